Background: an optimization exercise with open tools, aiming at small area, a short achievable clock period and few clock cycles per item. Do not read the settings as production practice. Where RTL was checked, it was by simulation tests only, not by an equivalence proof against the original. Runs are listed by start time; runs that overlapped did not see each other's results, and the first one shown may already differ from the original design. Not every run is shown, and edits may drop behaviour that the tests do not exercise. No functional check of the RTL was part of runs 6, 7, 9, 13 to 15, 17, 21, 25 and 26. Power figures rest on the tool's default switching activity, not on a simulated workload.

<file path="flow/design.v">
`timescale 1ns/1ps
module fc_layer #(
    parameter INPUT_SIZE  = 16,
    parameter OUTPUT_SIZE = 8,
    parameter DATA_WIDTH  = 8
)(
    input  logic                          clk,
    input  logic                          reset,
    input  logic                          start,
    output logic                          done,
    input  logic signed [INPUT_SIZE*DATA_WIDTH-1:0]  input_data_flat,
    input  logic signed [OUTPUT_SIZE*INPUT_SIZE*DATA_WIDTH-1:0] weights_flat,
    input  logic signed [OUTPUT_SIZE*DATA_WIDTH-1:0]            bias_flat,
    output logic signed [OUTPUT_SIZE*DATA_WIDTH-1:0] output_data_flat
);
    logic signed [DATA_WIDTH-1:0] input_data     [INPUT_SIZE];
    logic signed [DATA_WIDTH-1:0] weights        [OUTPUT_SIZE][INPUT_SIZE];
    logic signed [DATA_WIDTH-1:0] bias           [OUTPUT_SIZE];
    logic signed [DATA_WIDTH-1:0] output_data    [OUTPUT_SIZE];
    logic [$clog2(INPUT_SIZE)-1:0] counter;
    logic computing;
    logic signed [2*DATA_WIDTH-1:0] acc [OUTPUT_SIZE];
    typedef enum logic [1:0] {
        IDLE      = 2'b00,
        COMPUTE   = 2'b01,
        COMPLETE  = 2'b10,
        WAIT_DONE = 2'b11
    } state_t;
    state_t state, next_state;
    always_ff @(posedge clk or posedge reset) begin
        if (reset)
            state <= IDLE;
        else
            state <= next_state;
    end
    always_comb begin
        case (state)
            IDLE:       next_state = start ? COMPUTE : IDLE;
            COMPUTE:    next_state = (counter == INPUT_SIZE-1) ? COMPLETE : COMPUTE;
            COMPLETE:   next_state = WAIT_DONE;
            WAIT_DONE:  next_state = start ? WAIT_DONE : IDLE;
            default:    next_state = IDLE;
        endcase
    end
    always_comb begin
        for (int i = 0; i < INPUT_SIZE; i++) begin
            input_data[i] = input_data_flat[(i+1)*DATA_WIDTH-1 -: DATA_WIDTH];
        end
        for (int i = 0; i < OUTPUT_SIZE; i++) begin
            bias[i] = bias_flat[(i+1)*DATA_WIDTH-1 -: DATA_WIDTH];
            for (int j = 0; j < INPUT_SIZE; j++) begin
                weights[i][j] = weights_flat[(i*INPUT_SIZE + j + 1)*DATA_WIDTH-1 -: DATA_WIDTH];
            end
        end
    end
    always_ff @(posedge clk or posedge reset) begin
        if (reset) begin
            counter    <= 0;
            done       <= 0;
            computing  <= 0;
            for (int i = 0; i < OUTPUT_SIZE; i++) begin
                acc[i] <= 0;
                output_data[i] <= 0;
            end
        end else begin
            case (state)
                IDLE: begin
                    counter   <= 0;
                    done      <= 0;
                    computing <= 0;
                    for (int i = 0; i < OUTPUT_SIZE; i++) begin
                        acc[i] <= bias[i];
                    end
                end
                COMPUTE: begin
                    for (int i = 0; i < OUTPUT_SIZE; i++) begin
                        acc[i] <= acc[i] + weights[i][counter] * input_data[counter];
                    end
                    counter <= counter + 1;
                end
                COMPLETE: begin
                    for (int i = 0; i < OUTPUT_SIZE; i++) begin
                        if (acc[i] > $signed(2**(DATA_WIDTH-1)-1))
                            output_data[i] <= $signed(2**(DATA_WIDTH-1)-1);
                        else if (acc[i] < $signed(-1 * 2**(DATA_WIDTH-1)))
                            output_data[i] <= $signed(-1 * 2**(DATA_WIDTH-1));
                        else
                            output_data[i] <= acc[i][DATA_WIDTH-1:0];
                    end
                    done <= 1;
                end
                WAIT_DONE: begin
                    done <= 0;
                end
            endcase
        end
    end
    always_comb begin
        for (int i = 0; i < OUTPUT_SIZE; i++) begin
            output_data_flat[(i+1)*DATA_WIDTH-1 -: DATA_WIDTH] = output_data[i];
        end
    end
endmodule
</file>
<file path="flow/run.sh">
#!/bin/bash
# synth_recipe.tcl (not shown) runs the flow's synth.tcl, then flattens the netlist and writes it again
# the make line also repeats each setting of config.mk as NAME=value (left out here)
make -C /OpenROAD-flow-scripts/flow DESIGN_CONFIG=/design/flow/config.mk WORK_HOME=/design/flow/orfs CLKGATE_MAP_FILE= SYNTH_SCRIPT=/design/flow/synth_recipe.tcl finish
</file>
<file path="flow/config.mk">
export PLATFORM = sky130hd
export DESIGN_NAME = fc_layer
export DESIGN_NICKNAME = fc_layer
export VERILOG_FILES = /design/flow/design.v
export SDC_FILE = /design/flow/constraint.sdc
export NUM_CORES = 4
export LEC_CHECK = 0
export CAP_MARGIN = 20
export CORE_AREA = 5 5 475 475
export DIE_AREA = 0 0 480 480
export SLEW_MARGIN = 20
</file>
<file path="flow/constraint.sdc">
create_clock -name core_clock -period 10.0 [get_ports {clk}]
set_input_delay 2.0000 -clock core_clock [delete_from_list [all_inputs] [get_ports {clk}]]
set_output_delay 2.0000 -clock core_clock [all_outputs]
set_load 0.01 [all_outputs]
</file>
==> impl_metrics.env, run 1 <==
export IMPL_drive_gt1_frac=0.0715
export IMPL_crit_chain="clkdlybuf4s50_1, a222oi_1, buf_4, nor2_1, nor4_1, a2bb2oi_2, nor2_1, fa_1, inv_1, fa_1, inv_1, fa_1, fa_1, ha_1, ha_1, or3_1, a21oi_1, o31ai_1, a2111oi_0, nor3_1"
export IMPL_syn_instance_count=4835
export IMPL_grtUsageTotal=0.267
export IMPL_clk_latency_ns=0.57
export IMPL_setup_tns_ns=0
export IMPL_critPathLaunchType="input pin"
export IMPL_synthAdderAreaFrac=0.360
export IMPL_antenna_left=0
export IMPL_crit_type="in -> reg"
export IMPL_htreeDepth=4
export IMPL_rsz0062_at_grt="false"
export IMPL_cts_tree="yes"
export IMPL_max_freq_ghz=0.113
export IMPL_routabilityCongestion=0.982
export IMPL_hold_buffers=0
export IMPL_cts_buffers=17
export IMPL_synth_simple_gate_area_frac=0.133
export IMPL_area_growth_pct=42.1
export IMPL_hold_viol=0
export IMPL_drt_iter0_drc=4196
export IMPL_yosys_warnings=6
export IMPL_start_util=0.193
export IMPL_synth_xor_area_frac=0.0276
export IMPL_ys_seq_area_frac=0.118
export IMPL_dp_slack_ns=0.531
export IMPL_worstPathArrival_ns=9.26
export IMPL_io_pins=1284
export IMPL_clockBufferDepth=2
export IMPL_avgSynthCellArea_um2=8.76
export IMPL_cp_common_cell="fa_1"
export IMPL_grt_busiest_layer="met2"
export IMPL_gr_total_overflow=0
export IMPL_post_cts_setup_buffer_count=0
export IMPL_first_pass_iters=9
export IMPL_cp_max_fo=11
export IMPL_cts_resized=0
export IMPL_place_detailed_instances=8936
export IMPL_clkSinkCount=199
export IMPL_ys_types=81
export IMPL_fin_worst_skew_ns=0.0283
export IMPL_met2_usage=0.420
export IMPL_status="no timing/DRC/antenna violations"
export IMPL_end_kind="flop"
export IMPL_clockRootBuffer="clkbuf_16"
export IMPL_slew_viol_final=0
export IMPL_min_period_ns=8.85
export IMPL_vias=45200
export IMPL_async_flop_share=1.00
export IMPL_grt_antenna_before_repair=144
export IMPL_slew_headroom=0.206
export IMPL_setup_viol=0
export IMPL_drc=0
export IMPL_vias_per_cell=4.97
export IMPL_die_h_um=480
export IMPL_synth_enable_flop_cells=0
export IMPL_wirelength_um=320000
export IMPL_max_slew_worst_pin_slew_ns=1.19
export IMPL_gr_usage_met1=0.320
export IMPL_cp_data_required_time_ns=10.42
export IMPL_coreArea_mm2=0.220
export IMPL_synth_top_family_by_area="adder cells"
export IMPL_layout_commonest_cell="clkdlybuf4s50_1"
export IMPL_hold_path_class="reg -> reg"
export IMPL_drv_cap=0
export IMPL_cpPeakStageDelay_ns=0.92
export IMPL_hpwl_um=270000
export IMPL_post_route_period_util=0.885
export IMPL_ys_flop_type="dfrtp_1"
export IMPL_synthMuxAreaShare=0.0485
export IMPL_worst_slack_ns=1.15
export IMPL_layout_nets=8090
export IMPL_grt_pass1_wl_um=419000
export IMPL_grt_pass1_vias=46100
export IMPL_layout_common_cells="clkdlybuf4s50_1, inv_1, fa_1"
export IMPL_num_rows=172
export IMPL_synth_compound_area_frac=0.212
export IMPL_die_w_um=480
export IMPL_slowest_stage="nor4_1"
export IMPL_clk_pin_slew_ns=0.08
export IMPL_portBuffers=1283
export IMPL_synth_seq_cells=199
export IMPL_wl_per_cell_um=35.3
export IMPL_syn_cell_area_mm2=0.0423
export IMPL_holdWs_ns=0.520
export IMPL_die_area_mm2=0.230
export IMPL_final_fill_count=23500
export IMPL_finalNonFillerCells=9078
export IMPL_grt_util_met3=0.0724
export IMPL_grt_max_degree=117
-- cells by family after synthesis --
family / Yosys count
buffers and inverters: 1033
multiplexers: 181
XOR/XNOR: 121
AO/OA/AOI/OAI: 1225
adder cells (fa/ha/maj): 873
flip-flops: 199
AND/OR/NAND/NOR: 1203
-- synthesized netlist by cell type, drive strengths merged (17+ instances only) --
master,count,share of area
a21o,30,0.0053
xnor2,97,0.020
a22oi,157,0.028
dfrtp,199,0.12
nor2b,21,0.0031
o21ai,227,0.027
a31oi,56,0.0098
or2,51,0.0075
nand4,17,0.0025
a211oi,42,0.0074
mux2,42,0.011
and2,93,0.014
buf,217,0.030
a22o,46,0.0095
nor4,36,0.0055
or3,22,0.0033
nand2b,52,0.0077
and3,33,0.0049
inv,717,0.064
a31o,24,0.0050
nand2,346,0.031
a221oi,86,0.018
o21a,38,0.0067
o2bb2ai,28,0.0058
nor2,374,0.034
ha,297,0.088
o22ai,76,0.011
a21oi,135,0.016
nand3,82,0.0097
mux2i,124,0.029
nor3,52,0.0063
clkbuf,99,0.0088
o211ai,25,0.0044
a222oi,90,0.021
fa,576,0.27
-- flip-flops by register name, indices dropped and copies added, names as in the netlist --
register     flops
output_data     64
acc            128
done             1
state            2
counter          4
-- metrics by stage --
stage          area, um^2  utilization
2_1_floorplan       42300            -
3_3_place_gp        59200        0.269
3_5_place_dp        59300        0.270
4_1_cts             59900        0.273
5_1_grt             60000        0.273
6_report            60200        0.274
-- final timing paths --
kind / startpoint / to / slack [ns] / depth (start not counted)
worst max-delay path: weights_flat[527] / acc[4][13]$_DFFE_PP0P_ / 1.15 / 20
max in group asynchronous: reset / output_data[4][2]$_DFFE_PP0N_ / 6.80 / 3
worst min-delay path: output_data[2][7]$_DFFE_PP0N_ / output_data[2][7]$_DFFE_PP0N_ / 0.52 / 1
worst min register to register: output_data[2][7]$_DFFE_PP0N_ / output_data[2][7]$_DFFE_PP0N_ / 0.52 / 1
min in group asynchronous: reset / output_data[5][1]$_DFFE_PP0N_ / 1.87 / 2
worst max register to register: counter[1]$_DFFE_PP0P_ / acc[4][13]$_DFFE_PP0P_ / 1.33 / 23
-- metal layers --
metal	vias up	wire length, um
met5	-	217
met3	510	27800
li1	19200	-
met2	2405	145000
met4	30	23600
met1	23000	123000
-- layout make-up --
type,instances,area (um^2),share of cell area
diodes,110,275,0.00458
clock buffers,18,439,0.00730
clock inverters,13,173,0.00287
inverters,717,2710,0.0450
multi-input cells,3603,33500,0.556
flip-flops and latches,199,4990,0.0829
well taps,2958,3700,0.0615
repair buffers,1460,14400,0.239
-- worst max-delay path, delay by kind of cell --
| kind | cells | cell delay [ns] |
|---|---|---|
| simple gates | 5 | 1.80 |
| buf+inv | 4 | 0.81 |
| compound gates | 5 | 1.92 |
| fa+ha+maj | 6 | 2.71 |
Testbench counts, summed over its fixed seeds: cycles 7,296, inferences 384.
Power of run 1 is not shown: default switching activity piles up to over one toggle a cycle in this logic, so the estimate is an artifact.
==> run 2: changes to the inputs <==
==> flow/design.v (replaced) <==
`timescale 1ns/1ps
module fc_layer #(
    parameter INPUT_SIZE  = 16,
    parameter OUTPUT_SIZE = 8,
    parameter DATA_WIDTH  = 8
)(
    input  logic                          clk,
    input  logic                          reset,
    input  logic                          start,
    output logic                          done,
    input  logic signed [INPUT_SIZE*DATA_WIDTH-1:0]  input_data_flat,
    input  logic signed [OUTPUT_SIZE*INPUT_SIZE*DATA_WIDTH-1:0] weights_flat,
    input  logic signed [OUTPUT_SIZE*DATA_WIDTH-1:0]            bias_flat,
    output logic signed [OUTPUT_SIZE*DATA_WIDTH-1:0] output_data_flat
);
    logic [1:0] k;
    logic       valid;    
    logic       first, last, en;
    assign first = (k == 2'd3);
    assign last  = (k == 2'd0);
    assign en    = !first || start;
    always_ff @(posedge clk or posedge reset) begin
        if (reset) begin
            k     <= 2'd3;
            done  <= 1'b0;
            valid <= 1'b0;
        end else begin
            if (en) k <= k - 2'd1;
            done <= last;
            if (last) valid <= 1'b1;
        end
    end
    logic [15:0] neg, one, two;
    always_comb begin
        for (int j = 0; j < 16; j++) begin
            logic b2, b1, b0;
            case (k)
                2'd3: begin b2 = input_data_flat[8*j+7]; b1 = input_data_flat[8*j+6]; b0 = input_data_flat[8*j+5]; end
                2'd2: begin b2 = input_data_flat[8*j+5]; b1 = input_data_flat[8*j+4]; b0 = input_data_flat[8*j+3]; end
                2'd1: begin b2 = input_data_flat[8*j+3]; b1 = input_data_flat[8*j+2]; b0 = input_data_flat[8*j+1]; end
                default: begin b2 = input_data_flat[8*j+1]; b1 = input_data_flat[8*j+0]; b0 = 1'b0; end
            endcase
            one[j] = b1 ^ b0;
            two[j] = (b2 & !b1 & !b0) | (!b2 & b1 & b0);
            neg[j] = b2 & !(b1 & b0);
        end
    end
    logic [4:0] e;
    fc_popcount u_pc (.n(neg), .e(e));
    localparam logic [15:0] K0 = 16'h02C0;
    logic [15:0] s_q [OUTPUT_SIZE];
    logic [15:0] c_q [OUTPUT_SIZE];
    for (genvar i = 0; i < OUTPUT_SIZE; i++) begin : g_out
        logic [143:0] pp;
        logic [15:0]  as_, ac_, bb, so, co;
        always_comb begin
            for (int j = 0; j < 16; j++) begin
                logic [8:0] w, wn;
                w  = {weights_flat[8*(16*i+j)+7], weights_flat[8*(16*i+j) +: 8]};
                wn = w ^ {9{neg[j]}};
                pp[9*j] = (one[j] & wn[0]) | (two[j] & neg[j]);
                for (int t = 1; t < 9; t++)
                    pp[9*j+t] = (one[j] & wn[t]) | (two[j] & wn[t-1]);
            end
            as_ = first ? K0 : {s_q[i][13:0], 2'b00};
            ac_ = first ? 16'h0000 : {c_q[i][13:0], 2'b00};
            bb  = last ? {{8{bias_flat[8*i+7]}}, bias_flat[8*i +: 8]} : 16'h0000;
        end
        fc_csa u_csa (.pp(pp), .as_(as_), .ac_(ac_), .bb(bb), .e(e), .so(so), .co(co));
        always_ff @(posedge clk) begin
            if (en) begin
                s_q[i] <= so;
                c_q[i] <= co;
            end
        end
        logic [15:0] acc;
        assign acc = s_q[i] + c_q[i];
        always_comb begin
            if (!valid)
                output_data_flat[8*i +: 8] = 8'h00;
            else if (!acc[15] && acc[14:7] != 8'h00)
                output_data_flat[8*i +: 8] = 8'h7f;
            else if (acc[15] && acc[14:7] != 8'hff)
                output_data_flat[8*i +: 8] = 8'h80;
            else
                output_data_flat[8*i +: 8] = acc[7:0];
        end
    end
endmodule
module fc_popcount (
  input  logic [15:0] n,
  output logic [4:0]  e
);
  wire ps1 = n[0] ^ n[1] ^ n[2];
  wire pc2 = (n[0] & n[1]) | (n[0] & n[2]) | (n[1] & n[2]);
  wire ps3 = n[3] ^ n[4] ^ n[5];
  wire pc4 = (n[3] & n[4]) | (n[3] & n[5]) | (n[4] & n[5]);
  wire ps5 = n[6] ^ n[7] ^ n[8];
  wire pc6 = (n[6] & n[7]) | (n[6] & n[8]) | (n[7] & n[8]);
  wire ps7 = n[9] ^ n[10] ^ n[11];
  wire pc8 = (n[9] & n[10]) | (n[9] & n[11]) | (n[10] & n[11]);
  wire ps9 = n[12] ^ n[13] ^ n[14];
  wire pc10 = (n[12] & n[13]) | (n[12] & n[14]) | (n[13] & n[14]);
  wire ps11 = n[15] ^ ps1 ^ ps3;
  wire pc12 = (n[15] & ps1) | (n[15] & ps3) | (ps1 & ps3);
  wire ps13 = ps5 ^ ps7 ^ ps9;
  wire pc14 = (ps5 & ps7) | (ps5 & ps9) | (ps7 & ps9);
  wire ps15 = ps11 ^ ps13;
  wire pc16 = ps11 & ps13;
  wire ps17 = pc2 ^ pc4 ^ pc6;
  wire pc18 = (pc2 & pc4) | (pc2 & pc6) | (pc4 & pc6);
  wire ps19 = pc8 ^ pc10 ^ pc12;
  wire pc20 = (pc8 & pc10) | (pc8 & pc12) | (pc10 & pc12);
  wire ps21 = pc14 ^ ps17 ^ pc16;
  wire pc22 = (pc14 & ps17) | (pc14 & pc16) | (ps17 & pc16);
  wire ps23 = ps19 ^ ps21;
  wire pc24 = ps19 & ps21;
  wire ps25 = pc18 ^ pc20 ^ pc22;
  wire pc26 = (pc18 & pc20) | (pc18 & pc22) | (pc20 & pc22);
  wire ps27 = pc24 ^ ps25;
  wire pc28 = pc24 & ps25;
  wire ps29 = pc26 ^ pc28;
  wire pc30 = pc26 & pc28;
  assign e[0] = ps15;
  assign e[1] = ps23;
  assign e[2] = ps27;
  assign e[3] = ps29;
  assign e[4] = pc30;
endmodule
module fc_csa (
  input  logic [143:0] pp,
  input  logic [15:0]  as_,
  input  logic [15:0]  ac_,
  input  logic [15:0]  bb,
  input  logic [4:0]   e,
  output logic [15:0]  so,
  output logic [15:0]  co
);
  wire ts1 = bb[0] ^ pp[0] ^ pp[9];
  wire tc2 = (bb[0] & pp[0]) | (bb[0] & pp[9]) | (pp[0] & pp[9]);
  wire ts3 = pp[18] ^ pp[27] ^ pp[36];
  wire tc4 = (pp[18] & pp[27]) | (pp[18] & pp[36]) | (pp[27] & pp[36]);
  wire ts5 = pp[45] ^ pp[54] ^ pp[63];
  wire tc6 = (pp[45] & pp[54]) | (pp[45] & pp[63]) | (pp[54] & pp[63]);
  wire ts7 = pp[72] ^ pp[81] ^ pp[90];
  wire tc8 = (pp[72] & pp[81]) | (pp[72] & pp[90]) | (pp[81] & pp[90]);
  wire ts9 = pp[99] ^ pp[108] ^ pp[117];
  wire tc10 = (pp[99] & pp[108]) | (pp[99] & pp[117]) | (pp[108] & pp[117]);
  wire ts11 = pp[126] ^ pp[135] ^ ts1;
  wire tc12 = (pp[126] & pp[135]) | (pp[126] & ts1) | (pp[135] & ts1);
  wire ts13 = ts3 ^ ts5 ^ ts7;
  wire tc14 = (ts3 & ts5) | (ts3 & ts7) | (ts5 & ts7);
  wire ts15 = ts9 ^ ts11 ^ ts13;
  wire tc16 = (ts9 & ts11) | (ts9 & ts13) | (ts11 & ts13);
  wire ts17 = bb[1] ^ pp[1] ^ pp[10];
  wire tc18 = (bb[1] & pp[1]) | (bb[1] & pp[10]) | (pp[1] & pp[10]);
  wire ts19 = pp[19] ^ pp[28] ^ pp[37];
  wire tc20 = (pp[19] & pp[28]) | (pp[19] & pp[37]) | (pp[28] & pp[37]);
  wire ts21 = pp[46] ^ pp[55] ^ pp[64];
  wire tc22 = (pp[46] & pp[55]) | (pp[46] & pp[64]) | (pp[55] & pp[64]);
  wire ts23 = pp[73] ^ pp[82] ^ pp[91];
  wire tc24 = (pp[73] & pp[82]) | (pp[73] & pp[91]) | (pp[82] & pp[91]);
  wire ts25 = pp[100] ^ pp[109] ^ pp[118];
  wire tc26 = (pp[100] & pp[109]) | (pp[100] & pp[118]) | (pp[109] & pp[118]);
  wire ts27 = pp[127] ^ pp[136] ^ tc2;
  wire tc28 = (pp[127] & pp[136]) | (pp[127] & tc2) | (pp[136] & tc2);
  wire ts29 = tc4 ^ tc6 ^ tc8;
  wire tc30 = (tc4 & tc6) | (tc4 & tc8) | (tc6 & tc8);
  wire ts31 = tc10 ^ ts17 ^ ts19;
  wire tc32 = (tc10 & ts17) | (tc10 & ts19) | (ts17 & ts19);
  wire ts33 = ts21 ^ ts23 ^ ts25;
  wire tc34 = (ts21 & ts23) | (ts21 & ts25) | (ts23 & ts25);
  wire ts35 = tc12 ^ tc14 ^ ts27;
  wire tc36 = (tc12 & tc14) | (tc12 & ts27) | (tc14 & ts27);
  wire ts37 = ts29 ^ ts31 ^ ts33;
  wire tc38 = (ts29 & ts31) | (ts29 & ts33) | (ts31 & ts33);
  wire ts39 = tc16 ^ ts35 ^ ts37;
  wire tc40 = (tc16 & ts35) | (tc16 & ts37) | (ts35 & ts37);
  wire ts41 = as_[2] ^ ac_[2] ^ bb[2];
  wire tc42 = (as_[2] & ac_[2]) | (as_[2] & bb[2]) | (ac_[2] & bb[2]);
  wire ts43 = pp[2] ^ pp[11] ^ pp[20];
  wire tc44 = (pp[2] & pp[11]) | (pp[2] & pp[20]) | (pp[11] & pp[20]);
  wire ts45 = pp[29] ^ pp[38] ^ pp[47];
  wire tc46 = (pp[29] & pp[38]) | (pp[29] & pp[47]) | (pp[38] & pp[47]);
  wire ts47 = pp[56] ^ pp[65] ^ pp[74];
  wire tc48 = (pp[56] & pp[65]) | (pp[56] & pp[74]) | (pp[65] & pp[74]);
  wire ts49 = pp[83] ^ pp[92] ^ pp[101];
  wire tc50 = (pp[83] & pp[92]) | (pp[83] & pp[101]) | (pp[92] & pp[101]);
  wire ts51 = pp[110] ^ pp[119] ^ pp[128];
  wire tc52 = (pp[110] & pp[119]) | (pp[110] & pp[128]) | (pp[119] & pp[128]);
  wire ts53 = pp[137] ^ ts41 ^ tc18;
  wire tc54 = (pp[137] & ts41) | (pp[137] & tc18) | (ts41 & tc18);
  wire ts55 = tc20 ^ tc22 ^ tc24;
  wire tc56 = (tc20 & tc22) | (tc20 & tc24) | (tc22 & tc24);
  wire ts57 = tc26 ^ ts43 ^ ts45;
  wire tc58 = (tc26 & ts43) | (tc26 & ts45) | (ts43 & ts45);
  wire ts59 = ts47 ^ ts49 ^ ts51;
  wire tc60 = (ts47 & ts49) | (ts47 & ts51) | (ts49 & ts51);
  wire ts61 = tc28 ^ tc30 ^ tc32;
  wire tc62 = (tc28 & tc30) | (tc28 & tc32) | (tc30 & tc32);
  wire ts63 = tc34 ^ ts53 ^ ts55;
  wire tc64 = (tc34 & ts53) | (tc34 & ts55) | (ts53 & ts55);
  wire ts65 = ts57 ^ ts59 ^ tc36;
  wire tc66 = (ts57 & ts59) | (ts57 & tc36) | (ts59 & tc36);
  wire ts67 = tc38 ^ ts61 ^ ts63;
  wire tc68 = (tc38 & ts61) | (tc38 & ts63) | (ts61 & ts63);
  wire ts69 = ts65 ^ tc40 ^ ts67;
  wire tc70 = (ts65 & tc40) | (ts65 & ts67) | (tc40 & ts67);
  wire ts71 = as_[3] ^ ac_[3] ^ bb[3];
  wire tc72 = (as_[3] & ac_[3]) | (as_[3] & bb[3]) | (ac_[3] & bb[3]);
  wire ts73 = tc42 ^ pp[3] ^ pp[12];
  wire tc74 = (tc42 & pp[3]) | (tc42 & pp[12]) | (pp[3] & pp[12]);
  wire ts75 = pp[21] ^ pp[30] ^ pp[39];
  wire tc76 = (pp[21] & pp[30]) | (pp[21] & pp[39]) | (pp[30] & pp[39]);
  wire ts77 = pp[48] ^ pp[57] ^ pp[66];
  wire tc78 = (pp[48] & pp[57]) | (pp[48] & pp[66]) | (pp[57] & pp[66]);
  wire ts79 = pp[75] ^ pp[84] ^ pp[93];
  wire tc80 = (pp[75] & pp[84]) | (pp[75] & pp[93]) | (pp[84] & pp[93]);
  wire ts81 = pp[102] ^ pp[111] ^ pp[120];
  wire tc82 = (pp[102] & pp[111]) | (pp[102] & pp[120]) | (pp[111] & pp[120]);
  wire ts83 = pp[129] ^ pp[138] ^ ts71;
  wire tc84 = (pp[129] & pp[138]) | (pp[129] & ts71) | (pp[138] & ts71);
  wire ts85 = tc44 ^ tc46 ^ tc48;
  wire tc86 = (tc44 & tc46) | (tc44 & tc48) | (tc46 & tc48);
  wire ts87 = tc50 ^ tc52 ^ ts73;
  wire tc88 = (tc50 & tc52) | (tc50 & ts73) | (tc52 & ts73);
  wire ts89 = ts75 ^ ts77 ^ ts79;
  wire tc90 = (ts75 & ts77) | (ts75 & ts79) | (ts77 & ts79);
  wire ts91 = ts81 ^ ts83 ^ tc54;
  wire tc92 = (ts81 & ts83) | (ts81 & tc54) | (ts83 & tc54);
  wire ts93 = tc56 ^ tc58 ^ tc60;
  wire tc94 = (tc56 & tc58) | (tc56 & tc60) | (tc58 & tc60);
  wire ts95 = ts85 ^ ts87 ^ ts89;
  wire tc96 = (ts85 & ts87) | (ts85 & ts89) | (ts87 & ts89);
  wire ts97 = tc62 ^ tc64 ^ ts91;
  wire tc98 = (tc62 & tc64) | (tc62 & ts91) | (tc64 & ts91);
  wire ts99 = ts93 ^ ts95 ^ tc66;
  wire tc100 = (ts93 & ts95) | (ts93 & tc66) | (ts95 & tc66);
  wire ts101 = tc68 ^ ts97 ^ ts99;
  wire tc102 = (tc68 & ts97) | (tc68 & ts99) | (ts97 & ts99);
  wire ts103 = tc70 ^ e[3];
  wire tc104 = tc70 & e[3];
  wire ts105 = as_[4] ^ ac_[4] ^ bb[4];
  wire tc106 = (as_[4] & ac_[4]) | (as_[4] & bb[4]) | (ac_[4] & bb[4]);
  wire ts107 = tc72 ^ pp[4] ^ pp[13];
  wire tc108 = (tc72 & pp[4]) | (tc72 & pp[13]) | (pp[4] & pp[13]);
  wire ts109 = pp[22] ^ pp[31] ^ pp[40];
  wire tc110 = (pp[22] & pp[31]) | (pp[22] & pp[40]) | (pp[31] & pp[40]);
  wire ts111 = pp[49] ^ pp[58] ^ pp[67];
  wire tc112 = (pp[49] & pp[58]) | (pp[49] & pp[67]) | (pp[58] & pp[67]);
  wire ts113 = pp[76] ^ pp[85] ^ pp[94];
  wire tc114 = (pp[76] & pp[85]) | (pp[76] & pp[94]) | (pp[85] & pp[94]);
  wire ts115 = pp[103] ^ pp[112] ^ pp[121];
  wire tc116 = (pp[103] & pp[112]) | (pp[103] & pp[121]) | (pp[112] & pp[121]);
  wire ts117 = pp[130] ^ pp[139] ^ ts105;
  wire tc118 = (pp[130] & pp[139]) | (pp[130] & ts105) | (pp[139] & ts105);
  wire ts119 = tc74 ^ tc76 ^ tc78;
  wire tc120 = (tc74 & tc76) | (tc74 & tc78) | (tc76 & tc78);
  wire ts121 = tc80 ^ tc82 ^ tc84;
  wire tc122 = (tc80 & tc82) | (tc80 & tc84) | (tc82 & tc84);
  wire ts123 = ts107 ^ ts109 ^ ts111;
  wire tc124 = (ts107 & ts109) | (ts107 & ts111) | (ts109 & ts111);
  wire ts125 = ts113 ^ ts115 ^ ts117;
  wire tc126 = (ts113 & ts115) | (ts113 & ts117) | (ts115 & ts117);
  wire ts127 = tc86 ^ tc88 ^ tc90;
  wire tc128 = (tc86 & tc88) | (tc86 & tc90) | (tc88 & tc90);
  wire ts129 = ts119 ^ ts121 ^ ts123;
  wire tc130 = (ts119 & ts121) | (ts119 & ts123) | (ts121 & ts123);
  wire ts131 = ts125 ^ tc92 ^ tc94;
  wire tc132 = (ts125 & tc92) | (ts125 & tc94) | (tc92 & tc94);
  wire ts133 = tc96 ^ ts127 ^ ts129;
  wire tc134 = (tc96 & ts127) | (tc96 & ts129) | (ts127 & ts129);
  wire ts135 = tc98 ^ ts131 ^ ts133;
  wire tc136 = (tc98 & ts131) | (tc98 & ts133) | (ts131 & ts133);
  wire ts137 = tc100 ^ ts135 ^ e[4];
  wire tc138 = (tc100 & ts135) | (tc100 & e[4]) | (ts135 & e[4]);
  wire ts139 = tc102 ^ tc104;
  wire tc140 = tc102 & tc104;
  wire ts141 = as_[5] ^ ac_[5] ^ bb[5];
  wire tc142 = (as_[5] & ac_[5]) | (as_[5] & bb[5]) | (ac_[5] & bb[5]);
  wire ts143 = tc106 ^ pp[5] ^ pp[14];
  wire tc144 = (tc106 & pp[5]) | (tc106 & pp[14]) | (pp[5] & pp[14]);
  wire ts145 = pp[23] ^ pp[32] ^ pp[41];
  wire tc146 = (pp[23] & pp[32]) | (pp[23] & pp[41]) | (pp[32] & pp[41]);
  wire ts147 = pp[50] ^ pp[59] ^ pp[68];
  wire tc148 = (pp[50] & pp[59]) | (pp[50] & pp[68]) | (pp[59] & pp[68]);
  wire ts149 = pp[77] ^ pp[86] ^ pp[95];
  wire tc150 = (pp[77] & pp[86]) | (pp[77] & pp[95]) | (pp[86] & pp[95]);
  wire ts151 = pp[104] ^ pp[113] ^ pp[122];
  wire tc152 = (pp[104] & pp[113]) | (pp[104] & pp[122]) | (pp[113] & pp[122]);
  wire ts153 = pp[131] ^ pp[140] ^ ts141;
  wire tc154 = (pp[131] & pp[140]) | (pp[131] & ts141) | (pp[140] & ts141);
  wire ts155 = tc108 ^ tc110 ^ tc112;
  wire tc156 = (tc108 & tc110) | (tc108 & tc112) | (tc110 & tc112);
  wire ts157 = tc114 ^ tc116 ^ tc118;
  wire tc158 = (tc114 & tc116) | (tc114 & tc118) | (tc116 & tc118);
  wire ts159 = ts143 ^ ts145 ^ ts147;
  wire tc160 = (ts143 & ts145) | (ts143 & ts147) | (ts145 & ts147);
  wire ts161 = ts149 ^ ts151 ^ ts153;
  wire tc162 = (ts149 & ts151) | (ts149 & ts153) | (ts151 & ts153);
  wire ts163 = tc120 ^ tc122 ^ tc124;
  wire tc164 = (tc120 & tc122) | (tc120 & tc124) | (tc122 & tc124);
  wire ts165 = tc126 ^ ts155 ^ ts157;
  wire tc166 = (tc126 & ts155) | (tc126 & ts157) | (ts155 & ts157);
  wire ts167 = ts159 ^ ts161 ^ tc128;
  wire tc168 = (ts159 & ts161) | (ts159 & tc128) | (ts161 & tc128);
  wire ts169 = tc130 ^ ts163 ^ ts165;
  wire tc170 = (tc130 & ts163) | (tc130 & ts165) | (ts163 & ts165);
  wire ts171 = tc132 ^ ts167 ^ tc134;
  wire tc172 = (tc132 & ts167) | (tc132 & tc134) | (ts167 & tc134);
  wire ts173 = ts169 ^ tc136 ^ ts171;
  wire tc174 = (ts169 & tc136) | (ts169 & ts171) | (tc136 & ts171);
  wire ts175 = ts173 ^ tc138;
  wire tc176 = ts173 & tc138;
  wire ts177 = as_[6] ^ ac_[6] ^ bb[6];
  wire tc178 = (as_[6] & ac_[6]) | (as_[6] & bb[6]) | (ac_[6] & bb[6]);
  wire ts179 = tc142 ^ pp[6] ^ pp[15];
  wire tc180 = (tc142 & pp[6]) | (tc142 & pp[15]) | (pp[6] & pp[15]);
  wire ts181 = pp[24] ^ pp[33] ^ pp[42];
  wire tc182 = (pp[24] & pp[33]) | (pp[24] & pp[42]) | (pp[33] & pp[42]);
  wire ts183 = pp[51] ^ pp[60] ^ pp[69];
  wire tc184 = (pp[51] & pp[60]) | (pp[51] & pp[69]) | (pp[60] & pp[69]);
  wire ts185 = pp[78] ^ pp[87] ^ pp[96];
  wire tc186 = (pp[78] & pp[87]) | (pp[78] & pp[96]) | (pp[87] & pp[96]);
  wire ts187 = pp[105] ^ pp[114] ^ pp[123];
  wire tc188 = (pp[105] & pp[114]) | (pp[105] & pp[123]) | (pp[114] & pp[123]);
  wire ts189 = pp[132] ^ pp[141] ^ ts177;
  wire tc190 = (pp[132] & pp[141]) | (pp[132] & ts177) | (pp[141] & ts177);
  wire ts191 = tc144 ^ tc146 ^ tc148;
  wire tc192 = (tc144 & tc146) | (tc144 & tc148) | (tc146 & tc148);
  wire ts193 = tc150 ^ tc152 ^ tc154;
  wire tc194 = (tc150 & tc152) | (tc150 & tc154) | (tc152 & tc154);
  wire ts195 = ts179 ^ ts181 ^ ts183;
  wire tc196 = (ts179 & ts181) | (ts179 & ts183) | (ts181 & ts183);
  wire ts197 = ts185 ^ ts187 ^ ts189;
  wire tc198 = (ts185 & ts187) | (ts185 & ts189) | (ts187 & ts189);
  wire ts199 = tc156 ^ tc158 ^ tc160;
  wire tc200 = (tc156 & tc158) | (tc156 & tc160) | (tc158 & tc160);
  wire ts201 = tc162 ^ ts191 ^ ts193;
  wire tc202 = (tc162 & ts191) | (tc162 & ts193) | (ts191 & ts193);
  wire ts203 = ts195 ^ ts197 ^ tc164;
  wire tc204 = (ts195 & ts197) | (ts195 & tc164) | (ts197 & tc164);
  wire ts205 = tc166 ^ ts199 ^ ts201;
  wire tc206 = (tc166 & ts199) | (tc166 & ts201) | (ts199 & ts201);
  wire ts207 = tc168 ^ tc170 ^ ts203;
  wire tc208 = (tc168 & tc170) | (tc168 & ts203) | (tc170 & ts203);
  wire ts209 = ts205 ^ tc172 ^ ts207;
  wire tc210 = (ts205 & tc172) | (ts205 & ts207) | (tc172 & ts207);
  wire ts211 = ts209 ^ tc174;
  wire tc212 = ts209 & tc174;
  wire ts213 = as_[7] ^ ac_[7] ^ bb[7];
  wire tc214 = (as_[7] & ac_[7]) | (as_[7] & bb[7]) | (ac_[7] & bb[7]);
  wire ts215 = tc178 ^ pp[7] ^ pp[16];
  wire tc216 = (tc178 & pp[7]) | (tc178 & pp[16]) | (pp[7] & pp[16]);
  wire ts217 = pp[25] ^ pp[34] ^ pp[43];
  wire tc218 = (pp[25] & pp[34]) | (pp[25] & pp[43]) | (pp[34] & pp[43]);
  wire ts219 = pp[52] ^ pp[61] ^ pp[70];
  wire tc220 = (pp[52] & pp[61]) | (pp[52] & pp[70]) | (pp[61] & pp[70]);
  wire ts221 = pp[79] ^ pp[88] ^ pp[97];
  wire tc222 = (pp[79] & pp[88]) | (pp[79] & pp[97]) | (pp[88] & pp[97]);
  wire ts223 = pp[106] ^ pp[115] ^ pp[124];
  wire tc224 = (pp[106] & pp[115]) | (pp[106] & pp[124]) | (pp[115] & pp[124]);
  wire ts225 = pp[133] ^ pp[142] ^ ts213;
  wire tc226 = (pp[133] & pp[142]) | (pp[133] & ts213) | (pp[142] & ts213);
  wire ts227 = tc180 ^ tc182 ^ tc184;
  wire tc228 = (tc180 & tc182) | (tc180 & tc184) | (tc182 & tc184);
  wire ts229 = tc186 ^ tc188 ^ tc190;
  wire tc230 = (tc186 & tc188) | (tc186 & tc190) | (tc188 & tc190);
  wire ts231 = ts215 ^ ts217 ^ ts219;
  wire tc232 = (ts215 & ts217) | (ts215 & ts219) | (ts217 & ts219);
  wire ts233 = ts221 ^ ts223 ^ ts225;
  wire tc234 = (ts221 & ts223) | (ts221 & ts225) | (ts223 & ts225);
  wire ts235 = tc192 ^ tc194 ^ tc196;
  wire tc236 = (tc192 & tc194) | (tc192 & tc196) | (tc194 & tc196);
  wire ts237 = tc198 ^ ts227 ^ ts229;
  wire tc238 = (tc198 & ts227) | (tc198 & ts229) | (ts227 & ts229);
  wire ts239 = ts231 ^ ts233 ^ tc200;
  wire tc240 = (ts231 & ts233) | (ts231 & tc200) | (ts233 & tc200);
  wire ts241 = tc202 ^ ts235 ^ ts237;
  wire tc242 = (tc202 & ts235) | (tc202 & ts237) | (ts235 & ts237);
  wire ts243 = tc204 ^ tc206 ^ ts239;
  wire tc244 = (tc204 & tc206) | (tc204 & ts239) | (tc206 & ts239);
  wire ts245 = ts241 ^ tc208 ^ ts243;
  wire tc246 = (ts241 & tc208) | (ts241 & ts243) | (tc208 & ts243);
  wire ts247 = tc210 ^ ts245;
  wire tc248 = tc210 & ts245;
  wire ts249 = as_[8] ^ ac_[8] ^ bb[8];
  wire tc250 = (as_[8] & ac_[8]) | (as_[8] & bb[8]) | (ac_[8] & bb[8]);
  wire ts251 = tc214 ^ ~pp[8] ^ ~pp[17];
  wire tc252 = (tc214 & ~pp[8]) | (tc214 & ~pp[17]) | (~pp[8] & ~pp[17]);
  wire ts253 = ~pp[26] ^ ~pp[35] ^ ~pp[44];
  wire tc254 = (~pp[26] & ~pp[35]) | (~pp[26] & ~pp[44]) | (~pp[35] & ~pp[44]);
  wire ts255 = ~pp[53] ^ ~pp[62] ^ ~pp[71];
  wire tc256 = (~pp[53] & ~pp[62]) | (~pp[53] & ~pp[71]) | (~pp[62] & ~pp[71]);
  wire ts257 = ~pp[80] ^ ~pp[89] ^ ~pp[98];
  wire tc258 = (~pp[80] & ~pp[89]) | (~pp[80] & ~pp[98]) | (~pp[89] & ~pp[98]);
  wire ts259 = ~pp[107] ^ ~pp[116] ^ ~pp[125];
  wire tc260 = (~pp[107] & ~pp[116]) | (~pp[107] & ~pp[125]) | (~pp[116] & ~pp[125]);
  wire ts261 = ~pp[134] ^ ~pp[143] ^ ts249;
  wire tc262 = (~pp[134] & ~pp[143]) | (~pp[134] & ts249) | (~pp[143] & ts249);
  wire ts263 = tc216 ^ tc218 ^ tc220;
  wire tc264 = (tc216 & tc218) | (tc216 & tc220) | (tc218 & tc220);
  wire ts265 = tc222 ^ tc224 ^ tc226;
  wire tc266 = (tc222 & tc224) | (tc222 & tc226) | (tc224 & tc226);
  wire ts267 = ts251 ^ ts253 ^ ts255;
  wire tc268 = (ts251 & ts253) | (ts251 & ts255) | (ts253 & ts255);
  wire ts269 = ts257 ^ ts259 ^ ts261;
  wire tc270 = (ts257 & ts259) | (ts257 & ts261) | (ts259 & ts261);
  wire ts271 = tc228 ^ tc230 ^ tc232;
  wire tc272 = (tc228 & tc230) | (tc228 & tc232) | (tc230 & tc232);
  wire ts273 = tc234 ^ ts263 ^ ts265;
  wire tc274 = (tc234 & ts263) | (tc234 & ts265) | (ts263 & ts265);
  wire ts275 = ts267 ^ ts269 ^ tc236;
  wire tc276 = (ts267 & ts269) | (ts267 & tc236) | (ts269 & tc236);
  wire ts277 = tc238 ^ ts271 ^ ts273;
  wire tc278 = (tc238 & ts271) | (tc238 & ts273) | (ts271 & ts273);
  wire ts279 = tc240 ^ tc242 ^ ts275;
  wire tc280 = (tc240 & tc242) | (tc240 & ts275) | (tc242 & ts275);
  wire ts281 = ts277 ^ tc244 ^ ts279;
  wire tc282 = (ts277 & tc244) | (ts277 & ts279) | (tc244 & ts279);
  wire ts283 = tc246 ^ ts281;
  wire tc284 = tc246 & ts281;
  wire ts285 = as_[9] ^ ac_[9] ^ bb[9];
  wire tc286 = (as_[9] & ac_[9]) | (as_[9] & bb[9]) | (ac_[9] & bb[9]);
  wire ts287 = tc250 ^ ts285 ^ tc252;
  wire tc288 = (tc250 & ts285) | (tc250 & tc252) | (ts285 & tc252);
  wire ts289 = tc254 ^ tc256 ^ tc258;
  wire tc290 = (tc254 & tc256) | (tc254 & tc258) | (tc256 & tc258);
  wire ts291 = tc260 ^ tc262 ^ tc264;
  wire tc292 = (tc260 & tc262) | (tc260 & tc264) | (tc262 & tc264);
  wire ts293 = tc266 ^ tc268 ^ tc270;
  wire tc294 = (tc266 & tc268) | (tc266 & tc270) | (tc268 & tc270);
  wire ts295 = ts287 ^ ts289 ^ tc272;
  wire tc296 = (ts287 & ts289) | (ts287 & tc272) | (ts289 & tc272);
  wire ts297 = tc274 ^ ts291 ^ ts293;
  wire tc298 = (tc274 & ts291) | (tc274 & ts293) | (ts291 & ts293);
  wire ts299 = tc276 ^ tc278 ^ ts295;
  wire tc300 = (tc276 & tc278) | (tc276 & ts295) | (tc278 & ts295);
  wire ts301 = ts297 ^ tc280 ^ ts299;
  wire tc302 = (ts297 & tc280) | (ts297 & ts299) | (tc280 & ts299);
  wire ts303 = tc282 ^ ts301;
  wire tc304 = tc282 & ts301;
  wire ts305 = as_[10] ^ ac_[10] ^ bb[10];
  wire tc306 = (as_[10] & ac_[10]) | (as_[10] & bb[10]) | (ac_[10] & bb[10]);
  wire ts307 = tc286 ^ ts305 ^ tc288;
  wire tc308 = (tc286 & ts305) | (tc286 & tc288) | (ts305 & tc288);
  wire ts309 = tc290 ^ tc292 ^ tc294;
  wire tc310 = (tc290 & tc292) | (tc290 & tc294) | (tc292 & tc294);
  wire ts311 = ts307 ^ tc296 ^ tc298;
  wire tc312 = (ts307 & tc296) | (ts307 & tc298) | (tc296 & tc298);
  wire ts313 = ts309 ^ tc300 ^ ts311;
  wire tc314 = (ts309 & tc300) | (ts309 & ts311) | (tc300 & ts311);
  wire ts315 = tc302 ^ ts313;
  wire tc316 = tc302 & ts313;
  wire ts317 = as_[11] ^ ac_[11] ^ bb[11];
  wire tc318 = (as_[11] & ac_[11]) | (as_[11] & bb[11]) | (ac_[11] & bb[11]);
  wire ts319 = tc306 ^ ts317 ^ tc308;
  wire tc320 = (tc306 & ts317) | (tc306 & tc308) | (ts317 & tc308);
  wire ts321 = tc310 ^ ts319 ^ tc312;
  wire tc322 = (tc310 & ts319) | (tc310 & tc312) | (ts319 & tc312);
  wire ts323 = tc314 ^ ts321;
  wire tc324 = tc314 & ts321;
  wire ts325 = as_[12] ^ ac_[12] ^ bb[12];
  wire tc326 = (as_[12] & ac_[12]) | (as_[12] & bb[12]) | (ac_[12] & bb[12]);
  wire ts327 = tc318 ^ ts325 ^ tc320;
  wire tc328 = (tc318 & ts325) | (tc318 & tc320) | (ts325 & tc320);
  wire ts329 = ts327 ^ tc322;
  wire tc330 = ts327 & tc322;
  wire ts331 = as_[13] ^ ac_[13] ^ bb[13];
  wire tc332 = (as_[13] & ac_[13]) | (as_[13] & bb[13]) | (ac_[13] & bb[13]);
  wire ts333 = tc326 ^ ts331 ^ tc328;
  wire tc334 = (tc326 & ts331) | (tc326 & tc328) | (ts331 & tc328);
  wire ts335 = as_[14] ^ ac_[14] ^ bb[14];
  wire tc336 = (as_[14] & ac_[14]) | (as_[14] & bb[14]) | (ac_[14] & bb[14]);
  wire ts337 = tc332 ^ ts335;
  wire tc338 = tc332 & ts335;
  wire ts339 = as_[15] ^ ac_[15] ^ bb[15];
  wire ts340 = tc336 ^ ts339;
  assign so[0] = e[0];
  assign co[0] = ts15;
  assign so[1] = e[1];
  assign co[1] = ts39;
  assign so[2] = e[2];
  assign co[2] = ts69;
  assign so[3] = ts101;
  assign co[3] = ts103;
  assign so[4] = ts137;
  assign co[4] = ts139;
  assign so[5] = tc140;
  assign co[5] = ts175;
  assign so[6] = tc176;
  assign co[6] = ts211;
  assign so[7] = tc212;
  assign co[7] = ts247;
  assign so[8] = tc248;
  assign co[8] = ts283;
  assign so[9] = tc284;
  assign co[9] = ts303;
  assign so[10] = tc304;
  assign co[10] = ts315;
  assign so[11] = tc316;
  assign co[11] = ts323;
  assign so[12] = tc324;
  assign co[12] = ts329;
  assign so[13] = tc330;
  assign co[13] = ts333;
  assign so[14] = tc334;
  assign co[14] = ts337;
  assign so[15] = tc338;
  assign co[15] = ts340;
endmodule
--- a/flow/config.mk
+++ b/flow/config.mk
@@ -6,6 +6,6 @@
 export NUM_CORES = 4
 export LEC_CHECK = 0
 export CAP_MARGIN = 20
-export CORE_AREA = 5 5 475 475
-export DIE_AREA = 0 0 480 480
+export CORE_AREA = 5 5 315 315
+export DIE_AREA = 0 0 320 320
 export SLEW_MARGIN = 20
==> run 2 against run 1 <==
  * The flow now stops in I/O pin placement (3_2_place_iop)
  * Synthesized area up 59%
  * Synthesized cell count grew 47%
==> impl_metrics.env, run 2 <==
export IMPL_status="did not finish"
export IMPL_haltStage="I/O pin placement (3_2_place_iop)"
export IMPL_tool_error="[ERROR PPL-0024] Number of IO pins (1284) exceeds maximum number of available positions (1154). Increase the die perimeter from 1280.00um to 1746.24um."
export IMPL_die_w_um=320
export IMPL_syn_instance_count=7131
export IMPL_synth_top_family_by_area="adder cells"
export IMPL_yosys_area_top_type="fa_1"
export IMPL_start_util=0.710
export IMPL_synth_top_cell_area_share=0.380
export IMPL_async_flop_share=0.0167
export IMPL_synth_compound_area_frac=0.152
export IMPL_ys_seq_area_frac=0.106
export IMPL_syn_cell_area_mm2=0.0675
export IMPL_yosys_warnings=3
export IMPL_num_rows=113
export IMPL_synthAdderAreaFrac=0.423
export IMPL_synth_seq_cells=239
export IMPL_yosysMostFrequentCell="fa_1"
export IMPL_synth_xor_area_frac=0.150
export IMPL_ys_types=98
export IMPL_synth_simple_gate_area_frac=0.0729
export IMPL_ys_top_cells_by_area="fa_1, edfxtp_1, xor2_1, xnor2_1, inv_1"
export IMPL_netlist_top_cells_count="fa_1, inv_1, xor2_1"
export IMPL_avgSynthCellArea_um2=9.47
export IMPL_ys_flop_type="edfxtp_1"
export IMPL_synthMuxAreaShare=0.00145
export IMPL_synth_enable_flop_cells=235
export IMPL_die_h_um=320
## run 2: cells by family after synthesis
family / count (synthesis)
mux: 9
flops: 239
simple gates: 1045
compound gates: 1542
fa+ha+maj: 1515
xor+xnor: 1154
buf+inv: 1627
Testbench counts for the RTL of run 2, summed over its fixed seeds: cycles 1,920, inferences 384.
==> run 3: changes to the inputs <==
==> flow/design.v (replaced) <==
`timescale 1ns/1ps
module fc_layer #(
    parameter INPUT_SIZE  = 16,
    parameter OUTPUT_SIZE = 8,
    parameter DATA_WIDTH  = 8
)(
    input  logic                          clk,
    input  logic                          reset,
    input  logic                          start,
    output logic                          done,
    input  logic signed [INPUT_SIZE*DATA_WIDTH-1:0]  input_data_flat,
    input  logic signed [OUTPUT_SIZE*INPUT_SIZE*DATA_WIDTH-1:0] weights_flat,
    input  logic signed [OUTPUT_SIZE*DATA_WIDTH-1:0]            bias_flat,
    output logic signed [OUTPUT_SIZE*DATA_WIDTH-1:0] output_data_flat
);
    logic [1:0] k;
    logic       valid;    
    logic       first, last, en;
    assign first = (k == 2'd3);
    assign last  = (k == 2'd0);
    assign en    = !first || start;
    always_ff @(posedge clk or posedge reset) begin
        if (reset) begin
            k     <= 2'd3;
            done  <= 1'b0;
            valid <= 1'b0;
        end else begin
            if (en) k <= k - 2'd1;
            done <= last;
            if (last) valid <= 1'b1;
        end
    end
    logic [15:0] neg, one, two;
    always_comb begin
        for (int j = 0; j < 16; j++) begin
            logic b2, b1, b0;
            case (k)
                2'd3: begin b2 = input_data_flat[8*j+7]; b1 = input_data_flat[8*j+6]; b0 = input_data_flat[8*j+5]; end
                2'd2: begin b2 = input_data_flat[8*j+5]; b1 = input_data_flat[8*j+4]; b0 = input_data_flat[8*j+3]; end
                2'd1: begin b2 = input_data_flat[8*j+3]; b1 = input_data_flat[8*j+2]; b0 = input_data_flat[8*j+1]; end
                default: begin b2 = input_data_flat[8*j+1]; b1 = input_data_flat[8*j+0]; b0 = 1'b0; end
            endcase
            one[j] = b1 ^ b0;
            two[j] = (b2 & !b1 & !b0) | (!b2 & b1 & b0);
            neg[j] = b2 & !(b1 & b0);
        end
    end
    logic [4:0] e;
    fc_popcount u_pc (.n(neg), .e(e));
    localparam logic [15:0] K0 = 16'h02C0;
    logic [15:0] s_q [OUTPUT_SIZE];
    logic [15:0] c_q [OUTPUT_SIZE];
    for (genvar i = 0; i < OUTPUT_SIZE; i++) begin : g_out
        logic [143:0] pp;
        logic [15:0]  as_, ac_, bb, so, co;
        always_comb begin
            for (int j = 0; j < 16; j++) begin
                logic [8:0] w, wn;
                w  = {weights_flat[8*(16*i+j)+7], weights_flat[8*(16*i+j) +: 8]};
                wn = w ^ {9{neg[j]}};
                pp[9*j] = (one[j] & wn[0]) | (two[j] & neg[j]);
                for (int t = 1; t < 9; t++)
                    pp[9*j+t] = (one[j] & wn[t]) | (two[j] & wn[t-1]);
            end
            as_ = first ? K0 : {s_q[i][13:0], 2'b00};
            ac_ = first ? 16'h0000 : {c_q[i][13:0], 2'b00};
            bb  = last ? {{8{bias_flat[8*i+7]}}, bias_flat[8*i +: 8]} : 16'h0000;
        end
        fc_csa u_csa (.pp(pp), .as_(as_), .ac_(ac_), .bb(bb), .e(e), .so(so), .co(co));
        always_ff @(posedge clk) begin
            if (en) begin
                s_q[i] <= so;
                c_q[i] <= co;
            end
        end
        logic [15:0] acc;
        assign acc = s_q[i] + c_q[i];
        always_comb begin
            if (!valid)
                output_data_flat[8*i +: 8] = 8'h00;
            else if (!acc[15] && acc[14:7] != 8'h00)
                output_data_flat[8*i +: 8] = 8'h7f;
            else if (acc[15] && acc[14:7] != 8'hff)
                output_data_flat[8*i +: 8] = 8'h80;
            else
                output_data_flat[8*i +: 8] = acc[7:0];
        end
    end
endmodule
module fc_popcount (
  input  logic [15:0] n,
  output logic [4:0]  e
);
  wire ps1, pc2;
  fc_fa u_ps1 (.a(n[0]), .b(n[1]), .c(n[2]), .s(ps1), .co(pc2));
  wire ps3, pc4;
  fc_fa u_ps3 (.a(n[3]), .b(n[4]), .c(n[5]), .s(ps3), .co(pc4));
  wire ps5, pc6;
  fc_fa u_ps5 (.a(n[6]), .b(n[7]), .c(n[8]), .s(ps5), .co(pc6));
  wire ps7, pc8;
  fc_fa u_ps7 (.a(n[9]), .b(n[10]), .c(n[11]), .s(ps7), .co(pc8));
  wire ps9, pc10;
  fc_fa u_ps9 (.a(n[12]), .b(n[13]), .c(n[14]), .s(ps9), .co(pc10));
  wire ps11, pc12;
  fc_fa u_ps11 (.a(n[15]), .b(ps1), .c(ps3), .s(ps11), .co(pc12));
  wire ps13, pc14;
  fc_fa u_ps13 (.a(ps5), .b(ps7), .c(ps9), .s(ps13), .co(pc14));
  wire ps15, pc16;
  fc_ha u_ps15 (.a(ps11), .b(ps13), .s(ps15), .co(pc16));
  wire ps17, pc18;
  fc_fa u_ps17 (.a(pc2), .b(pc4), .c(pc6), .s(ps17), .co(pc18));
  wire ps19, pc20;
  fc_fa u_ps19 (.a(pc8), .b(pc10), .c(pc12), .s(ps19), .co(pc20));
  wire ps21, pc22;
  fc_fa u_ps21 (.a(pc14), .b(ps17), .c(pc16), .s(ps21), .co(pc22));
  wire ps23, pc24;
  fc_ha u_ps23 (.a(ps19), .b(ps21), .s(ps23), .co(pc24));
  wire ps25, pc26;
  fc_fa u_ps25 (.a(pc18), .b(pc20), .c(pc22), .s(ps25), .co(pc26));
  wire ps27, pc28;
  fc_ha u_ps27 (.a(pc24), .b(ps25), .s(ps27), .co(pc28));
  wire ps29, pc30;
  fc_ha u_ps29 (.a(pc26), .b(pc28), .s(ps29), .co(pc30));
  assign e[0] = ps15;
  assign e[1] = ps23;
  assign e[2] = ps27;
  assign e[3] = ps29;
  assign e[4] = pc30;
endmodule
module fc_csa (
  input  logic [143:0] pp,
  input  logic [15:0]  as_,
  input  logic [15:0]  ac_,
  input  logic [15:0]  bb,
  input  logic [4:0]   e,
  output logic [15:0]  so,
  output logic [15:0]  co
);
  wire ts1, tc2;
  fc_fa u_ts1 (.a(bb[0]), .b(pp[0]), .c(pp[9]), .s(ts1), .co(tc2));
  wire ts3, tc4;
  fc_fa u_ts3 (.a(pp[18]), .b(pp[27]), .c(pp[36]), .s(ts3), .co(tc4));
  wire ts5, tc6;
  fc_fa u_ts5 (.a(pp[45]), .b(pp[54]), .c(pp[63]), .s(ts5), .co(tc6));
  wire ts7, tc8;
  fc_fa u_ts7 (.a(pp[72]), .b(pp[81]), .c(pp[90]), .s(ts7), .co(tc8));
  wire ts9, tc10;
  fc_fa u_ts9 (.a(pp[99]), .b(pp[108]), .c(pp[117]), .s(ts9), .co(tc10));
  wire ts11, tc12;
  fc_fa u_ts11 (.a(pp[126]), .b(pp[135]), .c(ts1), .s(ts11), .co(tc12));
  wire ts13, tc14;
  fc_fa u_ts13 (.a(ts3), .b(ts5), .c(ts7), .s(ts13), .co(tc14));
  wire ts15, tc16;
  fc_fa u_ts15 (.a(ts9), .b(ts11), .c(ts13), .s(ts15), .co(tc16));
  wire ts17, tc18;
  fc_fa u_ts17 (.a(bb[1]), .b(pp[1]), .c(pp[10]), .s(ts17), .co(tc18));
  wire ts19, tc20;
  fc_fa u_ts19 (.a(pp[19]), .b(pp[28]), .c(pp[37]), .s(ts19), .co(tc20));
  wire ts21, tc22;
  fc_fa u_ts21 (.a(pp[46]), .b(pp[55]), .c(pp[64]), .s(ts21), .co(tc22));
  wire ts23, tc24;
  fc_fa u_ts23 (.a(pp[73]), .b(pp[82]), .c(pp[91]), .s(ts23), .co(tc24));
  wire ts25, tc26;
  fc_fa u_ts25 (.a(pp[100]), .b(pp[109]), .c(pp[118]), .s(ts25), .co(tc26));
  wire ts27, tc28;
  fc_fa u_ts27 (.a(pp[127]), .b(pp[136]), .c(tc2), .s(ts27), .co(tc28));
  wire ts29, tc30;
  fc_fa u_ts29 (.a(tc4), .b(tc6), .c(tc8), .s(ts29), .co(tc30));
  wire ts31, tc32;
  fc_fa u_ts31 (.a(tc10), .b(ts17), .c(ts19), .s(ts31), .co(tc32));
  wire ts33, tc34;
  fc_fa u_ts33 (.a(ts21), .b(ts23), .c(ts25), .s(ts33), .co(tc34));
  wire ts35, tc36;
  fc_fa u_ts35 (.a(tc12), .b(tc14), .c(ts27), .s(ts35), .co(tc36));
  wire ts37, tc38;
  fc_fa u_ts37 (.a(ts29), .b(ts31), .c(ts33), .s(ts37), .co(tc38));
  wire ts39, tc40;
  fc_fa u_ts39 (.a(tc16), .b(ts35), .c(ts37), .s(ts39), .co(tc40));
  wire ts41, tc42;
  fc_fa u_ts41 (.a(as_[2]), .b(ac_[2]), .c(bb[2]), .s(ts41), .co(tc42));
  wire ts43, tc44;
  fc_fa u_ts43 (.a(pp[2]), .b(pp[11]), .c(pp[20]), .s(ts43), .co(tc44));
  wire ts45, tc46;
  fc_fa u_ts45 (.a(pp[29]), .b(pp[38]), .c(pp[47]), .s(ts45), .co(tc46));
  wire ts47, tc48;
  fc_fa u_ts47 (.a(pp[56]), .b(pp[65]), .c(pp[74]), .s(ts47), .co(tc48));
  wire ts49, tc50;
  fc_fa u_ts49 (.a(pp[83]), .b(pp[92]), .c(pp[101]), .s(ts49), .co(tc50));
  wire ts51, tc52;
  fc_fa u_ts51 (.a(pp[110]), .b(pp[119]), .c(pp[128]), .s(ts51), .co(tc52));
  wire ts53, tc54;
  fc_fa u_ts53 (.a(pp[137]), .b(ts41), .c(tc18), .s(ts53), .co(tc54));
  wire ts55, tc56;
  fc_fa u_ts55 (.a(tc20), .b(tc22), .c(tc24), .s(ts55), .co(tc56));
  wire ts57, tc58;
  fc_fa u_ts57 (.a(tc26), .b(ts43), .c(ts45), .s(ts57), .co(tc58));
  wire ts59, tc60;
  fc_fa u_ts59 (.a(ts47), .b(ts49), .c(ts51), .s(ts59), .co(tc60));
  wire ts61, tc62;
  fc_fa u_ts61 (.a(tc28), .b(tc30), .c(tc32), .s(ts61), .co(tc62));
  wire ts63, tc64;
  fc_fa u_ts63 (.a(tc34), .b(ts53), .c(ts55), .s(ts63), .co(tc64));
  wire ts65, tc66;
  fc_fa u_ts65 (.a(ts57), .b(ts59), .c(tc36), .s(ts65), .co(tc66));
  wire ts67, tc68;
  fc_fa u_ts67 (.a(tc38), .b(ts61), .c(ts63), .s(ts67), .co(tc68));
  wire ts69, tc70;
  fc_fa u_ts69 (.a(ts65), .b(tc40), .c(ts67), .s(ts69), .co(tc70));
  wire ts71, tc72;
  fc_fa u_ts71 (.a(as_[3]), .b(ac_[3]), .c(bb[3]), .s(ts71), .co(tc72));
  wire ts73, tc74;
  fc_fa u_ts73 (.a(tc42), .b(pp[3]), .c(pp[12]), .s(ts73), .co(tc74));
  wire ts75, tc76;
  fc_fa u_ts75 (.a(pp[21]), .b(pp[30]), .c(pp[39]), .s(ts75), .co(tc76));
  wire ts77, tc78;
  fc_fa u_ts77 (.a(pp[48]), .b(pp[57]), .c(pp[66]), .s(ts77), .co(tc78));
  wire ts79, tc80;
  fc_fa u_ts79 (.a(pp[75]), .b(pp[84]), .c(pp[93]), .s(ts79), .co(tc80));
  wire ts81, tc82;
  fc_fa u_ts81 (.a(pp[102]), .b(pp[111]), .c(pp[120]), .s(ts81), .co(tc82));
  wire ts83, tc84;
  fc_fa u_ts83 (.a(pp[129]), .b(pp[138]), .c(ts71), .s(ts83), .co(tc84));
  wire ts85, tc86;
  fc_fa u_ts85 (.a(tc44), .b(tc46), .c(tc48), .s(ts85), .co(tc86));
  wire ts87, tc88;
  fc_fa u_ts87 (.a(tc50), .b(tc52), .c(ts73), .s(ts87), .co(tc88));
  wire ts89, tc90;
  fc_fa u_ts89 (.a(ts75), .b(ts77), .c(ts79), .s(ts89), .co(tc90));
  wire ts91, tc92;
  fc_fa u_ts91 (.a(ts81), .b(ts83), .c(tc54), .s(ts91), .co(tc92));
  wire ts93, tc94;
  fc_fa u_ts93 (.a(tc56), .b(tc58), .c(tc60), .s(ts93), .co(tc94));
  wire ts95, tc96;
  fc_fa u_ts95 (.a(ts85), .b(ts87), .c(ts89), .s(ts95), .co(tc96));
  wire ts97, tc98;
  fc_fa u_ts97 (.a(tc62), .b(tc64), .c(ts91), .s(ts97), .co(tc98));
  wire ts99, tc100;
  fc_fa u_ts99 (.a(ts93), .b(ts95), .c(tc66), .s(ts99), .co(tc100));
  wire ts101, tc102;
  fc_fa u_ts101 (.a(tc68), .b(ts97), .c(ts99), .s(ts101), .co(tc102));
  wire ts103, tc104;
  fc_ha u_ts103 (.a(tc70), .b(e[3]), .s(ts103), .co(tc104));
  wire ts105, tc106;
  fc_fa u_ts105 (.a(as_[4]), .b(ac_[4]), .c(bb[4]), .s(ts105), .co(tc106));
  wire ts107, tc108;
  fc_fa u_ts107 (.a(tc72), .b(pp[4]), .c(pp[13]), .s(ts107), .co(tc108));
  wire ts109, tc110;
  fc_fa u_ts109 (.a(pp[22]), .b(pp[31]), .c(pp[40]), .s(ts109), .co(tc110));
  wire ts111, tc112;
  fc_fa u_ts111 (.a(pp[49]), .b(pp[58]), .c(pp[67]), .s(ts111), .co(tc112));
  wire ts113, tc114;
  fc_fa u_ts113 (.a(pp[76]), .b(pp[85]), .c(pp[94]), .s(ts113), .co(tc114));
  wire ts115, tc116;
  fc_fa u_ts115 (.a(pp[103]), .b(pp[112]), .c(pp[121]), .s(ts115), .co(tc116));
  wire ts117, tc118;
  fc_fa u_ts117 (.a(pp[130]), .b(pp[139]), .c(ts105), .s(ts117), .co(tc118));
  wire ts119, tc120;
  fc_fa u_ts119 (.a(tc74), .b(tc76), .c(tc78), .s(ts119), .co(tc120));
  wire ts121, tc122;
  fc_fa u_ts121 (.a(tc80), .b(tc82), .c(tc84), .s(ts121), .co(tc122));
  wire ts123, tc124;
  fc_fa u_ts123 (.a(ts107), .b(ts109), .c(ts111), .s(ts123), .co(tc124));
  wire ts125, tc126;
  fc_fa u_ts125 (.a(ts113), .b(ts115), .c(ts117), .s(ts125), .co(tc126));
  wire ts127, tc128;
  fc_fa u_ts127 (.a(tc86), .b(tc88), .c(tc90), .s(ts127), .co(tc128));
  wire ts129, tc130;
  fc_fa u_ts129 (.a(ts119), .b(ts121), .c(ts123), .s(ts129), .co(tc130));
  wire ts131, tc132;
  fc_fa u_ts131 (.a(ts125), .b(tc92), .c(tc94), .s(ts131), .co(tc132));
  wire ts133, tc134;
  fc_fa u_ts133 (.a(tc96), .b(ts127), .c(ts129), .s(ts133), .co(tc134));
  wire ts135, tc136;
  fc_fa u_ts135 (.a(tc98), .b(ts131), .c(ts133), .s(ts135), .co(tc136));
  wire ts137, tc138;
  fc_fa u_ts137 (.a(tc100), .b(ts135), .c(e[4]), .s(ts137), .co(tc138));
  wire ts139, tc140;
  fc_ha u_ts139 (.a(tc102), .b(tc104), .s(ts139), .co(tc140));
  wire ts141, tc142;
  fc_fa u_ts141 (.a(as_[5]), .b(ac_[5]), .c(bb[5]), .s(ts141), .co(tc142));
  wire ts143, tc144;
  fc_fa u_ts143 (.a(tc106), .b(pp[5]), .c(pp[14]), .s(ts143), .co(tc144));
  wire ts145, tc146;
  fc_fa u_ts145 (.a(pp[23]), .b(pp[32]), .c(pp[41]), .s(ts145), .co(tc146));
  wire ts147, tc148;
  fc_fa u_ts147 (.a(pp[50]), .b(pp[59]), .c(pp[68]), .s(ts147), .co(tc148));
  wire ts149, tc150;
  fc_fa u_ts149 (.a(pp[77]), .b(pp[86]), .c(pp[95]), .s(ts149), .co(tc150));
  wire ts151, tc152;
  fc_fa u_ts151 (.a(pp[104]), .b(pp[113]), .c(pp[122]), .s(ts151), .co(tc152));
  wire ts153, tc154;
  fc_fa u_ts153 (.a(pp[131]), .b(pp[140]), .c(ts141), .s(ts153), .co(tc154));
  wire ts155, tc156;
  fc_fa u_ts155 (.a(tc108), .b(tc110), .c(tc112), .s(ts155), .co(tc156));
  wire ts157, tc158;
  fc_fa u_ts157 (.a(tc114), .b(tc116), .c(tc118), .s(ts157), .co(tc158));
  wire ts159, tc160;
  fc_fa u_ts159 (.a(ts143), .b(ts145), .c(ts147), .s(ts159), .co(tc160));
  wire ts161, tc162;
  fc_fa u_ts161 (.a(ts149), .b(ts151), .c(ts153), .s(ts161), .co(tc162));
  wire ts163, tc164;
  fc_fa u_ts163 (.a(tc120), .b(tc122), .c(tc124), .s(ts163), .co(tc164));
  wire ts165, tc166;
  fc_fa u_ts165 (.a(tc126), .b(ts155), .c(ts157), .s(ts165), .co(tc166));
  wire ts167, tc168;
  fc_fa u_ts167 (.a(ts159), .b(ts161), .c(tc128), .s(ts167), .co(tc168));
  wire ts169, tc170;
  fc_fa u_ts169 (.a(tc130), .b(ts163), .c(ts165), .s(ts169), .co(tc170));
  wire ts171, tc172;
  fc_fa u_ts171 (.a(tc132), .b(ts167), .c(tc134), .s(ts171), .co(tc172));
  wire ts173, tc174;
  fc_fa u_ts173 (.a(ts169), .b(tc136), .c(ts171), .s(ts173), .co(tc174));
  wire ts175, tc176;
  fc_ha u_ts175 (.a(ts173), .b(tc138), .s(ts175), .co(tc176));
  wire ts177, tc178;
  fc_fa u_ts177 (.a(as_[6]), .b(ac_[6]), .c(bb[6]), .s(ts177), .co(tc178));
  wire ts179, tc180;
  fc_fa u_ts179 (.a(tc142), .b(pp[6]), .c(pp[15]), .s(ts179), .co(tc180));
  wire ts181, tc182;
  fc_fa u_ts181 (.a(pp[24]), .b(pp[33]), .c(pp[42]), .s(ts181), .co(tc182));
  wire ts183, tc184;
  fc_fa u_ts183 (.a(pp[51]), .b(pp[60]), .c(pp[69]), .s(ts183), .co(tc184));
  wire ts185, tc186;
  fc_fa u_ts185 (.a(pp[78]), .b(pp[87]), .c(pp[96]), .s(ts185), .co(tc186));
  wire ts187, tc188;
  fc_fa u_ts187 (.a(pp[105]), .b(pp[114]), .c(pp[123]), .s(ts187), .co(tc188));
  wire ts189, tc190;
  fc_fa u_ts189 (.a(pp[132]), .b(pp[141]), .c(ts177), .s(ts189), .co(tc190));
  wire ts191, tc192;
  fc_fa u_ts191 (.a(tc144), .b(tc146), .c(tc148), .s(ts191), .co(tc192));
  wire ts193, tc194;
  fc_fa u_ts193 (.a(tc150), .b(tc152), .c(tc154), .s(ts193), .co(tc194));
  wire ts195, tc196;
  fc_fa u_ts195 (.a(ts179), .b(ts181), .c(ts183), .s(ts195), .co(tc196));
  wire ts197, tc198;
  fc_fa u_ts197 (.a(ts185), .b(ts187), .c(ts189), .s(ts197), .co(tc198));
  wire ts199, tc200;
  fc_fa u_ts199 (.a(tc156), .b(tc158), .c(tc160), .s(ts199), .co(tc200));
  wire ts201, tc202;
  fc_fa u_ts201 (.a(tc162), .b(ts191), .c(ts193), .s(ts201), .co(tc202));
  wire ts203, tc204;
  fc_fa u_ts203 (.a(ts195), .b(ts197), .c(tc164), .s(ts203), .co(tc204));
  wire ts205, tc206;
  fc_fa u_ts205 (.a(tc166), .b(ts199), .c(ts201), .s(ts205), .co(tc206));
  wire ts207, tc208;
  fc_fa u_ts207 (.a(tc168), .b(tc170), .c(ts203), .s(ts207), .co(tc208));
  wire ts209, tc210;
  fc_fa u_ts209 (.a(ts205), .b(tc172), .c(ts207), .s(ts209), .co(tc210));
  wire ts211, tc212;
  fc_ha u_ts211 (.a(ts209), .b(tc174), .s(ts211), .co(tc212));
  wire ts213, tc214;
  fc_fa u_ts213 (.a(as_[7]), .b(ac_[7]), .c(bb[7]), .s(ts213), .co(tc214));
  wire ts215, tc216;
  fc_fa u_ts215 (.a(tc178), .b(pp[7]), .c(pp[16]), .s(ts215), .co(tc216));
  wire ts217, tc218;
  fc_fa u_ts217 (.a(pp[25]), .b(pp[34]), .c(pp[43]), .s(ts217), .co(tc218));
  wire ts219, tc220;
  fc_fa u_ts219 (.a(pp[52]), .b(pp[61]), .c(pp[70]), .s(ts219), .co(tc220));
  wire ts221, tc222;
  fc_fa u_ts221 (.a(pp[79]), .b(pp[88]), .c(pp[97]), .s(ts221), .co(tc222));
  wire ts223, tc224;
  fc_fa u_ts223 (.a(pp[106]), .b(pp[115]), .c(pp[124]), .s(ts223), .co(tc224));
  wire ts225, tc226;
  fc_fa u_ts225 (.a(pp[133]), .b(pp[142]), .c(ts213), .s(ts225), .co(tc226));
  wire ts227, tc228;
  fc_fa u_ts227 (.a(tc180), .b(tc182), .c(tc184), .s(ts227), .co(tc228));
  wire ts229, tc230;
  fc_fa u_ts229 (.a(tc186), .b(tc188), .c(tc190), .s(ts229), .co(tc230));
  wire ts231, tc232;
  fc_fa u_ts231 (.a(ts215), .b(ts217), .c(ts219), .s(ts231), .co(tc232));
  wire ts233, tc234;
  fc_fa u_ts233 (.a(ts221), .b(ts223), .c(ts225), .s(ts233), .co(tc234));
  wire ts235, tc236;
  fc_fa u_ts235 (.a(tc192), .b(tc194), .c(tc196), .s(ts235), .co(tc236));
  wire ts237, tc238;
  fc_fa u_ts237 (.a(tc198), .b(ts227), .c(ts229), .s(ts237), .co(tc238));
  wire ts239, tc240;
  fc_fa u_ts239 (.a(ts231), .b(ts233), .c(tc200), .s(ts239), .co(tc240));
  wire ts241, tc242;
  fc_fa u_ts241 (.a(tc202), .b(ts235), .c(ts237), .s(ts241), .co(tc242));
  wire ts243, tc244;
  fc_fa u_ts243 (.a(tc204), .b(tc206), .c(ts239), .s(ts243), .co(tc244));
  wire ts245, tc246;
  fc_fa u_ts245 (.a(ts241), .b(tc208), .c(ts243), .s(ts245), .co(tc246));
  wire ts247, tc248;
  fc_ha u_ts247 (.a(tc210), .b(ts245), .s(ts247), .co(tc248));
  wire ts249, tc250;
  fc_fa u_ts249 (.a(as_[8]), .b(ac_[8]), .c(bb[8]), .s(ts249), .co(tc250));
  wire ts251, tc252;
  fc_fa u_ts251 (.a(tc214), .b(~pp[8]), .c(~pp[17]), .s(ts251), .co(tc252));
  wire ts253, tc254;
  fc_fa u_ts253 (.a(~pp[26]), .b(~pp[35]), .c(~pp[44]), .s(ts253), .co(tc254));
  wire ts255, tc256;
  fc_fa u_ts255 (.a(~pp[53]), .b(~pp[62]), .c(~pp[71]), .s(ts255), .co(tc256));
  wire ts257, tc258;
  fc_fa u_ts257 (.a(~pp[80]), .b(~pp[89]), .c(~pp[98]), .s(ts257), .co(tc258));
  wire ts259, tc260;
  fc_fa u_ts259 (.a(~pp[107]), .b(~pp[116]), .c(~pp[125]), .s(ts259), .co(tc260));
  wire ts261, tc262;
  fc_fa u_ts261 (.a(~pp[134]), .b(~pp[143]), .c(ts249), .s(ts261), .co(tc262));
  wire ts263, tc264;
  fc_fa u_ts263 (.a(tc216), .b(tc218), .c(tc220), .s(ts263), .co(tc264));
  wire ts265, tc266;
  fc_fa u_ts265 (.a(tc222), .b(tc224), .c(tc226), .s(ts265), .co(tc266));
  wire ts267, tc268;
  fc_fa u_ts267 (.a(ts251), .b(ts253), .c(ts255), .s(ts267), .co(tc268));
  wire ts269, tc270;
  fc_fa u_ts269 (.a(ts257), .b(ts259), .c(ts261), .s(ts269), .co(tc270));
  wire ts271, tc272;
  fc_fa u_ts271 (.a(tc228), .b(tc230), .c(tc232), .s(ts271), .co(tc272));
  wire ts273, tc274;
  fc_fa u_ts273 (.a(tc234), .b(ts263), .c(ts265), .s(ts273), .co(tc274));
  wire ts275, tc276;
  fc_fa u_ts275 (.a(ts267), .b(ts269), .c(tc236), .s(ts275), .co(tc276));
  wire ts277, tc278;
  fc_fa u_ts277 (.a(tc238), .b(ts271), .c(ts273), .s(ts277), .co(tc278));
  wire ts279, tc280;
  fc_fa u_ts279 (.a(tc240), .b(tc242), .c(ts275), .s(ts279), .co(tc280));
  wire ts281, tc282;
  fc_fa u_ts281 (.a(ts277), .b(tc244), .c(ts279), .s(ts281), .co(tc282));
  wire ts283, tc284;
  fc_ha u_ts283 (.a(tc246), .b(ts281), .s(ts283), .co(tc284));
  wire ts285, tc286;
  fc_fa u_ts285 (.a(as_[9]), .b(ac_[9]), .c(bb[9]), .s(ts285), .co(tc286));
  wire ts287, tc288;
  fc_fa u_ts287 (.a(tc250), .b(ts285), .c(tc252), .s(ts287), .co(tc288));
  wire ts289, tc290;
  fc_fa u_ts289 (.a(tc254), .b(tc256), .c(tc258), .s(ts289), .co(tc290));
  wire ts291, tc292;
  fc_fa u_ts291 (.a(tc260), .b(tc262), .c(tc264), .s(ts291), .co(tc292));
  wire ts293, tc294;
  fc_fa u_ts293 (.a(tc266), .b(tc268), .c(tc270), .s(ts293), .co(tc294));
  wire ts295, tc296;
  fc_fa u_ts295 (.a(ts287), .b(ts289), .c(tc272), .s(ts295), .co(tc296));
  wire ts297, tc298;
  fc_fa u_ts297 (.a(tc274), .b(ts291), .c(ts293), .s(ts297), .co(tc298));
  wire ts299, tc300;
  fc_fa u_ts299 (.a(tc276), .b(tc278), .c(ts295), .s(ts299), .co(tc300));
  wire ts301, tc302;
  fc_fa u_ts301 (.a(ts297), .b(tc280), .c(ts299), .s(ts301), .co(tc302));
  wire ts303, tc304;
  fc_ha u_ts303 (.a(tc282), .b(ts301), .s(ts303), .co(tc304));
  wire ts305, tc306;
  fc_fa u_ts305 (.a(as_[10]), .b(ac_[10]), .c(bb[10]), .s(ts305), .co(tc306));
  wire ts307, tc308;
  fc_fa u_ts307 (.a(tc286), .b(ts305), .c(tc288), .s(ts307), .co(tc308));
  wire ts309, tc310;
  fc_fa u_ts309 (.a(tc290), .b(tc292), .c(tc294), .s(ts309), .co(tc310));
  wire ts311, tc312;
  fc_fa u_ts311 (.a(ts307), .b(tc296), .c(tc298), .s(ts311), .co(tc312));
  wire ts313, tc314;
  fc_fa u_ts313 (.a(ts309), .b(tc300), .c(ts311), .s(ts313), .co(tc314));
  wire ts315, tc316;
  fc_ha u_ts315 (.a(tc302), .b(ts313), .s(ts315), .co(tc316));
  wire ts317, tc318;
  fc_fa u_ts317 (.a(as_[11]), .b(ac_[11]), .c(bb[11]), .s(ts317), .co(tc318));
  wire ts319, tc320;
  fc_fa u_ts319 (.a(tc306), .b(ts317), .c(tc308), .s(ts319), .co(tc320));
  wire ts321, tc322;
  fc_fa u_ts321 (.a(tc310), .b(ts319), .c(tc312), .s(ts321), .co(tc322));
  wire ts323, tc324;
  fc_ha u_ts323 (.a(tc314), .b(ts321), .s(ts323), .co(tc324));
  wire ts325, tc326;
  fc_fa u_ts325 (.a(as_[12]), .b(ac_[12]), .c(bb[12]), .s(ts325), .co(tc326));
  wire ts327, tc328;
  fc_fa u_ts327 (.a(tc318), .b(ts325), .c(tc320), .s(ts327), .co(tc328));
  wire ts329, tc330;
  fc_ha u_ts329 (.a(ts327), .b(tc322), .s(ts329), .co(tc330));
  wire ts331, tc332;
  fc_fa u_ts331 (.a(as_[13]), .b(ac_[13]), .c(bb[13]), .s(ts331), .co(tc332));
  wire ts333, tc334;
  fc_fa u_ts333 (.a(tc326), .b(ts331), .c(tc328), .s(ts333), .co(tc334));
  wire ts335, tc336;
  fc_fa u_ts335 (.a(as_[14]), .b(ac_[14]), .c(bb[14]), .s(ts335), .co(tc336));
  wire ts337, tc338;
  fc_ha u_ts337 (.a(tc332), .b(ts335), .s(ts337), .co(tc338));
  wire ts339, tc340;
  fc_fa u_ts339 (.a(as_[15]), .b(ac_[15]), .c(bb[15]), .s(ts339), .co(tc340));
  wire ts341, tc342;
  fc_ha u_ts341 (.a(tc336), .b(ts339), .s(ts341), .co(tc342));
  assign so[0] = e[0];
  assign co[0] = ts15;
  assign so[1] = e[1];
  assign co[1] = ts39;
  assign so[2] = e[2];
  assign co[2] = ts69;
  assign so[3] = ts101;
  assign co[3] = ts103;
  assign so[4] = ts137;
  assign co[4] = ts139;
  assign so[5] = tc140;
  assign co[5] = ts175;
  assign so[6] = tc176;
  assign co[6] = ts211;
  assign so[7] = tc212;
  assign co[7] = ts247;
  assign so[8] = tc248;
  assign co[8] = ts283;
  assign so[9] = tc284;
  assign co[9] = ts303;
  assign so[10] = tc304;
  assign co[10] = ts315;
  assign so[11] = tc316;
  assign co[11] = ts323;
  assign so[12] = tc324;
  assign co[12] = ts329;
  assign so[13] = tc330;
  assign co[13] = ts333;
  assign so[14] = tc334;
  assign co[14] = ts337;
  assign so[15] = tc338;
  assign co[15] = ts341;
endmodule
module fc_fa (
  input  logic a, b, c,
  output logic s, co
);
  assign s  = a ^ b ^ c;
  assign co = (a & b) | (a & c) | (b & c);
endmodule
module fc_ha (
  input  logic a, b,
  output logic s, co
);
  assign s  = a ^ b;
  assign co = a & b;
endmodule
--- a/flow/config.mk
+++ b/flow/config.mk
@@ -6,6 +6,8 @@
 export NUM_CORES = 4
 export LEC_CHECK = 0
 export CAP_MARGIN = 20
-export CORE_AREA = 5 5 315 315
-export DIE_AREA = 0 0 320 320
+export CORE_AREA = 5 5 435 435
+export DIE_AREA = 0 0 440 440
 export SLEW_MARGIN = 20
+export SYNTH_HIERARCHICAL = 1
+export SYNTH_MINIMUM_KEEP_SIZE = 0
==> run 3 against run 2 <==
  * The run now finishes clean
  * Synthesized cell count shrank 13%
  * Synthesized area fell by 3.5%
==> impl_metrics.env, run 3 <==
export IMPL_status="no timing/DRC/antenna violations"
export IMPL_multi_input_area_mm2=0.0534
export IMPL_placed_area_mm2=0.0794
export IMPL_start_util=0.355
export IMPL_clk_latency_ns=0.59
export IMPL_yosys_warnings=9
export IMPL_worstPathArrival_ns=8.61
export IMPL_r2r_cells=18
export IMPL_setup_tns_ns=0
export IMPL_grt_util_met3=0.122
export IMPL_rrSetupSlack_ns=2.04
export IMPL_die_w_um=440
export IMPL_layout_commonest_cell="fa_1"
export IMPL_io_pins=1284
export IMPL_post_cts_setup_buffer_count=0
export IMPL_cp_data_required_time_ns=10.32
export IMPL_drc=0
export IMPL_rsz0062_at_grt="false"
export IMPL_grtUsageTotal=0.394
export IMPL_crit_type="in -> reg"
export IMPL_syn_instance_count=6172
export IMPL_gr_total_overflow=0
export IMPL_cts_tree="yes"
export IMPL_min_period_ns=8.29
export IMPL_hpwl_um=319000
export IMPL_avgSynthCellArea_um2=10.6
export IMPL_hold_viol=0
export IMPL_met2_usage=0.595
export IMPL_grt_pass1_vias=62300
export IMPL_htreeDepth=2
export IMPL_hold_buffers=0
export IMPL_setup_viol=0
export IMPL_clk_pin_slew_ns=0.06
export IMPL_gr_usage_met1=0.494
export IMPL_final_fill_count=17700
export IMPL_syn_cell_area_mm2=0.0652
export IMPL_slew_headroom=0.171
export IMPL_hold_path_depth=2
export IMPL_grt_max_degree=160
export IMPL_cts_resized=0
export IMPL_layout_nets=9705
export IMPL_seqCellArea_mm2=0.00779
export IMPL_hold_path_class="reg -> reg"
export IMPL_clockBufferDepth=3
export IMPL_die_h_um=440
export IMPL_coreArea_mm2=0.183
export IMPL_fin_worst_skew_ns=0.0269
export IMPL_slew_viol_final=0
export IMPL_first_pass_iters=6
export IMPL_drive_gt1_frac=0.0480
export IMPL_portBuffers=1283
export IMPL_vias_per_cell=6.26
export IMPL_hp_start="k[1]$_DFFE_PP1P_"
export IMPL_top_regs="c_q (128), s_q (128), k (2)"
export IMPL_max_slew_worst_pin_slew_ns=1.24
export IMPL_num_rows=157
export IMPL_end_kind="flop"
export IMPL_critPathLaunchType="input pin"
export IMPL_die_area_mm2=0.194
export IMPL_wirelength_um=393000
export IMPL_clkSinkCount=260
export IMPL_worstHoldEndpoint="k[1]$_DFFE_PP1P_"
export IMPL_max_freq_ghz=0.121
export IMPL_antenna_left=0
export IMPL_rr_startpoint="k[0]$_DFFE_PP1P_"
export IMPL_wl_per_cell_um=41.2
export IMPL_clockRootBuffer="clkbuf_16"
export IMPL_post_route_period_util=0.829
export IMPL_routabilityCongestion=1.02
export IMPL_grt_busiest_layer="met2"
export IMPL_drv_cap=0
export IMPL_vias=59700
export IMPL_cts_buffers=36
export IMPL_final_cell_area_mm2=0.0808
export IMPL_grt_pass1_wl_um=520000
export IMPL_area_growth_pct=24.0
export IMPL_grt_antenna_before_repair=105
export IMPL_drt_iter0_drc=7730
export IMPL_cp_max_fo=22
export IMPL_r2r_end="c_q[7][5]$_DFFE_PP_"
export IMPL_layout_common_cells="fa_1, clkdlybuf4s50_1, xnor2_1"
run 3: routing by layer:
layer | vias up | routed length (um)
met5 | - | 286
met4 | 28 | 28100
met3 | 1100 | 44200
met2 | 4761 | 173000
met1 | 30800 | 147000
li1 | 23000 | -
run 3: through the flow:
stage	setup slack (ns)	util	cells	hold WS [ns]
after floorplan	1.14	-	6172	0.499
after global placement	1.12	0.432	9378	0.526
after detailed placement	1.28	0.433	9379	0.538
after CTS	1.88	0.439	9444	0.545
after global routing	1.69	0.440	9492	0.577
final	1.71	0.441	9538	0.547
run 3: final cells by class:
class | count | share of cell area
Sequential cell | 260 | 0.0964
Clock inverter | 22 | 0.00245
Clock buffer | 43 | 0.0120
Antenna cell | 92 | 0.00285
Tap cell | 2464 | 0.0381
Inverter | 206 | 0.0101
Timing Repair Buffer | 1418 | 0.177
Multi-Input combinational cell | 5033 | 0.661
run 3: worst max path at each step:
stage | start | to | slack [ns] | depth (start not counted)
floorplan | start | c_q[0][0]$_DFFE_PP_ | 1.14 | 1
global placement | input_data_flat[71] | c_q[3][5]$_DFFE_PP_ | 1.12 | 15
detailed placement | input_data_flat[60] | c_q[2][5]$_DFFE_PP_ | 1.28 | 16
CTS | input_data_flat[60] | c_q[2][5]$_DFFE_PP_ | 1.88 | 16
global route | input_data_flat[60] | c_q[2][5]$_DFFE_PP_ | 1.69 | 16
finish | input_data_flat[60] | c_q[2][4]$_DFFE_PP_ | 1.71 | 16
run 3: worst max-delay path: stages:
cell and delay (ns):
clkdlybuf4s50_1 0.44, a222oi_1 0.48, nand2_1 0.20, o21a_1 0.19
ha_1 0.21, nor2_4 0.32, buf_4 0.47, xnor2_1 0.37
o21ai_0 0.76, fa_1 0.66, fa_1 0.47, fa_1 0.44
fa_1 0.41, fa_1 0.46, fa_1 0.38, ha_1 0.30
Testbench counts for the RTL of run 3, summed over its fixed seeds: cycles 1,920, inferences 384.
Power of run 3 is left out for the same reason.
==> run 4: changes to the inputs <==
==> flow/design.v (replaced) <==
`timescale 1ns/1ps
module fc_layer #(
    parameter INPUT_SIZE  = 16,
    parameter OUTPUT_SIZE = 8,
    parameter DATA_WIDTH  = 8
)(
    input  logic                          clk,
    input  logic                          reset,
    input  logic                          start,
    output logic                          done,
    input  logic signed [INPUT_SIZE*DATA_WIDTH-1:0]  input_data_flat,
    input  logic signed [OUTPUT_SIZE*INPUT_SIZE*DATA_WIDTH-1:0] weights_flat,
    input  logic signed [OUTPUT_SIZE*DATA_WIDTH-1:0]            bias_flat,
    output logic signed [OUTPUT_SIZE*DATA_WIDTH-1:0] output_data_flat
);
    logic [1:0] k;
    logic       valid;    
    logic       first, last, en;
    assign first = (k == 2'd0);
    assign last  = (k == 2'd3);
    assign en    = !first || start;
    always_ff @(posedge clk or posedge reset) begin
        if (reset) begin
            k     <= 2'd0;
            done  <= 1'b0;
            valid <= 1'b0;
        end else begin
            if (en) k <= k + 2'd1;
            done <= last;
            if (last) valid <= 1'b1;
        end
    end
    logic [15:0] neg, one, two;
    always_comb begin
        for (int j = 0; j < 16; j++) begin
            logic b2, b1, b0;
            case (k)
                2'd0: begin b2 = input_data_flat[8*j+1]; b1 = input_data_flat[8*j+0]; b0 = 1'b0; end
                2'd1: begin b2 = input_data_flat[8*j+3]; b1 = input_data_flat[8*j+2]; b0 = input_data_flat[8*j+1]; end
                2'd2: begin b2 = input_data_flat[8*j+5]; b1 = input_data_flat[8*j+4]; b0 = input_data_flat[8*j+3]; end
                default: begin b2 = input_data_flat[8*j+7]; b1 = input_data_flat[8*j+6]; b0 = input_data_flat[8*j+5]; end
            endcase
            one[j] = b1 ^ b0;
            two[j] = (b2 & !b1 & !b0) | (!b2 & b1 & b0);
            neg[j] = b2 & !(b1 & b0);
        end
    end
    logic [4:0] e;
    fc_popcount u_pc (.n(neg), .e(e));
    localparam logic [15:0] K0 = 16'hB000;
    logic [13:0] s_q  [OUTPUT_SIZE];
    logic [13:0] c_q  [OUTPUT_SIZE];
    logic [7:0]  lo_q [OUTPUT_SIZE];
    for (genvar i = 0; i < OUTPUT_SIZE; i++) begin : g_out
        logic [143:0] pp;
        logic [15:0]  as_, ac_;
        logic [15:2]  so, co;
        logic [1:0]   r;
        always_comb begin
            for (int j = 0; j < 16; j++) begin
                logic [8:0] w, wn;
                w  = {weights_flat[8*(16*i+j)+7], weights_flat[8*(16*i+j) +: 8]};
                wn = w ^ {9{neg[j]}};
                pp[9*j] = (one[j] & wn[0]) | (two[j] & neg[j]);
                for (int t = 1; t < 9; t++)
                    pp[9*j+t] = (one[j] & wn[t]) | (two[j] & wn[t-1]);
            end
            as_ = first ? {{8{bias_flat[8*i+7]}}, bias_flat[8*i +: 8]} : {2'b00, s_q[i]};
            ac_ = first ? K0 : {2'b00, c_q[i]};
        end
        fc_csa u_csa (.pp(pp), .as_(as_), .ac_(ac_), .e(e), .r(r), .so(so), .co(co));
        always_ff @(posedge clk) begin
            if (en) begin
                s_q[i][7:0] <= so[9:2];
                c_q[i][7:0] <= co[9:2];
                lo_q[i]     <= {r, lo_q[i][7:2]};
            end
            s_q[i][13:8] <= so[15:10];
            c_q[i][13:8] <= co[15:10];
        end
        logic [7:0]  hi;
        logic [15:0] acc;
        assign hi  = s_q[i][7:0] + c_q[i][7:0];
        assign acc = {hi, lo_q[i]};
        always_comb begin
            if (!valid)
                output_data_flat[8*i +: 8] = 8'h00;
            else if (!acc[15] && acc[14:7] != 8'h00)
                output_data_flat[8*i +: 8] = 8'h7f;
            else if (acc[15] && acc[14:7] != 8'hff)
                output_data_flat[8*i +: 8] = 8'h80;
            else
                output_data_flat[8*i +: 8] = acc[7:0];
        end
    end
endmodule
module fc_popcount (
  input  logic [15:0] n,
  output logic [4:0]  e
);
  wire ps1, pc2;
  fc_fa u_ps1 (.a(n[0]), .b(n[1]), .c(n[2]), .s(ps1), .co(pc2));
  wire ps3, pc4;
  fc_fa u_ps3 (.a(n[3]), .b(n[4]), .c(n[5]), .s(ps3), .co(pc4));
  wire ps5, pc6;
  fc_fa u_ps5 (.a(n[6]), .b(n[7]), .c(n[8]), .s(ps5), .co(pc6));
  wire ps7, pc8;
  fc_fa u_ps7 (.a(n[9]), .b(n[10]), .c(n[11]), .s(ps7), .co(pc8));
  wire ps9, pc10;
  fc_fa u_ps9 (.a(n[12]), .b(n[13]), .c(n[14]), .s(ps9), .co(pc10));
  wire ps11, pc12;
  fc_fa u_ps11 (.a(n[15]), .b(ps1), .c(ps3), .s(ps11), .co(pc12));
  wire ps13, pc14;
  fc_fa u_ps13 (.a(ps5), .b(ps7), .c(ps9), .s(ps13), .co(pc14));
  wire ps15, pc16;
  fc_ha u_ps15 (.a(ps11), .b(ps13), .s(ps15), .co(pc16));
  wire ps17, pc18;
  fc_fa u_ps17 (.a(pc2), .b(pc4), .c(pc6), .s(ps17), .co(pc18));
  wire ps19, pc20;
  fc_fa u_ps19 (.a(pc8), .b(pc10), .c(pc12), .s(ps19), .co(pc20));
  wire ps21, pc22;
  fc_fa u_ps21 (.a(pc14), .b(ps17), .c(pc16), .s(ps21), .co(pc22));
  wire ps23, pc24;
  fc_ha u_ps23 (.a(ps19), .b(ps21), .s(ps23), .co(pc24));
  wire ps25, pc26;
  fc_fa u_ps25 (.a(pc18), .b(pc20), .c(pc22), .s(ps25), .co(pc26));
  wire ps27, pc28;
  fc_ha u_ps27 (.a(pc24), .b(ps25), .s(ps27), .co(pc28));
  wire ps29, pc30;
  fc_ha u_ps29 (.a(pc26), .b(pc28), .s(ps29), .co(pc30));
  assign e[0] = ps15;
  assign e[1] = ps23;
  assign e[2] = ps27;
  assign e[3] = ps29;
  assign e[4] = pc30;
endmodule
module fc_csa (
  input  logic [143:0] pp,
  input  logic [15:0]  as_,
  input  logic [15:0]  ac_,
  input  logic [4:0]   e,
  output logic [1:0]   r,
  output logic [15:2]  so,
  output logic [15:2]  co
);
  wire ts1, tc2;
  fc_fa u_ts1 (.a(as_[0]), .b(ac_[0]), .c(pp[0]), .s(ts1), .co(tc2));
  wire ts3, tc4;
  fc_fa u_ts3 (.a(pp[9]), .b(pp[18]), .c(pp[27]), .s(ts3), .co(tc4));
  wire ts5, tc6;
  fc_fa u_ts5 (.a(pp[36]), .b(pp[45]), .c(pp[54]), .s(ts5), .co(tc6));
  wire ts7, tc8;
  fc_fa u_ts7 (.a(pp[63]), .b(pp[72]), .c(pp[81]), .s(ts7), .co(tc8));
  wire ts9, tc10;
  fc_fa u_ts9 (.a(pp[90]), .b(pp[99]), .c(pp[108]), .s(ts9), .co(tc10));
  wire ts11, tc12;
  fc_fa u_ts11 (.a(pp[117]), .b(pp[126]), .c(pp[135]), .s(ts11), .co(tc12));
  wire ts13, tc14;
  fc_fa u_ts13 (.a(ts1), .b(ts3), .c(ts5), .s(ts13), .co(tc14));
  wire ts15, tc16;
  fc_fa u_ts15 (.a(ts7), .b(ts9), .c(ts11), .s(ts15), .co(tc16));
  wire ts17, tc18;
  fc_fa u_ts17 (.a(ts13), .b(ts15), .c(e[0]), .s(ts17), .co(tc18));
  wire ts19, tc20;
  fc_fa u_ts19 (.a(as_[1]), .b(ac_[1]), .c(pp[1]), .s(ts19), .co(tc20));
  wire ts21, tc22;
  fc_fa u_ts21 (.a(pp[10]), .b(pp[19]), .c(pp[28]), .s(ts21), .co(tc22));
  wire ts23, tc24;
  fc_fa u_ts23 (.a(pp[37]), .b(pp[46]), .c(pp[55]), .s(ts23), .co(tc24));
  wire ts25, tc26;
  fc_fa u_ts25 (.a(pp[64]), .b(pp[73]), .c(pp[82]), .s(ts25), .co(tc26));
  wire ts27, tc28;
  fc_fa u_ts27 (.a(pp[91]), .b(pp[100]), .c(pp[109]), .s(ts27), .co(tc28));
  wire ts29, tc30;
  fc_fa u_ts29 (.a(pp[118]), .b(pp[127]), .c(pp[136]), .s(ts29), .co(tc30));
  wire ts31, tc32;
  fc_fa u_ts31 (.a(tc2), .b(tc4), .c(tc6), .s(ts31), .co(tc32));
  wire ts33, tc34;
  fc_fa u_ts33 (.a(tc8), .b(tc10), .c(tc12), .s(ts33), .co(tc34));
  wire ts35, tc36;
  fc_fa u_ts35 (.a(ts19), .b(ts21), .c(ts23), .s(ts35), .co(tc36));
  wire ts37, tc38;
  fc_fa u_ts37 (.a(ts25), .b(ts27), .c(ts29), .s(ts37), .co(tc38));
  wire ts39, tc40;
  fc_fa u_ts39 (.a(tc14), .b(tc16), .c(ts31), .s(ts39), .co(tc40));
  wire ts41, tc42;
  fc_fa u_ts41 (.a(ts33), .b(ts35), .c(ts37), .s(ts41), .co(tc42));
  wire ts43, tc44;
  fc_fa u_ts43 (.a(ts39), .b(ts41), .c(tc18), .s(ts43), .co(tc44));
  wire ts45, tc46;
  fc_ha u_ts45 (.a(e[1]), .b(ts43), .s(ts45), .co(tc46));
  wire ts47, tc48;
  fc_fa u_ts47 (.a(as_[2]), .b(ac_[2]), .c(pp[2]), .s(ts47), .co(tc48));
  wire ts49, tc50;
  fc_fa u_ts49 (.a(pp[11]), .b(pp[20]), .c(pp[29]), .s(ts49), .co(tc50));
  wire ts51, tc52;
  fc_fa u_ts51 (.a(pp[38]), .b(pp[47]), .c(pp[56]), .s(ts51), .co(tc52));
  wire ts53, tc54;
  fc_fa u_ts53 (.a(pp[65]), .b(pp[74]), .c(pp[83]), .s(ts53), .co(tc54));
  wire ts55, tc56;
  fc_fa u_ts55 (.a(pp[92]), .b(pp[101]), .c(pp[110]), .s(ts55), .co(tc56));
  wire ts57, tc58;
  fc_fa u_ts57 (.a(pp[119]), .b(pp[128]), .c(pp[137]), .s(ts57), .co(tc58));
  wire ts59, tc60;
  fc_fa u_ts59 (.a(tc20), .b(tc22), .c(tc24), .s(ts59), .co(tc60));
  wire ts61, tc62;
  fc_fa u_ts61 (.a(tc26), .b(tc28), .c(tc30), .s(ts61), .co(tc62));
  wire ts63, tc64;
  fc_fa u_ts63 (.a(ts47), .b(ts49), .c(ts51), .s(ts63), .co(tc64));
  wire ts65, tc66;
  fc_fa u_ts65 (.a(ts53), .b(ts55), .c(ts57), .s(ts65), .co(tc66));
  wire ts67, tc68;
  fc_fa u_ts67 (.a(tc32), .b(tc34), .c(tc36), .s(ts67), .co(tc68));
  wire ts69, tc70;
  fc_fa u_ts69 (.a(tc38), .b(ts59), .c(ts61), .s(ts69), .co(tc70));
  wire ts71, tc72;
  fc_fa u_ts71 (.a(ts63), .b(ts65), .c(tc40), .s(ts71), .co(tc72));
  wire ts73, tc74;
  fc_fa u_ts73 (.a(tc42), .b(ts67), .c(ts69), .s(ts73), .co(tc74));
  wire ts75, tc76;
  fc_fa u_ts75 (.a(ts71), .b(ts73), .c(tc44), .s(ts75), .co(tc76));
  wire ts77, tc78;
  fc_ha u_ts77 (.a(e[2]), .b(tc46), .s(ts77), .co(tc78));
  wire ts79, tc80;
  fc_fa u_ts79 (.a(as_[3]), .b(ac_[3]), .c(pp[3]), .s(ts79), .co(tc80));
  wire ts81, tc82;
  fc_fa u_ts81 (.a(pp[12]), .b(pp[21]), .c(pp[30]), .s(ts81), .co(tc82));
  wire ts83, tc84;
  fc_fa u_ts83 (.a(pp[39]), .b(pp[48]), .c(pp[57]), .s(ts83), .co(tc84));
  wire ts85, tc86;
  fc_fa u_ts85 (.a(pp[66]), .b(pp[75]), .c(pp[84]), .s(ts85), .co(tc86));
  wire ts87, tc88;
  fc_fa u_ts87 (.a(pp[93]), .b(pp[102]), .c(pp[111]), .s(ts87), .co(tc88));
  wire ts89, tc90;
  fc_fa u_ts89 (.a(pp[120]), .b(pp[129]), .c(pp[138]), .s(ts89), .co(tc90));
  wire ts91, tc92;
  fc_fa u_ts91 (.a(tc48), .b(tc50), .c(tc52), .s(ts91), .co(tc92));
  wire ts93, tc94;
  fc_fa u_ts93 (.a(tc54), .b(tc56), .c(tc58), .s(ts93), .co(tc94));
  wire ts95, tc96;
  fc_fa u_ts95 (.a(ts79), .b(ts81), .c(ts83), .s(ts95), .co(tc96));
  wire ts97, tc98;
  fc_fa u_ts97 (.a(ts85), .b(ts87), .c(ts89), .s(ts97), .co(tc98));
  wire ts99, tc100;
  fc_fa u_ts99 (.a(tc60), .b(tc62), .c(tc64), .s(ts99), .co(tc100));
  wire ts101, tc102;
  fc_fa u_ts101 (.a(tc66), .b(ts91), .c(ts93), .s(ts101), .co(tc102));
  wire ts103, tc104;
  fc_fa u_ts103 (.a(ts95), .b(ts97), .c(tc68), .s(ts103), .co(tc104));
  wire ts105, tc106;
  fc_fa u_ts105 (.a(tc70), .b(ts99), .c(ts101), .s(ts105), .co(tc106));
  wire ts107, tc108;
  fc_fa u_ts107 (.a(tc72), .b(tc74), .c(ts103), .s(ts107), .co(tc108));
  wire ts109, tc110;
  fc_fa u_ts109 (.a(ts105), .b(ts107), .c(tc76), .s(ts109), .co(tc110));
  wire ts111, tc112;
  fc_ha u_ts111 (.a(e[3]), .b(tc78), .s(ts111), .co(tc112));
  wire ts113, tc114;
  fc_fa u_ts113 (.a(as_[4]), .b(ac_[4]), .c(pp[4]), .s(ts113), .co(tc114));
  wire ts115, tc116;
  fc_fa u_ts115 (.a(pp[13]), .b(pp[22]), .c(pp[31]), .s(ts115), .co(tc116));
  wire ts117, tc118;
  fc_fa u_ts117 (.a(pp[40]), .b(pp[49]), .c(pp[58]), .s(ts117), .co(tc118));
  wire ts119, tc120;
  fc_fa u_ts119 (.a(pp[67]), .b(pp[76]), .c(pp[85]), .s(ts119), .co(tc120));
  wire ts121, tc122;
  fc_fa u_ts121 (.a(pp[94]), .b(pp[103]), .c(pp[112]), .s(ts121), .co(tc122));
  wire ts123, tc124;
  fc_fa u_ts123 (.a(pp[121]), .b(pp[130]), .c(pp[139]), .s(ts123), .co(tc124));
  wire ts125, tc126;
  fc_fa u_ts125 (.a(tc80), .b(tc82), .c(tc84), .s(ts125), .co(tc126));
  wire ts127, tc128;
  fc_fa u_ts127 (.a(tc86), .b(tc88), .c(tc90), .s(ts127), .co(tc128));
  wire ts129, tc130;
  fc_fa u_ts129 (.a(ts113), .b(ts115), .c(ts117), .s(ts129), .co(tc130));
  wire ts131, tc132;
  fc_fa u_ts131 (.a(ts119), .b(ts121), .c(ts123), .s(ts131), .co(tc132));
  wire ts133, tc134;
  fc_fa u_ts133 (.a(tc92), .b(tc94), .c(tc96), .s(ts133), .co(tc134));
  wire ts135, tc136;
  fc_fa u_ts135 (.a(tc98), .b(ts125), .c(ts127), .s(ts135), .co(tc136));
  wire ts137, tc138;
  fc_fa u_ts137 (.a(ts129), .b(ts131), .c(tc100), .s(ts137), .co(tc138));
  wire ts139, tc140;
  fc_fa u_ts139 (.a(tc102), .b(ts133), .c(ts135), .s(ts139), .co(tc140));
  wire ts141, tc142;
  fc_fa u_ts141 (.a(tc104), .b(tc106), .c(ts137), .s(ts141), .co(tc142));
  wire ts143, tc144;
  fc_fa u_ts143 (.a(ts139), .b(tc108), .c(ts141), .s(ts143), .co(tc144));
  wire ts145, tc146;
  fc_fa u_ts145 (.a(e[4]), .b(ts143), .c(tc110), .s(ts145), .co(tc146));
  wire ts147, tc148;
  fc_fa u_ts147 (.a(as_[5]), .b(ac_[5]), .c(pp[5]), .s(ts147), .co(tc148));
  wire ts149, tc150;
  fc_fa u_ts149 (.a(pp[14]), .b(pp[23]), .c(pp[32]), .s(ts149), .co(tc150));
  wire ts151, tc152;
  fc_fa u_ts151 (.a(pp[41]), .b(pp[50]), .c(pp[59]), .s(ts151), .co(tc152));
  wire ts153, tc154;
  fc_fa u_ts153 (.a(pp[68]), .b(pp[77]), .c(pp[86]), .s(ts153), .co(tc154));
  wire ts155, tc156;
  fc_fa u_ts155 (.a(pp[95]), .b(pp[104]), .c(pp[113]), .s(ts155), .co(tc156));
  wire ts157, tc158;
  fc_fa u_ts157 (.a(pp[122]), .b(pp[131]), .c(pp[140]), .s(ts157), .co(tc158));
  wire ts159, tc160;
  fc_fa u_ts159 (.a(tc114), .b(tc116), .c(tc118), .s(ts159), .co(tc160));
  wire ts161, tc162;
  fc_fa u_ts161 (.a(tc120), .b(tc122), .c(tc124), .s(ts161), .co(tc162));
  wire ts163, tc164;
  fc_fa u_ts163 (.a(ts147), .b(ts149), .c(ts151), .s(ts163), .co(tc164));
  wire ts165, tc166;
  fc_fa u_ts165 (.a(ts153), .b(ts155), .c(ts157), .s(ts165), .co(tc166));
  wire ts167, tc168;
  fc_fa u_ts167 (.a(tc126), .b(tc128), .c(tc130), .s(ts167), .co(tc168));
  wire ts169, tc170;
  fc_fa u_ts169 (.a(tc132), .b(ts159), .c(ts161), .s(ts169), .co(tc170));
  wire ts171, tc172;
  fc_fa u_ts171 (.a(ts163), .b(ts165), .c(tc134), .s(ts171), .co(tc172));
  wire ts173, tc174;
  fc_fa u_ts173 (.a(tc136), .b(ts167), .c(ts169), .s(ts173), .co(tc174));
  wire ts175, tc176;
  fc_fa u_ts175 (.a(tc138), .b(tc140), .c(ts171), .s(ts175), .co(tc176));
  wire ts177, tc178;
  fc_fa u_ts177 (.a(ts173), .b(tc142), .c(ts175), .s(ts177), .co(tc178));
  wire ts179, tc180;
  fc_ha u_ts179 (.a(tc144), .b(ts177), .s(ts179), .co(tc180));
  wire ts181, tc182;
  fc_fa u_ts181 (.a(as_[6]), .b(ac_[6]), .c(pp[6]), .s(ts181), .co(tc182));
  wire ts183, tc184;
  fc_fa u_ts183 (.a(pp[15]), .b(pp[24]), .c(pp[33]), .s(ts183), .co(tc184));
  wire ts185, tc186;
  fc_fa u_ts185 (.a(pp[42]), .b(pp[51]), .c(pp[60]), .s(ts185), .co(tc186));
  wire ts187, tc188;
  fc_fa u_ts187 (.a(pp[69]), .b(pp[78]), .c(pp[87]), .s(ts187), .co(tc188));
  wire ts189, tc190;
  fc_fa u_ts189 (.a(pp[96]), .b(pp[105]), .c(pp[114]), .s(ts189), .co(tc190));
  wire ts191, tc192;
  fc_fa u_ts191 (.a(pp[123]), .b(pp[132]), .c(pp[141]), .s(ts191), .co(tc192));
  wire ts193, tc194;
  fc_fa u_ts193 (.a(tc148), .b(tc150), .c(tc152), .s(ts193), .co(tc194));
  wire ts195, tc196;
  fc_fa u_ts195 (.a(tc154), .b(tc156), .c(tc158), .s(ts195), .co(tc196));
  wire ts197, tc198;
  fc_fa u_ts197 (.a(ts181), .b(ts183), .c(ts185), .s(ts197), .co(tc198));
  wire ts199, tc200;
  fc_fa u_ts199 (.a(ts187), .b(ts189), .c(ts191), .s(ts199), .co(tc200));
  wire ts201, tc202;
  fc_fa u_ts201 (.a(tc160), .b(tc162), .c(tc164), .s(ts201), .co(tc202));
  wire ts203, tc204;
  fc_fa u_ts203 (.a(tc166), .b(ts193), .c(ts195), .s(ts203), .co(tc204));
  wire ts205, tc206;
  fc_fa u_ts205 (.a(ts197), .b(ts199), .c(tc168), .s(ts205), .co(tc206));
  wire ts207, tc208;
  fc_fa u_ts207 (.a(tc170), .b(ts201), .c(ts203), .s(ts207), .co(tc208));
  wire ts209, tc210;
  fc_fa u_ts209 (.a(tc172), .b(tc174), .c(ts205), .s(ts209), .co(tc210));
  wire ts211, tc212;
  fc_fa u_ts211 (.a(ts207), .b(tc176), .c(ts209), .s(ts211), .co(tc212));
  wire ts213, tc214;
  fc_ha u_ts213 (.a(tc178), .b(ts211), .s(ts213), .co(tc214));
  wire ts215, tc216;
  fc_fa u_ts215 (.a(as_[7]), .b(ac_[7]), .c(pp[7]), .s(ts215), .co(tc216));
  wire ts217, tc218;
  fc_fa u_ts217 (.a(pp[16]), .b(pp[25]), .c(pp[34]), .s(ts217), .co(tc218));
  wire ts219, tc220;
  fc_fa u_ts219 (.a(pp[43]), .b(pp[52]), .c(pp[61]), .s(ts219), .co(tc220));
  wire ts221, tc222;
  fc_fa u_ts221 (.a(pp[70]), .b(pp[79]), .c(pp[88]), .s(ts221), .co(tc222));
  wire ts223, tc224;
  fc_fa u_ts223 (.a(pp[97]), .b(pp[106]), .c(pp[115]), .s(ts223), .co(tc224));
  wire ts225, tc226;
  fc_fa u_ts225 (.a(pp[124]), .b(pp[133]), .c(pp[142]), .s(ts225), .co(tc226));
  wire ts227, tc228;
  fc_fa u_ts227 (.a(tc182), .b(tc184), .c(tc186), .s(ts227), .co(tc228));
  wire ts229, tc230;
  fc_fa u_ts229 (.a(tc188), .b(tc190), .c(tc192), .s(ts229), .co(tc230));
  wire ts231, tc232;
  fc_fa u_ts231 (.a(ts215), .b(ts217), .c(ts219), .s(ts231), .co(tc232));
  wire ts233, tc234;
  fc_fa u_ts233 (.a(ts221), .b(ts223), .c(ts225), .s(ts233), .co(tc234));
  wire ts235, tc236;
  fc_fa u_ts235 (.a(tc194), .b(tc196), .c(tc198), .s(ts235), .co(tc236));
  wire ts237, tc238;
  fc_fa u_ts237 (.a(tc200), .b(ts227), .c(ts229), .s(ts237), .co(tc238));
  wire ts239, tc240;
  fc_fa u_ts239 (.a(ts231), .b(ts233), .c(tc202), .s(ts239), .co(tc240));
  wire ts241, tc242;
  fc_fa u_ts241 (.a(tc204), .b(ts235), .c(ts237), .s(ts241), .co(tc242));
  wire ts243, tc244;
  fc_fa u_ts243 (.a(tc206), .b(tc208), .c(ts239), .s(ts243), .co(tc244));
  wire ts245, tc246;
  fc_fa u_ts245 (.a(ts241), .b(tc210), .c(ts243), .s(ts245), .co(tc246));
  wire ts247, tc248;
  fc_ha u_ts247 (.a(tc212), .b(ts245), .s(ts247), .co(tc248));
  wire ts249, tc250;
  fc_fa u_ts249 (.a(as_[8]), .b(ac_[8]), .c(~pp[8]), .s(ts249), .co(tc250));
  wire ts251, tc252;
  fc_fa u_ts251 (.a(~pp[17]), .b(~pp[26]), .c(~pp[35]), .s(ts251), .co(tc252));
  wire ts253, tc254;
  fc_fa u_ts253 (.a(~pp[44]), .b(~pp[53]), .c(~pp[62]), .s(ts253), .co(tc254));
  wire ts255, tc256;
  fc_fa u_ts255 (.a(~pp[71]), .b(~pp[80]), .c(~pp[89]), .s(ts255), .co(tc256));
  wire ts257, tc258;
  fc_fa u_ts257 (.a(~pp[98]), .b(~pp[107]), .c(~pp[116]), .s(ts257), .co(tc258));
  wire ts259, tc260;
  fc_fa u_ts259 (.a(~pp[125]), .b(~pp[134]), .c(~pp[143]), .s(ts259), .co(tc260));
  wire ts261, tc262;
  fc_fa u_ts261 (.a(tc216), .b(tc218), .c(tc220), .s(ts261), .co(tc262));
  wire ts263, tc264;
  fc_fa u_ts263 (.a(tc222), .b(tc224), .c(tc226), .s(ts263), .co(tc264));
  wire ts265, tc266;
  fc_fa u_ts265 (.a(ts249), .b(ts251), .c(ts253), .s(ts265), .co(tc266));
  wire ts267, tc268;
  fc_fa u_ts267 (.a(ts255), .b(ts257), .c(ts259), .s(ts267), .co(tc268));
  wire ts269, tc270;
  fc_fa u_ts269 (.a(tc228), .b(tc230), .c(tc232), .s(ts269), .co(tc270));
  wire ts271, tc272;
  fc_fa u_ts271 (.a(tc234), .b(ts261), .c(ts263), .s(ts271), .co(tc272));
  wire ts273, tc274;
  fc_fa u_ts273 (.a(ts265), .b(ts267), .c(tc236), .s(ts273), .co(tc274));
  wire ts275, tc276;
  fc_fa u_ts275 (.a(tc238), .b(ts269), .c(ts271), .s(ts275), .co(tc276));
  wire ts277, tc278;
  fc_fa u_ts277 (.a(tc240), .b(tc242), .c(ts273), .s(ts277), .co(tc278));
  wire ts279, tc280;
  fc_fa u_ts279 (.a(ts275), .b(tc244), .c(ts277), .s(ts279), .co(tc280));
  wire ts281, tc282;
  fc_ha u_ts281 (.a(tc246), .b(ts279), .s(ts281), .co(tc282));
  wire ts283, tc284;
  fc_fa u_ts283 (.a(as_[9]), .b(ac_[9]), .c(tc250), .s(ts283), .co(tc284));
  wire ts285, tc286;
  fc_fa u_ts285 (.a(tc252), .b(tc254), .c(tc256), .s(ts285), .co(tc286));
  wire ts287, tc288;
  fc_fa u_ts287 (.a(tc258), .b(tc260), .c(tc262), .s(ts287), .co(tc288));
  wire ts289, tc290;
  fc_fa u_ts289 (.a(tc264), .b(tc266), .c(tc268), .s(ts289), .co(tc290));
  wire ts291, tc292;
  fc_fa u_ts291 (.a(ts283), .b(ts285), .c(tc270), .s(ts291), .co(tc292));
  wire ts293, tc294;
  fc_fa u_ts293 (.a(tc272), .b(ts287), .c(ts289), .s(ts293), .co(tc294));
  wire ts295, tc296;
  fc_fa u_ts295 (.a(tc274), .b(tc276), .c(ts291), .s(ts295), .co(tc296));
  wire ts297, tc298;
  fc_fa u_ts297 (.a(ts293), .b(tc278), .c(ts295), .s(ts297), .co(tc298));
  wire ts299, tc300;
  fc_ha u_ts299 (.a(tc280), .b(ts297), .s(ts299), .co(tc300));
  wire ts301, tc302;
  fc_fa u_ts301 (.a(as_[10]), .b(ac_[10]), .c(tc284), .s(ts301), .co(tc302));
  wire ts303, tc304;
  fc_fa u_ts303 (.a(tc286), .b(tc288), .c(tc290), .s(ts303), .co(tc304));
  wire ts305, tc306;
  fc_fa u_ts305 (.a(ts301), .b(tc292), .c(tc294), .s(ts305), .co(tc306));
  wire ts307, tc308;
  fc_fa u_ts307 (.a(ts303), .b(tc296), .c(ts305), .s(ts307), .co(tc308));
  wire ts309, tc310;
  fc_ha u_ts309 (.a(tc298), .b(ts307), .s(ts309), .co(tc310));
  wire ts311, tc312;
  fc_fa u_ts311 (.a(as_[11]), .b(ac_[11]), .c(tc302), .s(ts311), .co(tc312));
  wire ts313, tc314;
  fc_fa u_ts313 (.a(tc304), .b(ts311), .c(tc306), .s(ts313), .co(tc314));
  wire ts315, tc316;
  fc_ha u_ts315 (.a(tc308), .b(ts313), .s(ts315), .co(tc316));
  wire ts317, tc318;
  fc_fa u_ts317 (.a(as_[12]), .b(ac_[12]), .c(tc312), .s(ts317), .co(tc318));
  wire ts319, tc320;
  fc_ha u_ts319 (.a(ts317), .b(tc314), .s(ts319), .co(tc320));
  wire ts321, tc322;
  fc_fa u_ts321 (.a(as_[13]), .b(ac_[13]), .c(tc318), .s(ts321), .co(tc322));
  wire ts323, tc324;
  fc_ha u_ts323 (.a(as_[14]), .b(ac_[14]), .s(ts323), .co(tc324));
  wire ts325, tc326;
  fc_ha u_ts325 (.a(as_[15]), .b(ac_[15]), .s(ts325), .co(tc326));
  assign r[0] = ts17;
  assign r[1] = ts45;
  assign so[2] = ts75;
  assign co[2] = ts77;
  assign so[3] = ts109;
  assign co[3] = ts111;
  assign so[4] = tc112;
  assign co[4] = ts145;
  assign so[5] = tc146;
  assign co[5] = ts179;
  assign so[6] = tc180;
  assign co[6] = ts213;
  assign so[7] = tc214;
  assign co[7] = ts247;
  assign so[8] = tc248;
  assign co[8] = ts281;
  assign so[9] = tc282;
  assign co[9] = ts299;
  assign so[10] = tc300;
  assign co[10] = ts309;
  assign so[11] = tc310;
  assign co[11] = ts315;
  assign so[12] = tc316;
  assign co[12] = ts319;
  assign so[13] = tc320;
  assign co[13] = ts321;
  assign so[14] = tc322;
  assign co[14] = ts323;
  assign so[15] = tc324;
  assign co[15] = ts325;
endmodule
module fc_fa (
  input  logic a, b, c,
  output logic s, co
);
  assign s  = a ^ b ^ c;
  assign co = (a & b) | (a & c) | (b & c);
endmodule
module fc_ha (
  input  logic a, b,
  output logic s, co
);
  assign s  = a ^ b;
  assign co = a & b;
endmodule
==> run 4 against run 3 <==
  * Utilization down 2.0 points
  * Critical path type unchanged
  * Synthesized area down 4.5%
  * Still clean
  * Final cell count down 5.3%
  * Non-clock buffer count up 8
==> impl_metrics.env, run 4 <==
export IMPL_status="no timing/DRC/antenna violations"
export IMPL_cpPeakStageDelay_ns=0.77
export IMPL_crit_chain="clkdlybuf4s50_1, a222oi_1, or2_1, a21o_2, inv_6, buf_12, xnor2_1, o22ai_1, fa_1, fa_1, fa_1, fa_1, fa_1, fa_1, ha_1"
export IMPL_start_util=0.339
export IMPL_multi_input_area_mm2=0.0492
export IMPL_setup_tns_ns=0
export IMPL_die_h_um=440
export IMPL_drive_gt1_frac=0.0701
export IMPL_clk_pin_slew_ns=0.06
export IMPL_r2r_cells=17
export IMPL_drv_cap=0
export IMPL_hold_buffers=0
export IMPL_cp_data_required_time_ns=10.42
export IMPL_first_pass_iters=6
export IMPL_layout_commonest_cell="clkdlybuf4s50_1"
export IMPL_clockRootBuffer="clkbuf_16"
export IMPL_critPathLaunchType="input pin"
export IMPL_end_kind="flop"
export IMPL_yosys_warnings=10
export IMPL_hpwl_um=302000
export IMPL_hold_path_depth=0
export IMPL_avgSynthCellArea_um2=11.1
export IMPL_worst_path_buf_inv=3
export IMPL_slew_headroom=0.185
export IMPL_yosysMostFrequentCell="fa_1"
export IMPL_setup_viol=0
export IMPL_wirelength_um=370000
export IMPL_ys_seq_area_frac=0.125
export IMPL_fin_worst_skew_ns=0.0291
export IMPL_cts_resized=0
export IMPL_vias=54200
export IMPL_synth_seq_cells=292
export IMPL_die_w_um=440
export IMPL_slew_viol_final=0
export IMPL_crit_type="in -> reg"
export IMPL_hold_viol=0
export IMPL_worstPathArrival_ns=8.85
export IMPL_min_period_ns=8.43
export IMPL_post_route_period_util=0.843
export IMPL_layout_common_cells="clkdlybuf4s50_1, fa_1, o22ai_1"
export IMPL_hold_path_class="reg -> reg"
export IMPL_clkSinkCount=292
export IMPL_cp_max_fo=26
export IMPL_portBuffers=1283
export IMPL_post_cts_setup_buffer_count=0
export IMPL_grt_pass1_vias=57000
export IMPL_coreArea_mm2=0.183
export IMPL_die_area_mm2=0.194
export IMPL_seqCellArea_mm2=0.00779
export IMPL_netlist_top_cells_count="fa_1, o22ai_1, xnor2_1"
export IMPL_path_depth=15
export IMPL_rsz0062_at_grt="false"
export IMPL_clk_latency_ns=0.69
export IMPL_io_pins=1284
export IMPL_cts_buffers=48
export IMPL_final_fill_count=17700
export IMPL_ys_flop_type="edfxtp_1"
export IMPL_holdWs_ns=0.437
export IMPL_gr_total_overflow=0
export IMPL_antenna_left=0
export IMPL_top_regs="c_q (112), s_q (112), lo_q (64)"
export IMPL_synth_enable_flop_cells=192
export IMPL_cts_tree="yes"
export IMPL_async_flop_share=0.0137
export IMPL_syn_instance_count=5618
export IMPL_ys_types=66
export IMPL_drt_iter0_drc=6547
export IMPL_grtUsageTotal=0.371
export IMPL_grt_antenna_before_repair=111
export IMPL_max_freq_ghz=0.119
export IMPL_routabilityCongestion=1.01
export IMPL_htreeDepth=2
export IMPL_synth_top_cell_area_share=0.392
export IMPL_area_growth_pct=23.9
export IMPL_max_slew_worst_pin_slew_ns=1.22
export IMPL_vias_per_cell=6.00
export IMPL_cp_common_cell="fa_1"
export IMPL_ys_top_cells_by_area="fa_1, xnor2_1, o22ai_1, edfxtp_1, ha_1"
export IMPL_path_delay_family="adder cells"
export IMPL_slowest_stage="a21o_2"
export IMPL_yosys_area_top_type="fa_1"
export IMPL_syn_cell_area_mm2=0.0623
export IMPL_num_rows=157
export IMPL_layout_nets=9074
export IMPL_wl_per_cell_um=40.9
export IMPL_grt_max_degree=105
export IMPL_clockBufferDepth=3
export IMPL_grt_pass1_wl_um=488000
export IMPL_drc=0
run 4: changes by cell type in the layout (fill, tap and decap cells not counted), moves of 38 or more:
| cell | change |
|---|---|
| ha_1 | -59 |
| edfxtp_1 | -64 |
| nor2b_1 | -104 |
| o21ai_0 | -123 |
| fa_1 | -72 |
| mux2_2 | +73 |
| o22ai_1 | +119 |
| nor3_1 | -38 |
| a21oi_1 | +86 |
| and2_1 | -61 |
| xnor2_2 | +59 |
| xnor2_1 | -101 |
| nor2_1 | -203 |
| dfxtp_1 | +96 |
run 4: worst paths after layout:
path,startpoint,to,slack (ns)
min reg2reg,lo_q[4][6]$_DFFE_PP_,lo_q[4][4]$_DFFE_PP_,0.44
min in group asynchronous,reset,done$_DFF_PP0_,1.57
max in group asynchronous,reset,valid$_DFFE_PP0P_,8.22
min,lo_q[4][6]$_DFFE_PP_,lo_q[4][4]$_DFFE_PP_,0.44
max reg2reg,k[0]$_DFFE_PP0P_,c_q[0][5]$_DFFE_PP_,1.82
max,input_data_flat[29],c_q[0][5]$_DFFE_PP_,1.57
run 4: final cells by class:
type | count | area share
clock buffer | 61 | 0.0171
inverter | 233 | 0.0124
tap | 2464 | 0.0400
multi-input combinational | 4451 | 0.637
antenna | 77 | 0.00250
clock inverter | 29 | 0.00302
sequential | 292 | 0.101
timing repair buffer | 1426 | 0.187
run 4: per-module statistics from Yosys, one instance, submodules excluded:
module,copies in the design,cells inside,flip-flops and latches
fc_layer,1,3926,292
fc_popcount,1,5,0
fc_fa,1211,1,0
fc_csa,8,46,0
fc_ha,108,1,0
run 4: kinds of logic (layout without fill, tap and decap cells):
kind of cell	count (synthesis)	count (layout)	share of synthesized area
compound gates	1500	1500	0.152
fa+ha+maj	1403	1403	0.429
xor+xnor	1075	1075	0.159
buf+inv	882	1749	0.0896
simple gates	388	388	0.0318
flops	292	292	0.125
mux	77	77	0.0138
other cells	1	85	0.0000602
run 4: worst register-to-register path: cells and delay by family (launching register included):
| kind | cells | cell delay (ns) |
|---|---|---|
| adder cells (fa/ha/maj) | 9 | 4.14 |
| buffers and inverters | 3 | 1.54 |
| AO/OA/AOI/OAI | 3 | 1.13 |
| XOR/XNOR | 1 | 0.57 |
| flip-flops | 1 | 0.43 |
| AND/OR/NAND/NOR | 1 | 0.12 |
run 4: layer usage:
layer	global-route usage	up-vias	share of wire
met5	0.00857	-	0.00075
met4	0.247	24	0.081
met3	0.110	960	0.11
met2	0.557	4081	0.44
met1	0.462	28000	0.37
li1	-	21200	-
run 4: stage by stage:
stage / util / instances / setup WS, ns / area (um^2)
5_1_grt: 0.420 / 9013 / 1.42 / 77100
3_5_place_dp: 0.411 / 8866 / 0.909 / 75400
2_1_floorplan: - / 5625 / 2.56 / 62300
6_report: 0.421 / 9033 / 1.57 / 77200
3_3_place_gp: 0.411 / 8866 / 0.848 / 75400
4_1_cts: 0.419 / 8956 / 1.67 / 76900
Testbench counts for the RTL of run 4, summed over its fixed seeds: cycles 1,920, inferences 384.
Power of run 4 is left out for the same reason.
==> run 5: changes to the inputs <==
--- a/flow/config.mk
+++ b/flow/config.mk
@@ -8,6 +8,7 @@
 export CAP_MARGIN = 20
 export CORE_AREA = 5 5 435 435
 export DIE_AREA = 0 0 440 440
+export SETUP_SLACK_MARGIN = 3
 export SLEW_MARGIN = 20
 export SYNTH_HIERARCHICAL = 1
 export SYNTH_MINIMUM_KEEP_SIZE = 0
==> run 5 against run 4 <==
  * Still clean
  * Non-clock buffer count rose by 248
  * Register-to-register slack improved by 1.1 ns
  * Clock skew rose by 0.027 ns
  * Global-route usage rose by 3.5 points
  * Synthesized cell count did not move
  * Maximum frequency rose by 16%
  * Sequential share of layout area fell by 1.4 points
  * Clock-buffer cell count rose by 2
  * Worst setup slack improved by 1.2 ns
  * Highest routed layer unchanged
==> impl_metrics.env, run 5 <==
export IMPL_synth_seq_cells=292
export IMPL_yosysMostFrequentCell="fa_1"
export IMPL_clk_pin_slew_ns=0.06
export IMPL_io_pins=1284
export IMPL_first_pass_iters=7
export IMPL_drv_cap=0
export IMPL_wirelength_um=415000
export IMPL_critPathLaunchType="input pin"
export IMPL_layout_commonest_cell="clkdlybuf4s50_1"
export IMPL_layout_common_cells="clkdlybuf4s50_1, o22ai_1, fa_1"
export IMPL_area_growth_pct=44.1
export IMPL_multi_input_area_mm2=0.0563
export IMPL_synth_compound_area_frac=0.152
export IMPL_synth_simple_gate_area_frac=0.0318
export IMPL_netlist_top_cells_count="fa_1, o22ai_1, xnor2_1"
export IMPL_worstPathArrival_ns=7.71
export IMPL_end_kind="flop"
export IMPL_routabilityCongestion=1.04
export IMPL_start_util=0.339
export IMPL_cp_max_fo=72
export IMPL_clk_latency_ns=0.71
export IMPL_cts_buffers=47
export IMPL_crit_chain="clkdlybuf4s50_1, a222oi_1, buf_4, buf_4, nand3_1, o31ai_1, o21ai_4, buf_12, o22ai_1, fa_2, fa_2, fa_1, fa_1, fa_2, fa_1, fa_1"
export IMPL_worst_slack_ns=2.72
export IMPL_status="no timing/DRC/antenna violations"
export IMPL_drive_gt1_frac=0.281
export IMPL_cts_tree="yes"
export IMPL_cp_common_cell="fa_1"
export IMPL_crit_type="in -> reg"
export IMPL_hold_viol=0
export IMPL_grt_pass1_wl_um=527000
export IMPL_grt_max_degree=122
export IMPL_synth_top_family_by_area="adder cells"
export IMPL_syn_instance_count=5618
export IMPL_clkSinkCount=292
export IMPL_wl_per_cell_um=44.5
export IMPL_coreArea_mm2=0.183
export IMPL_grt_pass1_vias=59100
export IMPL_ys_types=66
export IMPL_vias=57400
export IMPL_die_area_mm2=0.194
export IMPL_max_freq_ghz=0.137
export IMPL_slowest_stage="fa_2"
export IMPL_grt_antenna_before_repair=94
export IMPL_setup_tns_ns=0
export IMPL_gr_total_overflow=0
export IMPL_slew_viol_final=0
export IMPL_avgSynthCellArea_um2=11.1
export IMPL_htreeDepth=2
export IMPL_async_flop_share=0.0137
export IMPL_grtUsageTotal=0.406
export IMPL_seqCellArea_mm2=0.00779
export IMPL_setup_viol=0
export IMPL_fin_worst_skew_ns=0.0562
export IMPL_die_w_um=440
export IMPL_rsz0062_at_grt="true"
export IMPL_layout_nets=9358
export IMPL_max_slew_worst_pin_slew_ns=1.13
export IMPL_top_regs="c_q (112), s_q (112), lo_q (64)"
export IMPL_clockBufferDepth=3
export IMPL_synthMuxAreaShare=0.0138
export IMPL_clockRootBuffer="clkbuf_16"
export IMPL_synth_enable_flop_cells=192
export IMPL_ys_seq_area_frac=0.125
export IMPL_final_fill_count=16500
export IMPL_post_route_period_util=0.728
export IMPL_num_rows=157
export IMPL_synth_xor_area_frac=0.159
export IMPL_drt_iter0_drc=6825
export IMPL_hold_path_class="reg -> reg"
export IMPL_dp_slack_ns=0.953
export IMPL_drc=0
export IMPL_yosys_warnings=10
export IMPL_slew_headroom=0.245
export IMPL_vias_per_cell=6.16
export IMPL_antenna_left=0
export IMPL_portBuffers=1283
export IMPL_min_period_ns=7.28
export IMPL_cpPeakStageDelay_ns=0.55
export IMPL_synth_top_cell_area_share=0.392
export IMPL_syn_cell_area_mm2=0.0623
export IMPL_ys_top_cells_by_area="fa_1, xnor2_1, o22ai_1, edfxtp_1, ha_1"
export IMPL_synthAdderAreaFrac=0.429
export IMPL_cp_data_required_time_ns=10.43
export IMPL_die_h_um=440
export IMPL_hpwl_um=300000
export IMPL_ys_flop_type="edfxtp_1"
export IMPL_yosys_area_top_type="fa_1"
run 5: cell counts after synthesis:
No cell type changed its count.
run 5: cell families (layout without fill, tap and decap cells):
kind of cell | count (synthesis) | count (layout)
AND/OR/NAND/NOR | 388 | 388
adder cells (fa/ha/maj) | 1403 | 1403
XOR/XNOR | 1075 | 1075
multiplexers | 77 | 77
other | 1 | 87
buffers and inverters | 882 | 2031
AO/OA/AOI/OAI | 1500 | 1500
flip-flops | 292 | 292
run 5: cell type report:
cell class                      count  area share
Clock buffer                       63      0.0151
Inverter                          233      0.0155
Clock inverter                     24     0.00262
Antenna cell                       79     0.00220
Timing Repair inverter             37     0.00862
Timing Repair Buffer             1674       0.207
Tap cell                         2464      0.0344
Multi-Input combinational cell   4451       0.628
Sequential cell                   292      0.0868
run 5: critical path: cells and delay by family:
family	cells	cell delay, ns
adders and majority gates	7	3.22
buffers and inverters	4	0.98
AOI/OAI and AO/OA	4	1.12
and+or+nand+nor	1	0.09
run 5: path summary, 6_finish.rpt:
| kind | slack (ns) | start | to | depth (start not counted) |
|---|---|---|---|---|
| worst max-delay path | 2.72 | input_data_flat[77] | c_q[4][2]$_DFFE_PP_ | 16 |
| worst min-delay path | 0.45 | lo_q[3][3]$_DFFE_PP_ | lo_q[3][1]$_DFFE_PP_ | 0 |
| worst max register to register | 2.96 | k[1]$_DFFE_PP0P_ | c_q[4][2]$_DFFE_PP_ | 16 |
| worst min register to register | 0.45 | lo_q[3][3]$_DFFE_PP_ | lo_q[3][1]$_DFFE_PP_ | 0 |
| max in group asynchronous | 8.22 | reset | valid$_DFFE_PP0P_ | 2 |
| min in group asynchronous | 1.52 | reset | done$_DFF_PP0_ | 2 |
run 5: routing by layer:
layer	wire, um	track usage
met1	148000	0.488
met2	178000	0.602
met3	50900	0.150
met4	37800	0.284
met5	167	0.00428
run 5: through the flow:
| stage | hold slack [ns] | std cells | util | area, um^2 |
|---|---|---|---|---|
| finish | 0.447 | 9317 | 0.489 | 89700 |
| global route | 0.455 | 9296 | 0.489 | 89700 |
| CTS | 0.448 | 9149 | 0.463 | 84900 |
| detailed placement | 0.434 | 8850 | 0.417 | 76500 |
| global placement | 0.419 | 8848 | 0.416 | 76400 |
| floorplan | 0.417 | 5625 | - | 63400 |
run 5: what timing repair did:
| item | 4_1_cts | 5_1_grt |
|---|---|---|
| endpoints found under the hold margin | 0 | 0 |
| setup endpoints to repair | 203 | 118 |
| cloned | 55 | 20 |
| pin swaps | 152 | 189 |
| resized for setup | 721 | 582 |
| hold buffers | 0 | 0 |
| buffers inserted | 157 | 69 |
run 5: Yosys stat by module, one instance, submodules excluded:
module,cell area [um^2],flip-flops and latches,times used,cells inside
fc_popcount,37.5,0,1,5
fc_ha,12.5,0,108,1
fc_csa,285,0,8,46
fc_fa,20.0,0,1211,1
fc_layer,34300,292,1,3926
Power of run 5 is left out for the same reason.
==> run 6: changes to the inputs <==
--- a/flow/design.v
+++ b/flow/design.v
@@ -30,7 +30,7 @@
             if (last) valid <= 1'b1;
         end
     end
-    logic [15:0] neg, one, two;
+    logic [15:0] sgn, neg, one, two;
     always_comb begin
         for (int j = 0; j < 16; j++) begin
             logic b2, b1, b0;
@@ -40,6 +40,7 @@
                 2'd2: begin b2 = input_data_flat[8*j+5]; b1 = input_data_flat[8*j+4]; b0 = input_data_flat[8*j+3]; end
                 default: begin b2 = input_data_flat[8*j+7]; b1 = input_data_flat[8*j+6]; b0 = input_data_flat[8*j+5]; end
             endcase
+            sgn[j] = b2;
             one[j] = b1 ^ b0;
             two[j] = (b2 & !b1 & !b0) | (!b2 & b1 & b0);
             neg[j] = b2 & !(b1 & b0);
@@ -60,8 +61,8 @@
             for (int j = 0; j < 16; j++) begin
                 logic [8:0] w, wn;
                 w  = {weights_flat[8*(16*i+j)+7], weights_flat[8*(16*i+j) +: 8]};
-                wn = w ^ {9{neg[j]}};
-                pp[9*j] = (one[j] & wn[0]) | (two[j] & neg[j]);
+                wn = w ^ {9{sgn[j]}};
+                pp[9*j] = (one[j] & wn[0]) | (two[j] & sgn[j]);
                 for (int t = 1; t < 9; t++)
                     pp[9*j+t] = (one[j] & wn[t]) | (two[j] & wn[t-1]);
             end
==> flow/flow/run.sh (new file) <==
#!/bin/bash
# The standard layout, except that the ports are buffered with sky130_fd_sc_hd__buf_1
# rather than the delay buffer buffer_ports picks by itself.
set -euo pipefail
bash standard.sh "BUFFER_PORTS_ARGS=-buffer_cell sky130_fd_sc_hd__buf_1" finish > run_make.log 2>&1
==> flow/standard.sh (new file) <==
#!/bin/bash
# synth_recipe.tcl (not shown) runs the flow's synth.tcl, then flattens the netlist and writes it again
# the make line also repeats each setting of config.mk as NAME=value (left out here)
make -C /OpenROAD-flow-scripts/flow DESIGN_CONFIG=/design/flow/config.mk WORK_HOME=/design/flow/orfs CLKGATE_MAP_FILE= SYNTH_SCRIPT=/design/flow/synth_recipe.tcl "${@:-finish}"
--- a/flow/config.mk
+++ b/flow/config.mk
@@ -8,7 +8,6 @@
 export CAP_MARGIN = 20
 export CORE_AREA = 5 5 435 435
 export DIE_AREA = 0 0 440 440
-export SETUP_SLACK_MARGIN = 3
 export SLEW_MARGIN = 20
 export SYNTH_HIERARCHICAL = 1
 export SYNTH_MINIMUM_KEEP_SIZE = 0
removed: flow/run.sh
==> run 6 against run 5 <==
  * Still clean on timing, DRC and antenna
  * Sequential share of layout area is 2.7 points higher
  * Via count is 5.2% lower
  * Global-route usage is 5.8 points lower
  * Routed wire length is 16% lower
  * Non-clock buffer count is 286 lower
  * Sequential cell count stayed put
  * Worst hold slack hardly changed
  * First-iteration DRC count is 1.1% higher
  * Die area stayed put
  * Synthesized area is 1.2% lower
  * Largest cell class unchanged
==> impl_metrics.env, run 6 <==
export IMPL_vias_per_cell=6.04
export IMPL_synthMuxAreaShare=0.0154
export IMPL_rr_startpoint="k[0]$_DFFE_PP0P_"
export IMPL_fin_worst_skew_ns=0.0258
export IMPL_yosys_area_top_type="fa_1"
export IMPL_gr_total_overflow=0
export IMPL_clockBufferDepth=3
export IMPL_rsz0062_at_grt="false"
export IMPL_top_regs="c_q (112), s_q (112), lo_q (64)"
export IMPL_ys_seq_area_frac=0.127
export IMPL_layout_nets=9067
export IMPL_synth_compound_area_frac=0.152
export IMPL_cts_buffers=47
export IMPL_hold_path_class="reg -> reg"
export IMPL_wirelength_um=349000
export IMPL_coreArea_mm2=0.183
export IMPL_clkSinkCount=292
export IMPL_syn_instance_count=5629
export IMPL_hp_start="lo_q[4][3]$_DFFE_PP_"
export IMPL_drc=0
export IMPL_vias=54400
export IMPL_drive_gt1_frac=0.0591
export IMPL_clk_pin_slew_ns=0.06
export IMPL_setup_viol=0
export IMPL_async_flop_share=0.0137
export IMPL_yosys_warnings=10
export IMPL_netlist_top_cells_count="fa_1, xnor2_1, o22ai_1"
export IMPL_area_growth_pct=11.4
export IMPL_drv_cap=0
export IMPL_first_pass_iters=8
export IMPL_hpwl_um=284000
export IMPL_post_route_period_util=0.776
export IMPL_cts_resized=0
export IMPL_worstPathArrival_ns=8.16
export IMPL_slew_viol_final=0
export IMPL_io_pins=1284
export IMPL_cp_data_required_time_ns=10.40
export IMPL_num_rows=157
export IMPL_cts_tree="yes"
export IMPL_syn_cell_area_mm2=0.0615
export IMPL_drt_iter0_drc=6897
export IMPL_clockRootBuffer="clkbuf_16"
export IMPL_antenna_left=0
export IMPL_wl_per_cell_um=38.8
export IMPL_start_util=0.335
export IMPL_grt_pass1_wl_um=461000
export IMPL_layout_commonest_cell="buf_1"
export IMPL_hold_viol=0
export IMPL_routabilityCongestion=1.06
export IMPL_hold_buffers=0
export IMPL_setup_tns_ns=0
export IMPL_cp_max_fo=49
export IMPL_end_kind="flop"
export IMPL_ys_top_cells_by_area="fa_1, xnor2_1, edfxtp_1, o22ai_1, ha_1"
export IMPL_portBuffers=1283
export IMPL_synth_xor_area_frac=0.152
export IMPL_synth_seq_cells=292
export IMPL_seqCellArea_mm2=0.00779
export IMPL_final_fill_count=18600
export IMPL_critPathLaunchType="flop"
export IMPL_slew_headroom=0.193
export IMPL_die_h_um=440
export IMPL_ys_types=76
export IMPL_ys_flop_type="edfxtp_1"
export IMPL_avgSynthCellArea_um2=10.9
export IMPL_grtUsageTotal=0.349
export IMPL_synth_top_family_by_area="adder cells"
export IMPL_crit_start="k[0]$_DFFE_PP0P_"
export IMPL_crit_type="reg -> reg"
export IMPL_synth_simple_gate_area_frac=0.0382
export IMPL_layout_common_cells="buf_1, fa_1, xnor2_1"
export IMPL_grt_pass1_vias=56400
export IMPL_synth_enable_flop_cells=192
export IMPL_grt_max_degree=122
export IMPL_htreeDepth=2
export IMPL_max_slew_worst_pin_slew_ns=1.20
export IMPL_yosysMostFrequentCell="fa_1"
export IMPL_post_cts_setup_buffer_count=0
export IMPL_clk_latency_ns=0.68
export IMPL_synthAdderAreaFrac=0.434
export IMPL_die_w_um=440
export IMPL_multi_input_area_mm2=0.0491
export IMPL_max_freq_ghz=0.129
export IMPL_synth_top_cell_area_share=0.397
export IMPL_min_period_ns=7.76
export IMPL_grt_antenna_before_repair=84
export IMPL_die_area_mm2=0.194
export IMPL_status="no timing/DRC/antenna violations"
## run 6: cell types whose count changed after synthesis, moves of 13 or more
cell | before | now
buf_12 | 31 | 0
inv_1 | 202 | 215
nor2_1 | 53 | 74
o21ai_0 | 86 | 222
o21ai_1 | 25 | 6
o22ai_1 | 1016 | 897
o31ai_1 | 20 | 6
xnor2_1 | 978 | 1038
xnor2_2 | 62 | 0
## run 6: metrics by stage
step                      utilization  cell area (um^2)  hold slack, ns  std cells  setup WS (ns)
final                           0.373             68500           0.447       9014           2.24
after global placement          0.363             66600           0.432       8858           1.80
after floorplan                     -             61600           0.426       5636           2.73
after CTS                       0.372             68300           0.444       8947           2.45
after detailed placement        0.363             66700           0.435       8859           1.83
after global routing            0.373             68400           0.462       8976           2.12
## run 6: critical path, cell delays in order (launching register included)
cell and delay (ns):
dfrtp_1 0.40, ha_2 0.21, clkinv_2 0.60, buf_4 0.55, mux2_8 0.61, xnor2_1 1.03, o22ai_1 0.64, fa_1 0.65
fa_1 0.47, fa_1 0.51, fa_1 0.41, fa_1 0.53, fa_1 0.42, ha_1 0.28
## run 6: cell families (layout without fill, tap and decap cells)
group,after synthesis,count (layout)
XOR/XNOR,1071,1071
adder cells (fa/ha/maj),1403,1403
other,1,74
flip-flops,292,292
buffers and inverters,859,1707
AND/OR/NAND/NOR,440,440
AO/OA/AOI/OAI,1481,1481
multiplexers,82,82
## run 6: cell type report
| type | instances | area share |
|---|---|---|
| multi-input cells | 4485 | 0.717 |
| clock inverters | 21 | 0.00332 |
| flip-flops and latches | 292 | 0.114 |
| diodes | 66 | 0.00241 |
| clock buffers | 67 | 0.0205 |
| inverters | 231 | 0.0133 |
| well taps | 2464 | 0.0450 |
| repair buffers | 1388 | 0.0847 |
## run 6: path summary, 6_finish.rpt
path | endpoint | slack, ns | cells past startpoint
worst max register to register | c_q[6][4]$_DFFE_PP_ | 2.24 | 13
worst max-delay path | c_q[6][4]$_DFFE_PP_ | 2.24 | 13
max in group asynchronous | valid$_DFFE_PP0P_ | 8.59 | 2
worst min register to register | lo_q[4][1]$_DFFE_PP_ | 0.45 | 0
min in group asynchronous | done$_DFF_PP0_ | 1.19 | 2
worst min-delay path | lo_q[4][1]$_DFFE_PP_ | 0.45 | 0
## run 6: routing by layer
metal | vias to the layer above | share of wire | track usage
met1 | 28100 | 0.37 | 0.438
met3 | 991 | 0.11 | 0.0922
met4 | 16 | 0.078 | 0.227
met5 | - | 0.00032 | 0
met2 | 4298 | 0.44 | 0.531
li1 | 21000 | - | -
## run 6: modules after synthesis, one instance, submodules excluded
module | cell area (um^2) | flops+latches
fc_popcount | 37.5 | 0
fc_layer | 33600 | 292
fc_csa | 285 | 0
fc_fa | 20.0 | 0
fc_ha | 12.5 | 0
Power of run 6 is left out for the same reason.
==> run 7: changes to the inputs <==
--- a/flow/design.v
+++ b/flow/design.v
@@ -30,16 +30,25 @@
             if (last) valid <= 1'b1;
         end
     end
+    logic [2:0]  d_q [16];
     logic [15:0] sgn, neg, one, two;
-    always_comb begin
+    always_ff @(posedge clk) begin
         for (int j = 0; j < 16; j++) begin
-            logic b2, b1, b0;
             case (k)
-                2'd0: begin b2 = input_data_flat[8*j+1]; b1 = input_data_flat[8*j+0]; b0 = 1'b0; end
-                2'd1: begin b2 = input_data_flat[8*j+3]; b1 = input_data_flat[8*j+2]; b0 = input_data_flat[8*j+1]; end
-                2'd2: begin b2 = input_data_flat[8*j+5]; b1 = input_data_flat[8*j+4]; b0 = input_data_flat[8*j+3]; end
-                default: begin b2 = input_data_flat[8*j+7]; b1 = input_data_flat[8*j+6]; b0 = input_data_flat[8*j+5]; end
+                2'd0:    d_q[j] <= input_data_flat[8*j+1 +: 3];
+                2'd1:    d_q[j] <= input_data_flat[8*j+3 +: 3];
+                default: d_q[j] <= input_data_flat[8*j+5 +: 3];
             endcase
+        end
+    end
+    always_comb begin
+        for (int j = 0; j < 16; j++) begin
+            logic b2, b1, b0;
+            if (first) begin
+                b2 = input_data_flat[8*j+1]; b1 = input_data_flat[8*j+0]; b0 = 1'b0;
+            end else begin
+                {b2, b1, b0} = d_q[j];
+            end
             sgn[j] = b2;
             one[j] = b1 ^ b0;
             two[j] = (b2 & !b1 & !b0) | (!b2 & b1 & b0);
==> run 7 against run 6 <==
  * Still clean
  * Clock-buffer cell count is 1 higher
  * Register-to-register slack got worse by 0.33 ns
  * Synthesized area increased by 5.0%
  * Via count fell by 0.65%
  * Synthesized cell count increased by 1.4%
  * Critical endpoint is now c_q[2][8]$_DFF_P_
  * Highest routed layer unchanged
==> impl_metrics.env, run 7 <==
export IMPL_cts_buffers=50
export IMPL_wl_per_cell_um=40.6
export IMPL_ys_types=53
export IMPL_min_period_ns=8.10
export IMPL_antenna_left=0
export IMPL_ys_top_cells_by_area="fa_1, xnor2_1, a22o_1, edfxtp_1, dfxtp_1"
export IMPL_wirelength_um=367000
export IMPL_crit_start="k[0]$_DFFE_PP0P_"
export IMPL_clkSinkCount=340
export IMPL_clk_latency_ns=0.68
export IMPL_ys_seq_area_frac=0.135
export IMPL_die_area_mm2=0.194
export IMPL_area_growth_pct=10.6
export IMPL_slew_headroom=0.199
export IMPL_post_route_util=0.389
export IMPL_num_rows=157
export IMPL_portBuffers=1283
export IMPL_cts_resized=0
export IMPL_clockRootBuffer="clkbuf_16"
export IMPL_avgSynthCellArea_um2=11.3
export IMPL_clockBufferDepth=3
export IMPL_first_pass_iters=8
export IMPL_setup_viol=0
export IMPL_grt_pass1_wl_um=481000
export IMPL_vias_per_cell=5.97
export IMPL_syn_instance_count=5705
export IMPL_top_regs="c_q (112), s_q (112), lo_q (64)"
export IMPL_post_route_period_util=0.810
export IMPL_cp_max_fo=45
export IMPL_yosysMostFrequentCell="fa_1"
export IMPL_die_w_um=440
export IMPL_synth_top_cell_area_share=0.378
export IMPL_setup_tns_ns=0
export IMPL_hold_buffers=0
export IMPL_layout_nets=9120
export IMPL_post_cts_setup_buffer_count=0
export IMPL_clk_pin_slew_ns=0.06
export IMPL_coreArea_mm2=0.183
export IMPL_critPathLaunchType="flop"
export IMPL_layout_common_cells="buf_1, fa_1, xnor2_1"
export IMPL_max_slew_worst_pin_slew_ns=1.20
export IMPL_drt_iter0_drc=6151
export IMPL_grt_max_degree=104
export IMPL_finalNonFillerCells=9050
export IMPL_synth_enable_flop_cells=192
export IMPL_drive_gt1_frac=0.0538
export IMPL_rr_startpoint="k[0]$_DFFE_PP0P_"
export IMPL_hold_path_class="reg -> reg"
export IMPL_slew_viol_final=0
export IMPL_status="no timing/DRC/antenna violations"
export IMPL_ys_flop_type="edfxtp_1"
export IMPL_worstPathArrival_ns=8.61
export IMPL_hpwl_um=293000
export IMPL_crit_type="reg -> reg"
export IMPL_netlist_top_cells_count="fa_1, xnor2_1, a22o_1"
export IMPL_place_detailed_instances=8910
export IMPL_max_freq_ghz=0.124
export IMPL_syn_cell_area_mm2=0.0646
export IMPL_vias=54100
export IMPL_hp_start="lo_q[2][3]$_DFFE_PP_"
export IMPL_drv_cap=0
export IMPL_fin_worst_skew_ns=0.0511
export IMPL_grt_pass1_vias=57300
export IMPL_yosys_warnings=11
export IMPL_drc=0
export IMPL_htreeDepth=2
export IMPL_cp_data_required_time_ns=10.52
export IMPL_grt_antenna_before_repair=52
export IMPL_cts_tree="yes"
export IMPL_die_h_um=440
export IMPL_rsz0062_at_grt="false"
export IMPL_synth_seq_cells=340
export IMPL_layout_commonest_cell="buf_1"
export IMPL_async_flop_share=0.0118
export IMPL_io_pins=1284
export IMPL_yosys_area_top_type="fa_1"
export IMPL_end_kind="flop"
export IMPL_gr_total_overflow=0
export IMPL_hold_viol=0
export IMPL_grtUsageTotal=0.368
export IMPL_start_util=0.352
export IMPL_routabilityCongestion=1.04
[run 7: changes by cell type after synthesis, moves of 67 or more]
cell,previous run,this run
a21oi_1,144,20
a22o_1,1,896
buf_2,128,61
buf_4,266,340
nand2_1,130,368
nor2b_1,112,240
o21ai_0,222,88
o22ai_1,897,5
[run 7: critical path, cell delays in order, from the launching register on]
cell     delay (ns)
dfrtp_1        0.40
inv_1          0.14
ha_4           0.74
buf_4          0.42
mux2i_4        0.31
or3_2          0.79
nand2_4        0.87
nor2_4         0.98
nor2b_1        0.10
inv_1          0.10
fa_1           0.45
fa_1           0.46
fa_1           0.49
fa_1           0.39
fa_1           0.52
fa_1           0.42
ha_1           0.29
[run 7: path summary, 6_finish.rpt]
kind,end,slack (ns),cells after the start
max reg2reg,c_q[2][8]$_DFF_P_,1.90,16
max,c_q[2][8]$_DFF_P_,1.90,16
max in group asynchronous,valid$_DFFE_PP0P_,8.62,2
min reg2reg,lo_q[2][1]$_DFFE_PP_,0.45,0
min in group asynchronous,k[0]$_DFFE_PP0P_,1.21,2
min,lo_q[2][1]$_DFFE_PP_,0.45,0
[run 7: per-module statistics from Yosys, one instance, submodules excluded]
module	area, um^2	flip-flops and latches	copies in the design
fc_layer	36700	340	1
fc_fa	20.0	0	1211
fc_ha	12.5	0	108
fc_popcount	37.5	0	1
fc_csa	285	0	8
[run 7: cell type report]
type                            instances  area [um^2]
Fill cell                           18300       112000
Multi-Input combinational cell       4546        51400
Sequential cell                       340         8750
Timing Repair Buffer                 1365         5650
Tap cell                             2464         3080
Clock buffer                           68         1500
Inverter                              196          736
Clock inverter                         26          259
Antenna cell                           45          113
[run 7: metrics by stage]
stage,cell area (um^2),hold WS (ns),setup slack [ns]
after detailed placement,69600,0.436,1.53
after CTS,71300,0.451,1.95
final,71500,0.450,1.90
after floorplan,64600,0.427,2.73
after global placement,69600,0.432,1.58
after global routing,71400,0.462,1.86
[run 7: logic make-up after synthesis]
family / after synthesis / share of synthesized area
xor+xnor: 1076 / 0.146
simple gates: 801 / 0.0608
buf+inv: 826 / 0.0789
mux: 88 / 0.0159
other cells: 1 / 0.0000580
flops: 340 / 0.135
compound gates: 1171 / 0.150
fa+ha+maj: 1402 / 0.413
[run 7: per-layer routing]
layer	GRT usage	up-vias	part of all wire
li1	-	20800	-
met1	0.452	28000	0.37
met2	0.543	4219	0.43
met3	0.113	1047	0.11
met4	0.273	18	0.091
met5	0.00176	-	0.00041
Power of run 7 is left out for the same reason.
==> run 8: changes to the inputs <==
--- a/flow/design.v
+++ b/flow/design.v
@@ -30,26 +30,16 @@
             if (last) valid <= 1'b1;
         end
     end
-    logic [2:0]  d_q [16];
-    logic [15:0] sgn, neg, one, two;
-    always_ff @(posedge clk) begin
-        for (int j = 0; j < 16; j++) begin
-            case (k)
-                2'd0:    d_q[j] <= input_data_flat[8*j+1 +: 3];
-                2'd1:    d_q[j] <= input_data_flat[8*j+3 +: 3];
-                default: d_q[j] <= input_data_flat[8*j+5 +: 3];
-            endcase
-        end
-    end
+    logic [15:0] neg, one, two;
     always_comb begin
         for (int j = 0; j < 16; j++) begin
             logic b2, b1, b0;
-            if (first) begin
-                b2 = input_data_flat[8*j+1]; b1 = input_data_flat[8*j+0]; b0 = 1'b0;
-            end else begin
-                {b2, b1, b0} = d_q[j];
-            end
-            sgn[j] = b2;
+            case (k)
+                2'd0: begin b2 = input_data_flat[8*j+1]; b1 = input_data_flat[8*j+0]; b0 = 1'b0; end
+                2'd1: begin b2 = input_data_flat[8*j+3]; b1 = input_data_flat[8*j+2]; b0 = input_data_flat[8*j+1]; end
+                2'd2: begin b2 = input_data_flat[8*j+5]; b1 = input_data_flat[8*j+4]; b0 = input_data_flat[8*j+3]; end
+                default: begin b2 = input_data_flat[8*j+7]; b1 = input_data_flat[8*j+6]; b0 = input_data_flat[8*j+5]; end
+            endcase
             one[j] = b1 ^ b0;
             two[j] = (b2 & !b1 & !b0) | (!b2 & b1 & b0);
             neg[j] = b2 & !(b1 & b0);
@@ -70,8 +60,8 @@
             for (int j = 0; j < 16; j++) begin
                 logic [8:0] w, wn;
                 w  = {weights_flat[8*(16*i+j)+7], weights_flat[8*(16*i+j) +: 8]};
-                wn = w ^ {9{sgn[j]}};
-                pp[9*j] = (one[j] & wn[0]) | (two[j] & sgn[j]);
+                wn = w ^ {9{neg[j]}};
+                pp[9*j] = (one[j] & wn[0]) | (two[j] & neg[j]);
                 for (int t = 1; t < 9; t++)
                     pp[9*j+t] = (one[j] & wn[t]) | (two[j] & wn[t-1]);
             end
==> run 8 against run 7 <==
  * Still clean
  * Die area unchanged
  * Maximum frequency down 1.6%
  * Global-route usage down 0.40 points
  * Worst hold slack worse by 0.015 ns
  * Synthesized cell count down 1.5%
  * Utilization down 1.3 points
  * First-iteration DRC count up 18%
==> impl_metrics.env, run 8 <==
export IMPL_avgSynthCellArea_um2=11.1
export IMPL_synth_top_cell_area_share=0.392
export IMPL_grt_antenna_before_repair=97
export IMPL_cts_tree="yes"
export IMPL_synth_seq_cells=292
export IMPL_holdWs_ns=0.435
export IMPL_io_pins=1284
export IMPL_layout_commonest_cell="buf_1"
export IMPL_clockRootBuffer="clkbuf_16"
export IMPL_critPathLaunchType="input pin"
export IMPL_die_h_um=440
export IMPL_dp_slack_ns=1.12
export IMPL_slew_headroom=0.183
export IMPL_worstPathArrival_ns=8.63
export IMPL_max_freq_ghz=0.122
export IMPL_ys_types=66
export IMPL_top_regs="c_q (112), s_q (112), lo_q (64)"
export IMPL_die_area_mm2=0.194
export IMPL_cp_max_fo=30
export IMPL_ys_top_cells_by_area="fa_1, xnor2_1, o22ai_1, edfxtp_1, ha_1"
export IMPL_ys_flop_type="edfxtp_1"
export IMPL_crit_chain="buf_1, a22oi_1, nand2_1, mux2_2, ha_1, or3_2, inv_4, buf_12, buf_4, xnor2_1, o22ai_1, fa_1, fa_1, fa_1, fa_1, fa_1, fa_1, fa_1"
export IMPL_layout_nets=9065
export IMPL_layout_common_cells="buf_1, fa_1, o22ai_1"
export IMPL_post_route_period_util=0.823
export IMPL_rrSetupSlack_ns=1.87
export IMPL_clk_latency_ns=0.69
export IMPL_status="no timing/DRC/antenna violations"
export IMPL_netlist_top_cells_count="fa_1, o22ai_1, xnor2_1"
export IMPL_wl_per_cell_um=40.3
export IMPL_drv_cap=0
export IMPL_cts_resized=0
export IMPL_rsz0062_at_grt="false"
export IMPL_wirelength_um=364000
export IMPL_finalNonFillerCells=9034
export IMPL_num_rows=157
export IMPL_synth_enable_flop_cells=192
export IMPL_end_kind="flop"
export IMPL_hpwl_um=296000
export IMPL_drt_iter0_drc=7255
export IMPL_place_detailed_instances=8858
export IMPL_syn_cell_area_mm2=0.0623
export IMPL_hold_viol=0
export IMPL_ys_seq_area_frac=0.125
export IMPL_htreeDepth=2
export IMPL_yosys_area_top_type="fa_1"
export IMPL_gr_total_overflow=0
export IMPL_portBuffers=1283
export IMPL_drive_gt1_frac=0.0687
export IMPL_post_cts_setup_buffer_count=0
export IMPL_cpPeakStageDelay_ns=0.89
export IMPL_cp_data_required_time_ns=10.40
export IMPL_antenna_left=0
export IMPL_coreArea_mm2=0.183
export IMPL_slew_viol_final=0
export IMPL_vias=54700
export IMPL_worst_slack_ns=1.77
export IMPL_yosys_warnings=10
export IMPL_min_period_ns=8.23
export IMPL_drc=0
export IMPL_clk_pin_slew_ns=0.06
export IMPL_clockBufferDepth=3
export IMPL_grt_max_degree=98
export IMPL_grt_pass1_vias=57000
export IMPL_die_w_um=440
export IMPL_grt_pass1_wl_um=479000
export IMPL_area_growth_pct=10.9
export IMPL_vias_per_cell=6.06
export IMPL_cts_buffers=47
export IMPL_syn_instance_count=5618
export IMPL_first_pass_iters=8
export IMPL_hold_buffers=0
export IMPL_setup_tns_ns=0
export IMPL_slowest_stage="or3_2"
export IMPL_routabilityCongestion=1.09
export IMPL_hold_path_class="reg -> reg"
export IMPL_setup_viol=0
export IMPL_crit_type="in -> reg"
export IMPL_yosysMostFrequentCell="fa_1"
export IMPL_async_flop_share=0.0137
export IMPL_clkSinkCount=292
export IMPL_start_util=0.339
export IMPL_grtUsageTotal=0.364
export IMPL_cp_common_cell="fa_1"
export IMPL_fin_worst_skew_ns=0.0661
export IMPL_max_slew_worst_pin_slew_ns=1.22
-- run 8: layout make-up --
class	instances	area (um^2)
antenna	88	220
sequential	292	7790
multi-input combinational	4451	49200
clock inverter	22	209
timing repair buffer	1418	6220
clock buffer	66	1400
tap	2464	3080
inverter	233	957
fill	18600	114000
-- run 8: final timing paths --
kind / startpoint / end / cells after the start
setup / recovery: input_data_flat[4] / c_q[2][2]$_DFFE_PP_ / 18
hold / removal: lo_q[3][4]$_DFFE_PP_ / lo_q[3][2]$_DFFE_PP_ / 0
setup reg to reg: k[0]$_DFFE_PP0P_ / c_q[6][2]$_DFFE_PP_ / 19
hold reg to reg: lo_q[3][4]$_DFFE_PP_ / lo_q[3][2]$_DFFE_PP_ / 0
max in group asynchronous: reset / valid$_DFFE_PP0P_ / 2
min in group asynchronous: reset / done$_DFF_PP0_ / 2
-- run 8: metal layers --
| layer | up-vias | GRT usage | share of wire |
|---|---|---|---|
| li1 | 21100 | - | - |
| met1 | 28100 | 0.442 | 0.36 |
| met2 | 4479 | 0.533 | 0.43 |
| met3 | 1005 | 0.138 | 0.12 |
| met4 | 22 | 0.251 | 0.085 |
| met5 | - | 0 | 0.00040 |
-- run 8: kinds of logic after synthesis --
kind of cell,Yosys count,share of synthesized area
xor+xnor,1075,0.159
compound gates,1500,0.152
simple gates,388,0.0318
buf+inv,882,0.0896
other cells,1,0.0000602
mux,77,0.0138
flops,292,0.125
fa+ha+maj,1403,0.429
-- run 8: critical path: cells and delay by family --
family | cells | cell delay [ns]
adder cells (fa/ha/maj) | 8 | 3.49
XOR/XNOR | 1 | 0.16
AND/OR/NAND/NOR | 2 | 1.00
buffers and inverters | 4 | 1.15
AO/OA/AOI/OAI | 2 | 0.39
multiplexers | 1 | 0.27
-- run 8: per-module statistics from Yosys (local to each module, per instance) --
module	flip-flops and latches	area, um^2	cells inside
fc_fa	0	20.0	1
fc_csa	0	285	46
fc_ha	0	12.5	1
fc_layer	292	34300	3926
fc_popcount	0	37.5	5
-- run 8: per-stage QoR --
step | area (um^2) | util
5_1_grt | 69000 | 0.376
4_1_cts | 68800 | 0.375
6_report | 69000 | 0.376
2_1_floorplan | 62300 | -
3_5_place_dp | 67200 | 0.366
3_3_place_gp | 67200 | 0.366
Testbench counts for the RTL of run 8, summed over its fixed seeds: cycles 1,920, inferences 384.
Power of run 8 is left out for the same reason.
==> run 9: changes to the inputs <==
--- a/flow/design.v
+++ b/flow/design.v
@@ -30,7 +30,7 @@
             if (last) valid <= 1'b1;
         end
     end
-    logic [15:0] neg, one, two;
+    logic [15:0] sgn, neg, one, two;
     always_comb begin
         for (int j = 0; j < 16; j++) begin
             logic b2, b1, b0;
@@ -40,6 +40,7 @@
                 2'd2: begin b2 = input_data_flat[8*j+5]; b1 = input_data_flat[8*j+4]; b0 = input_data_flat[8*j+3]; end
                 default: begin b2 = input_data_flat[8*j+7]; b1 = input_data_flat[8*j+6]; b0 = input_data_flat[8*j+5]; end
             endcase
+            sgn[j] = b2;
             one[j] = b1 ^ b0;
             two[j] = (b2 & !b1 & !b0) | (!b2 & b1 & b0);
             neg[j] = b2 & !(b1 & b0);
@@ -60,8 +61,8 @@
             for (int j = 0; j < 16; j++) begin
                 logic [8:0] w, wn;
                 w  = {weights_flat[8*(16*i+j)+7], weights_flat[8*(16*i+j) +: 8]};
-                wn = w ^ {9{neg[j]}};
-                pp[9*j] = (one[j] & wn[0]) | (two[j] & neg[j]);
+                wn = w ^ {9{sgn[j]}};
+                pp[9*j] = (one[j] & wn[0]) | (two[j] & sgn[j]);
                 for (int t = 1; t < 9; t++)
                     pp[9*j+t] = (one[j] & wn[t]) | (two[j] & wn[t-1]);
             end
--- a/flow/config.mk
+++ b/flow/config.mk
@@ -8,6 +8,7 @@
 export CAP_MARGIN = 20
 export CORE_AREA = 5 5 435 435
 export DIE_AREA = 0 0 440 440
+export SETUP_SLACK_MARGIN = 3
 export SLEW_MARGIN = 20
 export SYNTH_HIERARCHICAL = 1
 export SYNTH_MINIMUM_KEEP_SIZE = 0
==> run 9 against run 8 <==
  * The layout now fails its checks (antenna violations)
  * Utilization up 1.1 points
  * Critical path type unchanged
  * Global-route usage down 0.68 points
  * Clock skew down 0.033 ns
==> impl_metrics.env, run 9 <==
export IMPL_status="failed layout checks"
export IMPL_so_faults="antenna violations"
export IMPL_antenna_left=2
export IMPL_portBuffers=1283
export IMPL_start_util=0.335
export IMPL_slew_headroom=0.238
export IMPL_cp_common_cell="fa_1"
export IMPL_coreArea_mm2=0.183
export IMPL_yosys_warnings=10
export IMPL_fin_worst_skew_ns=0.0328
export IMPL_rsz0062_at_grt="true"
export IMPL_grtUsageTotal=0.357
export IMPL_synth_top_family_by_area="adder cells"
export IMPL_grt_pass1_vias=56400
export IMPL_clkSinkCount=292
export IMPL_clockBufferDepth=3
export IMPL_die_area_mm2=0.194
export IMPL_layout_nets=9167
export IMPL_synth_simple_gate_area_frac=0.0382
export IMPL_cts_tree="yes"
export IMPL_synthMuxAreaShare=0.0154
export IMPL_area_growth_pct=15.4
export IMPL_worst_slack_ns=2.92
export IMPL_min_period_ns=7.08
export IMPL_synthAdderAreaFrac=0.434
export IMPL_syn_cell_area_mm2=0.0615
export IMPL_slew_viol_final=0
export IMPL_vias=55100
export IMPL_yosys_area_top_type="fa_1"
export IMPL_yosysMostFrequentCell="fa_1"
export IMPL_async_flop_share=0.0137
export IMPL_dp_slack_ns=1.83
export IMPL_max_freq_ghz=0.141
export IMPL_ys_flop_type="edfxtp_1"
export IMPL_first_pass_iters=8
export IMPL_layout_commonest_cell="buf_1"
export IMPL_hpwl_um=286000
export IMPL_holdWs_ns=0.453
export IMPL_netlist_top_cells_count="fa_1, xnor2_1, o22ai_1"
export IMPL_slowest_stage="xnor2_1"
export IMPL_synth_xor_area_frac=0.152
export IMPL_clk_latency_ns=0.67
export IMPL_critPathLaunchType="input pin"
export IMPL_drt_iter0_drc=6545
export IMPL_synth_seq_cells=292
export IMPL_setup_viol=0
export IMPL_layout_common_cells="buf_1, fa_1, xnor2_1"
export IMPL_ys_seq_area_frac=0.127
export IMPL_hold_viol=0
export IMPL_grt_pass1_wl_um=468000
export IMPL_cpPeakStageDelay_ns=0.74
export IMPL_cts_buffers=46
export IMPL_synth_enable_flop_cells=192
export IMPL_avgSynthCellArea_um2=10.9
export IMPL_die_h_um=440
export IMPL_num_rows=157
export IMPL_post_route_util=0.387
export IMPL_routabilityCongestion=1.04
export IMPL_synth_top_cell_area_share=0.397
export IMPL_ys_top_cells_by_area="fa_1, xnor2_1, edfxtp_1, o22ai_1, ha_1"
export IMPL_drive_gt1_frac=0.0901
export IMPL_cp_max_fo=5
export IMPL_post_route_period_util=0.708
export IMPL_max_slew_worst_pin_slew_ns=1.13
export IMPL_cp_data_required_time_ns=10.40
export IMPL_crit_type="in -> reg"
export IMPL_wl_per_cell_um=41.1
export IMPL_grt_antenna_before_repair=81
export IMPL_gr_total_overflow=0
export IMPL_final_fill_count=18400
export IMPL_grt_max_degree=136
export IMPL_hold_path_class="reg -> reg"
export IMPL_top_regs="c_q (112), s_q (112), lo_q (64)"
export IMPL_worstPathArrival_ns=7.48
export IMPL_drc=0
export IMPL_synth_compound_area_frac=0.152
export IMPL_clockRootBuffer="clkbuf_16"
export IMPL_clk_pin_slew_ns=0.05
export IMPL_wirelength_um=375000
export IMPL_drv_cap=0
export IMPL_syn_instance_count=5629
export IMPL_end_kind="flop"
export IMPL_htreeDepth=2
export IMPL_die_w_um=440
export IMPL_io_pins=1284
export IMPL_setup_tns_ns=0
export IMPL_vias_per_cell=6.05
export IMPL_ys_types=76
export IMPL_crit_chain="buf_1, a22oi_2, nand2_2, mux2_8, buf_12, xnor2_1, o22ai_1, fa_1, fa_1, fa_1, fa_1, fa_1, fa_1, ha_1"
## run 9: stage by stage
stage	std cells	instance area [um^2]
floorplan	5636	61600
global placement	8864	66700
detailed placement	8866	66700
CTS	8979	69000
global route	9080	70900
finish	9117	71000
## run 9: path summary, 6_finish.rpt
check | slack (ns) | depth (start not counted) | end | from
hold / removal | 0.45 | 0 | lo_q[3][3]$_DFFE_PP_ | lo_q[3][5]$_DFFE_PP_
setup reg to reg | 3.09 | 16 | c_q[3][2]$_DFFE_PP_ | k[0]$_DFFE_PP0P_
max in group asynchronous | 8.54 | 2 | valid$_DFFE_PP0P_ | reset
min in group asynchronous | 1.23 | 2 | done$_DFF_PP0_ | reset
setup / recovery | 2.92 | 14 | c_q[6][3]$_DFFE_PP_ | input_data_flat[45]
hold reg to reg | 0.45 | 0 | lo_q[3][3]$_DFFE_PP_ | lo_q[3][5]$_DFFE_PP_
## run 9: critical path: cells and delay by family
| kind | cells | cell delay, ns |
|---|---|---|
| compound gates | 2 | 0.45 |
| fa+ha+maj | 7 | 3.18 |
| buf+inv | 2 | 0.30 |
| mux | 1 | 0.47 |
| xor+xnor | 1 | 0.74 |
| simple gates | 1 | 0.31 |
## run 9: modules after synthesis, one instance, submodules excluded
module	area, um^2	copies in the design	cells inside
fc_ha	12.5	108	1
fc_fa	20.0	1211	1
fc_csa	285	8	46
fc_popcount	37.5	1	5
fc_layer	33600	1	3937
## run 9: final cells by class
class / count / area, um^2 / share of cell area
timing repair buffer: 1467 / 6920 / 0.0975
clock buffer: 59 / 1240 / 0.0175
multi-input combinational: 4500 / 50400 / 0.710
sequential: 292 / 7790 / 0.110
inverter: 231 / 1120 / 0.0158
clock inverter: 27 / 230 / 0.00324
antenna: 70 / 175 / 0.00247
tap: 2464 / 3080 / 0.0434
timing repair inverter: 7 / 61.3 / 0.000863
## run 9: cell families after synthesis
logic type	Yosys count
compound gates	1481
xor+xnor	1071
fa+ha+maj	1403
buf+inv	859
flops	292
mux	82
other cells	1
simple gates	440
## run 9: metal layers
| metal | wire length (um) | vias up | global-route usage |
|---|---|---|---|
| li1 | - | 21300 | - |
| met1 | 133000 | 28100 | 0.428 |
| met2 | 162000 | 4455 | 0.536 |
| met3 | 45800 | 1219 | 0.115 |
| met4 | 34400 | 24 | 0.263 |
| met5 | 212 | - | 0 |
## run 9: repair_timing
item	CTS	global route
hold endpoints to repair	0	0
hold buffers	0	0
endpoints found under the setup margin	125	103
gates cloned	8	16
setup buffers	19	52
gates resized for setup	87	198
pin swaps	7	10
Power of run 9 is left out for the same reason.
==> run 10: changes to the inputs <==
--- a/flow/design.v
+++ b/flow/design.v
@@ -13,37 +13,42 @@
     input  logic signed [OUTPUT_SIZE*DATA_WIDTH-1:0]            bias_flat,
     output logic signed [OUTPUT_SIZE*DATA_WIDTH-1:0] output_data_flat
 );
-    logic [1:0] k;
+    logic [3:0] st;
     logic       valid;    
     logic       first, last, en;
-    assign first = (k == 2'd0);
-    assign last  = (k == 2'd3);
+    assign first = st[0];
+    assign last  = st[3];
     assign en    = !first || start;
     always_ff @(posedge clk or posedge reset) begin
         if (reset) begin
-            k     <= 2'd0;
+            st    <= 4'b0001;
             done  <= 1'b0;
             valid <= 1'b0;
         end else begin
-            if (en) k <= k + 2'd1;
+            if (en) st <= {st[2:0], st[3]};
             done <= last;
             if (last) valid <= 1'b1;
         end
     end
     logic [15:0] sgn, neg, one, two;
+    logic [15:0] sgnn, onen, twon, nz;
     always_comb begin
         for (int j = 0; j < 16; j++) begin
             logic b2, b1, b0;
-            case (k)
-                2'd0: begin b2 = input_data_flat[8*j+1]; b1 = input_data_flat[8*j+0]; b0 = 1'b0; end
-                2'd1: begin b2 = input_data_flat[8*j+3]; b1 = input_data_flat[8*j+2]; b0 = input_data_flat[8*j+1]; end
-                2'd2: begin b2 = input_data_flat[8*j+5]; b1 = input_data_flat[8*j+4]; b0 = input_data_flat[8*j+3]; end
-                default: begin b2 = input_data_flat[8*j+7]; b1 = input_data_flat[8*j+6]; b0 = input_data_flat[8*j+5]; end
-            endcase
+            b2 = (st[0] & input_data_flat[8*j+1]) | (st[1] & input_data_flat[8*j+3]) |
+                 (st[2] & input_data_flat[8*j+5]) | (st[3] & input_data_flat[8*j+7]);
+            b1 = (st[0] & input_data_flat[8*j+0]) | (st[1] & input_data_flat[8*j+2]) |
+                 (st[2] & input_data_flat[8*j+4]) | (st[3] & input_data_flat[8*j+6]);
+            b0 = (st[1] & input_data_flat[8*j+1]) | (st[2] & input_data_flat[8*j+3]) |
+                 (st[3] & input_data_flat[8*j+5]);
             sgn[j] = b2;
             one[j] = b1 ^ b0;
             two[j] = (b2 & !b1 & !b0) | (!b2 & b1 & b0);
             neg[j] = b2 & !(b1 & b0);
+            sgnn[j] = !sgn[j];
+            onen[j] = !one[j];
+            twon[j] = !two[j];
+            nz[j]   = one[j] | two[j];
         end
     end
     logic [4:0] e;
@@ -58,17 +63,18 @@
         logic [15:2]  so, co;
         logic [1:0]   r;
         always_comb begin
-            for (int j = 0; j < 16; j++) begin
-                logic [8:0] w, wn;
-                w  = {weights_flat[8*(16*i+j)+7], weights_flat[8*(16*i+j) +: 8]};
-                wn = w ^ {9{sgn[j]}};
-                pp[9*j] = (one[j] & wn[0]) | (two[j] & sgn[j]);
-                for (int t = 1; t < 9; t++)
-                    pp[9*j+t] = (one[j] & wn[t]) | (two[j] & wn[t-1]);
-            end
             as_ = first ? {{8{bias_flat[8*i+7]}}, bias_flat[8*i +: 8]} : {2'b00, s_q[i]};
             ac_ = first ? K0 : {2'b00, c_q[i]};
         end
+        for (genvar j = 0; j < 16; j++) begin : g_row
+            logic [7:0] wnn;
+            assign wnn = ~(weights_flat[8*(16*i+j) +: 8] ^ {8{sgn[j]}});
+            fc_sel u_s0 (.a1(onen[j]), .a2(wnn[0]), .b1(twon[j]), .b2(sgnn[j]), .y(pp[9*j]));
+            for (genvar t = 1; t < 8; t++) begin : g_bit
+                fc_sel u_s (.a1(onen[j]), .a2(wnn[t]), .b1(twon[j]), .b2(wnn[t-1]), .y(pp[9*j+t]));
+            end
+            assign pp[9*j+8] = ~(nz[j] & ~wnn[7]);   
+        end
         fc_csa u_csa (.pp(pp), .as_(as_), .ac_(ac_), .e(e), .r(r), .so(so), .co(co));
         always_ff @(posedge clk) begin
             if (en) begin
@@ -95,6 +101,12 @@
         end
     end
 endmodule
+module fc_sel (
+    input  logic a1, a2, b1, b2,
+    output logic y
+);
+    assign y = !((a1 | a2) & (b1 | b2));
+endmodule
 module fc_popcount (
   input  logic [15:0] n,
   output logic [4:0]  e
@@ -393,17 +405,17 @@
   wire ts247, tc248;
   fc_ha u_ts247 (.a(tc212), .b(ts245), .s(ts247), .co(tc248));
   wire ts249, tc250;
-  fc_fa u_ts249 (.a(as_[8]), .b(ac_[8]), .c(~pp[8]), .s(ts249), .co(tc250));
+  fc_fa u_ts249 (.a(as_[8]), .b(ac_[8]), .c(pp[8]), .s(ts249), .co(tc250));
   wire ts251, tc252;
-  fc_fa u_ts251 (.a(~pp[17]), .b(~pp[26]), .c(~pp[35]), .s(ts251), .co(tc252));
+  fc_fa u_ts251 (.a(pp[17]), .b(pp[26]), .c(pp[35]), .s(ts251), .co(tc252));
   wire ts253, tc254;
-  fc_fa u_ts253 (.a(~pp[44]), .b(~pp[53]), .c(~pp[62]), .s(ts253), .co(tc254));
+  fc_fa u_ts253 (.a(pp[44]), .b(pp[53]), .c(pp[62]), .s(ts253), .co(tc254));
   wire ts255, tc256;
-  fc_fa u_ts255 (.a(~pp[71]), .b(~pp[80]), .c(~pp[89]), .s(ts255), .co(tc256));
+  fc_fa u_ts255 (.a(pp[71]), .b(pp[80]), .c(pp[89]), .s(ts255), .co(tc256));
   wire ts257, tc258;
-  fc_fa u_ts257 (.a(~pp[98]), .b(~pp[107]), .c(~pp[116]), .s(ts257), .co(tc258));
+  fc_fa u_ts257 (.a(pp[98]), .b(pp[107]), .c(pp[116]), .s(ts257), .co(tc258));
   wire ts259, tc260;
-  fc_fa u_ts259 (.a(~pp[125]), .b(~pp[134]), .c(~pp[143]), .s(ts259), .co(tc260));
+  fc_fa u_ts259 (.a(pp[125]), .b(pp[134]), .c(pp[143]), .s(ts259), .co(tc260));
   wire ts261, tc262;
   fc_fa u_ts261 (.a(tc216), .b(tc218), .c(tc220), .s(ts261), .co(tc262));
   wire ts263, tc264;
--- a/flow/config.mk
+++ b/flow/config.mk
@@ -8,7 +8,6 @@
 export CAP_MARGIN = 20
 export CORE_AREA = 5 5 435 435
 export DIE_AREA = 0 0 440 440
-export SETUP_SLACK_MARGIN = 3
 export SLEW_MARGIN = 20
 export SYNTH_HIERARCHICAL = 1
 export SYNTH_MINIMUM_KEEP_SIZE = 0
==> run 10 against run 9 <==
  * The run now finishes clean
  * Utilization decreased by 1.8 points
  * Synthesized cell count decreased by 8.4%
  * Via count decreased by 2.6%
  * Routed wire length increased by 2.0%
==> impl_metrics.env, run 10 <==
export IMPL_async_flop_share=0.0204
export IMPL_syn_instance_count=5155
export IMPL_ys_flop_type="edfxtp_1"
export IMPL_num_rows=157
export IMPL_critPathLaunchType="input pin"
export IMPL_p_sw_frac=0.407
export IMPL_multi_input_area_mm2=0.0485
export IMPL_rr_startpoint="st[2]$_DFFE_PP0P_"
export IMPL_ys_top_cells_by_area="fa_1, xnor2_1, o22ai_1, edfxtp_1, buf_4"
export IMPL_post_cts_setup_buffer_count=0
export IMPL_antenna_left=0
export IMPL_cts_resized=0
export IMPL_ys_types=61
export IMPL_clockRootBuffer="clkbuf_16"
export IMPL_clkSinkCount=294
export IMPL_grt_antenna_before_repair=64
export IMPL_yosysMostFrequentCell="fa_1"
export IMPL_worstPathArrival_ns=8.48
export IMPL_slew_viol_final=0
export IMPL_drv_cap=0
export IMPL_worst_path_buf_inv=3
export IMPL_hold_buffers=0
export IMPL_max_slew_worst_pin_slew_ns=1.21
export IMPL_grt_pass1_vias=56200
export IMPL_drc=0
export IMPL_crit_type="in -> reg"
export IMPL_end_kind="flop"
export IMPL_post_route_period_util=0.793
export IMPL_max_freq_ghz=0.126
export IMPL_synth_seq_cells=294
export IMPL_combPwrFrac=0.471
export IMPL_placed_area_mm2=0.0659
export IMPL_htreeDepth=2
export IMPL_slew_headroom=0.188
export IMPL_slowest_stage="a31oi_4"
export IMPL_first_pass_iters=6
export IMPL_netlist_top_cells_count="fa_1, xnor2_1, o22ai_1"
export IMPL_layout_common_cells="buf_1, fa_1, xnor2_1"
export IMPL_cp_common_cell="fa_1"
export IMPL_seq_power_share=0.278
export IMPL_portBuffers=1283
export IMPL_synth_enable_flop_cells=192
export IMPL_power_share_clock=0.251
export IMPL_holdWs_ns=0.453
export IMPL_final_fill_count=18600
export IMPL_syn_cell_area_mm2=0.0592
export IMPL_top_regs="c_q (112), s_q (112), lo_q (64)"
export IMPL_internal_power_mw=4.33
export IMPL_yosys_area_top_type="fa_1"
export IMPL_powerDensity_mw_per_mm2=108
export IMPL_min_period_ns=7.93
export IMPL_seqCellArea_mm2=0.00785
export IMPL_cts_tree="yes"
export IMPL_grt_pass1_wl_um=497000
export IMPL_layout_nets=8832
export IMPL_r2r_cells=15
export IMPL_clk_pin_slew_ns=0.06
export IMPL_clk_latency_ns=0.71
export IMPL_wl_per_cell_um=43.7
export IMPL_hp_start="lo_q[4][5]$_DFFE_PP_"
export IMPL_power_switching_mw=2.97
export IMPL_ir_worst_vdd_uv=215
export IMPL_yosys_warnings=10
export IMPL_cpPeakStageDelay_ns=0.64
export IMPL_clockBufferDepth=3
export IMPL_avgSynthCellArea_um2=11.5
export IMPL_die_area_mm2=0.194
export IMPL_cp_max_fo=33
export IMPL_routabilityCongestion=1.05
export IMPL_synth_top_cell_area_share=0.412
export IMPL_vias=53700
export IMPL_wirelength_um=383000
export IMPL_vias_per_cell=6.13
export IMPL_hold_path_depth=0
export IMPL_hold_path_class="reg -> reg"
export IMPL_path_delay_family="adder cells"
export IMPL_hpwl_um=311000
export IMPL_die_h_um=440
export IMPL_fin_worst_skew_ns=0.0619
export IMPL_rrSetupSlack_ns=2.45
export IMPL_cts_buffers=47
export IMPL_setup_tns_ns=0
export IMPL_ys_seq_area_frac=0.132
export IMPL_coreArea_mm2=0.183
export IMPL_cp_data_required_time_ns=10.55
export IMPL_grtUsageTotal=0.384
export IMPL_start_util=0.322
export IMPL_p_leak_nw=25.9
export IMPL_worstHoldEndpoint="lo_q[4][3]$_DFFE_PP_"
export IMPL_hold_viol=0
export IMPL_layout_commonest_cell="buf_1"
export IMPL_area_growth_pct=14.3
export IMPL_rsz0062_at_grt="false"
export IMPL_status="no timing/DRC/antenna violations"
export IMPL_worst_slack_ns=2.07
export IMPL_crit_chain="buf_1, a22oi_1, nand2_4, inv_2, nor3_1, a31oi_4, buf_12, nand2_2, nand2b_1, fa_1, fa_1, fa_1, fa_1, fa_1, fa_1, ha_1"
export IMPL_final_cell_area_mm2=0.0676
export IMPL_r2r_end="c_q[2][8]$_DFF_P_"
export IMPL_die_w_um=440
export IMPL_gr_total_overflow=0
export IMPL_drive_gt1_frac=0.0657
export IMPL_setup_viol=0
export IMPL_post_route_util=0.369
export IMPL_dp_slack_ns=1.56
export IMPL_io_pins=1284
export IMPL_grt_max_degree=66
export IMPL_drt_iter0_drc=6483
-- run 10: changes by cell type in the layout (fill, tap and decap cells not counted), moves of 30 or more --
cell	change
xnor2_1	+98
o21ai_0	-137
diode_2	-30
nand2_1	-35
nand2b_1	+130
a22oi_1	+57
inv_1	-146
a21oi_1	-120
xnor2_2	-81
o22ai_1	+132
-- run 10: area by class of cell --
cell class / count / area share
sequential: 294 / 0.116
clock inverter: 26 / 0.00355
clock buffer: 62 / 0.0209
timing repair buffer: 1411 / 0.0889
antenna: 40 / 0.00148
inverter: 100 / 0.00586
tap: 2464 / 0.0456
multi-input combinational: 4360 / 0.718
-- run 10: per-stage QoR --
stage / power [mW] / instances
floorplan: 5.10 / 5162
global placement: 5.39 / 8628
detailed placement: 5.45 / 8628
CTS: 7.32 / 8716
global route: 7.80 / 8742
finish: 7.29 / 8757
-- run 10: modules after synthesis, one instance, submodules excluded --
module       cells  flip-flops and latches  area, um^2
fc_csa          30                       0         225
fc_fa            1                       0        20.0
fc_ha            1                       0        12.5
fc_layer      2567                     294       25300
fc_popcount      5                       0        37.5
fc_sel           1                       0        6.26
-- run 10: power groups by stage --
stage | combinational [mW] | clock, mW | sequential [mW]
floorplan | 3.17 | 0 | 1.93
global placement | 3.36 | 0 | 2.03
detailed placement | 3.41 | 0 | 2.04
finish | 3.44 | 1.83 | 2.03
global route | 3.85 | 1.90 | 2.06
CTS | 3.44 | 1.86 | 2.02
-- run 10: worst register-to-register path, delay by kind of cell (launching register included) --
kind / cells / cell delay [ns]
adders and majority gates: 7 / 3.08
and+or+nand+nor: 4 / 1.96
DFF: 1 / 1.08
buffers and inverters: 2 / 0.85
AOI/OAI and AO/OA: 2 / 0.40
-- run 10: kinds of logic after synthesis --
group,share of synthesized area
multiplexers,0.0114
adder cells (fa/ha/maj),0.451
AND/OR/NAND/NOR,0.0432
flip-flops,0.132
other,0.0000634
XOR/XNOR,0.160
buffers and inverters,0.0546
AO/OA/AOI/OAI,0.148
-- run 10: metal layers --
layer,share of wire,global-route usage,vias up
met5,0.00030,0.00101,-
met4,0.091,0.276,14
met3,0.10,0.110,1084
met2,0.44,0.578,4328
met1,0.37,0.471,27900
li1,-,-,20300
-- run 10: worst max path at each step --
stage | slack (ns) | endpoint | cells past startpoint | startpoint
after floorplan | 0.96 | c_q[0][2]$_DFFE_PP_ | 14 | input_data_flat[61]
after global placement | 1.62 | c_q[7][8]$_DFF_P_ | 16 | input_data_flat[13]
after detailed placement | 1.56 | c_q[2][8]$_DFF_P_ | 16 | input_data_flat[13]
after CTS | 2.30 | c_q[2][8]$_DFF_P_ | 16 | input_data_flat[13]
after global routing | 2.03 | c_q[3][8]$_DFF_P_ | 16 | input_data_flat[13]
final | 2.07 | c_q[2][8]$_DFF_P_ | 16 | input_data_flat[81]
Testbench counts for the RTL of run 10, summed over its fixed seeds: cycles 1,920, inferences 384.
==> run 11: changes to the inputs <==
--- a/flow/config.mk
+++ b/flow/config.mk
@@ -8,6 +8,7 @@
 export CAP_MARGIN = 20
 export CORE_AREA = 5 5 435 435
 export DIE_AREA = 0 0 440 440
+export SETUP_SLACK_MARGIN = 4
 export SLEW_MARGIN = 20
 export SYNTH_HIERARCHICAL = 1
 export SYNTH_MINIMUM_KEEP_SIZE = 0
==> run 11 against run 10 <==
  * First-iteration DRC count up 17%
  * Cell area up 20%
  * Maximum frequency up 17%
  * Sequential cell count unchanged
  * Routed wire length up 16%
  * Die area unchanged
  * Synthesized cell count unchanged
  * Final cell count up 4.9%
  * Clock power down 4%
  * Synthesized area unchanged
  * Critical endpoint is now c_q[6][4]$_DFFE_PP_
  * Largest power group unchanged
==> impl_metrics.env, run 11 <==
export IMPL_die_w_um=440
export IMPL_grt_pass1_vias=60400
export IMPL_syn_instance_count=5155
export IMPL_cts_buffers=46
export IMPL_yosysMostFrequentCell="fa_1"
export IMPL_fin_worst_skew_ns=0.0776
export IMPL_async_flop_share=0.0204
export IMPL_cts_tree="yes"
export IMPL_die_area_mm2=0.194
export IMPL_grtUsageTotal=0.444
export IMPL_setup_tns_ns=0
export IMPL_coreArea_mm2=0.183
export IMPL_synth_enable_flop_cells=192
export IMPL_clk_pin_slew_ns=0.06
export IMPL_drt_iter0_drc=7587
export IMPL_wl_per_cell_um=48.5
export IMPL_grt_max_degree=111
export IMPL_clockBufferDepth=3
export IMPL_cp_data_required_time_ns=10.44
export IMPL_slew_headroom=0.264
export IMPL_rsz0062_at_grt="true"
export IMPL_htreeDepth=2
export IMPL_critPathLaunchType="input pin"
export IMPL_gr_usage_met1=0.519
export IMPL_status="no timing/DRC/antenna violations"
export IMPL_die_h_um=440
export IMPL_setup_viol=0
export IMPL_syn_cell_area_mm2=0.0592
export IMPL_routabilityCongestion=1.08
export IMPL_p_leak_nw=30.0
export IMPL_cp_max_fo=36
export IMPL_hpwl_um=312000
export IMPL_netlist_top_cells_count="fa_1, xnor2_1, o22ai_1"
export IMPL_grt_busiest_layer="met2"
export IMPL_ys_flop_type="edfxtp_1"
export IMPL_synth_top_cell_area_share=0.412
export IMPL_area_growth_pct=37.5
export IMPL_clockRootBuffer="clkbuf_16"
export IMPL_min_period_ns=6.80
export IMPL_ys_top_cells_by_area="fa_1, xnor2_1, o22ai_1, edfxtp_1, buf_4"
export IMPL_layout_nets=9220
export IMPL_grt_util_met3=0.164
export IMPL_avgSynthCellArea_um2=11.5
export IMPL_worstPathArrival_ns=7.24
export IMPL_vias=58200
export IMPL_top_regs="c_q (112), s_q (112), lo_q (64)"
export IMPL_ys_types=61
export IMPL_hold_buffers=0
export IMPL_max_slew_worst_pin_slew_ns=1.10
export IMPL_drv_cap=0
export IMPL_clk_latency_ns=0.70
export IMPL_end_kind="flop"
export IMPL_num_rows=157
export IMPL_finalNonFillerCells=9182
export IMPL_hold_viol=0
export IMPL_hold_path_class="reg -> reg"
export IMPL_yosys_warnings=10
export IMPL_drive_gt1_frac=0.297
export IMPL_grt_pass1_wl_um=566000
export IMPL_gr_total_overflow=0
export IMPL_first_pass_iters=8
export IMPL_vias_per_cell=6.34
export IMPL_max_freq_ghz=0.147
export IMPL_start_util=0.322
export IMPL_crit_type="in -> reg"
export IMPL_clkSinkCount=294
export IMPL_antenna_left=0
export IMPL_powerDensity_mw_per_mm2=97.3
export IMPL_met2_usage=0.645
export IMPL_slew_viol_final=0
export IMPL_io_pins=1284
export IMPL_yosys_area_top_type="fa_1"
export IMPL_portBuffers=1283
export IMPL_drc=0
export IMPL_layout_commonest_cell="buf_1"
export IMPL_ir_worst_vdd_uv=126
export IMPL_grt_antenna_before_repair=94
export IMPL_layout_common_cells="buf_1, o22ai_1, xnor2_1"
export IMPL_place_detailed_instances=8632
export IMPL_synth_seq_cells=294
export IMPL_holdWs_ns=0.450
export IMPL_post_route_period_util=0.680
export IMPL_wirelength_um=445000
export IMPL_ys_seq_area_frac=0.132
-- run 11: cell counts after synthesis --
No cell type changed its count.
-- run 11: layout make-up --
cell class	instances	area, um^2
Fill cell	17400	102000
Tap cell	2464	3080
Timing Repair inverter	5	37.5
Multi-Input combinational cell	4364	55400
Clock buffer	63	1370
Sequential cell	294	7850
Clock inverter	23	158
Antenna cell	78	195
Timing Repair Buffer	1791	12600
Inverter	100	644
-- run 11: power breakdown --
| group | internal [mW] | switching (mW) | total [mW] |
|---|---|---|---|
| Clock | 0.968 | 0.786 | 1.75 |
| Combinational | 1.88 | 2.25 | 4.13 |
| Sequential | 1.80 | 0.234 | 2.03 |
| Total | 4.65 | 3.27 | 7.92 |
-- run 11: logic make-up after synthesis --
kind of cell               after synthesis  synth area share
DFF                                    294             0.132
buffers and inverters                  508            0.0546
xor gates and xnor gates              1075             0.160
AOI/OAI and AO/OA                     1339             0.148
muxes                                   60            0.0114
and+or+nand+nor                        479            0.0432
adders and majority gates             1399             0.451
other                                    1         0.0000634
-- run 11: repair_timing --
action	4_1_cts	5_1_grt
buffers inserted	270	33
hold endpoints to repair	0	0
pin swaps	185	162
setup endpoints to repair	194	168
gates resized for setup	1225	311
gates cloned	77	6
-- run 11: final timing paths --
path | from | cells past startpoint | to | slack [ns]
worst max register to register | st[1]$_DFFE_PP0P_ | 14 | c_q[5][6]$_DFFE_PP_ | 3.34
worst min register to register | lo_q[0][3]$_DFFE_PP_ | 0 | lo_q[0][1]$_DFFE_PP_ | 0.45
max in group asynchronous | reset | 2 | st[0]$_DFFE_PP1P_ | 8.38
min in group asynchronous | reset | 2 | done$_DFF_PP0_ | 1.29
worst max-delay path | input_data_flat[37] | 13 | c_q[6][4]$_DFFE_PP_ | 3.20
worst min-delay path | lo_q[0][3]$_DFFE_PP_ | 0 | lo_q[0][1]$_DFFE_PP_ | 0.45
-- run 11: routing by layer --
metal  up-vias  share of wire  wire length (um)
li1      21300              -                 -
met1     30000           0.35            155000
met2      5261           0.42            187000
met3      1605           0.12             55000
met4        12           0.11             47200
met5         -        0.00022                99
-- run 11: per-stage QoR --
| stage | area, um^2 | util | setup WS [ns] | total power [mW] |
|---|---|---|---|---|
| 6_report | 81300 | 0.443 | 3.20 | 7.92 |
| 2_1_floorplan | 60200 | - | 2.72 | 5.16 |
| 4_1_cts | 79200 | 0.432 | 3.52 | 7.46 |
| 3_3_place_gp | 66600 | 0.363 | 1.46 | 5.43 |
| 5_1_grt | 81300 | 0.443 | 3.24 | 8.41 |
| 3_5_place_dp | 66600 | 0.363 | 1.46 | 5.53 |
-- run 11: critical path, stage by stage --
cell     delay [ns]
buf_1          0.11
a22oi_2        0.25
nand2_4        0.19
buf_12         0.22
xnor2_2        0.79
o22ai_2        0.32
fa_1           0.50
fa_1           0.48
fa_1           0.45
fa_1           0.47
fa_1           0.54
fa_1           0.42
ha_1           0.28
-- run 11: Yosys stat by module (local to each module, per instance) --
module,area [um^2],cells inside,flops+latches,times used
fc_csa,225,30,0,8
fc_fa,20.0,1,0,1211
fc_ha,12.5,1,0,108
fc_layer,25300,2567,294,1
fc_popcount,37.5,5,0,1
fc_sel,6.26,1,0,1024
==> run 12: changes to the inputs <==
--- a/flow/config.mk
+++ b/flow/config.mk
@@ -8,7 +8,7 @@
 export CAP_MARGIN = 20
 export CORE_AREA = 5 5 435 435
 export DIE_AREA = 0 0 440 440
-export SETUP_SLACK_MARGIN = 4
+export SETUP_SLACK_MARGIN = 3
 export SLEW_MARGIN = 20
 export SYNTH_HIERARCHICAL = 1
 export SYNTH_MINIMUM_KEEP_SIZE = 0
==> run 12 against run 11 <==
  * Still clean on timing, DRC and antenna
  * Cell area is 14% lower
  * Via count fell by 5.6%
  * Sequential cell count unchanged
  * Final cell count down 3.2%
  * Clock power rose by 2%
  * Clock skew shrank 0.027 ns
  * Worst hold slack worse by 0.0037 ns
  * Sequential share of layout area rose by 1.6 points
  * Global-route usage fell by 5.9 points
  * Clock-buffer cell count grew 3
  * Critical path depth increased by 2
  * Routed wire length decreased by 13%
  * Critical endpoint is now c_q[4][8]$_DFF_P_
  * Largest cell class unchanged
==> impl_metrics.env, run 12 <==
export IMPL_post_route_period_util=0.704
export IMPL_drive_gt1_frac=0.0978
export IMPL_netlist_top_cells_count="fa_1, xnor2_1, o22ai_1"
export IMPL_slew_headroom=0.162
export IMPL_grt_pass1_vias=57300
export IMPL_ir_worst_vdd_uv=155
export IMPL_first_pass_iters=8
export IMPL_placed_area_mm2=0.0663
export IMPL_clk_pin_slew_ns=0.06
export IMPL_rrSetupSlack_ns=3.14
export IMPL_layout_nets=8930
export IMPL_layout_common_cells="buf_1, fa_1, xnor2_1"
export IMPL_powerDensity_mw_per_mm2=104
export IMPL_avgSynthCellArea_um2=11.5
export IMPL_fin_worst_skew_ns=0.0509
export IMPL_hold_viol=0
export IMPL_rsz0062_at_grt="true"
export IMPL_slew_viol_final=0
export IMPL_async_flop_share=0.0204
export IMPL_io_pins=1284
export IMPL_clockRootBuffer="clkbuf_16"
export IMPL_htreeDepth=2
export IMPL_wirelength_um=388000
export IMPL_cts_tree="yes"
export IMPL_final_fill_count=18300
export IMPL_worst_slack_ns=2.96
export IMPL_final_cell_area_mm2=0.0698
export IMPL_hold_buffers=0
export IMPL_drv_cap=0
export IMPL_hold_path_class="reg -> reg"
export IMPL_start_util=0.322
export IMPL_min_period_ns=7.04
export IMPL_hpwl_um=301000
export IMPL_status="no timing/DRC/antenna violations"
export IMPL_grtUsageTotal=0.385
export IMPL_max_slew_worst_pin_slew_ns=1.25
export IMPL_grt_antenna_before_repair=100
export IMPL_setup_viol=0
export IMPL_yosysMostFrequentCell="fa_1"
export IMPL_finalNonFillerCells=8887
export IMPL_end_kind="flop"
export IMPL_cp_max_fo=57
export IMPL_coreArea_mm2=0.183
export IMPL_top_regs="c_q (112), s_q (112), lo_q (64)"
export IMPL_cp_data_required_time_ns=10.56
export IMPL_synth_enable_flop_cells=192
export IMPL_syn_cell_area_mm2=0.0592
export IMPL_portBuffers=1283
export IMPL_cts_buffers=47
export IMPL_ys_types=61
export IMPL_yosys_area_top_type="fa_1"
export IMPL_max_freq_ghz=0.142
export IMPL_gr_total_overflow=0
export IMPL_antenna_left=0
export IMPL_drc=0
export IMPL_routabilityCongestion=1.07
export IMPL_grt_pass1_wl_um=500000
export IMPL_drt_iter0_drc=6911
export IMPL_worstPathArrival_ns=7.59
export IMPL_vias_per_cell=6.18
export IMPL_clk_latency_ns=0.69
export IMPL_yosys_warnings=10
export IMPL_grt_max_degree=108
export IMPL_vias=54900
export IMPL_layout_commonest_cell="buf_1"
export IMPL_num_rows=157
export IMPL_die_w_um=440
export IMPL_ys_flop_type="edfxtp_1"
export IMPL_p_leak_nw=26.8
export IMPL_synth_seq_cells=294
export IMPL_area_growth_pct=17.9
export IMPL_dp_slack_ns=1.47
export IMPL_wl_per_cell_um=43.7
export IMPL_syn_instance_count=5155
export IMPL_ys_top_cells_by_area="fa_1, xnor2_1, o22ai_1, edfxtp_1, buf_4"
export IMPL_ys_seq_area_frac=0.132
export IMPL_place_detailed_instances=8624
export IMPL_die_h_um=440
export IMPL_die_area_mm2=0.194
export IMPL_synth_top_cell_area_share=0.412
export IMPL_clkSinkCount=294
export IMPL_critPathLaunchType="input pin"
export IMPL_clockBufferDepth=3
export IMPL_crit_type="in -> reg"
export IMPL_setup_tns_ns=0
[run 12: cell counts after synthesis]
No cell type changed its count.
[run 12: worst paths after layout]
check | from | endpoint | depth (start not counted)
worst max-delay path | input_data_flat[124] | c_q[4][8]$_DFF_P_ | 15
worst min-delay path | lo_q[5][6]$_DFFE_PP_ | lo_q[5][4]$_DFFE_PP_ | 0
worst max register to register | st[0]$_DFFE_PP1P_ | c_q[4][8]$_DFF_P_ | 15
worst min register to register | lo_q[5][6]$_DFFE_PP_ | lo_q[5][4]$_DFFE_PP_ | 0
max in group asynchronous | reset | st[0]$_DFFE_PP1P_ | 2
min in group asynchronous | reset | valid$_DFFE_PP0P_ | 2
[run 12: power by group]
part	internal, mW	total, mW	leakage (nW)	switching [mW]
sequential	1.80	2.02	3.01	0.222
clock	1.03	1.79	0.798	0.757
combinational	1.49	3.43	23.0	1.94
[run 12: critical path: stages]
cell and delay, ns:
buf_1 0.08, a22oi_2 0.40, nand2_2 0.23, ha_1 0.36
clkinvlp_4 0.23, buf_12 0.36, nand2_2 0.62, nand2b_1 0.29
fa_1 0.48, fa_1 0.41, fa_1 0.46, fa_1 0.40
fa_1 0.51, fa_1 0.42, ha_1 0.28
[run 12: stage by stage]
stage	hold slack, ns	total power, mW	util
finish	0.447	7.24	0.380
global route	0.456	7.79	0.380
CTS	0.450	7.25	0.376
detailed placement	0.433	5.41	0.361
global placement	0.433	5.33	0.361
floorplan	0.349	5.11	-
[run 12: kinds of logic after synthesis]
group                    after synthesis  synth area share
AO/OA/AOI/OAI                       1339             0.148
XOR/XNOR                            1075             0.160
adder cells (fa/ha/maj)             1399             0.451
buffers and inverters                508            0.0546
flip-flops                           294             0.132
multiplexers                          60            0.0114
other                                  1         0.0000634
AND/OR/NAND/NOR                      479            0.0432
[run 12: Yosys stat by module (local to each module, per instance)]
module,times used,flops+latches,area [um^2]
fc_fa,1211,0,20.0
fc_csa,8,0,225
fc_popcount,1,0,37.5
fc_ha,108,0,12.5
fc_layer,1,294,25300
fc_sel,1024,0,6.26
[run 12: per-layer routing]
layer | track usage | up-vias | wire, um
met5 | 0 | - | 228
met4 | 0.311 | 14 | 38800
met3 | 0.135 | 1371 | 47800
met2 | 0.547 | 5040 | 161000
met1 | 0.472 | 27900 | 140000
li1 | - | 20600 | -
[run 12: cell type report]
cell class	instances	area [um^2]	area share
timing repair buffer	1503	7160	0.103
timing repair inverter	4	27.5	0.000394
antenna	74	185	0.00265
multi-input combinational	4362	49300	0.707
tap	2464	3080	0.0442
clock buffer	66	1480	0.0212
clock inverter	20	119	0.00170
sequential	294	7850	0.112
inverter	100	543	0.00778
[run 12: repair_timing]
item,CTS,global route
pin swaps,12,5
cloned,9,4
endpoints found under the setup margin,159,95
setup buffers,51,39
gates resized for setup,86,65
==> run 13: changes to the inputs <==
--- a/flow/design.v
+++ b/flow/design.v
@@ -32,6 +32,7 @@
     end
     logic [15:0] sgn, neg, one, two;
     logic [15:0] sgnn, onen, twon, nz;
+    logic [15:0] db1, db0;
     always_comb begin
         for (int j = 0; j < 16; j++) begin
             logic b2, b1, b0;
@@ -42,15 +43,19 @@
             b0 = (st[1] & input_data_flat[8*j+1]) | (st[2] & input_data_flat[8*j+3]) |
                  (st[3] & input_data_flat[8*j+5]);
             sgn[j] = b2;
-            one[j] = b1 ^ b0;
+            db1[j] = b1;
+            db0[j] = b0;
             two[j] = (b2 & !b1 & !b0) | (!b2 & b1 & b0);
             neg[j] = b2 & !(b1 & b0);
             sgnn[j] = !sgn[j];
-            onen[j] = !one[j];
             twon[j] = !two[j];
-            nz[j]   = one[j] | two[j];
+            nz[j]   = !((b2 & b1 & b0) | (!b2 & !b1 & !b0));
         end
     end
+    for (genvar j = 0; j < 16; j++) begin : g_enc
+        fc_xnor u_onen (.a(db1[j]), .b(db0[j]), .y(onen[j]));
+    end
+    assign one = ~onen;
     logic [4:0] e;
     fc_popcount u_pc (.n(neg), .e(e));
     localparam logic [15:0] K0 = 16'hB000;
@@ -73,7 +78,7 @@
             for (genvar t = 1; t < 8; t++) begin : g_bit
                 fc_sel u_s (.a1(onen[j]), .a2(wnn[t]), .b1(twon[j]), .b2(wnn[t-1]), .y(pp[9*j+t]));
             end
-            assign pp[9*j+8] = ~(nz[j] & ~wnn[7]);   
+            fc_nb u_s8 (.a(wnn[7]), .b(nz[j]), .y(pp[9*j+8]));   
         end
         fc_csa u_csa (.pp(pp), .as_(as_), .ac_(ac_), .e(e), .r(r), .so(so), .co(co));
         always_ff @(posedge clk) begin
@@ -107,6 +112,18 @@
 );
     assign y = !((a1 | a2) & (b1 | b2));
 endmodule
+module fc_xnor (
+    input  logic a, b,
+    output logic y
+);
+    assign y = !(a ^ b);
+endmodule
+module fc_nb (
+    input  logic a, b,
+    output logic y
+);
+    assign y = !(!a & b);
+endmodule
 module fc_popcount (
   input  logic [15:0] n,
   output logic [4:0]  e
==> run 13 against run 12 <==
  * Critical path type unchanged
  * Still clean on timing, DRC and antenna
  * Critical endpoint is now c_q[6][2]$_DFFE_PP_
  * Utilization up 0.16 points
  * Synthesized cell count up 0.16%
  * Worst setup slack worse by 0.066 ns
  * Register-to-register slack worse by 0.02 ns
==> impl_metrics.env, run 13 <==
export IMPL_ys_top_cells_by_area="fa_1, xnor2_1, o22ai_1, edfxtp_1, ha_1"
export IMPL_synth_seq_cells=294
export IMPL_max_freq_ghz=0.141
export IMPL_portBuffers=1283
export IMPL_coreArea_mm2=0.183
export IMPL_grt_pass1_vias=56900
export IMPL_hold_buffers=0
export IMPL_htreeDepth=2
export IMPL_status="no timing/DRC/antenna violations"
export IMPL_total_power_mw=7.32
export IMPL_syn_instance_count=5163
export IMPL_hold_viol=0
export IMPL_hold_path_depth=0
export IMPL_grt_pass1_wl_um=492000
export IMPL_crit_type="in -> reg"
export IMPL_synth_top_cell_area_share=0.414
export IMPL_multi_input_area_mm2=0.0498
export IMPL_powerDensity_mw_per_mm2=104
export IMPL_grtUsageTotal=0.377
export IMPL_wirelength_um=384000
export IMPL_final_cell_area_mm2=0.0701
export IMPL_ir_worst_vdd_uv=138
export IMPL_layout_nets=8906
export IMPL_place_detailed_instances=8642
export IMPL_yosys_area_top_type="fa_1"
export IMPL_slew_headroom=0.142
export IMPL_first_pass_iters=9
export IMPL_fin_worst_skew_ns=0.0366
export IMPL_ys_seq_area_frac=0.133
export IMPL_dp_slack_ns=1.40
export IMPL_drv_cap=0
export IMPL_cp_data_required_time_ns=10.42
export IMPL_final_fill_count=18400
export IMPL_area_growth_pct=19.0
export IMPL_cp_max_fo=39
export IMPL_cts_buffers=48
export IMPL_clockBufferDepth=3
export IMPL_seqCellArea_mm2=0.00785
export IMPL_routabilityCongestion=1.04
export IMPL_max_slew_worst_pin_slew_ns=1.28
export IMPL_clk_latency_ns=0.68
export IMPL_finalNonFillerCells=8860
export IMPL_die_w_um=440
export IMPL_async_flop_share=0.0204
export IMPL_synth_enable_flop_cells=192
export IMPL_netlist_top_cells_count="fa_1, xnor2_1, o22ai_1"
export IMPL_r2r_cells=16
export IMPL_clkSinkCount=294
export IMPL_antenna_left=0
export IMPL_setup_tns_ns=0
export IMPL_min_period_ns=7.10
export IMPL_setup_viol=0
export IMPL_worst_slack_ns=2.90
export IMPL_yosys_warnings=10
export IMPL_start_util=0.321
export IMPL_die_h_um=440
export IMPL_ys_types=58
export IMPL_die_area_mm2=0.194
export IMPL_grt_antenna_before_repair=84
export IMPL_placed_area_mm2=0.0666
export IMPL_post_route_period_util=0.710
export IMPL_clockRootBuffer="clkbuf_16"
export IMPL_worstPathArrival_ns=7.52
export IMPL_gr_total_overflow=0
export IMPL_rsz0062_at_grt="true"
export IMPL_yosysMostFrequentCell="fa_1"
export IMPL_vias=54400
export IMPL_grt_max_degree=92
export IMPL_hold_path_class="reg -> reg"
export IMPL_critPathLaunchType="input pin"
export IMPL_p_leak_nw=26.8
export IMPL_vias_per_cell=6.14
export IMPL_io_pins=1284
export IMPL_syn_cell_area_mm2=0.0589
export IMPL_avgSynthCellArea_um2=11.4
export IMPL_holdWs_ns=0.459
export IMPL_wl_per_cell_um=43.3
export IMPL_post_route_util=0.382
export IMPL_hpwl_um=301000
export IMPL_layout_common_cells="buf_1, fa_1, xnor2_1"
export IMPL_layout_commonest_cell="buf_1"
export IMPL_ys_flop_type="edfxtp_1"
export IMPL_slew_viol_final=0
export IMPL_drt_iter0_drc=6970
export IMPL_cts_tree="yes"
export IMPL_drive_gt1_frac=0.0998
export IMPL_end_kind="flop"
export IMPL_top_regs="c_q (112), s_q (112), lo_q (64)"
export IMPL_drc=0
export IMPL_clk_pin_slew_ns=0.06
export IMPL_num_rows=157
## run 13: critical path: stages
cell	delay [ns]
buf_1	0.11
a22oi_1	0.34
nand2_4	0.34
buf_12	0.31
xnor2_1	0.61
o22ai_1	0.31
fa_1	0.59
fa_1	0.44
fa_1	0.44
fa_1	0.45
fa_1	0.43
fa_1	0.55
fa_1	0.41
## run 13: modules after synthesis (local to each module, per instance)
module       flip-flops and latches  area (um^2)  times used
fc_layer                        294        24100           1
fc_csa                            0          225           8
fc_popcount                       0         37.5           1
fc_fa                             0         20.0        1211
fc_ha                             0         12.5         108
fc_xnor                           0         8.76          16
fc_nb                             0         6.26         128
fc_sel                            0         6.26        1024
## run 13: cell families after synthesis
family | synth area share
buffers and inverters | 0.0496
adder cells (fa/ha/maj) | 0.449
XOR/XNOR | 0.163
flip-flops | 0.133
other | 0.0000637
multiplexers | 0.0111
AND/OR/NAND/NOR | 0.0450
AO/OA/AOI/OAI | 0.149
## run 13: path summary, 6_finish.rpt
kind | start | end | slack (ns)
hold reg to reg | lo_q[4][4]$_DFFE_PP_ | lo_q[4][2]$_DFFE_PP_ | 0.46
max in group asynchronous | reset | st[0]$_DFFE_PP1P_ | 8.48
setup reg to reg | st[1]$_DFFE_PP0P_ | c_q[5][2]$_DFFE_PP_ | 3.12
hold / removal | lo_q[4][4]$_DFFE_PP_ | lo_q[4][2]$_DFFE_PP_ | 0.46
min in group asynchronous | reset | done$_DFF_PP0_ | 1.23
setup / recovery | input_data_flat[45] | c_q[6][2]$_DFFE_PP_ | 2.90
## run 13: cell type report
cell class	count	share of cell area
Antenna cell	52	0.00186
Tap cell	2464	0.0440
Inverter	90	0.00632
Timing Repair Buffer	1486	0.101
Multi-Input combinational cell	4384	0.711
Clock buffer	67	0.0207
Sequential cell	294	0.112
Clock inverter	23	0.00264
## run 13: report_power, final
| part | internal, mW | total, mW | switching (mW) |
|---|---|---|---|
| registers | 1.80 | 2.05 | 0.250 |
| logic | 1.49 | 3.44 | 1.95 |
| clock network | 1.05 | 1.82 | 0.778 |
| total | 4.34 | 7.32 | 2.98 |
## run 13: layer usage
metal	GRT usage	share of wire	up-vias
met4	0.245	0.082	36
met2	0.588	0.45	4583
li1	-	-	20600
met3	0.124	0.12	1124
met1	0.446	0.35	28100
met5	0.00857	0.0011	-
## run 13: repair_timing
item | 4_1_cts | 5_1_grt
pin swaps | 3 | 15
gates cloned | 1 | 7
endpoints found under the setup margin | 138 | 70
buffers inserted | 16 | 52
gates resized for setup | 74 | 94
==> run 14: changes to the inputs <==
--- a/flow/design.v
+++ b/flow/design.v
@@ -33,15 +33,19 @@
     logic [15:0] sgn, neg, one, two;
     logic [15:0] sgnn, onen, twon, nz;
     logic [15:0] db1, db0;
+    logic [2:0]  dig_q [16];
+    always_ff @(posedge clk) begin
+        for (int j = 0; j < 16; j++)
+            dig_q[j] <= ({3{st[0]}} & input_data_flat[8*j+1 +: 3]) |
+                        ({3{st[1]}} & input_data_flat[8*j+3 +: 3]) |
+                        ({3{st[2]}} & input_data_flat[8*j+5 +: 3]);
+    end
     always_comb begin
         for (int j = 0; j < 16; j++) begin
             logic b2, b1, b0;
-            b2 = (st[0] & input_data_flat[8*j+1]) | (st[1] & input_data_flat[8*j+3]) |
-                 (st[2] & input_data_flat[8*j+5]) | (st[3] & input_data_flat[8*j+7]);
-            b1 = (st[0] & input_data_flat[8*j+0]) | (st[1] & input_data_flat[8*j+2]) |
-                 (st[2] & input_data_flat[8*j+4]) | (st[3] & input_data_flat[8*j+6]);
-            b0 = (st[1] & input_data_flat[8*j+1]) | (st[2] & input_data_flat[8*j+3]) |
-                 (st[3] & input_data_flat[8*j+5]);
+            b2 = first ? input_data_flat[8*j+1] : dig_q[j][2];
+            b1 = first ? input_data_flat[8*j+0] : dig_q[j][1];
+            b0 = !first & dig_q[j][0];
             sgn[j] = b2;
             db1[j] = b1;
             db0[j] = b0;
==> run 14 against run 13 <==
  * Via count fell by 0.75%
  * Synthesized cell count increased by 1.5%
  * Die area unchanged
  * Cell area down 0.40%
  * Global-route usage down 2.9 points
  * Clock-buffer cell count is 2 higher
==> impl_metrics.env, run 14 <==
export IMPL_portBuffers=1283
export IMPL_final_fill_count=18400
export IMPL_avgSynthCellArea_um2=11.5
export IMPL_antenna_left=0
export IMPL_io_pins=1284
export IMPL_clk_pin_slew_ns=0.06
export IMPL_ir_worst_vdd_uv=154
export IMPL_slew_headroom=0.155
export IMPL_top_regs="c_q (112), s_q (112), lo_q (64)"
export IMPL_vias_per_cell=6.09
export IMPL_synth_top_cell_area_share=0.404
export IMPL_setup_tns_ns=0
export IMPL_clkSinkCount=342
export IMPL_num_rows=157
export IMPL_min_period_ns=6.97
export IMPL_drt_iter0_drc=6757
export IMPL_cp_data_required_time_ns=10.42
export IMPL_area_growth_pct=15.5
export IMPL_first_pass_iters=6
export IMPL_routabilityCongestion=1.03
export IMPL_hold_viol=0
export IMPL_synth_enable_flop_cells=192
export IMPL_drive_gt1_frac=0.0681
export IMPL_start_util=0.329
export IMPL_cts_buffers=51
export IMPL_ys_seq_area_frac=0.146
export IMPL_coreArea_mm2=0.183
export IMPL_wirelength_um=350000
export IMPL_wl_per_cell_um=39.5
export IMPL_end_kind="flop"
export IMPL_grt_antenna_before_repair=89
export IMPL_placed_area_mm2=0.0676
export IMPL_grt_pass1_wl_um=461000
export IMPL_grtUsageTotal=0.348
export IMPL_die_h_um=440
export IMPL_clockBufferDepth=3
export IMPL_clockRootBuffer="clkbuf_16"
export IMPL_fin_worst_skew_ns=0.0367
export IMPL_die_w_um=440
export IMPL_critPathLaunchType="input pin"
export IMPL_ys_flop_type="edfxtp_1"
export IMPL_drv_cap=0
export IMPL_htreeDepth=2
export IMPL_layout_nets=8908
export IMPL_layout_commonest_cell="buf_1"
export IMPL_cts_tree="yes"
export IMPL_setup_viol=0
export IMPL_yosys_area_top_type="fa_1"
export IMPL_max_freq_ghz=0.143
export IMPL_worstPathArrival_ns=7.39
export IMPL_crit_type="in -> reg"
export IMPL_place_detailed_instances=8701
export IMPL_yosysMostFrequentCell="fa_1"
export IMPL_layout_common_cells="buf_1, fa_1, xor2_1"
export IMPL_hold_path_class="reg -> reg"
export IMPL_total_power_mw=7.46
export IMPL_powerDensity_mw_per_mm2=107
export IMPL_synth_seq_cells=342
export IMPL_final_cell_area_mm2=0.0698
export IMPL_yosys_warnings=11
export IMPL_syn_cell_area_mm2=0.0604
export IMPL_gr_total_overflow=0
export IMPL_finalNonFillerCells=8870
export IMPL_grt_max_degree=90
export IMPL_post_route_period_util=0.697
export IMPL_vias=54000
export IMPL_dp_slack_ns=2.00
export IMPL_cp_max_fo=25
export IMPL_async_flop_share=0.0175
export IMPL_netlist_top_cells_count="fa_1, xor2_1, o22ai_1"
export IMPL_grt_pass1_vias=56700
export IMPL_slew_viol_final=0
export IMPL_rsz0062_at_grt="true"
export IMPL_drc=0
export IMPL_p_leak_nw=28.2
export IMPL_die_area_mm2=0.194
export IMPL_status="no timing/DRC/antenna violations"
export IMPL_clk_latency_ns=0.68
export IMPL_r2r_cells=13
export IMPL_max_slew_worst_pin_slew_ns=1.26
export IMPL_worst_slack_ns=3.03
export IMPL_hpwl_um=278000
export IMPL_ys_types=57
export IMPL_hold_path_depth=0
export IMPL_ys_top_cells_by_area="fa_1, xor2_1, o22ai_1, edfxtp_1, dfxtp_1"
export IMPL_syn_instance_count=5242
[run 14: cell types whose count changed in the layout (fill, tap and decap cells not counted), moves of 39 or more]
cell,previous run,this run
xnor2_2,39,0
xnor2_1,1005,13
xor2_1,31,1059
dfxtp_1,96,144
o22ai_1,978,1024
a22oi_1,69,16
nand2_1,43,90
o22ai_2,46,0
[run 14: power breakdown]
part           switching (mW)  internal, mW
Sequential              0.216          1.99
Clock                   0.825          1.10
Combinational            1.91          1.42
Total                    2.95          4.51
[run 14: final timing paths]
path	from	endpoint	slack, ns
max in group asynchronous	reset	st[0]$_DFFE_PP1P_	8.47
min in group asynchronous	reset	st[2]$_DFFE_PP0P_	1.24
worst max-delay path	input_data_flat[49]	c_q[5][2]$_DFFE_PP_	3.03
worst min-delay path	st[3]$_DFFE_PP0P_	done$_DFF_PP0_	0.42
worst min register to register	st[3]$_DFFE_PP0P_	done$_DFF_PP0_	0.42
worst max register to register	st[0]$_DFFE_PP1P_	c_q[5][2]$_DFFE_PP_	3.06
[run 14: cell type report]
class	count	area, um^2	area share
multi-input combinational	4402	49500	0.709
sequential	342	8810	0.126
timing repair buffer	1410	6170	0.0885
tap	2464	3080	0.0442
clock buffer	69	1550	0.0223
inverter	99	372	0.00532
clock inverter	26	190	0.00272
antenna	58	145	0.00208
[run 14: repair_timing]
action                                  in CTS  in global routing
cloned                                       0                  2
buffers inserted                             8                  3
endpoints found under the setup margin      40                 22
hold buffers                                 0                  0
pin swaps                                    0                  4
resized for setup                            3                 24
[run 14: logic make-up (layout without fill, tap and decap cells)]
kind of cell	Yosys count	in the layout	synth area share
buffers and inverters	507	1604	0.0504
other	1	66	0.0000621
adders and majority gates	1383	1383	0.438
DFF	342	342	0.146
muxes	92	92	0.0175
AOI/OAI and AO/OA	1336	1336	0.147
xor gates and xnor gates	1091	1091	0.158
and+or+nand+nor	490	492	0.0437
[run 14: modules after synthesis, one instance, submodules excluded]
module	cells inside	times used	flops+latches	area (um^2)
fc_layer	2510	1	342	25600
fc_nb	1	128	0	6.26
fc_popcount	5	1	0	37.5
fc_xnor	1	16	0	8.76
fc_csa	30	8	0	225
fc_fa	1	1211	0	20.0
fc_ha	1	108	0	12.5
fc_sel	1	1024	0	6.26
[run 14: worst max-delay path, stage by stage]
cell	delay, ns
buf_1	0.12
mux2i_4	0.28
buf_4	0.44
buf_4	0.56
xor2_1	0.46
o22ai_1	0.18
fa_1	0.48
fa_1	0.41
fa_1	0.45
fa_1	0.57
fa_1	0.44
fa_1	0.52
fa_1	0.41
[run 14: metal layers]
metal	up-vias	share of wire	track usage
met5	-	0.00048	0
met3	1136	0.11	0.107
met1	27900	0.36	0.421
met2	4299	0.45	0.536
met4	20	0.082	0.232
li1	20600	-	-
[run 14: per-stage QoR]
stage / util / hold WS, ns
floorplan: - / 0.375
global placement: 0.368 / 0.404
detailed placement: 0.368 / 0.414
CTS: 0.378 / 0.429
global route: 0.380 / 0.456
finish: 0.380 / 0.421
==> run 15: changes to the inputs <==
==> flow/design.v (replaced) <==
`timescale 1ns/1ps
module fc_layer #(
    parameter INPUT_SIZE  = 16,
    parameter OUTPUT_SIZE = 8,
    parameter DATA_WIDTH  = 8
)(
    input  logic                          clk,
    input  logic                          reset,
    input  logic                          start,
    output logic                          done,
    input  logic signed [INPUT_SIZE*DATA_WIDTH-1:0]  input_data_flat,
    input  logic signed [OUTPUT_SIZE*INPUT_SIZE*DATA_WIDTH-1:0] weights_flat,
    input  logic signed [OUTPUT_SIZE*DATA_WIDTH-1:0]            bias_flat,
    output logic signed [OUTPUT_SIZE*DATA_WIDTH-1:0] output_data_flat
);
    logic [3:0] st;
    logic       valid;    
    logic       first, last, en;
    assign first = st[0];
    assign last  = st[3];
    assign en    = !first || start;
    always_ff @(posedge clk or posedge reset) begin
        if (reset) begin
            st    <= 4'b0001;
            done  <= 1'b0;
            valid <= 1'b0;
        end else begin
            if (en) st <= {st[2:0], st[3]};
            done <= last;
            if (last) valid <= 1'b1;
        end
    end
    logic [15:0] sgn, neg, one, two;
    logic [15:0] sgnn, onen, twon, nz;
    always_comb begin
        for (int j = 0; j < 16; j++) begin
            logic b2, b1, b0;
            b2 = (st[0] & input_data_flat[8*j+1]) | (st[1] & input_data_flat[8*j+3]) |
                 (st[2] & input_data_flat[8*j+5]) | (st[3] & input_data_flat[8*j+7]);
            b1 = (st[0] & input_data_flat[8*j+0]) | (st[1] & input_data_flat[8*j+2]) |
                 (st[2] & input_data_flat[8*j+4]) | (st[3] & input_data_flat[8*j+6]);
            b0 = (st[1] & input_data_flat[8*j+1]) | (st[2] & input_data_flat[8*j+3]) |
                 (st[3] & input_data_flat[8*j+5]);
            sgn[j] = b2;
            one[j] = b1 ^ b0;
            two[j] = (b2 & !b1 & !b0) | (!b2 & b1 & b0);
            neg[j] = b2 & !(b1 & b0);
            sgnn[j] = !sgn[j];
            onen[j] = !one[j];
            twon[j] = !two[j];
            nz[j]   = one[j] | two[j];
        end
    end
    logic [4:0] e;
    fc_popcount u_pc (.n(neg), .e(e));
    localparam logic [15:0] K0 = 16'hB000;
    logic [15:0] s_q  [OUTPUT_SIZE];
    logic [15:0] c_q  [OUTPUT_SIZE];
    logic [5:0]  lo_q [OUTPUT_SIZE];
    for (genvar i = 0; i < OUTPUT_SIZE; i++) begin : g_out
        logic [143:0] pp;
        logic [15:0]  as_, ac_;
        logic [15:0]  so, co;
        logic [1:0]   r;
        logic         cy;
        assign {cy, r} = s_q[i][1:0] + c_q[i][1:0];
        always_comb begin
            as_ = first ? {{8{bias_flat[8*i+7]}}, bias_flat[8*i +: 8]} : {2'b00, s_q[i][15:2]};
            ac_ = first ? K0 : {2'b00, c_q[i][15:2]};
        end
        for (genvar j = 0; j < 16; j++) begin : g_row
            logic [7:0] wnn;
            assign wnn = ~(weights_flat[8*(16*i+j) +: 8] ^ {8{sgn[j]}});
            fc_sel u_s0 (.a1(onen[j]), .a2(wnn[0]), .b1(twon[j]), .b2(sgnn[j]), .y(pp[9*j]));
            for (genvar t = 1; t < 8; t++) begin : g_bit
                fc_sel u_s (.a1(onen[j]), .a2(wnn[t]), .b1(twon[j]), .b2(wnn[t-1]), .y(pp[9*j+t]));
            end
            assign pp[9*j+8] = ~(nz[j] & ~wnn[7]);   
        end
        fc_csa u_csa (.pp(pp), .as_(as_), .ac_(ac_), .ci(!first & cy), .e(e), .so(so), .co(co));
        always_ff @(posedge clk) begin
            if (en) begin
                s_q[i][9:0] <= so[9:0];
                c_q[i][9:0] <= co[9:0];
                lo_q[i]     <= {r, lo_q[i][5:2]};
            end
            s_q[i][15:10] <= so[15:10];
            c_q[i][15:10] <= co[15:10];
        end
        logic [9:0]  hi;
        logic [15:0] acc;
        assign hi  = s_q[i][9:0] + c_q[i][9:0];
        assign acc = {hi, lo_q[i]};
        always_comb begin
            if (!valid)
                output_data_flat[8*i +: 8] = 8'h00;
            else if (!acc[15] && acc[14:7] != 8'h00)
                output_data_flat[8*i +: 8] = 8'h7f;
            else if (acc[15] && acc[14:7] != 8'hff)
                output_data_flat[8*i +: 8] = 8'h80;
            else
                output_data_flat[8*i +: 8] = acc[7:0];
        end
    end
endmodule
module fc_sel (
    input  logic a1, a2, b1, b2,
    output logic y
);
    assign y = !((a1 | a2) & (b1 | b2));
endmodule
module fc_popcount (
  input  logic [15:0] n,
  output logic [4:0]  e
);
  wire ps1, pc2;
  fc_fa u_ps1 (.a(n[0]), .b(n[1]), .c(n[2]), .s(ps1), .co(pc2));
  wire ps3, pc4;
  fc_fa u_ps3 (.a(n[3]), .b(n[4]), .c(n[5]), .s(ps3), .co(pc4));
  wire ps5, pc6;
  fc_fa u_ps5 (.a(n[6]), .b(n[7]), .c(n[8]), .s(ps5), .co(pc6));
  wire ps7, pc8;
  fc_fa u_ps7 (.a(n[9]), .b(n[10]), .c(n[11]), .s(ps7), .co(pc8));
  wire ps9, pc10;
  fc_fa u_ps9 (.a(n[12]), .b(n[13]), .c(n[14]), .s(ps9), .co(pc10));
  wire ps11, pc12;
  fc_fa u_ps11 (.a(n[15]), .b(ps1), .c(ps3), .s(ps11), .co(pc12));
  wire ps13, pc14;
  fc_fa u_ps13 (.a(ps5), .b(ps7), .c(ps9), .s(ps13), .co(pc14));
  wire ps15, pc16;
  fc_ha u_ps15 (.a(ps11), .b(ps13), .s(ps15), .co(pc16));
  wire ps17, pc18;
  fc_fa u_ps17 (.a(pc2), .b(pc4), .c(pc6), .s(ps17), .co(pc18));
  wire ps19, pc20;
  fc_fa u_ps19 (.a(pc8), .b(pc10), .c(pc12), .s(ps19), .co(pc20));
  wire ps21, pc22;
  fc_fa u_ps21 (.a(pc14), .b(ps17), .c(pc16), .s(ps21), .co(pc22));
  wire ps23, pc24;
  fc_ha u_ps23 (.a(ps19), .b(ps21), .s(ps23), .co(pc24));
  wire ps25, pc26;
  fc_fa u_ps25 (.a(pc18), .b(pc20), .c(pc22), .s(ps25), .co(pc26));
  wire ps27, pc28;
  fc_ha u_ps27 (.a(pc24), .b(ps25), .s(ps27), .co(pc28));
  wire ps29, pc30;
  fc_ha u_ps29 (.a(pc26), .b(pc28), .s(ps29), .co(pc30));
  assign e[0] = ps15;
  assign e[1] = ps23;
  assign e[2] = ps27;
  assign e[3] = ps29;
  assign e[4] = pc30;
endmodule
module fc_csa (
  input  logic [143:0] pp,
  input  logic [15:0]  as_,
  input  logic [15:0]  ac_,
  input  logic         ci,
  input  logic [4:0]   e,
  output logic [15:0]  so,
  output logic [15:0]  co
);
  wire ts1, tc2;
  fc_fa u_ts1 (.a(as_[0]), .b(ac_[0]), .c(ci), .s(ts1), .co(tc2));
  wire ts3, tc4;
  fc_fa u_ts3 (.a(ts1), .b(pp[0]), .c(pp[9]), .s(ts3), .co(tc4));
  wire ts5, tc6;
  fc_fa u_ts5 (.a(pp[18]), .b(pp[27]), .c(pp[36]), .s(ts5), .co(tc6));
  wire ts7, tc8;
  fc_fa u_ts7 (.a(pp[45]), .b(pp[54]), .c(pp[63]), .s(ts7), .co(tc8));
  wire ts9, tc10;
  fc_fa u_ts9 (.a(pp[72]), .b(pp[81]), .c(pp[90]), .s(ts9), .co(tc10));
  wire ts11, tc12;
  fc_fa u_ts11 (.a(pp[99]), .b(pp[108]), .c(pp[117]), .s(ts11), .co(tc12));
  wire ts13, tc14;
  fc_fa u_ts13 (.a(pp[126]), .b(pp[135]), .c(ts3), .s(ts13), .co(tc14));
  wire ts15, tc16;
  fc_fa u_ts15 (.a(ts5), .b(ts7), .c(ts9), .s(ts15), .co(tc16));
  wire ts17, tc18;
  fc_fa u_ts17 (.a(ts11), .b(ts13), .c(ts15), .s(ts17), .co(tc18));
  wire ts19, tc20;
  fc_fa u_ts19 (.a(as_[1]), .b(ac_[1]), .c(tc2), .s(ts19), .co(tc20));
  wire ts21, tc22;
  fc_fa u_ts21 (.a(ts19), .b(pp[1]), .c(pp[10]), .s(ts21), .co(tc22));
  wire ts23, tc24;
  fc_fa u_ts23 (.a(pp[19]), .b(pp[28]), .c(pp[37]), .s(ts23), .co(tc24));
  wire ts25, tc26;
  fc_fa u_ts25 (.a(pp[46]), .b(pp[55]), .c(pp[64]), .s(ts25), .co(tc26));
  wire ts27, tc28;
  fc_fa u_ts27 (.a(pp[73]), .b(pp[82]), .c(pp[91]), .s(ts27), .co(tc28));
  wire ts29, tc30;
  fc_fa u_ts29 (.a(pp[100]), .b(pp[109]), .c(pp[118]), .s(ts29), .co(tc30));
  wire ts31, tc32;
  fc_fa u_ts31 (.a(pp[127]), .b(pp[136]), .c(tc4), .s(ts31), .co(tc32));
  wire ts33, tc34;
  fc_fa u_ts33 (.a(tc6), .b(tc8), .c(tc10), .s(ts33), .co(tc34));
  wire ts35, tc36;
  fc_fa u_ts35 (.a(tc12), .b(ts21), .c(ts23), .s(ts35), .co(tc36));
  wire ts37, tc38;
  fc_fa u_ts37 (.a(ts25), .b(ts27), .c(ts29), .s(ts37), .co(tc38));
  wire ts39, tc40;
  fc_fa u_ts39 (.a(tc14), .b(tc16), .c(ts31), .s(ts39), .co(tc40));
  wire ts41, tc42;
  fc_fa u_ts41 (.a(ts33), .b(ts35), .c(ts37), .s(ts41), .co(tc42));
  wire ts43, tc44;
  fc_fa u_ts43 (.a(tc18), .b(ts39), .c(ts41), .s(ts43), .co(tc44));
  wire ts45, tc46;
  fc_fa u_ts45 (.a(as_[2]), .b(ac_[2]), .c(tc20), .s(ts45), .co(tc46));
  wire ts47, tc48;
  fc_fa u_ts47 (.a(pp[2]), .b(pp[11]), .c(pp[20]), .s(ts47), .co(tc48));
  wire ts49, tc50;
  fc_fa u_ts49 (.a(pp[29]), .b(pp[38]), .c(pp[47]), .s(ts49), .co(tc50));
  wire ts51, tc52;
  fc_fa u_ts51 (.a(pp[56]), .b(pp[65]), .c(pp[74]), .s(ts51), .co(tc52));
  wire ts53, tc54;
  fc_fa u_ts53 (.a(pp[83]), .b(pp[92]), .c(pp[101]), .s(ts53), .co(tc54));
  wire ts55, tc56;
  fc_fa u_ts55 (.a(pp[110]), .b(pp[119]), .c(pp[128]), .s(ts55), .co(tc56));
  wire ts57, tc58;
  fc_fa u_ts57 (.a(pp[137]), .b(ts45), .c(tc22), .s(ts57), .co(tc58));
  wire ts59, tc60;
  fc_fa u_ts59 (.a(tc24), .b(tc26), .c(tc28), .s(ts59), .co(tc60));
  wire ts61, tc62;
  fc_fa u_ts61 (.a(tc30), .b(ts47), .c(ts49), .s(ts61), .co(tc62));
  wire ts63, tc64;
  fc_fa u_ts63 (.a(ts51), .b(ts53), .c(ts55), .s(ts63), .co(tc64));
  wire ts65, tc66;
  fc_fa u_ts65 (.a(tc32), .b(tc34), .c(tc36), .s(ts65), .co(tc66));
  wire ts67, tc68;
  fc_fa u_ts67 (.a(tc38), .b(ts57), .c(ts59), .s(ts67), .co(tc68));
  wire ts69, tc70;
  fc_fa u_ts69 (.a(ts61), .b(ts63), .c(tc40), .s(ts69), .co(tc70));
  wire ts71, tc72;
  fc_fa u_ts71 (.a(tc42), .b(ts65), .c(ts67), .s(ts71), .co(tc72));
  wire ts73, tc74;
  fc_fa u_ts73 (.a(ts69), .b(tc44), .c(ts71), .s(ts73), .co(tc74));
  wire ts75, tc76;
  fc_fa u_ts75 (.a(as_[3]), .b(ac_[3]), .c(pp[3]), .s(ts75), .co(tc76));
  wire ts77, tc78;
  fc_fa u_ts77 (.a(pp[12]), .b(pp[21]), .c(pp[30]), .s(ts77), .co(tc78));
  wire ts79, tc80;
  fc_fa u_ts79 (.a(pp[39]), .b(pp[48]), .c(pp[57]), .s(ts79), .co(tc80));
  wire ts81, tc82;
  fc_fa u_ts81 (.a(pp[66]), .b(pp[75]), .c(pp[84]), .s(ts81), .co(tc82));
  wire ts83, tc84;
  fc_fa u_ts83 (.a(pp[93]), .b(pp[102]), .c(pp[111]), .s(ts83), .co(tc84));
  wire ts85, tc86;
  fc_fa u_ts85 (.a(pp[120]), .b(pp[129]), .c(pp[138]), .s(ts85), .co(tc86));
  wire ts87, tc88;
  fc_fa u_ts87 (.a(tc46), .b(tc48), .c(tc50), .s(ts87), .co(tc88));
  wire ts89, tc90;
  fc_fa u_ts89 (.a(tc52), .b(tc54), .c(tc56), .s(ts89), .co(tc90));
  wire ts91, tc92;
  fc_fa u_ts91 (.a(ts75), .b(ts77), .c(ts79), .s(ts91), .co(tc92));
  wire ts93, tc94;
  fc_fa u_ts93 (.a(ts81), .b(ts83), .c(ts85), .s(ts93), .co(tc94));
  wire ts95, tc96;
  fc_fa u_ts95 (.a(tc58), .b(tc60), .c(tc62), .s(ts95), .co(tc96));
  wire ts97, tc98;
  fc_fa u_ts97 (.a(tc64), .b(ts87), .c(ts89), .s(ts97), .co(tc98));
  wire ts99, tc100;
  fc_fa u_ts99 (.a(ts91), .b(ts93), .c(tc66), .s(ts99), .co(tc100));
  wire ts101, tc102;
  fc_fa u_ts101 (.a(tc68), .b(ts95), .c(ts97), .s(ts101), .co(tc102));
  wire ts103, tc104;
  fc_fa u_ts103 (.a(tc70), .b(tc72), .c(ts99), .s(ts103), .co(tc104));
  wire ts105, tc106;
  fc_fa u_ts105 (.a(ts101), .b(tc74), .c(ts103), .s(ts105), .co(tc106));
  wire ts107, tc108;
  fc_fa u_ts107 (.a(as_[4]), .b(ac_[4]), .c(pp[4]), .s(ts107), .co(tc108));
  wire ts109, tc110;
  fc_fa u_ts109 (.a(pp[13]), .b(pp[22]), .c(pp[31]), .s(ts109), .co(tc110));
  wire ts111, tc112;
  fc_fa u_ts111 (.a(pp[40]), .b(pp[49]), .c(pp[58]), .s(ts111), .co(tc112));
  wire ts113, tc114;
  fc_fa u_ts113 (.a(pp[67]), .b(pp[76]), .c(pp[85]), .s(ts113), .co(tc114));
  wire ts115, tc116;
  fc_fa u_ts115 (.a(pp[94]), .b(pp[103]), .c(pp[112]), .s(ts115), .co(tc116));
  wire ts117, tc118;
  fc_fa u_ts117 (.a(pp[121]), .b(pp[130]), .c(pp[139]), .s(ts117), .co(tc118));
  wire ts119, tc120;
  fc_fa u_ts119 (.a(tc76), .b(tc78), .c(tc80), .s(ts119), .co(tc120));
  wire ts121, tc122;
  fc_fa u_ts121 (.a(tc82), .b(tc84), .c(tc86), .s(ts121), .co(tc122));
  wire ts123, tc124;
  fc_fa u_ts123 (.a(ts107), .b(ts109), .c(ts111), .s(ts123), .co(tc124));
  wire ts125, tc126;
  fc_fa u_ts125 (.a(ts113), .b(ts115), .c(ts117), .s(ts125), .co(tc126));
  wire ts127, tc128;
  fc_fa u_ts127 (.a(tc88), .b(tc90), .c(tc92), .s(ts127), .co(tc128));
  wire ts129, tc130;
  fc_fa u_ts129 (.a(tc94), .b(ts119), .c(ts121), .s(ts129), .co(tc130));
  wire ts131, tc132;
  fc_fa u_ts131 (.a(ts123), .b(ts125), .c(tc96), .s(ts131), .co(tc132));
  wire ts133, tc134;
  fc_fa u_ts133 (.a(tc98), .b(ts127), .c(ts129), .s(ts133), .co(tc134));
  wire ts135, tc136;
  fc_fa u_ts135 (.a(tc100), .b(tc102), .c(ts131), .s(ts135), .co(tc136));
  wire ts137, tc138;
  fc_fa u_ts137 (.a(ts133), .b(tc104), .c(ts135), .s(ts137), .co(tc138));
  wire ts139, tc140;
  fc_ha u_ts139 (.a(e[4]), .b(tc106), .s(ts139), .co(tc140));
  wire ts141, tc142;
  fc_fa u_ts141 (.a(as_[5]), .b(ac_[5]), .c(pp[5]), .s(ts141), .co(tc142));
  wire ts143, tc144;
  fc_fa u_ts143 (.a(pp[14]), .b(pp[23]), .c(pp[32]), .s(ts143), .co(tc144));
  wire ts145, tc146;
  fc_fa u_ts145 (.a(pp[41]), .b(pp[50]), .c(pp[59]), .s(ts145), .co(tc146));
  wire ts147, tc148;
  fc_fa u_ts147 (.a(pp[68]), .b(pp[77]), .c(pp[86]), .s(ts147), .co(tc148));
  wire ts149, tc150;
  fc_fa u_ts149 (.a(pp[95]), .b(pp[104]), .c(pp[113]), .s(ts149), .co(tc150));
  wire ts151, tc152;
  fc_fa u_ts151 (.a(pp[122]), .b(pp[131]), .c(pp[140]), .s(ts151), .co(tc152));
  wire ts153, tc154;
  fc_fa u_ts153 (.a(tc108), .b(tc110), .c(tc112), .s(ts153), .co(tc154));
  wire ts155, tc156;
  fc_fa u_ts155 (.a(tc114), .b(tc116), .c(tc118), .s(ts155), .co(tc156));
  wire ts157, tc158;
  fc_fa u_ts157 (.a(ts141), .b(ts143), .c(ts145), .s(ts157), .co(tc158));
  wire ts159, tc160;
  fc_fa u_ts159 (.a(ts147), .b(ts149), .c(ts151), .s(ts159), .co(tc160));
  wire ts161, tc162;
  fc_fa u_ts161 (.a(tc120), .b(tc122), .c(tc124), .s(ts161), .co(tc162));
  wire ts163, tc164;
  fc_fa u_ts163 (.a(tc126), .b(ts153), .c(ts155), .s(ts163), .co(tc164));
  wire ts165, tc166;
  fc_fa u_ts165 (.a(ts157), .b(ts159), .c(tc128), .s(ts165), .co(tc166));
  wire ts167, tc168;
  fc_fa u_ts167 (.a(tc130), .b(ts161), .c(ts163), .s(ts167), .co(tc168));
  wire ts169, tc170;
  fc_fa u_ts169 (.a(tc132), .b(tc134), .c(ts165), .s(ts169), .co(tc170));
  wire ts171, tc172;
  fc_fa u_ts171 (.a(ts167), .b(tc136), .c(ts169), .s(ts171), .co(tc172));
  wire ts173, tc174;
  fc_ha u_ts173 (.a(tc138), .b(ts171), .s(ts173), .co(tc174));
  wire ts175, tc176;
  fc_fa u_ts175 (.a(as_[6]), .b(ac_[6]), .c(pp[6]), .s(ts175), .co(tc176));
  wire ts177, tc178;
  fc_fa u_ts177 (.a(pp[15]), .b(pp[24]), .c(pp[33]), .s(ts177), .co(tc178));
  wire ts179, tc180;
  fc_fa u_ts179 (.a(pp[42]), .b(pp[51]), .c(pp[60]), .s(ts179), .co(tc180));
  wire ts181, tc182;
  fc_fa u_ts181 (.a(pp[69]), .b(pp[78]), .c(pp[87]), .s(ts181), .co(tc182));
  wire ts183, tc184;
  fc_fa u_ts183 (.a(pp[96]), .b(pp[105]), .c(pp[114]), .s(ts183), .co(tc184));
  wire ts185, tc186;
  fc_fa u_ts185 (.a(pp[123]), .b(pp[132]), .c(pp[141]), .s(ts185), .co(tc186));
  wire ts187, tc188;
  fc_fa u_ts187 (.a(tc142), .b(tc144), .c(tc146), .s(ts187), .co(tc188));
  wire ts189, tc190;
  fc_fa u_ts189 (.a(tc148), .b(tc150), .c(tc152), .s(ts189), .co(tc190));
  wire ts191, tc192;
  fc_fa u_ts191 (.a(ts175), .b(ts177), .c(ts179), .s(ts191), .co(tc192));
  wire ts193, tc194;
  fc_fa u_ts193 (.a(ts181), .b(ts183), .c(ts185), .s(ts193), .co(tc194));
  wire ts195, tc196;
  fc_fa u_ts195 (.a(tc154), .b(tc156), .c(tc158), .s(ts195), .co(tc196));
  wire ts197, tc198;
  fc_fa u_ts197 (.a(tc160), .b(ts187), .c(ts189), .s(ts197), .co(tc198));
  wire ts199, tc200;
  fc_fa u_ts199 (.a(ts191), .b(ts193), .c(tc162), .s(ts199), .co(tc200));
  wire ts201, tc202;
  fc_fa u_ts201 (.a(tc164), .b(ts195), .c(ts197), .s(ts201), .co(tc202));
  wire ts203, tc204;
  fc_fa u_ts203 (.a(tc166), .b(tc168), .c(ts199), .s(ts203), .co(tc204));
  wire ts205, tc206;
  fc_fa u_ts205 (.a(ts201), .b(tc170), .c(ts203), .s(ts205), .co(tc206));
  wire ts207, tc208;
  fc_ha u_ts207 (.a(tc172), .b(ts205), .s(ts207), .co(tc208));
  wire ts209, tc210;
  fc_fa u_ts209 (.a(as_[7]), .b(ac_[7]), .c(pp[7]), .s(ts209), .co(tc210));
  wire ts211, tc212;
  fc_fa u_ts211 (.a(pp[16]), .b(pp[25]), .c(pp[34]), .s(ts211), .co(tc212));
  wire ts213, tc214;
  fc_fa u_ts213 (.a(pp[43]), .b(pp[52]), .c(pp[61]), .s(ts213), .co(tc214));
  wire ts215, tc216;
  fc_fa u_ts215 (.a(pp[70]), .b(pp[79]), .c(pp[88]), .s(ts215), .co(tc216));
  wire ts217, tc218;
  fc_fa u_ts217 (.a(pp[97]), .b(pp[106]), .c(pp[115]), .s(ts217), .co(tc218));
  wire ts219, tc220;
  fc_fa u_ts219 (.a(pp[124]), .b(pp[133]), .c(pp[142]), .s(ts219), .co(tc220));
  wire ts221, tc222;
  fc_fa u_ts221 (.a(tc176), .b(tc178), .c(tc180), .s(ts221), .co(tc222));
  wire ts223, tc224;
  fc_fa u_ts223 (.a(tc182), .b(tc184), .c(tc186), .s(ts223), .co(tc224));
  wire ts225, tc226;
  fc_fa u_ts225 (.a(ts209), .b(ts211), .c(ts213), .s(ts225), .co(tc226));
  wire ts227, tc228;
  fc_fa u_ts227 (.a(ts215), .b(ts217), .c(ts219), .s(ts227), .co(tc228));
  wire ts229, tc230;
  fc_fa u_ts229 (.a(tc188), .b(tc190), .c(tc192), .s(ts229), .co(tc230));
  wire ts231, tc232;
  fc_fa u_ts231 (.a(tc194), .b(ts221), .c(ts223), .s(ts231), .co(tc232));
  wire ts233, tc234;
  fc_fa u_ts233 (.a(ts225), .b(ts227), .c(tc196), .s(ts233), .co(tc234));
  wire ts235, tc236;
  fc_fa u_ts235 (.a(tc198), .b(ts229), .c(ts231), .s(ts235), .co(tc236));
  wire ts237, tc238;
  fc_fa u_ts237 (.a(tc200), .b(tc202), .c(ts233), .s(ts237), .co(tc238));
  wire ts239, tc240;
  fc_fa u_ts239 (.a(ts235), .b(tc204), .c(ts237), .s(ts239), .co(tc240));
  wire ts241, tc242;
  fc_ha u_ts241 (.a(tc206), .b(ts239), .s(ts241), .co(tc242));
  wire ts243, tc244;
  fc_fa u_ts243 (.a(as_[8]), .b(ac_[8]), .c(pp[8]), .s(ts243), .co(tc244));
  wire ts245, tc246;
  fc_fa u_ts245 (.a(pp[17]), .b(pp[26]), .c(pp[35]), .s(ts245), .co(tc246));
  wire ts247, tc248;
  fc_fa u_ts247 (.a(pp[44]), .b(pp[53]), .c(pp[62]), .s(ts247), .co(tc248));
  wire ts249, tc250;
  fc_fa u_ts249 (.a(pp[71]), .b(pp[80]), .c(pp[89]), .s(ts249), .co(tc250));
  wire ts251, tc252;
  fc_fa u_ts251 (.a(pp[98]), .b(pp[107]), .c(pp[116]), .s(ts251), .co(tc252));
  wire ts253, tc254;
  fc_fa u_ts253 (.a(pp[125]), .b(pp[134]), .c(pp[143]), .s(ts253), .co(tc254));
  wire ts255, tc256;
  fc_fa u_ts255 (.a(tc210), .b(tc212), .c(tc214), .s(ts255), .co(tc256));
  wire ts257, tc258;
  fc_fa u_ts257 (.a(tc216), .b(tc218), .c(tc220), .s(ts257), .co(tc258));
  wire ts259, tc260;
  fc_fa u_ts259 (.a(ts243), .b(ts245), .c(ts247), .s(ts259), .co(tc260));
  wire ts261, tc262;
  fc_fa u_ts261 (.a(ts249), .b(ts251), .c(ts253), .s(ts261), .co(tc262));
  wire ts263, tc264;
  fc_fa u_ts263 (.a(tc222), .b(tc224), .c(tc226), .s(ts263), .co(tc264));
  wire ts265, tc266;
  fc_fa u_ts265 (.a(tc228), .b(ts255), .c(ts257), .s(ts265), .co(tc266));
  wire ts267, tc268;
  fc_fa u_ts267 (.a(ts259), .b(ts261), .c(tc230), .s(ts267), .co(tc268));
  wire ts269, tc270;
  fc_fa u_ts269 (.a(tc232), .b(ts263), .c(ts265), .s(ts269), .co(tc270));
  wire ts271, tc272;
  fc_fa u_ts271 (.a(tc234), .b(tc236), .c(ts267), .s(ts271), .co(tc272));
  wire ts273, tc274;
  fc_fa u_ts273 (.a(ts269), .b(tc238), .c(ts271), .s(ts273), .co(tc274));
  wire ts275, tc276;
  fc_ha u_ts275 (.a(tc240), .b(ts273), .s(ts275), .co(tc276));
  wire ts277, tc278;
  fc_fa u_ts277 (.a(as_[9]), .b(ac_[9]), .c(tc244), .s(ts277), .co(tc278));
  wire ts279, tc280;
  fc_fa u_ts279 (.a(tc246), .b(tc248), .c(tc250), .s(ts279), .co(tc280));
  wire ts281, tc282;
  fc_fa u_ts281 (.a(tc252), .b(tc254), .c(tc256), .s(ts281), .co(tc282));
  wire ts283, tc284;
  fc_fa u_ts283 (.a(tc258), .b(tc260), .c(tc262), .s(ts283), .co(tc284));
  wire ts285, tc286;
  fc_fa u_ts285 (.a(ts277), .b(ts279), .c(tc264), .s(ts285), .co(tc286));
  wire ts287, tc288;
  fc_fa u_ts287 (.a(tc266), .b(ts281), .c(ts283), .s(ts287), .co(tc288));
  wire ts289, tc290;
  fc_fa u_ts289 (.a(tc268), .b(tc270), .c(ts285), .s(ts289), .co(tc290));
  wire ts291, tc292;
  fc_fa u_ts291 (.a(ts287), .b(tc272), .c(ts289), .s(ts291), .co(tc292));
  wire ts293, tc294;
  fc_ha u_ts293 (.a(tc274), .b(ts291), .s(ts293), .co(tc294));
  wire ts295, tc296;
  fc_fa u_ts295 (.a(as_[10]), .b(ac_[10]), .c(tc278), .s(ts295), .co(tc296));
  wire ts297, tc298;
  fc_fa u_ts297 (.a(tc280), .b(tc282), .c(tc284), .s(ts297), .co(tc298));
  wire ts299, tc300;
  fc_fa u_ts299 (.a(ts295), .b(tc286), .c(tc288), .s(ts299), .co(tc300));
  wire ts301, tc302;
  fc_fa u_ts301 (.a(ts297), .b(tc290), .c(ts299), .s(ts301), .co(tc302));
  wire ts303, tc304;
  fc_ha u_ts303 (.a(tc292), .b(ts301), .s(ts303), .co(tc304));
  wire ts305, tc306;
  fc_fa u_ts305 (.a(as_[11]), .b(ac_[11]), .c(tc296), .s(ts305), .co(tc306));
  wire ts307, tc308;
  fc_fa u_ts307 (.a(tc298), .b(ts305), .c(tc300), .s(ts307), .co(tc308));
  wire ts309, tc310;
  fc_ha u_ts309 (.a(tc302), .b(ts307), .s(ts309), .co(tc310));
  wire ts311, tc312;
  fc_fa u_ts311 (.a(as_[12]), .b(ac_[12]), .c(tc306), .s(ts311), .co(tc312));
  wire ts313, tc314;
  fc_ha u_ts313 (.a(ts311), .b(tc308), .s(ts313), .co(tc314));
  wire ts315, tc316;
  fc_fa u_ts315 (.a(as_[13]), .b(ac_[13]), .c(tc312), .s(ts315), .co(tc316));
  wire ts317, tc318;
  fc_ha u_ts317 (.a(as_[14]), .b(ac_[14]), .s(ts317), .co(tc318));
  wire ts319, tc320;
  fc_ha u_ts319 (.a(as_[15]), .b(ac_[15]), .s(ts319), .co(tc320));
  assign so[0] = e[0];
  assign co[0] = ts17;
  assign so[1] = e[1];
  assign co[1] = ts43;
  assign so[2] = e[2];
  assign co[2] = ts73;
  assign so[3] = e[3];
  assign co[3] = ts105;
  assign so[4] = ts137;
  assign co[4] = ts139;
  assign so[5] = tc140;
  assign co[5] = ts173;
  assign so[6] = tc174;
  assign co[6] = ts207;
  assign so[7] = tc208;
  assign co[7] = ts241;
  assign so[8] = tc242;
  assign co[8] = ts275;
  assign so[9] = tc276;
  assign co[9] = ts293;
  assign so[10] = tc294;
  assign co[10] = ts303;
  assign so[11] = tc304;
  assign co[11] = ts309;
  assign so[12] = tc310;
  assign co[12] = ts313;
  assign so[13] = tc314;
  assign co[13] = ts315;
  assign so[14] = tc316;
  assign co[14] = ts317;
  assign so[15] = tc318;
  assign co[15] = ts319;
endmodule
module fc_fa (
  input  logic a, b, c,
  output logic s, co
);
  assign s  = a ^ b ^ c;
  assign co = (a & b) | (a & c) | (b & c);
endmodule
module fc_ha (
  input  logic a, b,
  output logic s, co
);
  assign s  = a ^ b;
  assign co = a & b;
endmodule
==> run 15 against run 14 <==
  * Still clean
  * Critical path depth increased by 1
  * Worst setup slack got worse by 0.073 ns
  * Clock-buffer cell count increased by 5
  * Maximum frequency decreased by 1.0%
  * Sequential cell count decreased by 32
  * Register-to-register slack improved by 0.14 ns
  * Clock skew decreased by 0.0031 ns
  * Critical path type unchanged
  * Largest power group unchanged
==> impl_metrics.env, run 15 <==
export IMPL_min_period_ns=7.04
export IMPL_hold_path_class="reg -> reg"
export IMPL_cpPeakStageDelay_ns=0.71
export IMPL_hold_viol=0
export IMPL_worst_path_buf_inv=3
export IMPL_max_freq_ghz=0.142
export IMPL_status="no timing/DRC/antenna violations"
export IMPL_portBuffers=1283
export IMPL_vias=56500
export IMPL_routabilityCongestion=1.04
export IMPL_gr_total_overflow=0
export IMPL_max_slew_worst_pin_slew_ns=1.23
export IMPL_rrSetupSlack_ns=3.20
export IMPL_slowest_stage="xnor2_1"
export IMPL_powerDensity_mw_per_mm2=106
export IMPL_io_pins=1284
export IMPL_die_w_um=440
export IMPL_ys_top_cells_by_area="fa_1, xnor2_1, o22ai_1, edfxtp_1, ha_1"
export IMPL_avgSynthCellArea_um2=11.2
export IMPL_ys_types=69
export IMPL_start_util=0.328
export IMPL_syn_cell_area_mm2=0.0601
export IMPL_post_route_period_util=0.704
export IMPL_clockRootBuffer="clkbuf_16"
export IMPL_drv_cap=0
export IMPL_drc=0
export IMPL_grt_pass1_vias=58900
export IMPL_crit_type="in -> reg"
export IMPL_p_leak_nw=27.0
export IMPL_ys_flop_type="edfxtp_1"
export IMPL_htreeDepth=2
export IMPL_top_regs="c_q (128), s_q (128), lo_q (48)"
export IMPL_vias_per_cell=6.22
export IMPL_first_pass_iters=9
export IMPL_drt_iter0_drc=6950
export IMPL_hold_buffers=0
export IMPL_die_h_um=440
export IMPL_cts_buffers=48
export IMPL_num_rows=157
export IMPL_critPathLaunchType="input pin"
export IMPL_ir_worst_vdd_uv=127
export IMPL_slew_viol_final=0
export IMPL_grt_max_degree=105
export IMPL_crit_chain="buf_1, a22oi_1, nand2_4, buf_4, buf_4, xnor2_1, o22ai_1, fa_1, fa_1, fa_1, fa_1, fa_1, fa_1, ha_1"
export IMPL_cp_common_cell="fa_1"
export IMPL_clockBufferDepth=3
export IMPL_clkSinkCount=310
export IMPL_yosys_warnings=10
export IMPL_clk_latency_ns=0.67
export IMPL_netlist_top_cells_count="fa_1, xnor2_1, o22ai_1"
export IMPL_slew_headroom=0.175
export IMPL_post_route_util=0.386
export IMPL_worstPathArrival_ns=7.43
export IMPL_cp_max_fo=30
export IMPL_end_kind="flop"
export IMPL_coreArea_mm2=0.183
export IMPL_synth_seq_cells=310
export IMPL_holdWs_ns=0.432
export IMPL_grt_antenna_before_repair=116
export IMPL_yosys_area_top_type="fa_1"
export IMPL_ys_seq_area_frac=0.138
export IMPL_die_area_mm2=0.194
export IMPL_total_power_mw=7.50
export IMPL_grt_pass1_wl_um=503000
export IMPL_setup_viol=0
export IMPL_wl_per_cell_um=42.8
export IMPL_final_cell_area_mm2=0.0709
export IMPL_synth_top_cell_area_share=0.403
export IMPL_hpwl_um=307000
export IMPL_placed_area_mm2=0.0677
export IMPL_layout_common_cells="buf_1, fa_1, xnor2_1"
export IMPL_synth_enable_flop_cells=208
export IMPL_async_flop_share=0.0194
export IMPL_clk_pin_slew_ns=0.06
export IMPL_fin_worst_skew_ns=0.0336
export IMPL_layout_commonest_cell="buf_1"
export IMPL_drive_gt1_frac=0.0944
export IMPL_grtUsageTotal=0.387
export IMPL_cts_tree="yes"
export IMPL_cp_data_required_time_ns=10.39
export IMPL_syn_instance_count=5367
export IMPL_yosysMostFrequentCell="fa_1"
export IMPL_area_growth_pct=17.9
export IMPL_antenna_left=0
export IMPL_setup_tns_ns=0
export IMPL_rsz0062_at_grt="true"
export IMPL_path_delay_family="adder cells"
export IMPL_layout_nets=9094
export IMPL_wirelength_um=390000
==> run 15: metrics by stage <==
stage / std cells / setup WS (ns)
floorplan: 5374 / 2.83
global placement: 8820 / 1.42
detailed placement: 8826 / 1.44
CTS: 8956 / 3.01
global route: 9045 / 3.00
finish: 9092 / 2.96
==> run 15: cells by family after synthesis <==
group                      synth area share
and+or+nand+nor                      0.0507
DFF                                   0.138
buffers and inverters                0.0542
xor gates and xnor gates              0.158
adders and majority gates             0.441
other                             0.0000624
muxes                                0.0114
AOI/OAI and AO/OA                     0.147
==> run 15: routing by layer <==
layer / vias up / track usage / wire (um)
li1: 21200 / - / -
met5: - / 0 / 106
met1: 29000 / 0.455 / 138000
met2: 4922 / 0.577 / 170000
met4: 16 / 0.319 / 38100
met3: 1351 / 0.122 / 43700
==> run 15: modules after synthesis, one instance, submodules excluded <==
module,flops+latches,cells,cell area [um^2]
fc_ha,0,1,12.5
fc_csa,0,32,240
fc_popcount,0,5,37.5
fc_fa,0,1,20.0
fc_sel,0,1,6.26
fc_layer,310,2787,26500
==> run 15: worst paths after layout <==
path,end,cells after the start,from
max reg2reg,c_q[5][4]$_DFFE_PP_,12,st[0]$_DFFE_PP1P_
min in group asynchronous,st[2]$_DFFE_PP0P_,2,reset
min,lo_q[6][0]$_DFFE_PP_,0,lo_q[6][2]$_DFFE_PP_
max in group asynchronous,st[0]$_DFFE_PP1P_,2,reset
min reg2reg,lo_q[6][0]$_DFFE_PP_,0,lo_q[6][2]$_DFFE_PP_
max,c_q[3][9]$_DFFE_PP_,14,input_data_flat[49]
==> run 15: area by class of cell <==
class	count	area, um^2
flip-flops and latches	310	8330
fillers	18500	113000
repair buffers	1483	7040
clock buffers	74	1540
well taps	2464	3080
clock inverters	16	98.8
inverters	135	634
repair inverters	2	15.0
multi-input cells	4504	49900
diodes	104	260
==> run 15: power by group <==
group          total (mW)  internal [mW]  switching [mW]
clock                1.82           1.06           0.756
sequential           2.06           1.87           0.192
combinational        3.62           1.57            2.05
==> run 15: repair_timing <==
| item | in CTS | in global routing |
|---|---|---|
| endpoints found under the setup margin | 162 | 105 |
| setup buffers | 38 | 30 |
| pin swaps | 2 | 10 |
| resized for setup | 66 | 54 |
| cloned | 2 | 2 |
==> run 16: changes to the inputs <==
==> flow/design.v: back to that of run 10 <==
--- a/flow/config.mk
+++ b/flow/config.mk
@@ -8,7 +8,7 @@
 export CAP_MARGIN = 20
 export CORE_AREA = 5 5 435 435
 export DIE_AREA = 0 0 440 440
-export SETUP_SLACK_MARGIN = 3
+export SETUP_SLACK_MARGIN = 2.5
 export SLEW_MARGIN = 20
 export SYNTH_HIERARCHICAL = 1
 export SYNTH_MINIMUM_KEEP_SIZE = 0
==> run 16 against run 15 <==
  * Via count is 4.7% lower
  * Combinational power is 5% lower
  * Sequential cell count is 16 lower
  * Sequential share of layout area is 0.20 points lower
  * Worst hold slack worse by 0.0021 ns
  * Die area stayed put
  * Non-clock buffer count is 59 lower
  * Critical path depth stayed put
  * Final cell count is 3.3% lower
  * Global-route usage is 0.55 points lower
  * Utilization is 1.6 points lower
  * Sequential power hardly changed
  * Critical path type unchanged
==> impl_metrics.env, run 16 <==
export IMPL_grt_max_degree=66
export IMPL_internal_power_mw=4.39
export IMPL_routed_wl_met3_um=39600
export IMPL_yosys_warnings=10
export IMPL_avgSynthCellArea_um2=11.5
export IMPL_dp_slack_ns=1.43
export IMPL_p_leak_nw=26.0
export IMPL_synth_seq_cells=294
export IMPL_p_sw_frac=0.403
export IMPL_end_kind="flop"
export IMPL_post_route_period_util=0.755
export IMPL_grt_pass1_vias=56300
export IMPL_post_route_util=0.370
export IMPL_die_h_um=440
export IMPL_slowest_stage="clkinv_2"
export IMPL_die_area_mm2=0.194
export IMPL_layout_common_cells="buf_1, fa_1, xnor2_1"
export IMPL_synth_top_family_by_area="adder cells"
export IMPL_wl_per_cell_um=43.3
export IMPL_layout_commonest_cell="buf_1"
export IMPL_clk_pin_slew_ns=0.05
export IMPL_layout_nets=8846
export IMPL_max_freq_ghz=0.132
export IMPL_hold_viol=0
export IMPL_ys_seq_area_frac=0.132
export IMPL_synth_xor_area_frac=0.160
export IMPL_setup_viol=0
export IMPL_met1_length_um=142000
export IMPL_clk_latency_ns=0.68
export IMPL_vias_per_cell=6.13
export IMPL_final_cell_area_mm2=0.0679
export IMPL_fin_worst_skew_ns=0.0617
export IMPL_min_period_ns=7.55
export IMPL_clockRootBuffer="clkbuf_16"
export IMPL_worst_slack_ns=2.45
export IMPL_routabilityCongestion=1.06
export IMPL_ys_flop_type="edfxtp_1"
export IMPL_drv_cap=0
export IMPL_placed_area_mm2=0.0659
export IMPL_drt_iter0_drc=6757
export IMPL_yosysMostFrequentCell="fa_1"
export IMPL_syn_cell_area_mm2=0.0592
export IMPL_hold_path_class="reg -> reg"
export IMPL_cp_max_fo=40
export IMPL_area_growth_pct=14.8
export IMPL_hpwl_um=307000
export IMPL_seq_power_share=0.277
export IMPL_wirelength_um=381000
export IMPL_netlist_top_cells_count="fa_1, xnor2_1, o22ai_1"
export IMPL_num_rows=157
export IMPL_rsz0062_at_grt="false"
export IMPL_grt_antenna_before_repair=97
export IMPL_cp_data_required_time_ns=10.36
export IMPL_status="no timing/DRC/antenna violations"
export IMPL_top_regs="c_q (112), s_q (112), lo_q (64)"
export IMPL_yosys_area_top_type="fa_1"
export IMPL_powerDensity_mw_per_mm2=108
export IMPL_gr_total_overflow=0
export IMPL_synthAdderAreaFrac=0.451
export IMPL_cpPeakStageDelay_ns=0.57
export IMPL_htreeDepth=2
export IMPL_crit_type="in -> reg"
export IMPL_synth_enable_flop_cells=192
export IMPL_drc=0
export IMPL_cts_buffers=48
export IMPL_async_flop_share=0.0204
export IMPL_wl_met2_um=166000
export IMPL_die_w_um=440
export IMPL_finalNonFillerCells=8796
export IMPL_clkSinkCount=294
export IMPL_grtUsageTotal=0.381
export IMPL_holdWs_ns=0.430
export IMPL_slew_headroom=0.127
export IMPL_cp_common_cell="fa_1"
export IMPL_combPwrFrac=0.468
export IMPL_io_pins=1284
export IMPL_total_power_mw=7.35
export IMPL_dr_max_layer_used="met5"
export IMPL_drive_gt1_frac=0.0683
export IMPL_coreArea_mm2=0.183
export IMPL_slew_viol_final=0
export IMPL_antenna_left=0
export IMPL_vias=53900
export IMPL_ys_types=61
export IMPL_synth_top_cell_area_share=0.412
export IMPL_power_share_clock=0.255
export IMPL_grt_pass1_wl_um=494000
export IMPL_power_switching_mw=2.96
export IMPL_syn_instance_count=5155
export IMPL_crit_chain="buf_1, a22oi_1, nand2_1, ha_1, clkinv_2, buf_12, o22ai_1, fa_1, fa_1, fa_1, fa_1, fa_1, fa_1, fa_1"
export IMPL_ir_worst_vdd_uv=135
export IMPL_ys_top_cells_by_area="fa_1, xnor2_1, o22ai_1, edfxtp_1, buf_4"
export IMPL_synthMuxAreaShare=0.0114
export IMPL_first_pass_iters=8
export IMPL_worstPathArrival_ns=7.91
export IMPL_max_slew_worst_pin_slew_ns=1.30
export IMPL_synth_compound_area_frac=0.148
export IMPL_clockBufferDepth=3
export IMPL_place_detailed_instances=8635
export IMPL_start_util=0.322
export IMPL_cts_tree="yes"
export IMPL_critPathLaunchType="input pin"
export IMPL_synth_simple_gate_area_frac=0.0432
export IMPL_setup_tns_ns=0
export IMPL_portBuffers=1283
==> run 16: cell type report <==
type,count,area (um^2)
fill,18500,116000
multi-input combinational,4360,48600
sequential,294,7850
timing repair buffer,1424,6130
tap,2464,3080
clock buffer,55,1310
inverter,100,417
clock inverter,34,390
antenna,65,163
==> run 16: power groups by stage <==
stage	logic (mW)	registers, mW	clock network, mW
final	3.44	2.04	1.87
after global routing	3.87	2.06	1.95
after CTS	3.43	2.03	1.91
after detailed placement	3.40	2.05	0
after global placement	3.32	2.04	0
after floorplan	3.17	1.93	0
==> run 16: what timing repair did <==
item                       CTS  global route
gates resized for setup     11            18
hold buffers                 0             0
setup endpoints to repair   90            51
buffers inserted             7             0
pin swaps                    0             0
==> run 16: modules after synthesis, one instance, submodules excluded <==
module,cells inside,flops+latches
fc_layer,2567,294
fc_csa,30,0
fc_popcount,5,0
fc_fa,1,0
fc_ha,1,0
fc_sel,1,0
==> run 16: kinds of logic after synthesis <==
logic type	count (synthesis)
fa+ha+maj	1399
compound gates	1339
xor+xnor	1075
buf+inv	508
simple gates	479
flops	294
mux	60
other cells	1
==> run 16: worst paths after layout <==
check / startpoint / endpoint / slack, ns / cells past startpoint
setup / recovery: input_data_flat[48] / c_q[3][2]$_DFFE_PP_ / 2.45 / 14
hold / removal: lo_q[0][2]$_DFFE_PP_ / lo_q[0][0]$_DFFE_PP_ / 0.43 / 0
setup reg to reg: st[0]$_DFFE_PP1P_ / c_q[3][8]$_DFF_P_ / 2.86 / 15
hold reg to reg: lo_q[0][2]$_DFFE_PP_ / lo_q[0][0]$_DFFE_PP_ / 0.43 / 0
max in group asynchronous: reset / st[0]$_DFFE_PP1P_ / 8.30 / 2
min in group asynchronous: reset / st[1]$_DFFE_PP0P_ / 1.38 / 2
==> run 16: per-layer routing <==
metal  vias to the layer above  track usage
met5                         -      0.00101
met4                        16        0.276
met3                      1122        0.110
met2                      4338        0.570
met1                     28000        0.469
li1                      20400            -
==> run 16: worst max-delay path: cells and delay by family <==
family,cells,cell delay (ns)
compound gates,2,0.52
fa+ha+maj,8,3.77
buf+inv,3,1.10
simple gates,1,0.36
Testbench counts for the RTL of run 16, summed over its fixed seeds: cycles 1,920, inferences 384.
==> run 17: changes to the inputs <==
==> flow/design.v (replaced) <==
`timescale 1ns/1ps
module fc_layer #(
    parameter INPUT_SIZE  = 16,
    parameter OUTPUT_SIZE = 8,
    parameter DATA_WIDTH  = 8
)(
    input  logic                          clk,
    input  logic                          reset,
    input  logic                          start,
    output logic                          done,
    input  logic signed [INPUT_SIZE*DATA_WIDTH-1:0]  input_data_flat,
    input  logic signed [OUTPUT_SIZE*INPUT_SIZE*DATA_WIDTH-1:0] weights_flat,
    input  logic signed [OUTPUT_SIZE*DATA_WIDTH-1:0]            bias_flat,
    output logic signed [OUTPUT_SIZE*DATA_WIDTH-1:0] output_data_flat
);
    logic [3:0] st;
    logic       valid;    
    logic       first, last, en;
    assign first = st[0];
    assign last  = st[3];
    assign en    = !first || start;
    always_ff @(posedge clk or posedge reset) begin
        if (reset) begin
            st    <= 4'b0001;
            done  <= 1'b0;
            valid <= 1'b0;
        end else begin
            if (en) st <= {st[2:0], st[3]};
            done <= last;
            if (last) valid <= 1'b1;
        end
    end
    logic [15:0] sgn0, onen0, twon0, nz0, neg0;
    logic [15:0] sgn_n, onen_n, twon_n, nz_n, neg_n;
    logic [15:0] sgn_q, onen_q, twon_q, nz_q;
    logic [15:0] sgn, sgnn, onen, twon, nz;
    logic [4:0]  e, e0, e_n, e_q;
    always_comb begin
        for (int j = 0; j < 16; j++) begin
            logic b2, b1, b0;
            sgn0[j]  = input_data_flat[8*j+1];
            onen0[j] = !input_data_flat[8*j+0];
            twon0[j] = !(input_data_flat[8*j+1] & !input_data_flat[8*j+0]);
            nz0[j]   = input_data_flat[8*j+1] | input_data_flat[8*j+0];
            neg0[j]  = input_data_flat[8*j+1];
            b2 = (st[0] & input_data_flat[8*j+3]) | (st[1] & input_data_flat[8*j+5]) |
                 (st[2] & input_data_flat[8*j+7]);
            b1 = (st[0] & input_data_flat[8*j+2]) | (st[1] & input_data_flat[8*j+4]) |
                 (st[2] & input_data_flat[8*j+6]);
            b0 = (st[0] & input_data_flat[8*j+1]) | (st[1] & input_data_flat[8*j+3]) |
                 (st[2] & input_data_flat[8*j+5]);
            sgn_n[j]  = b2;
            onen_n[j] = !(b1 ^ b0);
            twon_n[j] = !((b2 & !b1 & !b0) | (!b2 & b1 & b0));
            nz_n[j]   = !((b2 & b1 & b0) | (!b2 & !b1 & !b0));
            neg_n[j]  = b2 & !(b1 & b0);
        end
    end
    fc_popcount u_pc0 (.n(neg0), .e(e0));
    fc_popcount u_pcn (.n(neg_n), .e(e_n));
    always_ff @(posedge clk) begin
        sgn_q  <= sgn_n;
        onen_q <= onen_n;
        twon_q <= twon_n;
        nz_q   <= nz_n;
        e_q    <= e_n;
    end
    fc_pick #(.W(69)) u_pick (.sel(first), .a({sgn0, onen0, twon0, nz0, e0}),
                              .b({sgn_q, onen_q, twon_q, nz_q, e_q}), .y({sgn, onen, twon, nz, e}));
    assign sgnn = ~sgn;
    localparam logic [15:0] K0 = 16'hB000;
    logic [15:0] s_q  [OUTPUT_SIZE];
    logic [15:0] c_q  [OUTPUT_SIZE];
    logic [5:0]  lo_q [OUTPUT_SIZE];
    for (genvar i = 0; i < OUTPUT_SIZE; i++) begin : g_out
        logic [143:0] pp;
        logic [15:0]  as_, ac_;
        logic [15:0]  so, co;
        logic [1:0]   r;
        logic         cy;
        assign {cy, r} = s_q[i][1:0] + c_q[i][1:0];
        always_comb begin
            as_ = first ? {{8{bias_flat[8*i+7]}}, bias_flat[8*i +: 8]} : {2'b00, s_q[i][15:2]};
            ac_ = first ? K0 : {2'b00, c_q[i][15:2]};
        end
        for (genvar j = 0; j < 16; j++) begin : g_row
            logic [7:0] wnn;
            assign wnn = ~(weights_flat[8*(16*i+j) +: 8] ^ {8{sgn[j]}});
            fc_sel u_s0 (.a1(onen[j]), .a2(wnn[0]), .b1(twon[j]), .b2(sgnn[j]), .y(pp[9*j]));
            for (genvar t = 1; t < 8; t++) begin : g_bit
                fc_sel u_s (.a1(onen[j]), .a2(wnn[t]), .b1(twon[j]), .b2(wnn[t-1]), .y(pp[9*j+t]));
            end
            assign pp[9*j+8] = ~(nz[j] & ~wnn[7]);   
        end
        fc_csa u_csa (.pp(pp), .as_(as_), .ac_(ac_), .ci(!first & cy), .e(e), .so(so), .co(co));
        always_ff @(posedge clk) begin
            if (en) begin
                s_q[i][9:0] <= so[9:0];
                c_q[i][9:0] <= co[9:0];
                lo_q[i]     <= {r, lo_q[i][5:2]};
            end
            s_q[i][15:10] <= so[15:10];
            c_q[i][15:10] <= co[15:10];
        end
        logic [9:0]  hi;
        logic [15:0] acc;
        assign hi  = s_q[i][9:0] + c_q[i][9:0];
        assign acc = {hi, lo_q[i]};
        always_comb begin
            if (!valid)
                output_data_flat[8*i +: 8] = 8'h00;
            else if (!acc[15] && acc[14:7] != 8'h00)
                output_data_flat[8*i +: 8] = 8'h7f;
            else if (acc[15] && acc[14:7] != 8'hff)
                output_data_flat[8*i +: 8] = 8'h80;
            else
                output_data_flat[8*i +: 8] = acc[7:0];
        end
    end
endmodule
module fc_sel (
    input  logic a1, a2, b1, b2,
    output logic y
);
    assign y = !((a1 | a2) & (b1 | b2));
endmodule
module fc_pick #(
    parameter W = 1
)(
    input  logic         sel,
    input  logic [W-1:0] a,
    input  logic [W-1:0] b,
    output logic [W-1:0] y
);
    assign y = sel ? a : b;
endmodule
module fc_popcount (
  input  logic [15:0] n,
  output logic [4:0]  e
);
  wire ps1, pc2;
  fc_fa u_ps1 (.a(n[0]), .b(n[1]), .c(n[2]), .s(ps1), .co(pc2));
  wire ps3, pc4;
  fc_fa u_ps3 (.a(n[3]), .b(n[4]), .c(n[5]), .s(ps3), .co(pc4));
  wire ps5, pc6;
  fc_fa u_ps5 (.a(n[6]), .b(n[7]), .c(n[8]), .s(ps5), .co(pc6));
  wire ps7, pc8;
  fc_fa u_ps7 (.a(n[9]), .b(n[10]), .c(n[11]), .s(ps7), .co(pc8));
  wire ps9, pc10;
  fc_fa u_ps9 (.a(n[12]), .b(n[13]), .c(n[14]), .s(ps9), .co(pc10));
  wire ps11, pc12;
  fc_fa u_ps11 (.a(n[15]), .b(ps1), .c(ps3), .s(ps11), .co(pc12));
  wire ps13, pc14;
  fc_fa u_ps13 (.a(ps5), .b(ps7), .c(ps9), .s(ps13), .co(pc14));
  wire ps15, pc16;
  fc_ha u_ps15 (.a(ps11), .b(ps13), .s(ps15), .co(pc16));
  wire ps17, pc18;
  fc_fa u_ps17 (.a(pc2), .b(pc4), .c(pc6), .s(ps17), .co(pc18));
  wire ps19, pc20;
  fc_fa u_ps19 (.a(pc8), .b(pc10), .c(pc12), .s(ps19), .co(pc20));
  wire ps21, pc22;
  fc_fa u_ps21 (.a(pc14), .b(ps17), .c(pc16), .s(ps21), .co(pc22));
  wire ps23, pc24;
  fc_ha u_ps23 (.a(ps19), .b(ps21), .s(ps23), .co(pc24));
  wire ps25, pc26;
  fc_fa u_ps25 (.a(pc18), .b(pc20), .c(pc22), .s(ps25), .co(pc26));
  wire ps27, pc28;
  fc_ha u_ps27 (.a(pc24), .b(ps25), .s(ps27), .co(pc28));
  wire ps29, pc30;
  fc_ha u_ps29 (.a(pc26), .b(pc28), .s(ps29), .co(pc30));
  assign e[0] = ps15;
  assign e[1] = ps23;
  assign e[2] = ps27;
  assign e[3] = ps29;
  assign e[4] = pc30;
endmodule
module fc_csa (
  input  logic [143:0] pp,
  input  logic [15:0]  as_,
  input  logic [15:0]  ac_,
  input  logic         ci,
  input  logic [4:0]   e,
  output logic [15:0]  so,
  output logic [15:0]  co
);
  wire ts1, tc2;
  fc_fa u_ts1 (.a(as_[0]), .b(ac_[0]), .c(ci), .s(ts1), .co(tc2));
  wire ts3, tc4;
  fc_fa u_ts3 (.a(ts1), .b(pp[0]), .c(pp[9]), .s(ts3), .co(tc4));
  wire ts5, tc6;
  fc_fa u_ts5 (.a(pp[18]), .b(pp[27]), .c(pp[36]), .s(ts5), .co(tc6));
  wire ts7, tc8;
  fc_fa u_ts7 (.a(pp[45]), .b(pp[54]), .c(pp[63]), .s(ts7), .co(tc8));
  wire ts9, tc10;
  fc_fa u_ts9 (.a(pp[72]), .b(pp[81]), .c(pp[90]), .s(ts9), .co(tc10));
  wire ts11, tc12;
  fc_fa u_ts11 (.a(pp[99]), .b(pp[108]), .c(pp[117]), .s(ts11), .co(tc12));
  wire ts13, tc14;
  fc_fa u_ts13 (.a(pp[126]), .b(pp[135]), .c(ts3), .s(ts13), .co(tc14));
  wire ts15, tc16;
  fc_fa u_ts15 (.a(ts5), .b(ts7), .c(ts9), .s(ts15), .co(tc16));
  wire ts17, tc18;
  fc_fa u_ts17 (.a(ts11), .b(ts13), .c(ts15), .s(ts17), .co(tc18));
  wire ts19, tc20;
  fc_fa u_ts19 (.a(as_[1]), .b(ac_[1]), .c(tc2), .s(ts19), .co(tc20));
  wire ts21, tc22;
  fc_fa u_ts21 (.a(ts19), .b(pp[1]), .c(pp[10]), .s(ts21), .co(tc22));
  wire ts23, tc24;
  fc_fa u_ts23 (.a(pp[19]), .b(pp[28]), .c(pp[37]), .s(ts23), .co(tc24));
  wire ts25, tc26;
  fc_fa u_ts25 (.a(pp[46]), .b(pp[55]), .c(pp[64]), .s(ts25), .co(tc26));
  wire ts27, tc28;
  fc_fa u_ts27 (.a(pp[73]), .b(pp[82]), .c(pp[91]), .s(ts27), .co(tc28));
  wire ts29, tc30;
  fc_fa u_ts29 (.a(pp[100]), .b(pp[109]), .c(pp[118]), .s(ts29), .co(tc30));
  wire ts31, tc32;
  fc_fa u_ts31 (.a(pp[127]), .b(pp[136]), .c(tc4), .s(ts31), .co(tc32));
  wire ts33, tc34;
  fc_fa u_ts33 (.a(tc6), .b(tc8), .c(tc10), .s(ts33), .co(tc34));
  wire ts35, tc36;
  fc_fa u_ts35 (.a(tc12), .b(ts21), .c(ts23), .s(ts35), .co(tc36));
  wire ts37, tc38;
  fc_fa u_ts37 (.a(ts25), .b(ts27), .c(ts29), .s(ts37), .co(tc38));
  wire ts39, tc40;
  fc_fa u_ts39 (.a(tc14), .b(tc16), .c(ts31), .s(ts39), .co(tc40));
  wire ts41, tc42;
  fc_fa u_ts41 (.a(ts33), .b(ts35), .c(ts37), .s(ts41), .co(tc42));
  wire ts43, tc44;
  fc_fa u_ts43 (.a(tc18), .b(ts39), .c(ts41), .s(ts43), .co(tc44));
  wire ts45, tc46;
  fc_fa u_ts45 (.a(as_[2]), .b(ac_[2]), .c(tc20), .s(ts45), .co(tc46));
  wire ts47, tc48;
  fc_fa u_ts47 (.a(pp[2]), .b(pp[11]), .c(pp[20]), .s(ts47), .co(tc48));
  wire ts49, tc50;
  fc_fa u_ts49 (.a(pp[29]), .b(pp[38]), .c(pp[47]), .s(ts49), .co(tc50));
  wire ts51, tc52;
  fc_fa u_ts51 (.a(pp[56]), .b(pp[65]), .c(pp[74]), .s(ts51), .co(tc52));
  wire ts53, tc54;
  fc_fa u_ts53 (.a(pp[83]), .b(pp[92]), .c(pp[101]), .s(ts53), .co(tc54));
  wire ts55, tc56;
  fc_fa u_ts55 (.a(pp[110]), .b(pp[119]), .c(pp[128]), .s(ts55), .co(tc56));
  wire ts57, tc58;
  fc_fa u_ts57 (.a(pp[137]), .b(ts45), .c(tc22), .s(ts57), .co(tc58));
  wire ts59, tc60;
  fc_fa u_ts59 (.a(tc24), .b(tc26), .c(tc28), .s(ts59), .co(tc60));
  wire ts61, tc62;
  fc_fa u_ts61 (.a(tc30), .b(ts47), .c(ts49), .s(ts61), .co(tc62));
  wire ts63, tc64;
  fc_fa u_ts63 (.a(ts51), .b(ts53), .c(ts55), .s(ts63), .co(tc64));
  wire ts65, tc66;
  fc_fa u_ts65 (.a(tc32), .b(tc34), .c(tc36), .s(ts65), .co(tc66));
  wire ts67, tc68;
  fc_fa u_ts67 (.a(tc38), .b(ts57), .c(ts59), .s(ts67), .co(tc68));
  wire ts69, tc70;
  fc_fa u_ts69 (.a(ts61), .b(ts63), .c(tc40), .s(ts69), .co(tc70));
  wire ts71, tc72;
  fc_fa u_ts71 (.a(tc42), .b(ts65), .c(ts67), .s(ts71), .co(tc72));
  wire ts73, tc74;
  fc_fa u_ts73 (.a(ts69), .b(tc44), .c(ts71), .s(ts73), .co(tc74));
  wire ts75, tc76;
  fc_fa u_ts75 (.a(as_[3]), .b(ac_[3]), .c(pp[3]), .s(ts75), .co(tc76));
  wire ts77, tc78;
  fc_fa u_ts77 (.a(pp[12]), .b(pp[21]), .c(pp[30]), .s(ts77), .co(tc78));
  wire ts79, tc80;
  fc_fa u_ts79 (.a(pp[39]), .b(pp[48]), .c(pp[57]), .s(ts79), .co(tc80));
  wire ts81, tc82;
  fc_fa u_ts81 (.a(pp[66]), .b(pp[75]), .c(pp[84]), .s(ts81), .co(tc82));
  wire ts83, tc84;
  fc_fa u_ts83 (.a(pp[93]), .b(pp[102]), .c(pp[111]), .s(ts83), .co(tc84));
  wire ts85, tc86;
  fc_fa u_ts85 (.a(pp[120]), .b(pp[129]), .c(pp[138]), .s(ts85), .co(tc86));
  wire ts87, tc88;
  fc_fa u_ts87 (.a(tc46), .b(tc48), .c(tc50), .s(ts87), .co(tc88));
  wire ts89, tc90;
  fc_fa u_ts89 (.a(tc52), .b(tc54), .c(tc56), .s(ts89), .co(tc90));
  wire ts91, tc92;
  fc_fa u_ts91 (.a(ts75), .b(ts77), .c(ts79), .s(ts91), .co(tc92));
  wire ts93, tc94;
  fc_fa u_ts93 (.a(ts81), .b(ts83), .c(ts85), .s(ts93), .co(tc94));
  wire ts95, tc96;
  fc_fa u_ts95 (.a(tc58), .b(tc60), .c(tc62), .s(ts95), .co(tc96));
  wire ts97, tc98;
  fc_fa u_ts97 (.a(tc64), .b(ts87), .c(ts89), .s(ts97), .co(tc98));
  wire ts99, tc100;
  fc_fa u_ts99 (.a(ts91), .b(ts93), .c(tc66), .s(ts99), .co(tc100));
  wire ts101, tc102;
  fc_fa u_ts101 (.a(tc68), .b(ts95), .c(ts97), .s(ts101), .co(tc102));
  wire ts103, tc104;
  fc_fa u_ts103 (.a(tc70), .b(tc72), .c(ts99), .s(ts103), .co(tc104));
  wire ts105, tc106;
  fc_fa u_ts105 (.a(ts101), .b(tc74), .c(ts103), .s(ts105), .co(tc106));
  wire ts107, tc108;
  fc_fa u_ts107 (.a(as_[4]), .b(ac_[4]), .c(pp[4]), .s(ts107), .co(tc108));
  wire ts109, tc110;
  fc_fa u_ts109 (.a(pp[13]), .b(pp[22]), .c(pp[31]), .s(ts109), .co(tc110));
  wire ts111, tc112;
  fc_fa u_ts111 (.a(pp[40]), .b(pp[49]), .c(pp[58]), .s(ts111), .co(tc112));
  wire ts113, tc114;
  fc_fa u_ts113 (.a(pp[67]), .b(pp[76]), .c(pp[85]), .s(ts113), .co(tc114));
  wire ts115, tc116;
  fc_fa u_ts115 (.a(pp[94]), .b(pp[103]), .c(pp[112]), .s(ts115), .co(tc116));
  wire ts117, tc118;
  fc_fa u_ts117 (.a(pp[121]), .b(pp[130]), .c(pp[139]), .s(ts117), .co(tc118));
  wire ts119, tc120;
  fc_fa u_ts119 (.a(tc76), .b(tc78), .c(tc80), .s(ts119), .co(tc120));
  wire ts121, tc122;
  fc_fa u_ts121 (.a(tc82), .b(tc84), .c(tc86), .s(ts121), .co(tc122));
  wire ts123, tc124;
  fc_fa u_ts123 (.a(ts107), .b(ts109), .c(ts111), .s(ts123), .co(tc124));
  wire ts125, tc126;
  fc_fa u_ts125 (.a(ts113), .b(ts115), .c(ts117), .s(ts125), .co(tc126));
  wire ts127, tc128;
  fc_fa u_ts127 (.a(tc88), .b(tc90), .c(tc92), .s(ts127), .co(tc128));
  wire ts129, tc130;
  fc_fa u_ts129 (.a(tc94), .b(ts119), .c(ts121), .s(ts129), .co(tc130));
  wire ts131, tc132;
  fc_fa u_ts131 (.a(ts123), .b(ts125), .c(tc96), .s(ts131), .co(tc132));
  wire ts133, tc134;
  fc_fa u_ts133 (.a(tc98), .b(ts127), .c(ts129), .s(ts133), .co(tc134));
  wire ts135, tc136;
  fc_fa u_ts135 (.a(tc100), .b(tc102), .c(ts131), .s(ts135), .co(tc136));
  wire ts137, tc138;
  fc_fa u_ts137 (.a(ts133), .b(tc104), .c(ts135), .s(ts137), .co(tc138));
  wire ts139, tc140;
  fc_ha u_ts139 (.a(e[4]), .b(tc106), .s(ts139), .co(tc140));
  wire ts141, tc142;
  fc_fa u_ts141 (.a(as_[5]), .b(ac_[5]), .c(pp[5]), .s(ts141), .co(tc142));
  wire ts143, tc144;
  fc_fa u_ts143 (.a(pp[14]), .b(pp[23]), .c(pp[32]), .s(ts143), .co(tc144));
  wire ts145, tc146;
  fc_fa u_ts145 (.a(pp[41]), .b(pp[50]), .c(pp[59]), .s(ts145), .co(tc146));
  wire ts147, tc148;
  fc_fa u_ts147 (.a(pp[68]), .b(pp[77]), .c(pp[86]), .s(ts147), .co(tc148));
  wire ts149, tc150;
  fc_fa u_ts149 (.a(pp[95]), .b(pp[104]), .c(pp[113]), .s(ts149), .co(tc150));
  wire ts151, tc152;
  fc_fa u_ts151 (.a(pp[122]), .b(pp[131]), .c(pp[140]), .s(ts151), .co(tc152));
  wire ts153, tc154;
  fc_fa u_ts153 (.a(tc108), .b(tc110), .c(tc112), .s(ts153), .co(tc154));
  wire ts155, tc156;
  fc_fa u_ts155 (.a(tc114), .b(tc116), .c(tc118), .s(ts155), .co(tc156));
  wire ts157, tc158;
  fc_fa u_ts157 (.a(ts141), .b(ts143), .c(ts145), .s(ts157), .co(tc158));
  wire ts159, tc160;
  fc_fa u_ts159 (.a(ts147), .b(ts149), .c(ts151), .s(ts159), .co(tc160));
  wire ts161, tc162;
  fc_fa u_ts161 (.a(tc120), .b(tc122), .c(tc124), .s(ts161), .co(tc162));
  wire ts163, tc164;
  fc_fa u_ts163 (.a(tc126), .b(ts153), .c(ts155), .s(ts163), .co(tc164));
  wire ts165, tc166;
  fc_fa u_ts165 (.a(ts157), .b(ts159), .c(tc128), .s(ts165), .co(tc166));
  wire ts167, tc168;
  fc_fa u_ts167 (.a(tc130), .b(ts161), .c(ts163), .s(ts167), .co(tc168));
  wire ts169, tc170;
  fc_fa u_ts169 (.a(tc132), .b(tc134), .c(ts165), .s(ts169), .co(tc170));
  wire ts171, tc172;
  fc_fa u_ts171 (.a(ts167), .b(tc136), .c(ts169), .s(ts171), .co(tc172));
  wire ts173, tc174;
  fc_ha u_ts173 (.a(tc138), .b(ts171), .s(ts173), .co(tc174));
  wire ts175, tc176;
  fc_fa u_ts175 (.a(as_[6]), .b(ac_[6]), .c(pp[6]), .s(ts175), .co(tc176));
  wire ts177, tc178;
  fc_fa u_ts177 (.a(pp[15]), .b(pp[24]), .c(pp[33]), .s(ts177), .co(tc178));
  wire ts179, tc180;
  fc_fa u_ts179 (.a(pp[42]), .b(pp[51]), .c(pp[60]), .s(ts179), .co(tc180));
  wire ts181, tc182;
  fc_fa u_ts181 (.a(pp[69]), .b(pp[78]), .c(pp[87]), .s(ts181), .co(tc182));
  wire ts183, tc184;
  fc_fa u_ts183 (.a(pp[96]), .b(pp[105]), .c(pp[114]), .s(ts183), .co(tc184));
  wire ts185, tc186;
  fc_fa u_ts185 (.a(pp[123]), .b(pp[132]), .c(pp[141]), .s(ts185), .co(tc186));
  wire ts187, tc188;
  fc_fa u_ts187 (.a(tc142), .b(tc144), .c(tc146), .s(ts187), .co(tc188));
  wire ts189, tc190;
  fc_fa u_ts189 (.a(tc148), .b(tc150), .c(tc152), .s(ts189), .co(tc190));
  wire ts191, tc192;
  fc_fa u_ts191 (.a(ts175), .b(ts177), .c(ts179), .s(ts191), .co(tc192));
  wire ts193, tc194;
  fc_fa u_ts193 (.a(ts181), .b(ts183), .c(ts185), .s(ts193), .co(tc194));
  wire ts195, tc196;
  fc_fa u_ts195 (.a(tc154), .b(tc156), .c(tc158), .s(ts195), .co(tc196));
  wire ts197, tc198;
  fc_fa u_ts197 (.a(tc160), .b(ts187), .c(ts189), .s(ts197), .co(tc198));
  wire ts199, tc200;
  fc_fa u_ts199 (.a(ts191), .b(ts193), .c(tc162), .s(ts199), .co(tc200));
  wire ts201, tc202;
  fc_fa u_ts201 (.a(tc164), .b(ts195), .c(ts197), .s(ts201), .co(tc202));
  wire ts203, tc204;
  fc_fa u_ts203 (.a(tc166), .b(tc168), .c(ts199), .s(ts203), .co(tc204));
  wire ts205, tc206;
  fc_fa u_ts205 (.a(ts201), .b(tc170), .c(ts203), .s(ts205), .co(tc206));
  wire ts207, tc208;
  fc_ha u_ts207 (.a(tc172), .b(ts205), .s(ts207), .co(tc208));
  wire ts209, tc210;
  fc_fa u_ts209 (.a(as_[7]), .b(ac_[7]), .c(pp[7]), .s(ts209), .co(tc210));
  wire ts211, tc212;
  fc_fa u_ts211 (.a(pp[16]), .b(pp[25]), .c(pp[34]), .s(ts211), .co(tc212));
  wire ts213, tc214;
  fc_fa u_ts213 (.a(pp[43]), .b(pp[52]), .c(pp[61]), .s(ts213), .co(tc214));
  wire ts215, tc216;
  fc_fa u_ts215 (.a(pp[70]), .b(pp[79]), .c(pp[88]), .s(ts215), .co(tc216));
  wire ts217, tc218;
  fc_fa u_ts217 (.a(pp[97]), .b(pp[106]), .c(pp[115]), .s(ts217), .co(tc218));
  wire ts219, tc220;
  fc_fa u_ts219 (.a(pp[124]), .b(pp[133]), .c(pp[142]), .s(ts219), .co(tc220));
  wire ts221, tc222;
  fc_fa u_ts221 (.a(tc176), .b(tc178), .c(tc180), .s(ts221), .co(tc222));
  wire ts223, tc224;
  fc_fa u_ts223 (.a(tc182), .b(tc184), .c(tc186), .s(ts223), .co(tc224));
  wire ts225, tc226;
  fc_fa u_ts225 (.a(ts209), .b(ts211), .c(ts213), .s(ts225), .co(tc226));
  wire ts227, tc228;
  fc_fa u_ts227 (.a(ts215), .b(ts217), .c(ts219), .s(ts227), .co(tc228));
  wire ts229, tc230;
  fc_fa u_ts229 (.a(tc188), .b(tc190), .c(tc192), .s(ts229), .co(tc230));
  wire ts231, tc232;
  fc_fa u_ts231 (.a(tc194), .b(ts221), .c(ts223), .s(ts231), .co(tc232));
  wire ts233, tc234;
  fc_fa u_ts233 (.a(ts225), .b(ts227), .c(tc196), .s(ts233), .co(tc234));
  wire ts235, tc236;
  fc_fa u_ts235 (.a(tc198), .b(ts229), .c(ts231), .s(ts235), .co(tc236));
  wire ts237, tc238;
  fc_fa u_ts237 (.a(tc200), .b(tc202), .c(ts233), .s(ts237), .co(tc238));
  wire ts239, tc240;
  fc_fa u_ts239 (.a(ts235), .b(tc204), .c(ts237), .s(ts239), .co(tc240));
  wire ts241, tc242;
  fc_ha u_ts241 (.a(tc206), .b(ts239), .s(ts241), .co(tc242));
  wire ts243, tc244;
  fc_fa u_ts243 (.a(as_[8]), .b(ac_[8]), .c(pp[8]), .s(ts243), .co(tc244));
  wire ts245, tc246;
  fc_fa u_ts245 (.a(pp[17]), .b(pp[26]), .c(pp[35]), .s(ts245), .co(tc246));
  wire ts247, tc248;
  fc_fa u_ts247 (.a(pp[44]), .b(pp[53]), .c(pp[62]), .s(ts247), .co(tc248));
  wire ts249, tc250;
  fc_fa u_ts249 (.a(pp[71]), .b(pp[80]), .c(pp[89]), .s(ts249), .co(tc250));
  wire ts251, tc252;
  fc_fa u_ts251 (.a(pp[98]), .b(pp[107]), .c(pp[116]), .s(ts251), .co(tc252));
  wire ts253, tc254;
  fc_fa u_ts253 (.a(pp[125]), .b(pp[134]), .c(pp[143]), .s(ts253), .co(tc254));
  wire ts255, tc256;
  fc_fa u_ts255 (.a(tc210), .b(tc212), .c(tc214), .s(ts255), .co(tc256));
  wire ts257, tc258;
  fc_fa u_ts257 (.a(tc216), .b(tc218), .c(tc220), .s(ts257), .co(tc258));
  wire ts259, tc260;
  fc_fa u_ts259 (.a(ts243), .b(ts245), .c(ts247), .s(ts259), .co(tc260));
  wire ts261, tc262;
  fc_fa u_ts261 (.a(ts249), .b(ts251), .c(ts253), .s(ts261), .co(tc262));
  wire ts263, tc264;
  fc_fa u_ts263 (.a(tc222), .b(tc224), .c(tc226), .s(ts263), .co(tc264));
  wire ts265, tc266;
  fc_fa u_ts265 (.a(tc228), .b(ts255), .c(ts257), .s(ts265), .co(tc266));
  wire ts267, tc268;
  fc_fa u_ts267 (.a(ts259), .b(ts261), .c(tc230), .s(ts267), .co(tc268));
  wire ts269, tc270;
  fc_fa u_ts269 (.a(tc232), .b(ts263), .c(ts265), .s(ts269), .co(tc270));
  wire ts271, tc272;
  fc_fa u_ts271 (.a(tc234), .b(tc236), .c(ts267), .s(ts271), .co(tc272));
  wire ts273, tc274;
  fc_fa u_ts273 (.a(ts269), .b(tc238), .c(ts271), .s(ts273), .co(tc274));
  wire ts275, tc276;
  fc_ha u_ts275 (.a(tc240), .b(ts273), .s(ts275), .co(tc276));
  wire ts277, tc278;
  fc_fa u_ts277 (.a(as_[9]), .b(ac_[9]), .c(tc244), .s(ts277), .co(tc278));
  wire ts279, tc280;
  fc_fa u_ts279 (.a(tc246), .b(tc248), .c(tc250), .s(ts279), .co(tc280));
  wire ts281, tc282;
  fc_fa u_ts281 (.a(tc252), .b(tc254), .c(tc256), .s(ts281), .co(tc282));
  wire ts283, tc284;
  fc_fa u_ts283 (.a(tc258), .b(tc260), .c(tc262), .s(ts283), .co(tc284));
  wire ts285, tc286;
  fc_fa u_ts285 (.a(ts277), .b(ts279), .c(tc264), .s(ts285), .co(tc286));
  wire ts287, tc288;
  fc_fa u_ts287 (.a(tc266), .b(ts281), .c(ts283), .s(ts287), .co(tc288));
  wire ts289, tc290;
  fc_fa u_ts289 (.a(tc268), .b(tc270), .c(ts285), .s(ts289), .co(tc290));
  wire ts291, tc292;
  fc_fa u_ts291 (.a(ts287), .b(tc272), .c(ts289), .s(ts291), .co(tc292));
  wire ts293, tc294;
  fc_ha u_ts293 (.a(tc274), .b(ts291), .s(ts293), .co(tc294));
  wire ts295, tc296;
  fc_fa u_ts295 (.a(as_[10]), .b(ac_[10]), .c(tc278), .s(ts295), .co(tc296));
  wire ts297, tc298;
  fc_fa u_ts297 (.a(tc280), .b(tc282), .c(tc284), .s(ts297), .co(tc298));
  wire ts299, tc300;
  fc_fa u_ts299 (.a(ts295), .b(tc286), .c(tc288), .s(ts299), .co(tc300));
  wire ts301, tc302;
  fc_fa u_ts301 (.a(ts297), .b(tc290), .c(ts299), .s(ts301), .co(tc302));
  wire ts303, tc304;
  fc_ha u_ts303 (.a(tc292), .b(ts301), .s(ts303), .co(tc304));
  wire ts305, tc306;
  fc_fa u_ts305 (.a(as_[11]), .b(ac_[11]), .c(tc296), .s(ts305), .co(tc306));
  wire ts307, tc308;
  fc_fa u_ts307 (.a(tc298), .b(ts305), .c(tc300), .s(ts307), .co(tc308));
  wire ts309, tc310;
  fc_ha u_ts309 (.a(tc302), .b(ts307), .s(ts309), .co(tc310));
  wire ts311, tc312;
  fc_fa u_ts311 (.a(as_[12]), .b(ac_[12]), .c(tc306), .s(ts311), .co(tc312));
  wire ts313, tc314;
  fc_ha u_ts313 (.a(ts311), .b(tc308), .s(ts313), .co(tc314));
  wire ts315, tc316;
  fc_fa u_ts315 (.a(as_[13]), .b(ac_[13]), .c(tc312), .s(ts315), .co(tc316));
  wire ts317, tc318;
  fc_ha u_ts317 (.a(as_[14]), .b(ac_[14]), .s(ts317), .co(tc318));
  wire ts319, tc320;
  fc_ha u_ts319 (.a(as_[15]), .b(ac_[15]), .s(ts319), .co(tc320));
  assign so[0] = e[0];
  assign co[0] = ts17;
  assign so[1] = e[1];
  assign co[1] = ts43;
  assign so[2] = e[2];
  assign co[2] = ts73;
  assign so[3] = e[3];
  assign co[3] = ts105;
  assign so[4] = ts137;
  assign co[4] = ts139;
  assign so[5] = tc140;
  assign co[5] = ts173;
  assign so[6] = tc174;
  assign co[6] = ts207;
  assign so[7] = tc208;
  assign co[7] = ts241;
  assign so[8] = tc242;
  assign co[8] = ts275;
  assign so[9] = tc276;
  assign co[9] = ts293;
  assign so[10] = tc294;
  assign co[10] = ts303;
  assign so[11] = tc304;
  assign co[11] = ts309;
  assign so[12] = tc310;
  assign co[12] = ts313;
  assign so[13] = tc314;
  assign co[13] = ts315;
  assign so[14] = tc316;
  assign co[14] = ts317;
  assign so[15] = tc318;
  assign co[15] = ts319;
endmodule
module fc_fa (
  input  logic a, b, c,
  output logic s, co
);
  assign s  = a ^ b ^ c;
  assign co = (a & b) | (a & c) | (b & c);
endmodule
module fc_ha (
  input  logic a, b,
  output logic s, co
);
  assign s  = a ^ b;
  assign co = a & b;
endmodule
--- a/flow/config.mk
+++ b/flow/config.mk
@@ -8,7 +8,7 @@
 export CAP_MARGIN = 20
 export CORE_AREA = 5 5 435 435
 export DIE_AREA = 0 0 440 440
-export SETUP_SLACK_MARGIN = 2.5
+export SETUP_SLACK_MARGIN = 3
 export SLEW_MARGIN = 20
 export SYNTH_HIERARCHICAL = 1
 export SYNTH_MINIMUM_KEEP_SIZE = 0
==> run 17 against run 16 <==
  * Clock-buffer cell count rose by 20
  * Non-clock buffer count fell by 52
  * Sequential share of layout area rose by 2.1 points
  * Power rose by 11%
  * Still clean on timing, DRC and antenna
  * Register-to-register slack improved by 0.16 ns
  * Sequential cell count rose by 85
  * Final cell count rose by 4.1%
  * Utilization rose by 1.7 points
  * Critical path type unchanged
==> impl_metrics.env, run 17 <==
export IMPL_status="no timing/DRC/antenna violations"
export IMPL_netlist_top_cells_count="fa_1, xnor2_1, o22ai_1"
export IMPL_area_growth_pct=13.2
export IMPL_yosysMostFrequentCell="fa_1"
export IMPL_gr_total_overflow=0
export IMPL_max_slew_worst_pin_slew_ns=1.30
export IMPL_grt_antenna_before_repair=75
export IMPL_die_area_mm2=0.194
export IMPL_async_flop_share=0.0158
export IMPL_wl_met2_um=165000
export IMPL_synth_enable_flop_cells=208
export IMPL_top_regs="c_q (128), s_q (128), lo_q (48)"
export IMPL_crit_type="in -> reg"
export IMPL_multi_input_area_mm2=0.0502
export IMPL_cp_max_fo=44
export IMPL_grt_pass1_wl_um=507000
export IMPL_wirelength_um=391000
export IMPL_clockRootBuffer="clkbuf_16"
export IMPL_portBuffers=1283
export IMPL_ir_worst_vdd_uv=137
export IMPL_hpwl_um=303000
export IMPL_final_fill_count=18500
export IMPL_grtUsageTotal=0.387
export IMPL_layout_commonest_cell="buf_1"
export IMPL_setup_tns_ns=0
export IMPL_ys_types=67
export IMPL_routed_wl_met3_um=50100
export IMPL_routabilityCongestion=1.08
export IMPL_num_rows=157
export IMPL_crit_chain="buf_1, mux2_8, buf_4, xnor2_1, o22ai_1, fa_1, fa_1, fa_1, fa_1, fa_1, fa_1, ha_1"
export IMPL_end_kind="flop"
export IMPL_vias_per_cell=6.34
export IMPL_seqCellArea_mm2=0.00971
export IMPL_yosys_warnings=10
export IMPL_clkSinkCount=379
export IMPL_wl_per_cell_um=42.7
export IMPL_cpPeakStageDelay_ns=0.68
export IMPL_cts_tree="yes"
export IMPL_fin_worst_skew_ns=0.0241
export IMPL_slowest_stage="mux2_8"
export IMPL_met1_length_um=141000
export IMPL_slew_viol_final=0
export IMPL_htreeDepth=2
export IMPL_ys_flop_type="edfxtp_1"
export IMPL_clk_pin_slew_ns=0.07
export IMPL_powerDensity_mw_per_mm2=114
export IMPL_vias=58000
export IMPL_ys_seq_area_frac=0.154
export IMPL_grt_pass1_vias=59900
export IMPL_synth_seq_cells=379
export IMPL_worst_slack_ns=2.86
export IMPL_drt_iter0_drc=7676
export IMPL_rsz0062_at_grt="true"
export IMPL_drive_gt1_frac=0.0571
export IMPL_synth_top_cell_area_share=0.389
export IMPL_die_w_um=440
export IMPL_critPathLaunchType="input pin"
export IMPL_clk_latency_ns=0.73
export IMPL_layout_nets=9214
export IMPL_coreArea_mm2=0.183
export IMPL_hold_buffers=0
export IMPL_yosys_area_top_type="fa_1"
export IMPL_worstPathArrival_ns=7.61
export IMPL_dr_max_layer_used="met5"
export IMPL_path_delay_family="adder cells"
export IMPL_hold_viol=0
export IMPL_cp_data_required_time_ns=10.48
export IMPL_cp_common_cell="fa_1"
export IMPL_die_h_um=440
export IMPL_post_route_period_util=0.714
export IMPL_syn_cell_area_mm2=0.0629
export IMPL_drc=0
export IMPL_p_leak_nw=27.7
export IMPL_avgSynthCellArea_um2=11.2
export IMPL_cts_buffers=55
export IMPL_hold_path_class="reg -> reg"
export IMPL_worst_path_buf_inv=2
export IMPL_ys_top_cells_by_area="fa_1, xnor2_1, o22ai_1, edfxtp_1, dfxtp_1"
export IMPL_antenna_left=0
export IMPL_dp_slack_ns=2.22
export IMPL_first_pass_iters=7
export IMPL_clockBufferDepth=3
export IMPL_min_period_ns=7.14
export IMPL_slew_headroom=0.128
export IMPL_grt_max_degree=123
export IMPL_drv_cap=0
export IMPL_max_freq_ghz=0.140
export IMPL_setup_viol=0
export IMPL_start_util=0.343
export IMPL_layout_common_cells="buf_1, fa_1, xnor2_1"
export IMPL_syn_instance_count=5593
export IMPL_io_pins=1284
==> run 17: where the power goes <==
group | switching, mW | internal (mW) | total [mW]
Combinational | 2.19 | 1.60 | 3.79
Sequential | 0.189 | 2.15 | 2.33
Clock | 0.907 | 1.09 | 2.00
Total | 3.29 | 4.84 | 8.13
==> run 17: worst reg2reg max path, cell delays in order, from the launching register on <==
cell	delay, ns
dfstp_4	1.05
buf_6	0.47
mux2_8	0.60
buf_6	0.57
xnor2_2	0.58
o22ai_1	0.22
fa_1	0.59
fa_1	0.47
fa_1	0.53
fa_1	0.43
fa_1	0.54
fa_1	0.42
ha_1	0.28
==> run 17: repair_timing <==
item	CTS	global route
gates cloned	0	3
endpoints found under the hold margin	0	0
setup endpoints to repair	103	28
buffers inserted	2	2
pin swaps	0	0
resized for setup	2	10
==> run 17: cell families after synthesis <==
family                     synth area share
xor gates and xnor gates              0.150
and+or+nand+nor                      0.0505
DFF                                   0.154
muxes                                0.0239
AOI/OAI and AO/OA                     0.142
buffers and inverters                0.0535
other                             0.0000597
adders and majority gates             0.426
==> run 17: modules after synthesis (local to each module, per instance), excerpt <==
module       area [um^2]  cells inside
fc_layer           28100          2916
fc_csa               240            32
fc_popcount         37.5             5
fc_sel              6.26             1
fc_ha               12.5             1
fc_fa               20.0             1
==> run 17: final timing paths <==
kind | start | to | slack (ns) | depth (start not counted)
setup / recovery | input_data_flat[65] | c_q[5][5]$_DFFE_PP_ | 2.86 | 12
hold / removal | st[3]$_DFFE_PP0P_ | done$_DFF_PP0_ | 0.42 | 0
setup reg to reg | st[0]$_DFFE_PP1P_ | c_q[5][5]$_DFFE_PP_ | 3.02 | 12
hold reg to reg | st[3]$_DFFE_PP0P_ | done$_DFF_PP0_ | 0.42 | 0
max in group asynchronous | reset | st[0]$_DFFE_PP1P_ | 8.52 | 2
min in group asynchronous | reset | done$_DFF_PP0_ | 1.22 | 2
==> run 17: per-layer routing <==
| layer | vias to the layer above | track usage |
|---|---|---|
| met5 | - | 0.00126 |
| met3 | 1287 | 0.135 |
| met1 | 29900 | 0.476 |
| li1 | 21600 | - |
| met2 | 5246 | 0.561 |
| met4 | 18 | 0.279 |
==> run 17: metrics by stage <==
step / hold WS (ns) / total power [mW] / cell area (um^2) / std cells / util
after global routing: 0.436 / 8.68 / 71100 / 9139 / 0.388
after global placement: 0.397 / 5.94 / 69100 / 8988 / 0.377
after detailed placement: 0.398 / 6.07 / 69100 / 8988 / 0.377
after floorplan: 0.375 / 5.71 / 62900 / 5600 / -
after CTS: 0.410 / 8.10 / 70900 / 9093 / 0.386
final: 0.415 / 8.13 / 71200 / 9155 / 0.388
==> run 17: area by class of cell <==
type,count,area share
clock inverter,28,0.00315
multi-input combinational,4604,0.706
timing repair buffer,1372,0.0786
antenna,56,0.00197
clock buffer,75,0.0210
inverter,177,0.00939
tap,2464,0.0433
sequential,379,0.136
==> run 18: changes to the inputs <==
==> flow/design.v: back to that of run 10 <==
--- a/flow/config.mk
+++ b/flow/config.mk
@@ -8,7 +8,7 @@
 export CAP_MARGIN = 20
 export CORE_AREA = 5 5 435 435
 export DIE_AREA = 0 0 440 440
-export SETUP_SLACK_MARGIN = 3
+export SETUP_SLACK_MARGIN = 3.5
 export SLEW_MARGIN = 20
 export SYNTH_HIERARCHICAL = 1
 export SYNTH_MINIMUM_KEEP_SIZE = 0
==> run 18 against run 17 <==
  * Routed wire length is 7.8% higher
  * Utilization is 3.9 points higher
  * Cell area is 10% higher
  * Via count is 2.1% lower
  * Sequential power is 13% lower
  * First-iteration DRC count is 5.2% lower
  * Register-to-register slack better by 0.52 ns
  * Die area stayed put
  * Critical path type unchanged
  * Largest power group unchanged
==> impl_metrics.env, run 18 <==
export IMPL_status="no timing/DRC/antenna violations"
export IMPL_power_share_clock=0.242
export IMPL_area_growth_pct=32.3
export IMPL_seq_power_share=0.272
export IMPL_wl_per_cell_um=46.4
export IMPL_finalNonFillerCells=9070
export IMPL_avgSynthCellArea_um2=11.5
export IMPL_cp_max_fo=34
export IMPL_layout_commonest_cell="buf_1"
export IMPL_total_power_mw=7.46
export IMPL_min_period_ns=6.65
export IMPL_combPwrFrac=0.486
export IMPL_ys_flop_type="edfxtp_1"
export IMPL_die_w_um=440
export IMPL_top_regs="c_q (112), s_q (112), lo_q (64)"
export IMPL_cts_buffers=47
export IMPL_hpwl_um=309000
export IMPL_hold_viol=0
export IMPL_yosysMostFrequentCell="fa_1"
export IMPL_vias=56800
export IMPL_slew_headroom=0.304
export IMPL_powerDensity_mw_per_mm2=95.3
export IMPL_critPathLaunchType="input pin"
export IMPL_syn_instance_count=5155
export IMPL_drive_gt1_frac=0.233
export IMPL_p_sw_frac=0.407
export IMPL_clockBufferDepth=3
export IMPL_hold_path_class="reg -> reg"
export IMPL_setup_tns_ns=0
export IMPL_slew_viol_final=0
export IMPL_p_leak_nw=30.1
export IMPL_wirelength_um=421000
export IMPL_grt_max_degree=67
export IMPL_syn_cell_area_mm2=0.0592
export IMPL_io_pins=1284
export IMPL_setup_viol=0
export IMPL_async_flop_share=0.0204
export IMPL_ys_seq_area_frac=0.132
export IMPL_routabilityCongestion=1.03
export IMPL_clk_latency_ns=0.70
export IMPL_vias_per_cell=6.27
export IMPL_fin_worst_skew_ns=0.0549
export IMPL_synth_top_cell_area_share=0.412
export IMPL_gr_total_overflow=0
export IMPL_ys_top_cells_by_area="fa_1, xnor2_1, o22ai_1, edfxtp_1, buf_4"
export IMPL_max_freq_ghz=0.150
export IMPL_rsz0062_at_grt="true"
export IMPL_grt_pass1_wl_um=522000
export IMPL_die_h_um=440
export IMPL_num_rows=157
export IMPL_clockRootBuffer="clkbuf_16"
export IMPL_grt_pass1_vias=57500
export IMPL_synth_enable_flop_cells=192
export IMPL_post_route_period_util=0.665
export IMPL_yosys_area_top_type="fa_1"
export IMPL_grt_antenna_before_repair=78
export IMPL_coreArea_mm2=0.183
export IMPL_synth_seq_cells=294
export IMPL_layout_common_cells="buf_1, fa_1, o22ai_1"
export IMPL_drc=0
export IMPL_portBuffers=1283
export IMPL_grtUsageTotal=0.405
export IMPL_clkSinkCount=294
export IMPL_internal_power_mw=4.42
export IMPL_die_area_mm2=0.194
export IMPL_end_kind="flop"
export IMPL_max_slew_worst_pin_slew_ns=1.04
export IMPL_clk_pin_slew_ns=0.06
export IMPL_crit_type="in -> reg"
export IMPL_antenna_left=0
export IMPL_place_detailed_instances=8638
export IMPL_netlist_top_cells_count="fa_1, xnor2_1, o22ai_1"
export IMPL_ir_worst_vdd_uv=133
export IMPL_yosys_warnings=10
export IMPL_first_pass_iters=8
export IMPL_start_util=0.322
export IMPL_cp_data_required_time_ns=10.44
export IMPL_drt_iter0_drc=7275
export IMPL_drv_cap=0
export IMPL_final_fill_count=17700
export IMPL_layout_nets=9131
export IMPL_power_switching_mw=3.03
export IMPL_cts_tree="yes"
export IMPL_htreeDepth=2
export IMPL_worstPathArrival_ns=7.09
export IMPL_ys_types=61
[run 18: cell count changes after synthesis, moves of 37 or more]
cell / change
buf_1: -37
clkbuf_1: -97
a22oi_1: +39
a21oi_1: -73
mux2_2: -59
inv_1: -74
dfxtp_1: -69
buf_4: +74
[run 18: metrics by stage]
step	utilization	hold slack [ns]	instance area, um^2	setup WS [ns]
CTS	0.395	0.438	72500	3.44
finish	0.427	0.450	78300	3.35
detailed placement	0.363	0.434	66600	1.26
global placement	0.363	0.434	66500	1.30
global route	0.426	0.454	78200	3.38
floorplan	-	0.349	60000	2.72
[run 18: logic make-up after synthesis]
family | synth area share
fa+ha+maj | 0.451
xor+xnor | 0.160
simple gates | 0.0432
other cells | 0.0000634
buf+inv | 0.0546
compound gates | 0.148
flops | 0.132
mux | 0.0114
[run 18: power by group through the flow]
stage / Sequential (mW) / Clock [mW] / Combinational (mW)
detailed placement: 2.04 / 0 / 3.42
CTS: 2.02 / 1.84 / 3.48
finish: 2.03 / 1.81 / 3.62
global placement: 2.04 / 0 / 3.36
floorplan: 1.93 / 0 / 3.20
global route: 2.06 / 1.87 / 4.03
[run 18: path summary, 6_finish.rpt]
| kind | from | to | slack [ns] | cells after the start |
|---|---|---|---|---|
| setup / recovery | input_data_flat[121] | c_q[6][6]$_DFFE_PP_ | 3.35 | 13 |
| hold / removal | lo_q[4][3]$_DFFE_PP_ | lo_q[4][1]$_DFFE_PP_ | 0.45 | 0 |
| setup reg to reg | st[1]$_DFFE_PP0P_ | c_q[5][2]$_DFFE_PP_ | 3.54 | 13 |
| hold reg to reg | lo_q[4][3]$_DFFE_PP_ | lo_q[4][1]$_DFFE_PP_ | 0.45 | 0 |
| max in group asynchronous | reset | st[0]$_DFFE_PP1P_ | 8.49 | 2 |
| min in group asynchronous | reset | valid$_DFFE_PP0P_ | 1.22 | 2 |
[run 18: repair_timing]
action,4_1_cts,5_1_grt
resized for setup,392,725
endpoints found under the setup margin,191,115
hold buffers,0,0
buffers inserted,165,70
cloned,31,24
pin swaps,58,130
[run 18: metal layers]
metal  vias up  GRT usage  share of wire
met5         -    0.00983         0.0019
met4        28      0.293          0.098
met3      1428      0.131           0.13
met2      5042      0.592           0.42
met1     29300      0.501           0.36
li1      21000          -              -
[run 18: critical path: stages]
cell	delay [ns]
buf_1	0.11
a22oi_2	0.23
nand2_4	0.17
buf_12	0.20
xnor2_1	0.76
o22ai_1	0.24
fa_1	0.52
fa_1	0.43
fa_1	0.53
fa_1	0.43
fa_1	0.54
fa_1	0.41
ha_1	0.28
[run 18: area by class of cell]
type	instances	area (um^2)	area share
Multi-Input combinational cell	4365	54500	0.696
Timing Repair Buffer	1696	10300	0.132
Sequential cell	294	7850	0.100
Tap cell	2464	3080	0.0394
Clock buffer	61	1360	0.0174
Inverter	100	702	0.00897
Clock inverter	27	258	0.00329
Antenna cell	54	135	0.00173
Timing Repair inverter	9	67.6	0.000863
[run 18: per-module statistics from Yosys, one instance, submodules excluded]
| module | times used | cells | flops+latches | area, um^2 |
|---|---|---|---|---|
| fc_fa | 1211 | 1 | 0 | 20.0 |
| fc_layer | 1 | 2567 | 294 | 25300 |
| fc_popcount | 1 | 5 | 0 | 37.5 |
| fc_sel | 1024 | 1 | 0 | 6.26 |
| fc_csa | 8 | 30 | 0 | 225 |
| fc_ha | 108 | 1 | 0 | 12.5 |
Testbench counts for the RTL of run 18, summed over its fixed seeds: cycles 1,920, inferences 384.
==> run 19: changes to the inputs <==
--- a/flow/config.mk
+++ b/flow/config.mk
@@ -12,3 +12,4 @@
 export SLEW_MARGIN = 20
 export SYNTH_HIERARCHICAL = 1
 export SYNTH_MINIMUM_KEEP_SIZE = 0
+export TNS_END_PERCENT = 20
==> run 19 against run 18 <==
  * Via count grew 0.92%
  * Non-clock buffer count is 19 lower
  * Utilization decreased by 0.39 points
  * Worst setup slack better by 0.014 ns
  * Clock-buffer cell count shrank 6
  * Global-route usage up 0.69 points
  * Cell area fell by 0.92%
  * First-iteration DRC count grew 8.5%
  * Critical endpoint is now c_q[7][7]$_DFFE_PP_
  * Final cell count is 0.32% higher
  * Sequential share of layout area is 0.093 points higher
==> impl_metrics.env, run 19 <==
export IMPL_portBuffers=1283
export IMPL_setup_tns_ns=0
export IMPL_cts_buffers=45
export IMPL_gr_total_overflow=0
export IMPL_cts_tree="yes"
export IMPL_cp_data_required_time_ns=10.43
export IMPL_synth_enable_flop_cells=192
export IMPL_drv_cap=0
export IMPL_ir_worst_vdd_uv=119
export IMPL_synthMuxAreaShare=0.0114
export IMPL_power_switching_mw=3.00
export IMPL_synth_top_cell_area_share=0.412
export IMPL_crit_type="in -> reg"
export IMPL_synth_simple_gate_area_frac=0.0432
export IMPL_start_util=0.322
export IMPL_grt_antenna_before_repair=122
export IMPL_seq_power_share=0.276
export IMPL_grt_max_degree=60
export IMPL_crit_start="input_data_flat[121]"
export IMPL_status="no timing/DRC/antenna violations"
export IMPL_die_w_um=440
export IMPL_min_period_ns=6.64
export IMPL_rrSetupSlack_ns=3.57
export IMPL_post_route_util=0.423
export IMPL_synth_xor_area_frac=0.160
export IMPL_powerDensity_mw_per_mm2=95.2
export IMPL_wl_per_cell_um=47.2
export IMPL_yosysMostFrequentCell="fa_1"
export IMPL_placed_area_mm2=0.0662
export IMPL_grt_pass1_wl_um=529000
export IMPL_synth_seq_cells=294
export IMPL_wirelength_um=429000
export IMPL_vias=57400
export IMPL_syn_cell_area_mm2=0.0592
export IMPL_ys_seq_area_frac=0.132
export IMPL_worstPathArrival_ns=7.07
export IMPL_first_pass_iters=8
export IMPL_max_freq_ghz=0.151
export IMPL_slew_headroom=0.341
export IMPL_synth_top_family_by_area="adder cells"
export IMPL_internal_power_mw=4.38
export IMPL_clk_pin_slew_ns=0.06
export IMPL_p_sw_frac=0.406
export IMPL_combPwrFrac=0.486
export IMPL_seqCellArea_mm2=0.00785
export IMPL_io_pins=1284
export IMPL_p_leak_nw=29.7
export IMPL_layout_commonest_cell="buf_1"
export IMPL_top_regs="c_q (112), s_q (112), lo_q (64)"
export IMPL_die_area_mm2=0.194
export IMPL_critPathLaunchType="input pin"
export IMPL_netlist_top_cells_count="fa_1, xnor2_1, o22ai_1"
export IMPL_hold_path_class="reg -> reg"
export IMPL_async_flop_share=0.0204
export IMPL_layout_common_cells="buf_1, fa_1, o22ai_1"
export IMPL_r2r_end="c_q[1][2]$_DFFE_PP_"
export IMPL_final_cell_area_mm2=0.0775
export IMPL_crit_end="c_q[7][7]$_DFFE_PP_"
export IMPL_r2r_cells=15
export IMPL_max_slew_worst_pin_slew_ns=0.989
export IMPL_routabilityCongestion=1.11
export IMPL_clockRootBuffer="clkbuf_16"
export IMPL_post_route_period_util=0.664
export IMPL_hpwl_um=310000
export IMPL_ys_top_cells_by_area="fa_1, xnor2_1, o22ai_1, edfxtp_1, buf_4"
export IMPL_rsz0062_at_grt="true"
export IMPL_rr_startpoint="st[0]$_DFFE_PP1P_"
export IMPL_fin_worst_skew_ns=0.0322
export IMPL_die_h_um=440
export IMPL_grt_pass1_vias=57900
export IMPL_area_growth_pct=31.0
export IMPL_ys_types=61
export IMPL_clockBufferDepth=3
export IMPL_antenna_left=0
export IMPL_drive_gt1_frac=0.214
export IMPL_end_kind="flop"
export IMPL_layout_nets=9106
export IMPL_setup_viol=0
export IMPL_htreeDepth=2
export IMPL_synth_compound_area_frac=0.148
export IMPL_clk_latency_ns=0.69
export IMPL_ys_flop_type="edfxtp_1"
export IMPL_final_fill_count=17700
export IMPL_drc=0
export IMPL_yosys_warnings=10
export IMPL_slew_viol_final=0
export IMPL_syn_instance_count=5155
export IMPL_clkSinkCount=294
export IMPL_drt_iter0_drc=7890
export IMPL_cp_max_fo=40
export IMPL_vias_per_cell=6.30
export IMPL_grtUsageTotal=0.412
export IMPL_coreArea_mm2=0.183
export IMPL_multi_input_area_mm2=0.0537
export IMPL_power_share_clock=0.238
export IMPL_synthAdderAreaFrac=0.451
export IMPL_yosys_area_top_type="fa_1"
export IMPL_hold_viol=0
export IMPL_avgSynthCellArea_um2=11.5
export IMPL_num_rows=157
export IMPL_hold_path_depth=0
## run 19: cell count changes in the layout (fill, tap and decap cells not counted), sizes merged
cell,delta
bufinv,+2
clkinvlp,-2
buf,-23
clkbuf,-4
inv,-1
bufbuf,+2
diode,+58
clkinv,-3
## run 19: stage by stage
stage | setup slack, ns | cells | power [mW] | hold WS, ns
2_1_floorplan | 2.72 | 5162 | 5.12 | 0.349
3_3_place_gp | 1.52 | 8622 | 5.38 | 0.433
3_5_place_dp | 1.57 | 8623 | 5.45 | 0.432
4_1_cts | 3.48 | 8897 | 7.29 | 0.444
5_1_grt | 3.39 | 9054 | 7.87 | 0.457
6_report | 3.36 | 9099 | 7.38 | 0.447
## run 19: worst max-delay path, cell delays in order
cell     delay (ns)
buf_1          0.11
a22oi_2        0.34
nand2_8        0.19
buf_12         0.24
xnor2_1        0.53
o22ai_1        0.23
fa_1           0.55
fa_1           0.44
fa_1           0.47
fa_1           0.48
fa_1           0.54
fa_1           0.41
ha_1           0.28
## run 19: cell type report
type	count	area share
clock inverter	27	0.00366
multi-input combinational	4365	0.692
timing repair inverter	5	0.000484
timing repair buffer	1677	0.134
clock buffer	55	0.0162
antenna	112	0.00361
inverter	100	0.00899
sequential	294	0.101
tap	2464	0.0398
## run 19: metal layers
layer  part of all wire  up-vias  global-route usage  routed length [um]
met5            0.00061        -            0.000756                 262
met3               0.13     1482               0.140               55500
li1                   -    21100                   -                   -
met2               0.42     5329               0.598              180000
met4              0.099       28               0.312               42300
met1               0.35    29500               0.504              152000
## run 19: power groups by stage
| stage | registers, mW | clock network (mW) | logic [mW] |
|---|---|---|---|
| after CTS | 2.03 | 1.78 | 3.48 |
| after global placement | 2.04 | 0 | 3.34 |
| final | 2.04 | 1.75 | 3.59 |
| after global routing | 2.07 | 1.81 | 3.99 |
| after detailed placement | 2.05 | 0 | 3.40 |
| after floorplan | 1.93 | 0 | 3.19 |
## run 19: worst min path at each step
stage	slack, ns	start	to
finish	0.45	lo_q[6][3]$_DFFE_PP_	lo_q[6][1]$_DFFE_PP_
CTS	0.44	lo_q[6][3]$_DFFE_PP_	lo_q[6][1]$_DFFE_PP_
detailed placement	0.43	lo_q[6][3]$_DFFE_PP_	lo_q[6][1]$_DFFE_PP_
global route	0.46	lo_q[4][4]$_DFFE_PP_	lo_q[4][2]$_DFFE_PP_
floorplan	0.35	st[3]$_DFFE_PP0P_	done$_DFF_PP0_
global placement	0.43	lo_q[5][3]$_DFFE_PP_	lo_q[5][1]$_DFFE_PP_
## run 19: repair_timing
item | in CTS | in global routing
hold endpoints to repair | 0 | 0
buffers inserted | 158 | 62
endpoints found under the setup margin | 195 | 126
pin swaps | 50 | 116
hold buffers | 0 | 0
cloned | 34 | 28
resized for setup | 491 | 563
## run 19: modules after synthesis (local to each module, per instance)
module       cells  cell area [um^2]
fc_csa          30               225
fc_fa            1              20.0
fc_ha            1              12.5
fc_layer      2567             25300
fc_popcount      5              37.5
fc_sel           1              6.26
## run 19: cell families after synthesis
kind of cell,count (synthesis)
xor gates and xnor gates,1075
adders and majority gates,1399
AOI/OAI and AO/OA,1339
muxes,60
buffers and inverters,508
and+or+nand+nor,479
other,1
DFF,294
==> run 20: changes to the inputs <==
--- a/flow/config.mk
+++ b/flow/config.mk
@@ -8,8 +8,8 @@
 export CAP_MARGIN = 20
 export CORE_AREA = 5 5 435 435
 export DIE_AREA = 0 0 440 440
-export SETUP_SLACK_MARGIN = 3.5
+export PLACE_DENSITY = 0.75
+export SETUP_SLACK_MARGIN = 3
 export SLEW_MARGIN = 20
 export SYNTH_HIERARCHICAL = 1
 export SYNTH_MINIMUM_KEEP_SIZE = 0
-export TNS_END_PERCENT = 20
==> run 20 against run 19 <==
  * Still clean
  * Sequential share of layout area grew 1.0 points
  * Sequential cell count is the same
  * Routed wire length shrank 8.1%
  * Synthesized cell count is the same
  * Synthesized area is the same
  * Critical endpoint is now c_q[0][2]$_DFFE_PP_
  * Clock power is essentially flat
  * Clock skew grew 0.036 ns
==> impl_metrics.env, run 20 <==
export IMPL_ys_top_cells_by_area="fa_1, xnor2_1, o22ai_1, edfxtp_1, buf_4"
export IMPL_netlist_top_cells_count="fa_1, xnor2_1, o22ai_1"
export IMPL_top_regs="c_q (112), s_q (112), lo_q (64)"
export IMPL_portBuffers=1283
export IMPL_synth_top_family_by_area="adder cells"
export IMPL_clockBufferDepth=3
export IMPL_crit_type="in -> reg"
export IMPL_drt_iter0_drc=8348
export IMPL_drive_gt1_frac=0.106
export IMPL_rsz0062_at_grt="true"
export IMPL_synth_enable_flop_cells=192
export IMPL_layout_common_cells="buf_1, fa_1, xnor2_1"
export IMPL_rr_startpoint="st[0]$_DFFE_PP1P_"
export IMPL_cp_data_required_time_ns=10.41
export IMPL_clockRootBuffer="clkbuf_16"
export IMPL_area_growth_pct=19.0
export IMPL_first_pass_iters=9
export IMPL_cp_max_fo=46
export IMPL_cpPeakStageDelay_ns=0.69
export IMPL_drv_cap=0
export IMPL_syn_instance_count=5155
export IMPL_yosys_warnings=10
export IMPL_hold_buffers=0
export IMPL_grt_pass1_wl_um=505000
export IMPL_avgSynthCellArea_um2=11.5
export IMPL_p_leak_nw=27.0
export IMPL_setup_tns_ns=0
export IMPL_slew_viol_final=0
export IMPL_grt_max_degree=127
export IMPL_cp_common_cell="fa_1"
export IMPL_powerDensity_mw_per_mm2=103
export IMPL_yosys_area_top_type="fa_1"
export IMPL_hold_path_class="reg -> reg"
export IMPL_clk_latency_ns=0.67
export IMPL_rrSetupSlack_ns=3.17
export IMPL_placed_area_mm2=0.0663
export IMPL_die_area_mm2=0.194
export IMPL_antenna_left=0
export IMPL_hpwl_um=311000
export IMPL_coreArea_mm2=0.183
export IMPL_synth_top_cell_area_share=0.412
export IMPL_ir_worst_vdd_uv=122
export IMPL_crit_chain="buf_1, a22oi_2, nand2_8, buf_12, xnor2_1, o22ai_1, fa_1, fa_1, fa_1, fa_1, fa_1, fa_1, fa_1"
export IMPL_worstPathArrival_ns=7.56
export IMPL_ys_flop_type="edfxtp_1"
export IMPL_ys_types=61
export IMPL_setup_viol=0
export IMPL_r2r_cells=15
export IMPL_layout_nets=8950
export IMPL_yosysMostFrequentCell="fa_1"
export IMPL_slowest_stage="xnor2_1"
export IMPL_max_slew_worst_pin_slew_ns=1.15
export IMPL_ys_seq_area_frac=0.132
export IMPL_path_delay_family="adder cells"
export IMPL_die_w_um=440
export IMPL_r2r_end="c_q[6][4]$_DFFE_PP_"
export IMPL_gr_total_overflow=0
export IMPL_final_cell_area_mm2=0.0704
export IMPL_fin_worst_skew_ns=0.0686
export IMPL_crit_end="c_q[0][2]$_DFFE_PP_"
export IMPL_wl_per_cell_um=44.2
export IMPL_routabilityCongestion=1.09
export IMPL_post_route_period_util=0.716
export IMPL_grt_pass1_vias=57500
export IMPL_slew_headroom=0.226
export IMPL_wirelength_um=395000
export IMPL_status="no timing/DRC/antenna violations"
export IMPL_vias=56000
export IMPL_grtUsageTotal=0.389
export IMPL_vias_per_cell=6.27
export IMPL_cts_tree="yes"
export IMPL_grt_antenna_before_repair=118
export IMPL_hold_viol=0
export IMPL_cts_buffers=45
export IMPL_htreeDepth=2
export IMPL_start_util=0.322
export IMPL_synthMuxAreaShare=0.0114
export IMPL_synth_simple_gate_area_frac=0.0432
export IMPL_min_period_ns=7.16
export IMPL_num_rows=157
export IMPL_crit_start="input_data_flat[87]"
export IMPL_layout_commonest_cell="buf_1"
export IMPL_path_depth=13
export IMPL_async_flop_share=0.0204
export IMPL_clk_pin_slew_ns=0.06
export IMPL_synth_seq_cells=294
export IMPL_die_h_um=440
export IMPL_synthAdderAreaFrac=0.451
export IMPL_synth_compound_area_frac=0.148
export IMPL_io_pins=1284
export IMPL_worst_path_buf_inv=2
export IMPL_syn_cell_area_mm2=0.0592
export IMPL_synth_xor_area_frac=0.160
export IMPL_clkSinkCount=294
export IMPL_critPathLaunchType="input pin"
export IMPL_drc=0
export IMPL_end_kind="flop"
export IMPL_max_freq_ghz=0.140
-- run 20: cell counts after synthesis --
No cell type changed its count.
-- run 20: logic make-up after synthesis --
| group | Yosys count |
|---|---|
| AO/OA/AOI/OAI | 1339 |
| XOR/XNOR | 1075 |
| adder cells (fa/ha/maj) | 1399 |
| buffers and inverters | 508 |
| flip-flops | 294 |
| multiplexers | 60 |
| other | 1 |
| AND/OR/NAND/NOR | 479 |
-- run 20: worst min-delay path by stage --
stage                         start  depth (start not counted)                   end  slack (ns)
6_report       lo_q[0][3]$_DFFE_PP_                          0  lo_q[0][1]$_DFFE_PP_        0.45
5_1_grt        lo_q[7][3]$_DFFE_PP_                          0  lo_q[7][1]$_DFFE_PP_        0.46
4_1_cts        lo_q[1][2]$_DFFE_PP_                          0  lo_q[1][0]$_DFFE_PP_        0.45
3_5_place_dp   lo_q[1][2]$_DFFE_PP_                          0  lo_q[1][0]$_DFFE_PP_        0.43
3_3_place_gp   lo_q[7][4]$_DFFE_PP_                          0  lo_q[7][2]$_DFFE_PP_        0.43
2_1_floorplan     st[3]$_DFFE_PP0P_                          0        done$_DFF_PP0_        0.35
-- run 20: final cells by class --
type,count,area (um^2)
diodes,88,220
clock buffers,60,1310
clock inverters,24,270
fillers,18300,113000
inverters,100,544
multi-input cells,4367,49600
flip-flops and latches,294,7850
well taps,2464,3080
repair buffers,1515,7410
repair inverters,9,67.6
-- run 20: worst reg2reg max path, stage by stage (launching register included) --
cell and delay [ns]:
dfstp_4 0.93, buf_4 0.46, a22oi_1 0.22, nand2_4 0.16
inv_4 0.19, nor3_1 0.40, a31oi_4 0.06, buf_4 0.30
o22ai_1 0.68, fa_1 0.57, fa_1 0.43, fa_1 0.53
fa_1 0.42, fa_1 0.54, fa_1 0.41, ha_1 0.30
-- run 20: metrics by stage --
stage                     total power, mW  hold WS (ns)  setup slack, ns   util  cells
after floorplan                      5.11         0.349             2.72      -   5162
after global placement               5.27         0.432             1.56  0.361   8622
after detailed placement             5.44         0.434             1.50  0.361   8622
after CTS                            7.25         0.449             2.96  0.378   8792
after global routing                 7.79         0.464             2.94  0.383   8897
final                                7.28         0.451             2.84  0.384   8921
-- run 20: repair_timing --
action                                  CTS  global route
setup buffers                            70            37
endpoints found under the setup margin  155            74
hold endpoints to repair                  0             0
gates resized for setup                 114            77
pin swaps                                16            14
gates cloned                             16             4
-- run 20: Yosys stat by module, one instance, submodules excluded --
module | cell area [um^2] | cells inside
fc_sel | 6.26 | 1
fc_ha | 12.5 | 1
fc_layer | 25300 | 2567
fc_fa | 20.0 | 1
fc_csa | 225 | 30
fc_popcount | 37.5 | 5
-- run 20: where the power goes --
| part | switching, mW | total [mW] | internal [mW] |
|---|---|---|---|
| combinational | 1.97 | 3.49 | 1.51 |
| clock | 0.756 | 1.77 | 1.01 |
| sequential | 0.224 | 2.02 | 1.80 |
-- run 20: per-layer routing --
layer | wire [um] | track usage | share of wire
met5 | 176 | 0 | 0.00045
met4 | 41300 | 0.326 | 0.10
met3 | 55400 | 0.158 | 0.14
met2 | 162000 | 0.550 | 0.41
met1 | 136000 | 0.461 | 0.34
==> run 21: changes to the inputs <==
--- a/flow/design.v
+++ b/flow/design.v
@@ -130,9 +130,9 @@
   wire ps17, pc18;
   fc_fa u_ps17 (.a(pc2), .b(pc4), .c(pc6), .s(ps17), .co(pc18));
   wire ps19, pc20;
-  fc_fa u_ps19 (.a(pc8), .b(pc10), .c(pc12), .s(ps19), .co(pc20));
+  fc_fa u_ps19 (.a(pc8), .b(pc10), .c(ps17), .s(ps19), .co(pc20));
   wire ps21, pc22;
-  fc_fa u_ps21 (.a(pc14), .b(ps17), .c(pc16), .s(ps21), .co(pc22));
+  fc_fa u_ps21 (.a(pc12), .b(pc14), .c(pc16), .s(ps21), .co(pc22));
   wire ps23, pc24;
   fc_ha u_ps23 (.a(ps19), .b(ps21), .s(ps23), .co(pc24));
   wire ps25, pc26;
@@ -169,11 +169,11 @@
   wire ts11, tc12;
   fc_fa u_ts11 (.a(pp[117]), .b(pp[126]), .c(pp[135]), .s(ts11), .co(tc12));
   wire ts13, tc14;
-  fc_fa u_ts13 (.a(ts1), .b(ts3), .c(ts5), .s(ts13), .co(tc14));
+  fc_fa u_ts13 (.a(e[0]), .b(ts1), .c(ts3), .s(ts13), .co(tc14));
   wire ts15, tc16;
-  fc_fa u_ts15 (.a(ts7), .b(ts9), .c(ts11), .s(ts15), .co(tc16));
+  fc_fa u_ts15 (.a(ts5), .b(ts7), .c(ts9), .s(ts15), .co(tc16));
   wire ts17, tc18;
-  fc_fa u_ts17 (.a(ts13), .b(ts15), .c(e[0]), .s(ts17), .co(tc18));
+  fc_fa u_ts17 (.a(ts11), .b(ts13), .c(ts15), .s(ts17), .co(tc18));
   wire ts19, tc20;
   fc_fa u_ts19 (.a(as_[1]), .b(ac_[1]), .c(pp[1]), .s(ts19), .co(tc20));
   wire ts21, tc22;
@@ -195,13 +195,13 @@
   wire ts37, tc38;
   fc_fa u_ts37 (.a(ts25), .b(ts27), .c(ts29), .s(ts37), .co(tc38));
   wire ts39, tc40;
-  fc_fa u_ts39 (.a(tc14), .b(tc16), .c(ts31), .s(ts39), .co(tc40));
+  fc_fa u_ts39 (.a(e[1]), .b(tc14), .c(tc16), .s(ts39), .co(tc40));
   wire ts41, tc42;
-  fc_fa u_ts41 (.a(ts33), .b(ts35), .c(ts37), .s(ts41), .co(tc42));
+  fc_fa u_ts41 (.a(ts31), .b(ts33), .c(ts35), .s(ts41), .co(tc42));
   wire ts43, tc44;
-  fc_fa u_ts43 (.a(ts39), .b(ts41), .c(tc18), .s(ts43), .co(tc44));
+  fc_fa u_ts43 (.a(ts37), .b(tc18), .c(ts39), .s(ts43), .co(tc44));
   wire ts45, tc46;
-  fc_ha u_ts45 (.a(e[1]), .b(ts43), .s(ts45), .co(tc46));
+  fc_ha u_ts45 (.a(ts41), .b(ts43), .s(ts45), .co(tc46));
   wire ts47, tc48;
   fc_fa u_ts47 (.a(as_[2]), .b(ac_[2]), .c(pp[2]), .s(ts47), .co(tc48));
   wire ts49, tc50;
@@ -227,13 +227,13 @@
   wire ts69, tc70;
   fc_fa u_ts69 (.a(tc38), .b(ts59), .c(ts61), .s(ts69), .co(tc70));
   wire ts71, tc72;
-  fc_fa u_ts71 (.a(ts63), .b(ts65), .c(tc40), .s(ts71), .co(tc72));
+  fc_fa u_ts71 (.a(ts63), .b(ts65), .c(e[2]), .s(ts71), .co(tc72));
   wire ts73, tc74;
-  fc_fa u_ts73 (.a(tc42), .b(ts67), .c(ts69), .s(ts73), .co(tc74));
+  fc_fa u_ts73 (.a(tc40), .b(tc42), .c(ts67), .s(ts73), .co(tc74));
   wire ts75, tc76;
-  fc_fa u_ts75 (.a(ts71), .b(ts73), .c(tc44), .s(ts75), .co(tc76));
+  fc_fa u_ts75 (.a(ts69), .b(ts71), .c(tc44), .s(ts75), .co(tc76));
   wire ts77, tc78;
-  fc_ha u_ts77 (.a(e[2]), .b(tc46), .s(ts77), .co(tc78));
+  fc_ha u_ts77 (.a(ts73), .b(tc46), .s(ts77), .co(tc78));
   wire ts79, tc80;
   fc_fa u_ts79 (.a(as_[3]), .b(ac_[3]), .c(pp[3]), .s(ts79), .co(tc80));
   wire ts81, tc82;
@@ -263,11 +263,11 @@
   wire ts105, tc106;
   fc_fa u_ts105 (.a(tc70), .b(ts99), .c(ts101), .s(ts105), .co(tc106));
   wire ts107, tc108;
-  fc_fa u_ts107 (.a(tc72), .b(tc74), .c(ts103), .s(ts107), .co(tc108));
+  fc_fa u_ts107 (.a(e[3]), .b(tc72), .c(tc74), .s(ts107), .co(tc108));
   wire ts109, tc110;
-  fc_fa u_ts109 (.a(ts105), .b(ts107), .c(tc76), .s(ts109), .co(tc110));
+  fc_fa u_ts109 (.a(ts103), .b(ts105), .c(tc76), .s(ts109), .co(tc110));
   wire ts111, tc112;
-  fc_ha u_ts111 (.a(e[3]), .b(tc78), .s(ts111), .co(tc112));
+  fc_ha u_ts111 (.a(ts107), .b(tc78), .s(ts111), .co(tc112));
   wire ts113, tc114;
   fc_fa u_ts113 (.a(as_[4]), .b(ac_[4]), .c(pp[4]), .s(ts113), .co(tc114));
   wire ts115, tc116;
@@ -297,11 +297,11 @@
   wire ts139, tc140;
   fc_fa u_ts139 (.a(tc102), .b(ts133), .c(ts135), .s(ts139), .co(tc140));
   wire ts141, tc142;
-  fc_fa u_ts141 (.a(tc104), .b(tc106), .c(ts137), .s(ts141), .co(tc142));
+  fc_fa u_ts141 (.a(e[4]), .b(tc104), .c(tc106), .s(ts141), .co(tc142));
   wire ts143, tc144;
-  fc_fa u_ts143 (.a(ts139), .b(tc108), .c(ts141), .s(ts143), .co(tc144));
+  fc_fa u_ts143 (.a(ts137), .b(ts139), .c(tc108), .s(ts143), .co(tc144));
   wire ts145, tc146;
-  fc_fa u_ts145 (.a(e[4]), .b(ts143), .c(tc110), .s(ts145), .co(tc146));
+  fc_fa u_ts145 (.a(ts141), .b(tc112), .c(tc110), .s(ts145), .co(tc146));
   wire ts147, tc148;
   fc_fa u_ts147 (.a(as_[5]), .b(ac_[5]), .c(pp[5]), .s(ts147), .co(tc148));
   wire ts149, tc150;
@@ -488,7 +488,7 @@
   assign co[2] = ts77;
   assign so[3] = ts109;
   assign co[3] = ts111;
-  assign so[4] = tc112;
+  assign so[4] = ts143;
   assign co[4] = ts145;
   assign so[5] = tc146;
   assign co[5] = ts179;
--- a/flow/config.mk
+++ b/flow/config.mk
@@ -8,7 +8,6 @@
 export CAP_MARGIN = 20
 export CORE_AREA = 5 5 435 435
 export DIE_AREA = 0 0 440 440
-export PLACE_DENSITY = 0.75
 export SETUP_SLACK_MARGIN = 3
 export SLEW_MARGIN = 20
 export SYNTH_HIERARCHICAL = 1
==> run 21 against run 20 <==
  * Critical endpoint is now c_q[0][5]$_DFFE_PP_
  * Cell area decreased by 1.4%
  * Routed wire length rose by 2.1%
  * Clock skew is 0.0079 ns lower
  * Sequential cell count is the same
  * Synthesized area stayed put
  * Power decreased by 1.7%
  * Clock power barely moved
  * Critical path depth grew 1
  * Combinational power shrank 3%
  * Maximum frequency rose by 1.5%
  * Still clean
  * Via count fell by 2.2%
==> impl_metrics.env, run 21 <==
export IMPL_drc=0
export IMPL_drt_iter0_drc=6257
export IMPL_cts_buffers=45
export IMPL_htreeDepth=2
export IMPL_p_leak_nw=26.7
export IMPL_syn_instance_count=5155
export IMPL_syn_cell_area_mm2=0.0592
export IMPL_clkSinkCount=294
export IMPL_first_pass_iters=6
export IMPL_num_rows=157
export IMPL_cp_common_cell="fa_1"
export IMPL_vias=54800
export IMPL_max_slew_worst_pin_slew_ns=1.29
export IMPL_area_growth_pct=17.3
export IMPL_wl_per_cell_um=45.5
export IMPL_post_route_util=0.378
export IMPL_fin_worst_skew_ns=0.0607
export IMPL_clk_pin_slew_ns=0.06
export IMPL_setup_tns_ns=0
export IMPL_cp_max_fo=34
export IMPL_async_flop_share=0.0204
export IMPL_rsz0062_at_grt="true"
export IMPL_met2_usage=0.600
export IMPL_avgSynthCellArea_um2=11.5
export IMPL_hold_path_class="reg -> reg"
export IMPL_grtUsageTotal=0.402
export IMPL_cts_tree="yes"
export IMPL_clk_latency_ns=0.70
export IMPL_critPathLaunchType="input pin"
export IMPL_netlist_top_cells_count="fa_1, xnor2_1, o22ai_1"
export IMPL_status="no timing/DRC/antenna violations"
export IMPL_synth_seq_cells=294
export IMPL_clockBufferDepth=3
export IMPL_yosys_warnings=10
export IMPL_die_w_um=440
export IMPL_gr_total_overflow=0
export IMPL_die_h_um=440
export IMPL_yosysMostFrequentCell="fa_1"
export IMPL_slew_headroom=0.138
export IMPL_setup_viol=0
export IMPL_layout_commonest_cell="buf_1"
export IMPL_ys_seq_area_frac=0.132
export IMPL_grt_max_degree=110
export IMPL_cpPeakStageDelay_ns=0.57
export IMPL_antenna_left=0
export IMPL_layout_nets=8922
export IMPL_grt_busiest_layer="met2"
export IMPL_io_pins=1284
export IMPL_top_regs="c_q (112), s_q (112), lo_q (64)"
export IMPL_ys_top_cells_by_area="fa_1, xnor2_1, o22ai_1, edfxtp_1, buf_4"
export IMPL_layout_common_cells="buf_1, fa_1, o22ai_1"
export IMPL_ir_worst_vdd_uv=133
export IMPL_grt_pass1_vias=57700
export IMPL_clockRootBuffer="clkbuf_16"
export IMPL_synth_enable_flop_cells=192
export IMPL_coreArea_mm2=0.183
export IMPL_crit_chain="buf_1, a22oi_1, nand2_4, buf_8, buf_12, xnor2_1, o22ai_1, fa_1, fa_1, fa_1, fa_1, fa_1, fa_1, ha_1"
export IMPL_gr_usage_met1=0.479
export IMPL_crit_type="in -> reg"
export IMPL_slew_viol_final=0
export IMPL_post_route_period_util=0.705
export IMPL_ys_flop_type="edfxtp_1"
export IMPL_routabilityCongestion=1.03
export IMPL_hold_viol=0
export IMPL_ys_types=61
export IMPL_hpwl_um=313000
export IMPL_yosys_area_top_type="fa_1"
export IMPL_cp_data_required_time_ns=10.44
export IMPL_die_area_mm2=0.194
export IMPL_portBuffers=1283
export IMPL_end_kind="flop"
export IMPL_start_util=0.322
export IMPL_synth_top_cell_area_share=0.412
export IMPL_holdWs_ns=0.448
export IMPL_final_fill_count=18500
export IMPL_wirelength_um=403000
export IMPL_grt_pass1_wl_um=518000
export IMPL_vias_per_cell=6.18
export IMPL_slowest_stage="fa_1"
export IMPL_powerDensity_mw_per_mm2=103
export IMPL_drive_gt1_frac=0.0918
export IMPL_drv_cap=0
export IMPL_min_period_ns=7.05
export IMPL_worstPathArrival_ns=7.49
export IMPL_max_freq_ghz=0.142
export IMPL_grt_util_met3=0.126
export IMPL_grt_antenna_before_repair=66
[run 21: where the power goes]
part	internal (mW)	switching [mW]	total, mW
logic	1.45	1.94	3.39
clock network	1.01	0.734	1.74
registers	1.80	0.229	2.03
total	4.25	2.90	7.16
[run 21: kinds of logic after synthesis]
family,count (synthesis),synth area share
muxes,60,0.0114
DFF,294,0.132
buffers and inverters,508,0.0546
and+or+nand+nor,479,0.0432
adders and majority gates,1399,0.451
xor gates and xnor gates,1075,0.160
AOI/OAI and AO/OA,1339,0.148
other,1,0.0000634
[run 21: Yosys stat by module, one instance, submodules excluded]
module / times used / cells
fc_layer: 1 / 2567
fc_csa: 8 / 30
fc_popcount: 1 / 5
fc_fa: 1211 / 1
fc_ha: 108 / 1
fc_sel: 1024 / 1
[run 21: through the flow]
step / setup slack (ns) / power (mW) / cells / instance area, um^2
6_report: 2.95 / 7.16 / 8863 / 69400
5_1_grt: 2.96 / 7.66 / 8836 / 69400
4_1_cts: 2.98 / 7.16 / 8775 / 68600
3_5_place_dp: 1.33 / 5.38 / 8623 / 65900
3_3_place_gp: 1.38 / 5.28 / 8623 / 65900
2_1_floorplan: 2.89 / 5.05 / 5162 / 59600
[run 21: area by class of cell]
cell class	count	area, um^2	area share
tap	2464	3080	0.0444
clock buffer	68	1420	0.0205
sequential	294	7860	0.113
inverter	100	500	0.00721
timing repair inverter	4	30.0	0.000433
clock inverter	15	123	0.00177
multi-input combinational	4370	49300	0.709
antenna	59	148	0.00213
timing repair buffer	1489	7010	0.101
[run 21: routing by layer]
metal	part of all wire	vias up
met4	0.098	18
met2	0.43	4527
met3	0.11	1291
met5	0.00028	-
li1	-	20500
met1	0.36	28400
[run 21: path summary, 6_finish.rpt]
path,startpoint,end,slack [ns],depth (start not counted)
worst max-delay path,input_data_flat[93],c_q[0][5]$_DFFE_PP_,2.95,14
worst min-delay path,lo_q[6][3]$_DFFE_PP_,lo_q[6][1]$_DFFE_PP_,0.45,0
worst max register to register,st[2]$_DFFE_PP0P_,c_q[0][5]$_DFFE_PP_,3.04,14
worst min register to register,lo_q[6][3]$_DFFE_PP_,lo_q[6][1]$_DFFE_PP_,0.45,0
max in group asynchronous,reset,st[0]$_DFFE_PP1P_,8.45,2
min in group asynchronous,reset,st[1]$_DFFE_PP0P_,1.26,2
[run 21: critical path: cells and delay by family]
kind | cells | cell delay (ns)
adder cells (fa/ha/maj) | 7 | 3.34
buffers and inverters | 3 | 1.04
AO/OA/AOI/OAI | 2 | 0.46
XOR/XNOR | 1 | 0.34
AND/OR/NAND/NOR | 1 | 0.16
[run 21: repair_timing]
| action | CTS | global route |
|---|---|---|
| buffers inserted | 53 | 27 |
| pin swaps | 25 | 12 |
| hold buffers | 0 | 0 |
| resized for setup | 107 | 91 |
| cloned | 16 | 2 |
| endpoints found under the setup margin | 191 | 113 |
==> run 22: changes to the inputs <==
==> flow/design.v: back to that of run 10 <==
--- a/flow/config.mk
+++ b/flow/config.mk
@@ -12,3 +12,4 @@
 export SLEW_MARGIN = 20
 export SYNTH_HIERARCHICAL = 1
 export SYNTH_MINIMUM_KEEP_SIZE = 0
+export TNS_END_PERCENT = 20
==> run 22 against run 21 <==
  * Clock skew fell by 0.0099 ns
  * Clock-buffer cell count shrank 2
  * Non-clock buffer count grew 14
  * Utilization up 0.19 points
  * Synthesized cell count is the same
  * Via count grew 0.31%
  * Sequential cell count unchanged
  * Still clean
  * Sequential power barely moved
  * Routed wire length is 3.7% lower
  * Maximum frequency increased by 0.25%
  * Synthesized area unchanged
==> impl_metrics.env, run 22 <==
export IMPL_drive_gt1_frac=0.0978
export IMPL_yosys_warnings=10
export IMPL_grt_busiest_layer="met2"
export IMPL_ir_worst_vdd_uv=155
export IMPL_layout_common_cells="buf_1, fa_1, xnor2_1"
export IMPL_ys_types=61
export IMPL_seqCellArea_mm2=0.00785
export IMPL_vias=54900
export IMPL_start_util=0.322
export IMPL_gr_total_overflow=0
export IMPL_max_freq_ghz=0.142
export IMPL_clkSinkCount=294
export IMPL_hpwl_um=301000
export IMPL_coreArea_mm2=0.183
export IMPL_grt_pass1_wl_um=500000
export IMPL_first_pass_iters=8
export IMPL_routabilityCongestion=1.07
export IMPL_synth_seq_cells=294
export IMPL_ys_flop_type="edfxtp_1"
export IMPL_crit_end="c_q[4][8]$_DFF_P_"
export IMPL_r2r_end="c_q[4][8]$_DFF_P_"
export IMPL_setup_tns_ns=0
export IMPL_syn_cell_area_mm2=0.0592
export IMPL_layout_commonest_cell="buf_1"
export IMPL_synth_top_cell_area_share=0.412
export IMPL_io_pins=1284
export IMPL_grtUsageTotal=0.385
export IMPL_clk_pin_slew_ns=0.06
export IMPL_hold_path_class="reg -> reg"
export IMPL_rrSetupSlack_ns=3.14
export IMPL_clockBufferDepth=3
export IMPL_critPathLaunchType="input pin"
export IMPL_synth_enable_flop_cells=192
export IMPL_top_regs="c_q (112), s_q (112), lo_q (64)"
export IMPL_r2r_cells=15
export IMPL_wirelength_um=388000
export IMPL_clk_latency_ns=0.69
export IMPL_avgSynthCellArea_um2=11.5
export IMPL_drt_iter0_drc=6911
export IMPL_syn_instance_count=5155
export IMPL_drv_cap=0
export IMPL_rr_startpoint="st[0]$_DFFE_PP1P_"
export IMPL_crit_start="input_data_flat[124]"
export IMPL_setup_viol=0
export IMPL_grt_max_degree=108
export IMPL_powerDensity_mw_per_mm2=104
export IMPL_gr_usage_met1=0.472
export IMPL_yosys_area_top_type="fa_1"
export IMPL_die_h_um=440
export IMPL_drc=0
export IMPL_ys_seq_area_frac=0.132
export IMPL_path_delay_family="adder cells"
export IMPL_cts_buffers=47
export IMPL_grt_antenna_before_repair=100
export IMPL_rsz0062_at_grt="true"
export IMPL_yosysMostFrequentCell="fa_1"
export IMPL_crit_chain="buf_1, a22oi_2, nand2_2, ha_1, clkinvlp_4, buf_12, nand2_2, nand2b_1, fa_1, fa_1, fa_1, fa_1, fa_1, fa_1, ha_1"
export IMPL_ys_top_cells_by_area="fa_1, xnor2_1, o22ai_1, edfxtp_1, buf_4"
export IMPL_cts_tree="yes"
export IMPL_vias_per_cell=6.18
export IMPL_worstPathArrival_ns=7.59
export IMPL_cp_common_cell="fa_1"
export IMPL_die_area_mm2=0.194
export IMPL_slew_viol_final=0
export IMPL_crit_type="in -> reg"
export IMPL_cp_max_fo=57
export IMPL_final_fill_count=18300
export IMPL_layout_nets=8930
export IMPL_worst_path_buf_inv=3
export IMPL_hold_viol=0
export IMPL_end_kind="flop"
export IMPL_placed_area_mm2=0.0663
export IMPL_max_slew_worst_pin_slew_ns=1.25
export IMPL_netlist_top_cells_count="fa_1, xnor2_1, o22ai_1"
export IMPL_slew_headroom=0.162
export IMPL_grt_pass1_vias=57300
export IMPL_htreeDepth=2
export IMPL_met2_usage=0.547
export IMPL_post_route_period_util=0.704
export IMPL_multi_input_area_mm2=0.0493
export IMPL_hold_buffers=0
export IMPL_grt_util_met3=0.135
export IMPL_die_w_um=440
export IMPL_cp_data_required_time_ns=10.56
export IMPL_num_rows=157
export IMPL_fin_worst_skew_ns=0.0509
export IMPL_wl_per_cell_um=43.7
export IMPL_p_leak_nw=26.8
export IMPL_slowest_stage="nand2_2"
export IMPL_status="no timing/DRC/antenna violations"
export IMPL_portBuffers=1283
export IMPL_area_growth_pct=17.9
export IMPL_min_period_ns=7.04
export IMPL_path_depth=15
export IMPL_final_cell_area_mm2=0.0698
export IMPL_antenna_left=0
export IMPL_clockRootBuffer="clkbuf_16"
export IMPL_cpPeakStageDelay_ns=0.62
export IMPL_async_flop_share=0.0204
run 22: repair_timing:
action | in CTS | in global routing
resized for setup | 86 | 65
cloned | 9 | 4
setup endpoints to repair | 159 | 95
buffers inserted | 51 | 39
pin swaps | 12 | 5
run 22: how the worst min path moves through the flow:
stage,from,end,slack (ns),cells past startpoint
2_1_floorplan,st[3]$_DFFE_PP0P_,done$_DFF_PP0_,0.35,0
3_3_place_gp,lo_q[4][5]$_DFFE_PP_,lo_q[4][3]$_DFFE_PP_,0.43,0
3_5_place_dp,lo_q[4][4]$_DFFE_PP_,lo_q[4][2]$_DFFE_PP_,0.43,0
4_1_cts,lo_q[3][5]$_DFFE_PP_,lo_q[3][3]$_DFFE_PP_,0.45,0
5_1_grt,lo_q[3][5]$_DFFE_PP_,lo_q[3][3]$_DFFE_PP_,0.46,0
6_report,lo_q[5][6]$_DFFE_PP_,lo_q[5][4]$_DFFE_PP_,0.45,0
run 22: worst register-to-register path, stage by stage, from the launching register on:
cell        delay (ns)
dfstp_4           0.95
buf_12            0.52
a22oi_1           0.22
nand2_2           0.22
ha_1              0.30
clkinvlp_4        0.23
buf_12            0.36
nand2_2           0.64
nand2b_1          0.32
fa_1              0.48
fa_1              0.41
fa_1              0.46
fa_1              0.40
fa_1              0.51
fa_1              0.42
ha_1              0.28
run 22: layer usage:
| layer | part of all wire | wire length (um) | vias to the layer above |
|---|---|---|---|
| met2 | 0.42 | 161000 | 5040 |
| met5 | 0.00059 | 228 | - |
| li1 | - | - | 20600 |
| met1 | 0.36 | 140000 | 27900 |
| met4 | 0.10 | 38800 | 14 |
| met3 | 0.12 | 47800 | 1371 |
run 22: cells by family after synthesis:
kind of cell | Yosys count | synth area share
xor+xnor | 1075 | 0.160
compound gates | 1339 | 0.148
mux | 60 | 0.0114
flops | 294 | 0.132
buf+inv | 508 | 0.0546
simple gates | 479 | 0.0432
other cells | 1 | 0.0000634
fa+ha+maj | 1399 | 0.451
run 22: layout make-up:
cell class | count | share of cell area
multi-input cells | 4362 | 0.707
flip-flops and latches | 294 | 0.112
clock buffers | 66 | 0.0212
clock inverters | 20 | 0.00170
inverters | 100 | 0.00778
repair buffers | 1503 | 0.103
diodes | 74 | 0.00265
repair inverters | 4 | 0.000394
well taps | 2464 | 0.0442
run 22: power breakdown:
group / leakage, nW / internal [mW] / total [mW] / switching, mW
Combinational: 23.0 / 1.49 / 3.43 / 1.94
Sequential: 3.01 / 1.80 / 2.02 / 0.222
Clock: 0.798 / 1.03 / 1.79 / 0.757
Total: 26.8 / 4.32 / 7.24 / 2.92
run 22: per-stage QoR:
step | setup WS (ns) | power [mW] | hold WS, ns | cells | utilization
2_1_floorplan | 2.72 | 5.11 | 0.349 | 5162 | -
3_3_place_gp | 1.51 | 5.33 | 0.433 | 8624 | 0.361
3_5_place_dp | 1.47 | 5.41 | 0.433 | 8624 | 0.361
4_1_cts | 2.98 | 7.25 | 0.450 | 8770 | 0.376
5_1_grt | 2.98 | 7.79 | 0.456 | 8855 | 0.380
6_report | 2.96 | 7.24 | 0.447 | 8887 | 0.380
run 22: per-module statistics from Yosys, one instance, submodules excluded:
module | times used | cell area (um^2) | flops+latches
fc_layer | 1 | 25300 | 294
fc_csa | 8 | 225 | 0
fc_popcount | 1 | 37.5 | 0
fc_fa | 1211 | 20.0 | 0
fc_ha | 108 | 12.5 | 0
fc_sel | 1024 | 6.26 | 0
Testbench counts for the RTL of run 22, summed over its fixed seeds: cycles 1,920, inferences 384.
==> run 23: changes to the inputs <==
--- a/flow/config.mk
+++ b/flow/config.mk
@@ -5,6 +5,7 @@
 export SDC_FILE = /design/flow/constraint.sdc
 export NUM_CORES = 4
 export LEC_CHECK = 0
+export ABC_CLOCK_PERIOD_IN_PS = 4000
 export CAP_MARGIN = 20
 export CORE_AREA = 5 5 435 435
 export DIE_AREA = 0 0 440 440
@@ -12,4 +13,3 @@
 export SLEW_MARGIN = 20
 export SYNTH_HIERARCHICAL = 1
 export SYNTH_MINIMUM_KEEP_SIZE = 0
-export TNS_END_PERCENT = 20
==> run 23 against run 22 <==
  * Still clean on timing, DRC and antenna
  * Non-clock buffer count unchanged
  * Cell area unchanged
  * Clock-buffer cell count unchanged
  * Clock skew unchanged
  * Critical endpoint unchanged
  * Largest power group unchanged
==> impl_metrics.env, run 23 <==
export IMPL_ys_flop_type="edfxtp_1"
export IMPL_ir_worst_vdd_uv=155
export IMPL_htreeDepth=2
export IMPL_crit_start="input_data_flat[124]"
export IMPL_clockBufferDepth=3
export IMPL_num_rows=157
export IMPL_avgSynthCellArea_um2=11.5
export IMPL_clockRootBuffer="clkbuf_16"
export IMPL_ys_top_cells_by_area="fa_1, xnor2_1, o22ai_1, edfxtp_1, buf_4"
export IMPL_ys_seq_area_frac=0.132
export IMPL_wirelength_um=388000
export IMPL_grt_pass1_vias=57300
export IMPL_total_power_mw=7.24
export IMPL_hold_viol=0
export IMPL_cp_data_required_time_ns=10.56
export IMPL_first_pass_iters=8
export IMPL_max_freq_ghz=0.142
export IMPL_synth_enable_flop_cells=192
export IMPL_critPathLaunchType="input pin"
export IMPL_layout_commonest_cell="buf_1"
export IMPL_max_slew_worst_pin_slew_ns=1.25
export IMPL_grt_max_degree=108
export IMPL_crit_end="c_q[4][8]$_DFF_P_"
export IMPL_end_kind="flop"
export IMPL_rrSetupSlack_ns=3.14
export IMPL_ys_types=61
export IMPL_yosysMostFrequentCell="fa_1"
export IMPL_top_regs="c_q (112), s_q (112), lo_q (64)"
export IMPL_p_leak_nw=26.8
export IMPL_wl_per_cell_um=43.7
export IMPL_layout_common_cells="buf_1, fa_1, xnor2_1"
export IMPL_vias=54900
export IMPL_syn_instance_count=5155
export IMPL_grtUsageTotal=0.385
export IMPL_crit_type="in -> reg"
export IMPL_drt_iter0_drc=6911
export IMPL_drv_cap=0
export IMPL_start_util=0.322
export IMPL_rsz0062_at_grt="true"
export IMPL_gr_total_overflow=0
export IMPL_io_pins=1284
export IMPL_cp_max_fo=57
export IMPL_die_w_um=440
export IMPL_slew_headroom=0.162
export IMPL_grt_util_met3=0.135
export IMPL_grt_busiest_layer="met2"
export IMPL_min_period_ns=7.04
export IMPL_grt_pass1_wl_um=500000
export IMPL_synth_seq_cells=294
export IMPL_cts_tree="yes"
export IMPL_yosys_warnings=10
export IMPL_die_h_um=440
export IMPL_gr_usage_met1=0.472
export IMPL_synth_top_cell_area_share=0.412
export IMPL_area_growth_pct=17.9
export IMPL_layout_nets=8930
export IMPL_vias_per_cell=6.18
export IMPL_async_flop_share=0.0204
export IMPL_r2r_cells=15
export IMPL_routabilityCongestion=1.07
export IMPL_drive_gt1_frac=0.0978
export IMPL_status="no timing/DRC/antenna violations"
export IMPL_hpwl_um=301000
export IMPL_drc=0
export IMPL_coreArea_mm2=0.183
export IMPL_grt_antenna_before_repair=100
export IMPL_syn_cell_area_mm2=0.0592
export IMPL_final_fill_count=18300
export IMPL_netlist_top_cells_count="fa_1, xnor2_1, o22ai_1"
export IMPL_post_route_util=0.380
export IMPL_cts_buffers=47
export IMPL_worstPathArrival_ns=7.59
export IMPL_slew_viol_final=0
export IMPL_clk_pin_slew_ns=0.06
export IMPL_yosys_area_top_type="fa_1"
export IMPL_clkSinkCount=294
export IMPL_rr_startpoint="st[0]$_DFFE_PP1P_"
export IMPL_portBuffers=1283
export IMPL_post_route_period_util=0.704
export IMPL_powerDensity_mw_per_mm2=104
export IMPL_clk_latency_ns=0.69
export IMPL_die_area_mm2=0.194
export IMPL_setup_viol=0
export IMPL_met2_usage=0.547
export IMPL_fin_worst_skew_ns=0.0509
export IMPL_hold_buffers=0
export IMPL_setup_tns_ns=0
export IMPL_antenna_left=0
export IMPL_r2r_end="c_q[4][8]$_DFF_P_"
export IMPL_hold_path_class="reg -> reg"
## run 23: cell counts after synthesis
Identical to the previous run, type by type.
## run 23: timing repair
action / in CTS / in global routing
gates cloned: 9 / 4
pin swaps: 12 / 5
setup endpoints to repair: 159 / 95
gates resized for setup: 86 / 65
buffers inserted: 51 / 39
## run 23: power breakdown
group	switching (mW)	total [mW]	leakage [nW]	internal (mW)
clock	0.757	1.79	0.798	1.03
sequential	0.222	2.02	3.01	1.80
combinational	1.94	3.43	23.0	1.49
total	2.92	7.24	26.8	4.32
## run 23: kinds of logic (layout without fill, tap and decap cells)
family | count (synthesis) | in the layout | share of synthesized area
buffers and inverters | 508 | 1693 | 0.0546
adders and majority gates | 1399 | 1399 | 0.451
DFF | 294 | 294 | 0.132
xor gates and xnor gates | 1075 | 1075 | 0.160
muxes | 60 | 60 | 0.0114
other | 1 | 82 | 0.0000634
AOI/OAI and AO/OA | 1339 | 1339 | 0.148
and+or+nand+nor | 479 | 481 | 0.0432
## run 23: worst min path at each step
stage / from / to / slack (ns) / cells after the start
floorplan: st[3]$_DFFE_PP0P_ / done$_DFF_PP0_ / 0.35 / 0
global placement: lo_q[4][5]$_DFFE_PP_ / lo_q[4][3]$_DFFE_PP_ / 0.43 / 0
detailed placement: lo_q[4][4]$_DFFE_PP_ / lo_q[4][2]$_DFFE_PP_ / 0.43 / 0
CTS: lo_q[3][5]$_DFFE_PP_ / lo_q[3][3]$_DFFE_PP_ / 0.45 / 0
global route: lo_q[3][5]$_DFFE_PP_ / lo_q[3][3]$_DFFE_PP_ / 0.46 / 0
finish: lo_q[5][6]$_DFFE_PP_ / lo_q[5][4]$_DFFE_PP_ / 0.45 / 0
## run 23: modules after synthesis (local to each module, per instance)
module	cells inside	cell area (um^2)	flip-flops and latches
fc_ha	1	12.5	0
fc_layer	2567	25300	294
fc_fa	1	20.0	0
fc_csa	30	225	0
fc_popcount	5	37.5	0
fc_sel	1	6.26	0
## run 23: layer usage
metal | wire length (um) | share of wire | vias to the layer above
met5 | 228 | 0.00059 | -
met4 | 38800 | 0.10 | 14
met3 | 47800 | 0.12 | 1371
li1 | - | - | 20600
met1 | 140000 | 0.36 | 27900
met2 | 161000 | 0.42 | 5040
## run 23: cell type report
class | instances | area [um^2] | area share
multi-input cells | 4362 | 49300 | 0.707
flip-flops and latches | 294 | 7850 | 0.112
inverters | 100 | 543 | 0.00778
diodes | 74 | 185 | 0.00265
repair buffers | 1503 | 7160 | 0.103
repair inverters | 4 | 27.5 | 0.000394
well taps | 2464 | 3080 | 0.0442
clock inverters | 20 | 119 | 0.00170
clock buffers | 66 | 1480 | 0.0212
## run 23: through the flow
step | std cells | setup WS [ns] | area, um^2 | hold WS [ns]
after floorplan | 5162 | 2.72 | 59800 | 0.349
after global placement | 8624 | 1.51 | 66300 | 0.433
after detailed placement | 8624 | 1.47 | 66300 | 0.433
after CTS | 8770 | 2.98 | 68900 | 0.450
after global routing | 8855 | 2.98 | 69700 | 0.456
final | 8887 | 2.96 | 69800 | 0.447
## run 23: worst max-delay path, stage by stage
cell        delay (ns)
buf_1             0.08
a22oi_2           0.40
nand2_2           0.23
ha_1              0.36
clkinvlp_4        0.23
buf_12            0.36
nand2_2           0.62
nand2b_1          0.29
fa_1              0.48
fa_1              0.41
fa_1              0.46
fa_1              0.40
fa_1              0.51
fa_1              0.42
ha_1              0.28
==> run 24: changes to the inputs <==
--- a/flow/config.mk
+++ b/flow/config.mk
@@ -5,9 +5,9 @@
 export SDC_FILE = /design/flow/constraint.sdc
 export NUM_CORES = 4
 export LEC_CHECK = 0
-export ABC_CLOCK_PERIOD_IN_PS = 4000
 export CAP_MARGIN = 20
 export CORE_AREA = 5 5 435 435
+export CTS_BUF_LIST = sky130_fd_sc_hd__clkbuf_4 sky130_fd_sc_hd__clkbuf_8
 export DIE_AREA = 0 0 440 440
 export SETUP_SLACK_MARGIN = 3
 export SLEW_MARGIN = 20
==> run 24 against run 23 <==
  * Worst hold slack got worse by 0.0062 ns
  * Clock skew is 0.014 ns lower
  * Largest cell class unchanged
  * Combinational power about the same
  * Critical endpoint is now c_q[5][2]$_DFFE_PP_
  * Global-route usage shrank 0.34 points
  * Final cell count increased by 0.46%
  * Cell area shrank 0.43%
  * Sequential power hardly changed
  * Power fell by 1.5%
  * Register-to-register slack hardly changed
==> impl_metrics.env, run 24 <==
export IMPL_die_area_mm2=0.194
export IMPL_area_growth_pct=17.4
export IMPL_worstPathArrival_ns=7.61
export IMPL_first_pass_iters=9
export IMPL_fin_worst_skew_ns=0.0373
export IMPL_yosys_area_top_type="fa_1"
export IMPL_die_h_um=440
export IMPL_clkSinkCount=294
export IMPL_hold_viol=0
export IMPL_htreeDepth=3
export IMPL_r2r_end="c_q[5][2]$_DFFE_PP_"
export IMPL_cp_max_fo=57
export IMPL_multi_input_area_mm2=0.0492
export IMPL_rrSetupSlack_ns=3.13
export IMPL_synth_seq_cells=294
export IMPL_end_kind="flop"
export IMPL_cts_tree="yes"
export IMPL_ys_seq_area_frac=0.132
export IMPL_coreArea_mm2=0.183
export IMPL_netlist_top_cells_count="fa_1, xnor2_1, o22ai_1"
export IMPL_ys_flop_type="edfxtp_1"
export IMPL_num_rows=157
export IMPL_worstHoldEndpoint="lo_q[0][2]$_DFFE_PP_"
export IMPL_avgSynthCellArea_um2=11.5
export IMPL_worst_slack_ns=2.91
export IMPL_clockRootBuffer="clkbuf_8"
export IMPL_wl_per_cell_um=43.1
export IMPL_top_regs="c_q (112), s_q (112), lo_q (64)"
export IMPL_grt_antenna_before_repair=93
export IMPL_clk_latency_ns=0.81
export IMPL_seqCellArea_mm2=0.00785
export IMPL_syn_cell_area_mm2=0.0592
export IMPL_cts_buffers=71
export IMPL_cp_data_required_time_ns=10.52
export IMPL_ys_types=61
export IMPL_start_util=0.322
export IMPL_grt_max_degree=108
export IMPL_p_leak_nw=26.7
export IMPL_antenna_left=0
export IMPL_slew_viol_final=0
export IMPL_ys_top_cells_by_area="fa_1, xnor2_1, o22ai_1, edfxtp_1, buf_4"
export IMPL_hold_path_class="reg -> reg"
export IMPL_clk_pin_slew_ns=0.06
export IMPL_drive_gt1_frac=0.100
export IMPL_yosysMostFrequentCell="fa_1"
export IMPL_vias_per_cell=6.15
export IMPL_min_period_ns=7.09
export IMPL_routabilityCongestion=1.07
export IMPL_synth_top_cell_area_share=0.412
export IMPL_max_freq_ghz=0.141
export IMPL_hp_start="lo_q[0][4]$_DFFE_PP_"
export IMPL_hpwl_um=301000
export IMPL_die_w_um=440
export IMPL_r2r_cells=14
export IMPL_grt_pass1_vias=57300
export IMPL_crit_type="in -> reg"
export IMPL_total_power_mw=7.13
export IMPL_io_pins=1284
export IMPL_async_flop_share=0.0204
export IMPL_critPathLaunchType="input pin"
export IMPL_hold_path_depth=0
export IMPL_drv_cap=0
export IMPL_post_route_period_util=0.709
export IMPL_grt_pass1_wl_um=495000
export IMPL_portBuffers=1283
export IMPL_wirelength_um=385000
export IMPL_drt_iter0_drc=7232
export IMPL_layout_nets=8954
export IMPL_grtUsageTotal=0.382
export IMPL_clockBufferDepth=3
export IMPL_final_fill_count=18400
export IMPL_dp_slack_ns=1.47
export IMPL_setup_tns_ns=0
export IMPL_vias=54900
export IMPL_ir_worst_vdd_uv=104
export IMPL_status="no timing/DRC/antenna violations"
export IMPL_rsz0062_at_grt="true"
export IMPL_layout_commonest_cell="buf_1"
export IMPL_max_slew_worst_pin_slew_ns=1.28
export IMPL_slew_headroom=0.144
export IMPL_syn_instance_count=5155
export IMPL_layout_common_cells="buf_1, fa_1, xnor2_1"
export IMPL_gr_total_overflow=0
export IMPL_hold_buffers=0
export IMPL_rr_startpoint="st[0]$_DFFE_PP1P_"
export IMPL_drc=0
export IMPL_powerDensity_mw_per_mm2=103
export IMPL_synth_enable_flop_cells=192
export IMPL_yosys_warnings=10
export IMPL_setup_viol=0
run 24: cell counts after synthesis:
Identical to the previous run, type by type.
run 24: through the flow:
step	util	instance area [um^2]	instances	hold slack, ns
final	0.379	69500	8928	0.440
after detailed placement	0.361	66300	8624	0.433
after global routing	0.378	69400	8905	0.437
after CTS	0.373	68500	8795	0.438
after floorplan	-	59800	5162	0.349
after global placement	0.361	66300	8624	0.433
run 24: how the worst max path moves through the flow:
| stage | start | end | slack (ns) | cells past startpoint |
|---|---|---|---|---|
| after floorplan | input_data_flat[9] | c_q[0][2]$_DFFE_PP_ | 2.72 | 14 |
| after global placement | input_data_flat[37] | c_q[6][2]$_DFFE_PP_ | 1.51 | 15 |
| after detailed placement | input_data_flat[37] | c_q[6][2]$_DFFE_PP_ | 1.47 | 15 |
| after CTS | input_data_flat[21] | c_q[5][8]$_DFF_P_ | 2.91 | 16 |
| after global routing | input_data_flat[77] | c_q[3][2]$_DFFE_PP_ | 3.01 | 15 |
| final | input_data_flat[124] | c_q[5][2]$_DFFE_PP_ | 2.91 | 14 |
run 24: logic make-up after synthesis:
| logic type | synth area share |
|---|---|
| DFF | 0.132 |
| and+or+nand+nor | 0.0432 |
| other | 0.0000634 |
| adders and majority gates | 0.451 |
| muxes | 0.0114 |
| AOI/OAI and AO/OA | 0.148 |
| xor gates and xnor gates | 0.160 |
| buffers and inverters | 0.0546 |
run 24: final cells by class:
| type | count | share of cell area |
|---|---|---|
| diodes | 72 | 0.00259 |
| clock buffers | 102 | 0.0187 |
| clock inverters | 27 | 0.00344 |
| inverters | 100 | 0.00756 |
| multi-input cells | 4362 | 0.708 |
| flip-flops and latches | 294 | 0.113 |
| well taps | 2464 | 0.0444 |
| repair buffers | 1503 | 0.102 |
| repair inverters | 4 | 0.000396 |
run 24: where the power goes:
group	total, mW	internal [mW]	leakage, nW	switching [mW]
Combinational	3.42	1.48	22.9	1.94
Clock	1.68	0.937	0.812	0.746
Sequential	2.02	1.80	3.01	0.222
run 24: Yosys stat by module, one instance, submodules excluded:
module       cell area (um^2)  times used  cells
fc_csa                    225           8     30
fc_fa                    20.0        1211      1
fc_ha                    12.5         108      1
fc_layer                25300           1   2567
fc_popcount              37.5           1      5
fc_sel                   6.26        1024      1
run 24: critical path, stage by stage:
cell and delay, ns:
buf_1 0.08, a22oi_2 0.36, nand2_1 0.32, ha_1 0.42
clkinvlp_4 0.26, buf_12 0.30, o22ai_1 0.42, fa_1 0.52
fa_1 0.41, fa_1 0.52, fa_1 0.41, fa_1 0.55
fa_1 0.44, fa_1 0.47
run 24: metal layers:
layer	track usage	vias up	share of wire
met5	0	-	0.00074
met4	0.311	30	0.10
met3	0.134	1327	0.12
met2	0.543	4970	0.41
met1	0.466	28000	0.36
li1	-	20600	-
run 24: what timing repair did:
action	4_1_cts	5_1_grt
endpoints found under the hold margin	0	0
setup endpoints to repair	153	107
gates cloned	6	4
pin swaps	5	9
buffers inserted	36	57
gates resized for setup	54	57
==> run 25: too many edits to list; what changed since run 24 <==
flow/design.v: 529 -> 545 lines; modules unchanged: 3
  fc_layer: edited, 102 -> 118 lines
  fc_popcount: edited, 40 -> 40 lines
  fc_csa: edited, 366 -> 366 lines, shown in part
==> module fc_layer, changes in run 25 <==
@@ -29,7 +29,7 @@
             if (last) valid <= 1'b1;
         end
     end
-    logic [15:0] sgn, neg, one, two;
+    logic [15:0] sgn, one, two;
     logic [15:0] sgnn, onen, twon, nz;
     always_comb begin
         for (int j = 0; j < 16; j++) begin
@@ -43,15 +43,31 @@
             sgn[j] = b2;
             one[j] = b1 ^ b0;
             two[j] = (b2 & !b1 & !b0) | (!b2 & b1 & b0);
-            neg[j] = b2 & !(b1 & b0);
             sgnn[j] = !sgn[j];
             onen[j] = !one[j];
             twon[j] = !two[j];
             nz[j]   = one[j] | two[j];
         end
     end
-    logic [4:0] e;
-    fc_popcount u_pc (.n(neg), .e(e));
+    logic [15:0] neg0, neg_n;
+    logic [4:0]  e, e0, e_n, e_q;
+    always_comb begin
+        for (int j = 0; j < 16; j++) begin
+            logic n2, n1, n0;
+            n2 = (st[0] & input_data_flat[8*j+3]) | (st[1] & input_data_flat[8*j+5]) |
+                 (st[2] & input_data_flat[8*j+7]);
+            n1 = (st[0] & input_data_flat[8*j+2]) | (st[1] & input_data_flat[8*j+4]) |
+                 (st[2] & input_data_flat[8*j+6]);
+            n0 = (st[0] & input_data_flat[8*j+1]) | (st[1] & input_data_flat[8*j+3]) |
+                 (st[2] & input_data_flat[8*j+5]);
+            neg_n[j] = n2 & !(n1 & n0);
+            neg0[j]  = input_data_flat[8*j+1];
+        end
+    end
+    fc_popcount u_pc0 (.n(neg0), .e(e0));
+    fc_popcount u_pcn (.n(neg_n), .e(e_n));
+    always_ff @(posedge clk) e_q <= e_n;
+    assign e = first ? 5'd0 : e_q;
     localparam logic [15:0] K0 = 16'hB000;
     logic [13:0] s_q  [OUTPUT_SIZE];
     logic [13:0] c_q  [OUTPUT_SIZE];
@@ -63,7 +79,7 @@
         logic [1:0]   r;
         always_comb begin
             as_ = first ? {{8{bias_flat[8*i+7]}}, bias_flat[8*i +: 8]} : {2'b00, s_q[i]};
-            ac_ = first ? K0 : {2'b00, c_q[i]};
+            ac_ = first ? (K0 | {11'd0, e0}) : {2'b00, c_q[i]};
         end
         for (genvar j = 0; j < 16; j++) begin : g_row
             logic [7:0] wnn;
==> module fc_popcount, changes in run 25 <==
@@ -21,9 +21,9 @@
   wire ps17, pc18;
   fc_fa u_ps17 (.a(pc2), .b(pc4), .c(pc6), .s(ps17), .co(pc18));
   wire ps19, pc20;
-  fc_fa u_ps19 (.a(pc8), .b(pc10), .c(pc12), .s(ps19), .co(pc20));
+  fc_fa u_ps19 (.a(pc8), .b(pc10), .c(ps17), .s(ps19), .co(pc20));
   wire ps21, pc22;
-  fc_fa u_ps21 (.a(pc14), .b(ps17), .c(pc16), .s(ps21), .co(pc22));
+  fc_fa u_ps21 (.a(pc12), .b(pc14), .c(pc16), .s(ps21), .co(pc22));
   wire ps23, pc24;
   fc_ha u_ps23 (.a(ps19), .b(ps21), .s(ps23), .co(pc24));
   wire ps25, pc26;
==> module fc_csa, changes in run 25, first 35 of 354 lines <==
@@ -8,203 +8,203 @@
   output logic [15:2]  co
 );
   wire ts1, tc2;
-  fc_fa u_ts1 (.a(as_[0]), .b(ac_[0]), .c(pp[0]), .s(ts1), .co(tc2));
+  fc_fa u_ts1 (.a(as_[0]), .b(ac_[0]), .c(e[0]), .s(ts1), .co(tc2));
   wire ts3, tc4;
-  fc_fa u_ts3 (.a(pp[9]), .b(pp[18]), .c(pp[27]), .s(ts3), .co(tc4));
+  fc_fa u_ts3 (.a(ts1), .b(pp[0]), .c(pp[9]), .s(ts3), .co(tc4));
   wire ts5, tc6;
-  fc_fa u_ts5 (.a(pp[36]), .b(pp[45]), .c(pp[54]), .s(ts5), .co(tc6));
+  fc_fa u_ts5 (.a(pp[18]), .b(pp[27]), .c(pp[36]), .s(ts5), .co(tc6));
   wire ts7, tc8;
-  fc_fa u_ts7 (.a(pp[63]), .b(pp[72]), .c(pp[81]), .s(ts7), .co(tc8));
+  fc_fa u_ts7 (.a(pp[45]), .b(pp[54]), .c(pp[63]), .s(ts7), .co(tc8));
   wire ts9, tc10;
-  fc_fa u_ts9 (.a(pp[90]), .b(pp[99]), .c(pp[108]), .s(ts9), .co(tc10));
+  fc_fa u_ts9 (.a(pp[72]), .b(pp[81]), .c(pp[90]), .s(ts9), .co(tc10));
   wire ts11, tc12;
-  fc_fa u_ts11 (.a(pp[117]), .b(pp[126]), .c(pp[135]), .s(ts11), .co(tc12));
+  fc_fa u_ts11 (.a(pp[99]), .b(pp[108]), .c(pp[117]), .s(ts11), .co(tc12));
   wire ts13, tc14;
-  fc_fa u_ts13 (.a(ts1), .b(ts3), .c(ts5), .s(ts13), .co(tc14));
+  fc_fa u_ts13 (.a(pp[126]), .b(pp[135]), .c(ts3), .s(ts13), .co(tc14));
   wire ts15, tc16;
-  fc_fa u_ts15 (.a(ts7), .b(ts9), .c(ts11), .s(ts15), .co(tc16));
+  fc_fa u_ts15 (.a(ts5), .b(ts7), .c(ts9), .s(ts15), .co(tc16));
   wire ts17, tc18;
-  fc_fa u_ts17 (.a(ts13), .b(ts15), .c(e[0]), .s(ts17), .co(tc18));
+  fc_fa u_ts17 (.a(ts11), .b(ts13), .c(ts15), .s(ts17), .co(tc18));
   wire ts19, tc20;
-  fc_fa u_ts19 (.a(as_[1]), .b(ac_[1]), .c(pp[1]), .s(ts19), .co(tc20));
+  fc_fa u_ts19 (.a(as_[1]), .b(ac_[1]), .c(e[1]), .s(ts19), .co(tc20));
   wire ts21, tc22;
-  fc_fa u_ts21 (.a(pp[10]), .b(pp[19]), .c(pp[28]), .s(ts21), .co(tc22));
--- a/flow/config.mk
+++ b/flow/config.mk
@@ -7,7 +7,6 @@
 export LEC_CHECK = 0
 export CAP_MARGIN = 20
 export CORE_AREA = 5 5 435 435
-export CTS_BUF_LIST = sky130_fd_sc_hd__clkbuf_4 sky130_fd_sc_hd__clkbuf_8
 export DIE_AREA = 0 0 440 440
 export SETUP_SLACK_MARGIN = 3
 export SLEW_MARGIN = 20
==> run 25 against run 24 <==
  * First-iteration DRC count increased by 13%
  * Register-to-register slack got worse by 1.0 ns
  * Critical endpoint is now c_q[2][6]$_DFFE_PP_
  * Highest routed layer unchanged
  * Global-route usage decreased by 0.93 points
==> impl_metrics.env, run 25 <==
export IMPL_gr_usage_met1=0.449
export IMPL_vias_per_cell=6.28
export IMPL_syn_cell_area_mm2=0.0603
export IMPL_ys_types=69
export IMPL_synth_enable_flop_cells=192
export IMPL_internal_power_mw=4.67
export IMPL_ys_flop_type="edfxtp_1"
export IMPL_status="no timing/DRC/antenna violations"
export IMPL_vias=56700
export IMPL_die_w_um=440
export IMPL_grt_max_degree=113
export IMPL_seq_power_share=0.260
export IMPL_crit_type="in -> reg"
export IMPL_start_util=0.329
export IMPL_crit_start="input_data_flat[113]"
export IMPL_netlist_top_cells_count="fa_1, xnor2_1, o22ai_1"
export IMPL_synth_seq_cells=299
export IMPL_hold_path_class="reg -> reg"
export IMPL_max_freq_ghz=0.114
export IMPL_yosys_area_top_type="fa_1"
export IMPL_num_rows=157
export IMPL_async_flop_share=0.0201
export IMPL_combPwrFrac=0.524
export IMPL_antenna_left=0
export IMPL_wl_per_cell_um=41.5
export IMPL_area_growth_pct=17.2
export IMPL_cp_max_fo=4
export IMPL_r2r_cells=14
export IMPL_rr_startpoint="st[1]$_DFFE_PP0P_"
export IMPL_drv_cap=0
export IMPL_holdWs_ns=0.450
export IMPL_multi_input_area_mm2=0.0510
export IMPL_die_h_um=440
export IMPL_clk_latency_ns=0.65
export IMPL_yosys_warnings=10
export IMPL_layout_commonest_cell="buf_1"
export IMPL_power_switching_mw=3.19
export IMPL_cts_tree="yes"
export IMPL_grt_busiest_layer="met2"
export IMPL_cp_data_required_time_ns=10.41
export IMPL_yosysMostFrequentCell="fa_1"
export IMPL_top_regs="c_q (112), s_q (112), lo_q (64)"
export IMPL_htreeDepth=2
export IMPL_seqCellArea_mm2=0.00795
export IMPL_hold_path_depth=0
export IMPL_post_route_util=0.385
export IMPL_post_route_period_util=0.875
export IMPL_grt_pass1_wl_um=490000
export IMPL_powerDensity_mw_per_mm2=111
export IMPL_die_area_mm2=0.194
export IMPL_wirelength_um=374000
export IMPL_grt_antenna_before_repair=107
export IMPL_layout_nets=9043
export IMPL_setup_tns_ns=0
export IMPL_drc=0
export IMPL_critPathLaunchType="input pin"
export IMPL_slew_viol_final=0
export IMPL_p_sw_frac=0.406
export IMPL_hp_start="lo_q[2][3]$_DFFE_PP_"
export IMPL_clockRootBuffer="clkbuf_16"
export IMPL_hold_buffers=0
export IMPL_rsz0062_at_grt="true"
export IMPL_setup_viol=0
export IMPL_hpwl_um=297000
export IMPL_power_share_clock=0.216
export IMPL_routabilityCongestion=1.00
export IMPL_max_slew_worst_pin_slew_ns=1.45
export IMPL_coreArea_mm2=0.183
export IMPL_ys_seq_area_frac=0.132
export IMPL_clkSinkCount=299
export IMPL_min_period_ns=8.75
export IMPL_cts_buffers=46
export IMPL_end_kind="flop"
export IMPL_syn_instance_count=5359
export IMPL_ys_top_cells_by_area="fa_1, xnor2_1, o22ai_1, edfxtp_1, buf_4"
export IMPL_drt_iter0_drc=8140
export IMPL_clk_pin_slew_ns=0.07
export IMPL_p_leak_nw=26.0
export IMPL_hold_viol=0
export IMPL_portBuffers=1283
export IMPL_fin_worst_skew_ns=0.0326
export IMPL_avgSynthCellArea_um2=11.3
export IMPL_worstPathArrival_ns=9.16
export IMPL_clockBufferDepth=3
export IMPL_ir_worst_vdd_uv=123
export IMPL_slew_headroom=0.0308
export IMPL_synth_top_cell_area_share=0.408
export IMPL_final_cell_area_mm2=0.0707
export IMPL_layout_common_cells="buf_1, o22ai_1, xnor2_1"
export IMPL_io_pins=1284
export IMPL_first_pass_iters=9
export IMPL_grt_util_met3=0.138
export IMPL_met2_usage=0.534
export IMPL_placed_area_mm2=0.0680
export IMPL_grtUsageTotal=0.373
export IMPL_final_fill_count=18500
export IMPL_grt_pass1_vias=58900
export IMPL_gr_total_overflow=0
export IMPL_drive_gt1_frac=0.122
-- run 25: per-module statistics from Yosys (local to each module, per instance) --
module / cells inside / times used
fc_fa: 1 / 1222
fc_popcount: 5 / 2
fc_sel: 1 / 1024
fc_csa: 30 / 8
fc_ha: 1 / 112
fc_layer: 2751 / 1
-- run 25: stage by stage --
stage | worst slack [ns] | power, mW | std cells
final | 1.25 | 7.86 | 9023
after CTS | 1.27 | 7.62 | 8924
after floorplan | 0.889 | 5.35 | 5366
after detailed placement | 0.342 | 5.68 | 8826
after global routing | 1.22 | 8.47 | 8967
after global placement | 0.443 | 5.58 | 8823
-- run 25: worst max-delay path, cell delays in order --
cell and delay, ns:
buf_8 0.10, fa_2 0.59, fa_1 0.42, ha_2 0.19, fa_2 0.33, fa_1 0.48, ha_2 0.22, ha_4 0.18
nand2_8 0.13, buf_12 0.18, o21ai_4 0.08, fa_2 0.38, fa_2 0.35, fa_2 0.55, fa_2 0.44, fa_2 0.36
fa_2 0.37, fa_2 0.55, fa_2 0.44, fa_2 0.53, ha_2 0.26
-- run 25: worst paths after layout --
check / endpoint / slack [ns]
setup / recovery: c_q[2][6]$_DFFE_PP_ / 1.25
hold / removal: lo_q[2][1]$_DFFE_PP_ / 0.45
setup reg to reg: c_q[4][8]$_DFF_P_ / 2.12
hold reg to reg: lo_q[2][1]$_DFFE_PP_ / 0.45
max in group asynchronous: st[0]$_DFFE_PP1P_ / 8.43
min in group asynchronous: st[2]$_DFFE_PP0P_ / 1.28
-- run 25: kinds of logic (layout without fill, tap and decap cells) --
logic type,after synthesis,count (layout),synth area share
adders and majority gates,1398,1398,0.443
DFF,299,299,0.132
xor gates and xnor gates,1084,1084,0.160
AOI/OAI and AO/OA,1423,1423,0.153
other,1,103,0.0000622
muxes,60,60,0.0112
buffers and inverters,549,1647,0.0553
and+or+nand+nor,545,545,0.0457
-- run 25: area by class of cell --
class                   instances  area share
multi-input cells            4518       0.722
flip-flops and latches        299       0.112
repair buffers               1436      0.0907
well taps                    2464      0.0436
clock buffers                  58      0.0179
inverters                     125     0.00664
clock inverters                28     0.00365
diodes                         95     0.00336
-- run 25: power by group through the flow --
stage / logic (mW) / clock network [mW] / registers, mW
after detailed placement: 3.63 / 0 / 2.05
final: 4.12 / 1.70 / 2.05
after global routing: 4.62 / 1.77 / 2.08
after floorplan: 3.40 / 0 / 1.95
after CTS: 3.86 / 1.73 / 2.04
after global placement: 3.53 / 0 / 2.05
-- run 25: repair_timing --
| action | CTS | global route |
|---|---|---|
| setup endpoints to repair | 188 | 191 |
| pin swaps | 126 | 67 |
| endpoints found under the hold margin | 0 | 0 |
| gates resized for setup | 131 | 68 |
| setup buffers | 12 | 0 |
-- run 25: metal layers --
metal  wire length [um]  vias to the layer above
li1                   -                    21200
met1             132000                    28800
met2             159000                     5345
met3              49600                     1303
met4              33800                       24
met5                254                        -
==> run 26: changes to the inputs <==
--- a/flow/design.v
+++ b/flow/design.v
@@ -68,7 +68,7 @@
     fc_popcount u_pc0 (.n(neg0), .e(e0));
     fc_popcount u_pcn (.n(neg_n), .e(e_n));
     always_ff @(posedge clk) e_q <= e_n;
-    assign e = first ? 5'd0 : e_q;
+    assign e = first ? e0 : e_q;
     localparam logic [15:0] K0 = 16'hB000;
     logic [13:0] s_q  [OUTPUT_SIZE];
     logic [13:0] c_q  [OUTPUT_SIZE];
@@ -80,7 +80,7 @@
         logic [1:0]   r;
         always_comb begin
             as_ = first ? {{8{bias_flat[8*i+7]}}, bias_flat[8*i +: 8]} : {2'b00, s_q[i]};
-            ac_ = first ? (K0 | {11'd0, e0}) : {2'b00, c_q[i]};
+            ac_ = first ? K0 : {2'b00, c_q[i]};
         end
         for (genvar j = 0; j < 16; j++) begin : g_row
             logic [7:0] wnn;
@@ -173,203 +173,203 @@
   output logic [15:2]  co
 );
   wire ts1, tc2;
-  fc_fa u_ts1 (.a(as_[0]), .b(ac_[0]), .c(e[0]), .s(ts1), .co(tc2));
+  fc_fa u_ts1 (.a(as_[0]), .b(ac_[0]), .c(pp[0]), .s(ts1), .co(tc2));
   wire ts3, tc4;
-  fc_fa u_ts3 (.a(ts1), .b(pp[0]), .c(pp[9]), .s(ts3), .co(tc4));
+  fc_fa u_ts3 (.a(pp[9]), .b(pp[18]), .c(pp[27]), .s(ts3), .co(tc4));
   wire ts5, tc6;
-  fc_fa u_ts5 (.a(pp[18]), .b(pp[27]), .c(pp[36]), .s(ts5), .co(tc6));
+  fc_fa u_ts5 (.a(pp[36]), .b(pp[45]), .c(pp[54]), .s(ts5), .co(tc6));
   wire ts7, tc8;
-  fc_fa u_ts7 (.a(pp[45]), .b(pp[54]), .c(pp[63]), .s(ts7), .co(tc8));
+  fc_fa u_ts7 (.a(pp[63]), .b(pp[72]), .c(pp[81]), .s(ts7), .co(tc8));
   wire ts9, tc10;
-  fc_fa u_ts9 (.a(pp[72]), .b(pp[81]), .c(pp[90]), .s(ts9), .co(tc10));
+  fc_fa u_ts9 (.a(pp[90]), .b(pp[99]), .c(pp[108]), .s(ts9), .co(tc10));
   wire ts11, tc12;
-  fc_fa u_ts11 (.a(pp[99]), .b(pp[108]), .c(pp[117]), .s(ts11), .co(tc12));
+  fc_fa u_ts11 (.a(pp[117]), .b(pp[126]), .c(pp[135]), .s(ts11), .co(tc12));
   wire ts13, tc14;
-  fc_fa u_ts13 (.a(pp[126]), .b(pp[135]), .c(ts3), .s(ts13), .co(tc14));
+  fc_fa u_ts13 (.a(e[0]), .b(ts1), .c(ts3), .s(ts13), .co(tc14));
   wire ts15, tc16;
   fc_fa u_ts15 (.a(ts5), .b(ts7), .c(ts9), .s(ts15), .co(tc16));
   wire ts17, tc18;
   fc_fa u_ts17 (.a(ts11), .b(ts13), .c(ts15), .s(ts17), .co(tc18));
   wire ts19, tc20;
-  fc_fa u_ts19 (.a(as_[1]), .b(ac_[1]), .c(e[1]), .s(ts19), .co(tc20));
+  fc_fa u_ts19 (.a(as_[1]), .b(ac_[1]), .c(pp[1]), .s(ts19), .co(tc20));
   wire ts21, tc22;
-  fc_fa u_ts21 (.a(tc2), .b(ts19), .c(pp[1]), .s(ts21), .co(tc22));
+  fc_fa u_ts21 (.a(pp[10]), .b(pp[19]), .c(pp[28]), .s(ts21), .co(tc22));
   wire ts23, tc24;
-  fc_fa u_ts23 (.a(pp[10]), .b(pp[19]), .c(pp[28]), .s(ts23), .co(tc24));
+  fc_fa u_ts23 (.a(pp[37]), .b(pp[46]), .c(pp[55]), .s(ts23), .co(tc24));
   wire ts25, tc26;
-  fc_fa u_ts25 (.a(pp[37]), .b(pp[46]), .c(pp[55]), .s(ts25), .co(tc26));
+  fc_fa u_ts25 (.a(pp[64]), .b(pp[73]), .c(pp[82]), .s(ts25), .co(tc26));
   wire ts27, tc28;
-  fc_fa u_ts27 (.a(pp[64]), .b(pp[73]), .c(pp[82]), .s(ts27), .co(tc28));
+  fc_fa u_ts27 (.a(pp[91]), .b(pp[100]), .c(pp[109]), .s(ts27), .co(tc28));
   wire ts29, tc30;
-  fc_fa u_ts29 (.a(pp[91]), .b(pp[100]), .c(pp[109]), .s(ts29), .co(tc30));
+  fc_fa u_ts29 (.a(pp[118]), .b(pp[127]), .c(pp[136]), .s(ts29), .co(tc30));
   wire ts31, tc32;
-  fc_fa u_ts31 (.a(pp[118]), .b(pp[127]), .c(pp[136]), .s(ts31), .co(tc32));
+  fc_fa u_ts31 (.a(e[1]), .b(tc2), .c(tc4), .s(ts31), .co(tc32));
   wire ts33, tc34;
-  fc_fa u_ts33 (.a(tc4), .b(tc6), .c(tc8), .s(ts33), .co(tc34));
+  fc_fa u_ts33 (.a(tc6), .b(tc8), .c(tc10), .s(ts33), .co(tc34));
   wire ts35, tc36;
-  fc_fa u_ts35 (.a(tc10), .b(tc12), .c(ts21), .s(ts35), .co(tc36));
+  fc_fa u_ts35 (.a(tc12), .b(ts19), .c(ts21), .s(ts35), .co(tc36));
   wire ts37, tc38;
   fc_fa u_ts37 (.a(ts23), .b(ts25), .c(ts27), .s(ts37), .co(tc38));
   wire ts39, tc40;
-  fc_fa u_ts39 (.a(ts29), .b(ts31), .c(tc14), .s(ts39), .co(tc40));
+  fc_fa u_ts39 (.a(ts29), .b(tc14), .c(tc16), .s(ts39), .co(tc40));
   wire ts41, tc42;
-  fc_fa u_ts41 (.a(tc16), .b(ts33), .c(ts35), .s(ts41), .co(tc42));
+  fc_fa u_ts41 (.a(ts31), .b(ts33), .c(ts35), .s(ts41), .co(tc42));
   wire ts43, tc44;
   fc_fa u_ts43 (.a(ts37), .b(tc18), .c(ts39), .s(ts43), .co(tc44));
   wire ts45, tc46;
   fc_ha u_ts45 (.a(ts41), .b(ts43), .s(ts45), .co(tc46));
   wire ts47, tc48;
-  fc_fa u_ts47 (.a(as_[2]), .b(ac_[2]), .c(e[2]), .s(ts47), .co(tc48));
+  fc_fa u_ts47 (.a(as_[2]), .b(ac_[2]), .c(pp[2]), .s(ts47), .co(tc48));
   wire ts49, tc50;
-  fc_fa u_ts49 (.a(tc20), .b(ts47), .c(pp[2]), .s(ts49), .co(tc50));
+  fc_fa u_ts49 (.a(pp[11]), .b(pp[20]), .c(pp[29]), .s(ts49), .co(tc50));
   wire ts51, tc52;
-  fc_fa u_ts51 (.a(pp[11]), .b(pp[20]), .c(pp[29]), .s(ts51), .co(tc52));
+  fc_fa u_ts51 (.a(pp[38]), .b(pp[47]), .c(pp[56]), .s(ts51), .co(tc52));
   wire ts53, tc54;
-  fc_fa u_ts53 (.a(pp[38]), .b(pp[47]), .c(pp[56]), .s(ts53), .co(tc54));
+  fc_fa u_ts53 (.a(pp[65]), .b(pp[74]), .c(pp[83]), .s(ts53), .co(tc54));
   wire ts55, tc56;
-  fc_fa u_ts55 (.a(pp[65]), .b(pp[74]), .c(pp[83]), .s(ts55), .co(tc56));
+  fc_fa u_ts55 (.a(pp[92]), .b(pp[101]), .c(pp[110]), .s(ts55), .co(tc56));
   wire ts57, tc58;
-  fc_fa u_ts57 (.a(pp[92]), .b(pp[101]), .c(pp[110]), .s(ts57), .co(tc58));
+  fc_fa u_ts57 (.a(pp[119]), .b(pp[128]), .c(pp[137]), .s(ts57), .co(tc58));
   wire ts59, tc60;
-  fc_fa u_ts59 (.a(pp[119]), .b(pp[128]), .c(pp[137]), .s(ts59), .co(tc60));
+  fc_fa u_ts59 (.a(e[2]), .b(tc20), .c(tc22), .s(ts59), .co(tc60));
   wire ts61, tc62;
-  fc_fa u_ts61 (.a(tc22), .b(tc24), .c(tc26), .s(ts61), .co(tc62));
+  fc_fa u_ts61 (.a(tc24), .b(tc26), .c(tc28), .s(ts61), .co(tc62));
   wire ts63, tc64;
-  fc_fa u_ts63 (.a(tc28), .b(tc30), .c(tc32), .s(ts63), .co(tc64));
+  fc_fa u_ts63 (.a(tc30), .b(ts47), .c(ts49), .s(ts63), .co(tc64));
   wire ts65, tc66;
-  fc_fa u_ts65 (.a(ts49), .b(ts51), .c(ts53), .s(ts65), .co(tc66));
+  fc_fa u_ts65 (.a(ts51), .b(ts53), .c(ts55), .s(ts65), .co(tc66));
   wire ts67, tc68;
-  fc_fa u_ts67 (.a(ts55), .b(ts57), .c(ts59), .s(ts67), .co(tc68));
+  fc_fa u_ts67 (.a(ts57), .b(tc32), .c(tc34), .s(ts67), .co(tc68));
   wire ts69, tc70;
-  fc_fa u_ts69 (.a(tc34), .b(tc36), .c(tc38), .s(ts69), .co(tc70));
+  fc_fa u_ts69 (.a(tc36), .b(tc38), .c(ts59), .s(ts69), .co(tc70));
   wire ts71, tc72;
   fc_fa u_ts71 (.a(ts61), .b(ts63), .c(ts65), .s(ts71), .co(tc72));
   wire ts73, tc74;
-  fc_fa u_ts73 (.a(ts67), .b(tc40), .c(tc42), .s(ts73), .co(tc74));
+  fc_fa u_ts73 (.a(tc40), .b(ts67), .c(tc42), .s(ts73), .co(tc74));
   wire ts75, tc76;
   fc_fa u_ts75 (.a(ts69), .b(ts71), .c(tc44), .s(ts75), .co(tc76));
   wire ts77, tc78;
   fc_ha u_ts77 (.a(ts73), .b(tc46), .s(ts77), .co(tc78));
   wire ts79, tc80;
-  fc_fa u_ts79 (.a(as_[3]), .b(ac_[3]), .c(e[3]), .s(ts79), .co(tc80));
+  fc_fa u_ts79 (.a(as_[3]), .b(ac_[3]), .c(pp[3]), .s(ts79), .co(tc80));
   wire ts81, tc82;
-  fc_fa u_ts81 (.a(tc48), .b(ts79), .c(pp[3]), .s(ts81), .co(tc82));
+  fc_fa u_ts81 (.a(pp[12]), .b(pp[21]), .c(pp[30]), .s(ts81), .co(tc82));
   wire ts83, tc84;
-  fc_fa u_ts83 (.a(pp[12]), .b(pp[21]), .c(pp[30]), .s(ts83), .co(tc84));
+  fc_fa u_ts83 (.a(pp[39]), .b(pp[48]), .c(pp[57]), .s(ts83), .co(tc84));
   wire ts85, tc86;
-  fc_fa u_ts85 (.a(pp[39]), .b(pp[48]), .c(pp[57]), .s(ts85), .co(tc86));
+  fc_fa u_ts85 (.a(pp[66]), .b(pp[75]), .c(pp[84]), .s(ts85), .co(tc86));
   wire ts87, tc88;
-  fc_fa u_ts87 (.a(pp[66]), .b(pp[75]), .c(pp[84]), .s(ts87), .co(tc88));
+  fc_fa u_ts87 (.a(pp[93]), .b(pp[102]), .c(pp[111]), .s(ts87), .co(tc88));
   wire ts89, tc90;
-  fc_fa u_ts89 (.a(pp[93]), .b(pp[102]), .c(pp[111]), .s(ts89), .co(tc90));
+  fc_fa u_ts89 (.a(pp[120]), .b(pp[129]), .c(pp[138]), .s(ts89), .co(tc90));
   wire ts91, tc92;
-  fc_fa u_ts91 (.a(pp[120]), .b(pp[129]), .c(pp[138]), .s(ts91), .co(tc92));
+  fc_fa u_ts91 (.a(e[3]), .b(tc48), .c(tc50), .s(ts91), .co(tc92));
   wire ts93, tc94;
-  fc_fa u_ts93 (.a(tc50), .b(tc52), .c(tc54), .s(ts93), .co(tc94));
+  fc_fa u_ts93 (.a(tc52), .b(tc54), .c(tc56), .s(ts93), .co(tc94));
   wire ts95, tc96;
-  fc_fa u_ts95 (.a(tc56), .b(tc58), .c(tc60), .s(ts95), .co(tc96));
+  fc_fa u_ts95 (.a(tc58), .b(ts79), .c(ts81), .s(ts95), .co(tc96));
   wire ts97, tc98;
-  fc_fa u_ts97 (.a(ts81), .b(ts83), .c(ts85), .s(ts97), .co(tc98));
+  fc_fa u_ts97 (.a(ts83), .b(ts85), .c(ts87), .s(ts97), .co(tc98));
   wire ts99, tc100;
-  fc_fa u_ts99 (.a(ts87), .b(ts89), .c(ts91), .s(ts99), .co(tc100));
+  fc_fa u_ts99 (.a(ts89), .b(tc60), .c(tc62), .s(ts99), .co(tc100));
   wire ts101, tc102;
-  fc_fa u_ts101 (.a(tc62), .b(tc64), .c(tc66), .s(ts101), .co(tc102));
+  fc_fa u_ts101 (.a(tc64), .b(tc66), .c(ts91), .s(ts101), .co(tc102));
   wire ts103, tc104;
-  fc_fa u_ts103 (.a(tc68), .b(ts93), .c(ts95), .s(ts103), .co(tc104));
+  fc_fa u_ts103 (.a(ts93), .b(ts95), .c(ts97), .s(ts103), .co(tc104));
   wire ts105, tc106;
-  fc_fa u_ts105 (.a(ts97), .b(ts99), .c(tc70), .s(ts105), .co(tc106));
+  fc_fa u_ts105 (.a(tc68), .b(tc70), .c(ts99), .s(ts105), .co(tc106));
   wire ts107, tc108;
   fc_fa u_ts107 (.a(tc72), .b(ts101), .c(ts103), .s(ts107), .co(tc108));
   wire ts109, tc110;
   fc_fa u_ts109 (.a(tc74), .b(ts105), .c(ts107), .s(ts109), .co(tc110));
   wire ts111, tc112;
-  fc_ha u_ts111 (.a(tc76), .b(ts109), .s(ts111), .co(tc112));
+  fc_ha u_ts111 (.a(tc76), .b(tc78), .s(ts111), .co(tc112));
   wire ts113, tc114;
-  fc_fa u_ts113 (.a(as_[4]), .b(ac_[4]), .c(e[4]), .s(ts113), .co(tc114));
+  fc_fa u_ts113 (.a(as_[4]), .b(ac_[4]), .c(pp[4]), .s(ts113), .co(tc114));
   wire ts115, tc116;
-  fc_fa u_ts115 (.a(tc80), .b(ts113), .c(pp[4]), .s(ts115), .co(tc116));
+  fc_fa u_ts115 (.a(pp[13]), .b(pp[22]), .c(pp[31]), .s(ts115), .co(tc116));
   wire ts117, tc118;
-  fc_fa u_ts117 (.a(pp[13]), .b(pp[22]), .c(pp[31]), .s(ts117), .co(tc118));
+  fc_fa u_ts117 (.a(pp[40]), .b(pp[49]), .c(pp[58]), .s(ts117), .co(tc118));
   wire ts119, tc120;
-  fc_fa u_ts119 (.a(pp[40]), .b(pp[49]), .c(pp[58]), .s(ts119), .co(tc120));
+  fc_fa u_ts119 (.a(pp[67]), .b(pp[76]), .c(pp[85]), .s(ts119), .co(tc120));
   wire ts121, tc122;
-  fc_fa u_ts121 (.a(pp[67]), .b(pp[76]), .c(pp[85]), .s(ts121), .co(tc122));
+  fc_fa u_ts121 (.a(pp[94]), .b(pp[103]), .c(pp[112]), .s(ts121), .co(tc122));
   wire ts123, tc124;
-  fc_fa u_ts123 (.a(pp[94]), .b(pp[103]), .c(pp[112]), .s(ts123), .co(tc124));
+  fc_fa u_ts123 (.a(pp[121]), .b(pp[130]), .c(pp[139]), .s(ts123), .co(tc124));
   wire ts125, tc126;
-  fc_fa u_ts125 (.a(pp[121]), .b(pp[130]), .c(pp[139]), .s(ts125), .co(tc126));
+  fc_fa u_ts125 (.a(e[4]), .b(tc80), .c(tc82), .s(ts125), .co(tc126));
   wire ts127, tc128;
-  fc_fa u_ts127 (.a(tc82), .b(tc84), .c(tc86), .s(ts127), .co(tc128));
+  fc_fa u_ts127 (.a(tc84), .b(tc86), .c(tc88), .s(ts127), .co(tc128));
   wire ts129, tc130;
-  fc_fa u_ts129 (.a(tc88), .b(tc90), .c(tc92), .s(ts129), .co(tc130));
+  fc_fa u_ts129 (.a(tc90), .b(ts113), .c(ts115), .s(ts129), .co(tc130));
   wire ts131, tc132;
-  fc_fa u_ts131 (.a(ts115), .b(ts117), .c(ts119), .s(ts131), .co(tc132));
+  fc_fa u_ts131 (.a(ts117), .b(ts119), .c(ts121), .s(ts131), .co(tc132));
   wire ts133, tc134;
-  fc_fa u_ts133 (.a(ts121), .b(ts123), .c(ts125), .s(ts133), .co(tc134));
+  fc_fa u_ts133 (.a(ts123), .b(tc92), .c(tc94), .s(ts133), .co(tc134));
   wire ts135, tc136;
-  fc_fa u_ts135 (.a(tc94), .b(tc96), .c(tc98), .s(ts135), .co(tc136));
+  fc_fa u_ts135 (.a(tc96), .b(tc98), .c(ts125), .s(ts135), .co(tc136));
   wire ts137, tc138;
-  fc_fa u_ts137 (.a(tc100), .b(ts127), .c(ts129), .s(ts137), .co(tc138));
+  fc_fa u_ts137 (.a(ts127), .b(ts129), .c(ts131), .s(ts137), .co(tc138));
   wire ts139, tc140;
-  fc_fa u_ts139 (.a(ts131), .b(ts133), .c(tc102), .s(ts139), .co(tc140));
+  fc_fa u_ts139 (.a(tc100), .b(tc102), .c(ts133), .s(ts139), .co(tc140));
   wire ts141, tc142;
   fc_fa u_ts141 (.a(tc104), .b(ts135), .c(ts137), .s(ts141), .co(tc142));
   wire ts143, tc144;
-  fc_fa u_ts143 (.a(tc106), .b(tc108), .c(ts139), .s(ts143), .co(tc144));
+  fc_fa u_ts143 (.a(tc106), .b(ts139), .c(tc108), .s(ts143), .co(tc144));
   wire ts145, tc146;
   fc_fa u_ts145 (.a(ts141), .b(tc110), .c(ts143), .s(ts145), .co(tc146));
   wire ts147, tc148;
-  fc_fa u_ts147 (.a(as_[5]), .b(ac_[5]), .c(tc114), .s(ts147), .co(tc148));
+  fc_fa u_ts147 (.a(as_[5]), .b(ac_[5]), .c(pp[5]), .s(ts147), .co(tc148));
   wire ts149, tc150;
-  fc_fa u_ts149 (.a(ts147), .b(pp[5]), .c(pp[14]), .s(ts149), .co(tc150));
+  fc_fa u_ts149 (.a(pp[14]), .b(pp[23]), .c(pp[32]), .s(ts149), .co(tc150));
   wire ts151, tc152;
-  fc_fa u_ts151 (.a(pp[23]), .b(pp[32]), .c(pp[41]), .s(ts151), .co(tc152));
+  fc_fa u_ts151 (.a(pp[41]), .b(pp[50]), .c(pp[59]), .s(ts151), .co(tc152));
   wire ts153, tc154;
-  fc_fa u_ts153 (.a(pp[50]), .b(pp[59]), .c(pp[68]), .s(ts153), .co(tc154));
+  fc_fa u_ts153 (.a(pp[68]), .b(pp[77]), .c(pp[86]), .s(ts153), .co(tc154));
   wire ts155, tc156;
-  fc_fa u_ts155 (.a(pp[77]), .b(pp[86]), .c(pp[95]), .s(ts155), .co(tc156));
+  fc_fa u_ts155 (.a(pp[95]), .b(pp[104]), .c(pp[113]), .s(ts155), .co(tc156));
   wire ts157, tc158;
-  fc_fa u_ts157 (.a(pp[104]), .b(pp[113]), .c(pp[122]), .s(ts157), .co(tc158));
+  fc_fa u_ts157 (.a(pp[122]), .b(pp[131]), .c(pp[140]), .s(ts157), .co(tc158));
   wire ts159, tc160;
-  fc_fa u_ts159 (.a(pp[131]), .b(pp[140]), .c(tc116), .s(ts159), .co(tc160));
+  fc_fa u_ts159 (.a(tc114), .b(tc116), .c(tc118), .s(ts159), .co(tc160));
   wire ts161, tc162;
-  fc_fa u_ts161 (.a(tc118), .b(tc120), .c(tc122), .s(ts161), .co(tc162));
+  fc_fa u_ts161 (.a(tc120), .b(tc122), .c(tc124), .s(ts161), .co(tc162));
   wire ts163, tc164;
-  fc_fa u_ts163 (.a(tc124), .b(tc126), .c(ts149), .s(ts163), .co(tc164));
+  fc_fa u_ts163 (.a(ts147), .b(ts149), .c(ts151), .s(ts163), .co(tc164));
   wire ts165, tc166;
-  fc_fa u_ts165 (.a(ts151), .b(ts153), .c(ts155), .s(ts165), .co(tc166));
+  fc_fa u_ts165 (.a(ts153), .b(ts155), .c(ts157), .s(ts165), .co(tc166));
   wire ts167, tc168;
-  fc_fa u_ts167 (.a(ts157), .b(tc128), .c(tc130), .s(ts167), .co(tc168));
+  fc_fa u_ts167 (.a(tc126), .b(tc128), .c(tc130), .s(ts167), .co(tc168));
   wire ts169, tc170;
-  fc_fa u_ts169 (.a(tc132), .b(tc134), .c(ts159), .s(ts169), .co(tc170));
+  fc_fa u_ts169 (.a(tc132), .b(ts159), .c(ts161), .s(ts169), .co(tc170));
   wire ts171, tc172;
-  fc_fa u_ts171 (.a(ts161), .b(ts163), .c(ts165), .s(ts171), .co(tc172));
+  fc_fa u_ts171 (.a(ts163), .b(ts165), .c(tc134), .s(ts171), .co(tc172));
   wire ts173, tc174;
   fc_fa u_ts173 (.a(tc136), .b(tc138), .c(ts167), .s(ts173), .co(tc174));
   wire ts175, tc176;
-  fc_fa u_ts175 (.a(ts169), .b(ts171), .c(tc140), .s(ts175), .co(tc176));
+  fc_fa u_ts175 (.a(ts169), .b(tc140), .c(ts171), .s(ts175), .co(tc176));
   wire ts177, tc178;
   fc_fa u_ts177 (.a(tc142), .b(ts173), .c(ts175), .s(ts177), .co(tc178));
   wire ts179, tc180;
   fc_ha u_ts179 (.a(tc144), .b(ts177), .s(ts179), .co(tc180));
   wire ts181, tc182;
-  fc_fa u_ts181 (.a(as_[6]), .b(ac_[6]), .c(tc148), .s(ts181), .co(tc182));
+  fc_fa u_ts181 (.a(as_[6]), .b(ac_[6]), .c(pp[6]), .s(ts181), .co(tc182));
   wire ts183, tc184;
-  fc_fa u_ts183 (.a(ts181), .b(pp[6]), .c(pp[15]), .s(ts183), .co(tc184));
+  fc_fa u_ts183 (.a(pp[15]), .b(pp[24]), .c(pp[33]), .s(ts183), .co(tc184));
   wire ts185, tc186;
-  fc_fa u_ts185 (.a(pp[24]), .b(pp[33]), .c(pp[42]), .s(ts185), .co(tc186));
+  fc_fa u_ts185 (.a(pp[42]), .b(pp[51]), .c(pp[60]), .s(ts185), .co(tc186));
   wire ts187, tc188;
-  fc_fa u_ts187 (.a(pp[51]), .b(pp[60]), .c(pp[69]), .s(ts187), .co(tc188));
+  fc_fa u_ts187 (.a(pp[69]), .b(pp[78]), .c(pp[87]), .s(ts187), .co(tc188));
   wire ts189, tc190;
-  fc_fa u_ts189 (.a(pp[78]), .b(pp[87]), .c(pp[96]), .s(ts189), .co(tc190));
+  fc_fa u_ts189 (.a(pp[96]), .b(pp[105]), .c(pp[114]), .s(ts189), .co(tc190));
   wire ts191, tc192;
-  fc_fa u_ts191 (.a(pp[105]), .b(pp[114]), .c(pp[123]), .s(ts191), .co(tc192));
+  fc_fa u_ts191 (.a(pp[123]), .b(pp[132]), .c(pp[141]), .s(ts191), .co(tc192));
   wire ts193, tc194;
-  fc_fa u_ts193 (.a(pp[132]), .b(pp[141]), .c(tc150), .s(ts193), .co(tc194));
+  fc_fa u_ts193 (.a(tc148), .b(tc150), .c(tc152), .s(ts193), .co(tc194));
   wire ts195, tc196;
-  fc_fa u_ts195 (.a(tc152), .b(tc154), .c(tc156), .s(ts195), .co(tc196));
+  fc_fa u_ts195 (.a(tc154), .b(tc156), .c(tc158), .s(ts195), .co(tc196));
   wire ts197, tc198;
-  fc_fa u_ts197 (.a(tc158), .b(ts183), .c(ts185), .s(ts197), .co(tc198));
+  fc_fa u_ts197 (.a(ts181), .b(ts183), .c(ts185), .s(ts197), .co(tc198));
   wire ts199, tc200;
   fc_fa u_ts199 (.a(ts187), .b(ts189), .c(ts191), .s(ts199), .co(tc200));
   wire ts201, tc202;
@@ -379,31 +379,31 @@
   wire ts205, tc206;
   fc_fa u_ts205 (.a(ts197), .b(ts199), .c(tc168), .s(ts205), .co(tc206));
   wire ts207, tc208;
-  fc_fa u_ts207 (.a(tc170), .b(tc172), .c(ts201), .s(ts207), .co(tc208));
+  fc_fa u_ts207 (.a(tc170), .b(ts201), .c(ts203), .s(ts207), .co(tc208));
   wire ts209, tc210;
-  fc_fa u_ts209 (.a(ts203), .b(tc174), .c(ts205), .s(ts209), .co(tc210));
+  fc_fa u_ts209 (.a(tc172), .b(tc174), .c(ts205), .s(ts209), .co(tc210));
   wire ts211, tc212;
   fc_fa u_ts211 (.a(ts207), .b(tc176), .c(ts209), .s(ts211), .co(tc212));
   wire ts213, tc214;
   fc_ha u_ts213 (.a(tc178), .b(ts211), .s(ts213), .co(tc214));
   wire ts215, tc216;
-  fc_fa u_ts215 (.a(as_[7]), .b(ac_[7]), .c(tc182), .s(ts215), .co(tc216));
+  fc_fa u_ts215 (.a(as_[7]), .b(ac_[7]), .c(pp[7]), .s(ts215), .co(tc216));
   wire ts217, tc218;
-  fc_fa u_ts217 (.a(pp[7]), .b(pp[16]), .c(pp[25]), .s(ts217), .co(tc218));
+  fc_fa u_ts217 (.a(pp[16]), .b(pp[25]), .c(pp[34]), .s(ts217), .co(tc218));
   wire ts219, tc220;
-  fc_fa u_ts219 (.a(pp[34]), .b(pp[43]), .c(pp[52]), .s(ts219), .co(tc220));
+  fc_fa u_ts219 (.a(pp[43]), .b(pp[52]), .c(pp[61]), .s(ts219), .co(tc220));
   wire ts221, tc222;
-  fc_fa u_ts221 (.a(pp[61]), .b(pp[70]), .c(pp[79]), .s(ts221), .co(tc222));
+  fc_fa u_ts221 (.a(pp[70]), .b(pp[79]), .c(pp[88]), .s(ts221), .co(tc222));
   wire ts223, tc224;
-  fc_fa u_ts223 (.a(pp[88]), .b(pp[97]), .c(pp[106]), .s(ts223), .co(tc224));
+  fc_fa u_ts223 (.a(pp[97]), .b(pp[106]), .c(pp[115]), .s(ts223), .co(tc224));
   wire ts225, tc226;
-  fc_fa u_ts225 (.a(pp[115]), .b(pp[124]), .c(pp[133]), .s(ts225), .co(tc226));
+  fc_fa u_ts225 (.a(pp[124]), .b(pp[133]), .c(pp[142]), .s(ts225), .co(tc226));
   wire ts227, tc228;
-  fc_fa u_ts227 (.a(pp[142]), .b(ts215), .c(tc184), .s(ts227), .co(tc228));
+  fc_fa u_ts227 (.a(tc182), .b(tc184), .c(tc186), .s(ts227), .co(tc228));
   wire ts229, tc230;
-  fc_fa u_ts229 (.a(tc186), .b(tc188), .c(tc190), .s(ts229), .co(tc230));
+  fc_fa u_ts229 (.a(tc188), .b(tc190), .c(tc192), .s(ts229), .co(tc230));
   wire ts231, tc232;
-  fc_fa u_ts231 (.a(tc192), .b(ts217), .c(ts219), .s(ts231), .co(tc232));
+  fc_fa u_ts231 (.a(ts215), .b(ts217), .c(ts219), .s(ts231), .co(tc232));
   wire ts233, tc234;
   fc_fa u_ts233 (.a(ts221), .b(ts223), .c(ts225), .s(ts233), .co(tc234));
   wire ts235, tc236;
@@ -502,7 +502,7 @@
   assign r[1] = ts45;
   assign so[2] = ts75;
   assign co[2] = ts77;
-  assign so[3] = tc78;
+  assign so[3] = ts109;
   assign co[3] = ts111;
   assign so[4] = tc112;
   assign co[4] = ts145;
==> run 26 against run 25 <==
  * Critical path depth shrank 6
  * Sequential share of layout area shrank 0.31 points
  * Largest power group unchanged
  * Worst hold slack lost 0.0089 ns
==> impl_metrics.env, run 26 <==
export IMPL_status="no timing/DRC/antenna violations"
export IMPL_worst_path_buf_inv=4
export IMPL_drv_cap=0
export IMPL_grtUsageTotal=0.395
export IMPL_synth_enable_flop_cells=192
export IMPL_die_h_um=440
export IMPL_antenna_left=0
export IMPL_io_pins=1284
export IMPL_htreeDepth=2
export IMPL_post_route_period_util=0.723
export IMPL_cp_data_required_time_ns=10.41
export IMPL_wirelength_um=397000
export IMPL_syn_instance_count=5311
export IMPL_gr_total_overflow=0
export IMPL_wl_per_cell_um=44.0
export IMPL_wl_met2_um=165000
export IMPL_yosysMostFrequentCell="fa_1"
export IMPL_final_cell_area_mm2=0.0727
export IMPL_yosys_warnings=10
export IMPL_placed_area_mm2=0.0686
export IMPL_hold_path_class="reg -> reg"
export IMPL_vias_per_cell=6.24
export IMPL_layout_commonest_cell="buf_1"
export IMPL_dr_max_layer_used="met5"
export IMPL_portBuffers=1283
export IMPL_seqCellArea_mm2=0.00795
export IMPL_grt_antenna_before_repair=115
export IMPL_hold_buffers=0
export IMPL_crit_type="in -> reg"
export IMPL_setup_tns_ns=0
export IMPL_p_leak_nw=26.9
export IMPL_coreArea_mm2=0.183
export IMPL_cts_buffers=46
export IMPL_slew_headroom=0.185
export IMPL_async_flop_share=0.0201
export IMPL_hpwl_um=317000
export IMPL_path_delay_family="adder cells"
export IMPL_setup_viol=0
export IMPL_die_area_mm2=0.194
export IMPL_crit_chain="buf_8, buf_4, a222oi_1, buf_4, nand2_8, buf_8, xnor2_1, o22ai_1, fa_1, fa_1, fa_2, fa_2, fa_2, fa_2, ha_2"
export IMPL_worstPathArrival_ns=7.64
export IMPL_yosys_area_top_type="fa_1"
export IMPL_clk_latency_ns=0.68
export IMPL_netlist_top_cells_count="fa_1, xnor2_1, o22ai_1"
export IMPL_die_w_um=440
export IMPL_max_freq_ghz=0.138
export IMPL_clockRootBuffer="clkbuf_16"
export IMPL_slowest_stage="xnor2_1"
export IMPL_area_growth_pct=21.2
export IMPL_critPathLaunchType="input pin"
export IMPL_rsz0062_at_grt="true"
export IMPL_cp_max_fo=21
export IMPL_drive_gt1_frac=0.154
export IMPL_powerDensity_mw_per_mm2=104
export IMPL_clkSinkCount=299
export IMPL_slew_viol_final=0
export IMPL_multi_input_area_mm2=0.0520
export IMPL_met1_length_um=147000
export IMPL_routabilityCongestion=1.05
export IMPL_fin_worst_skew_ns=0.0509
export IMPL_hold_viol=0
export IMPL_end_kind="flop"
export IMPL_cpPeakStageDelay_ns=0.80
export IMPL_clockBufferDepth=3
export IMPL_vias=56400
export IMPL_avgSynthCellArea_um2=11.3
export IMPL_layout_common_cells="buf_1, xnor2_1, fa_1"
export IMPL_cts_tree="yes"
export IMPL_ys_types=64
export IMPL_ys_flop_type="edfxtp_1"
export IMPL_first_pass_iters=7
export IMPL_grt_max_degree=74
export IMPL_layout_nets=9078
export IMPL_cp_common_cell="fa_2"
export IMPL_syn_cell_area_mm2=0.0600
export IMPL_ir_worst_vdd_uv=122
export IMPL_synth_seq_cells=299
export IMPL_routed_wl_met3_um=52900
export IMPL_ys_seq_area_frac=0.132
export IMPL_start_util=0.327
export IMPL_ys_top_cells_by_area="fa_1, xnor2_1, o22ai_1, edfxtp_1, buf_4"
export IMPL_top_regs="c_q (112), s_q (112), lo_q (64)"
export IMPL_grt_pass1_wl_um=512000
export IMPL_max_slew_worst_pin_slew_ns=1.22
export IMPL_final_fill_count=18300
export IMPL_min_period_ns=7.23
export IMPL_synth_top_cell_area_share=0.411
export IMPL_drt_iter0_drc=7752
export IMPL_grt_pass1_vias=57800
export IMPL_clk_pin_slew_ns=0.07
export IMPL_drc=0
export IMPL_num_rows=157
## run 26: cell types whose count changed after synthesis, moves of 9 or more
cell	delta
buf_2	+19
buf_6	-13
inv_1	-31
inv_2	-9
nor2b_1	+35
o21ai_0	-40
xnor2_1	+18
xnor2_2	-21
## run 26: repair_timing
action	in CTS	in global routing
gates resized for setup	83	98
cloned	6	2
pin swaps	56	54
setup buffers	72	34
setup endpoints to repair	161	98
## run 26: stage by stage
stage	setup slack [ns]	utilization	hold slack, ns	power [mW]	cells
after CTS	2.88	0.390	0.444	7.52	8925
after detailed placement	1.60	0.374	0.434	5.63	8763
after global placement	1.58	0.374	0.431	5.51	8762
after global routing	2.79	0.396	0.457	8.09	9009
after floorplan	2.48	-	0.352	5.25	5318
final	2.77	0.396	0.441	7.57	9041
## run 26: final timing paths
kind | from | to | slack, ns | cells past startpoint
setup reg to reg | st[3]$_DFFE_PP0P_ | c_q[0][5]$_DFFE_PP_ | 3.10 | 14
max in group asynchronous | reset | st[0]$_DFFE_PP1P_ | 8.37 | 2
min in group asynchronous | reset | valid$_DFFE_PP0P_ | 1.36 | 2
hold / removal | lo_q[5][3]$_DFFE_PP_ | lo_q[5][1]$_DFFE_PP_ | 0.44 | 0
setup / recovery | input_data_flat[33] | c_q[7][3]$_DFFE_PP_ | 2.77 | 15
hold reg to reg | lo_q[5][3]$_DFFE_PP_ | lo_q[5][1]$_DFFE_PP_ | 0.44 | 0
## run 26: worst register-to-register path, delay by kind of cell, from the launching register on
family          cells  cell delay (ns)
fa+ha+maj           7             3.25
buf+inv             3             1.64
xor+xnor            1             0.15
simple gates        1             0.29
flops               1             1.01
compound gates      2             0.35
## run 26: logic make-up after synthesis
logic type                 Yosys count  share of synthesized area
and+or+nand+nor                    575                     0.0494
other                                1                  0.0000625
adders and majority gates         1398                      0.446
DFF                                299                      0.132
buffers and inverters              508                     0.0518
muxes                               65                     0.0122
AOI/OAI and AO/OA                 1381                      0.150
xor gates and xnor gates          1084                      0.158
## run 26: Yosys stat by module (local to each module, per instance)
module | flip-flops and latches | cells | cell area [um^2] | times used
fc_layer | 299 | 2703 | 25800 | 1
fc_ha | 0 | 1 | 12.5 | 112
fc_sel | 0 | 1 | 6.26 | 1024
fc_csa | 0 | 30 | 225 | 8
fc_fa | 0 | 1 | 20.0 | 1222
fc_popcount | 0 | 5 | 37.5 | 2
## run 26: layout make-up
| type | instances | area share |
|---|---|---|
| antenna | 80 | 0.00275 |
| sequential | 299 | 0.109 |
| tap | 2464 | 0.0424 |
| multi-input combinational | 4518 | 0.715 |
| timing repair buffer | 1511 | 0.104 |
| inverter | 85 | 0.00458 |
| clock buffer | 61 | 0.0176 |
| clock inverter | 23 | 0.00406 |
## run 26: power breakdown
group / leakage [nW] / switching [mW] / total, mW / internal (mW)
sequential: 3.05 / 0.227 / 2.05 / 1.82
combinational: 23.1 / 2.10 / 3.70 / 1.60
clock: 0.769 / 0.767 / 1.82 / 1.06
total: 26.9 / 3.09 / 7.57 / 4.48
## run 26: layer usage
metal,up-vias,global-route usage
met5,-,0.0106
met4,51,0.267
met3,1130,0.162
met2,4921,0.556
met1,29100,0.493
li1,21200,-
==> run 27: changes to the inputs <==
==> flow/design.v: back to that of run 10 <==
--- a/flow/config.mk
+++ b/flow/config.mk
@@ -6,8 +6,8 @@
 export NUM_CORES = 4
 export LEC_CHECK = 0
 export CAP_MARGIN = 20
-export CORE_AREA = 5 5 435 435
-export DIE_AREA = 0 0 440 440
+export CORE_AREA = 5 5 455 455
+export DIE_AREA = 0 0 460 460
 export SETUP_SLACK_MARGIN = 3
 export SLEW_MARGIN = 20
 export SYNTH_HIERARCHICAL = 1
==> run 27 against run 26 <==
  * Synthesized area down 1.3%
  * Largest cell class unchanged
  * Non-clock buffer count rose by 63
  * Worst hold slack better by 0.0091 ns
  * Combinational power is 7.0% lower
  * Synthesized cell count decreased by 2.9%
  * Sequential power barely moved
  * Critical endpoint is now c_q[6][5]$_DFFE_PP_
==> impl_metrics.env, run 27 <==
export IMPL_hp_start="lo_q[5][5]$_DFFE_PP_"
export IMPL_portBuffers=1283
export IMPL_die_area_mm2=0.212
export IMPL_top_regs="c_q (112), s_q (112), lo_q (64)"
export IMPL_drt_iter0_drc=7248
export IMPL_clockBufferDepth=3
export IMPL_ys_seq_area_frac=0.132
export IMPL_hold_path_class="reg -> reg"
export IMPL_wl_per_cell_um=44.9
export IMPL_drv_cap=0
export IMPL_synth_enable_flop_cells=192
export IMPL_rsz0062_at_grt="true"
export IMPL_synth_top_cell_area_share=0.412
export IMPL_rrSetupSlack_ns=3.20
export IMPL_grt_pass1_wl_um=522000
export IMPL_netlist_top_cells_count="fa_1, xnor2_1, o22ai_1"
export IMPL_worst_slack_ns=2.86
export IMPL_placed_area_mm2=0.0669
export IMPL_grt_antenna_before_repair=123
export IMPL_async_flop_share=0.0204
export IMPL_syn_instance_count=5155
export IMPL_worstPathArrival_ns=7.58
export IMPL_post_route_period_util=0.714
export IMPL_htreeDepth=2
export IMPL_drc=0
export IMPL_yosysMostFrequentCell="fa_1"
export IMPL_combPwrFrac=0.471
export IMPL_num_rows=165
export IMPL_crit_type="in -> reg"
export IMPL_grt_max_degree=121
export IMPL_ys_flop_type="edfxtp_1"
export IMPL_hpwl_um=320000
export IMPL_cp_max_fo=43
export IMPL_cp_data_required_time_ns=10.44
export IMPL_power_switching_mw=2.94
export IMPL_die_w_um=460
export IMPL_internal_power_mw=4.38
export IMPL_r2r_end="c_q[0][2]$_DFFE_PP_"
export IMPL_hold_viol=0
export IMPL_layout_common_cells="buf_1, fa_1, xnor2_1"
export IMPL_start_util=0.293
export IMPL_yosys_area_top_type="fa_1"
export IMPL_slew_headroom=0.172
export IMPL_ys_top_cells_by_area="fa_1, xnor2_1, o22ai_1, edfxtp_1, buf_4"
export IMPL_powerDensity_mw_per_mm2=103
export IMPL_end_kind="flop"
export IMPL_max_freq_ghz=0.140
export IMPL_clockRootBuffer="clkbuf_16"
export IMPL_min_period_ns=7.14
export IMPL_final_cell_area_mm2=0.0711
export IMPL_routabilityCongestion=1.01
export IMPL_setup_tns_ns=0
export IMPL_max_slew_worst_pin_slew_ns=1.23
export IMPL_ir_worst_vdd_uv=124
export IMPL_wirelength_um=411000
export IMPL_gr_total_overflow=0
export IMPL_vias=54800
export IMPL_seq_power_share=0.276
export IMPL_antenna_left=0
export IMPL_grt_pass1_vias=57000
export IMPL_r2r_cells=16
export IMPL_clk_latency_ns=0.69
export IMPL_hold_buffers=0
export IMPL_grtUsageTotal=0.372
export IMPL_yosys_warnings=10
export IMPL_p_sw_frac=0.402
export IMPL_status="no timing/DRC/antenna violations"
export IMPL_layout_nets=9008
export IMPL_slew_viol_final=0
export IMPL_cts_buffers=48
export IMPL_coreArea_mm2=0.202
export IMPL_clkSinkCount=294
export IMPL_syn_cell_area_mm2=0.0592
export IMPL_fin_worst_skew_ns=0.0410
export IMPL_synth_seq_cells=294
export IMPL_rr_startpoint="st[3]$_DFFE_PP0P_"
export IMPL_clk_pin_slew_ns=0.06
export IMPL_avgSynthCellArea_um2=11.5
export IMPL_worstHoldEndpoint="lo_q[5][3]$_DFFE_PP_"
export IMPL_vias_per_cell=5.99
export IMPL_hold_path_depth=0
export IMPL_power_share_clock=0.253
export IMPL_area_growth_pct=20.1
export IMPL_die_h_um=460
export IMPL_post_route_util=0.352
export IMPL_critPathLaunchType="input pin"
export IMPL_setup_viol=0
export IMPL_first_pass_iters=6
export IMPL_p_leak_nw=27.3
export IMPL_dp_slack_ns=1.08
export IMPL_layout_commonest_cell="buf_1"
export IMPL_io_pins=1284
export IMPL_cts_tree="yes"
export IMPL_drive_gt1_frac=0.111
export IMPL_ys_types=61
run 27: per-module statistics from Yosys, one instance, submodules excluded:
module	copies in the design	cells	flops+latches
fc_layer	1	2567	294
fc_csa	8	30	0
fc_popcount	1	5	0
fc_fa	1211	1	0
fc_ha	108	1	0
fc_sel	1024	1	0
run 27: power groups by stage:
stage               logic, mW  clock network (mW)  registers (mW)
global placement         3.28                   0            2.02
detailed placement       3.39                   0            2.03
floorplan                3.18                   0            1.93
CTS                      3.43                1.89            2.01
finish                   3.44                1.85            2.02
global route             3.86                1.92            2.05
run 27: metrics by stage:
stage / power [mW] / std cells / hold WS (ns)
global route: 7.83 / 9126 / 0.453
finish: 7.32 / 9156 / 0.451
global placement: 5.31 / 8866 / 0.432
CTS: 7.33 / 9055 / 0.452
detailed placement: 5.43 / 8866 / 0.434
floorplan: 5.11 / 5162 / 0.349
run 27: logic make-up (layout without fill, tap and decap cells):
family                   after synthesis  count (layout)  share of synthesized area
adder cells (fa/ha/maj)             1399            1399                      0.451
AO/OA/AOI/OAI                       1339            1340                      0.148
XOR/XNOR                            1075            1075                      0.160
buffers and inverters                508            1771                     0.0546
AND/OR/NAND/NOR                      479             483                     0.0432
flip-flops                           294             294                      0.132
multiplexers                          60              60                     0.0114
other                                  1              62                  0.0000634
run 27: cell type report:
type                            count  area, um^2
Tap cell                         2672        3340
Clock inverter                     28         241
Clock buffer                       62        1440
Inverter                          100         532
Multi-Input combinational cell   4365       49400
Sequential cell                   294        7850
Timing Repair inverter              7        52.6
Timing Repair Buffer             1574        8070
Fill cell                       20500      131000
Antenna cell                       54         135
run 27: timing repair:
| action | CTS | global route |
|---|---|---|
| buffers inserted | 85 | 41 |
| pin swaps | 21 | 13 |
| cloned | 14 | 5 |
| gates resized for setup | 89 | 76 |
| setup endpoints to repair | 207 | 90 |
run 27: worst max path at each step:
stage / start / end / slack [ns] / depth (start not counted)
floorplan: input_data_flat[9] / c_q[0][2]$_DFFE_PP_ / 2.72 / 14
global placement: input_data_flat[5] / c_q[3][2]$_DFFE_PP_ / 1.12 / 15
detailed placement: input_data_flat[5] / c_q[3][2]$_DFFE_PP_ / 1.08 / 15
CTS: input_data_flat[8] / c_q[3][2]$_DFFE_PP_ / 2.96 / 14
global route: input_data_flat[9] / c_q[0][2]$_DFFE_PP_ / 3.00 / 15
finish: input_data_flat[25] / c_q[6][5]$_DFFE_PP_ / 2.86 / 13
run 27: routing by layer:
metal / vias to the layer above / global-route usage / wire length [um]
li1: 20700 / - / -
met1: 28400 / 0.466 / 157000
met2: 4579 / 0.551 / 174000
met3: 1121 / 0.129 / 47700
met4: 44 / 0.229 / 32300
met5: - / 0.00781 / 491
run 27: critical path, cell delays in order:
cell and delay [ns]:
buf_1 0.09, a22oi_1 0.29, nand2_4 0.13, buf_12 0.21
xnor2_1 1.15, o22ai_1 0.24, fa_1 0.48, fa_1 0.51
fa_1 0.46, fa_1 0.47, fa_1 0.54, fa_1 0.43
ha_1 0.30
Testbench counts for the RTL of run 27, summed over its fixed seeds: cycles 1,920, inferences 384.
==> run 28: changes to the inputs <==
--- a/flow/config.mk
+++ b/flow/config.mk
@@ -6,9 +6,9 @@
 export NUM_CORES = 4
 export LEC_CHECK = 0
 export CAP_MARGIN = 20
-export CORE_AREA = 5 5 455 455
-export DIE_AREA = 0 0 460 460
-export SETUP_SLACK_MARGIN = 3
+export CORE_AREA = 5 5 435 435
+export DIE_AREA = 0 0 440 440
+export SETUP_SLACK_MARGIN = 3.25
 export SLEW_MARGIN = 20
 export SYNTH_HIERARCHICAL = 1
 export SYNTH_MINIMUM_KEEP_SIZE = 0
==> run 28 against run 27 <==
  * Still clean
  * First-iteration DRC count decreased by 6.3%
  * Register-to-register slack improved by 0.20 ns
  * Non-clock buffer count decreased by 55
  * Worst setup slack improved by 0.35 ns
  * Synthesized area unchanged
  * Sequential share of layout area about the same
  * Final cell count decreased by 2.7%
  * Clock power decreased by 7%
  * Routed wire length decreased by 3.8%
  * Die area decreased by 8.5%
  * Critical endpoint is now c_q[6][2]$_DFFE_PP_
==> impl_metrics.env, run 28 <==
export IMPL_status="no timing/DRC/antenna violations"
export IMPL_vias=54500
export IMPL_powerDensity_mw_per_mm2=102
export IMPL_hold_path_depth=0
export IMPL_async_flop_share=0.0204
export IMPL_max_slew_worst_pin_slew_ns=1.16
export IMPL_ir_worst_vdd_uv=128
export IMPL_syn_instance_count=5155
export IMPL_min_period_ns=6.80
export IMPL_hpwl_um=308000
export IMPL_cp_max_fo=24
export IMPL_critPathLaunchType="input pin"
export IMPL_grt_max_degree=100
export IMPL_grt_antenna_before_repair=126
export IMPL_start_util=0.322
export IMPL_cts_tree="yes"
export IMPL_max_freq_ghz=0.147
export IMPL_die_w_um=440
export IMPL_clk_latency_ns=0.71
export IMPL_wl_per_cell_um=44.4
export IMPL_p_leak_nw=27.3
export IMPL_wirelength_um=396000
export IMPL_hold_viol=0
export IMPL_hold_path_class="reg -> reg"
export IMPL_hold_buffers=0
export IMPL_htreeDepth=2
export IMPL_crit_type="in -> reg"
export IMPL_num_rows=157
export IMPL_synth_top_cell_area_share=0.412
export IMPL_ys_types=61
export IMPL_dp_slack_ns=1.40
export IMPL_io_pins=1284
export IMPL_clockRootBuffer="clkbuf_16"
export IMPL_layout_common_cells="buf_1, fa_1, o22ai_1"
export IMPL_routabilityCongestion=1.04
export IMPL_power_share_clock=0.239
export IMPL_ys_seq_area_frac=0.132
export IMPL_layout_nets=8951
export IMPL_vias_per_cell=6.12
export IMPL_drive_gt1_frac=0.109
export IMPL_die_h_um=440
export IMPL_coreArea_mm2=0.183
export IMPL_ys_top_cells_by_area="fa_1, xnor2_1, o22ai_1, edfxtp_1, buf_4"
export IMPL_drt_iter0_drc=6795
export IMPL_netlist_top_cells_count="fa_1, xnor2_1, o22ai_1"
export IMPL_clk_pin_slew_ns=0.06
export IMPL_portBuffers=1283
export IMPL_top_regs="c_q (112), s_q (112), lo_q (64)"
export IMPL_yosys_area_top_type="fa_1"
export IMPL_syn_cell_area_mm2=0.0592
export IMPL_total_power_mw=7.19
export IMPL_clockBufferDepth=3
export IMPL_grt_pass1_wl_um=508000
export IMPL_power_switching_mw=2.94
export IMPL_grtUsageTotal=0.393
export IMPL_clkSinkCount=294
export IMPL_cts_buffers=45
export IMPL_worst_slack_ns=3.20
export IMPL_drv_cap=0
export IMPL_area_growth_pct=19.7
export IMPL_setup_tns_ns=0
export IMPL_r2r_cells=14
export IMPL_gr_total_overflow=0
export IMPL_drc=0
export IMPL_grt_pass1_vias=56300
export IMPL_yosysMostFrequentCell="fa_1"
export IMPL_ys_flop_type="edfxtp_1"
export IMPL_setup_viol=0
export IMPL_slew_headroom=0.227
export IMPL_rsz0062_at_grt="true"
export IMPL_combPwrFrac=0.480
export IMPL_cp_data_required_time_ns=10.45
export IMPL_end_kind="flop"
export IMPL_p_sw_frac=0.408
export IMPL_avgSynthCellArea_um2=11.5
export IMPL_synth_enable_flop_cells=192
export IMPL_fin_worst_skew_ns=0.0706
export IMPL_die_area_mm2=0.194
export IMPL_slew_viol_final=0
export IMPL_layout_commonest_cell="buf_1"
export IMPL_worstPathArrival_ns=7.25
export IMPL_first_pass_iters=6
export IMPL_synth_seq_cells=294
export IMPL_holdWs_ns=0.450
export IMPL_internal_power_mw=4.26
export IMPL_yosys_warnings=10
export IMPL_final_fill_count=18400
export IMPL_antenna_left=0
export IMPL_post_route_period_util=0.680
export IMPL_seq_power_share=0.281
==> run 28: cell count changes in the layout (fill, tap and decap cells not counted), sizes merged <==
cell      change
clkbuf        +4
clkinvlp      +3
bufbuf        +4
clkinv        -9
bufinv        -3
diode        +22
buf          -58
inv           +1
nand2         -1
a31oi         -1
==> run 28: per-module statistics from Yosys (local to each module, per instance) <==
module / times used / flip-flops and latches / cell area, um^2
fc_fa: 1211 / 0 / 20.0
fc_ha: 108 / 0 / 12.5
fc_csa: 8 / 0 / 225
fc_popcount: 1 / 0 / 37.5
fc_sel: 1024 / 0 / 6.26
fc_layer: 1 / 294 / 25300
==> run 28: cell type report <==
type / count / area (um^2) / area share
repair buffers: 1519 / 7720 / 0.109
well taps: 2464 / 3080 / 0.0435
repair inverters: 10 / 75.1 / 0.00106
clock inverters: 17 / 118 / 0.00166
multi-input cells: 4363 / 49800 / 0.703
flip-flops and latches: 294 / 7850 / 0.111
clock buffers: 67 / 1390 / 0.0196
diodes: 76 / 190 / 0.00269
inverters: 100 / 592 / 0.00836
==> run 28: power groups by stage <==
stage	clock network (mW)	logic, mW	registers (mW)
final	1.72	3.45	2.02
after global routing	1.78	3.88	2.05
after CTS	1.75	3.44	2.02
after detailed placement	0	3.39	2.04
after global placement	0	3.29	2.03
after floorplan	0	3.18	1.93
==> run 28: timing repair <==
| action | CTS | global route |
|---|---|---|
| gates resized for setup | 184 | 161 |
| buffers inserted | 71 | 27 |
| pin swaps | 13 | 15 |
| endpoints found under the hold margin | 0 | 0 |
| gates cloned | 20 | 4 |
| setup endpoints to repair | 198 | 105 |
==> run 28: through the flow <==
step,std cells,area [um^2],util
6_report,8910,70800,0.386
5_1_grt,8894,70800,0.386
4_1_cts,8803,69400,0.378
3_5_place_dp,8628,66000,0.360
3_3_place_gp,8628,66000,0.360
2_1_floorplan,5162,59600,-
==> run 28: path summary, 6_finish.rpt <==
kind                                       from                   end  slack [ns]
max                         input_data_flat[32]   c_q[6][2]$_DFFE_PP_        3.20
min                        lo_q[2][2]$_DFFE_PP_  lo_q[2][0]$_DFFE_PP_        0.45
max reg2reg                   st[1]$_DFFE_PP0P_   c_q[7][2]$_DFFE_PP_        3.40
min reg2reg                lo_q[2][2]$_DFFE_PP_  lo_q[2][0]$_DFFE_PP_        0.45
max in group asynchronous                 reset     st[3]$_DFFE_PP0P_        8.45
min in group asynchronous                 reset     valid$_DFFE_PP0P_        1.24
==> run 28: critical path, cell delays in order <==
cell and delay (ns):
buf_1 0.13, a22oi_1 0.27, nand2_2 0.23, ha_4 0.47
clkinvlp_4 0.11, buf_4 0.20, buf_12 0.19, o22ai_2 0.21
fa_1 0.57, fa_1 0.44, fa_1 0.47, fa_1 0.45
fa_1 0.54, fa_1 0.44, fa_1 0.45
==> run 28: cells by family (layout without fill, tap and decap cells) <==
group / after synthesis / count (layout) / synth area share
fa+ha+maj: 1399 / 1399 / 0.451
compound gates: 1339 / 1339 / 0.148
xor+xnor: 1075 / 1075 / 0.160
buf+inv: 508 / 1713 / 0.0546
simple gates: 479 / 482 / 0.0432
flops: 294 / 294 / 0.132
mux: 60 / 60 / 0.0114
other cells: 1 / 84 / 0.0000634
==> run 28: per-layer routing <==
layer / up-vias / routed length, um / track usage
li1: 20600 / - / -
met2: 4479 / 169000 / 0.581
met4: 12 / 37700 / 0.291
met5: - / 78 / 0
met3: 1191 / 43300 / 0.114
met1: 28200 / 146000 / 0.489
==> run 29: changes to the inputs <==
--- a/flow/config.mk
+++ b/flow/config.mk
@@ -5,10 +5,10 @@
 export SDC_FILE = /design/flow/constraint.sdc
 export NUM_CORES = 4
 export LEC_CHECK = 0
-export CAP_MARGIN = 20
+export CAP_MARGIN = 5
 export CORE_AREA = 5 5 435 435
 export DIE_AREA = 0 0 440 440
 export SETUP_SLACK_MARGIN = 3.25
-export SLEW_MARGIN = 20
+export SLEW_MARGIN = 5
 export SYNTH_HIERARCHICAL = 1
 export SYNTH_MINIMUM_KEEP_SIZE = 0
==> run 29 against run 28 <==
  * Still clean on timing, DRC and antenna
  * Largest power group unchanged
  * Largest cell class unchanged
  * Critical path depth unchanged
  * Synthesized cell count is the same
  * Sequential cell count unchanged
  * Highest routed layer unchanged
  * Maximum frequency did not move
  * Non-clock buffer count stayed put
  * Critical endpoint unchanged
==> impl_metrics.env, run 29 <==
export IMPL_status="no timing/DRC/antenna violations"
export IMPL_total_power_mw=7.19
export IMPL_hold_path_class="reg -> reg"
export IMPL_dr_max_layer_used="met5"
export IMPL_worstPathArrival_ns=7.25
export IMPL_layout_nets=8951
export IMPL_slowest_stage="fa_1"
export IMPL_slew_headroom=0.227
export IMPL_yosys_warnings=10
export IMPL_layout_common_cells="buf_1, fa_1, o22ai_1"
export IMPL_cp_common_cell="fa_1"
export IMPL_ys_flop_type="edfxtp_1"
export IMPL_hpwl_um=308000
export IMPL_setup_tns_ns=0
export IMPL_yosysMostFrequentCell="fa_1"
export IMPL_num_rows=157
export IMPL_cp_max_fo=24
export IMPL_synth_top_family_by_area="adder cells"
export IMPL_io_pins=1284
export IMPL_post_route_period_util=0.680
export IMPL_area_growth_pct=19.7
export IMPL_coreArea_mm2=0.183
export IMPL_slew_viol_final=0
export IMPL_clockRootBuffer="clkbuf_16"
export IMPL_synthAdderAreaFrac=0.451
export IMPL_cpPeakStageDelay_ns=0.57
export IMPL_die_h_um=440
export IMPL_crit_chain="buf_1, a22oi_1, nand2_2, ha_4, clkinvlp_4, buf_4, buf_12, o22ai_2, fa_1, fa_1, fa_1, fa_1, fa_1, fa_1, fa_1"
export IMPL_max_freq_ghz=0.147
export IMPL_async_flop_share=0.0204
export IMPL_drc=0
export IMPL_rr_startpoint="st[1]$_DFFE_PP0P_"
export IMPL_ys_types=61
export IMPL_ys_seq_area_frac=0.132
export IMPL_synth_enable_flop_cells=192
export IMPL_first_pass_iters=6
export IMPL_yosys_area_top_type="fa_1"
export IMPL_hp_start="lo_q[2][2]$_DFFE_PP_"
export IMPL_routabilityCongestion=1.04
export IMPL_crit_type="in -> reg"
export IMPL_netlist_top_cells_count="fa_1, xnor2_1, o22ai_1"
export IMPL_post_route_util=0.386
export IMPL_ir_worst_vdd_uv=128
export IMPL_vias=54500
export IMPL_antenna_left=0
export IMPL_ys_top_cells_by_area="fa_1, xnor2_1, o22ai_1, edfxtp_1, buf_4"
export IMPL_wl_per_cell_um=44.4
export IMPL_placed_area_mm2=0.0660
export IMPL_grt_max_degree=100
export IMPL_critPathLaunchType="input pin"
export IMPL_synth_compound_area_frac=0.148
export IMPL_routed_wl_met3_um=43300
export IMPL_layout_commonest_cell="buf_1"
export IMPL_vias_per_cell=6.12
export IMPL_drv_cap=0
export IMPL_max_slew_worst_pin_slew_ns=1.16
export IMPL_portBuffers=1283
export IMPL_avgSynthCellArea_um2=11.5
export IMPL_met1_length_um=146000
export IMPL_worst_slack_ns=3.20
export IMPL_grt_pass1_vias=56300
export IMPL_die_area_mm2=0.194
export IMPL_synth_simple_gate_area_frac=0.0432
export IMPL_syn_cell_area_mm2=0.0592
export IMPL_synth_xor_area_frac=0.160
export IMPL_start_util=0.322
export IMPL_syn_instance_count=5155
export IMPL_cts_buffers=45
export IMPL_htreeDepth=2
export IMPL_wl_met2_um=169000
export IMPL_die_w_um=440
export IMPL_grtUsageTotal=0.393
export IMPL_synthMuxAreaShare=0.0114
export IMPL_holdWs_ns=0.450
export IMPL_final_cell_area_mm2=0.0708
export IMPL_drt_iter0_drc=6795
export IMPL_synth_seq_cells=294
export IMPL_crit_start="input_data_flat[32]"
export IMPL_grt_antenna_before_repair=126
export IMPL_setup_viol=0
export IMPL_synth_top_cell_area_share=0.412
export IMPL_powerDensity_mw_per_mm2=102
export IMPL_end_kind="flop"
export IMPL_top_regs="c_q (112), s_q (112), lo_q (64)"
export IMPL_clockBufferDepth=3
export IMPL_clk_pin_slew_ns=0.06
export IMPL_cts_tree="yes"
export IMPL_place_detailed_instances=8628
export IMPL_fin_worst_skew_ns=0.0706
export IMPL_min_period_ns=6.80
export IMPL_wirelength_um=396000
export IMPL_rsz0062_at_grt="true"
export IMPL_clk_latency_ns=0.71
export IMPL_finalNonFillerCells=8910
export IMPL_dp_slack_ns=1.40
export IMPL_gr_total_overflow=0
export IMPL_hold_buffers=0
export IMPL_grt_pass1_wl_um=508000
export IMPL_clkSinkCount=294
export IMPL_cp_data_required_time_ns=10.45
export IMPL_p_leak_nw=27.3
export IMPL_drive_gt1_frac=0.109
export IMPL_hold_viol=0
run 29: cell counts in the layout (fill, tap and decap cells not counted):
Identical to the previous run, type by type.
run 29: critical path, delay by kind of cell:
| family | cells | cell delay [ns] |
|---|---|---|
| simple gates | 1 | 0.23 |
| buf+inv | 4 | 0.63 |
| fa+ha+maj | 8 | 3.83 |
| compound gates | 2 | 0.48 |
run 29: per-module statistics from Yosys, one instance, submodules excluded:
module | flip-flops and latches | cell area, um^2 | cells inside
fc_csa | 0 | 225 | 30
fc_fa | 0 | 20.0 | 1
fc_ha | 0 | 12.5 | 1
fc_layer | 294 | 25300 | 2567
fc_popcount | 0 | 37.5 | 5
fc_sel | 0 | 6.26 | 1
run 29: area by class of cell:
type | count | area, um^2
Tap cell | 2464 | 3080
Timing Repair inverter | 10 | 75.1
Fill cell | 18400 | 113000
Clock inverter | 17 | 118
Sequential cell | 294 | 7850
Timing Repair Buffer | 1519 | 7720
Antenna cell | 76 | 190
Multi-Input combinational cell | 4363 | 49800
Clock buffer | 67 | 1390
Inverter | 100 | 592
run 29: worst paths after layout:
kind / end / slack [ns] / depth (start not counted)
setup / recovery: c_q[6][2]$_DFFE_PP_ / 3.20 / 15
hold / removal: lo_q[2][0]$_DFFE_PP_ / 0.45 / 0
setup reg to reg: c_q[7][2]$_DFFE_PP_ / 3.40 / 14
hold reg to reg: lo_q[2][0]$_DFFE_PP_ / 0.45 / 0
max in group asynchronous: st[3]$_DFFE_PP0P_ / 8.45 / 2
min in group asynchronous: valid$_DFFE_PP0P_ / 1.24 / 2
run 29: logic make-up (layout without fill, tap and decap cells):
kind of cell,count (synthesis),in the layout
xor gates and xnor gates,1075,1075
and+or+nand+nor,479,482
muxes,60,60
other,1,84
buffers and inverters,508,1713
adders and majority gates,1399,1399
DFF,294,294
AOI/OAI and AO/OA,1339,1339
run 29: repair_timing:
action                                  in CTS  in global routing
endpoints found under the setup margin     198                105
gates cloned                                20                  4
gates resized for setup                    184                161
pin swaps                                   13                 15
setup buffers                               71                 27
run 29: power by group:
group,switching [mW],total [mW],leakage [nW],internal [mW]
logic,1.96,3.45,23.5,1.50
registers,0.222,2.02,3.01,1.80
clock network,0.758,1.72,0.746,0.962
total,2.94,7.19,27.3,4.26
run 29: metal layers:
layer / up-vias / GRT usage
met2: 4479 / 0.581
met5: - / 0
met4: 12 / 0.291
met1: 28200 / 0.489
li1: 20600 / -
met3: 1191 / 0.114
==> run 30: changes to the inputs <==
--- a/flow/config.mk
+++ b/flow/config.mk
@@ -5,10 +5,11 @@
 export SDC_FILE = /design/flow/constraint.sdc
 export NUM_CORES = 4
 export LEC_CHECK = 0
-export CAP_MARGIN = 5
+export CAP_MARGIN = 20
 export CORE_AREA = 5 5 435 435
 export DIE_AREA = 0 0 440 440
+export GPL_ROUTABILITY_DRIVEN = 0
 export SETUP_SLACK_MARGIN = 3.25
-export SLEW_MARGIN = 5
+export SLEW_MARGIN = 20
 export SYNTH_HIERARCHICAL = 1
 export SYNTH_MINIMUM_KEEP_SIZE = 0
==> run 30 against run 29 <==
  * Still clean on timing, DRC and antenna
  * Clock-buffer cell count is 2 higher
  * Register-to-register slack worse by 0.13 ns
  * Worst setup slack worse by 0.089 ns
  * Synthesized area stayed put
  * Global-route usage is 1.3 points lower
  * Final cell count is 0.70% higher
  * Critical endpoint is now c_q[2][2]$_DFFE_PP_
==> impl_metrics.env, run 30 <==
export IMPL_dp_slack_ns=1.35
export IMPL_vias_per_cell=6.30
export IMPL_netlist_top_cells_count="fa_1, xnor2_1, o22ai_1"
export IMPL_slew_headroom=0.324
export IMPL_fin_worst_skew_ns=0.0671
export IMPL_wirelength_um=387000
export IMPL_r2r_cells=14
export IMPL_clk_pin_slew_ns=0.06
export IMPL_syn_cell_area_mm2=0.0592
export IMPL_final_fill_count=18200
export IMPL_synth_top_cell_area_share=0.412
export IMPL_ys_top_cells_by_area="fa_1, xnor2_1, o22ai_1, edfxtp_1, buf_4"
export IMPL_htreeDepth=2
export IMPL_setup_tns_ns=0
export IMPL_die_h_um=440
export IMPL_setup_viol=0
export IMPL_post_route_period_util=0.688
export IMPL_critPathLaunchType="input pin"
export IMPL_grt_max_degree=65
export IMPL_io_pins=1284
export IMPL_cts_buffers=46
export IMPL_r2r_end="c_q[2][2]$_DFFE_PP_"
export IMPL_multi_input_area_mm2=0.0500
export IMPL_avgSynthCellArea_um2=11.5
export IMPL_yosysMostFrequentCell="fa_1"
export IMPL_seqCellArea_mm2=0.00785
export IMPL_p_leak_nw=27.4
export IMPL_total_power_mw=7.23
export IMPL_max_slew_worst_pin_slew_ns=1.01
export IMPL_rr_startpoint="st[2]$_DFFE_PP0P_"
export IMPL_crit_end="c_q[2][2]$_DFFE_PP_"
export IMPL_ys_types=61
export IMPL_die_w_um=440
export IMPL_cts_tree="yes"
export IMPL_max_freq_ghz=0.145
export IMPL_grt_pass1_vias=57200
export IMPL_syn_instance_count=5155
export IMPL_end_kind="flop"
export IMPL_grt_antenna_before_repair=196
export IMPL_crit_type="in -> reg"
export IMPL_layout_nets=8962
export IMPL_drc=0
export IMPL_ir_worst_vdd_uv=156
export IMPL_rrSetupSlack_ns=3.27
export IMPL_ys_flop_type="edfxtp_1"
export IMPL_crit_start="input_data_flat[45]"
export IMPL_synth_enable_flop_cells=192
export IMPL_slew_viol_final=0
export IMPL_grtUsageTotal=0.380
export IMPL_worst_slack_ns=3.12
export IMPL_gr_total_overflow=0
export IMPL_powerDensity_mw_per_mm2=101
export IMPL_clockRootBuffer="clkbuf_16"
export IMPL_drv_cap=0
export IMPL_layout_common_cells="buf_1, fa_1, xnor2_1"
export IMPL_async_flop_share=0.0204
export IMPL_yosys_area_top_type="fa_1"
export IMPL_hold_viol=0
export IMPL_hold_buffers=0
export IMPL_clk_latency_ns=0.67
export IMPL_status="no timing/DRC/antenna violations"
export IMPL_min_period_ns=6.88
export IMPL_cp_max_fo=32
export IMPL_hold_path_class="reg -> reg"
export IMPL_num_rows=157
export IMPL_layout_commonest_cell="buf_1"
export IMPL_first_pass_iters=9
export IMPL_grt_pass1_wl_um=495000
export IMPL_vias=56500
export IMPL_start_util=0.322
export IMPL_coreArea_mm2=0.183
export IMPL_drive_gt1_frac=0.115
export IMPL_worstPathArrival_ns=7.27
export IMPL_synth_seq_cells=294
export IMPL_clkSinkCount=294
export IMPL_antenna_left=0
export IMPL_die_area_mm2=0.194
export IMPL_hpwl_um=294000
export IMPL_area_growth_pct=20.7
export IMPL_rsz0062_at_grt="true"
export IMPL_ys_seq_area_frac=0.132
export IMPL_portBuffers=1283
export IMPL_wl_per_cell_um=43.1
export IMPL_drt_iter0_drc=8079
export IMPL_clockBufferDepth=3
export IMPL_cp_data_required_time_ns=10.39
export IMPL_top_regs="c_q (112), s_q (112), lo_q (64)"
export IMPL_yosys_warnings=10
-- run 30: modules after synthesis (local to each module, per instance) --
module / cell area [um^2] / flops+latches / cells / copies in the design
fc_fa: 20.0 / 0 / 1 / 1211
fc_ha: 12.5 / 0 / 1 / 108
fc_popcount: 37.5 / 0 / 5 / 1
fc_sel: 6.26 / 0 / 1 / 1024
fc_csa: 225 / 0 / 30 / 8
fc_layer: 25300 / 294 / 2567 / 1
-- run 30: worst min path at each step --
| stage | from | endpoint | slack (ns) | cells after the start |
|---|---|---|---|---|
| 2_1_floorplan | st[3]$_DFFE_PP0P_ | done$_DFF_PP0_ | 0.35 | 0 |
| 3_3_place_gp | lo_q[2][2]$_DFFE_PP_ | lo_q[2][0]$_DFFE_PP_ | 0.43 | 0 |
| 3_5_place_dp | lo_q[4][5]$_DFFE_PP_ | lo_q[4][3]$_DFFE_PP_ | 0.44 | 0 |
| 4_1_cts | lo_q[5][3]$_DFFE_PP_ | lo_q[5][1]$_DFFE_PP_ | 0.45 | 0 |
| 5_1_grt | lo_q[5][6]$_DFFE_PP_ | lo_q[5][4]$_DFFE_PP_ | 0.46 | 0 |
| 6_report | lo_q[5][3]$_DFFE_PP_ | lo_q[5][1]$_DFFE_PP_ | 0.44 | 0 |
-- run 30: area by class of cell --
class,count,share of cell area
antenna,128,0.00448
sequential,294,0.110
inverter,100,0.00774
tap,2464,0.0432
timing repair inverter,5,0.000525
timing repair buffer,1530,0.111
multi-input combinational,4367,0.701
clock inverter,15,0.00184
clock buffer,69,0.0207
-- run 30: cell families after synthesis --
kind of cell,synth area share
AOI/OAI and AO/OA,0.148
xor gates and xnor gates,0.160
adders and majority gates,0.451
buffers and inverters,0.0546
DFF,0.132
muxes,0.0114
other,0.0000634
and+or+nand+nor,0.0432
-- run 30: worst max-delay path, cell delays in order --
cell and delay [ns]:
buf_1 0.09, a22oi_1 0.27, nand2_4 0.14, buf_6 0.22, buf_12 0.25, xnor2_2 0.40, o22ai_1 0.17, fa_1 0.46
fa_1 0.46, fa_1 0.55, fa_1 0.59, fa_1 0.45, fa_1 0.52, fa_1 0.42
-- run 30: report_power, final --
part / total (mW) / internal (mW) / switching [mW]
Combinational: 3.43 / 1.50 / 1.93
Clock: 1.78 / 1.05 / 0.730
Sequential: 2.02 / 1.80 / 0.220
Total: 7.23 / 4.35 / 2.88
-- run 30: metrics by stage --
step | cell area (um^2) | utilization | hold slack, ns | instances
final | 71400 | 0.389 | 0.444 | 8972
after floorplan | 59600 | - | 0.349 | 5162
after global placement | 66000 | 0.360 | 0.432 | 8629
after CTS | 69600 | 0.379 | 0.454 | 8817
after global routing | 71300 | 0.389 | 0.459 | 8918
after detailed placement | 66100 | 0.360 | 0.437 | 8630
-- run 30: what timing repair did --
action                     in CTS  in global routing
resized for setup             176                203
pin swaps                      22                 17
gates cloned                   18                  6
setup endpoints to repair     200                116
buffers inserted               85                 21
-- run 30: layer usage --
metal,vias up,track usage,wire length [um]
li1,20700,-,-
met1,28300,0.439,132000
met2,5714,0.536,159000
met3,1783,0.176,55400
met4,70,0.312,39900
met5,-,0.00680,778
==> run 31: changes to the inputs <==
--- a/flow/config.mk
+++ b/flow/config.mk
@@ -7,8 +7,8 @@
 export LEC_CHECK = 0
 export CAP_MARGIN = 20
 export CORE_AREA = 5 5 435 435
+export CTS_BUF_LIST = sky130_fd_sc_hd__clkbuf_4 sky130_fd_sc_hd__clkbuf_8
 export DIE_AREA = 0 0 440 440
-export GPL_ROUTABILITY_DRIVEN = 0
 export SETUP_SLACK_MARGIN = 3.25
 export SLEW_MARGIN = 20
 export SYNTH_HIERARCHICAL = 1
==> run 31 against run 30 <==
  * Sequential power about the same
  * Synthesized cell count unchanged
  * Utilization fell by 0.93 points
  * Critical path depth down 1
==> impl_metrics.env, run 31 <==
export IMPL_status="no timing/DRC/antenna violations"
export IMPL_min_period_ns=6.81
export IMPL_synth_top_family_by_area="adder cells"
export IMPL_post_route_util=0.380
export IMPL_total_power_mw=7.14
export IMPL_yosys_warnings=10
export IMPL_portBuffers=1283
export IMPL_rsz0062_at_grt="true"
export IMPL_cts_tree="yes"
export IMPL_avgSynthCellArea_um2=11.5
export IMPL_setup_viol=0
export IMPL_num_rows=157
export IMPL_hold_path_class="reg -> reg"
export IMPL_clk_latency_ns=0.83
export IMPL_place_detailed_instances=8628
export IMPL_yosysMostFrequentCell="fa_1"
export IMPL_hold_path_depth=0
export IMPL_dp_slack_ns=1.40
export IMPL_die_h_um=440
export IMPL_drv_cap=0
export IMPL_end_kind="flop"
export IMPL_cp_max_fo=16
export IMPL_hp_start="lo_q[4][5]$_DFFE_PP_"
export IMPL_netlist_top_cells_count="fa_1, xnor2_1, o22ai_1"
export IMPL_hpwl_um=308000
export IMPL_drc=0
export IMPL_ir_worst_vdd_uv=73.0
export IMPL_ys_top_cells_by_area="fa_1, xnor2_1, o22ai_1, edfxtp_1, buf_4"
export IMPL_synthAdderAreaFrac=0.451
export IMPL_synth_xor_area_frac=0.160
export IMPL_antenna_left=0
export IMPL_yosys_area_top_type="fa_1"
export IMPL_max_slew_worst_pin_slew_ns=1.15
export IMPL_layout_common_cells="buf_1, fa_1, o22ai_1"
export IMPL_drt_iter0_drc=6733
export IMPL_die_area_mm2=0.194
export IMPL_post_route_period_util=0.681
export IMPL_critPathLaunchType="input pin"
export IMPL_rrSetupSlack_ns=3.32
export IMPL_hold_viol=0
export IMPL_synth_compound_area_frac=0.148
export IMPL_grt_max_degree=100
export IMPL_first_pass_iters=5
export IMPL_top_regs="c_q (112), s_q (112), lo_q (64)"
export IMPL_crit_type="in -> reg"
export IMPL_routabilityCongestion=1.04
export IMPL_clockRootBuffer="clkbuf_8"
export IMPL_powerDensity_mw_per_mm2=102
export IMPL_synth_seq_cells=294
export IMPL_ys_types=61
export IMPL_syn_instance_count=5155
export IMPL_worst_slack_ns=3.19
export IMPL_fin_worst_skew_ns=0.0857
export IMPL_io_pins=1284
export IMPL_async_flop_share=0.0204
export IMPL_grt_pass1_wl_um=502000
export IMPL_clockBufferDepth=3
export IMPL_gr_total_overflow=0
export IMPL_r2r_end="c_q[5][3]$_DFFE_PP_"
export IMPL_cts_buffers=68
export IMPL_layout_commonest_cell="buf_1"
export IMPL_rr_startpoint="st[2]$_DFFE_PP0P_"
export IMPL_slew_headroom=0.233
export IMPL_finalNonFillerCells=8913
export IMPL_wirelength_um=390000
export IMPL_synth_simple_gate_area_frac=0.0432
export IMPL_max_freq_ghz=0.147
export IMPL_final_cell_area_mm2=0.0697
export IMPL_worstPathArrival_ns=7.35
export IMPL_holdWs_ns=0.451
export IMPL_ys_seq_area_frac=0.132
export IMPL_die_w_um=440
export IMPL_syn_cell_area_mm2=0.0592
export IMPL_synth_top_cell_area_share=0.412
export IMPL_synthMuxAreaShare=0.0114
export IMPL_slew_viol_final=0
export IMPL_vias=54200
export IMPL_clkSinkCount=294
export IMPL_grt_pass1_vias=56200
export IMPL_grtUsageTotal=0.388
export IMPL_layout_nets=8940
export IMPL_drive_gt1_frac=0.101
export IMPL_worstHoldEndpoint="lo_q[4][3]$_DFFE_PP_"
export IMPL_grt_antenna_before_repair=122
export IMPL_placed_area_mm2=0.0660
export IMPL_wl_per_cell_um=43.8
export IMPL_coreArea_mm2=0.183
export IMPL_area_growth_pct=17.9
export IMPL_p_leak_nw=26.8
export IMPL_start_util=0.322
export IMPL_r2r_cells=17
export IMPL_clk_pin_slew_ns=0.06
export IMPL_htreeDepth=3
export IMPL_ys_flop_type="edfxtp_1"
export IMPL_vias_per_cell=6.08
export IMPL_synth_enable_flop_cells=192
export IMPL_cp_data_required_time_ns=10.54
export IMPL_setup_tns_ns=0
## run 31: worst max path at each step
stage / from / to / slack [ns] / cells after the start
final: input_data_flat[45] / c_q[0][5]$_DFFE_PP_ / 3.19 / 13
after global routing: input_data_flat[9] / c_q[7][2]$_DFFE_PP_ / 3.20 / 15
after CTS: input_data_flat[117] / c_q[4][2]$_DFFE_PP_ / 3.20 / 15
after detailed placement: input_data_flat[5] / c_q[6][2]$_DFFE_PP_ / 1.40 / 15
after global placement: input_data_flat[1] / c_q[6][2]$_DFFE_PP_ / 1.44 / 15
after floorplan: input_data_flat[61] / c_q[0][2]$_DFFE_PP_ / 2.71 / 14
## run 31: repair_timing
| item | in CTS | in global routing |
|---|---|---|
| buffers inserted | 65 | 6 |
| setup endpoints to repair | 182 | 93 |
| hold buffers | 0 | 0 |
| gates cloned | 14 | 3 |
| resized for setup | 124 | 120 |
| pin swaps | 12 | 6 |
## run 31: area by class of cell
type | count | area, um^2
Timing Repair Buffer | 1485 | 7140
Fill cell | 18600 | 114000
Clock buffer | 96 | 1200
Antenna cell | 71 | 178
Multi-Input combinational cell | 4363 | 49400
Inverter | 100 | 543
Timing Repair inverter | 10 | 75.1
Clock inverter | 30 | 303
Tap cell | 2464 | 3080
Sequential cell | 294 | 7850
## run 31: cell families after synthesis
family                     after synthesis
buffers and inverters                  508
and+or+nand+nor                        479
DFF                                    294
adders and majority gates             1399
muxes                                   60
xor gates and xnor gates              1075
other                                    1
AOI/OAI and AO/OA                     1339
## run 31: routing by layer
layer,track usage,vias up,wire [um],share of wire
met5,0,-,237,0.00061
met4,0.275,30,33000,0.085
met3,0.109,1120,41800,0.11
met2,0.580,4319,170000,0.44
met1,0.485,28200,145000,0.37
li1,-,20600,-,-
## run 31: worst max-delay path, cell delays in order
cell	delay, ns
buf_1	0.10
a22oi_1	0.30
nand2_4	0.17
buf_4	0.34
xnor2_1	0.93
o22ai_1	0.26
fa_1	0.55
fa_1	0.47
fa_1	0.44
fa_1	0.49
fa_1	0.52
fa_1	0.42
ha_1	0.29
## run 31: power by group
| group | total (mW) | switching [mW] | internal (mW) |
|---|---|---|---|
| clock | 1.67 | 0.754 | 0.913 |
| combinational | 3.45 | 1.95 | 1.50 |
| sequential | 2.02 | 0.223 | 1.80 |
| total | 7.14 | 2.93 | 4.21 |
## run 31: modules after synthesis (local to each module, per instance)
module / copies in the design / area, um^2 / cells inside
fc_layer: 1 / 25300 / 2567
fc_csa: 8 / 225 / 30
fc_ha: 108 / 12.5 / 1
fc_popcount: 1 / 37.5 / 5
fc_fa: 1211 / 20.0 / 1
fc_sel: 1024 / 6.26 / 1
==> run 32: changes to the inputs <==
--- a/flow/config.mk
+++ b/flow/config.mk
@@ -9,6 +9,7 @@
 export CORE_AREA = 5 5 435 435
 export CTS_BUF_LIST = sky130_fd_sc_hd__clkbuf_4 sky130_fd_sc_hd__clkbuf_8
 export DIE_AREA = 0 0 440 440
+export PLACE_DENSITY = 0.65
 export SETUP_SLACK_MARGIN = 3.25
 export SLEW_MARGIN = 20
 export SYNTH_HIERARCHICAL = 1
==> run 32 against run 31 <==
  * Via count increased by 1.8%
  * Synthesized cell count unchanged
  * Clock skew decreased by 0.019 ns
  * Worst hold slack got worse by 0.0030 ns
  * Sequential power about the same
  * Worst setup slack got worse by 0.091 ns
  * Still clean
  * Largest power group unchanged
  * Register-to-register slack about the same
  * Combinational power increased by 1%
  * Critical path depth unchanged
  * Maximum frequency decreased by 1.3%
  * Critical path type unchanged
==> impl_metrics.env, run 32 <==
export IMPL_antenna_left=0
export IMPL_routabilityCongestion=1.07
export IMPL_ys_types=61
export IMPL_grt_pass1_vias=57100
export IMPL_max_freq_ghz=0.145
export IMPL_worstPathArrival_ns=7.45
export IMPL_die_h_um=440
export IMPL_synth_enable_flop_cells=192
export IMPL_portBuffers=1283
export IMPL_grt_max_degree=65
export IMPL_hold_buffers=0
export IMPL_status="no timing/DRC/antenna violations"
export IMPL_async_flop_share=0.0204
export IMPL_hold_viol=0
export IMPL_coreArea_mm2=0.183
export IMPL_crit_end="c_q[6][4]$_DFFE_PP_"
export IMPL_ys_top_cells_by_area="fa_1, xnor2_1, o22ai_1, edfxtp_1, buf_4"
export IMPL_drv_cap=0
export IMPL_crit_type="in -> reg"
export IMPL_yosys_warnings=10
export IMPL_first_pass_iters=9
export IMPL_grt_antenna_before_repair=72
export IMPL_yosys_area_top_type="fa_1"
export IMPL_clockBufferDepth=3
export IMPL_rrSetupSlack_ns=3.32
export IMPL_post_route_period_util=0.690
export IMPL_die_w_um=440
export IMPL_netlist_top_cells_count="fa_1, xnor2_1, o22ai_1"
export IMPL_slew_viol_final=0
export IMPL_rsz0062_at_grt="true"
export IMPL_cts_tree="yes"
export IMPL_synth_top_cell_area_share=0.412
export IMPL_yosysMostFrequentCell="fa_1"
export IMPL_clk_latency_ns=0.81
export IMPL_setup_tns_ns=0
export IMPL_layout_nets=9004
export IMPL_layout_commonest_cell="buf_1"
export IMPL_clkSinkCount=294
export IMPL_rr_startpoint="st[3]$_DFFE_PP0P_"
export IMPL_grt_pass1_wl_um=507000
export IMPL_finalNonFillerCells=8951
export IMPL_clockRootBuffer="clkbuf_8"
export IMPL_ys_seq_area_frac=0.132
export IMPL_area_growth_pct=19.3
export IMPL_start_util=0.322
export IMPL_die_area_mm2=0.194
export IMPL_slew_headroom=0.263
export IMPL_cts_buffers=70
export IMPL_cp_data_required_time_ns=10.55
export IMPL_hold_path_class="reg -> reg"
export IMPL_num_rows=157
export IMPL_cp_max_fo=64
export IMPL_p_leak_nw=27.3
export IMPL_crit_start="input_data_flat[81]"
export IMPL_syn_cell_area_mm2=0.0592
export IMPL_critPathLaunchType="input pin"
export IMPL_clk_pin_slew_ns=0.06
export IMPL_powerDensity_mw_per_mm2=102
export IMPL_r2r_cells=14
export IMPL_avgSynthCellArea_um2=11.5
export IMPL_drive_gt1_frac=0.115
export IMPL_ir_worst_vdd_uv=95.2
export IMPL_layout_common_cells="buf_1, fa_1, o22ai_1"
export IMPL_place_detailed_instances=8636
export IMPL_wirelength_um=396000
export IMPL_hpwl_um=310000
export IMPL_grtUsageTotal=0.392
export IMPL_vias_per_cell=6.16
export IMPL_fin_worst_skew_ns=0.0662
export IMPL_r2r_end="c_q[0][2]$_DFFE_PP_"
export IMPL_io_pins=1284
export IMPL_vias=55200
export IMPL_drc=0
export IMPL_min_period_ns=6.90
export IMPL_synth_seq_cells=294
export IMPL_max_slew_worst_pin_slew_ns=1.10
export IMPL_htreeDepth=3
export IMPL_drt_iter0_drc=7035
export IMPL_end_kind="flop"
export IMPL_gr_total_overflow=0
export IMPL_syn_instance_count=5155
export IMPL_setup_viol=0
export IMPL_wl_per_cell_um=44.2
export IMPL_post_route_util=0.385
export IMPL_ys_flop_type="edfxtp_1"
export IMPL_top_regs="c_q (112), s_q (112), lo_q (64)"
[run 32: cell counts after synthesis]
No cell type changed its count.
[run 32: area by class of cell]
cell class,count,area [um^2]
Sequential cell,294,7850
Tap cell,2464,3080
Fill cell,18400,113000
Timing Repair Buffer,1548,7840
Timing Repair inverter,11,82.6
Antenna cell,46,115
Multi-Input combinational cell,4361,49500
Clock buffer,95,1210
Inverter,100,586
Clock inverter,32,322
[run 32: worst max-delay path: stages]
cell,delay (ns)
buf_1,0.11
a22oi_1,0.29
nand2_4,0.13
buf_12,0.22
xnor2_1,0.95
o22ai_1,0.27
fa_1,0.55
fa_1,0.54
fa_1,0.50
fa_1,0.47
fa_1,0.53
fa_1,0.41
ha_1,0.29
[run 32: worst min path at each step]
stage	cells past startpoint	start	end	slack (ns)
finish	0	lo_q[0][4]$_DFFE_PP_	lo_q[0][2]$_DFFE_PP_	0.45
global route	0	lo_q[6][3]$_DFFE_PP_	lo_q[6][1]$_DFFE_PP_	0.45
CTS	0	lo_q[6][3]$_DFFE_PP_	lo_q[6][1]$_DFFE_PP_	0.45
detailed placement	0	lo_q[6][3]$_DFFE_PP_	lo_q[6][1]$_DFFE_PP_	0.43
global placement	0	lo_q[6][3]$_DFFE_PP_	lo_q[6][1]$_DFFE_PP_	0.43
floorplan	0	st[3]$_DFFE_PP0P_	done$_DFF_PP0_	0.35
[run 32: kinds of logic after synthesis]
| group | after synthesis | synth area share |
|---|---|---|
| xor+xnor | 1075 | 0.160 |
| buf+inv | 508 | 0.0546 |
| compound gates | 1339 | 0.148 |
| simple gates | 479 | 0.0432 |
| flops | 294 | 0.132 |
| other cells | 1 | 0.0000634 |
| mux | 60 | 0.0114 |
| fa+ha+maj | 1399 | 0.451 |
[run 32: metal layers]
| metal | track usage | part of all wire |
|---|---|---|
| met1 | 0.482 | 0.36 |
| met2 | 0.574 | 0.42 |
| met3 | 0.123 | 0.12 |
| met4 | 0.293 | 0.098 |
| met5 | 0.00781 | 0.00073 |
[run 32: repair_timing]
| item | 4_1_cts | 5_1_grt |
|---|---|---|
| endpoints found under the setup margin | 185 | 116 |
| cloned | 13 | 5 |
| gates resized for setup | 130 | 176 |
| pin swaps | 5 | 11 |
| setup buffers | 82 | 42 |
[run 32: report_power, final]
part	switching, mW	internal [mW]
clock network	0.741	0.941
registers	0.217	1.80
logic	1.99	1.51
[run 32: stage by stage]
| stage | worst slack (ns) | cell area [um^2] | hold WS (ns) | power, mW |
|---|---|---|---|---|
| 2_1_floorplan | 2.71 | 59600 | 0.349 | 5.11 |
| 3_3_place_gp | 0.789 | 66000 | 0.431 | 5.35 |
| 3_5_place_dp | 1.18 | 66000 | 0.434 | 5.47 |
| 4_1_cts | 3.13 | 69100 | 0.447 | 7.20 |
| 5_1_grt | 3.22 | 70600 | 0.452 | 7.72 |
| 6_report | 3.10 | 70600 | 0.448 | 7.20 |
[run 32: Yosys stat by module, one instance, submodules excluded]
| module | flops+latches | cells | cell area, um^2 |
|---|---|---|---|
| fc_fa | 0 | 1 | 20.0 |
| fc_ha | 0 | 1 | 12.5 |
| fc_csa | 0 | 30 | 225 |
| fc_layer | 294 | 2567 | 25300 |
| fc_sel | 0 | 1 | 6.26 |
| fc_popcount | 0 | 5 | 37.5 |
==> run 33: changes to the inputs <==
--- a/flow/config.mk
+++ b/flow/config.mk
@@ -9,7 +9,7 @@
 export CORE_AREA = 5 5 435 435
 export CTS_BUF_LIST = sky130_fd_sc_hd__clkbuf_4 sky130_fd_sc_hd__clkbuf_8
 export DIE_AREA = 0 0 440 440
-export PLACE_DENSITY = 0.65
+export PLACE_DENSITY = 0.5
 export SETUP_SLACK_MARGIN = 3.25
 export SLEW_MARGIN = 20
 export SYNTH_HIERARCHICAL = 1
==> run 33 against run 32 <==
  * Clock power rose by 4%
  * Worst hold slack worse by 0.012 ns
  * Via count is 0.99% lower
  * Critical path depth did not move
  * Maximum frequency down 0.91%
  * First-iteration DRC count fell by 6.1%
  * Final cell count decreased by 0.41%
  * Still clean on timing, DRC and antenna
  * Sequential power hardly changed
  * Clock-buffer cell count increased by 10
  * Global-route usage rose by 1.4 points
  * Worst setup slack worse by 0.063 ns
  * Synthesized area stayed put
==> impl_metrics.env, run 33 <==
export IMPL_ir_worst_vdd_uv=96.5
export IMPL_dp_slack_ns=1.59
export IMPL_cpPeakStageDelay_ns=0.67
export IMPL_rsz0062_at_grt="true"
export IMPL_crit_type="in -> reg"
export IMPL_area_growth_pct=18.5
export IMPL_yosys_area_top_type="fa_1"
export IMPL_start_util=0.322
export IMPL_grtUsageTotal=0.406
export IMPL_clockRootBuffer="clkbuf_8"
export IMPL_fin_worst_skew_ns=0.0456
export IMPL_hold_viol=0
export IMPL_cp_common_cell="fa_1"
export IMPL_powerDensity_mw_per_mm2=103
export IMPL_multi_input_area_mm2=0.0494
export IMPL_syn_cell_area_mm2=0.0592
export IMPL_setup_tns_ns=0
export IMPL_path_delay_family="adder cells"
export IMPL_routabilityCongestion=1.01
export IMPL_cp_data_required_time_ns=10.55
export IMPL_yosys_warnings=10
export IMPL_vias_per_cell=6.13
export IMPL_p_leak_nw=27.0
export IMPL_drt_iter0_drc=6609
export IMPL_antenna_left=0
export IMPL_max_freq_ghz=0.144
export IMPL_hold_path_class="reg -> reg"
export IMPL_async_flop_share=0.0204
export IMPL_grt_pass1_vias=57800
export IMPL_seqCellArea_mm2=0.00785
export IMPL_io_pins=1284
export IMPL_first_pass_iters=8
export IMPL_cts_buffers=70
export IMPL_synth_seq_cells=294
export IMPL_rrSetupSlack_ns=3.31
export IMPL_vias=54600
export IMPL_crit_chain="buf_1, a22oi_1, nand2_4, buf_12, xnor2_1, o22ai_1, fa_1, fa_1, fa_1, fa_1, fa_1, fa_1, fa_1"
export IMPL_wl_per_cell_um=45.4
export IMPL_grt_max_degree=103
export IMPL_critPathLaunchType="input pin"
export IMPL_top_regs="c_q (112), s_q (112), lo_q (64)"
export IMPL_netlist_top_cells_count="fa_1, xnor2_1, o22ai_1"
export IMPL_layout_common_cells="buf_1, fa_1, o22ai_1"
export IMPL_portBuffers=1283
export IMPL_clockBufferDepth=3
export IMPL_worst_slack_ns=3.04
export IMPL_end_kind="flop"
export IMPL_final_fill_count=18600
export IMPL_hp_start="lo_q[2][2]$_DFFE_PP_"
export IMPL_min_period_ns=6.96
export IMPL_slew_viol_final=0
export IMPL_syn_instance_count=5155
export IMPL_post_route_util=0.382
export IMPL_grt_antenna_before_repair=94
export IMPL_layout_commonest_cell="buf_1"
export IMPL_drv_cap=0
export IMPL_cp_max_fo=34
export IMPL_worstHoldEndpoint="lo_q[2][0]$_DFFE_PP_"
export IMPL_hold_buffers=0
export IMPL_clk_latency_ns=0.82
export IMPL_ys_flop_type="edfxtp_1"
export IMPL_slowest_stage="xnor2_1"
export IMPL_ys_seq_area_frac=0.132
export IMPL_gr_total_overflow=0
export IMPL_rr_startpoint="st[0]$_DFFE_PP1P_"
export IMPL_hold_path_depth=0
export IMPL_die_area_mm2=0.194
export IMPL_worst_path_buf_inv=2
export IMPL_setup_viol=0
export IMPL_r2r_end="c_q[4][2]$_DFFE_PP_"
export IMPL_hpwl_um=307000
export IMPL_ys_types=61
export IMPL_htreeDepth=3
export IMPL_synth_top_cell_area_share=0.412
export IMPL_r2r_cells=15
export IMPL_synth_enable_flop_cells=192
export IMPL_clkSinkCount=294
export IMPL_yosysMostFrequentCell="fa_1"
export IMPL_worstPathArrival_ns=7.52
export IMPL_status="no timing/DRC/antenna violations"
export IMPL_avgSynthCellArea_um2=11.5
export IMPL_coreArea_mm2=0.183
export IMPL_total_power_mw=7.24
export IMPL_drc=0
export IMPL_die_w_um=440
export IMPL_clk_pin_slew_ns=0.07
export IMPL_num_rows=157
export IMPL_grt_pass1_wl_um=521000
export IMPL_post_route_period_util=0.696
export IMPL_ys_top_cells_by_area="fa_1, xnor2_1, o22ai_1, edfxtp_1, buf_4"
export IMPL_slew_headroom=0.206
export IMPL_wirelength_um=405000
export IMPL_cts_tree="yes"
export IMPL_die_h_um=440
export IMPL_layout_nets=8948
export IMPL_max_slew_worst_pin_slew_ns=1.19
export IMPL_drive_gt1_frac=0.102
## run 33: cell counts after synthesis
Identical to the previous run, type by type.
## run 33: power by group
part           leakage, nW  internal, mW  switching [mW]  total, mW
combinational         23.1          1.50            1.98       3.48
sequential            3.01          1.80           0.226       2.03
clock                0.815         0.976           0.759       1.74
total                 27.0          4.27            2.97       7.24
## run 33: how the worst max path moves through the flow
stage                                    from             endpoint  slack (ns)  cells after the start
after global routing      input_data_flat[67]  c_q[3][2]$_DFFE_PP_        3.19                     15
after global placement    input_data_flat[45]    c_q[4][8]$_DFF_P_        1.49                     15
after detailed placement  input_data_flat[76]  c_q[3][2]$_DFFE_PP_        1.59                     14
after CTS                 input_data_flat[67]  c_q[4][2]$_DFFE_PP_        3.20                     15
final                     input_data_flat[17]  c_q[6][2]$_DFFE_PP_        3.04                     13
after floorplan           input_data_flat[61]  c_q[0][2]$_DFFE_PP_        2.71                     14
## run 33: per-layer routing
metal / up-vias / GRT usage / wire [um]
met5: - / 0.00529 / 360
met3: 1190 / 0.131 / 45500
met4: 34 / 0.282 / 35200
li1: 20600 / - / -
met1: 28400 / 0.493 / 147000
met2: 4347 / 0.612 / 177000
## run 33: stage by stage
stage                     area (um^2)  hold WS [ns]  instances
after floorplan                 59600         0.349       5162
after global placement          66000         0.433       8615
after detailed placement        66000         0.432       8616
after CTS                       69200         0.436       8829
after global routing            70100         0.454       8889
final                           70100         0.437       8914
## run 33: per-module statistics from Yosys, one instance, submodules excluded
module / times used / cells inside / flops+latches / cell area (um^2)
fc_csa: 8 / 30 / 0 / 225
fc_fa: 1211 / 1 / 0 / 20.0
fc_ha: 108 / 1 / 0 / 12.5
fc_layer: 1 / 2567 / 294 / 25300
fc_popcount: 1 / 5 / 0 / 37.5
fc_sel: 1024 / 1 / 0 / 6.26
## run 33: repair_timing
action | CTS | global route
pin swaps | 9 | 4
setup buffers | 66 | 17
gates cloned | 22 | 1
hold endpoints to repair | 0 | 0
resized for setup | 128 | 112
setup endpoints to repair | 177 | 98
## run 33: layout make-up
cell class / count / share of cell area
sequential: 294 / 0.112
clock buffer: 105 / 0.0190
timing repair inverter: 10 / 0.00103
clock inverter: 20 / 0.00326
antenna: 67 / 0.00239
inverter: 100 / 0.00778
tap: 2464 / 0.0440
multi-input combinational: 4364 / 0.704
timing repair buffer: 1490 / 0.106
## run 33: cells by family (layout without fill, tap and decap cells)
| logic type | after synthesis | in the layout | synth area share |
|---|---|---|---|
| buf+inv | 508 | 1725 | 0.0546 |
| other cells | 1 | 75 | 0.0000634 |
| compound gates | 1339 | 1339 | 0.148 |
| mux | 60 | 60 | 0.0114 |
| flops | 294 | 294 | 0.132 |
| xor+xnor | 1075 | 1075 | 0.160 |
| simple gates | 479 | 483 | 0.0432 |
| fa+ha+maj | 1399 | 1399 | 0.451 |
## run 33: worst reg2reg max path: cells and delay by family, from the launching register on
| family | cells | cell delay (ns) |
|---|---|---|
| adder cells (fa/ha/maj) | 7 | 3.27 |
| flip-flops | 1 | 0.91 |
| AND/OR/NAND/NOR | 1 | 0.16 |
| buffers and inverters | 4 | 1.16 |
| AO/OA/AOI/OAI | 3 | 0.91 |

afterwards: timing with drivers on the ports:
How much do the figures lean on ideal ports? The routed layouts below were timed once more, with nothing changed but the port constraints.
Step 1 sets driving cells, clkbuf_16 on the clock port and buf_2 on the other inputs (assumed; they add their load-dependent delay and slew).
Step 2 adds t to the input delays and takes it off the output delays; t is the mean of the earliest and latest rising clock arrival at the registers after step 1. Input paths then give back, and output paths get back, about the clock's delay inside the block.
Slacks: ideal ports / drivers / drivers and shift; pairs: ideal ports / drivers.
| run | t, ns | setup WS [ns] | worst setup path at the end | worst register clock-pin slew, ns |
|---|---|---|---|---|
| run 1 | 0.638 | 1.152 / 1.168 / 0.530 | input to register | 0.11 / 0.11 |
| run 3 | 0.669 | 1.708 / 1.775 / 1.107 | input to register | 0.07 / 0.07 |
| run 4 | 0.762 | 1.566 / 1.634 / 0.872 | input to register | 0.07 / 0.07 |
| run 5 | 0.770 | 2.719 / 2.772 / 2.003 | input to register | 0.07 / 0.07 |
| run 6 | 0.754 | 2.236 / 2.236 / 1.566 | input to register | 0.07 / 0.07 |
| run 7 | 0.751 | 1.904 / 1.904 / 1.455 | input to register | 0.07 / 0.07 |
| run 8 | 0.752 | 1.771 / 1.841 / 1.090 | input to register | 0.08 / 0.08 |
| run 9 | 0.748 | 2.922 / 2.992 / 2.245 | input to register | 0.07 / 0.07 |
| run 10 | 0.774 | 2.073 / 2.139 / 1.364 | input to register | 0.07 / 0.07 |
| run 11 | 0.754 | 3.197 / 3.229 / 2.475 | input to register | 0.07 / 0.07 |
| run 12 | 0.758 | 2.964 / 3.033 / 2.275 | input to register | 0.07 / 0.07 |
| run 13 | 0.757 | 2.898 / 2.963 / 2.206 | input to register | 0.07 / 0.07 |
| run 14 | 0.751 | 3.031 / 3.056 / 2.337 | input to register | 0.07 / 0.07 |
| run 15 | 0.750 | 2.958 / 3.011 / 2.261 | input to register | 0.07 / 0.07 |
| run 16 | 0.734 | 2.450 / 2.511 / 1.777 | input to register | 0.08 / 0.08 |
| run 17 | 0.803 | 2.863 / 2.928 / 2.124 | input to register | 0.07 / 0.07 |
| run 18 | 0.756 | 3.347 / 3.373 / 2.616 | input to register | 0.07 / 0.07 |
| run 19 | 0.766 | 3.361 / 3.432 / 2.666 | input to register | 0.07 / 0.07 |
| run 20 | 0.734 | 2.843 / 2.908 / 2.174 | input to register | 0.08 / 0.08 |
| run 21 | 0.762 | 2.946 / 2.951 / 2.189 | input to register | 0.07 / 0.07 |
| run 22 | 0.758 | 2.964 / 3.033 / 2.275 | input to register | 0.07 / 0.07 |
| run 23 | 0.758 | 2.964 / 3.033 / 2.275 | input to register | 0.07 / 0.07 |
| run 24 | 0.866 | 2.909 / 2.975 / 2.109 | input to register | 0.08 / 0.08 |
| run 25 | 0.726 | 1.252 / 1.300 / 0.574 | input to register | 0.07 / 0.07 |
| run 26 | 0.751 | 2.767 / 2.820 / 2.069 | input to register | 0.07 / 0.07 |
| run 27 | 0.766 | 2.859 / 2.930 / 2.164 | input to register | 0.07 / 0.07 |
| run 28 | 0.768 | 3.204 / 3.186 / 2.417 | input to register | 0.09 / 0.09 |
| run 29 | 0.768 | 3.204 / 3.186 / 2.417 | input to register | 0.09 / 0.09 |
| run 30 | 0.727 | 3.115 / 3.181 / 2.454 | input to register | 0.07 / 0.07 |
| run 31 | 0.887 | 3.193 / 3.232 / 2.345 | input to register | 0.08 / 0.08 |
| run 32 | 0.853 | 3.102 / 3.138 / 2.285 | input to register | 0.07 / 0.07 |
| run 33 | 0.893 | 3.039 / 3.107 / 2.214 | input to register | 0.09 / 0.09 |
For run 31, which loses most, drivers alone change the setup slack by +0.039 ns; drivers and shift together by -0.848 ns.
